Background: an optimization exercise with open tools, aiming at small area and a short achievable clock period. Do not read the settings as production practice. Where RTL was checked, it was by simulation tests only, not by an equivalence proof against the original. Order is by start time. A run may have started before the one above it ended, and the first run may already hold edits. Not every run is shown, and edits may drop behaviour that the tests do not exercise. The RTL of runs 8 to 10 and 17 was laid out without a check of its function.

`design/flow/run.sh`:
```
#!/bin/bash
# synth_recipe.tcl (not shown) runs the flow's synth.tcl, then flattens the netlist and writes it again
# the make line also repeats each setting of config.mk as NAME=value (left out here)
make -C /OpenROAD-flow-scripts/flow DESIGN_CONFIG=/design/flow/config.mk WORK_HOME=/design/flow/orfs CLKGATE_MAP_FILE= SYNTH_SCRIPT=/design/flow/synth_recipe.tcl finish
```
`design/flow/config.mk`:
```
export PLATFORM = sky130hd
export DESIGN_NAME = fir_filter
export DESIGN_NICKNAME = fir_filter
export VERILOG_FILES = /design/flow/design.v
export SDC_FILE = /design/flow/constraint.sdc
export NUM_CORES = 4
export LEC_CHECK = 0
export CAP_MARGIN = 20
export CORE_MARGIN = 2
export CORE_UTILIZATION = 40
export SLEW_MARGIN = 20
```
`design/flow/constraint.sdc`:
```
create_clock -name core_clock -period 7.0 [get_ports {clk}]
set_input_delay 1.4000 -clock core_clock [delete_from_list [all_inputs] [get_ports {clk}]]
set_output_delay 1.4000 -clock core_clock [all_outputs]
set_load 0.01 [all_outputs]
```
`design/flow/design.v`:
```
module fir_filter
(
    input  logic        clk,      
    input  logic        reset,    
    input  logic [15:0] data_in,  
    output logic [15:0] data_out  
);
localparam FILTER_LENGTH = 10;                
localparam logic [16*FILTER_LENGTH-1:0] COEFFICIENTS = {16'd89, 16'd795, 16'd2665, 16'd5374, 16'd7461, 16'd7461, 16'd5374, 16'd2665, 16'd795, 16'd89};
logic [15:0] x[FILTER_LENGTH-1:0];             
logic [31:0] mult_results[FILTER_LENGTH-1:0];  
logic [31:0] sum_result;                       
logic [31:0] sum_all;                          
always_comb begin
    sum_all = '0;
    for (int i = 0; i < FILTER_LENGTH; i = i + 1)
        sum_all = sum_all + mult_results[i];
end
always_ff @(posedge clk or posedge reset) begin
    if (reset) begin
        for (int i = 0; i < FILTER_LENGTH; i = i + 1)begin
            x[i] <= '0;
            mult_results[i] <= '0;
        end
        sum_result   <= '0;
        data_out     <= '0;
    end else begin
        x[0] <= data_in;
        for(int i = 1; i < FILTER_LENGTH; i = i + 1) begin
            x[i] <= x[i-1];
        end
        for(int i = 0; i < FILTER_LENGTH; i = i + 1) begin
            mult_results[i] <= x[i] * COEFFICIENTS[16*i +: 16];
        end
        sum_result <= sum_all;
        data_out <= sum_result[31:16] + (sum_result[15] ? 1 : 0);  
    end
end
endmodule
```
==> run summary, run 1 <==
status=no timing/DRC/antenna violations; Post-synth ARST share=100%; setup violators final=0; EDFF count, synth=0; synthesized area=just under 50000 um2; Die ar.=roughly 130000 um2; yosys warns=3; RSZ-0062 raised after global routing=no; total number of vias=30500; vias in the first global route=between 30000 and 40000; # DRC=0; WS Path Type=register to register; Setup crit start kind=register; Clk Latency, worst-skew pair=0.64 ns; DP Wirelength=approximately 96000 um; Final Core Density=~44%; Final period util=95.0%; Crit Path Max Fanout=4; Final ANT Viol Nets=0; clk_skew=roughly 0.016 ns; largest net degree at the start of global routing=about 150; # hold bufs at CTS=0; TritonCTS Buffers=54; drt pass-1 iters=7; max-cap violations=0; initial antenna violation count=1; DR vias/cell=between 4 and 5; Fmax achieved=roughly 150 MHz; nets@finish=~6300; clk slew on worst S/H paths=approximately 0.06 ns; Hold Fails Final Rpt=0; GRT Util Overall=between 10% and 20%; data required time of the critical path=around 7.6 ns; Iter 0 DRT Violations=~1300; DRT Wirelength=between 100000 and 150000 um; top cell family by delay on the critical path=adder cells; Max-Slew Margin vs Limit=41.2%; post-layout min period=approximately 6.7 ns; Avg Inst Size Synth=10.9 um2; first-pass GRT wire length=roughly 180000 um; CP bufs+invs=3; Mapped Cells=approximately 4500; synth unique cells=74; crit-path max cell delay=between 0.5 and 0.6 ns; Setup crit end kind=register; Primary FF master, synth=dfrtp_1; Die H=around 360 um; cell area after placement=~52000 um2; clock buffer depth=3; Core Rows=129; PortBufs=33; CTS tree=built; WL/cell=17.7 um; initial cell density of the core=about 40%; Layout area overhead=9.16%; Min-Delay Path Class=register to register; io pins=34; clock root cell=clkbuf_16; Routability Congestion=between 0.8 and 0.9; design area=54100 um2; Yosys reg bits=between 400 and 500; Worst Path Arrival=7.21 ns; CTS HTree Levels=2; final hold slack=roughly 0.47 ns; Core Box Area=about 120000 um2; net count after synthesis=about 6200; Critical Path Slowest Stage Cell=fa_1; Worst-Margin Slew=0.875 ns; Seq/Total Area, Yosys=about 22%; most used cell, CP=fa_1; Die X=approximately 360 um; grt total ovfl=0; clock sink count=444; Pins Over Slew Limit=0; share of cells above drive strength 1=approximately 3.5%
==> layout by cell type (no fill, tap or decap), drive strengths merged, types with 54 or more instances in the layout <==
cell type  netlist  routed
fa             691     691
ha             936     936
xnor2          195     195
nand3           54      54
inv           1171    1178
nor2           134     134
a21o           102     102
dfrtp          444     444
o21ai           87      87
clkbuf           5      65
xor2            65      65
nand2           85      85
a21oi          187     187
==> Yosys cell counts, types with 4 or more instances <==
cell type / number / share of area [%]
a31o_2: 4 / 0.071
nand3_1: 54 / 0.55
a2111oi_0: 4 / 0.071
o21ai_0: 82 / 0.83
o21bai_1: 33 / 0.50
dfrtp_1: 444 / 22
a221oi_1: 5 / 0.088
o21ai_1: 4 / 0.040
a41oi_1: 5 / 0.088
a221oi_2: 4 / 0.12
o21ba_2: 5 / 0.10
nand2b_1: 17 / 0.21
xnor2_1: 195 / 3.4
a211o_1: 5 / 0.088
a21boi_0: 4 / 0.061
a31oi_1: 16 / 0.20
a311oi_1: 4 / 0.071
o2111ai_1: 5 / 0.088
xor2_1: 65 / 1.1
and3_1: 26 / 0.33
nand4b_1: 4 / 0.071
a211oi_1: 20 / 0.30
nor2_1: 134 / 1.0
o31a_1: 4 / 0.071
nor3_1: 31 / 0.31
a21oi_2: 4 / 0.071
clkbuf_1: 5 / 0.038
a21o_1: 102 / 1.5
nand4_1: 15 / 0.19
o31ai_1: 11 / 0.17
or2_2: 9 / 0.11
a221o_1: 6 / 0.12
a21oi_1: 182 / 1.8
ha_1: 936 / 24
or3_1: 17 / 0.21
inv_1: 1171 / 8.9
nand2_1: 85 / 0.64
and4_1: 6 / 0.11
o21a_1: 33 / 0.50
nor2b_1: 28 / 0.35
o211ai_1: 11 / 0.17
fa_1: 691 / 28
and2_1: 9 / 0.11
==> final timing paths <==
kind | from | end | slack [ns] | depth (start not counted)
max reg2reg | mult_results[0][1] | sum_result[30] | 0.35 | 27
max in group asynchronous | reset | x[1][15] | 4.50 | 3
min in group asynchronous | reset | x[7][15] | 1.25 | 2
min | x[0][6] | x[1][6] | 0.47 | 0
min reg2reg | x[0][6] | x[1][6] | 0.47 | 0
max | mult_results[0][1] | sum_result[30] | 0.35 | 27
==> cell families (layout without fill, tap and decap cells) <==
group / after synthesis / count (layout) / synth area share (%)
other cells: 0 / 2 / 0
fa+ha+maj: 1627 / 1627 / 51.6
xor+xnor: 260 / 260 / 4.60
mux: 3 / 3 / 0.0606
simple gates: 443 / 443 / 4.35
compound gates: 589 / 589 / 8.05
flops: 444 / 444 / 22.4
buf+inv: 1176 / 1329 / 8.91
==> area by class of cell <==
class / count / area (um2)
Clock buffer: 65 / 1440
Antenna cell: 2 / 5.00
Inverter: 1171 / 4400
Clock inverter: 35 / 477
Timing Repair Buffer: 58 / 543
Fill cell: 11700 / 69300
Sequential cell: 444 / 11100
Tap cell: 1637 / 2050
Multi-Input combinational cell: 2922 / 34000
==> sequential cells by signal, indices dropped and copies added (netlist names) <==
register	flops
sum_result	17
x	145
data_out	16
mult_results	266
==> metal layers <==
metal	wire length (um)	global-route usage, %	share of wire [%]	vias up
met4	2170	3.92	1.9	0
met5	0	0	0	-
li1	-	-	-	14700
met3	3470	1.90	3.1	113
met1	53900	26.5	48	15300
met2	52800	31.3	47	321
==> metrics by stage <==
stage | worst slack (ns) | TNS (ns) | std cells
6_report | 0.349 | 0 | 6334
5_1_grt | 0.0161 | 0 | 6332
4_1_cts | 0.0146 | 0 | 6327
3_5_place_dp | -0.0203 | -0.0387 | 6227
3_3_place_gp | 0.0382 | 0 | 6227
2_1_floorplan | -0.401 | -178.13 | 4542
==> timing repair <==
item,in CTS,in global routing
pin swaps,0,9
endpoints found under the setup margin,2,8
resized for setup,1,7
buffers inserted,0,5
hold endpoints to repair,0,0
==> worst register-to-register path, stage by stage (launching register included) <==
cell and delay [ns]:
dfrtp_1 0.40, fa_1 0.55, ha_2 0.19, inv_1 0.07
fa_2 0.40, nor2b_1 0.15, o21ai_2 0.07, a21bo_1 0.24
a31oi_4 0.24, nor2_1 0.10, o21bai_1 0.13, a21oi_1 0.09
xnor2_1 0.15, fa_1 0.50, inv_1 0.05, fa_1 0.44
fa_1 0.51, inv_1 0.04, ha_1 0.28, and3_1 0.21
a221oi_2 0.32, o21ai_1 0.09, o211ai_1 0.29, o21ai_2 0.14
a21oi_2 0.22, o211ai_1 0.20, a221oi_2 0.33, xnor2_1 0.15
Power of run 1 is not shown: default switching activity piles up to over one toggle a cycle in this logic, so the estimate is an artifact.
==> run 2: changes to the inputs <==
==> design/flow/design.v (replaced) <==
module fir_filter (
    input  logic        clk,
    input  logic        reset,
    input  logic [15:0] data_in,
    output logic [15:0] data_out
);
logic [15:0] x[8:0];
logic [16:0] p0, p1, p2, p3, p4;
logic [106:0] s0;
logic [47:0] s1;
wire w1 = 1'b1 ^ p0[0] ^ ~p1[0];
wire w2 = (1'b1 & p0[0]) | (1'b1 & ~p1[0]) | (p0[0] & ~p1[0]);
wire w3 = p2[0] ^ p4[0] ^ w1;
wire w4 = (p2[0] & p4[0]) | (p2[0] & w1) | (p4[0] & w1);
wire w5 = 1'b1 ^ p0[1] ^ ~p1[1];
wire w6 = (1'b1 & p0[1]) | (1'b1 & ~p1[1]) | (p0[1] & ~p1[1]);
wire w7 = p2[1] ^ ~p3[0] ^ p4[1];
wire w8 = (p2[1] & ~p3[0]) | (p2[1] & p4[1]) | (~p3[0] & p4[1]);
wire w9 = w2 ^ w5 ^ w7;
wire w10 = (w2 & w5) | (w2 & w7) | (w5 & w7);
wire w11 = w4 ^ w9;
wire w12 = w4 & w9;
wire w13 = 1'b1 ^ p0[2] ^ ~p1[2];
wire w14 = (1'b1 & p0[2]) | (1'b1 & ~p1[2]) | (p0[2] & ~p1[2]);
wire w15 = ~p1[0] ^ p2[2] ^ ~p3[1];
wire w16 = (~p1[0] & p2[2]) | (~p1[0] & ~p3[1]) | (p2[2] & ~p3[1]);
wire w17 = p4[2] ^ p4[0] ^ w6;
wire w18 = (p4[2] & p4[0]) | (p4[2] & w6) | (p4[0] & w6);
wire w19 = w8 ^ w13 ^ w15;
wire w20 = (w8 & w13) | (w8 & w15) | (w13 & w15);
wire w21 = w10 ^ w17 ^ w19;
wire w22 = (w10 & w17) | (w10 & w19) | (w17 & w19);
wire w23 = w12 ^ w21;
wire w24 = w12 & w21;
wire w25 = 1'b1 ^ p0[3] ^ ~p0[0];
wire w26 = (1'b1 & p0[3]) | (1'b1 & ~p0[0]) | (p0[3] & ~p0[0]);
wire w27 = ~p1[3] ^ ~p1[1] ^ p2[3];
wire w28 = (~p1[3] & ~p1[1]) | (~p1[3] & p2[3]) | (~p1[1] & p2[3]);
wire w29 = p2[0] ^ ~p3[2] ^ p4[3];
wire w30 = (p2[0] & ~p3[2]) | (p2[0] & p4[3]) | (~p3[2] & p4[3]);
wire w31 = p4[1] ^ w14 ^ w16;
wire w32 = (p4[1] & w14) | (p4[1] & w16) | (w14 & w16);
wire w33 = w25 ^ w27 ^ w29;
wire w34 = (w25 & w27) | (w25 & w29) | (w27 & w29);
wire w35 = w18 ^ w20 ^ w31;
wire w36 = (w18 & w20) | (w18 & w31) | (w20 & w31);
wire w37 = w33 ^ w22 ^ w35;
wire w38 = (w33 & w22) | (w33 & w35) | (w22 & w35);
wire w39 = p0[4] ^ ~p0[1] ^ ~p1[4];
wire w40 = (p0[4] & ~p0[1]) | (p0[4] & ~p1[4]) | (~p0[1] & ~p1[4]);
wire w41 = ~p1[2] ^ p2[4] ^ p2[1];
wire w42 = (~p1[2] & p2[4]) | (~p1[2] & p2[1]) | (p2[4] & p2[1]);
wire w43 = ~p3[3] ^ p4[4] ^ p4[2];
wire w44 = (~p3[3] & p4[4]) | (~p3[3] & p4[2]) | (p4[4] & p4[2]);
wire w45 = w26 ^ w28 ^ w30;
wire w46 = (w26 & w28) | (w26 & w30) | (w28 & w30);
wire w47 = w39 ^ w41 ^ w43;
wire w48 = (w39 & w41) | (w39 & w43) | (w41 & w43);
wire w49 = w32 ^ w34 ^ w45;
wire w50 = (w32 & w34) | (w32 & w45) | (w34 & w45);
wire w51 = w47 ^ w36 ^ w49;
wire w52 = (w47 & w36) | (w47 & w49) | (w36 & w49);
wire w53 = p0[5] ^ ~p0[2] ^ ~p0[0];
wire w54 = (p0[5] & ~p0[2]) | (p0[5] & ~p0[0]) | (~p0[2] & ~p0[0]);
wire w55 = ~p1[5] ^ ~p1[3] ^ p1[0];
wire w56 = (~p1[5] & ~p1[3]) | (~p1[5] & p1[0]) | (~p1[3] & p1[0]);
wire w57 = p2[5] ^ p2[2] ^ ~p2[0];
wire w58 = (p2[5] & p2[2]) | (p2[5] & ~p2[0]) | (p2[2] & ~p2[0]);
wire w59 = ~p3[4] ^ p4[5] ^ p4[3];
wire w60 = (~p3[4] & p4[5]) | (~p3[4] & p4[3]) | (p4[5] & p4[3]);
wire w61 = p4[0] ^ w40 ^ w42;
wire w62 = (p4[0] & w40) | (p4[0] & w42) | (w40 & w42);
wire w63 = w44 ^ w53 ^ w55;
wire w64 = (w44 & w53) | (w44 & w55) | (w53 & w55);
wire w65 = w57 ^ w59 ^ w46;
wire w66 = (w57 & w59) | (w57 & w46) | (w59 & w46);
wire w67 = w48 ^ w61 ^ w63;
wire w68 = (w48 & w61) | (w48 & w63) | (w61 & w63);
wire w69 = w50 ^ w65 ^ w67;
wire w70 = (w50 & w65) | (w50 & w67) | (w65 & w67);
wire w71 = 1'b1 ^ p0[6] ^ ~p0[3];
wire w72 = (1'b1 & p0[6]) | (1'b1 & ~p0[3]) | (p0[6] & ~p0[3]);
wire w73 = ~p0[1] ^ ~p1[6] ^ ~p1[4];
wire w74 = (~p0[1] & ~p1[6]) | (~p0[1] & ~p1[4]) | (~p1[6] & ~p1[4]);
wire w75 = p1[1] ^ p2[6] ^ p2[3];
wire w76 = (p1[1] & p2[6]) | (p1[1] & p2[3]) | (p2[6] & p2[3]);
wire w77 = ~p2[1] ^ ~p3[5] ^ p4[6];
wire w78 = (~p2[1] & ~p3[5]) | (~p2[1] & p4[6]) | (~p3[5] & p4[6]);
wire w79 = p4[4] ^ p4[1] ^ w54;
wire w80 = (p4[4] & p4[1]) | (p4[4] & w54) | (p4[1] & w54);
wire w81 = w56 ^ w58 ^ w60;
wire w82 = (w56 & w58) | (w56 & w60) | (w58 & w60);
wire w83 = w71 ^ w73 ^ w75;
wire w84 = (w71 & w73) | (w71 & w75) | (w73 & w75);
wire w85 = w77 ^ w62 ^ w64;
wire w86 = (w77 & w62) | (w77 & w64) | (w62 & w64);
wire w87 = w79 ^ w81 ^ w83;
wire w88 = (w79 & w81) | (w79 & w83) | (w81 & w83);
wire w89 = w66 ^ w68 ^ w85;
wire w90 = (w66 & w68) | (w66 & w85) | (w68 & w85);
wire w91 = p0[7] ^ ~p0[4] ^ ~p0[2];
wire w92 = (p0[7] & ~p0[4]) | (p0[7] & ~p0[2]) | (~p0[4] & ~p0[2]);
wire w93 = p0[0] ^ ~p1[7] ^ ~p1[5];
wire w94 = (p0[0] & ~p1[7]) | (p0[0] & ~p1[5]) | (~p1[7] & ~p1[5]);
wire w95 = p1[2] ^ p2[7] ^ p2[4];
wire w96 = (p1[2] & p2[7]) | (p1[2] & p2[4]) | (p2[7] & p2[4]);
wire w97 = ~p2[2] ^ p2[0] ^ ~p3[6];
wire w98 = (~p2[2] & p2[0]) | (~p2[2] & ~p3[6]) | (p2[0] & ~p3[6]);
wire w99 = p4[7] ^ p4[5] ^ p4[2];
wire w100 = (p4[7] & p4[5]) | (p4[7] & p4[2]) | (p4[5] & p4[2]);
wire w101 = w72 ^ w74 ^ w76;
wire w102 = (w72 & w74) | (w72 & w76) | (w74 & w76);
wire w103 = w78 ^ w91 ^ w93;
wire w104 = (w78 & w91) | (w78 & w93) | (w91 & w93);
wire w105 = w95 ^ w97 ^ w99;
wire w106 = (w95 & w97) | (w95 & w99) | (w97 & w99);
wire w107 = w80 ^ w82 ^ w84;
wire w108 = (w80 & w82) | (w80 & w84) | (w82 & w84);
wire w109 = w101 ^ w103 ^ w105;
wire w110 = (w101 & w103) | (w101 & w105) | (w103 & w105);
wire w111 = w86 ^ w88 ^ w107;
wire w112 = (w86 & w88) | (w86 & w107) | (w88 & w107);
wire w113 = 1'b1 ^ p0[8] ^ ~p0[5];
wire w114 = (1'b1 & p0[8]) | (1'b1 & ~p0[5]) | (p0[8] & ~p0[5]);
wire w115 = ~p0[3] ^ p0[1] ^ ~p1[8];
wire w116 = (~p0[3] & p0[1]) | (~p0[3] & ~p1[8]) | (p0[1] & ~p1[8]);
wire w117 = ~p1[6] ^ p1[3] ^ ~p1[0];
wire w118 = (~p1[6] & p1[3]) | (~p1[6] & ~p1[0]) | (p1[3] & ~p1[0]);
wire w119 = p2[8] ^ p2[5] ^ ~p2[3];
wire w120 = (p2[8] & p2[5]) | (p2[8] & ~p2[3]) | (p2[5] & ~p2[3]);
wire w121 = p2[1] ^ ~p3[7] ^ p3[0];
wire w122 = (p2[1] & ~p3[7]) | (p2[1] & p3[0]) | (~p3[7] & p3[0]);
wire w123 = p4[8] ^ p4[6] ^ p4[3];
wire w124 = (p4[8] & p4[6]) | (p4[8] & p4[3]) | (p4[6] & p4[3]);
wire w125 = p4[0] ^ w92 ^ w94;
wire w126 = (p4[0] & w92) | (p4[0] & w94) | (w92 & w94);
wire w127 = w96 ^ w98 ^ w100;
wire w128 = (w96 & w98) | (w96 & w100) | (w98 & w100);
wire w129 = w113 ^ w115 ^ w117;
wire w130 = (w113 & w115) | (w113 & w117) | (w115 & w117);
wire w131 = w119 ^ w121 ^ w123;
wire w132 = (w119 & w121) | (w119 & w123) | (w121 & w123);
wire w133 = w102 ^ w104 ^ w106;
wire w134 = (w102 & w104) | (w102 & w106) | (w104 & w106);
wire w135 = w125 ^ w127 ^ w129;
wire w136 = (w125 & w127) | (w125 & w129) | (w127 & w129);
wire w137 = w131 ^ w108 ^ w110;
wire w138 = (w131 & w108) | (w131 & w110) | (w108 & w110);
wire w139 = p0[9] ^ ~p0[6] ^ ~p0[4];
wire w140 = (p0[9] & ~p0[6]) | (p0[9] & ~p0[4]) | (~p0[6] & ~p0[4]);
wire w141 = p0[2] ^ ~p1[9] ^ ~p1[7];
wire w142 = (p0[2] & ~p1[9]) | (p0[2] & ~p1[7]) | (~p1[9] & ~p1[7]);
wire w143 = p1[4] ^ ~p1[1] ^ p2[9];
wire w144 = (p1[4] & ~p1[1]) | (p1[4] & p2[9]) | (~p1[1] & p2[9]);
wire w145 = p2[6] ^ ~p2[4] ^ p2[2];
wire w146 = (p2[6] & ~p2[4]) | (p2[6] & p2[2]) | (~p2[4] & p2[2]);
wire w147 = p2[0] ^ ~p3[8] ^ p3[1];
wire w148 = (p2[0] & ~p3[8]) | (p2[0] & p3[1]) | (~p3[8] & p3[1]);
wire w149 = p4[9] ^ p4[7] ^ p4[4];
wire w150 = (p4[9] & p4[7]) | (p4[9] & p4[4]) | (p4[7] & p4[4]);
wire w151 = p4[1] ^ w114 ^ w116;
wire w152 = (p4[1] & w114) | (p4[1] & w116) | (w114 & w116);
wire w153 = w118 ^ w120 ^ w122;
wire w154 = (w118 & w120) | (w118 & w122) | (w120 & w122);
wire w155 = w124 ^ w139 ^ w141;
wire w156 = (w124 & w139) | (w124 & w141) | (w139 & w141);
wire w157 = w143 ^ w145 ^ w147;
wire w158 = (w143 & w145) | (w143 & w147) | (w145 & w147);
wire w159 = w149 ^ w126 ^ w128;
wire w160 = (w149 & w126) | (w149 & w128) | (w126 & w128);
wire w161 = w130 ^ w132 ^ w151;
wire w162 = (w130 & w132) | (w130 & w151) | (w132 & w151);
wire w163 = w153 ^ w155 ^ w157;
wire w164 = (w153 & w155) | (w153 & w157) | (w155 & w157);
wire w165 = w134 ^ w136 ^ w159;
wire w166 = (w134 & w136) | (w134 & w159) | (w136 & w159);
wire w167 = 1'b1 ^ p0[10] ^ ~p0[7];
wire w168 = (1'b1 & p0[10]) | (1'b1 & ~p0[7]) | (p0[10] & ~p0[7]);
wire w169 = ~p0[5] ^ p0[3] ^ ~p1[10];
wire w170 = (~p0[5] & p0[3]) | (~p0[5] & ~p1[10]) | (p0[3] & ~p1[10]);
wire w171 = ~p1[8] ^ p1[5] ^ ~p1[2];
wire w172 = (~p1[8] & p1[5]) | (~p1[8] & ~p1[2]) | (p1[5] & ~p1[2]);
wire w173 = p1[0] ^ p2[10] ^ p2[7];
wire w174 = (p1[0] & p2[10]) | (p1[0] & p2[7]) | (p2[10] & p2[7]);
wire w175 = ~p2[5] ^ p2[3] ^ p2[1];
wire w176 = (~p2[5] & p2[3]) | (~p2[5] & p2[1]) | (p2[3] & p2[1]);
wire w177 = ~p3[9] ^ p3[2] ^ p3[0];
wire w178 = (~p3[9] & p3[2]) | (~p3[9] & p3[0]) | (p3[2] & p3[0]);
wire w179 = p4[10] ^ p4[8] ^ p4[5];
wire w180 = (p4[10] & p4[8]) | (p4[10] & p4[5]) | (p4[8] & p4[5]);
wire w181 = p4[2] ^ ~p4[0] ^ w140;
wire w182 = (p4[2] & ~p4[0]) | (p4[2] & w140) | (~p4[0] & w140);
wire w183 = w142 ^ w144 ^ w146;
wire w184 = (w142 & w144) | (w142 & w146) | (w144 & w146);
wire w185 = w148 ^ w150 ^ w167;
wire w186 = (w148 & w150) | (w148 & w167) | (w150 & w167);
wire w187 = w169 ^ w171 ^ w173;
wire w188 = (w169 & w171) | (w169 & w173) | (w171 & w173);
wire w189 = w175 ^ w177 ^ w179;
wire w190 = (w175 & w177) | (w175 & w179) | (w177 & w179);
wire w191 = w152 ^ w154 ^ w156;
wire w192 = (w152 & w154) | (w152 & w156) | (w154 & w156);
wire w193 = w158 ^ w181 ^ w183;
wire w194 = (w158 & w181) | (w158 & w183) | (w181 & w183);
wire w195 = w185 ^ w187 ^ w189;
wire w196 = (w185 & w187) | (w185 & w189) | (w187 & w189);
wire w197 = w160 ^ w162 ^ w164;
wire w198 = (w160 & w162) | (w160 & w164) | (w162 & w164);
wire w199 = w191 ^ w193 ^ w195;
wire w200 = (w191 & w193) | (w191 & w195) | (w193 & w195);
wire w201 = p0[11] ^ ~p0[8] ^ ~p0[6];
wire w202 = (p0[11] & ~p0[8]) | (p0[11] & ~p0[6]) | (~p0[8] & ~p0[6]);
wire w203 = p0[4] ^ ~p1[11] ^ ~p1[9];
wire w204 = (p0[4] & ~p1[11]) | (p0[4] & ~p1[9]) | (~p1[11] & ~p1[9]);
wire w205 = p1[6] ^ ~p1[3] ^ p1[1];
wire w206 = (p1[6] & ~p1[3]) | (p1[6] & p1[1]) | (~p1[3] & p1[1]);
wire w207 = p2[11] ^ p2[8] ^ ~p2[6];
wire w208 = (p2[11] & p2[8]) | (p2[11] & ~p2[6]) | (p2[8] & ~p2[6]);
wire w209 = p2[4] ^ p2[2] ^ p2[0];
wire w210 = (p2[4] & p2[2]) | (p2[4] & p2[0]) | (p2[2] & p2[0]);
wire w211 = ~p3[10] ^ p3[3] ^ p3[1];
wire w212 = (~p3[10] & p3[3]) | (~p3[10] & p3[1]) | (p3[3] & p3[1]);
wire w213 = p4[11] ^ p4[9] ^ p4[6];
wire w214 = (p4[11] & p4[9]) | (p4[11] & p4[6]) | (p4[9] & p4[6]);
wire w215 = p4[3] ^ ~p4[1] ^ w168;
wire w216 = (p4[3] & ~p4[1]) | (p4[3] & w168) | (~p4[1] & w168);
wire w217 = w170 ^ w172 ^ w174;
wire w218 = (w170 & w172) | (w170 & w174) | (w172 & w174);
wire w219 = w176 ^ w178 ^ w180;
wire w220 = (w176 & w178) | (w176 & w180) | (w178 & w180);
wire w221 = w201 ^ w203 ^ w205;
wire w222 = (w201 & w203) | (w201 & w205) | (w203 & w205);
wire w223 = w207 ^ w209 ^ w211;
wire w224 = (w207 & w209) | (w207 & w211) | (w209 & w211);
wire w225 = w213 ^ w182 ^ w184;
wire w226 = (w213 & w182) | (w213 & w184) | (w182 & w184);
wire w227 = w186 ^ w188 ^ w190;
wire w228 = (w186 & w188) | (w186 & w190) | (w188 & w190);
wire w229 = w215 ^ w217 ^ w219;
wire w230 = (w215 & w217) | (w215 & w219) | (w217 & w219);
wire w231 = w221 ^ w223 ^ w192;
wire w232 = (w221 & w223) | (w221 & w192) | (w223 & w192);
wire w233 = w194 ^ w196 ^ w225;
wire w234 = (w194 & w196) | (w194 & w225) | (w196 & w225);
wire w235 = p0[12] ^ ~p0[9] ^ ~p0[7];
wire w236 = (p0[12] & ~p0[9]) | (p0[12] & ~p0[7]) | (~p0[9] & ~p0[7]);
wire w237 = p0[5] ^ ~p1[12] ^ ~p1[10];
wire w238 = (p0[5] & ~p1[12]) | (p0[5] & ~p1[10]) | (~p1[12] & ~p1[10]);
wire w239 = p1[7] ^ ~p1[4] ^ p1[2];
wire w240 = (p1[7] & ~p1[4]) | (p1[7] & p1[2]) | (~p1[4] & p1[2]);
wire w241 = p2[12] ^ p2[9] ^ ~p2[7];
wire w242 = (p2[12] & p2[9]) | (p2[12] & ~p2[7]) | (p2[9] & ~p2[7]);
wire w243 = p2[5] ^ p2[3] ^ p2[1];
wire w244 = (p2[5] & p2[3]) | (p2[5] & p2[1]) | (p2[3] & p2[1]);
wire w245 = ~p3[11] ^ p3[4] ^ p3[2];
wire w246 = (~p3[11] & p3[4]) | (~p3[11] & p3[2]) | (p3[4] & p3[2]);
wire w247 = p3[0] ^ p4[12] ^ p4[10];
wire w248 = (p3[0] & p4[12]) | (p3[0] & p4[10]) | (p4[12] & p4[10]);
wire w249 = p4[7] ^ p4[4] ^ ~p4[2];
wire w250 = (p4[7] & p4[4]) | (p4[7] & ~p4[2]) | (p4[4] & ~p4[2]);
wire w251 = w202 ^ w204 ^ w206;
wire w252 = (w202 & w204) | (w202 & w206) | (w204 & w206);
wire w253 = w208 ^ w210 ^ w212;
wire w254 = (w208 & w210) | (w208 & w212) | (w210 & w212);
wire w255 = w214 ^ w235 ^ w237;
wire w256 = (w214 & w235) | (w214 & w237) | (w235 & w237);
wire w257 = w239 ^ w241 ^ w243;
wire w258 = (w239 & w241) | (w239 & w243) | (w241 & w243);
wire w259 = w245 ^ w247 ^ w249;
wire w260 = (w245 & w247) | (w245 & w249) | (w247 & w249);
wire w261 = w216 ^ w218 ^ w220;
wire w262 = (w216 & w218) | (w216 & w220) | (w218 & w220);
wire w263 = w222 ^ w224 ^ w251;
wire w264 = (w222 & w224) | (w222 & w251) | (w224 & w251);
wire w265 = w253 ^ w255 ^ w257;
wire w266 = (w253 & w255) | (w253 & w257) | (w255 & w257);
wire w267 = w259 ^ w226 ^ w228;
wire w268 = (w259 & w226) | (w259 & w228) | (w226 & w228);
wire w269 = w230 ^ w261 ^ w263;
wire w270 = (w230 & w261) | (w230 & w263) | (w261 & w263);
wire w271 = p0[13] ^ ~p0[10] ^ ~p0[8];
wire w272 = (p0[13] & ~p0[10]) | (p0[13] & ~p0[8]) | (~p0[10] & ~p0[8]);
wire w273 = p0[6] ^ ~p1[13] ^ ~p1[11];
wire w274 = (p0[6] & ~p1[13]) | (p0[6] & ~p1[11]) | (~p1[13] & ~p1[11]);
wire w275 = p1[8] ^ ~p1[5] ^ p1[3];
wire w276 = (p1[8] & ~p1[5]) | (p1[8] & p1[3]) | (~p1[5] & p1[3]);
wire w277 = p2[13] ^ p2[10] ^ ~p2[8];
wire w278 = (p2[13] & p2[10]) | (p2[13] & ~p2[8]) | (p2[10] & ~p2[8]);
wire w279 = p2[6] ^ p2[4] ^ p2[2];
wire w280 = (p2[6] & p2[4]) | (p2[6] & p2[2]) | (p2[4] & p2[2]);
wire w281 = ~p3[12] ^ p3[5] ^ p3[3];
wire w282 = (~p3[12] & p3[5]) | (~p3[12] & p3[3]) | (p3[5] & p3[3]);
wire w283 = p3[1] ^ p4[13] ^ p4[11];
wire w284 = (p3[1] & p4[13]) | (p3[1] & p4[11]) | (p4[13] & p4[11]);
wire w285 = p4[8] ^ p4[5] ^ ~p4[3];
wire w286 = (p4[8] & p4[5]) | (p4[8] & ~p4[3]) | (p4[5] & ~p4[3]);
wire w287 = p4[0] ^ w236 ^ w238;
wire w288 = (p4[0] & w236) | (p4[0] & w238) | (w236 & w238);
wire w289 = w240 ^ w242 ^ w244;
wire w290 = (w240 & w242) | (w240 & w244) | (w242 & w244);
wire w291 = w246 ^ w248 ^ w250;
wire w292 = (w246 & w248) | (w246 & w250) | (w248 & w250);
wire w293 = w271 ^ w273 ^ w275;
wire w294 = (w271 & w273) | (w271 & w275) | (w273 & w275);
wire w295 = w277 ^ w279 ^ w281;
wire w296 = (w277 & w279) | (w277 & w281) | (w279 & w281);
wire w297 = w283 ^ w285 ^ w252;
wire w298 = (w283 & w285) | (w283 & w252) | (w285 & w252);
wire w299 = w254 ^ w256 ^ w258;
wire w300 = (w254 & w256) | (w254 & w258) | (w256 & w258);
wire w301 = w260 ^ w287 ^ w289;
wire w302 = (w260 & w287) | (w260 & w289) | (w287 & w289);
wire w303 = w291 ^ w293 ^ w295;
wire w304 = (w291 & w293) | (w291 & w295) | (w293 & w295);
wire w305 = w262 ^ w264 ^ w266;
wire w306 = (w262 & w264) | (w262 & w266) | (w264 & w266);
wire w307 = w297 ^ w299 ^ w301;
wire w308 = (w297 & w299) | (w297 & w301) | (w299 & w301);
wire w309 = p0[14] ^ ~p0[11] ^ ~p0[9];
wire w310 = (p0[14] & ~p0[11]) | (p0[14] & ~p0[9]) | (~p0[11] & ~p0[9]);
wire w311 = p0[7] ^ ~p1[14] ^ ~p1[12];
wire w312 = (p0[7] & ~p1[14]) | (p0[7] & ~p1[12]) | (~p1[14] & ~p1[12]);
wire w313 = p1[9] ^ ~p1[6] ^ p1[4];
wire w314 = (p1[9] & ~p1[6]) | (p1[9] & p1[4]) | (~p1[6] & p1[4]);
wire w315 = p2[14] ^ p2[11] ^ ~p2[9];
wire w316 = (p2[14] & p2[11]) | (p2[14] & ~p2[9]) | (p2[11] & ~p2[9]);
wire w317 = p2[7] ^ p2[5] ^ p2[3];
wire w318 = (p2[7] & p2[5]) | (p2[7] & p2[3]) | (p2[5] & p2[3]);
wire w319 = ~p3[13] ^ p3[6] ^ p3[4];
wire w320 = (~p3[13] & p3[6]) | (~p3[13] & p3[4]) | (p3[6] & p3[4]);
wire w321 = p3[2] ^ p4[14] ^ p4[12];
wire w322 = (p3[2] & p4[14]) | (p3[2] & p4[12]) | (p4[14] & p4[12]);
wire w323 = p4[9] ^ p4[6] ^ ~p4[4];
wire w324 = (p4[9] & p4[6]) | (p4[9] & ~p4[4]) | (p4[6] & ~p4[4]);
wire w325 = p4[1] ^ w272 ^ w274;
wire w326 = (p4[1] & w272) | (p4[1] & w274) | (w272 & w274);
wire w327 = w276 ^ w278 ^ w280;
wire w328 = (w276 & w278) | (w276 & w280) | (w278 & w280);
wire w329 = w282 ^ w284 ^ w286;
wire w330 = (w282 & w284) | (w282 & w286) | (w284 & w286);
wire w331 = w309 ^ w311 ^ w313;
wire w332 = (w309 & w311) | (w309 & w313) | (w311 & w313);
wire w333 = w315 ^ w317 ^ w319;
wire w334 = (w315 & w317) | (w315 & w319) | (w317 & w319);
wire w335 = w321 ^ w323 ^ w288;
wire w336 = (w321 & w323) | (w321 & w288) | (w323 & w288);
wire w337 = w290 ^ w292 ^ w294;
wire w338 = (w290 & w292) | (w290 & w294) | (w292 & w294);
wire w339 = w296 ^ w325 ^ w327;
wire w340 = (w296 & w325) | (w296 & w327) | (w325 & w327);
wire w341 = w329 ^ w331 ^ w333;
wire w342 = (w329 & w331) | (w329 & w333) | (w331 & w333);
wire w343 = w298 ^ w300 ^ w302;
wire w344 = (w298 & w300) | (w298 & w302) | (w300 & w302);
wire w345 = w304 ^ w335 ^ w337;
wire w346 = (w304 & w335) | (w304 & w337) | (w335 & w337);
wire w347 = 1'b1 ^ p0[15] ^ ~p0[12];
wire w348 = (1'b1 & p0[15]) | (1'b1 & ~p0[12]) | (p0[15] & ~p0[12]);
wire w349 = ~p0[10] ^ p0[8] ^ ~p1[15];
wire w350 = (~p0[10] & p0[8]) | (~p0[10] & ~p1[15]) | (p0[8] & ~p1[15]);
wire w351 = ~p1[13] ^ p1[10] ^ ~p1[7];
wire w352 = (~p1[13] & p1[10]) | (~p1[13] & ~p1[7]) | (p1[10] & ~p1[7]);
wire w353 = p1[5] ^ p2[15] ^ p2[12];
wire w354 = (p1[5] & p2[15]) | (p1[5] & p2[12]) | (p2[15] & p2[12]);
wire w355 = ~p2[10] ^ p2[8] ^ p2[6];
wire w356 = (~p2[10] & p2[8]) | (~p2[10] & p2[6]) | (p2[8] & p2[6]);
wire w357 = p2[4] ^ ~p3[14] ^ p3[7];
wire w358 = (p2[4] & ~p3[14]) | (p2[4] & p3[7]) | (~p3[14] & p3[7]);
wire w359 = p3[5] ^ p3[3] ^ p4[15];
wire w360 = (p3[5] & p3[3]) | (p3[5] & p4[15]) | (p3[3] & p4[15]);
wire w361 = p4[13] ^ p4[10] ^ p4[7];
wire w362 = (p4[13] & p4[10]) | (p4[13] & p4[7]) | (p4[10] & p4[7]);
wire w363 = ~p4[5] ^ p4[2] ^ w310;
wire w364 = (~p4[5] & p4[2]) | (~p4[5] & w310) | (p4[2] & w310);
wire w365 = w312 ^ w314 ^ w316;
wire w366 = (w312 & w314) | (w312 & w316) | (w314 & w316);
wire w367 = w318 ^ w320 ^ w322;
wire w368 = (w318 & w320) | (w318 & w322) | (w320 & w322);
wire w369 = w324 ^ w347 ^ w349;
wire w370 = (w324 & w347) | (w324 & w349) | (w347 & w349);
wire w371 = w351 ^ w353 ^ w355;
wire w372 = (w351 & w353) | (w351 & w355) | (w353 & w355);
wire w373 = w357 ^ w359 ^ w361;
wire w374 = (w357 & w359) | (w357 & w361) | (w359 & w361);
wire w375 = w326 ^ w328 ^ w330;
wire w376 = (w326 & w328) | (w326 & w330) | (w328 & w330);
wire w377 = w332 ^ w334 ^ w363;
wire w378 = (w332 & w334) | (w332 & w363) | (w334 & w363);
wire w379 = w365 ^ w367 ^ w369;
wire w380 = (w365 & w367) | (w365 & w369) | (w367 & w369);
wire w381 = w371 ^ w373 ^ w336;
wire w382 = (w371 & w373) | (w371 & w336) | (w373 & w336);
wire w383 = w338 ^ w340 ^ w342;
wire w384 = (w338 & w340) | (w338 & w342) | (w340 & w342);
wire w385 = w375 ^ w377 ^ w379;
wire w386 = (w375 & w377) | (w375 & w379) | (w377 & w379);
wire w387 = p0[16] ^ ~p0[13] ^ ~p0[11];
wire w388 = (p0[16] & ~p0[13]) | (p0[16] & ~p0[11]) | (~p0[13] & ~p0[11]);
wire w389 = p0[9] ^ ~p1[16] ^ ~p1[14];
wire w390 = (p0[9] & ~p1[16]) | (p0[9] & ~p1[14]) | (~p1[16] & ~p1[14]);
wire w391 = p1[11] ^ ~p1[8] ^ p1[6];
wire w392 = (p1[11] & ~p1[8]) | (p1[11] & p1[6]) | (~p1[8] & p1[6]);
wire w393 = p2[16] ^ p2[13] ^ ~p2[11];
wire w394 = (p2[16] & p2[13]) | (p2[16] & ~p2[11]) | (p2[13] & ~p2[11]);
wire w395 = p2[9] ^ p2[7] ^ p2[5];
wire w396 = (p2[9] & p2[7]) | (p2[9] & p2[5]) | (p2[7] & p2[5]);
wire w397 = ~p3[15] ^ p3[8] ^ p3[6];
wire w398 = (~p3[15] & p3[8]) | (~p3[15] & p3[6]) | (p3[8] & p3[6]);
wire w399 = p3[4] ^ p4[16] ^ p4[14];
wire w400 = (p3[4] & p4[16]) | (p3[4] & p4[14]) | (p4[16] & p4[14]);
wire w401 = p4[11] ^ p4[8] ^ ~p4[6];
wire w402 = (p4[11] & p4[8]) | (p4[11] & ~p4[6]) | (p4[8] & ~p4[6]);
wire w403 = p4[3] ^ w348 ^ w350;
wire w404 = (p4[3] & w348) | (p4[3] & w350) | (w348 & w350);
wire w405 = w352 ^ w354 ^ w356;
wire w406 = (w352 & w354) | (w352 & w356) | (w354 & w356);
wire w407 = w358 ^ w360 ^ w362;
wire w408 = (w358 & w360) | (w358 & w362) | (w360 & w362);
wire w409 = w387 ^ w389 ^ w391;
wire w410 = (w387 & w389) | (w387 & w391) | (w389 & w391);
wire w411 = w393 ^ w395 ^ w397;
wire w412 = (w393 & w395) | (w393 & w397) | (w395 & w397);
wire w413 = w399 ^ w401 ^ w364;
wire w414 = (w399 & w401) | (w399 & w364) | (w401 & w364);
wire w415 = w366 ^ w368 ^ w370;
wire w416 = (w366 & w368) | (w366 & w370) | (w368 & w370);
wire w417 = w372 ^ w374 ^ w403;
wire w418 = (w372 & w374) | (w372 & w403) | (w374 & w403);
wire w419 = w405 ^ w407 ^ w409;
wire w420 = (w405 & w407) | (w405 & w409) | (w407 & w409);
wire w421 = w411 ^ w376 ^ w378;
wire w422 = (w411 & w376) | (w411 & w378) | (w376 & w378);
wire w423 = w380 ^ w413 ^ w415;
wire w424 = (w380 & w413) | (w380 & w415) | (w413 & w415);
wire w425 = 1'b1 ^ ~p0[14] ^ ~p0[12];
wire w426 = (1'b1 & ~p0[14]) | (1'b1 & ~p0[12]) | (~p0[14] & ~p0[12]);
wire w427 = p0[10] ^ ~p1[15] ^ p1[12];
wire w428 = (p0[10] & ~p1[15]) | (p0[10] & p1[12]) | (~p1[15] & p1[12]);
wire w429 = ~p1[9] ^ p1[7] ^ p2[14];
wire w430 = (~p1[9] & p1[7]) | (~p1[9] & p2[14]) | (p1[7] & p2[14]);
wire w431 = ~p2[12] ^ p2[10] ^ p2[8];
wire w432 = (~p2[12] & p2[10]) | (~p2[12] & p2[8]) | (p2[10] & p2[8]);
wire w433 = p2[6] ^ ~p3[16] ^ p3[9];
wire w434 = (p2[6] & ~p3[16]) | (p2[6] & p3[9]) | (~p3[16] & p3[9]);
wire w435 = p3[7] ^ p3[5] ^ p4[15];
wire w436 = (p3[7] & p3[5]) | (p3[7] & p4[15]) | (p3[5] & p4[15]);
wire w437 = p4[12] ^ p4[9] ^ ~p4[7];
wire w438 = (p4[12] & p4[9]) | (p4[12] & ~p4[7]) | (p4[9] & ~p4[7]);
wire w439 = p4[4] ^ w388 ^ w390;
wire w440 = (p4[4] & w388) | (p4[4] & w390) | (w388 & w390);
wire w441 = w392 ^ w394 ^ w396;
wire w442 = (w392 & w394) | (w392 & w396) | (w394 & w396);
wire w443 = w398 ^ w400 ^ w402;
wire w444 = (w398 & w400) | (w398 & w402) | (w400 & w402);
wire w445 = w425 ^ w427 ^ w429;
wire w446 = (w425 & w427) | (w425 & w429) | (w427 & w429);
wire w447 = w431 ^ w433 ^ w435;
wire w448 = (w431 & w433) | (w431 & w435) | (w433 & w435);
wire w449 = w437 ^ w404 ^ w406;
wire w450 = (w437 & w404) | (w437 & w406) | (w404 & w406);
wire w451 = w408 ^ w410 ^ w412;
wire w452 = (w408 & w410) | (w408 & w412) | (w410 & w412);
wire w453 = w439 ^ w441 ^ w443;
wire w454 = (w439 & w441) | (w439 & w443) | (w441 & w443);
wire w455 = w445 ^ w447 ^ w414;
wire w456 = (w445 & w447) | (w445 & w414) | (w447 & w414);
wire w457 = w416 ^ w418 ^ w420;
wire w458 = (w416 & w418) | (w416 & w420) | (w418 & w420);
wire w459 = w449 ^ w451 ^ w453;
wire w460 = (w449 & w451) | (w449 & w453) | (w451 & w453);
wire w461 = ~p0[15] ^ ~p0[13] ^ p0[11];
wire w462 = (~p0[15] & ~p0[13]) | (~p0[15] & p0[11]) | (~p0[13] & p0[11]);
wire w463 = ~p1[16] ^ p1[13] ^ ~p1[10];
wire w464 = (~p1[16] & p1[13]) | (~p1[16] & ~p1[10]) | (p1[13] & ~p1[10]);
wire w465 = p1[8] ^ p2[15] ^ ~p2[13];
wire w466 = (p1[8] & p2[15]) | (p1[8] & ~p2[13]) | (p2[15] & ~p2[13]);
wire w467 = p2[11] ^ p2[9] ^ p2[7];
wire w468 = (p2[11] & p2[9]) | (p2[11] & p2[7]) | (p2[9] & p2[7]);
wire w469 = p3[10] ^ p3[8] ^ p3[6];
wire w470 = (p3[10] & p3[8]) | (p3[10] & p3[6]) | (p3[8] & p3[6]);
wire w471 = p4[16] ^ p4[13] ^ p4[10];
wire w472 = (p4[16] & p4[13]) | (p4[16] & p4[10]) | (p4[13] & p4[10]);
wire w473 = ~p4[8] ^ p4[5] ^ w426;
wire w474 = (~p4[8] & p4[5]) | (~p4[8] & w426) | (p4[5] & w426);
wire w475 = w428 ^ w430 ^ w432;
wire w476 = (w428 & w430) | (w428 & w432) | (w430 & w432);
wire w477 = w434 ^ w436 ^ w438;
wire w478 = (w434 & w436) | (w434 & w438) | (w436 & w438);
wire w479 = w461 ^ w463 ^ w465;
wire w480 = (w461 & w463) | (w461 & w465) | (w463 & w465);
wire w481 = w467 ^ w469 ^ w471;
wire w482 = (w467 & w469) | (w467 & w471) | (w469 & w471);
wire w483 = w440 ^ w442 ^ w444;
wire w484 = (w440 & w442) | (w440 & w444) | (w442 & w444);
wire w485 = w446 ^ w448 ^ w473;
wire w486 = (w446 & w448) | (w446 & w473) | (w448 & w473);
wire w487 = w475 ^ w477 ^ w479;
wire w488 = (w475 & w477) | (w475 & w479) | (w477 & w479);
wire w489 = w481 ^ w450 ^ w452;
wire w490 = (w481 & w450) | (w481 & w452) | (w450 & w452);
wire w491 = w454 ^ w483 ^ w485;
wire w492 = (w454 & w483) | (w454 & w485) | (w483 & w485);
wire w493 = ~p0[16] ^ ~p0[14] ^ p0[12];
wire w494 = (~p0[16] & ~p0[14]) | (~p0[16] & p0[12]) | (~p0[14] & p0[12]);
wire w495 = p1[14] ^ ~p1[11] ^ p1[9];
wire w496 = (p1[14] & ~p1[11]) | (p1[14] & p1[9]) | (~p1[11] & p1[9]);
wire w497 = p2[16] ^ ~p2[14] ^ p2[12];
wire w498 = (p2[16] & ~p2[14]) | (p2[16] & p2[12]) | (~p2[14] & p2[12]);
wire w499 = p2[10] ^ p2[8] ^ p3[11];
wire w500 = (p2[10] & p2[8]) | (p2[10] & p3[11]) | (p2[8] & p3[11]);
wire w501 = p3[9] ^ p3[7] ^ p4[14];
wire w502 = (p3[9] & p3[7]) | (p3[9] & p4[14]) | (p3[7] & p4[14]);
wire w503 = p4[11] ^ ~p4[9] ^ p4[6];
wire w504 = (p4[11] & ~p4[9]) | (p4[11] & p4[6]) | (~p4[9] & p4[6]);
wire w505 = w462 ^ w464 ^ w466;
wire w506 = (w462 & w464) | (w462 & w466) | (w464 & w466);
wire w507 = w468 ^ w470 ^ w472;
wire w508 = (w468 & w470) | (w468 & w472) | (w470 & w472);
wire w509 = w493 ^ w495 ^ w497;
wire w510 = (w493 & w495) | (w493 & w497) | (w495 & w497);
wire w511 = w499 ^ w501 ^ w503;
wire w512 = (w499 & w501) | (w499 & w503) | (w501 & w503);
wire w513 = w474 ^ w476 ^ w478;
wire w514 = (w474 & w476) | (w474 & w478) | (w476 & w478);
wire w515 = w480 ^ w482 ^ w505;
wire w516 = (w480 & w482) | (w480 & w505) | (w482 & w505);
wire w517 = w507 ^ w509 ^ w511;
wire w518 = (w507 & w509) | (w507 & w511) | (w509 & w511);
wire w519 = w484 ^ w486 ^ w488;
wire w520 = (w484 & w486) | (w484 & w488) | (w486 & w488);
wire w521 = w513 ^ w515 ^ w517;
wire w522 = (w513 & w515) | (w513 & w517) | (w515 & w517);
wire w523 = ~p0[15] ^ p0[13] ^ p1[15];
wire w524 = (~p0[15] & p0[13]) | (~p0[15] & p1[15]) | (p0[13] & p1[15]);
wire w525 = ~p1[12] ^ p1[10] ^ ~p2[15];
wire w526 = (~p1[12] & p1[10]) | (~p1[12] & ~p2[15]) | (p1[10] & ~p2[15]);
wire w527 = p2[13] ^ p2[11] ^ p2[9];
wire w528 = (p2[13] & p2[11]) | (p2[13] & p2[9]) | (p2[11] & p2[9]);
wire w529 = p3[12] ^ p3[10] ^ p3[8];
wire w530 = (p3[12] & p3[10]) | (p3[12] & p3[8]) | (p3[10] & p3[8]);
wire w531 = p4[15] ^ p4[12] ^ ~p4[10];
wire w532 = (p4[15] & p4[12]) | (p4[15] & ~p4[10]) | (p4[12] & ~p4[10]);
wire w533 = p4[7] ^ w494 ^ w496;
wire w534 = (p4[7] & w494) | (p4[7] & w496) | (w494 & w496);
wire w535 = w498 ^ w500 ^ w502;
wire w536 = (w498 & w500) | (w498 & w502) | (w500 & w502);
wire w537 = w504 ^ w523 ^ w525;
wire w538 = (w504 & w523) | (w504 & w525) | (w523 & w525);
wire w539 = w527 ^ w529 ^ w531;
wire w540 = (w527 & w529) | (w527 & w531) | (w529 & w531);
wire w541 = w506 ^ w508 ^ w510;
wire w542 = (w506 & w508) | (w506 & w510) | (w508 & w510);
wire w543 = w512 ^ w533 ^ w535;
wire w544 = (w512 & w533) | (w512 & w535) | (w533 & w535);
wire w545 = w537 ^ w539 ^ w514;
wire w546 = (w537 & w539) | (w537 & w514) | (w539 & w514);
wire w547 = w516 ^ w518 ^ w541;
wire w548 = (w516 & w518) | (w516 & w541) | (w518 & w541);
wire w549 = 1'b1 ^ ~p0[16] ^ p0[14];
wire w550 = (1'b1 & ~p0[16]) | (1'b1 & p0[14]) | (~p0[16] & p0[14]);
wire w551 = p1[16] ^ ~p1[13] ^ p1[11];
wire w552 = (p1[16] & ~p1[13]) | (p1[16] & p1[11]) | (~p1[13] & p1[11]);
wire w553 = ~p2[16] ^ p2[14] ^ p2[12];
wire w554 = (~p2[16] & p2[14]) | (~p2[16] & p2[12]) | (p2[14] & p2[12]);
wire w555 = p2[10] ^ p3[13] ^ p3[11];
wire w556 = (p2[10] & p3[13]) | (p2[10] & p3[11]) | (p3[13] & p3[11]);
wire w557 = p3[9] ^ p4[16] ^ p4[13];
wire w558 = (p3[9] & p4[16]) | (p3[9] & p4[13]) | (p4[16] & p4[13]);
wire w559 = ~p4[11] ^ p4[8] ^ w524;
wire w560 = (~p4[11] & p4[8]) | (~p4[11] & w524) | (p4[8] & w524);
wire w561 = w526 ^ w528 ^ w530;
wire w562 = (w526 & w528) | (w526 & w530) | (w528 & w530);
wire w563 = w532 ^ w549 ^ w551;
wire w564 = (w532 & w549) | (w532 & w551) | (w549 & w551);
wire w565 = w553 ^ w555 ^ w557;
wire w566 = (w553 & w555) | (w553 & w557) | (w555 & w557);
wire w567 = w534 ^ w536 ^ w538;
wire w568 = (w534 & w536) | (w534 & w538) | (w536 & w538);
wire w569 = w540 ^ w559 ^ w561;
wire w570 = (w540 & w559) | (w540 & w561) | (w559 & w561);
wire w571 = w563 ^ w565 ^ w542;
wire w572 = (w563 & w565) | (w563 & w542) | (w565 & w542);
wire w573 = w544 ^ w567 ^ w569;
wire w574 = (w544 & w567) | (w544 & w569) | (w567 & w569);
wire w575 = 1'b1 ^ p0[15] ^ ~p1[14];
wire w576 = (1'b1 & p0[15]) | (1'b1 & ~p1[14]) | (p0[15] & ~p1[14]);
wire w577 = p1[12] ^ p2[15] ^ p2[13];
wire w578 = (p1[12] & p2[15]) | (p1[12] & p2[13]) | (p2[15] & p2[13]);
wire w579 = p2[11] ^ p3[14] ^ p3[12];
wire w580 = (p2[11] & p3[14]) | (p2[11] & p3[12]) | (p3[14] & p3[12]);
wire w581 = p3[10] ^ p4[14] ^ ~p4[12];
wire w582 = (p3[10] & p4[14]) | (p3[10] & ~p4[12]) | (p4[14] & ~p4[12]);
wire w583 = p4[9] ^ w550 ^ w552;
wire w584 = (p4[9] & w550) | (p4[9] & w552) | (w550 & w552);
wire w585 = w554 ^ w556 ^ w558;
wire w586 = (w554 & w556) | (w554 & w558) | (w556 & w558);
wire w587 = w575 ^ w577 ^ w579;
wire w588 = (w575 & w577) | (w575 & w579) | (w577 & w579);
wire w589 = w581 ^ w560 ^ w562;
wire w590 = (w581 & w560) | (w581 & w562) | (w560 & w562);
wire w591 = w564 ^ w566 ^ w583;
wire w592 = (w564 & w566) | (w564 & w583) | (w566 & w583);
wire w593 = w585 ^ w587 ^ w568;
wire w594 = (w585 & w587) | (w585 & w568) | (w587 & w568);
wire w595 = w570 ^ w589 ^ w591;
wire w596 = (w570 & w589) | (w570 & w591) | (w589 & w591);
wire w597 = p0[16] ^ ~p1[15] ^ p1[13];
wire w598 = (p0[16] & ~p1[15]) | (p0[16] & p1[13]) | (~p1[15] & p1[13]);
wire w599 = p2[16] ^ p2[14] ^ p2[12];
wire w600 = (p2[16] & p2[14]) | (p2[16] & p2[12]) | (p2[14] & p2[12]);
wire w601 = p3[15] ^ p3[13] ^ p3[11];
wire w602 = (p3[15] & p3[13]) | (p3[15] & p3[11]) | (p3[13] & p3[11]);
wire w603 = p4[15] ^ ~p4[13] ^ p4[10];
wire w604 = (p4[15] & ~p4[13]) | (p4[15] & p4[10]) | (~p4[13] & p4[10]);
wire w605 = w576 ^ w578 ^ w580;
wire w606 = (w576 & w578) | (w576 & w580) | (w578 & w580);
wire w607 = w582 ^ w597 ^ w599;
wire w608 = (w582 & w597) | (w582 & w599) | (w597 & w599);
wire w609 = w601 ^ w603 ^ w584;
wire w610 = (w601 & w603) | (w601 & w584) | (w603 & w584);
wire w611 = w586 ^ w588 ^ w605;
wire w612 = (w586 & w588) | (w586 & w605) | (w588 & w605);
wire w613 = w607 ^ w590 ^ w592;
wire w614 = (w607 & w590) | (w607 & w592) | (w590 & w592);
wire w615 = 1'b1 ^ ~p1[16] ^ p1[14];
wire w616 = (1'b1 & ~p1[16]) | (1'b1 & p1[14]) | (~p1[16] & p1[14]);
wire w617 = p2[15] ^ p2[13] ^ p3[16];
wire w618 = (p2[15] & p2[13]) | (p2[15] & p3[16]) | (p2[13] & p3[16]);
wire w619 = p3[14] ^ p3[12] ^ p4[16];
wire w620 = (p3[14] & p3[12]) | (p3[14] & p4[16]) | (p3[12] & p4[16]);
wire w621 = ~p4[14] ^ p4[11] ^ w598;
wire w622 = (~p4[14] & p4[11]) | (~p4[14] & w598) | (p4[11] & w598);
wire w623 = w600 ^ w602 ^ w604;
wire w624 = (w600 & w602) | (w600 & w604) | (w602 & w604);
wire w625 = w615 ^ w617 ^ w619;
wire w626 = (w615 & w617) | (w615 & w619) | (w617 & w619);
wire w627 = w606 ^ w608 ^ w621;
wire w628 = (w606 & w608) | (w606 & w621) | (w608 & w621);
wire w629 = w623 ^ w625 ^ w610;
wire w630 = (w623 & w625) | (w623 & w610) | (w625 & w610);
wire w631 = p1[15] ^ p2[16] ^ p2[14];
wire w632 = (p1[15] & p2[16]) | (p1[15] & p2[14]) | (p2[16] & p2[14]);
wire w633 = p3[15] ^ p3[13] ^ ~p4[15];
wire w634 = (p3[15] & p3[13]) | (p3[15] & ~p4[15]) | (p3[13] & ~p4[15]);
wire w635 = p4[12] ^ w616 ^ w618;
wire w636 = (p4[12] & w616) | (p4[12] & w618) | (w616 & w618);
wire w637 = w620 ^ w631 ^ w633;
wire w638 = (w620 & w631) | (w620 & w633) | (w631 & w633);
wire w639 = w622 ^ w624 ^ w626;
wire w640 = (w622 & w624) | (w622 & w626) | (w624 & w626);
wire w641 = w635 ^ w637 ^ w628;
wire w642 = (w635 & w637) | (w635 & w628) | (w637 & w628);
wire w643 = 1'b1 ^ p1[16] ^ p2[15];
wire w644 = (1'b1 & p1[16]) | (1'b1 & p2[15]) | (p1[16] & p2[15]);
wire w645 = p3[16] ^ p3[14] ^ ~p4[16];
wire w646 = (p3[16] & p3[14]) | (p3[16] & ~p4[16]) | (p3[14] & ~p4[16]);
wire w647 = p4[13] ^ w632 ^ w634;
wire w648 = (p4[13] & w632) | (p4[13] & w634) | (w632 & w634);
wire w649 = w643 ^ w645 ^ w636;
wire w650 = (w643 & w645) | (w643 & w636) | (w645 & w636);
wire w651 = w638 ^ w647 ^ w640;
wire w652 = (w638 & w647) | (w638 & w640) | (w647 & w640);
wire w653 = p2[16] ^ p3[15] ^ p4[14];
wire w654 = (p2[16] & p3[15]) | (p2[16] & p4[14]) | (p3[15] & p4[14]);
wire w655 = w644 ^ w646 ^ w653;
wire w656 = (w644 & w646) | (w644 & w653) | (w646 & w653);
wire w657 = w648 ^ w655 ^ w650;
wire w658 = (w648 & w655) | (w648 & w650) | (w655 & w650);
wire w659 = 1'b1 ^ p3[16] ^ p4[15];
wire w660 = (1'b1 & p3[16]) | (1'b1 & p4[15]) | (p3[16] & p4[15]);
wire w661 = w654 ^ w659 ^ w656;
wire w662 = (w654 & w659) | (w654 & w656) | (w659 & w656);
wire w663 = 1'b1 ^ p4[16] ^ w660;
wire w664 = (1'b1 & p4[16]) | (1'b1 & w660) | (p4[16] & w660);
wire w665 = s0[0] ^ s0[1];
wire w666 = s0[0] & s0[1];
wire w667 = s0[2] ^ s0[3] ^ w666;
wire w668 = (s0[2] & s0[3]) | (s0[2] & w666) | (s0[3] & w666);
wire w669 = s0[4] ^ s0[5] ^ w668;
wire w670 = (s0[4] & s0[5]) | (s0[4] & w668) | (s0[5] & w668);
wire w671 = s0[6] ^ s0[7] ^ s0[8];
wire w672 = (s0[6] & s0[7]) | (s0[6] & s0[8]) | (s0[7] & s0[8]);
wire w673 = w671 ^ w670;
wire w674 = w671 & w670;
wire w675 = s0[9] ^ s0[10] ^ s0[11];
wire w676 = (s0[9] & s0[10]) | (s0[9] & s0[11]) | (s0[10] & s0[11]);
wire w677 = s0[12] ^ s0[13] ^ s0[14];
wire w678 = (s0[12] & s0[13]) | (s0[12] & s0[14]) | (s0[13] & s0[14]);
wire w679 = s0[15] ^ w676 ^ w677;
wire w680 = (s0[15] & w676) | (s0[15] & w677) | (w676 & w677);
wire w681 = s0[16] ^ s0[17] ^ s0[18];
wire w682 = (s0[16] & s0[17]) | (s0[16] & s0[18]) | (s0[17] & s0[18]);
wire w683 = s0[19] ^ w678 ^ w681;
wire w684 = (s0[19] & w678) | (s0[19] & w681) | (w678 & w681);
wire w685 = w680 ^ w683;
wire w686 = w680 & w683;
wire w687 = s0[20] ^ s0[21] ^ s0[22];
wire w688 = (s0[20] & s0[21]) | (s0[20] & s0[22]) | (s0[21] & s0[22]);
wire w689 = w682 ^ w687 ^ w684;
wire w690 = (w682 & w687) | (w682 & w684) | (w687 & w684);
wire w691 = w686 ^ w689;
wire w692 = w686 & w689;
wire w693 = s0[23] ^ s0[24] ^ s0[25];
wire w694 = (s0[23] & s0[24]) | (s0[23] & s0[25]) | (s0[24] & s0[25]);
wire w695 = s0[26] ^ s0[27] ^ s0[28];
wire w696 = (s0[26] & s0[27]) | (s0[26] & s0[28]) | (s0[27] & s0[28]);
wire w697 = w688 ^ w693 ^ w695;
wire w698 = (w688 & w693) | (w688 & w695) | (w693 & w695);
wire w699 = s0[29] ^ s0[30] ^ s0[31];
wire w700 = (s0[29] & s0[30]) | (s0[29] & s0[31]) | (s0[30] & s0[31]);
wire w701 = s0[32] ^ s0[33] ^ w694;
wire w702 = (s0[32] & s0[33]) | (s0[32] & w694) | (s0[33] & w694);
wire w703 = w696 ^ w699 ^ w698;
wire w704 = (w696 & w699) | (w696 & w698) | (w699 & w698);
wire w705 = w701 ^ w703;
wire w706 = w701 & w703;
wire w707 = s0[34] ^ s0[35] ^ s0[36];
wire w708 = (s0[34] & s0[35]) | (s0[34] & s0[36]) | (s0[35] & s0[36]);
wire w709 = s0[37] ^ s0[38] ^ w700;
wire w710 = (s0[37] & s0[38]) | (s0[37] & w700) | (s0[38] & w700);
wire w711 = w707 ^ w702 ^ w709;
wire w712 = (w707 & w702) | (w707 & w709) | (w702 & w709);
wire w713 = s0[39] ^ s0[40] ^ s0[41];
wire w714 = (s0[39] & s0[40]) | (s0[39] & s0[41]) | (s0[40] & s0[41]);
wire w715 = s0[42] ^ s0[43] ^ s0[44];
wire w716 = (s0[42] & s0[43]) | (s0[42] & s0[44]) | (s0[43] & s0[44]);
wire w717 = w708 ^ w713 ^ w715;
wire w718 = (w708 & w713) | (w708 & w715) | (w713 & w715);
wire w719 = w710 ^ w717 ^ w712;
wire w720 = (w710 & w717) | (w710 & w712) | (w717 & w712);
wire w721 = s0[45] ^ s0[46] ^ s0[47];
wire w722 = (s0[45] & s0[46]) | (s0[45] & s0[47]) | (s0[46] & s0[47]);
wire w723 = s0[48] ^ s0[49] ^ w714;
wire w724 = (s0[48] & s0[49]) | (s0[48] & w714) | (s0[49] & w714);
wire w725 = w716 ^ w721 ^ w718;
wire w726 = (w716 & w721) | (w716 & w718) | (w721 & w718);
wire w727 = s0[50] ^ s0[51] ^ s0[52];
wire w728 = (s0[50] & s0[51]) | (s0[50] & s0[52]) | (s0[51] & s0[52]);
wire w729 = s0[53] ^ s0[54] ^ s0[55];
wire w730 = (s0[53] & s0[54]) | (s0[53] & s0[55]) | (s0[54] & s0[55]);
wire w731 = s0[56] ^ w722 ^ w727;
wire w732 = (s0[56] & w722) | (s0[56] & w727) | (w722 & w727);
wire w733 = w729 ^ w724 ^ w731;
wire w734 = (w729 & w724) | (w729 & w731) | (w724 & w731);
wire w735 = s0[57] ^ s0[58] ^ s0[59];
wire w736 = (s0[57] & s0[58]) | (s0[57] & s0[59]) | (s0[58] & s0[59]);
wire w737 = s0[60] ^ s0[61] ^ w728;
wire w738 = (s0[60] & s0[61]) | (s0[60] & w728) | (s0[61] & w728);
wire w739 = w730 ^ w735 ^ w732;
wire w740 = (w730 & w735) | (w730 & w732) | (w735 & w732);
wire w741 = w737 ^ w734;
wire w742 = w737 & w734;
wire w743 = s0[62] ^ s0[63] ^ s0[64];
wire w744 = (s0[62] & s0[63]) | (s0[62] & s0[64]) | (s0[63] & s0[64]);
wire w745 = s0[65] ^ s0[66] ^ s0[67];
wire w746 = (s0[65] & s0[66]) | (s0[65] & s0[67]) | (s0[66] & s0[67]);
wire w747 = w736 ^ w743 ^ w745;
wire w748 = (w736 & w743) | (w736 & w745) | (w743 & w745);
wire w749 = w738 ^ w747 ^ w740;
wire w750 = (w738 & w747) | (w738 & w740) | (w747 & w740);
wire w751 = s0[68] ^ s0[69] ^ s0[70];
wire w752 = (s0[68] & s0[69]) | (s0[68] & s0[70]) | (s0[69] & s0[70]);
wire w753 = s0[71] ^ w744 ^ w746;
wire w754 = (s0[71] & w744) | (s0[71] & w746) | (w744 & w746);
wire w755 = w751 ^ w748 ^ w753;
wire w756 = (w751 & w748) | (w751 & w753) | (w748 & w753);
wire w757 = s0[72] ^ s0[73] ^ s0[74];
wire w758 = (s0[72] & s0[73]) | (s0[72] & s0[74]) | (s0[73] & s0[74]);
wire w759 = s0[75] ^ s0[76] ^ w752;
wire w760 = (s0[75] & s0[76]) | (s0[75] & w752) | (s0[76] & w752);
wire w761 = w757 ^ w754 ^ w759;
wire w762 = (w757 & w754) | (w757 & w759) | (w754 & w759);
wire w763 = s0[77] ^ s0[78] ^ s0[79];
wire w764 = (s0[77] & s0[78]) | (s0[77] & s0[79]) | (s0[78] & s0[79]);
wire w765 = s0[80] ^ w758 ^ w763;
wire w766 = (s0[80] & w758) | (s0[80] & w763) | (w758 & w763);
wire w767 = w760 ^ w765;
wire w768 = w760 & w765;
wire w769 = s0[81] ^ s0[82] ^ s0[83];
wire w770 = (s0[81] & s0[82]) | (s0[81] & s0[83]) | (s0[82] & s0[83]);
wire w771 = s0[84] ^ w764 ^ w769;
wire w772 = (s0[84] & w764) | (s0[84] & w769) | (w764 & w769);
wire w773 = w766 ^ w771;
wire w774 = w766 & w771;
wire w775 = s0[85] ^ s0[86] ^ s0[87];
wire w776 = (s0[85] & s0[86]) | (s0[85] & s0[87]) | (s0[86] & s0[87]);
wire w777 = s0[88] ^ s0[89] ^ w770;
wire w778 = (s0[88] & s0[89]) | (s0[88] & w770) | (s0[89] & w770);
wire w779 = w775 ^ w772 ^ w777;
wire w780 = (w775 & w772) | (w775 & w777) | (w772 & w777);
wire w781 = s0[90] ^ s0[91] ^ s0[92];
wire w782 = (s0[90] & s0[91]) | (s0[90] & s0[92]) | (s0[91] & s0[92]);
wire w783 = s0[93] ^ w776 ^ w781;
wire w784 = (s0[93] & w776) | (s0[93] & w781) | (w776 & w781);
wire w785 = w778 ^ w783;
wire w786 = w778 & w783;
wire w787 = s0[94] ^ s0[95] ^ s0[96];
wire w788 = (s0[94] & s0[95]) | (s0[94] & s0[96]) | (s0[95] & s0[96]);
wire w789 = w782 ^ w787 ^ w784;
wire w790 = (w782 & w787) | (w782 & w784) | (w787 & w784);
wire w791 = s0[97] ^ s0[98] ^ s0[99];
wire w792 = (s0[97] & s0[98]) | (s0[97] & s0[99]) | (s0[98] & s0[99]);
wire w793 = w788 ^ w791;
wire w794 = w788 & w791;
wire w795 = s0[100] ^ s0[101] ^ w792;
wire w796 = (s0[100] & s0[101]) | (s0[100] & w792) | (s0[101] & w792);
wire w797 = s0[102] ^ s0[103];
wire w798 = s0[102] & s0[103];
wire w799 = s0[104] ^ s0[105];
wire w800 = s0[104] & s0[105];
wire w801 = 1'b1 ^ s0[106];
wire w802 = 1'b1 & s0[106];
wire w803 = s1[0] ^ s1[1] ^ s1[2];
wire w804 = (s1[0] & s1[1]) | (s1[0] & s1[2]) | (s1[1] & s1[2]);
wire w805 = s1[6] ^ s1[7] ^ s1[8];
wire w806 = (s1[6] & s1[7]) | (s1[6] & s1[8]) | (s1[7] & s1[8]);
wire w807 = s1[10] ^ s1[11] ^ s1[12];
wire w808 = (s1[10] & s1[11]) | (s1[10] & s1[12]) | (s1[11] & s1[12]);
wire w809 = s1[14] ^ s1[15] ^ s1[16];
wire w810 = (s1[14] & s1[15]) | (s1[14] & s1[16]) | (s1[15] & s1[16]);
wire w811 = s1[17] ^ s1[18];
wire w812 = s1[17] & s1[18];
wire w813 = s1[19] ^ s1[20];
wire w814 = s1[19] & s1[20];
wire w815 = s1[21] ^ s1[22];
wire w816 = s1[21] & s1[22];
wire w817 = s1[23] ^ s1[24];
wire w818 = s1[23] & s1[24];
wire w819 = s1[25] ^ s1[26];
wire w820 = s1[25] & s1[26];
wire w821 = s1[27] ^ s1[28];
wire w822 = s1[27] & s1[28];
wire w823 = s1[29] ^ s1[30];
wire w824 = s1[29] & s1[30];
wire w825 = s1[31] ^ s1[32];
wire w826 = s1[31] & s1[32];
wire w827 = s1[33] ^ s1[34];
wire w828 = s1[33] & s1[34];
wire w829 = s1[35] ^ s1[36];
wire w830 = s1[35] & s1[36];
wire w831 = s1[37] ^ s1[38];
wire w832 = s1[37] & s1[38];
wire w833 = s1[39] ^ s1[40];
wire w834 = s1[39] & s1[40];
wire w835 = s1[41] ^ s1[42];
wire w836 = s1[41] & s1[42];
wire w837 = s1[43] ^ s1[44];
wire w838 = s1[43] & s1[44];
wire w839 = s1[45] ^ s1[46];
wire w840 = s1[45] & s1[46];
wire w841 = 1'b1 ^ s1[47];
wire w842 = 1'b1 & s1[47];
wire [106:0] s0_d = {w664, w662, w663, w658, w661, w657, w652, w651, w642, w649, w641, w630, w639, w629, w614, w627, w612, w613, w596, w594, w611, w609, w595, w593, w574, w572, w573, w571, w548, w546, w547, w545, w522, w520, w543, w521, w519, w492, w490, w491, w489, w460, w458, w456, w487, w459, w457, w455, w424, w422, w423, w421, w386, w384, w382, w419, w417, w385, w383, w381, w346, w344, w345, w343, w308, w306, w341, w339, w307, w305, w270, w268, w303, w269, w267, w234, w232, w265, w233, w231, w200, w198, w229, w227, w199, w197, w166, w165, w138, w163, w161, w137, w112, w135, w133, w111, w90, w109, w89, w70, w87, w69, w52, w51, w38, w37, w24};
wire [47:0] s1_d = {w802, w801, w800, w799, w798, w796, w797, w795, w794, w790, w793, w789, w786, w780, w785, w779, w774, w773, w768, w762, w767, w761, w756, w750, w755, w749, w742, w741, w739, w733, w726, w720, w725, w723, w719, w706, w711, w704, w705, w692, w690, w697, w691, w685, w679, w674, w675, w672};
wire [23:0] fa_ = {w840, w838, w836, w834, w832, w830, w828, w826, w824, w822, w820, w818, w816, w814, w812, w811, w809, s1[13], w807, s1[9], w805, s1[5], s1[4], s1[3]};
wire [23:0] fb_ = {w841, w839, w837, w835, w833, w831, w829, w827, w825, w823, w821, w819, w817, w815, w813, w810, 1'b0, w808, 1'b0, w806, 1'b0, 1'b0, 1'b0, w804};
wire [23:0] tot = fa_ + fb_;
always_ff @(posedge clk or posedge reset) begin
    if (reset) begin
        for (int i = 0; i < 9; i++) x[i] <= '0;
        p0 <= '0; p1 <= '0; p2 <= '0; p3 <= '0; p4 <= '0;
        s0 <= 107'h1640b72a54cf0528da688e93e6c;
        s1 <= 48'h53334cd6267e;
        data_out <= '0;
    end else begin
        x[0] <= data_in;
        for (int i = 1; i < 9; i++) x[i] <= x[i-1];
        p0 <= data_in + x[8];
        p1 <= x[0] + x[7];
        p2 <= x[1] + x[6];
        p3 <= x[2] + x[5];
        p4 <= x[3] + x[4];
        s0 <= s0_d;
        s1 <= s1_d;
        data_out <= tot[23:8];
    end
end
endmodule
==> run 2 against run 1 <==
  * Hold slack worse by 0.099 ns
  * Via count down 60%
  * Non-clock buffer count is 19 lower
  * First-iteration DRC count shrank 53%
  * Register-to-register slack better by 3.4 ns
  * Synthesized cell count fell by 61%
  * Clock skew rose by 0.0070 ns
  * Critical path type is now input port to register
==> run summary, run 2 <==
total number of vias=12300 (-60%); setup ws final=3.44 ns (+3.09 ns); Avg Inst Size Synth=13.4 um2 (+23%); n_diodes=0 (-2); commonest non-fill, non-tap cell in the layout=inv_1; design area=26700 um2 (-51%); synthesized area=23800 um2 (-52%); Setup crit start kind=input port; Regs by FF count=x (144), s0 (107), s1 (48); Setup crit end kind=register; RSZ-0062 raised after global routing=no; Hold Fails Final Rpt=0 (unchanged); main combinational cell family by area after synthesis=adder cells; Die X=248 um (-30%); Max-Slew Margin vs Limit=37.9% (-3.3 points); min-delay src=x[5][10]; EDFF count, synth=0 (unchanged); Synth area leaders=dfrtp_1 34%, fa_1 32%, dfstp_2 8.2%, ha_1 7.4%, inv_1 7.3%; Post-Synth Adder-Cell Area=39.1% (-12 points); Clk Latency, worst-skew pair=0.58 ns (-0.06 ns); most instantiated library cell after synthesis=inv_1; nets@finish=2386 (-62%); PortBufs=33 (unchanged); Post-Synth Simple-Gate Area=2.39% (-2.0 points); max-cap violations=0 (unchanged); Core Box Area=58900 um2 (-52%); Die ar.=61300 um2 (-52%); Layout area overhead=12.3%; initial cell density of the core=40.3% (+0.17 points); worst reg-to-reg setup slack=3.73 ns (+3.38 ns); clock root cell=clkbuf_16; Pins Over Slew Limit=0 (unchanged); Die H=248 um (-30%); DP Wirelength=44900 um (-53%); vias in the first global route=14200 (-57%); Crit Path Max Fanout=4 (unchanged); Synth top cells by count=459 x inv_1, 376 x fa_1, 326 x dfrtp_1; initial antenna violation count=0 (-1); Post-Synth XOR/XNOR Area=3.02% (-1.6 points); DR vias/cell=4.64 (-3.6%); Worst Path Arrival=4.01 ns (-3.20 ns); post-CTS setup buffer count=0 (unchanged); TritonCTS Buffers=45 (-17%); cell area after placement=25100 um2 (-52%); # hold bufs at CTS=0 (unchanged); Worst R2R Start=p4[9]; clk_skew=0.0231 ns (+0.00697 ns); Core Rows=89 (-31%); Seq/Total Area, Yosys=42.5% (+20 points); share of cells above drive strength 1=9.23% (+5.7 points); max FFs per register=144 (-46%); mux share of post-synthesis cell area=0.0474% (-0.013 points); Worst-Margin Slew=0.925 ns (+0.0501 ns); commonest cells after routing, fill and taps aside=458 x inv_1, 376 x fa_1, 326 x dfrtp_1; Primary FF master, synth=dfrtp_1; Iter 0 DRT Violations=602 (-53%); status=no timing/DRC/antenna violations; CTS tree=built; # DRC=0 (unchanged); yosys warns=2 (-1); Routability Congestion=0.929 (+3.8%); Yosys reg bits=400 (-9.9%); largest net degree at the start of global routing=200 (+38%); Reg with most FFs=x; Fmax achieved=281 MHz (+87%); Min-Delay Path Class=register to register; clock sink count=400 (-9.9%); first-pass GRT wire length=85500 um (-54%); data required time of the critical path=7.45 ns (-0.11 ns); WS Path Type=input port to register; WL/cell=20.4 um (+15%); post-layout min period=3.56 ns (-3.09 ns); synth unique cells=61 (-18%); Mapped Cells=1767 (-61%); DRT Wirelength=54200 um (-52%); net count after synthesis=2301 (-63%); Placement Setup Slack=2.78 ns (+2.80 ns); CTS HTree Levels=2 (unchanged); post-CTS resize count=0 (-1); clock buffer depth=3 (unchanged); setup TNS=0 ns (unchanged); Post-synth ARST share=100% (unchanged); clk slew on worst S/H paths=0.06 ns (about the same); Final ANT Viol Nets=0 (unchanged); CP startpoint=data_in[0]; top cell type by total area after synthesis=dfrtp_1; setup violators final=0 (unchanged); grt total ovfl=0 (unchanged); drt pass-1 iters=4 (-3); io pins=34 (unchanged); GRT Util Overall=19.0% (+0.26 points); Synth top area share=34.3% (+6.4 points); compound-gate portion of the synthesized area=5.63% (-2.4 points); Final period util=50.9% (-44 points)
## run 2: metal layers
metal  wire [um]  global-route usage, %
met1       24500                   25.8
met2       26300                   31.7
met3        1920                   3.10
met4        1510                   5.53
met5           0                      0
## run 2: worst paths after layout
| check | to | cells past startpoint |
|---|---|---|
| setup / recovery | p0[10] | 10 |
| hold / removal | x[6][10] | 0 |
| setup reg to reg | s0[71] | 7 |
| hold reg to reg | x[6][10] | 0 |
| max in group asynchronous | p2[12] | 5 |
| min in group asynchronous | data_out[0] | 2 |
## run 2: cell families (layout without fill, tap and decap cells)
logic type	after synthesis	after routing
xor+xnor	82	82
simple gates	113	113
mux	1	1
buf+inv	460	579
compound gates	194	194
flops	400	400
fa+ha+maj	517	517
## run 2: per-stage QoR
| stage | instances | hold WS [ns] | util (%) |
|---|---|---|---|
| finish | 2659 | 0.373 | 45.3 |
| global route | 2659 | 0.381 | 45.3 |
| CTS | 2657 | 0.374 | 45.2 |
| detailed placement | 2576 | 0.364 | 42.6 |
| global placement | 2576 | 0.362 | 42.6 |
| floorplan | 1767 | 0.354 | - |
## run 2: final cells by class
cell class	instances	area, um2
Clock inverter	21	239
Timing Repair Buffer	39	433
Clock buffer	60	1280
Multi-Input combinational cell	907	11900
Fill cell	5255	32200
Tap cell	773	967
Inverter	459	1730
Sequential cell	400	10100
## run 2: critical path, stage by stage
cell and delay [ns]:
clkdlybuf4s50_1 0.43, ha_1 0.24, fa_1 0.40, a21o_1 0.19, a21oi_1 0.23, nor2b_1 0.10
o22ai_1 0.45, inv_1 0.13, a41o_1 0.27, xor2_1 0.16
Power of run 2 is not shown: the default activity estimate is doubtful for this run.
==> run 3: changes to the inputs <==
--- a/design/flow/config.mk
+++ b/design/flow/config.mk
@@ -7,2 +7,3 @@
 export LEC_CHECK = 0
+export ABC_CLOCK_PERIOD_IN_PS = 2500
 export CAP_MARGIN = 20
@@ -10,2 +11,3 @@
 export CORE_UTILIZATION = 40
+export SETUP_SLACK_MARGIN = 4.3
 export SLEW_MARGIN = 20
==> run 3 against run 2 <==
  * Critical endpoint is now s0[71]
  * Still clean on timing, DRC and antenna
  * Register-to-register slack improved by 0.39 ns
  * Routed wire length is 5.6% higher
  * Maximum frequency rose by 24%
==> run summary, run 3 <==
top cell type by total area after synthesis=dfrtp_1; commonest non-fill, non-tap cell in the layout=inv_1; Die X=248 um (unchanged); grt total ovfl=0 (unchanged); RSZ-0062 raised after global routing=yes; Yosys reg bits=400 (unchanged); Cells after DPL=2576 (unchanged); clock sink count=400 (unchanged); Fmax achieved=348 MHz (+24%); Iter 0 DRT Violations=746 (+24%); WS Path Type=register to register; Core Box Area=58900 um2 (unchanged); TritonCTS Buffers=44 (-2.2%); yosys warns=2 (unchanged); Die ar.=61300 um2 (unchanged); n_diodes=0 (unchanged); first-pass GRT wire length=88700 um (+3.7%); clk slew on worst S/H paths=0.06 ns (about the same); synth unique cells=61 (unchanged); worst path cell trace=clkinvlp_4 -> fa_1 -> inv_2 -> fa_1 -> inv_1 -> fa_1 -> inv_2 -> fa_2; Pins Over Slew Limit=0 (unchanged); commonest cells after routing, fill and taps aside=385 x inv_1, 297 x fa_1, 257 x dfrtp_1; Min-Delay Path Class=register to register; Mapped Cells=1767 (unchanged); setup ws final=4.12 ns (+0.683 ns); CTS tree=built; R2R depth=8 (+1); Hold Fails Final Rpt=0 (unchanged); Finished Layout Cells=2778 (+4.5%); Max-Slew Margin vs Limit=39.8% (+1.9 points); max-cap violations=0 (unchanged); Synth area leaders=dfrtp_1 34%, fa_1 32%, dfstp_2 8.2%, ha_1 7.4%, inv_1 7.3%; Final ANT Viol Nets=0 (unchanged); Synth top cells by count=459 x inv_1, 376 x fa_1, 326 x dfrtp_1; Worst Path Arrival=3.38 ns (-0.63 ns); total number of vias=13000 (+5.4%); DRT Wirelength=57200 um (+5.6%); Reg with most FFs=x; Setup crit end kind=register; worst hold stages=0 (unchanged); io pins=34 (unchanged); WL/cell=20.6 um (+1.1%); data required time of the critical path=7.50 ns (+0.05 ns); PortBufs=33 (unchanged); Core Rows=89 (unchanged); WL met1=25500 um (+4.3%); met2 routed WL=27600 um (+5.1%); status=no timing/DRC/antenna violations; initial antenna violation count=0 (unchanged); clock buffer depth=3 (unchanged); Die H=248 um (unchanged); DR vias/cell=4.67 (+0.84%); Clk Latency, worst-skew pair=0.58 ns (about the same); setup violators final=0 (unchanged); Seq/Total Area, Yosys=42.5% (unchanged); Primary FF master, synth=dfrtp_1; CTS HTree Levels=2 (unchanged); max FFs per register=144 (unchanged); post-layout min period=2.88 ns (-0.683 ns); largest net degree at the start of global routing=173 (-14%); Crit Path Max Fanout=3 (-1); nets@finish=2505 (+5.0%); most used cell, CP=fa_1; Routability Congestion=0.925 (-0.50%); GRT Util Overall=19.7% (+0.65 points); clk_skew=0.0203 ns (-0.00282 ns); most instantiated library cell after synthesis=inv_1; Final period util=41.1% (-9.8 points); Critical Path Slowest Stage Cell=fa_2; Synth top area share=34.3% (unchanged); DP Wirelength=45000 um (about the same); Setup crit start kind=register; synthesized area=23800 um2 (unchanged); Post-synth ARST share=100% (unchanged); DR top layer=met4; Placement Setup Slack=3.19 ns (+0.402 ns); crit-path max cell delay=0.53 ns (+0.08 ns); Avg Inst Size Synth=13.4 um2 (unchanged); Worst-Margin Slew=0.898 ns (-0.0271 ns); initial cell density of the core=40.3% (unchanged); # DRC=0 (unchanged); Regs by FF count=x (144), s0 (107), s1 (48); share of cells above drive strength 1=28.4% (+19 points); vias in the first global route=14700 (+3.7%); setup TNS=0 ns (unchanged); EDFF count, synth=0 (unchanged); Layout area overhead=20.0%; drt pass-1 iters=5 (+1); net count after synthesis=2301 (unchanged); met3 wire len=2120 um (+10%); clock root cell=clkbuf_16
==> run 3: cell counts after synthesis <==
No cell type changed its count.
==> run 3: final cells by class <==
| cell class | count | area, um2 |
|---|---|---|
| clock inverter | 24 | 368 |
| sequential | 400 | 10200 |
| timing repair inverter | 1 | 5.00 |
| multi-input combinational | 907 | 12500 |
| clock buffer | 56 | 1280 |
| fill | 5094 | 30400 |
| timing repair buffer | 158 | 1410 |
| inverter | 459 | 1780 |
| tap | 773 | 967 |
==> run 3: cell families (layout without fill, tap and decap cells) <==
group / after synthesis / in the layout / synth area share, %
fa+ha+maj: 517 / 517 / 39.1
buf+inv: 460 / 698 / 7.27
flops: 400 / 400 / 42.5
compound gates: 194 / 194 / 5.63
simple gates: 113 / 113 / 2.39
xor+xnor: 82 / 82 / 3.02
mux: 1 / 1 / 0.0474
==> run 3: timing repair <==
action | CTS | global route
hold buffers | 0 | 0
buffers inserted | 83 | 37
pin swaps | 75 | 72
resized for setup | 233 | 108
gates cloned | 1 | 1
endpoints found under the setup margin | 281 | 203
==> run 3: path summary, 6_finish.rpt <==
check | start | to | slack (ns)
setup / recovery | p2[8] | s0[71] | 4.12
max in group asynchronous | reset | data_out[15] | 4.62
setup reg to reg | p2[8] | s0[71] | 4.12
min in group asynchronous | reset | s1[8] | 1.39
hold reg to reg | x[5][5] | x[6][5] | 0.38
hold / removal | x[5][5] | x[6][5] | 0.38
==> run 3: stage by stage <==
step / cell area, um2 / util (%) / hold WS (ns)
final: 28500 / 48.4 / 0.380
after global routing: 28500 / 48.4 / 0.393
after CTS: 27900 / 47.4 / 0.382
after detailed placement: 25200 / 42.8 / 0.364
after global placement: 25200 / 42.8 / 0.361
after floorplan: 23900 / - / 0.354
==> run 3: critical path: cells and delay by family, from the launching register on <==
family / cells / cell delay, ns
adder cells (fa/ha/maj): 4 / 2.06
buffers and inverters: 4 / 0.31
flip-flops: 1 / 0.43
==> run 3: metal layers <==
layer  track usage, %  vias to the layer above
met3             2.51                      101
met1             26.9                     6833
met4             7.20                        0
met2             32.3                      264
met5                0                        -
li1                 -                     5789
Power of run 3 is not shown: the default activity estimate is doubtful for this run.
==> run 4: changes to the inputs <==
--- a/design/flow/config.mk
+++ b/design/flow/config.mk
@@ -11,3 +11,2 @@
 export CORE_UTILIZATION = 40
-export SETUP_SLACK_MARGIN = 4.3
 export SLEW_MARGIN = 20
==> run 4 against run 3 <==
  * Flip-flop and latch count stayed put
  * Worst setup slack worse by 0.68 ns
  * Area after synthesis stayed put
  * Non-clock buffer count is 119 lower
  * Cell area is 6.4% lower
  * Critical path depth is 2 higher
  * Register-to-register slack worse by 0.39 ns
  * Routed wire length is 5.3% lower
  * Clock skew is 0.0028 ns higher
  * Maximum frequency is 19% lower
  * Via count is 5.1% lower
  * First-iteration DRC count is 19% lower
  * Critical endpoint is now p0[10]
==> run summary, run 4 <==
status=no timing/DRC/antenna violations; Die ar.=61300 um2 (unchanged); # DRC=0 (unchanged); DR vias/cell=4.64 (-0.83%); grt total ovfl=0 (unchanged); Synth top area share=34.3% (unchanged); Finished Layout Cells=2659 (-4.3%); post-CTS setup buffer count=0 (-100%); # hold bufs at CTS=0 (unchanged); Setup crit end kind=register; Fmax achieved=281 MHz (-19%); design area=26700 um2 (-6.4%); yosys warns=2 (unchanged); drt pass-1 iters=4 (-1); commonest cells after routing, fill and taps aside=458 x inv_1, 376 x fa_1, 326 x dfrtp_1; Regs by FF count=x (144), s0 (107), s1 (48); Reg with most FFs=x; Seq/Total Area, Yosys=42.5% (unchanged); Core Rows=89 (unchanged); worst hold stages=0 (unchanged); top cell type by total area after synthesis=dfrtp_1; largest net degree at the start of global routing=200 (+16%); CTS HTree Levels=2 (unchanged); DRT Wirelength=54200 um (-5.3%); initial cell density of the core=40.3% (unchanged); Min-Delay Path Class=register to register; Primary FF master, synth=dfrtp_1; total number of vias=12300 (-5.1%); PortBufs=33 (unchanged); nets@finish=2386 (-4.8%); vias in the first global route=14200 (-3.6%); Pins Over Slew Limit=0 (unchanged); Avg Inst Size Synth=13.4 um2 (unchanged); Hold Fails Final Rpt=0 (unchanged); DP Wirelength=44900 um (about the same); Core Box Area=58900 um2 (unchanged); Final period util=50.9% (+9.8 points); clock buffer depth=3 (unchanged); EDFF count, synth=0 (unchanged); n_diodes=0 (unchanged); post-CTS resize count=0 (-100%); max FFs per register=144 (unchanged); setup TNS=0 ns (unchanged); Final ANT Viol Nets=0 (unchanged); Layout area overhead=12.3%; most instantiated library cell after synthesis=inv_1; clk slew on worst S/H paths=0.06 ns (about the same); Post-synth ARST share=100% (unchanged); Yosys reg bits=400 (unchanged); net count after synthesis=2301 (unchanged); commonest non-fill, non-tap cell in the layout=inv_1; Final Core Density=45.3% (-3.1 points); initial antenna violation count=0 (unchanged); Cells after DPL=2576 (unchanged); WL/cell=20.4 um (-1.1%); Die X=248 um (unchanged); Setup crit start kind=input port; data required time of the critical path=7.45 ns (-0.05 ns); Clk Latency, worst-skew pair=0.58 ns (about the same); Crit Path Max Fanout=4 (+1); share of cells above drive strength 1=9.23% (-19 points); io pins=34 (unchanged); Max-Slew Margin vs Limit=37.9% (-1.9 points); Iter 0 DRT Violations=602 (-19%); Die H=248 um (unchanged); GRT Util Overall=19.0% (-0.65 points); max-cap violations=0 (unchanged); Worst-Margin Slew=0.925 ns (+0.0271 ns); synth unique cells=61 (unchanged); synthesized area=23800 um2 (unchanged); setup violators final=0 (unchanged); Worst Path Arrival=4.01 ns (+0.63 ns); clock root cell=clkbuf_16; Synth top cells by count=459 x inv_1, 376 x fa_1, 326 x dfrtp_1; WS Path Type=input port to register; TritonCTS Buffers=45 (+2.3%); Mapped Cells=1767 (unchanged); post-layout min period=3.56 ns (+0.683 ns); R2R depth=7 (-1); CTS tree=built; clock sink count=400 (unchanged); cell area after placement=25100 um2 (-0.41%); Routability Congestion=0.929 (+0.50%); clk_skew=0.0231 ns (+0.00282 ns); first-pass GRT wire length=85500 um (-3.5%); Synth area leaders=dfrtp_1 34%, fa_1 32%, dfstp_2 8.2%, ha_1 7.4%, inv_1 7.3%; RSZ-0062 raised after global routing=no
run 4: cell counts after synthesis:
Identical to the previous run, type by type.
run 4: routing by layer:
| metal | part of all wire (%) | vias to the layer above | GRT usage (%) |
|---|---|---|---|
| met1 | 45 | 6497 | 25.8 |
| met3 | 3.5 | 89 | 3.10 |
| met5 | 0 | - | 0 |
| li1 | - | 5539 | - |
| met2 | 48 | 202 | 31.7 |
| met4 | 2.8 | 0 | 5.53 |
run 4: final timing paths:
check	start	to	slack, ns
worst min register to register	x[5][10]	x[6][10]	0.37
max in group asynchronous	reset	p2[12]	4.30
worst min-delay path	x[5][10]	x[6][10]	0.37
worst max-delay path	data_in[0]	p0[10]	3.44
worst max register to register	p4[9]	s0[71]	3.73
min in group asynchronous	reset	data_out[0]	1.15
run 4: per-stage QoR:
stage / worst slack, ns / hold slack (ns)
final: 3.44 / 0.373
after global routing: 3.28 / 0.381
after CTS: 3.39 / 0.374
after detailed placement: 2.78 / 0.364
after global placement: 2.88 / 0.362
after floorplan: 0.275 / 0.354
run 4: kinds of logic (layout without fill, tap and decap cells):
kind of cell | after synthesis | count (layout) | synth area share, %
simple gates | 113 | 113 | 2.39
compound gates | 194 | 194 | 5.63
buf+inv | 460 | 579 | 7.27
flops | 400 | 400 | 42.5
mux | 1 | 1 | 0.0474
xor+xnor | 82 | 82 | 3.02
fa+ha+maj | 517 | 517 | 39.1
run 4: worst max-delay path: stages:
cell,delay (ns)
clkdlybuf4s50_1,0.43
ha_1,0.24
fa_1,0.40
a21o_1,0.19
a21oi_1,0.23
nor2b_1,0.10
o22ai_1,0.45
inv_1,0.13
a41o_1,0.27
xor2_1,0.16
run 4: cell type report:
cell class | count | area, um2
Multi-Input combinational cell | 907 | 11900
Clock inverter | 21 | 239
Inverter | 459 | 1730
Tap cell | 773 | 967
Timing Repair Buffer | 39 | 433
Fill cell | 5255 | 32200
Clock buffer | 60 | 1280
Sequential cell | 400 | 10100
Power of run 4 is not shown: the default activity estimate is doubtful for this run.
==> run 5: changes to the inputs <==
==> design/flow/flow/run.sh (new file) <==
#!/bin/bash
# Own layout flow: the standard ORFS flow (standard.sh), with two changes:
#  - after the standard synthesis (synth_recipe.tcl, unchanged) has written the
#    netlist, flow/fixinv.py removes the inverters Yosys leaves around full adders
#    (a full adder is self-dual, so complementing all its pins keeps its function);
#    registers are not touched;
#  - extra ORFS settings exported from flow/env.sh (port buffer cell etc.).
# Each tool's output goes to a log file in this folder (ORFS keeps its own per-step
# logs under orfs/logs).
set -euo pipefail
HERE=$(pwd)
cp synth_recipe.tcl my_synth.tcl
cat >> my_synth.tcl <<EOS
exec python3 $HERE/flow/fixinv.py \$::env(RESULTS_DIR)/1_2_yosys.v \$::env(RESULTS_DIR)/1_2_yosys.v 2> $HERE/fixinv.log
EOS
sed "s#SYNTH_SCRIPT=[^ ]*#SYNTH_SCRIPT=$HERE/my_synth.tcl#" standard.sh > my_standard.sh
if [[ -f flow/env.sh ]]; then source flow/env.sh; fi
bash my_standard.sh > flow_make.log 2>&1
==> design/flow/flow/env.sh (new file) <==
export BUFFER_PORTS_ARGS="-buffer_cell sky130_fd_sc_hd__buf_2"
==> design/flow/flow/fixinv.py (new file) <==
#!/usr/bin/env python3
"""Remove inverters around full adders in a flat gate-level netlist written by Yosys.
A full adder is self-dual: FA(~a,~b,~c) = (~sum, ~cout). Each full adder may be
'flipped' (its inputs and outputs complemented); flips are chosen greedily to
minimise the number of inverters, which are then rebuilt (one per net that needs
its complement)."""
import re, sys

INV = re.compile(r'sky130_fd_sc_hd__(inv|clkinv)_\d+$')
FA = re.compile(r'sky130_fd_sc_hd__fa_\d+$')
OUTPINS = {'Y', 'X', 'Q', 'Q_N', 'SUM', 'COUT', 'HI', 'LO'}

def esc(n):
    return n + ' ' if n.startswith('\\') else n

def main(src, dst):
    text = open(src).read()
    m = re.search(r'^\s*module\s', text, re.M)
    # split into statements inside the (single) module
    head_end = text.index(';', m.start()) + 1
    body_end = text.rindex('endmodule')
    head, body, tail = text[:head_end], text[head_end:body_end], text[body_end:]
    stmts = []
    i = 0
    # statements end with ';' ; escaped identifiers may contain anything but whitespace
    tok = re.compile(r'\\\S+\s|[^;\\]+|;|\\')
    cur = ''
    for t in tok.findall(body):
        cur += t
        if t == ';':
            stmts.append(cur); cur = ''
    rest = cur
    inst_re = re.compile(r'^\s*(\S+)\s+(\\\S+\s|\S+)\s*\((.*)\)\s*;\s*$', re.S)
    pin_re = re.compile(r'\.(\w+)\s*\(\s*(\\\S+\s|[^()\s]+(?:\s*\[\s*\d+\s*\])?)\s*\)')
    cells = []
    others = []
    for s in stmts:
        st = s.strip()
        mm = inst_re.match(st)
        if mm and not st.startswith(('wire', 'input', 'output', 'assign', 'reg')):
            typ, name, pins = mm.group(1), mm.group(2).strip(), mm.group(3)
            pl = [(p, n.strip()) for p, n in pin_re.findall(pins)]
            cells.append([typ, name, pl])
        else:
            others.append(s)
    norm = lambda n: re.sub(r'\s+', '', n) if not n.startswith('\\') else n
    # drivers
    drv = {}
    for ci, (typ, name, pl) in enumerate(cells):
        for p, n in pl:
            if p in OUTPINS: drv[norm(n)] = (ci, p)
    inv_cells = [ci for ci, c in enumerate(cells) if INV.match(c[0])]
    inv_set = set(inv_cells)
    # base + parity for every net
    memo = {}
    def base(n):
        n = norm(n)
        if n in memo: return memo[n]
        d = drv.get(n)
        if d and d[0] in inv_set:
            a = dict(cells[d[0]][2])['A']
            b, q = base(a)
            r = (b, q ^ 1)
        else:
            r = (n, 0)
        memo[n] = r
        return r
    fa_cells = [ci for ci, c in enumerate(cells) if FA.match(c[0])]
    fa_idx = {ci: k for k, ci in enumerate(fa_cells)}
    flip = [0] * len(fa_cells)
    # consumers of each base: list of (ci, pin, parity)
    cons = {}
    ports_out = set()
    for s in others:
        mo = re.match(r'\s*output\s+(?:\[(\d+):(\d+)\]\s*)?(\S+)\s*;', s)
        if mo:
            nm = mo.group(3)
            if mo.group(1):
                for k in range(int(mo.group(2)), int(mo.group(1)) + 1): ports_out.add(f"{nm}[{k}]")
            else: ports_out.add(nm)
    for ci, (typ, name, pl) in enumerate(cells):
        if ci in inv_set: continue
        for p, n in pl:
            if p in OUTPINS: continue
            b, q = base(n)
            cons.setdefault(b, []).append((ci, p, q))
    assigns = [s for s in others if s.strip().startswith('assign')]
    for s in assigns:
        ma = re.match(r'\s*assign\s+(.*?)\s*=\s*(.*?)\s*;', s, re.S)
        b, q = base(ma.group(2))
        cons.setdefault(b, []).append((-1, ma.group(1), q))
    for po in ports_out:
        n = norm(po)
        if n in drv and drv[n][0] in inv_set:
            sys.exit("output port driven by an inverter; not handled")
    # nets driven by inverters that feed output ports directly are not handled (checked above)
    def src_flip(b):
        d = drv.get(b)
        if d and d[0] in fa_idx: return flip[fa_idx[d[0]]]
        return 0
    def is_const(b):
        return b in ("1'h0", "1'h1", "1'b0", "1'b1")
    def net_cost(b):
        if is_const(b): return 0
        fs = src_flip(b)
        for ci, p, q in cons.get(b, []):
            fc = flip[fa_idx[ci]] if ci in fa_idx else 0
            if q ^ fc ^ fs: return 1
        return 0
    # nets touched by each FA
    fa_nets = {}
    for ci in fa_cells:
        ns = set()
        for p, n in cells[ci][2]:
            ns.add(base(n)[0])
        fa_nets[ci] = ns
    def total():
        return sum(net_cost(b) for b in cons)
    before = sum(1 for b in cons if any(q for _, _, q in cons[b]) and not is_const(b))
    improved = True
    it = 0
    while improved and it < 50:
        improved = False; it += 1
        for ci in fa_cells:
            k = fa_idx[ci]
            c0 = sum(net_cost(b) for b in fa_nets[ci])
            flip[k] ^= 1
            c1 = sum(net_cost(b) for b in fa_nets[ci])
            if c1 < c0: improved = True
            else: flip[k] ^= 1
    after = total()
    # rebuild
    newinv = {}
    ninv = 0
    def inv_of(b):
        nonlocal ninv
        if b not in newinv:
            ninv += 1
            newinv[b] = f"_fixinv_{ninv}_"
        return newinv[b]
    out_cells = []
    for ci, (typ, name, pl) in enumerate(cells):
        if ci in inv_set: continue
        fc = flip[fa_idx[ci]] if ci in fa_idx else 0
        npl = []
        for p, n in pl:
            if p in OUTPINS:
                npl.append((p, n)); continue
            b, q = base(n)
            need = q ^ fc ^ src_flip(b)
            if is_const(b):
                v = b[-1] == '1'
                val = v ^ (q ^ fc)
                npl.append((p, "1'h1" if val else "1'h0"))
            elif need:
                npl.append((p, inv_of(b)))
            else:
                npl.append((p, b))
        out_cells.append((typ, name, npl))
    new_assigns = []
    for s in assigns:
        ma = re.match(r'\s*assign\s+(.*?)\s*=\s*(.*?)\s*;', s, re.S)
        b, q = base(ma.group(2))
        need = q ^ src_flip(b)
        if is_const(b):
            v = (b[-1] == '1') ^ q
            new_assigns.append(f"  assign {ma.group(1)} = {'1' if v else '0'}'h{'1' if v else '0'};\n")
        else:
            new_assigns.append(f"  assign {ma.group(1)} = {inv_of(b) if need else esc(b)};\n")
    lines = [head]
    for s in others:
        if s.strip().startswith('assign'): continue
        lines.append(s)
    for b, w in newinv.items():
        lines.append(f"\n  wire {w};")
    k = 0
    for b, w in newinv.items():
        k += 1
        lines.append(f"\n  sky130_fd_sc_hd__inv_1 _fixinv_cell_{k}_ ( .A({esc(b)}), .Y({w}) );")
    for typ, name, pl in out_cells:
        lines.append(f"\n  {typ} {name} ( " + ", ".join(f".{p}({n if not n.startswith(chr(92)) else n + ' '})" for p, n in pl) + " );")
    lines.append("\n" + "".join(new_assigns))
    lines.append(rest)
    lines.append(tail)
    open(dst, 'w').write("".join(lines))
    sys.stderr.write(f"fixinv: {len(inv_cells)} inverters before, {len(newinv)} after, {sum(flip)} of {len(fa_cells)} full adders flipped\n")

main(sys.argv[1], sys.argv[2])
==> design/flow/standard.sh (new file) <==
#!/bin/bash
# synth_recipe.tcl (not shown) runs the flow's synth.tcl, then flattens the netlist and writes it again
# the make line also repeats each setting of config.mk as NAME=value (left out here)
make -C /OpenROAD-flow-scripts/flow DESIGN_CONFIG=/design/flow/config.mk WORK_HOME=/design/flow/orfs CLKGATE_MAP_FILE= SYNTH_SCRIPT=/design/flow/synth_recipe.tcl "${@:-finish}"
--- a/design/flow/config.mk
+++ b/design/flow/config.mk
@@ -7,3 +7,2 @@
 export LEC_CHECK = 0
-export ABC_CLOCK_PERIOD_IN_PS = 2500
 export CAP_MARGIN = 20
@@ -11,2 +10,3 @@
 export CORE_UTILIZATION = 40
+export SETUP_SLACK_MARGIN = 4.3
 export SLEW_MARGIN = 20
removed: design/flow/run.sh
==> run 5 against run 4 <==
  * Clock skew is 0.0071 ns lower
  * Hold slack better by 0.0076 ns
  * Highest routed layer is now met5
  * First-iteration DRC count is 10% higher
  * Sequential share of layout area is 0.45 points higher
  * Cell area is 0.38% lower
  * Clock-buffer cell count is 6 lower
  * Critical endpoint is now s0[71]
  * Non-clock buffer count is 67 higher
==> run summary, run 5 <==
status=no timing/DRC/antenna violations; clk slew on worst S/H paths=0.06 ns (about the same); Placement Setup Slack=3.58 ns (+0.792 ns); # DRC=0 (unchanged); Avg Inst Size Synth=15.2 um2 (+13%); Core Rows=87 (-2.2%); clk_skew=0.0160 ns (-0.00709 ns); setup violators final=0 (unchanged); Min-Delay Path Class=register to register; max FFs per register=144 (unchanged); DP Wirelength=43600 um (-3.0%); Iter 0 DRT Violations=663 (+10%); grt total ovfl=0 (unchanged); CTS HTree Levels=2 (unchanged); worst hold stages=0 (unchanged); Final period util=39.3% (-12 points); largest net degree at the start of global routing=162 (-19%); WL/cell=22.1 um (+8.7%); n_diodes=0 (unchanged); Pins Over Slew Limit=0 (unchanged); total number of vias=11800 (-4.6%); Crit Path Max Fanout=4 (unchanged); data required time of the critical path=7.43 ns (-0.02 ns); net count after synthesis=2032 (-12%); Clk Latency, worst-skew pair=0.57 ns (about the same); initial antenna violation count=1 (+1); first-pass GRT wire length=84200 um (-1.6%); Die H=242 um (-2.1%); drt pass-1 iters=4 (unchanged); Setup crit end kind=register; setup ws final=4.25 ns (+0.806 ns); share of cells above drive strength 1=29.0% (+20 points); # hold bufs at CTS=0 (unchanged); Final ANT Viol Nets=0 (unchanged); TritonCTS Buffers=43 (-4.4%); Layout area overhead=16.8%; Max-Slew Margin vs Limit=35.6% (-2.2 points); Regs by FF count=x (144), s0 (107), s1 (48); CTS tree=built; initial cell density of the core=40.4% (+0.090 points); PortBufs=33 (unchanged); io pins=34 (unchanged); DRT Wirelength=53900 um (-0.40%); Fmax achieved=363 MHz (+29%); WS Path Type=register to register; DR vias/cell=4.82 (+4.1%); Core Box Area=56300 um2 (-4.5%); synthesized area=22700 um2 (-4.3%); R2R depth=5 (-2); Routability Congestion=0.874 (-5.9%); Worst Path Arrival=3.18 ns (-0.83 ns); min-delay src=x[6][11]; yosys warns=2 (unchanged); commonest non-fill, non-tap cell in the layout=fa_1; multi-input logic area=12400 um2 (+3.8%); register area=10200 um2 (+0.79%); RSZ-0062 raised after global routing=yes; Die X=242 um (-2.1%); final hold slack=0.381 ns (+0.00759 ns); Mapped Cells=1498 (-15%); GRT Util Overall=19.3% (+0.32 points); Worst-Margin Slew=0.965 ns (+0.0400 ns); clock root cell=clkbuf_16; Die ar.=58800 um2 (-4.2%); setup TNS=0 ns (unchanged); hold path endpoint=x[7][11]; post-layout min period=2.75 ns (-0.806 ns); worst reg-to-reg setup slack=4.25 ns (+0.52 ns); clock sink count=400 (unchanged); nets@finish=2182 (-8.5%); vias in the first global route=13500 (-5.0%); commonest cells after routing, fill and taps aside=305 x fa_1, 262 x dfrtp_1, 143 x inv_1; Hold Fails Final Rpt=0 (unchanged); clock buffer depth=3 (unchanged); Worst R2R Start=p0[14]; Reg with most FFs=x; fillcell total=4891 (-6.9%); Setup crit start kind=register; max-cap violations=0 (unchanged); Worst R2R End=s0[71]
## run 5: changes by cell type in the layout (fill, tap and decap cells not counted), sizes merged
cell	previous run	this run
bufinv	4	7
clkinv	11	9
clkinvlp	4	12
clkbuf	60	54
buf	6	106
inv	461	186
clkdlybuf4s50	33	0
## run 5: what timing repair did
item                       4_1_cts  5_1_grt
resized for setup              153       67
buffers inserted                58       12
pin swaps                       40       55
setup endpoints to repair       89       69
## run 5: area by class of cell
class	instances	share of cell area (%)
clock inverters	24	1.21
clock buffers	54	4.43
flip-flops and latches	400	38.3
repair buffers	106	3.04
multi-input cells	907	46.6
inverters	190	2.85
well taps	756	3.56
## run 5: worst max path at each step
stage                from           end  slack (ns)
5_1_grt             s1[6]  data_out[13]        4.21
3_5_place_dp   data_in[0]        p0[10]        3.58
2_1_floorplan       reset   data_out[0]        0.27
3_3_place_gp   data_in[1]        p0[15]        3.62
4_1_cts            p0[11]        s0[49]        4.24
6_report           p0[14]        s0[71]        4.25
## run 5: through the flow
| step | cells | cell area [um2] | util, % |
|---|---|---|---|
| floorplan | 1498 | 22800 | - |
| global placement | 2289 | 24000 | 42.6 |
| detailed placement | 2289 | 24000 | 42.6 |
| CTS | 2425 | 26300 | 46.7 |
| global route | 2437 | 26600 | 47.2 |
| finish | 2437 | 26600 | 47.2 |
## run 5: routing by layer
layer | vias to the layer above | track usage (%) | share of wire (%)
li1 | 5127 | - | -
met1 | 6271 | 27.3 | 45
met2 | 253 | 31.5 | 48
met3 | 105 | 2.90 | 4.1
met4 | 2 | 5.17 | 2.9
met5 | - | 0 | 0.024
## run 5: worst max-delay path: stages, from the launching register on
cell	delay (ns)
dfrtp_1	0.43
inv_1	0.20
fa_1	0.47
fa_1	0.53
fa_2	0.56
fa_1	0.41
Power of run 5 is not shown: the default activity estimate is doubtful for this run.
==> run 6: changes to the inputs <==
--- a/design/flow/config.mk
+++ b/design/flow/config.mk
@@ -10,2 +10,3 @@
 export CORE_UTILIZATION = 40
+export CTS_BUF_LIST = sky130_fd_sc_hd__clkbuf_8
 export SETUP_SLACK_MARGIN = 4.3
==> run 6 against run 5 <==
  * Still clean
  * First-iteration DRC count decreased by 3.8%
  * Clock skew increased by 0.018 ns
  * Global-route usage increased by 0.19 points
  * Synthesized cell count unchanged
  * Cell area increased by 0.42%
  * Flip-flop and latch count unchanged
  * Worst setup slack got worse by 0.0074 ns
  * Critical path depth increased by 1
  * Core utilization increased by 0.20 points
  * Hold slack got worse by 0.0047 ns
  * Maximum frequency decreased by 0.27%
  * Highest routed layer unchanged
==> run summary, run 6 <==
clock sink count=400 (unchanged); Reg with most FFs=x; setup violators final=0 (unchanged); Die X=242 um (unchanged); DP Wirelength=43600 um (unchanged); Fmax achieved=362 MHz (-0.27%); most used cell, CP=fa_2; CTS tree=built; status=no timing/DRC/antenna violations; io pins=34 (unchanged); Worst-Margin Slew=0.971 ns (+0.00582 ns); Setup crit start kind=register; clk slew on worst S/H paths=0.06 ns (about the same); Setup crit end kind=register; WS Path Type=register to register; data required time of the critical path=7.57 ns (+0.14 ns); max FFs per register=144 (unchanged); nets@finish=2216 (+1.6%); RSZ-0062 raised after global routing=yes; commonest non-fill, non-tap cell in the layout=fa_1; Avg Inst Size Synth=15.2 um2 (unchanged); crit-path max cell delay=0.60 ns (+0.04 ns); synthesized area=22700 um2 (unchanged); Die H=242 um (unchanged); vias in the first global route=13900 (+2.7%); Final period util=39.4% (+0.11 points); # hold bufs at CTS=0 (unchanged); Max-Slew Margin vs Limit=35.3% (-0.39 points); Regs by FF count=x (144), s0 (107), s1 (48); Cells after DPL=2289 (unchanged); Hold Fails Final Rpt=0 (unchanged); Crit Path Max Fanout=3 (-1); Iter 0 DRT Violations=638 (-3.8%); Mapped Cells=1498 (unchanged); met3 usage in global routing=3.35% (+0.44 points); Layout area overhead=17.3%; commonest cells after routing, fill and taps aside=291 x fa_1, 259 x dfrtp_1, 156 x inv_1; Pins Over Slew Limit=0 (unchanged); clk_skew=0.0338 ns (+0.0178 ns); M1 GR Usage=26.9% (-0.32 points); CTS HTree Levels=3 (+1); Worst Path Arrival=3.33 ns (+0.15 ns); net count after synthesis=2032 (unchanged); Finished Layout Cells=2495 (+2.4%); PortBufs=33 (unchanged); worst path cell trace=buf_6 -> fa_2 -> fa_1 -> inv_1 -> fa_2 -> fa_2; clock root cell=clkbuf_8; Routability Congestion=0.874 (unchanged); grt total ovfl=0 (unchanged); largest net degree at the start of global routing=162 (unchanged); clock buffer depth=3 (unchanged); DRT Wirelength=54100 um (+0.23%); max-cap violations=0 (unchanged); Final ANT Viol Nets=0 (unchanged); Core Rows=87 (unchanged); post-layout min period=2.76 ns (+0.00740 ns); Clk Latency, worst-skew pair=0.65 ns (+0.08 ns); WL/cell=21.7 um (-2.1%); initial cell density of the core=40.4% (unchanged); first-pass GRT wire length=84800 um (+0.73%); CP bufs+invs=2 (+1); top cell family by delay on the critical path=adder cells; met2 Usage GRT=31.5% (-0.059 points); total number of vias=11900 (+1.5%); gr busiest metal=met2; share of cells above drive strength 1=31.6% (+2.6 points); Core Box Area=56300 um2 (unchanged); DR vias/cell=4.78 (-0.85%); drt pass-1 iters=4 (unchanged); Min-Delay Path Class=register to register; Critical Path Slowest Stage Cell=fa_2; Die ar.=58800 um2 (unchanged); yosys warns=2 (unchanged); initial antenna violation count=2 (+1); setup TNS=0 ns (unchanged); # DRC=0 (unchanged); GRT Util Overall=19.5% (+0.19 points); TritonCTS Buffers=71 (+65%)
[run 6: final timing paths]
check,startpoint,endpoint,slack (ns),cells after the start
worst min-delay path,x[5][11],x[6][11],0.38,0
worst max register to register,p2[3],s0[22],4.24,6
worst max-delay path,p2[3],s0[22],4.24,6
min in group asynchronous,reset,p0[0],0.73,2
max in group asynchronous,reset,p3[7],5.02,3
worst min register to register,x[5][11],x[6][11],0.38,0
[run 6: area by class of cell]
cell class,count,area (um2)
Fill cell,4938,29600
Sequential cell,400,10200
Inverter,190,773
Timing Repair Buffer,112,880
Multi-Input combinational cell,907,12400
Clock buffer,92,1270
Antenna cell,1,2.50
Clock inverter,37,230
Tap cell,756,946
[run 6: layer usage]
metal | share of wire [%] | routed length, um
met5 | 0.024 | 13
met1 | 45 | 24300
met4 | 3.0 | 1600
met3 | 4.0 | 2160
met2 | 48 | 25900
[run 6: repair_timing]
item,4_1_cts,5_1_grt
buffers inserted,64,12
pin swaps,41,63
endpoints found under the setup margin,84,66
resized for setup,163,87
[run 6: per-stage QoR]
stage                     hold WS (ns)  util, %  cell area (um2)  setup WS, ns
after floorplan                  0.354        -            22800         0.275
after global placement           0.364     42.6            24000          3.62
after detailed placement         0.366     42.6            24000          3.58
after CTS                        0.377     46.8            26400          4.21
after global routing             0.379     47.4            26700          4.20
final                            0.376     47.4            26700          4.24
Power of run 6 is not shown: the default activity estimate is doubtful for this run.
==> run 7: changes to the inputs <==
--- a/design/flow/config.mk
+++ b/design/flow/config.mk
@@ -10,3 +10,3 @@
 export CORE_UTILIZATION = 40
-export CTS_BUF_LIST = sky130_fd_sc_hd__clkbuf_8
+export CTS_CLUSTER_SIZE = 30
 export SETUP_SLACK_MARGIN = 4.3
==> run 7 against run 6 <==
  * Cell area fell by 0.42%
  * Non-clock buffer count down 6
  * Still clean
  * Area after synthesis stayed put
  * Register-to-register slack hardly changed
  * Worst setup slack gained 0.0074 ns
  * Critical path type unchanged
  * Routed wire length shrank 0.23%
  * Sequential share of layout area increased by 0.14 points
  * Die area is the same
==> run summary, run 7 <==
status=no timing/DRC/antenna violations; post-layout min period=2.75 ns (-0.00740 ns); CTS tree=built; Setup crit end=s0[71]; Worst R2R End=s0[71]; commonest cells after routing, fill and taps aside=305 x fa_1, 262 x dfrtp_1, 143 x inv_1; TritonCTS Buffers=43 (-39%); Setup crit start kind=register; Layout area overhead=16.8%; Crit Path Max Fanout=4 (+1); worst reg-to-reg setup slack=4.25 ns (about the same); PortBufs=33 (unchanged); Routability Congestion=0.874 (unchanged); drt pass-1 iters=4 (unchanged); largest net degree at the start of global routing=162 (unchanged); GRT Util Overall=19.3% (-0.19 points); setup violators final=0 (unchanged); Iter 0 DRT Violations=663 (+3.9%); CTS HTree Levels=2 (-1); Worst R2R Start=p0[14]; Setup crit end kind=register; n_diodes=0 (-1); Die ar.=58800 um2 (unchanged); Regs by FF count=x (144), s0 (107), s1 (48); R2R depth=5 (-1); setup ws final=4.25 ns (+0.00740 ns); DP Wirelength=43600 um (unchanged); clock buffer depth=3 (unchanged); Reg with most FFs=x; clock root cell=clkbuf_16; Core Rows=87 (unchanged); # DRC=0 (unchanged); Min-Delay Path Class=register to register; vias in the first global route=13500 (-2.6%); Clk Latency, worst-skew pair=0.57 ns (-0.08 ns); Pins Over Slew Limit=0 (unchanged); CP startpoint=p0[14]; max-cap violations=0 (unchanged); Mapped Cells=1498 (unchanged); commonest non-fill, non-tap cell in the layout=fa_1; yosys warns=2 (unchanged); first-pass GRT wire length=84200 um (-0.72%); DR vias/cell=4.82 (+0.85%); io pins=34 (unchanged); net count after synthesis=2032 (unchanged); RSZ-0062 raised after global routing=yes; clock sink count=400 (unchanged); data required time of the critical path=7.43 ns (-0.14 ns); share of cells above drive strength 1=29.0% (-2.6 points); synthesized area=22700 um2 (unchanged); Avg Inst Size Synth=15.2 um2 (unchanged); Placement Setup Slack=3.58 ns (unchanged); Fmax achieved=363 MHz (+0.27%); Hold Fails Final Rpt=0 (unchanged); grt total ovfl=0 (unchanged); DRT Wirelength=53900 um (-0.23%); WL/cell=22.1 um (+2.1%); setup TNS=0 ns (unchanged); Final period util=39.3% (-0.11 points); Worst Path Arrival=3.18 ns (-0.15 ns); Worst-Margin Slew=0.965 ns (-0.00582 ns); WS Path Type=register to register; clk_skew=0.0160 ns (-0.0178 ns); Die H=242 um (unchanged); clk slew on worst S/H paths=0.06 ns (about the same); Core Box Area=56300 um2 (unchanged); total number of vias=11800 (-1.5%); Die X=242 um (unchanged); Final ANT Viol Nets=0 (unchanged); max FFs per register=144 (unchanged); initial cell density of the core=40.4% (unchanged); Max-Slew Margin vs Limit=35.6% (+0.39 points); nets@finish=2182 (-1.5%); initial antenna violation count=1 (-1)
-- run 7: cell count changes in the layout (fill, tap and decap cells not counted), moves of 4 or more --
cell | before | now
clkbuf_16 | 0 | 43
fa_1 | 291 | 305
buf_6 | 9 | 5
bufinv_16 | 1 | 7
clkbuf_1 | 0 | 5
inv_1 | 156 | 143
clkbuf_8 | 92 | 6
inv_4 | 12 | 7
fa_2 | 85 | 71
-- run 7: timing repair --
action,CTS,global route
buffers inserted,58,12
gates resized for setup,153,67
pin swaps,40,55
hold endpoints to repair,0,0
setup endpoints to repair,89,69
hold buffers,0,0
-- run 7: cell type report --
cell class / instances / area [um2]
fillers: 4891 / 29700
multi-input cells: 907 / 12400
flip-flops and latches: 400 / 10200
clock buffers: 54 / 1180
well taps: 756 / 946
repair buffers: 106 / 807
inverters: 190 / 757
clock inverters: 24 / 323
-- run 7: layer usage --
metal | vias to the layer above | wire, um | track usage [%]
met5 | - | 13 | 0
met1 | 6271 | 24400 | 27.3
met4 | 2 | 1570 | 5.17
met2 | 253 | 25700 | 31.5
li1 | 5127 | - | -
met3 | 105 | 2230 | 2.90
-- run 7: critical path: stages, from the launching register on --
cell and delay [ns]:
dfrtp_1 0.43, inv_1 0.20, fa_1 0.47, fa_1 0.53, fa_2 0.56, fa_1 0.41
-- run 7: worst min-delay path by stage --
stage / startpoint / end / slack, ns / depth (start not counted)
6_report: x[6][11] / x[7][11] / 0.38 / 0
5_1_grt: x[2][12] / x[3][12] / 0.39 / 0
4_1_cts: x[0][12] / x[1][12] / 0.38 / 0
3_5_place_dp: x[2][13] / x[3][13] / 0.37 / 0
3_3_place_gp: x[2][13] / x[3][13] / 0.36 / 0
2_1_floorplan: s0[106] / s1[47] / 0.35 / 0
-- run 7: metrics by stage --
stage	util [%]	hold WS [ns]	area, um2	cells
2_1_floorplan	-	0.354	22800	1498
3_3_place_gp	42.6	0.364	24000	2289
3_5_place_dp	42.6	0.366	24000	2289
4_1_cts	46.7	0.381	26300	2425
5_1_grt	47.2	0.386	26600	2437
6_report	47.2	0.381	26600	2437
Power of run 7 is not shown: the default activity estimate is doubtful for this run.
--- run 8: outline of the changes from run 7 ---
design/flow/design.v: 878 -> 1632 lines; modules unchanged: 0
  fir_filter: edited, 878 -> 1632 lines, shown in part
==> module fir_filter, changes in run 8, first 51 of 2474 lines <==
@@ -7,13 +7,518 @@
 logic [15:0] x[8:0];
-logic [16:0] p0, p1, p2, p3, p4;
-logic [106:0] s0;
-logic [47:0] s1;
-wire w1 = 1'b1 ^ p0[0] ^ ~p1[0];
-wire w2 = (1'b1 & p0[0]) | (1'b1 & ~p1[0]) | (p0[0] & ~p1[0]);
-wire w3 = p2[0] ^ p4[0] ^ w1;
-wire w4 = (p2[0] & p4[0]) | (p2[0] & w1) | (p4[0] & w1);
-wire w5 = 1'b1 ^ p0[1] ^ ~p1[1];
-wire w6 = (1'b1 & p0[1]) | (1'b1 & ~p1[1]) | (p0[1] & ~p1[1]);
-wire w7 = p2[1] ^ ~p3[0] ^ p4[1];
-wire w8 = (p2[1] & ~p3[0]) | (p2[1] & p4[1]) | (~p3[0] & p4[1]);
+logic [16:0] p1, p2, p3, p4;
+logic [8:0] p0lo;
+logic [7:0] x9h;
+wire [8:0] p0hi;
+wire [16:0] p0 = {p0hi, p0lo[7:0]};
+logic [112:0] s0;
+logic [56:0] s1;
+wire pa1_g0_0 = x[0][0] & x[7][0];
+wire pa1_p0 = x[0][0] ^ x[7][0];
+wire pa1_g1_0 = x[0][1] & x[7][1];
+wire pa1_p1 = x[0][1] ^ x[7][1];
+wire pa1_g2_0 = x[0][2] & x[7][2];
+wire pa1_p2 = x[0][2] ^ x[7][2];
+wire pa1_g3_0 = x[0][3] & x[7][3];
+wire pa1_p3 = x[0][3] ^ x[7][3];
+wire pa1_g4_0 = x[0][4] & x[7][4];
+wire pa1_p4 = x[0][4] ^ x[7][4];
+wire pa1_g5_0 = x[0][5] & x[7][5];
+wire pa1_p5 = x[0][5] ^ x[7][5];
+wire pa1_g6_0 = x[0][6] & x[7][6];
+wire pa1_p6 = x[0][6] ^ x[7][6];
+wire pa1_g7_0 = x[0][7] & x[7][7];
+wire pa1_p7 = x[0][7] ^ x[7][7];
+wire pa1_g8_0 = x[0][8] & x[7][8];
+wire pa1_p8 = x[0][8] ^ x[7][8];
+wire pa1_g9_0 = x[0][9] & x[7][9];
+wire pa1_p9 = x[0][9] ^ x[7][9];
+wire pa1_g10_0 = x[0][10] & x[7][10];
+wire pa1_p10 = x[0][10] ^ x[7][10];
+wire pa1_g11_0 = x[0][11] & x[7][11];
+wire pa1_p11 = x[0][11] ^ x[7][11];
+wire pa1_g12_0 = x[0][12] & x[7][12];
+wire pa1_p12 = x[0][12] ^ x[7][12];
+wire pa1_g13_0 = x[0][13] & x[7][13];
+wire pa1_p13 = x[0][13] ^ x[7][13];
+wire pa1_g14_0 = x[0][14] & x[7][14];
+wire pa1_p14 = x[0][14] ^ x[7][14];
+wire pa1_g15_0 = x[0][15] & x[7][15];
--- a/design/flow/flow/run.sh
+++ b/design/flow/flow/run.sh
@@ -2,4 +2,4 @@
 # Own layout flow: the standard ORFS flow (standard.sh), with two changes:
-#  - after the standard synthesis (synth_recipe.tcl, unchanged) has written the
-#    netlist, flow/fixinv.py removes the inverters Yosys leaves around full adders
+#  - synthesis skips the fine-grained 'abc -fast' pre-mapping (see below), and after it
+#    has written the netlist, flow/fixinv.py removes the inverters Yosys leaves around full adders
 #    (a full adder is self-dual, so complementing all its pins keeps its function);
@@ -11,3 +11,7 @@
 HERE=$(pwd)
-cp synth_recipe.tcl my_synth.tcl
+# The standard flow's synthesis script, with Yosys's fine-grained 'abc -fast' pre-mapping skipped
+# (-noabc), so the explicit full adders of the RTL reach extract_fa as written; the
+# final ABC mapping of synth.tcl still runs. Registers are mapped exactly as before.
+sed '1s/yosys synth -nofsm -noshare/yosys synth -nofsm -noshare -noabc/' synth_recipe.tcl > my_synth.tcl
+grep -q -- '-noabc' my_synth.tcl
 cat >> my_synth.tcl <<EOS
--- a/design/flow/config.mk
+++ b/design/flow/config.mk
@@ -10,2 +10,3 @@
 export CORE_UTILIZATION = 40
+export CTS_CLUSTER_DIAMETER = 120
 export CTS_CLUSTER_SIZE = 30
==> run 8 against run 7 <==
  * Routed wire length decreased by 13%
  * Non-clock buffer count rose by 10
  * Flip-flop and latch count up 15
  * Die area shrank 1.1%
  * Cell area down 4.4%
  * Sequential share of layout area increased by 3.3 points
  * Via count decreased by 13%
  * Synthesized cell count is 16% lower
  * First-iteration DRC count down 13%
  * Maximum frequency down 11%
  * Cell count down 12%
==> run summary, run 8 <==
worst hold stages=0 (unchanged); Critical Path Slowest Stage Cell=dfrtp_1; DR vias/cell=4.75 (-1.6%); initial antenna violation count=0 (-1); worst reg-to-reg setup slack=3.90 ns (-0.34 ns); net count after synthesis=1834 (-9.7%); data required time of the critical path=7.44 ns (about the same); Pins Over Slew Limit=0 (unchanged); Max-Slew Margin vs Limit=36.9% (+1.3 points); register area=10600 um2 (+3.9%); Worst R2R End=p4[15]; first-pass GRT wire length=75400 um (-10%); synthesized area=22500 um2 (-1.1%); fillcell total=4767 (-2.5%); Core Box Area=55300 um2 (-1.7%); Core Rows=86 (-1.1%); # DRC=0 (unchanged); Clk Latency, worst-skew pair=0.56 ns (about the same); largest net degree at the start of global routing=156 (-3.7%); total number of vias=10200 (-13%); nets@finish=1970 (-9.7%); n_diodes=0 (unchanged); drt pass-1 iters=4 (unchanged); initial cell density of the core=40.7% (+0.26 points); Worst-Margin Slew=0.946 ns (-0.0190 ns); clk slew on worst S/H paths=0.11 ns (+0.05 ns); Die ar.=58200 um2 (-1.1%); clock sink count=415 (+3.8%); setup TNS=0 ns (unchanged); grt total ovfl=0 (unchanged); io pins=34 (unchanged); Layout area overhead=12.9%; RSZ-0062 raised after global routing=yes; setup violators final=0 (unchanged); min-delay src=x[8][15]; Setup crit end kind=register; Setup crit start kind=register; Final period util=44.2% (+4.9 points); Fmax achieved=323 MHz (-11%); Iter 0 DRT Violations=577 (-13%); vias in the first global route=12300 (-8.6%); CTS tree=built; Die X=241 um (-0.54%); Mapped Cells=1259 (-16%); CTS HTree Levels=1 (-1); Worst R2R Start=x[4][0]; clock root cell=clkbuf_16; # hold bufs at CTS=0 (unchanged); worst path cell trace=ha_2 -> fa_2 -> a21o_1 -> a21o_4 -> a2111oi_4 -> o21bai_2 -> a21o_1 -> a2111oi_4 -> buf_4 -> o41ai_4 -> fa_2 -> xor2_1; R2R depth=12 (+7); GRT Util Overall=17.9% (-1.4 points); status=no timing/DRC/antenna violations; clock buffer depth=3 (unchanged); CP bufs+invs=1 (unchanged); multi-input logic area=12100 um2 (-2.3%); Crit Path Max Fanout=3 (-1); clk_skew=0.0343 ns (+0.0183 ns); post-layout min period=3.10 ns (+0.342 ns); commonest non-fill, non-tap cell in the layout=fa_1; Reg with most FFs=x; Min-Delay Path Class=register to register; top cell family by delay on the critical path=compound AO/OA/AOI/OAI gates; WL/cell=21.9 um (-1.2%); share of cells above drive strength 1=28.5% (-0.53 points); Final ANT Viol Nets=0 (unchanged); yosys warns=2 (unchanged); Worst Path Arrival=3.53 ns (+0.35 ns); max FFs per register=144 (unchanged); crit-path max cell delay=0.41 ns (-0.15 ns); max-cap violations=0 (unchanged); WS Path Type=register to register; DRT Wirelength=47100 um (-13%); Routability Congestion=0.874 (about the same); Avg Inst Size Synth=17.9 um2 (+18%); TritonCTS Buffers=18 (-58%); Regs by FF count=x (144), s0 (113), s1 (57); PortBufs=33 (unchanged); Hold Fails Final Rpt=0 (unchanged); hold path endpoint=x9h[7]; DP Wirelength=37000 um (-15%); commonest cells after routing, fill and taps aside=354 x fa_1, 274 x dfrtp_1, 120 x ha_1; Die H=241 um (-0.54%)
[run 8: changes by cell type in the layout (fill, tap and decap cells not counted), moves of 12 or more]
cell       previous run  this run
a21o_1               22        39
a21oi_1              50        12
clkbuf_16            43        18
dfrtp_1             262       274
fa_1                305       354
inv_1               143        91
inv_2                33         2
nor2_1               41        14
xnor2_1              51         8
[run 8: final cells by class]
cell class	count	area share, %
clock inverters	3	0.207
multi-input cells	749	47.6
inverters	95	1.43
well taps	748	3.68
clock buffers	29	1.94
repair buffers	116	3.52
flip-flops and latches	415	41.6
[run 8: how the worst max path moves through the flow]
stage | start | to | slack, ns | cells after the start
floorplan | reset | data_out[0] | 0.06 | 1
global placement | s1[3] | data_out[15] | 3.75 | 11
detailed placement | s1[3] | data_out[15] | 3.66 | 11
CTS | x[1][0] | p2[13] | 3.85 | 12
global route | x[3][0] | p4[15] | 3.70 | 12
finish | x[4][0] | p4[15] | 3.90 | 12
[run 8: metal layers]
layer	wire [um]	vias up	global-route usage [%]	share of wire, %
met1	19700	5687	24.2	42
li1	-	4270	-	-
met5	0	-	0	0
met4	1300	0	4.41	2.7
met2	23400	216	29.9	50
met3	2780	61	3.69	5.9
[run 8: timing repair]
item / in CTS / in global routing
endpoints found under the setup margin: 113 / 108
pin swaps: 24 / 54
setup buffers: 37 / 42
resized for setup: 84 / 100
[run 8: through the flow]
step                      setup WS, ns  utilization, %  instance area, um2  hold WS (ns)  instances
after floorplan                 0.0591               -               22600         0.331       1259
after global placement            3.75            43.0               23800         0.333       2044
after detailed placement          3.66            43.0               23800         0.335       2044
after CTS                         3.85            44.9               24800         0.355       2113
after global routing              3.70            45.9               25400         0.367       2155
final                             3.90            45.9               25400         0.350       2155
[run 8: worst register-to-register path, delay by kind of cell, from the launching register on]
kind	cells	cell delay, ns
xor+xnor	1	0.14
flops	1	0.41
compound gates	7	1.35
buf+inv	1	0.18
fa+ha+maj	3	0.88
Power of run 8 is not shown: the default activity estimate is doubtful for this run.
==> run 9: changes to the inputs <==
--- a/design/flow/design.v
+++ b/design/flow/design.v
@@ -13,3 +13,3 @@
 logic [112:0] s0;
-logic [56:0] s1;
+logic [47:0] s1;
 wire pa1_g0_0 = x[0][0] & x[7][0];
@@ -1231,30 +1231,30 @@
 wire w716 = (1'b1 & p4[16]) | (1'b1 & w712) | (p4[16] & w712);
-wire w717 = s0[0] ^ s0[1];
-wire w718 = s0[0] & s0[1];
-wire w719 = s0[3] ^ s0[4];
-wire w720 = s0[3] & s0[4];
-wire w721 = s0[5] ^ s0[6];
-wire w722 = s0[5] & s0[6];
+wire w717 = s0[0] ^ s0[1] ^ s0[2];
+wire w718 = (s0[0] & s0[1]) | (s0[0] & s0[2]) | (s0[1] & s0[2]);
+wire w719 = s0[3] ^ s0[4] ^ w718;
+wire w720 = (s0[3] & s0[4]) | (s0[3] & w718) | (s0[4] & w718);
+wire w721 = s0[5] ^ s0[6] ^ w720;
+wire w722 = (s0[5] & s0[6]) | (s0[5] & w720) | (s0[6] & w720);
 wire w723 = s0[7] ^ s0[8] ^ s0[9];
 wire w724 = (s0[7] & s0[8]) | (s0[7] & s0[9]) | (s0[8] & s0[9]);
-wire w725 = s0[10] ^ w722;
-wire w726 = s0[10] & w722;
+wire w725 = s0[10] ^ w723 ^ w722;
+wire w726 = (s0[10] & w723) | (s0[10] & w722) | (w723 & w722);
 wire w727 = s0[11] ^ s0[12] ^ s0[13];
 wire w728 = (s0[11] & s0[12]) | (s0[11] & s0[13]) | (s0[12] & s0[13]);
-wire w729 = w724 ^ w727;
-wire w730 = w724 & w727;
-wire w731 = s0[14] ^ s0[15] ^ s0[16];
-wire w732 = (s0[14] & s0[15]) | (s0[14] & s0[16]) | (s0[15] & s0[16]);
-wire w733 = w728 ^ w731;
-wire w734 = w728 & w731;
-wire w735 = s0[17] ^ s0[18] ^ s0[19];
-wire w736 = (s0[17] & s0[18]) | (s0[17] & s0[19]) | (s0[18] & s0[19]);
-wire w737 = s0[20] ^ s0[21] ^ w732;
-wire w738 = (s0[20] & s0[21]) | (s0[20] & w732) | (s0[21] & w732);
-wire w739 = w735 ^ w734;
-wire w740 = w735 & w734;
-wire w741 = s0[22] ^ s0[23] ^ s0[24];
-wire w742 = (s0[22] & s0[23]) | (s0[22] & s0[24]) | (s0[23] & s0[24]);
-wire w743 = w736 ^ w741 ^ w738;
-wire w744 = (w736 & w741) | (w736 & w738) | (w741 & w738);
+wire w729 = s0[14] ^ s0[15] ^ s0[16];
+wire w730 = (s0[14] & s0[15]) | (s0[14] & s0[16]) | (s0[15] & s0[16]);
+wire w731 = w728 ^ w729;
+wire w732 = w728 & w729;
+wire w733 = s0[17] ^ s0[18] ^ s0[19];
+wire w734 = (s0[17] & s0[18]) | (s0[17] & s0[19]) | (s0[18] & s0[19]);
+wire w735 = s0[20] ^ s0[21] ^ w730;
+wire w736 = (s0[20] & s0[21]) | (s0[20] & w730) | (s0[21] & w730);
+wire w737 = w733 ^ w732 ^ w735;
+wire w738 = (w733 & w732) | (w733 & w735) | (w732 & w735);
+wire w739 = s0[22] ^ s0[23] ^ s0[24];
+wire w740 = (s0[22] & s0[23]) | (s0[22] & s0[24]) | (s0[23] & s0[24]);
+wire w741 = w734 ^ w739 ^ w736;
+wire w742 = (w734 & w739) | (w734 & w736) | (w739 & w736);
+wire w743 = w738 ^ w741;
+wire w744 = w738 & w741;
 wire w745 = s0[25] ^ s0[26] ^ s0[27];
@@ -1263,4 +1263,4 @@
 wire w748 = (s0[28] & s0[29]) | (s0[28] & s0[30]) | (s0[29] & s0[30]);
-wire w749 = w742 ^ w745 ^ w747;
-wire w750 = (w742 & w745) | (w742 & w747) | (w745 & w747);
+wire w749 = w740 ^ w745 ^ w747;
+wire w750 = (w740 & w745) | (w740 & w747) | (w745 & w747);
 wire w751 = s0[31] ^ s0[32] ^ s0[33];
@@ -1271,26 +1271,26 @@
 wire w756 = (w748 & w751) | (w748 & w750) | (w751 & w750);
-wire w757 = s0[36] ^ s0[37] ^ s0[38];
-wire w758 = (s0[36] & s0[37]) | (s0[36] & s0[38]) | (s0[37] & s0[38]);
-wire w759 = s0[39] ^ s0[40] ^ w752;
-wire w760 = (s0[39] & s0[40]) | (s0[39] & w752) | (s0[40] & w752);
-wire w761 = w757 ^ w754 ^ w759;
-wire w762 = (w757 & w754) | (w757 & w759) | (w754 & w759);
-wire w763 = s0[41] ^ s0[42] ^ s0[43];
-wire w764 = (s0[41] & s0[42]) | (s0[41] & s0[43]) | (s0[42] & s0[43]);
-wire w765 = s0[44] ^ s0[45] ^ s0[46];
-wire w766 = (s0[44] & s0[45]) | (s0[44] & s0[46]) | (s0[45] & s0[46]);
-wire w767 = w758 ^ w763 ^ w765;
-wire w768 = (w758 & w763) | (w758 & w765) | (w763 & w765);
-wire w769 = w760 ^ w767;
-wire w770 = w760 & w767;
-wire w771 = s0[47] ^ s0[48] ^ s0[49];
-wire w772 = (s0[47] & s0[48]) | (s0[47] & s0[49]) | (s0[48] & s0[49]);
-wire w773 = s0[50] ^ s0[51] ^ s0[52];
-wire w774 = (s0[50] & s0[51]) | (s0[50] & s0[52]) | (s0[51] & s0[52]);
-wire w775 = s0[53] ^ w764 ^ w766;
-wire w776 = (s0[53] & w764) | (s0[53] & w766) | (w764 & w766);
-wire w777 = w771 ^ w773 ^ w768;
-wire w778 = (w771 & w773) | (w771 & w768) | (w773 & w768);
-wire w779 = w775 ^ w770;
-wire w780 = w775 & w770;
+wire w757 = w753 ^ w755;
+wire w758 = w753 & w755;
+wire w759 = s0[36] ^ s0[37] ^ s0[38];
+wire w760 = (s0[36] & s0[37]) | (s0[36] & s0[38]) | (s0[37] & s0[38]);
+wire w761 = s0[39] ^ s0[40] ^ w752;
+wire w762 = (s0[39] & s0[40]) | (s0[39] & w752) | (s0[40] & w752);
+wire w763 = w759 ^ w754 ^ w761;
+wire w764 = (w759 & w754) | (w759 & w761) | (w754 & w761);
+wire w765 = s0[41] ^ s0[42] ^ s0[43];
+wire w766 = (s0[41] & s0[42]) | (s0[41] & s0[43]) | (s0[42] & s0[43]);
+wire w767 = s0[44] ^ s0[45] ^ s0[46];
+wire w768 = (s0[44] & s0[45]) | (s0[44] & s0[46]) | (s0[45] & s0[46]);
+wire w769 = w760 ^ w765 ^ w767;
+wire w770 = (w760 & w765) | (w760 & w767) | (w765 & w767);
+wire w771 = w762 ^ w769 ^ w764;
+wire w772 = (w762 & w769) | (w762 & w764) | (w769 & w764);
+wire w773 = s0[47] ^ s0[48] ^ s0[49];
+wire w774 = (s0[47] & s0[48]) | (s0[47] & s0[49]) | (s0[48] & s0[49]);
+wire w775 = s0[50] ^ s0[51] ^ s0[52];
+wire w776 = (s0[50] & s0[51]) | (s0[50] & s0[52]) | (s0[51] & s0[52]);
+wire w777 = s0[53] ^ w766 ^ w768;
+wire w778 = (s0[53] & w766) | (s0[53] & w768) | (w766 & w768);
+wire w779 = w773 ^ w775 ^ w770;
+wire w780 = (w773 & w775) | (w773 & w770) | (w775 & w770);
 wire w781 = s0[54] ^ s0[55] ^ s0[56];
@@ -1299,92 +1299,130 @@
 wire w784 = (s0[57] & s0[58]) | (s0[57] & s0[59]) | (s0[58] & s0[59]);
-wire w785 = w772 ^ w774 ^ w781;
-wire w786 = (w772 & w774) | (w772 & w781) | (w774 & w781);
-wire w787 = w783 ^ w776 ^ w785;
-wire w788 = (w783 & w776) | (w783 & w785) | (w776 & w785);
-wire w789 = w778 ^ w787;
-wire w790 = w778 & w787;
-wire w791 = s0[60] ^ s0[61] ^ s0[62];
-wire w792 = (s0[60] & s0[61]) | (s0[60] & s0[62]) | (s0[61] & s0[62]);
-wire w793 = s0[63] ^ s0[64] ^ s0[65];
-wire w794 = (s0[63] & s0[64]) | (s0[63] & s0[65]) | (s0[64] & s0[65]);
-wire w795 = s0[66] ^ w782 ^ w784;
-wire w796 = (s0[66] & w782) | (s0[66] & w784) | (w782 & w784);
-wire w797 = w791 ^ w793 ^ w786;
-wire w798 = (w791 & w793) | (w791 & w786) | (w793 & w786);
-wire w799 = w795 ^ w788 ^ w797;
-wire w800 = (w795 & w788) | (w795 & w797) | (w788 & w797);
-wire w801 = s0[67] ^ s0[68] ^ s0[69];
-wire w802 = (s0[67] & s0[68]) | (s0[67] & s0[69]) | (s0[68] & s0[69]);
-wire w803 = s0[70] ^ s0[71] ^ w792;
-wire w804 = (s0[70] & s0[71]) | (s0[70] & w792) | (s0[71] & w792);
-wire w805 = w794 ^ w801 ^ w796;
-wire w806 = (w794 & w801) | (w794 & w796) | (w801 & w796);
-wire w807 = w803 ^ w798 ^ w805;
-wire w808 = (w803 & w798) | (w803 & w805) | (w798 & w805);
-wire w809 = s0[72] ^ s0[73] ^ s0[74];
-wire w810 = (s0[72] & s0[73]) | (s0[72] & s0[74]) | (s0[73] & s0[74]);
-wire w811 = s0[75] ^ s0[76] ^ s0[77];
-wire w812 = (s0[75] & s0[76]) | (s0[75] & s0[77]) | (s0[76] & s0[77]);
-wire w813 = w802 ^ w809 ^ w811;
-wire w814 = (w802 & w809) | (w802 & w811) | (w809 & w811);
-wire w815 = w804 ^ w813 ^ w806;
-wire w816 = (w804 & w813) | (w804 & w806) | (w813 & w806);
-wire w817 = s0[78] ^ s0[79] ^ s0[80];
-wire w818 = (s0[78] & s0[79]) | (s0[78] & s0[80]) | (s0[79] & s0[80]);
-wire w819 = s0[81] ^ s0[82] ^ w810;
-wire w820 = (s0[81] & s0[82]) | (s0[81] & w810) | (s0[82] & w810);
-wire w821 = w812 ^ w817 ^ w814;
-wire w822 = (w812 & w817) | (w812 & w814) | (w817 & w814);
-wire w823 = w819 ^ w821;
-wire w824 = w819 & w821;
-wire w825 = s0[83] ^ s0[84] ^ s0[85];
-wire w826 = (s0[83] & s0[84]) | (s0[83] & s0[85]) | (s0[84] & s0[85]);
-wire w827 = s0[86] ^ s0[87] ^ w818;
-wire w828 = (s0[86] & s0[87]) | (s0[86] & w818) | (s0[87] & w818);
-wire w829 = w825 ^ w820 ^ w827;
-wire w830 = (w825 & w820) | (w825 & w827) | (w820 & w827);
-wire w831 = w822 ^ w829;
-wire w832 = w822 & w829;
-wire w833 = s0[88] ^ s0[89] ^ s0[90];
-wire w834 = (s0[88] & s0[89]) | (s0[88] & s0[90]) | (s0[89] & s0[90]);
-wire w835 = s0[91] ^ s0[92] ^ w826;
-wire w836 = (s0[91] & s0[92]) | (s0[91] & w826) | (s0[92] & w826);
-wire w837 = w833 ^ w828 ^ w835;
-wire w838 = (w833 & w828) | (w833 & w835) | (w828 & w835);
-wire w839 = w830 ^ w837;
-wire w840 = w830 & w837;
-wire w841 = s0[93] ^ s0[94] ^ s0[95];
-wire w842 = (s0[93] & s0[94]) | (s0[93] & s0[95]) | (s0[94] & s0[95]);
-wire w843 = w834 ^ w841 ^ w836;
-wire w844 = (w834 & w841) | (w834 & w836) | (w841 & w836);
-wire w845 = w838 ^ w843;
-wire w846 = w838 & w843;
-wire w847 = s0[96] ^ s0[97] ^ s0[98];
-wire w848 = (s0[96] & s0[97]) | (s0[96] & s0[98]) | (s0[97] & s0[98]);
-wire w849 = s0[99] ^ w842 ^ w847;
-wire w850 = (s0[99] & w842) | (s0[99] & w847) | (w842 & w847);
-wire w851 = w849 ^ w844;
-wire w852 = w849 & w844;
-wire w853 = s0[100] ^ s0[101] ^ s0[102];
-wire w854 = (s0[100] & s0[101]) | (s0[100] & s0[102]) | (s0[101] & s0[102]);
-wire w855 = s0[103] ^ w848 ^ w853;
-wire w856 = (s0[103] & w848) | (s0[103] & w853) | (w848 & w853);
-wire w857 = w850 ^ w855;
-wire w858 = w850 & w855;
-wire w859 = s0[104] ^ s0[105] ^ w854;
-wire w860 = (s0[104] & s0[105]) | (s0[104] & w854) | (s0[105] & w854);
-wire w861 = w856 ^ w859;
-wire w862 = w856 & w859;
-wire w863 = s0[106] ^ s0[107] ^ w860;
-wire w864 = (s0[106] & s0[107]) | (s0[106] & w860) | (s0[107] & w860);
-wire w865 = s0[108] ^ s0[109];
-wire w866 = s0[108] & s0[109];
-wire w867 = s0[110] ^ s0[111];
-wire w868 = s0[110] & s0[111];
-wire w869 = 1'b1 ^ s0[112];
-wire w870 = 1'b1 & s0[112];
+wire w785 = w774 ^ w776 ^ w781;
+wire w786 = (w774 & w776) | (w774 & w781) | (w776 & w781);
+wire w787 = w783 ^ w778 ^ w785;
+wire w788 = (w783 & w778) | (w783 & w785) | (w778 & w785);
+wire w789 = s0[60] ^ s0[61] ^ s0[62];
+wire w790 = (s0[60] & s0[61]) | (s0[60] & s0[62]) | (s0[61] & s0[62]);
+wire w791 = s0[63] ^ s0[64] ^ s0[65];
+wire w792 = (s0[63] & s0[64]) | (s0[63] & s0[65]) | (s0[64] & s0[65]);
+wire w793 = s0[66] ^ w782 ^ w784;
+wire w794 = (s0[66] & w782) | (s0[66] & w784) | (w782 & w784);
+wire w795 = w789 ^ w791 ^ w786;
+wire w796 = (w789 & w791) | (w789 & w786) | (w791 & w786);
+wire w797 = w793 ^ w788;
+wire w798 = w793 & w788;
+wire w799 = s0[67] ^ s0[68] ^ s0[69];
+wire w800 = (s0[67] & s0[68]) | (s0[67] & s0[69]) | (s0[68] & s0[69]);
+wire w801 = s0[70] ^ s0[71] ^ w790;
+wire w802 = (s0[70] & s0[71]) | (s0[70] & w790) | (s0[71] & w790);
+wire w803 = w792 ^ w799 ^ w794;
+wire w804 = (w792 & w799) | (w792 & w794) | (w799 & w794);
+wire w805 = w801 ^ w796 ^ w803;
+wire w806 = (w801 & w796) | (w801 & w803) | (w796 & w803);
+wire w807 = s0[72] ^ s0[73] ^ s0[74];
+wire w808 = (s0[72] & s0[73]) | (s0[72] & s0[74]) | (s0[73] & s0[74]);
+wire w809 = s0[75] ^ s0[76] ^ s0[77];
+wire w810 = (s0[75] & s0[76]) | (s0[75] & s0[77]) | (s0[76] & s0[77]);
+wire w811 = w800 ^ w807 ^ w809;
+wire w812 = (w800 & w807) | (w800 & w809) | (w807 & w809);
+wire w813 = w802 ^ w811 ^ w804;
+wire w814 = (w802 & w811) | (w802 & w804) | (w811 & w804);
+wire w815 = s0[78] ^ s0[79] ^ s0[80];
+wire w816 = (s0[78] & s0[79]) | (s0[78] & s0[80]) | (s0[79] & s0[80]);
+wire w817 = s0[81] ^ s0[82] ^ w808;
+wire w818 = (s0[81] & s0[82]) | (s0[81] & w808) | (s0[82] & w808);
+wire w819 = w810 ^ w815 ^ w812;
+wire w820 = (w810 & w815) | (w810 & w812) | (w815 & w812);
+wire w821 = w817 ^ w819;
+wire w822 = w817 & w819;
+wire w823 = s0[83] ^ s0[84] ^ s0[85];
+wire w824 = (s0[83] & s0[84]) | (s0[83] & s0[85]) | (s0[84] & s0[85]);
+wire w825 = s0[86] ^ s0[87] ^ w816;
+wire w826 = (s0[86] & s0[87]) | (s0[86] & w816) | (s0[87] & w816);
+wire w827 = w823 ^ w818 ^ w825;
+wire w828 = (w823 & w818) | (w823 & w825) | (w818 & w825);
+wire w829 = w820 ^ w827;
+wire w830 = w820 & w827;
+wire w831 = s0[88] ^ s0[89] ^ s0[90];
+wire w832 = (s0[88] & s0[89]) | (s0[88] & s0[90]) | (s0[89] & s0[90]);
+wire w833 = s0[91] ^ s0[92] ^ w824;
+wire w834 = (s0[91] & s0[92]) | (s0[91] & w824) | (s0[92] & w824);
+wire w835 = w831 ^ w826 ^ w833;
+wire w836 = (w831 & w826) | (w831 & w833) | (w826 & w833);
+wire w837 = w828 ^ w835;
+wire w838 = w828 & w835;
+wire w839 = s0[93] ^ s0[94] ^ s0[95];
+wire w840 = (s0[93] & s0[94]) | (s0[93] & s0[95]) | (s0[94] & s0[95]);
+wire w841 = w832 ^ w839 ^ w834;
+wire w842 = (w832 & w839) | (w832 & w834) | (w839 & w834);
+wire w843 = w836 ^ w841;
+wire w844 = w836 & w841;
+wire w845 = s0[96] ^ s0[97] ^ s0[98];
+wire w846 = (s0[96] & s0[97]) | (s0[96] & s0[98]) | (s0[97] & s0[98]);
+wire w847 = s0[99] ^ w840 ^ w845;
+wire w848 = (s0[99] & w840) | (s0[99] & w845) | (w840 & w845);
+wire w849 = w847 ^ w842;
+wire w850 = w847 & w842;
+wire w851 = s0[100] ^ s0[101] ^ s0[102];
+wire w852 = (s0[100] & s0[101]) | (s0[100] & s0[102]) | (s0[101] & s0[102]);
+wire w853 = s0[103] ^ w846 ^ w851;
+wire w854 = (s0[103] & w846) | (s0[103] & w851) | (w846 & w851);
+wire w855 = w848 ^ w853;
+wire w856 = w848 & w853;
+wire w857 = s0[104] ^ s0[105] ^ w852;
+wire w858 = (s0[104] & s0[105]) | (s0[104] & w852) | (s0[105] & w852);
+wire w859 = w854 ^ w857;
+wire w860 = w854 & w857;
+wire w861 = s0[106] ^ s0[107] ^ w858;
+wire w862 = (s0[106] & s0[107]) | (s0[106] & w858) | (s0[107] & w858);
+wire w863 = s0[108] ^ s0[109];
+wire w864 = s0[108] & s0[109];
+wire w865 = s0[110] ^ s0[111];
+wire w866 = s0[110] & s0[111];
+wire w867 = 1'b1 ^ s0[112];
+wire w868 = 1'b1 & s0[112];
+wire w869 = s1[0] ^ s1[1] ^ s1[2];
+wire w870 = (s1[0] & s1[1]) | (s1[0] & s1[2]) | (s1[1] & s1[2]);
+wire w871 = s1[6] ^ s1[7] ^ s1[8];
+wire w872 = (s1[6] & s1[7]) | (s1[6] & s1[8]) | (s1[7] & s1[8]);
+wire w873 = s1[10] ^ s1[11] ^ s1[12];
+wire w874 = (s1[10] & s1[11]) | (s1[10] & s1[12]) | (s1[11] & s1[12]);
+wire w875 = s1[14] ^ s1[15] ^ s1[16];
+wire w876 = (s1[14] & s1[15]) | (s1[14] & s1[16]) | (s1[15] & s1[16]);
+wire w877 = s1[17] ^ s1[18];
+wire w878 = s1[17] & s1[18];
+wire w879 = s1[19] ^ s1[20];
+wire w880 = s1[19] & s1[20];
+wire w881 = s1[21] ^ s1[22];
+wire w882 = s1[21] & s1[22];
+wire w883 = s1[23] ^ s1[24];
+wire w884 = s1[23] & s1[24];
+wire w885 = s1[25] ^ s1[26];
+wire w886 = s1[25] & s1[26];
+wire w887 = s1[27] ^ s1[28];
+wire w888 = s1[27] & s1[28];
+wire w889 = s1[29] ^ s1[30];
+wire w890 = s1[29] & s1[30];
+wire w891 = s1[31] ^ s1[32];
+wire w892 = s1[31] & s1[32];
+wire w893 = s1[33] ^ s1[34];
+wire w894 = s1[33] & s1[34];
+wire w895 = s1[35] ^ s1[36];
+wire w896 = s1[35] & s1[36];
+wire w897 = s1[37] ^ s1[38];
+wire w898 = s1[37] & s1[38];
+wire w899 = s1[39] ^ s1[40];
+wire w900 = s1[39] & s1[40];
+wire w901 = s1[41] ^ s1[42];
+wire w902 = s1[41] & s1[42];
+wire w903 = s1[43] ^ s1[44];
+wire w904 = s1[43] & s1[44];
+wire w905 = s1[45] ^ s1[46];
+wire w906 = s1[45] & s1[46];
+wire w907 = 1'b1 ^ s1[47];
+wire w908 = 1'b1 & s1[47];
 wire [112:0] s0_d = {w716, w714, w715, w710, w713, w709, w704, w703, w694, w693, w682, w691, w680, w681, w666, w664, w679, w665, w648, w663, w647, w628, w626, w645, w643, w627, w625, w602, w600, w623, w601, w599, w574, w572, w570, w542, w573, w571, w569, w540, w538, w541, w539, w537, w504, w502, w464, w503, w501, w462, w460, w499, w458, w463, w461, w459, w420, w418, w416, w374, w419, w417, w415, w372, w370, w368, w373, w328, w371, w369, w326, w324, w327, w325, w323, w284, w282, w283, w281, w242, w240, w279, w204, w241, w239, w202, w200, w237, w203, w201, w168, w138, w167, w136, w165, w163, w137, w135, w110, w109, w88, w107, w68, w87, w66, w85, w67, w50, w49, w36, w24, w35, w22};
-wire [56:0] s1_d = {w870, w869, w868, w867, w866, w864, w865, w863, w862, w861, w858, w852, w857, w851, w846, w845, w840, w839, w832, w831, w824, w816, w823, w815, w808, w807, w800, w799, w790, w789, w780, w779, w777, w762, w769, w761, w756, w755, w753, w744, w749, w743, w740, w739, w737, w733, w730, w729, w726, w725, w723, w721, w720, w719, w718, w717, s0[2]};
-wire [28:0] fa_ = {1'b1, s1[54], s1[52], s1[50], s1[48], s1[46], s1[44], s1[42], s1[40], s1[38], s1[36], s1[34], s1[32], s1[30], s1[28], s1[26], s1[24], s1[22], s1[20], s1[18], s1[16], s1[14], s1[12], s1[10], s1[8], s1[6], s1[4], s1[2], s1[0]};
-wire [28:0] fb_ = {s1[56], s1[55], s1[53], s1[51], s1[49], s1[47], s1[45], s1[43], s1[41], s1[39], s1[37], s1[35], s1[33], s1[31], s1[29], s1[27], s1[25], s1[23], s1[21], s1[19], s1[17], s1[15], s1[13], s1[11], s1[9], s1[7], s1[5], s1[3], s1[1]};
+wire [47:0] s1_d = {w868, w867, w866, w865, w864, w862, w863, w861, w860, w859, w856, w850, w855, w849, w844, w843, w838, w837, w830, w829, w822, w814, w821, w813, w806, w805, w798, w797, w795, w787, w780, w772, w779, w777, w771, w758, w763, w756, w757, w744, w742, w749, w743, w737, w731, w726, w727, w724};
+wire [23:0] fa_ = {w906, w904, w902, w900, w898, w896, w894, w892, w890, w888, w886, w884, w882, w880, w878, w877, w875, s1[13], w873, s1[9], w871, s1[5], s1[4], s1[3]};
+wire [23:0] fb_ = {w907, w905, w903, w901, w899, w897, w895, w893, w891, w889, w887, w885, w883, w881, w879, w876, 1'b0, w874, 1'b0, w872, 1'b0, 1'b0, 1'b0, w870};
 wire fz_g0_0 = fa_[0] & fb_[0];
@@ -1437,12 +1475,2 @@
 wire fz_p23 = fa_[23] ^ fb_[23];
-wire fz_g24_0 = fa_[24] & fb_[24];
-wire fz_p24 = fa_[24] ^ fb_[24];
-wire fz_g25_0 = fa_[25] & fb_[25];
-wire fz_p25 = fa_[25] ^ fb_[25];
-wire fz_g26_0 = fa_[26] & fb_[26];
-wire fz_p26 = fa_[26] ^ fb_[26];
-wire fz_g27_0 = fa_[27] & fb_[27];
-wire fz_p27 = fa_[27] ^ fb_[27];
-wire fz_g28_0 = fa_[28] & fb_[28];
-wire fz_p28 = fa_[28] ^ fb_[28];
 wire fz_G1 = fz_g1_0 | (fz_p1 & fz_g0_0);
@@ -1471,141 +1499,106 @@
 wire fz_P12 = fz_p23 & fz_p22;
-wire fz_G13 = fz_g25_0 | (fz_p25 & fz_g24_0);
-wire fz_P13 = fz_p25 & fz_p24;
-wire fz_G14 = fz_g27_0 | (fz_p27 & fz_g26_0);
-wire fz_P14 = fz_p27 & fz_p26;
-wire fz_G15 = fz_g2_0 | (fz_p2 & fz_G1);
-wire fz_P15 = fz_p2 & fz_P1;
-wire fz_G16 = fz_G2 | (fz_P2 & fz_G1);
-wire fz_P16 = fz_P2 & fz_P1;
-wire fz_G17 = fz_g6_0 | (fz_p6 & fz_G3);
-wire fz_P17 = fz_p6 & fz_P3;
-wire fz_G18 = fz_G4 | (fz_P4 & fz_G3);
-wire fz_P18 = fz_P4 & fz_P3;
-wire fz_G19 = fz_g10_0 | (fz_p10 & fz_G5);
-wire fz_P19 = fz_p10 & fz_P5;
-wire fz_G20 = fz_G6 | (fz_P6 & fz_G5);
-wire fz_P20 = fz_P6 & fz_P5;
-wire fz_G21 = fz_g14_0 | (fz_p14 & fz_G7);
-wire fz_P21 = fz_p14 & fz_P7;
-wire fz_G22 = fz_G8 | (fz_P8 & fz_G7);
-wire fz_P22 = fz_P8 & fz_P7;
-wire fz_G23 = fz_g18_0 | (fz_p18 & fz_G9);
-wire fz_P23 = fz_p18 & fz_P9;
-wire fz_G24 = fz_G10 | (fz_P10 & fz_G9);
-wire fz_P24 = fz_P10 & fz_P9;
-wire fz_G25 = fz_g22_0 | (fz_p22 & fz_G11);
-wire fz_P25 = fz_p22 & fz_P11;
-wire fz_G26 = fz_G12 | (fz_P12 & fz_G11);
-wire fz_P26 = fz_P12 & fz_P11;
-wire fz_G27 = fz_g26_0 | (fz_p26 & fz_G13);
-wire fz_P27 = fz_p26 & fz_P13;
-wire fz_G28 = fz_G14 | (fz_P14 & fz_G13);
-wire fz_P28 = fz_P14 & fz_P13;
-wire fz_G29 = fz_g4_0 | (fz_p4 & fz_G16);
-wire fz_P29 = fz_p4 & fz_P16;
-wire fz_G30 = fz_G3 | (fz_P3 & fz_G16);
-wire fz_P30 = fz_P3 & fz_P16;
-wire fz_G31 = fz_G17 | (fz_P17 & fz_G16);
-wire fz_P31 = fz_P17 & fz_P16;
-wire fz_G32 = fz_G18 | (fz_P18 & fz_G16);
-wire fz_P32 = fz_P18 & fz_P16;
-wire fz_G33 = fz_g12_0 | (fz_p12 & fz_G20);
-wire fz_P33 = fz_p12 & fz_P20;
-wire fz_G34 = fz_G7 | (fz_P7 & fz_G20);
-wire fz_P34 = fz_P7 & fz_P20;
-wire fz_G35 = fz_G21 | (fz_P21 & fz_G20);
-wire fz_P35 = fz_P21 & fz_P20;
-wire fz_G36 = fz_G22 | (fz_P22 & fz_G20);
-wire fz_P36 = fz_P22 & fz_P20;
-wire fz_G37 = fz_g20_0 | (fz_p20 & fz_G24);
-wire fz_P37 = fz_p20 & fz_P24;
-wire fz_G38 = fz_G11 | (fz_P11 & fz_G24);
-wire fz_P38 = fz_P11 & fz_P24;
-wire fz_G39 = fz_G25 | (fz_P25 & fz_G24);
-wire fz_P39 = fz_P25 & fz_P24;
-wire fz_G40 = fz_G26 | (fz_P26 & fz_G24);
-wire fz_P40 = fz_P26 & fz_P24;
-wire fz_G41 = fz_g28_0 | (fz_p28 & fz_G28);
-wire fz_P41 = fz_p28 & fz_P28;
-wire fz_G42 = fz_g8_0 | (fz_p8 & fz_G32);
-wire fz_P42 = fz_p8 & fz_P32;
-wire fz_G43 = fz_G5 | (fz_P5 & fz_G32);
-wire fz_P43 = fz_P5 & fz_P32;
-wire fz_G44 = fz_G19 | (fz_P19 & fz_G32);
-wire fz_P44 = fz_P19 & fz_P32;
-wire fz_G45 = fz_G20 | (fz_P20 & fz_G32);
-wire fz_P45 = fz_P20 & fz_P32;
-wire fz_G46 = fz_G33 | (fz_P33 & fz_G32);
-wire fz_P46 = fz_P33 & fz_P32;
-wire fz_G47 = fz_G34 | (fz_P34 & fz_G32);
-wire fz_P47 = fz_P34 & fz_P32;
-wire fz_G48 = fz_G35 | (fz_P35 & fz_G32);
-wire fz_P48 = fz_P35 & fz_P32;
-wire fz_G49 = fz_G36 | (fz_P36 & fz_G32);
-wire fz_P49 = fz_P36 & fz_P32;
-wire fz_G50 = fz_g24_0 | (fz_p24 & fz_G40);
-wire fz_P50 = fz_p24 & fz_P40;
-wire fz_G51 = fz_G13 | (fz_P13 & fz_G40);
-wire fz_P51 = fz_P13 & fz_P40;
-wire fz_G52 = fz_G27 | (fz_P27 & fz_G40);
-wire fz_P52 = fz_P27 & fz_P40;
-wire fz_G53 = fz_G28 | (fz_P28 & fz_G40);
-wire fz_P53 = fz_P28 & fz_P40;
-wire fz_G54 = fz_G41 | (fz_P41 & fz_G40);
-wire fz_P54 = fz_P41 & fz_P40;
-wire fz_G55 = fz_g16_0 | (fz_p16 & fz_G49);
-wire fz_P55 = fz_p16 & fz_P49;
-wire fz_G56 = fz_G9 | (fz_P9 & fz_G49);
-wire fz_P56 = fz_P9 & fz_P49;
-wire fz_G57 = fz_G23 | (fz_P23 & fz_G49);
-wire fz_P57 = fz_P23 & fz_P49;
-wire fz_G58 = fz_G24 | (fz_P24 & fz_G49);
-wire fz_P58 = fz_P24 & fz_P49;
-wire fz_G59 = fz_G37 | (fz_P37 & fz_G49);
-wire fz_P59 = fz_P37 & fz_P49;
-wire fz_G60 = fz_G38 | (fz_P38 & fz_G49);
-wire fz_P60 = fz_P38 & fz_P49;
-wire fz_G61 = fz_G39 | (fz_P39 & fz_G49);
-wire fz_P61 = fz_P39 & fz_P49;
-wire fz_G62 = fz_G40 | (fz_P40 & fz_G49);
-wire fz_P62 = fz_P40 & fz_P49;
-wire fz_G63 = fz_G50 | (fz_P50 & fz_G49);
-wire fz_P63 = fz_P50 & fz_P49;
-wire fz_G64 = fz_G51 | (fz_P51 & fz_G49);
-wire fz_P64 = fz_P51 & fz_P49;
-wire fz_G65 = fz_G52 | (fz_P52 & fz_G49);
-wire fz_P65 = fz_P52 & fz_P49;
-wire fz_G66 = fz_G53 | (fz_P53 & fz_G49);
-wire fz_P66 = fz_P53 & fz_P49;
-wire fz_G67 = fz_G54 | (fz_P54 & fz_G49);
-wire fz_P67 = fz_P54 & fz_P49;
+wire fz_G13 = fz_g2_0 | (fz_p2 & fz_G1);
+wire fz_P13 = fz_p2 & fz_P1;
+wire fz_G14 = fz_G2 | (fz_P2 & fz_G1);
+wire fz_P14 = fz_P2 & fz_P1;
+wire fz_G15 = fz_g6_0 | (fz_p6 & fz_G3);
+wire fz_P15 = fz_p6 & fz_P3;
+wire fz_G16 = fz_G4 | (fz_P4 & fz_G3);
+wire fz_P16 = fz_P4 & fz_P3;
+wire fz_G17 = fz_g10_0 | (fz_p10 & fz_G5);
+wire fz_P17 = fz_p10 & fz_P5;
+wire fz_G18 = fz_G6 | (fz_P6 & fz_G5);
+wire fz_P18 = fz_P6 & fz_P5;
+wire fz_G19 = fz_g14_0 | (fz_p14 & fz_G7);
+wire fz_P19 = fz_p14 & fz_P7;
+wire fz_G20 = fz_G8 | (fz_P8 & fz_G7);
+wire fz_P20 = fz_P8 & fz_P7;
+wire fz_G21 = fz_g18_0 | (fz_p18 & fz_G9);
+wire fz_P21 = fz_p18 & fz_P9;
+wire fz_G22 = fz_G10 | (fz_P10 & fz_G9);
+wire fz_P22 = fz_P10 & fz_P9;
+wire fz_G23 = fz_g22_0 | (fz_p22 & fz_G11);
+wire fz_P23 = fz_p22 & fz_P11;
+wire fz_G24 = fz_G12 | (fz_P12 & fz_G11);
+wire fz_P24 = fz_P12 & fz_P11;
+wire fz_G25 = fz_g4_0 | (fz_p4 & fz_G14);
+wire fz_P25 = fz_p4 & fz_P14;
+wire fz_G26 = fz_G3 | (fz_P3 & fz_G14);
+wire fz_P26 = fz_P3 & fz_P14;
+wire fz_G27 = fz_G15 | (fz_P15 & fz_G14);
+wire fz_P27 = fz_P15 & fz_P14;
+wire fz_G28 = fz_G16 | (fz_P16 & fz_G14);
+wire fz_P28 = fz_P16 & fz_P14;
+wire fz_G29 = fz_g12_0 | (fz_p12 & fz_G18);
+wire fz_P29 = fz_p12 & fz_P18;
+wire fz_G30 = fz_G7 | (fz_P7 & fz_G18);
+wire fz_P30 = fz_P7 & fz_P18;
+wire fz_G31 = fz_G19 | (fz_P19 & fz_G18);
+wire fz_P31 = fz_P19 & fz_P18;
+wire fz_G32 = fz_G20 | (fz_P20 & fz_G18);
+wire fz_P32 = fz_P20 & fz_P18;
+wire fz_G33 = fz_g20_0 | (fz_p20 & fz_G22);
+wire fz_P33 = fz_p20 & fz_P22;
+wire fz_G34 = fz_G11 | (fz_P11 & fz_G22);
+wire fz_P34 = fz_P11 & fz_P22;
+wire fz_G35 = fz_G23 | (fz_P23 & fz_G22);
+wire fz_P35 = fz_P23 & fz_P22;
+wire fz_G36 = fz_G24 | (fz_P24 & fz_G22);
+wire fz_P36 = fz_P24 & fz_P22;
+wire fz_G37 = fz_g8_0 | (fz_p8 & fz_G28);
+wire fz_P37 = fz_p8 & fz_P28;
+wire fz_G38 = fz_G5 | (fz_P5 & fz_G28);
+wire fz_P38 = fz_P5 & fz_P28;
+wire fz_G39 = fz_G17 | (fz_P17 & fz_G28);
+wire fz_P39 = fz_P17 & fz_P28;
+wire fz_G40 = fz_G18 | (fz_P18 & fz_G28);
+wire fz_P40 = fz_P18 & fz_P28;
+wire fz_G41 = fz_G29 | (fz_P29 & fz_G28);
+wire fz_P41 = fz_P29 & fz_P28;
+wire fz_G42 = fz_G30 | (fz_P30 & fz_G28);
+wire fz_P42 = fz_P30 & fz_P28;
+wire fz_G43 = fz_G31 | (fz_P31 & fz_G28);
+wire fz_P43 = fz_P31 & fz_P28;
+wire fz_G44 = fz_G32 | (fz_P32 & fz_G28);
+wire fz_P44 = fz_P32 & fz_P28;
+wire fz_G45 = fz_g16_0 | (fz_p16 & fz_G44);
+wire fz_P45 = fz_p16 & fz_P44;
+wire fz_G46 = fz_G9 | (fz_P9 & fz_G44);
+wire fz_P46 = fz_P9 & fz_P44;
+wire fz_G47 = fz_G21 | (fz_P21 & fz_G44);
+wire fz_P47 = fz_P21 & fz_P44;
+wire fz_G48 = fz_G22 | (fz_P22 & fz_G44);
+wire fz_P48 = fz_P22 & fz_P44;
+wire fz_G49 = fz_G33 | (fz_P33 & fz_G44);
+wire fz_P49 = fz_P33 & fz_P44;
+wire fz_G50 = fz_G34 | (fz_P34 & fz_G44);
+wire fz_P50 = fz_P34 & fz_P44;
+wire fz_G51 = fz_G35 | (fz_P35 & fz_G44);
+wire fz_P51 = fz_P35 & fz_P44;
+wire fz_G52 = fz_G36 | (fz_P36 & fz_G44);
+wire fz_P52 = fz_P36 & fz_P44;
 wire fz_s1 = fz_p1 ^ fz_g0_0;
 wire fz_s2 = fz_p2 ^ fz_G1;
-wire fz_s3 = fz_p3 ^ fz_G15;
-wire fz_s4 = fz_p4 ^ fz_G16;
-wire fz_s5 = fz_p5 ^ fz_G29;
-wire fz_s6 = fz_p6 ^ fz_G30;
-wire fz_s7 = fz_p7 ^ fz_G31;
-wire fz_s8 = fz_p8 ^ fz_G32;
-wire fz_s9 = fz_p9 ^ fz_G42;
-wire fz_s10 = fz_p10 ^ fz_G43;
-wire fz_s11 = fz_p11 ^ fz_G44;
-wire fz_s12 = fz_p12 ^ fz_G45;
-wire fz_s13 = fz_p13 ^ fz_G46;
-wire fz_s14 = fz_p14 ^ fz_G47;
-wire fz_s15 = fz_p15 ^ fz_G48;
-wire fz_s16 = fz_p16 ^ fz_G49;
-wire fz_s17 = fz_p17 ^ fz_G55;
-wire fz_s18 = fz_p18 ^ fz_G56;
-wire fz_s19 = fz_p19 ^ fz_G57;
-wire fz_s20 = fz_p20 ^ fz_G58;
-wire fz_s21 = fz_p21 ^ fz_G59;
-wire fz_s22 = fz_p22 ^ fz_G60;
-wire fz_s23 = fz_p23 ^ fz_G61;
-wire fz_s24 = fz_p24 ^ fz_G62;
-wire fz_s25 = fz_p25 ^ fz_G63;
-wire fz_s26 = fz_p26 ^ fz_G64;
-wire fz_s27 = fz_p27 ^ fz_G65;
-wire fz_s28 = fz_p28 ^ fz_G66;
-wire [28:0] tot = {fz_s28, fz_s27, fz_s26, fz_s25, fz_s24, fz_s23, fz_s22, fz_s21, fz_s20, fz_s19, fz_s18, fz_s17, fz_s16, fz_s15, fz_s14, fz_s13, fz_s12, fz_s11, fz_s10, fz_s9, fz_s8, fz_s7, fz_s6, fz_s5, fz_s4, fz_s3, fz_s2, fz_s1, fz_p0};
+wire fz_s3 = fz_p3 ^ fz_G13;
+wire fz_s4 = fz_p4 ^ fz_G14;
+wire fz_s5 = fz_p5 ^ fz_G25;
+wire fz_s6 = fz_p6 ^ fz_G26;
+wire fz_s7 = fz_p7 ^ fz_G27;
+wire fz_s8 = fz_p8 ^ fz_G28;
+wire fz_s9 = fz_p9 ^ fz_G37;
+wire fz_s10 = fz_p10 ^ fz_G38;
+wire fz_s11 = fz_p11 ^ fz_G39;
+wire fz_s12 = fz_p12 ^ fz_G40;
+wire fz_s13 = fz_p13 ^ fz_G41;
+wire fz_s14 = fz_p14 ^ fz_G42;
+wire fz_s15 = fz_p15 ^ fz_G43;
+wire fz_s16 = fz_p16 ^ fz_G44;
+wire fz_s17 = fz_p17 ^ fz_G45;
+wire fz_s18 = fz_p18 ^ fz_G46;
+wire fz_s19 = fz_p19 ^ fz_G47;
+wire fz_s20 = fz_p20 ^ fz_G48;
+wire fz_s21 = fz_p21 ^ fz_G49;
+wire fz_s22 = fz_p22 ^ fz_G50;
+wire fz_s23 = fz_p23 ^ fz_G51;
+wire [23:0] tot = {fz_s23, fz_s22, fz_s21, fz_s20, fz_s19, fz_s18, fz_s17, fz_s16, fz_s15, fz_s14, fz_s13, fz_s12, fz_s11, fz_s10, fz_s9, fz_s8, fz_s7, fz_s6, fz_s5, fz_s4, fz_s3, fz_s2, fz_s1, fz_p0};
 always_ff @(posedge clk or posedge reset) begin
@@ -1615,3 +1608,3 @@
         s0 <= 113'h5510b26900d0065030e14081cc36;
-        s1 <= 57'ha69aa6ab699aab;
+        s1 <= 48'h534d5354ea7e;
         data_out <= '0;
@@ -1628,3 +1621,3 @@
         s1 <= s1_d;
-        data_out <= tot[28:13];
+        data_out <= tot[23:8];
     end
==> run 9 against run 8 <==
  * Still clean on timing, DRC and antenna
  * Non-clock buffer count grew 14
  * Clock-buffer cell count shrank 3
  * Routed wire length grew 2.3%
  * Cell count grew 1.3%
  * Core utilization is essentially flat
  * Worst setup slack gained 0.26 ns
  * Critical path depth shrank 1
  * Sequential share of layout area shrank 0.85 points
  * Critical endpoint unchanged
  * Highest routed layer unchanged
==> run summary, run 9 <==
multi-input logic area=12200 um2 (+0.83%); max FFs per register=144 (unchanged); Core Box Area=55200 um2 (-0.19%); total number of vias=10300 (+0.35%); Critical Path Slowest Stage Cell=dfrtp_1; final hold slack=0.360 ns (+0.00966 ns); worst path cell trace=ha_2 -> fa_2 -> a21o_1 -> a21o_4 -> a21oi_4 -> o31ai_4 -> o31a_1 -> nor4_4 -> nor2_2 -> fa_2 -> xor2_1; worst hold stages=0 (unchanged); Clk Latency, worst-skew pair=0.56 ns (about the same); DRT Wirelength=48200 um (+2.3%); Worst-Margin Slew=0.885 ns (-0.0611 ns); clock root cell=clkbuf_16; net count after synthesis=1855 (+1.1%); crit-path max cell delay=0.41 ns (about the same); Die H=240 um (-0.35%); Worst R2R Start=x[3][0]; vias in the first global route=12300 (-0.70%); TritonCTS Buffers=17 (-1); Final period util=40.5% (-3.7 points); status=no timing/DRC/antenna violations; Die ar.=57800 um2 (-0.69%); commonest non-fill, non-tap cell in the layout=fa_1; Mapped Cells=1276 (+1.4%); Setup crit start kind=register; drt pass-1 iters=4 (unchanged); grt total ovfl=0 (unchanged); Core Rows=86 (unchanged); hold path endpoint=x9h[0]; clock buffer depth=3 (unchanged); commonest cells after routing, fill and taps aside=378 x fa_1, 275 x dfrtp_1, 115 x ha_1; first-pass GRT wire length=75300 um (-0.17%); largest net degree at the start of global routing=144 (-7.7%); most used cell, CP=fa_2; DP Wirelength=37200 um (+0.79%); Worst Path Arrival=3.29 ns (-0.24 ns); share of cells above drive strength 1=27.9% (-0.63 points); Hold Fails Final Rpt=0 (unchanged); max-cap violations=0 (unchanged); # hold bufs at CTS=0 (unchanged); Iter 0 DRT Violations=677 (+17%); # DRC=0 (unchanged); WL/cell=22.1 um (+0.96%); top cell family by delay on the critical path=compound AO/OA/AOI/OAI gates; Crit path depth=11 (-1); RSZ-0062 raised after global routing=yes; clk_skew=0.0213 ns (-0.0131 ns); Avg Inst Size Synth=17.5 um2 (-2.0%); clk slew on worst S/H paths=0.12 ns (about the same); Reg with most FFs=x; setup TNS=0 ns (unchanged); data required time of the critical path=7.45 ns (about the same); Die X=240 um (-0.35%); io pins=34 (unchanged); yosys warns=2 (unchanged); Regs by FF count=x (144), s0 (113), s1 (48); Worst R2R End=p4[15]; Routability Congestion=0.896 (+2.6%); R2R depth=11 (-1); Crit Path Max Fanout=3 (unchanged); register area=10400 um2 (-2.2%); setup violators final=0 (unchanged); Min-Delay Path Class=register to register; initial cell density of the core=40.5% (-0.21 points); min-delay src=x[8][8]; GRT Util Overall=18.0% (+0.15 points); post-layout min period=2.84 ns (-0.259 ns); clock sink count=406 (-2.2%); WS Path Type=register to register; fillcell total=4723 (-0.92%); initial antenna violation count=0 (unchanged); DR vias/cell=4.70 (-0.94%); PortBufs=33 (unchanged); Max-Slew Margin vs Limit=41.0% (+4.1 points); Final ANT Viol Nets=0 (unchanged); CP bufs+invs=0 (-1); Pins Over Slew Limit=0 (unchanged); Layout area overhead=13.6%; Fmax achieved=353 MHz (+9.1%); CTS HTree Levels=1 (unchanged); Setup crit end kind=register; n_diodes=0 (unchanged); worst reg-to-reg setup slack=4.16 ns (+0.26 ns); nets@finish=2004 (+1.7%); CTS tree=built; synthesized area=22300 um2 (-0.71%)
-- run 9: how the worst max path moves through the flow --
stage | start | end | slack, ns
2_1_floorplan | reset | data_out[0] | 0.18
3_3_place_gp | data_in[0] | p0lo[7] | 3.81
3_5_place_dp | data_in[0] | p0lo[8] | 3.80
4_1_cts | x[3][0] | p4[15] | 4.14
5_1_grt | x[3][0] | p4[15] | 4.04
6_report | x[3][0] | p4[15] | 4.16
-- run 9: metrics by stage --
stage	instances	util (%)	area (um2)	setup WS, ns
finish	2183	46.0	25400	4.16
global route	2183	46.0	25400	4.04
detailed placement	2061	42.7	23600	3.80
CTS	2141	44.9	24800	4.14
floorplan	1276	-	22400	0.182
global placement	2061	42.7	23600	3.81
-- run 9: final cells by class --
type | instances | share of cell area (%)
Multi-Input combinational cell | 768 | 48.0
Sequential cell | 406 | 40.8
Timing Repair Buffer | 130 | 4.03
Tap cell | 748 | 3.69
Clock buffer | 26 | 1.81
Inverter | 102 | 1.54
Clock inverter | 3 | 0.108
-- run 9: layer usage --
metal	part of all wire, %	up-vias	global-route usage [%]
met5	0	-	0
met4	2.3	0	4.63
met2	48	187	28.8
met1	45	5701	25.7
li1	-	4331	-
met3	4.7	51	3.34
-- run 9: what timing repair did --
| action | CTS | global route |
|---|---|---|
| pin swaps | 58 | 65 |
| gates resized for setup | 121 | 74 |
| setup endpoints to repair | 104 | 65 |
| endpoints found under the hold margin | 0 | 0 |
| setup buffers | 51 | 42 |
Power of run 9 is not shown: the default activity estimate is doubtful for this run.
==> run 10: changes to the inputs <==
--- a/design/flow/design.v
+++ b/design/flow/design.v
@@ -46,70 +46,101 @@
 wire pa1_p15 = x[0][15] ^ x[7][15];
-wire pa1_G1 = pa1_g1_0 | (pa1_p1 & pa1_g0_0);
-wire pa1_P1 = pa1_p1 & pa1_p0;
-wire pa1_G2 = pa1_g3_0 | (pa1_p3 & pa1_g2_0);
-wire pa1_P2 = pa1_p3 & pa1_p2;
-wire pa1_G3 = pa1_g5_0 | (pa1_p5 & pa1_g4_0);
-wire pa1_P3 = pa1_p5 & pa1_p4;
-wire pa1_G4 = pa1_g7_0 | (pa1_p7 & pa1_g6_0);
-wire pa1_P4 = pa1_p7 & pa1_p6;
-wire pa1_G5 = pa1_g9_0 | (pa1_p9 & pa1_g8_0);
-wire pa1_P5 = pa1_p9 & pa1_p8;
-wire pa1_G6 = pa1_g11_0 | (pa1_p11 & pa1_g10_0);
-wire pa1_P6 = pa1_p11 & pa1_p10;
-wire pa1_G7 = pa1_g13_0 | (pa1_p13 & pa1_g12_0);
-wire pa1_P7 = pa1_p13 & pa1_p12;
-wire pa1_G8 = pa1_g15_0 | (pa1_p15 & pa1_g14_0);
-wire pa1_P8 = pa1_p15 & pa1_p14;
-wire pa1_G9 = pa1_G2 | (pa1_P2 & pa1_G1);
-wire pa1_P9 = pa1_P2 & pa1_P1;
-wire pa1_G10 = pa1_G4 | (pa1_P4 & pa1_G3);
-wire pa1_P10 = pa1_P4 & pa1_P3;
-wire pa1_G11 = pa1_G6 | (pa1_P6 & pa1_G5);
-wire pa1_P11 = pa1_P6 & pa1_P5;
-wire pa1_G12 = pa1_G8 | (pa1_P8 & pa1_G7);
-wire pa1_P12 = pa1_P8 & pa1_P7;
-wire pa1_G13 = pa1_G10 | (pa1_P10 & pa1_G9);
-wire pa1_P13 = pa1_P10 & pa1_P9;
-wire pa1_G14 = pa1_G12 | (pa1_P12 & pa1_G11);
-wire pa1_P14 = pa1_P12 & pa1_P11;
-wire pa1_G15 = pa1_G14 | (pa1_P14 & pa1_G13);
-wire pa1_P15 = pa1_P14 & pa1_P13;
-wire pa1_G16 = pa1_G11 | (pa1_P11 & pa1_G13);
-wire pa1_P16 = pa1_P11 & pa1_P13;
-wire pa1_G17 = pa1_G3 | (pa1_P3 & pa1_G9);
-wire pa1_P17 = pa1_P3 & pa1_P9;
-wire pa1_G18 = pa1_G5 | (pa1_P5 & pa1_G13);
-wire pa1_P18 = pa1_P5 & pa1_P13;
-wire pa1_G19 = pa1_G7 | (pa1_P7 & pa1_G16);
-wire pa1_P19 = pa1_P7 & pa1_P16;
-wire pa1_G20 = pa1_g2_0 | (pa1_p2 & pa1_G1);
-wire pa1_P20 = pa1_p2 & pa1_P1;
-wire pa1_G21 = pa1_g4_0 | (pa1_p4 & pa1_G9);
-wire pa1_P21 = pa1_p4 & pa1_P9;
-wire pa1_G22 = pa1_g6_0 | (pa1_p6 & pa1_G17);
-wire pa1_P22 = pa1_p6 & pa1_P17;
-wire pa1_G23 = pa1_g8_0 | (pa1_p8 & pa1_G13);
-wire pa1_P23 = pa1_p8 & pa1_P13;
-wire pa1_G24 = pa1_g10_0 | (pa1_p10 & pa1_G18);
-wire pa1_P24 = pa1_p10 & pa1_P18;
-wire pa1_G25 = pa1_g12_0 | (pa1_p12 & pa1_G16);
-wire pa1_P25 = pa1_p12 & pa1_P16;
-wire pa1_G26 = pa1_g14_0 | (pa1_p14 & pa1_G19);
-wire pa1_P26 = pa1_p14 & pa1_P19;
+wire pa1_G1 = pa1_g15_0 | (pa1_p15 & pa1_g14_0);
+wire pa1_P1 = pa1_p15 & pa1_p14;
+wire pa1_G2 = pa1_g14_0 | (pa1_p14 & pa1_g13_0);
+wire pa1_P2 = pa1_p14 & pa1_p13;
+wire pa1_G3 = pa1_g13_0 | (pa1_p13 & pa1_g12_0);
+wire pa1_P3 = pa1_p13 & pa1_p12;
+wire pa1_G4 = pa1_g12_0 | (pa1_p12 & pa1_g11_0);
+wire pa1_P4 = pa1_p12 & pa1_p11;
+wire pa1_G5 = pa1_g11_0 | (pa1_p11 & pa1_g10_0);
+wire pa1_P5 = pa1_p11 & pa1_p10;
+wire pa1_G6 = pa1_g10_0 | (pa1_p10 & pa1_g9_0);
+wire pa1_P6 = pa1_p10 & pa1_p9;
+wire pa1_G7 = pa1_g9_0 | (pa1_p9 & pa1_g8_0);
+wire pa1_P7 = pa1_p9 & pa1_p8;
+wire pa1_G8 = pa1_g8_0 | (pa1_p8 & pa1_g7_0);
+wire pa1_P8 = pa1_p8 & pa1_p7;
+wire pa1_G9 = pa1_g7_0 | (pa1_p7 & pa1_g6_0);
+wire pa1_P9 = pa1_p7 & pa1_p6;
+wire pa1_G10 = pa1_g6_0 | (pa1_p6 & pa1_g5_0);
+wire pa1_P10 = pa1_p6 & pa1_p5;
+wire pa1_G11 = pa1_g5_0 | (pa1_p5 & pa1_g4_0);
+wire pa1_P11 = pa1_p5 & pa1_p4;
+wire pa1_G12 = pa1_g4_0 | (pa1_p4 & pa1_g3_0);
+wire pa1_P12 = pa1_p4 & pa1_p3;
+wire pa1_G13 = pa1_g3_0 | (pa1_p3 & pa1_g2_0);
+wire pa1_P13 = pa1_p3 & pa1_p2;
+wire pa1_G14 = pa1_g2_0 | (pa1_p2 & pa1_g1_0);
+wire pa1_P14 = pa1_p2 & pa1_p1;
+wire pa1_G15 = pa1_g1_0 | (pa1_p1 & pa1_g0_0);
+wire pa1_G16 = pa1_G1 | (pa1_P1 & pa1_G3);
+wire pa1_P16 = pa1_P1 & pa1_P3;
+wire pa1_G17 = pa1_G2 | (pa1_P2 & pa1_G4);
+wire pa1_P17 = pa1_P2 & pa1_P4;
+wire pa1_G18 = pa1_G3 | (pa1_P3 & pa1_G5);
+wire pa1_P18 = pa1_P3 & pa1_P5;
+wire pa1_G19 = pa1_G4 | (pa1_P4 & pa1_G6);
+wire pa1_P19 = pa1_P4 & pa1_P6;
+wire pa1_G20 = pa1_G5 | (pa1_P5 & pa1_G7);
+wire pa1_P20 = pa1_P5 & pa1_P7;
+wire pa1_G21 = pa1_G6 | (pa1_P6 & pa1_G8);
+wire pa1_P21 = pa1_P6 & pa1_P8;
+wire pa1_G22 = pa1_G7 | (pa1_P7 & pa1_G9);
+wire pa1_P22 = pa1_P7 & pa1_P9;
+wire pa1_G23 = pa1_G8 | (pa1_P8 & pa1_G10);
+wire pa1_P23 = pa1_P8 & pa1_P10;
+wire pa1_G24 = pa1_G9 | (pa1_P9 & pa1_G11);
+wire pa1_P24 = pa1_P9 & pa1_P11;
+wire pa1_G25 = pa1_G10 | (pa1_P10 & pa1_G12);
+wire pa1_P25 = pa1_P10 & pa1_P12;
+wire pa1_G26 = pa1_G11 | (pa1_P11 & pa1_G13);
+wire pa1_P26 = pa1_P11 & pa1_P13;
+wire pa1_G27 = pa1_G12 | (pa1_P12 & pa1_G14);
+wire pa1_P27 = pa1_P12 & pa1_P14;
+wire pa1_G28 = pa1_G13 | (pa1_P13 & pa1_G15);
+wire pa1_G29 = pa1_G14 | (pa1_P14 & pa1_g0_0);
+wire pa1_G30 = pa1_G16 | (pa1_P16 & pa1_G20);
+wire pa1_P30 = pa1_P16 & pa1_P20;
+wire pa1_G31 = pa1_G17 | (pa1_P17 & pa1_G21);
+wire pa1_P31 = pa1_P17 & pa1_P21;
+wire pa1_G32 = pa1_G18 | (pa1_P18 & pa1_G22);
+wire pa1_P32 = pa1_P18 & pa1_P22;
+wire pa1_G33 = pa1_G19 | (pa1_P19 & pa1_G23);
+wire pa1_P33 = pa1_P19 & pa1_P23;
+wire pa1_G34 = pa1_G20 | (pa1_P20 & pa1_G24);
+wire pa1_P34 = pa1_P20 & pa1_P24;
+wire pa1_G35 = pa1_G21 | (pa1_P21 & pa1_G25);
+wire pa1_P35 = pa1_P21 & pa1_P25;
+wire pa1_G36 = pa1_G22 | (pa1_P22 & pa1_G26);
+wire pa1_P36 = pa1_P22 & pa1_P26;
+wire pa1_G37 = pa1_G23 | (pa1_P23 & pa1_G27);
+wire pa1_P37 = pa1_P23 & pa1_P27;
+wire pa1_G38 = pa1_G24 | (pa1_P24 & pa1_G28);
+wire pa1_G39 = pa1_G25 | (pa1_P25 & pa1_G29);
+wire pa1_G40 = pa1_G26 | (pa1_P26 & pa1_G15);
+wire pa1_G41 = pa1_G27 | (pa1_P27 & pa1_g0_0);
+wire pa1_G42 = pa1_G30 | (pa1_P30 & pa1_G38);
+wire pa1_G43 = pa1_G31 | (pa1_P31 & pa1_G39);
+wire pa1_G44 = pa1_G32 | (pa1_P32 & pa1_G40);
+wire pa1_G45 = pa1_G33 | (pa1_P33 & pa1_G41);
+wire pa1_G46 = pa1_G34 | (pa1_P34 & pa1_G28);
+wire pa1_G47 = pa1_G35 | (pa1_P35 & pa1_G29);
+wire pa1_G48 = pa1_G36 | (pa1_P36 & pa1_G15);
+wire pa1_G49 = pa1_G37 | (pa1_P37 & pa1_g0_0);
 wire pa1_s1 = pa1_p1 ^ pa1_g0_0;
-wire pa1_s2 = pa1_p2 ^ pa1_G1;
-wire pa1_s3 = pa1_p3 ^ pa1_G20;
-wire pa1_s4 = pa1_p4 ^ pa1_G9;
-wire pa1_s5 = pa1_p5 ^ pa1_G21;
-wire pa1_s6 = pa1_p6 ^ pa1_G17;
-wire pa1_s7 = pa1_p7 ^ pa1_G22;
-wire pa1_s8 = pa1_p8 ^ pa1_G13;
-wire pa1_s9 = pa1_p9 ^ pa1_G23;
-wire pa1_s10 = pa1_p10 ^ pa1_G18;
-wire pa1_s11 = pa1_p11 ^ pa1_G24;
-wire pa1_s12 = pa1_p12 ^ pa1_G16;
-wire pa1_s13 = pa1_p13 ^ pa1_G25;
-wire pa1_s14 = pa1_p14 ^ pa1_G19;
-wire pa1_s15 = pa1_p15 ^ pa1_G26;
-wire [16:0] p1_d = {pa1_G15, pa1_s15, pa1_s14, pa1_s13, pa1_s12, pa1_s11, pa1_s10, pa1_s9, pa1_s8, pa1_s7, pa1_s6, pa1_s5, pa1_s4, pa1_s3, pa1_s2, pa1_s1, pa1_p0};
+wire pa1_s2 = pa1_p2 ^ pa1_G15;
+wire pa1_s3 = pa1_p3 ^ pa1_G29;
+wire pa1_s4 = pa1_p4 ^ pa1_G28;
+wire pa1_s5 = pa1_p5 ^ pa1_G41;
+wire pa1_s6 = pa1_p6 ^ pa1_G40;
+wire pa1_s7 = pa1_p7 ^ pa1_G39;
+wire pa1_s8 = pa1_p8 ^ pa1_G38;
+wire pa1_s9 = pa1_p9 ^ pa1_G49;
+wire pa1_s10 = pa1_p10 ^ pa1_G48;
+wire pa1_s11 = pa1_p11 ^ pa1_G47;
+wire pa1_s12 = pa1_p12 ^ pa1_G46;
+wire pa1_s13 = pa1_p13 ^ pa1_G45;
+wire pa1_s14 = pa1_p14 ^ pa1_G44;
+wire pa1_s15 = pa1_p15 ^ pa1_G43;
+wire [16:0] p1_d = {pa1_G42, pa1_s15, pa1_s14, pa1_s13, pa1_s12, pa1_s11, pa1_s10, pa1_s9, pa1_s8, pa1_s7, pa1_s6, pa1_s5, pa1_s4, pa1_s3, pa1_s2, pa1_s1, pa1_p0};
 wire pa2_g0_0 = x[1][0] & x[6][0];
@@ -146,70 +177,101 @@
 wire pa2_p15 = x[1][15] ^ x[6][15];
-wire pa2_G1 = pa2_g1_0 | (pa2_p1 & pa2_g0_0);
-wire pa2_P1 = pa2_p1 & pa2_p0;
-wire pa2_G2 = pa2_g3_0 | (pa2_p3 & pa2_g2_0);
-wire pa2_P2 = pa2_p3 & pa2_p2;
-wire pa2_G3 = pa2_g5_0 | (pa2_p5 & pa2_g4_0);
-wire pa2_P3 = pa2_p5 & pa2_p4;
-wire pa2_G4 = pa2_g7_0 | (pa2_p7 & pa2_g6_0);
-wire pa2_P4 = pa2_p7 & pa2_p6;
-wire pa2_G5 = pa2_g9_0 | (pa2_p9 & pa2_g8_0);
-wire pa2_P5 = pa2_p9 & pa2_p8;
-wire pa2_G6 = pa2_g11_0 | (pa2_p11 & pa2_g10_0);
-wire pa2_P6 = pa2_p11 & pa2_p10;
-wire pa2_G7 = pa2_g13_0 | (pa2_p13 & pa2_g12_0);
-wire pa2_P7 = pa2_p13 & pa2_p12;
-wire pa2_G8 = pa2_g15_0 | (pa2_p15 & pa2_g14_0);
-wire pa2_P8 = pa2_p15 & pa2_p14;
-wire pa2_G9 = pa2_G2 | (pa2_P2 & pa2_G1);
-wire pa2_P9 = pa2_P2 & pa2_P1;
-wire pa2_G10 = pa2_G4 | (pa2_P4 & pa2_G3);
-wire pa2_P10 = pa2_P4 & pa2_P3;
-wire pa2_G11 = pa2_G6 | (pa2_P6 & pa2_G5);
-wire pa2_P11 = pa2_P6 & pa2_P5;
-wire pa2_G12 = pa2_G8 | (pa2_P8 & pa2_G7);
-wire pa2_P12 = pa2_P8 & pa2_P7;
-wire pa2_G13 = pa2_G10 | (pa2_P10 & pa2_G9);
-wire pa2_P13 = pa2_P10 & pa2_P9;
-wire pa2_G14 = pa2_G12 | (pa2_P12 & pa2_G11);
-wire pa2_P14 = pa2_P12 & pa2_P11;
-wire pa2_G15 = pa2_G14 | (pa2_P14 & pa2_G13);
-wire pa2_P15 = pa2_P14 & pa2_P13;
-wire pa2_G16 = pa2_G11 | (pa2_P11 & pa2_G13);
-wire pa2_P16 = pa2_P11 & pa2_P13;
-wire pa2_G17 = pa2_G3 | (pa2_P3 & pa2_G9);
-wire pa2_P17 = pa2_P3 & pa2_P9;
-wire pa2_G18 = pa2_G5 | (pa2_P5 & pa2_G13);
-wire pa2_P18 = pa2_P5 & pa2_P13;
-wire pa2_G19 = pa2_G7 | (pa2_P7 & pa2_G16);
-wire pa2_P19 = pa2_P7 & pa2_P16;
-wire pa2_G20 = pa2_g2_0 | (pa2_p2 & pa2_G1);
-wire pa2_P20 = pa2_p2 & pa2_P1;
-wire pa2_G21 = pa2_g4_0 | (pa2_p4 & pa2_G9);
-wire pa2_P21 = pa2_p4 & pa2_P9;
-wire pa2_G22 = pa2_g6_0 | (pa2_p6 & pa2_G17);
-wire pa2_P22 = pa2_p6 & pa2_P17;
-wire pa2_G23 = pa2_g8_0 | (pa2_p8 & pa2_G13);
-wire pa2_P23 = pa2_p8 & pa2_P13;
-wire pa2_G24 = pa2_g10_0 | (pa2_p10 & pa2_G18);
-wire pa2_P24 = pa2_p10 & pa2_P18;
-wire pa2_G25 = pa2_g12_0 | (pa2_p12 & pa2_G16);
-wire pa2_P25 = pa2_p12 & pa2_P16;
-wire pa2_G26 = pa2_g14_0 | (pa2_p14 & pa2_G19);
-wire pa2_P26 = pa2_p14 & pa2_P19;
+wire pa2_G1 = pa2_g15_0 | (pa2_p15 & pa2_g14_0);
+wire pa2_P1 = pa2_p15 & pa2_p14;
+wire pa2_G2 = pa2_g14_0 | (pa2_p14 & pa2_g13_0);
+wire pa2_P2 = pa2_p14 & pa2_p13;
+wire pa2_G3 = pa2_g13_0 | (pa2_p13 & pa2_g12_0);
+wire pa2_P3 = pa2_p13 & pa2_p12;
+wire pa2_G4 = pa2_g12_0 | (pa2_p12 & pa2_g11_0);
+wire pa2_P4 = pa2_p12 & pa2_p11;
+wire pa2_G5 = pa2_g11_0 | (pa2_p11 & pa2_g10_0);
+wire pa2_P5 = pa2_p11 & pa2_p10;
+wire pa2_G6 = pa2_g10_0 | (pa2_p10 & pa2_g9_0);
+wire pa2_P6 = pa2_p10 & pa2_p9;
+wire pa2_G7 = pa2_g9_0 | (pa2_p9 & pa2_g8_0);
+wire pa2_P7 = pa2_p9 & pa2_p8;
+wire pa2_G8 = pa2_g8_0 | (pa2_p8 & pa2_g7_0);
+wire pa2_P8 = pa2_p8 & pa2_p7;
+wire pa2_G9 = pa2_g7_0 | (pa2_p7 & pa2_g6_0);
+wire pa2_P9 = pa2_p7 & pa2_p6;
+wire pa2_G10 = pa2_g6_0 | (pa2_p6 & pa2_g5_0);
+wire pa2_P10 = pa2_p6 & pa2_p5;
+wire pa2_G11 = pa2_g5_0 | (pa2_p5 & pa2_g4_0);
+wire pa2_P11 = pa2_p5 & pa2_p4;
+wire pa2_G12 = pa2_g4_0 | (pa2_p4 & pa2_g3_0);
+wire pa2_P12 = pa2_p4 & pa2_p3;
+wire pa2_G13 = pa2_g3_0 | (pa2_p3 & pa2_g2_0);
+wire pa2_P13 = pa2_p3 & pa2_p2;
+wire pa2_G14 = pa2_g2_0 | (pa2_p2 & pa2_g1_0);
+wire pa2_P14 = pa2_p2 & pa2_p1;
+wire pa2_G15 = pa2_g1_0 | (pa2_p1 & pa2_g0_0);
+wire pa2_G16 = pa2_G1 | (pa2_P1 & pa2_G3);
+wire pa2_P16 = pa2_P1 & pa2_P3;
+wire pa2_G17 = pa2_G2 | (pa2_P2 & pa2_G4);
+wire pa2_P17 = pa2_P2 & pa2_P4;
+wire pa2_G18 = pa2_G3 | (pa2_P3 & pa2_G5);
+wire pa2_P18 = pa2_P3 & pa2_P5;
+wire pa2_G19 = pa2_G4 | (pa2_P4 & pa2_G6);
+wire pa2_P19 = pa2_P4 & pa2_P6;
+wire pa2_G20 = pa2_G5 | (pa2_P5 & pa2_G7);
+wire pa2_P20 = pa2_P5 & pa2_P7;
+wire pa2_G21 = pa2_G6 | (pa2_P6 & pa2_G8);
+wire pa2_P21 = pa2_P6 & pa2_P8;
+wire pa2_G22 = pa2_G7 | (pa2_P7 & pa2_G9);
+wire pa2_P22 = pa2_P7 & pa2_P9;
+wire pa2_G23 = pa2_G8 | (pa2_P8 & pa2_G10);
+wire pa2_P23 = pa2_P8 & pa2_P10;
+wire pa2_G24 = pa2_G9 | (pa2_P9 & pa2_G11);
+wire pa2_P24 = pa2_P9 & pa2_P11;
+wire pa2_G25 = pa2_G10 | (pa2_P10 & pa2_G12);
+wire pa2_P25 = pa2_P10 & pa2_P12;
+wire pa2_G26 = pa2_G11 | (pa2_P11 & pa2_G13);
+wire pa2_P26 = pa2_P11 & pa2_P13;
+wire pa2_G27 = pa2_G12 | (pa2_P12 & pa2_G14);
+wire pa2_P27 = pa2_P12 & pa2_P14;
+wire pa2_G28 = pa2_G13 | (pa2_P13 & pa2_G15);
+wire pa2_G29 = pa2_G14 | (pa2_P14 & pa2_g0_0);
+wire pa2_G30 = pa2_G16 | (pa2_P16 & pa2_G20);
+wire pa2_P30 = pa2_P16 & pa2_P20;
+wire pa2_G31 = pa2_G17 | (pa2_P17 & pa2_G21);
+wire pa2_P31 = pa2_P17 & pa2_P21;
+wire pa2_G32 = pa2_G18 | (pa2_P18 & pa2_G22);
+wire pa2_P32 = pa2_P18 & pa2_P22;
+wire pa2_G33 = pa2_G19 | (pa2_P19 & pa2_G23);
+wire pa2_P33 = pa2_P19 & pa2_P23;
+wire pa2_G34 = pa2_G20 | (pa2_P20 & pa2_G24);
+wire pa2_P34 = pa2_P20 & pa2_P24;
+wire pa2_G35 = pa2_G21 | (pa2_P21 & pa2_G25);
+wire pa2_P35 = pa2_P21 & pa2_P25;
+wire pa2_G36 = pa2_G22 | (pa2_P22 & pa2_G26);
+wire pa2_P36 = pa2_P22 & pa2_P26;
+wire pa2_G37 = pa2_G23 | (pa2_P23 & pa2_G27);
+wire pa2_P37 = pa2_P23 & pa2_P27;
+wire pa2_G38 = pa2_G24 | (pa2_P24 & pa2_G28);
+wire pa2_G39 = pa2_G25 | (pa2_P25 & pa2_G29);
+wire pa2_G40 = pa2_G26 | (pa2_P26 & pa2_G15);
+wire pa2_G41 = pa2_G27 | (pa2_P27 & pa2_g0_0);
+wire pa2_G42 = pa2_G30 | (pa2_P30 & pa2_G38);
+wire pa2_G43 = pa2_G31 | (pa2_P31 & pa2_G39);
+wire pa2_G44 = pa2_G32 | (pa2_P32 & pa2_G40);
+wire pa2_G45 = pa2_G33 | (pa2_P33 & pa2_G41);
+wire pa2_G46 = pa2_G34 | (pa2_P34 & pa2_G28);
+wire pa2_G47 = pa2_G35 | (pa2_P35 & pa2_G29);
+wire pa2_G48 = pa2_G36 | (pa2_P36 & pa2_G15);
+wire pa2_G49 = pa2_G37 | (pa2_P37 & pa2_g0_0);
 wire pa2_s1 = pa2_p1 ^ pa2_g0_0;
-wire pa2_s2 = pa2_p2 ^ pa2_G1;
-wire pa2_s3 = pa2_p3 ^ pa2_G20;
-wire pa2_s4 = pa2_p4 ^ pa2_G9;
-wire pa2_s5 = pa2_p5 ^ pa2_G21;
-wire pa2_s6 = pa2_p6 ^ pa2_G17;
-wire pa2_s7 = pa2_p7 ^ pa2_G22;
-wire pa2_s8 = pa2_p8 ^ pa2_G13;
-wire pa2_s9 = pa2_p9 ^ pa2_G23;
-wire pa2_s10 = pa2_p10 ^ pa2_G18;
-wire pa2_s11 = pa2_p11 ^ pa2_G24;
-wire pa2_s12 = pa2_p12 ^ pa2_G16;
-wire pa2_s13 = pa2_p13 ^ pa2_G25;
-wire pa2_s14 = pa2_p14 ^ pa2_G19;
-wire pa2_s15 = pa2_p15 ^ pa2_G26;
-wire [16:0] p2_d = {pa2_G15, pa2_s15, pa2_s14, pa2_s13, pa2_s12, pa2_s11, pa2_s10, pa2_s9, pa2_s8, pa2_s7, pa2_s6, pa2_s5, pa2_s4, pa2_s3, pa2_s2, pa2_s1, pa2_p0};
+wire pa2_s2 = pa2_p2 ^ pa2_G15;
+wire pa2_s3 = pa2_p3 ^ pa2_G29;
+wire pa2_s4 = pa2_p4 ^ pa2_G28;
+wire pa2_s5 = pa2_p5 ^ pa2_G41;
+wire pa2_s6 = pa2_p6 ^ pa2_G40;
+wire pa2_s7 = pa2_p7 ^ pa2_G39;
+wire pa2_s8 = pa2_p8 ^ pa2_G38;
+wire pa2_s9 = pa2_p9 ^ pa2_G49;
+wire pa2_s10 = pa2_p10 ^ pa2_G48;
+wire pa2_s11 = pa2_p11 ^ pa2_G47;
+wire pa2_s12 = pa2_p12 ^ pa2_G46;
+wire pa2_s13 = pa2_p13 ^ pa2_G45;
+wire pa2_s14 = pa2_p14 ^ pa2_G44;
+wire pa2_s15 = pa2_p15 ^ pa2_G43;
+wire [16:0] p2_d = {pa2_G42, pa2_s15, pa2_s14, pa2_s13, pa2_s12, pa2_s11, pa2_s10, pa2_s9, pa2_s8, pa2_s7, pa2_s6, pa2_s5, pa2_s4, pa2_s3, pa2_s2, pa2_s1, pa2_p0};
 wire pa3_g0_0 = x[2][0] & x[5][0];
@@ -246,70 +308,101 @@
 wire pa3_p15 = x[2][15] ^ x[5][15];
-wire pa3_G1 = pa3_g1_0 | (pa3_p1 & pa3_g0_0);
-wire pa3_P1 = pa3_p1 & pa3_p0;
-wire pa3_G2 = pa3_g3_0 | (pa3_p3 & pa3_g2_0);
-wire pa3_P2 = pa3_p3 & pa3_p2;
-wire pa3_G3 = pa3_g5_0 | (pa3_p5 & pa3_g4_0);
-wire pa3_P3 = pa3_p5 & pa3_p4;
-wire pa3_G4 = pa3_g7_0 | (pa3_p7 & pa3_g6_0);
-wire pa3_P4 = pa3_p7 & pa3_p6;
-wire pa3_G5 = pa3_g9_0 | (pa3_p9 & pa3_g8_0);
-wire pa3_P5 = pa3_p9 & pa3_p8;
-wire pa3_G6 = pa3_g11_0 | (pa3_p11 & pa3_g10_0);
-wire pa3_P6 = pa3_p11 & pa3_p10;
-wire pa3_G7 = pa3_g13_0 | (pa3_p13 & pa3_g12_0);
-wire pa3_P7 = pa3_p13 & pa3_p12;
-wire pa3_G8 = pa3_g15_0 | (pa3_p15 & pa3_g14_0);
-wire pa3_P8 = pa3_p15 & pa3_p14;
-wire pa3_G9 = pa3_G2 | (pa3_P2 & pa3_G1);
-wire pa3_P9 = pa3_P2 & pa3_P1;
-wire pa3_G10 = pa3_G4 | (pa3_P4 & pa3_G3);
-wire pa3_P10 = pa3_P4 & pa3_P3;
-wire pa3_G11 = pa3_G6 | (pa3_P6 & pa3_G5);
-wire pa3_P11 = pa3_P6 & pa3_P5;
-wire pa3_G12 = pa3_G8 | (pa3_P8 & pa3_G7);
-wire pa3_P12 = pa3_P8 & pa3_P7;
-wire pa3_G13 = pa3_G10 | (pa3_P10 & pa3_G9);
-wire pa3_P13 = pa3_P10 & pa3_P9;
-wire pa3_G14 = pa3_G12 | (pa3_P12 & pa3_G11);
-wire pa3_P14 = pa3_P12 & pa3_P11;
-wire pa3_G15 = pa3_G14 | (pa3_P14 & pa3_G13);
-wire pa3_P15 = pa3_P14 & pa3_P13;
-wire pa3_G16 = pa3_G11 | (pa3_P11 & pa3_G13);
-wire pa3_P16 = pa3_P11 & pa3_P13;
-wire pa3_G17 = pa3_G3 | (pa3_P3 & pa3_G9);
-wire pa3_P17 = pa3_P3 & pa3_P9;
-wire pa3_G18 = pa3_G5 | (pa3_P5 & pa3_G13);
-wire pa3_P18 = pa3_P5 & pa3_P13;
-wire pa3_G19 = pa3_G7 | (pa3_P7 & pa3_G16);
-wire pa3_P19 = pa3_P7 & pa3_P16;
-wire pa3_G20 = pa3_g2_0 | (pa3_p2 & pa3_G1);
-wire pa3_P20 = pa3_p2 & pa3_P1;
-wire pa3_G21 = pa3_g4_0 | (pa3_p4 & pa3_G9);
-wire pa3_P21 = pa3_p4 & pa3_P9;
-wire pa3_G22 = pa3_g6_0 | (pa3_p6 & pa3_G17);
-wire pa3_P22 = pa3_p6 & pa3_P17;
-wire pa3_G23 = pa3_g8_0 | (pa3_p8 & pa3_G13);
-wire pa3_P23 = pa3_p8 & pa3_P13;
-wire pa3_G24 = pa3_g10_0 | (pa3_p10 & pa3_G18);
-wire pa3_P24 = pa3_p10 & pa3_P18;
-wire pa3_G25 = pa3_g12_0 | (pa3_p12 & pa3_G16);
-wire pa3_P25 = pa3_p12 & pa3_P16;
-wire pa3_G26 = pa3_g14_0 | (pa3_p14 & pa3_G19);
-wire pa3_P26 = pa3_p14 & pa3_P19;
+wire pa3_G1 = pa3_g15_0 | (pa3_p15 & pa3_g14_0);
+wire pa3_P1 = pa3_p15 & pa3_p14;
+wire pa3_G2 = pa3_g14_0 | (pa3_p14 & pa3_g13_0);
+wire pa3_P2 = pa3_p14 & pa3_p13;
+wire pa3_G3 = pa3_g13_0 | (pa3_p13 & pa3_g12_0);
+wire pa3_P3 = pa3_p13 & pa3_p12;
+wire pa3_G4 = pa3_g12_0 | (pa3_p12 & pa3_g11_0);
+wire pa3_P4 = pa3_p12 & pa3_p11;
+wire pa3_G5 = pa3_g11_0 | (pa3_p11 & pa3_g10_0);
+wire pa3_P5 = pa3_p11 & pa3_p10;
+wire pa3_G6 = pa3_g10_0 | (pa3_p10 & pa3_g9_0);
+wire pa3_P6 = pa3_p10 & pa3_p9;
+wire pa3_G7 = pa3_g9_0 | (pa3_p9 & pa3_g8_0);
+wire pa3_P7 = pa3_p9 & pa3_p8;
+wire pa3_G8 = pa3_g8_0 | (pa3_p8 & pa3_g7_0);
+wire pa3_P8 = pa3_p8 & pa3_p7;
+wire pa3_G9 = pa3_g7_0 | (pa3_p7 & pa3_g6_0);
+wire pa3_P9 = pa3_p7 & pa3_p6;
+wire pa3_G10 = pa3_g6_0 | (pa3_p6 & pa3_g5_0);
+wire pa3_P10 = pa3_p6 & pa3_p5;
+wire pa3_G11 = pa3_g5_0 | (pa3_p5 & pa3_g4_0);
+wire pa3_P11 = pa3_p5 & pa3_p4;
+wire pa3_G12 = pa3_g4_0 | (pa3_p4 & pa3_g3_0);
+wire pa3_P12 = pa3_p4 & pa3_p3;
+wire pa3_G13 = pa3_g3_0 | (pa3_p3 & pa3_g2_0);
+wire pa3_P13 = pa3_p3 & pa3_p2;
+wire pa3_G14 = pa3_g2_0 | (pa3_p2 & pa3_g1_0);
+wire pa3_P14 = pa3_p2 & pa3_p1;
+wire pa3_G15 = pa3_g1_0 | (pa3_p1 & pa3_g0_0);
+wire pa3_G16 = pa3_G1 | (pa3_P1 & pa3_G3);
+wire pa3_P16 = pa3_P1 & pa3_P3;
+wire pa3_G17 = pa3_G2 | (pa3_P2 & pa3_G4);
+wire pa3_P17 = pa3_P2 & pa3_P4;
+wire pa3_G18 = pa3_G3 | (pa3_P3 & pa3_G5);
+wire pa3_P18 = pa3_P3 & pa3_P5;
+wire pa3_G19 = pa3_G4 | (pa3_P4 & pa3_G6);
+wire pa3_P19 = pa3_P4 & pa3_P6;
+wire pa3_G20 = pa3_G5 | (pa3_P5 & pa3_G7);
+wire pa3_P20 = pa3_P5 & pa3_P7;
+wire pa3_G21 = pa3_G6 | (pa3_P6 & pa3_G8);
+wire pa3_P21 = pa3_P6 & pa3_P8;
+wire pa3_G22 = pa3_G7 | (pa3_P7 & pa3_G9);
+wire pa3_P22 = pa3_P7 & pa3_P9;
+wire pa3_G23 = pa3_G8 | (pa3_P8 & pa3_G10);
+wire pa3_P23 = pa3_P8 & pa3_P10;
+wire pa3_G24 = pa3_G9 | (pa3_P9 & pa3_G11);
+wire pa3_P24 = pa3_P9 & pa3_P11;
+wire pa3_G25 = pa3_G10 | (pa3_P10 & pa3_G12);
+wire pa3_P25 = pa3_P10 & pa3_P12;
+wire pa3_G26 = pa3_G11 | (pa3_P11 & pa3_G13);
+wire pa3_P26 = pa3_P11 & pa3_P13;
+wire pa3_G27 = pa3_G12 | (pa3_P12 & pa3_G14);
+wire pa3_P27 = pa3_P12 & pa3_P14;
+wire pa3_G28 = pa3_G13 | (pa3_P13 & pa3_G15);
+wire pa3_G29 = pa3_G14 | (pa3_P14 & pa3_g0_0);
+wire pa3_G30 = pa3_G16 | (pa3_P16 & pa3_G20);
+wire pa3_P30 = pa3_P16 & pa3_P20;
+wire pa3_G31 = pa3_G17 | (pa3_P17 & pa3_G21);
+wire pa3_P31 = pa3_P17 & pa3_P21;
+wire pa3_G32 = pa3_G18 | (pa3_P18 & pa3_G22);
+wire pa3_P32 = pa3_P18 & pa3_P22;
+wire pa3_G33 = pa3_G19 | (pa3_P19 & pa3_G23);
+wire pa3_P33 = pa3_P19 & pa3_P23;
+wire pa3_G34 = pa3_G20 | (pa3_P20 & pa3_G24);
+wire pa3_P34 = pa3_P20 & pa3_P24;
+wire pa3_G35 = pa3_G21 | (pa3_P21 & pa3_G25);
+wire pa3_P35 = pa3_P21 & pa3_P25;
+wire pa3_G36 = pa3_G22 | (pa3_P22 & pa3_G26);
+wire pa3_P36 = pa3_P22 & pa3_P26;
+wire pa3_G37 = pa3_G23 | (pa3_P23 & pa3_G27);
+wire pa3_P37 = pa3_P23 & pa3_P27;
+wire pa3_G38 = pa3_G24 | (pa3_P24 & pa3_G28);
+wire pa3_G39 = pa3_G25 | (pa3_P25 & pa3_G29);
+wire pa3_G40 = pa3_G26 | (pa3_P26 & pa3_G15);
+wire pa3_G41 = pa3_G27 | (pa3_P27 & pa3_g0_0);
+wire pa3_G42 = pa3_G30 | (pa3_P30 & pa3_G38);
+wire pa3_G43 = pa3_G31 | (pa3_P31 & pa3_G39);
+wire pa3_G44 = pa3_G32 | (pa3_P32 & pa3_G40);
+wire pa3_G45 = pa3_G33 | (pa3_P33 & pa3_G41);
+wire pa3_G46 = pa3_G34 | (pa3_P34 & pa3_G28);
+wire pa3_G47 = pa3_G35 | (pa3_P35 & pa3_G29);
+wire pa3_G48 = pa3_G36 | (pa3_P36 & pa3_G15);
+wire pa3_G49 = pa3_G37 | (pa3_P37 & pa3_g0_0);
 wire pa3_s1 = pa3_p1 ^ pa3_g0_0;
-wire pa3_s2 = pa3_p2 ^ pa3_G1;
-wire pa3_s3 = pa3_p3 ^ pa3_G20;
-wire pa3_s4 = pa3_p4 ^ pa3_G9;
-wire pa3_s5 = pa3_p5 ^ pa3_G21;
-wire pa3_s6 = pa3_p6 ^ pa3_G17;
-wire pa3_s7 = pa3_p7 ^ pa3_G22;
-wire pa3_s8 = pa3_p8 ^ pa3_G13;
-wire pa3_s9 = pa3_p9 ^ pa3_G23;
-wire pa3_s10 = pa3_p10 ^ pa3_G18;
-wire pa3_s11 = pa3_p11 ^ pa3_G24;
-wire pa3_s12 = pa3_p12 ^ pa3_G16;
-wire pa3_s13 = pa3_p13 ^ pa3_G25;
-wire pa3_s14 = pa3_p14 ^ pa3_G19;
-wire pa3_s15 = pa3_p15 ^ pa3_G26;
-wire [16:0] p3_d = {pa3_G15, pa3_s15, pa3_s14, pa3_s13, pa3_s12, pa3_s11, pa3_s10, pa3_s9, pa3_s8, pa3_s7, pa3_s6, pa3_s5, pa3_s4, pa3_s3, pa3_s2, pa3_s1, pa3_p0};
+wire pa3_s2 = pa3_p2 ^ pa3_G15;
+wire pa3_s3 = pa3_p3 ^ pa3_G29;
+wire pa3_s4 = pa3_p4 ^ pa3_G28;
+wire pa3_s5 = pa3_p5 ^ pa3_G41;
+wire pa3_s6 = pa3_p6 ^ pa3_G40;
+wire pa3_s7 = pa3_p7 ^ pa3_G39;
+wire pa3_s8 = pa3_p8 ^ pa3_G38;
+wire pa3_s9 = pa3_p9 ^ pa3_G49;
+wire pa3_s10 = pa3_p10 ^ pa3_G48;
+wire pa3_s11 = pa3_p11 ^ pa3_G47;
+wire pa3_s12 = pa3_p12 ^ pa3_G46;
+wire pa3_s13 = pa3_p13 ^ pa3_G45;
+wire pa3_s14 = pa3_p14 ^ pa3_G44;
+wire pa3_s15 = pa3_p15 ^ pa3_G43;
+wire [16:0] p3_d = {pa3_G42, pa3_s15, pa3_s14, pa3_s13, pa3_s12, pa3_s11, pa3_s10, pa3_s9, pa3_s8, pa3_s7, pa3_s6, pa3_s5, pa3_s4, pa3_s3, pa3_s2, pa3_s1, pa3_p0};
 wire pa4_g0_0 = x[3][0] & x[4][0];
@@ -346,70 +439,101 @@
 wire pa4_p15 = x[3][15] ^ x[4][15];
-wire pa4_G1 = pa4_g1_0 | (pa4_p1 & pa4_g0_0);
-wire pa4_P1 = pa4_p1 & pa4_p0;
-wire pa4_G2 = pa4_g3_0 | (pa4_p3 & pa4_g2_0);
-wire pa4_P2 = pa4_p3 & pa4_p2;
-wire pa4_G3 = pa4_g5_0 | (pa4_p5 & pa4_g4_0);
-wire pa4_P3 = pa4_p5 & pa4_p4;
-wire pa4_G4 = pa4_g7_0 | (pa4_p7 & pa4_g6_0);
-wire pa4_P4 = pa4_p7 & pa4_p6;
-wire pa4_G5 = pa4_g9_0 | (pa4_p9 & pa4_g8_0);
-wire pa4_P5 = pa4_p9 & pa4_p8;
-wire pa4_G6 = pa4_g11_0 | (pa4_p11 & pa4_g10_0);
-wire pa4_P6 = pa4_p11 & pa4_p10;
-wire pa4_G7 = pa4_g13_0 | (pa4_p13 & pa4_g12_0);
-wire pa4_P7 = pa4_p13 & pa4_p12;
-wire pa4_G8 = pa4_g15_0 | (pa4_p15 & pa4_g14_0);
-wire pa4_P8 = pa4_p15 & pa4_p14;
-wire pa4_G9 = pa4_G2 | (pa4_P2 & pa4_G1);
-wire pa4_P9 = pa4_P2 & pa4_P1;
-wire pa4_G10 = pa4_G4 | (pa4_P4 & pa4_G3);
-wire pa4_P10 = pa4_P4 & pa4_P3;
-wire pa4_G11 = pa4_G6 | (pa4_P6 & pa4_G5);
-wire pa4_P11 = pa4_P6 & pa4_P5;
-wire pa4_G12 = pa4_G8 | (pa4_P8 & pa4_G7);
-wire pa4_P12 = pa4_P8 & pa4_P7;
-wire pa4_G13 = pa4_G10 | (pa4_P10 & pa4_G9);
-wire pa4_P13 = pa4_P10 & pa4_P9;
-wire pa4_G14 = pa4_G12 | (pa4_P12 & pa4_G11);
-wire pa4_P14 = pa4_P12 & pa4_P11;
-wire pa4_G15 = pa4_G14 | (pa4_P14 & pa4_G13);
-wire pa4_P15 = pa4_P14 & pa4_P13;
-wire pa4_G16 = pa4_G11 | (pa4_P11 & pa4_G13);
-wire pa4_P16 = pa4_P11 & pa4_P13;
-wire pa4_G17 = pa4_G3 | (pa4_P3 & pa4_G9);
-wire pa4_P17 = pa4_P3 & pa4_P9;
-wire pa4_G18 = pa4_G5 | (pa4_P5 & pa4_G13);
-wire pa4_P18 = pa4_P5 & pa4_P13;
-wire pa4_G19 = pa4_G7 | (pa4_P7 & pa4_G16);
-wire pa4_P19 = pa4_P7 & pa4_P16;
-wire pa4_G20 = pa4_g2_0 | (pa4_p2 & pa4_G1);
-wire pa4_P20 = pa4_p2 & pa4_P1;
-wire pa4_G21 = pa4_g4_0 | (pa4_p4 & pa4_G9);
-wire pa4_P21 = pa4_p4 & pa4_P9;
-wire pa4_G22 = pa4_g6_0 | (pa4_p6 & pa4_G17);
-wire pa4_P22 = pa4_p6 & pa4_P17;
-wire pa4_G23 = pa4_g8_0 | (pa4_p8 & pa4_G13);
-wire pa4_P23 = pa4_p8 & pa4_P13;
-wire pa4_G24 = pa4_g10_0 | (pa4_p10 & pa4_G18);
-wire pa4_P24 = pa4_p10 & pa4_P18;
-wire pa4_G25 = pa4_g12_0 | (pa4_p12 & pa4_G16);
-wire pa4_P25 = pa4_p12 & pa4_P16;
-wire pa4_G26 = pa4_g14_0 | (pa4_p14 & pa4_G19);
-wire pa4_P26 = pa4_p14 & pa4_P19;
+wire pa4_G1 = pa4_g15_0 | (pa4_p15 & pa4_g14_0);
+wire pa4_P1 = pa4_p15 & pa4_p14;
+wire pa4_G2 = pa4_g14_0 | (pa4_p14 & pa4_g13_0);
+wire pa4_P2 = pa4_p14 & pa4_p13;
+wire pa4_G3 = pa4_g13_0 | (pa4_p13 & pa4_g12_0);
+wire pa4_P3 = pa4_p13 & pa4_p12;
+wire pa4_G4 = pa4_g12_0 | (pa4_p12 & pa4_g11_0);
+wire pa4_P4 = pa4_p12 & pa4_p11;
+wire pa4_G5 = pa4_g11_0 | (pa4_p11 & pa4_g10_0);
+wire pa4_P5 = pa4_p11 & pa4_p10;
+wire pa4_G6 = pa4_g10_0 | (pa4_p10 & pa4_g9_0);
+wire pa4_P6 = pa4_p10 & pa4_p9;
+wire pa4_G7 = pa4_g9_0 | (pa4_p9 & pa4_g8_0);
+wire pa4_P7 = pa4_p9 & pa4_p8;
+wire pa4_G8 = pa4_g8_0 | (pa4_p8 & pa4_g7_0);
+wire pa4_P8 = pa4_p8 & pa4_p7;
+wire pa4_G9 = pa4_g7_0 | (pa4_p7 & pa4_g6_0);
+wire pa4_P9 = pa4_p7 & pa4_p6;
+wire pa4_G10 = pa4_g6_0 | (pa4_p6 & pa4_g5_0);
+wire pa4_P10 = pa4_p6 & pa4_p5;
+wire pa4_G11 = pa4_g5_0 | (pa4_p5 & pa4_g4_0);
+wire pa4_P11 = pa4_p5 & pa4_p4;
+wire pa4_G12 = pa4_g4_0 | (pa4_p4 & pa4_g3_0);
+wire pa4_P12 = pa4_p4 & pa4_p3;
+wire pa4_G13 = pa4_g3_0 | (pa4_p3 & pa4_g2_0);
+wire pa4_P13 = pa4_p3 & pa4_p2;
+wire pa4_G14 = pa4_g2_0 | (pa4_p2 & pa4_g1_0);
+wire pa4_P14 = pa4_p2 & pa4_p1;
+wire pa4_G15 = pa4_g1_0 | (pa4_p1 & pa4_g0_0);
+wire pa4_G16 = pa4_G1 | (pa4_P1 & pa4_G3);
+wire pa4_P16 = pa4_P1 & pa4_P3;
+wire pa4_G17 = pa4_G2 | (pa4_P2 & pa4_G4);
+wire pa4_P17 = pa4_P2 & pa4_P4;
+wire pa4_G18 = pa4_G3 | (pa4_P3 & pa4_G5);
+wire pa4_P18 = pa4_P3 & pa4_P5;
+wire pa4_G19 = pa4_G4 | (pa4_P4 & pa4_G6);
+wire pa4_P19 = pa4_P4 & pa4_P6;
+wire pa4_G20 = pa4_G5 | (pa4_P5 & pa4_G7);
+wire pa4_P20 = pa4_P5 & pa4_P7;
+wire pa4_G21 = pa4_G6 | (pa4_P6 & pa4_G8);
+wire pa4_P21 = pa4_P6 & pa4_P8;
+wire pa4_G22 = pa4_G7 | (pa4_P7 & pa4_G9);
+wire pa4_P22 = pa4_P7 & pa4_P9;
+wire pa4_G23 = pa4_G8 | (pa4_P8 & pa4_G10);
+wire pa4_P23 = pa4_P8 & pa4_P10;
+wire pa4_G24 = pa4_G9 | (pa4_P9 & pa4_G11);
+wire pa4_P24 = pa4_P9 & pa4_P11;
+wire pa4_G25 = pa4_G10 | (pa4_P10 & pa4_G12);
+wire pa4_P25 = pa4_P10 & pa4_P12;
+wire pa4_G26 = pa4_G11 | (pa4_P11 & pa4_G13);
+wire pa4_P26 = pa4_P11 & pa4_P13;
+wire pa4_G27 = pa4_G12 | (pa4_P12 & pa4_G14);
+wire pa4_P27 = pa4_P12 & pa4_P14;
+wire pa4_G28 = pa4_G13 | (pa4_P13 & pa4_G15);
+wire pa4_G29 = pa4_G14 | (pa4_P14 & pa4_g0_0);
+wire pa4_G30 = pa4_G16 | (pa4_P16 & pa4_G20);
+wire pa4_P30 = pa4_P16 & pa4_P20;
+wire pa4_G31 = pa4_G17 | (pa4_P17 & pa4_G21);
+wire pa4_P31 = pa4_P17 & pa4_P21;
+wire pa4_G32 = pa4_G18 | (pa4_P18 & pa4_G22);
+wire pa4_P32 = pa4_P18 & pa4_P22;
+wire pa4_G33 = pa4_G19 | (pa4_P19 & pa4_G23);
+wire pa4_P33 = pa4_P19 & pa4_P23;
+wire pa4_G34 = pa4_G20 | (pa4_P20 & pa4_G24);
+wire pa4_P34 = pa4_P20 & pa4_P24;
+wire pa4_G35 = pa4_G21 | (pa4_P21 & pa4_G25);
+wire pa4_P35 = pa4_P21 & pa4_P25;
+wire pa4_G36 = pa4_G22 | (pa4_P22 & pa4_G26);
+wire pa4_P36 = pa4_P22 & pa4_P26;
+wire pa4_G37 = pa4_G23 | (pa4_P23 & pa4_G27);
+wire pa4_P37 = pa4_P23 & pa4_P27;
+wire pa4_G38 = pa4_G24 | (pa4_P24 & pa4_G28);
+wire pa4_G39 = pa4_G25 | (pa4_P25 & pa4_G29);
+wire pa4_G40 = pa4_G26 | (pa4_P26 & pa4_G15);
+wire pa4_G41 = pa4_G27 | (pa4_P27 & pa4_g0_0);
+wire pa4_G42 = pa4_G30 | (pa4_P30 & pa4_G38);
+wire pa4_G43 = pa4_G31 | (pa4_P31 & pa4_G39);
+wire pa4_G44 = pa4_G32 | (pa4_P32 & pa4_G40);
+wire pa4_G45 = pa4_G33 | (pa4_P33 & pa4_G41);
+wire pa4_G46 = pa4_G34 | (pa4_P34 & pa4_G28);
+wire pa4_G47 = pa4_G35 | (pa4_P35 & pa4_G29);
+wire pa4_G48 = pa4_G36 | (pa4_P36 & pa4_G15);
+wire pa4_G49 = pa4_G37 | (pa4_P37 & pa4_g0_0);
 wire pa4_s1 = pa4_p1 ^ pa4_g0_0;
-wire pa4_s2 = pa4_p2 ^ pa4_G1;
-wire pa4_s3 = pa4_p3 ^ pa4_G20;
-wire pa4_s4 = pa4_p4 ^ pa4_G9;
-wire pa4_s5 = pa4_p5 ^ pa4_G21;
-wire pa4_s6 = pa4_p6 ^ pa4_G17;
-wire pa4_s7 = pa4_p7 ^ pa4_G22;
-wire pa4_s8 = pa4_p8 ^ pa4_G13;
-wire pa4_s9 = pa4_p9 ^ pa4_G23;
-wire pa4_s10 = pa4_p10 ^ pa4_G18;
-wire pa4_s11 = pa4_p11 ^ pa4_G24;
-wire pa4_s12 = pa4_p12 ^ pa4_G16;
-wire pa4_s13 = pa4_p13 ^ pa4_G25;
-wire pa4_s14 = pa4_p14 ^ pa4_G19;
-wire pa4_s15 = pa4_p15 ^ pa4_G26;
-wire [16:0] p4_d = {pa4_G15, pa4_s15, pa4_s14, pa4_s13, pa4_s12, pa4_s11, pa4_s10, pa4_s9, pa4_s8, pa4_s7, pa4_s6, pa4_s5, pa4_s4, pa4_s3, pa4_s2, pa4_s1, pa4_p0};
+wire pa4_s2 = pa4_p2 ^ pa4_G15;
+wire pa4_s3 = pa4_p3 ^ pa4_G29;
+wire pa4_s4 = pa4_p4 ^ pa4_G28;
+wire pa4_s5 = pa4_p5 ^ pa4_G41;
+wire pa4_s6 = pa4_p6 ^ pa4_G40;
+wire pa4_s7 = pa4_p7 ^ pa4_G39;
+wire pa4_s8 = pa4_p8 ^ pa4_G38;
+wire pa4_s9 = pa4_p9 ^ pa4_G49;
+wire pa4_s10 = pa4_p10 ^ pa4_G48;
+wire pa4_s11 = pa4_p11 ^ pa4_G47;
+wire pa4_s12 = pa4_p12 ^ pa4_G46;
+wire pa4_s13 = pa4_p13 ^ pa4_G45;
+wire pa4_s14 = pa4_p14 ^ pa4_G44;
+wire pa4_s15 = pa4_p15 ^ pa4_G43;
+wire [16:0] p4_d = {pa4_G42, pa4_s15, pa4_s14, pa4_s13, pa4_s12, pa4_s11, pa4_s10, pa4_s9, pa4_s8, pa4_s7, pa4_s6, pa4_s5, pa4_s4, pa4_s3, pa4_s2, pa4_s1, pa4_p0};
 wire pa0_g0_0 = data_in[0] & x[8][0];
==> run 10 against run 9 <==
  * Register-to-register slack improved by 0.14 ns
  * Clock skew increased by 0.0047 ns
  * Global-route usage decreased by 0.43 points
  * Clock-buffer cell count increased by 1
  * Non-clock buffer count decreased by 53
  * Worst setup slack improved by 0.14 ns
  * Cell count increased by 3.9%
  * Flip-flop and latch count unchanged
  * Routed wire length increased by 1.8%
==> run summary, run 10 <==
status=no timing/DRC/antenna violations; Critical Path Slowest Stage Cell=fa_1; nets@finish=2057 (+2.6%); vias in the first global route=13000 (+6.0%); drt pass-1 iters=5 (+1); Min-Delay Path Class=register to register; Layout area overhead=10.6%; max FFs per register=144 (unchanged); DR vias/cell=4.92 (+4.5%); crit-path max cell delay=0.55 ns (+0.14 ns); Reg with most FFs=x; clk_skew=0.0260 ns (+0.00473 ns); initial cell density of the core=40.5% (+0.059 points); CTS HTree Levels=1 (unchanged); data required time of the critical path=7.43 ns (-0.02 ns); commonest cells after routing, fill and taps aside=367 x fa_1, 272 x dfrtp_1, 123 x ha_1; Mapped Cells=1406 (+10%); Setup crit start kind=register; Worst-Margin Slew=0.878 ns (-0.00698 ns); RSZ-0062 raised after global routing=yes; cell area after placement=24000 um2 (+2.1%); Die H=243 um (+1.1%); worst path cell trace=buf_12 -> fa_1 -> fa_1 -> fa_1 -> fa_1; Final period util=38.5% (-2.0 points); synthesized area=22900 um2 (+2.3%); # DRC=0 (unchanged); Setup crit end kind=register; gr busiest metal=met2; setup ws final=4.30 ns (+0.140 ns); Die X=243 um (+1.1%); Max-Slew Margin vs Limit=41.5% (+0.47 points); Regs by FF count=x (144), s0 (113), s1 (48); Core Box Area=56400 um2 (+2.1%); Core Rows=87 (+1.2%); most used cell, CP=fa_1; Routability Congestion=0.900 (+0.40%); n_diodes=0 (unchanged); clock root cell=clkbuf_16; Fmax achieved=371 MHz (+5.2%); yosys warns=2 (unchanged); setup TNS=0 ns (unchanged); multi-input logic area=12500 um2 (+2.6%); io pins=34 (unchanged); Placement Setup Slack=3.79 ns (-0.0129 ns); largest net degree at the start of global routing=159 (+10%); met2 Usage GRT=28.7% (-0.089 points); clk slew on worst S/H paths=0.12 ns (about the same); Pins Over Slew Limit=0 (unchanged); design area=25300 um2 (-0.41%); GRT Util Overall=17.6% (-0.43 points); final hold slack=0.355 ns (-0.00454 ns); Worst Path Arrival=3.13 ns (-0.16 ns); setup violators final=0 (unchanged); Hold Fails Final Rpt=0 (unchanged); Final ANT Viol Nets=0 (unchanged); WS Path Type=register to register; post-layout min period=2.70 ns (-0.140 ns); DRT Wirelength=49100 um (+1.8%); total number of vias=11200 (+8.7%); max-cap violations=0 (unchanged); CP bufs+invs=1 (+1); register area=10300 um2 (-0.11%); grt total ovfl=0 (unchanged); met3 usage in global routing=1.86% (-1.5 points); commonest non-fill, non-tap cell in the layout=fa_1; M1 GR Usage=25.2% (-0.54 points); clock buffer depth=3 (unchanged); first-pass GRT wire length=78000 um (+3.6%); PortBufs=33 (unchanged); Iter 0 DRT Violations=799 (+18%); CTS tree=built; WL/cell=21.6 um (-2.1%); DP Wirelength=39000 um (+4.7%); Avg Inst Size Synth=16.3 um2 (-7.2%); initial antenna violation count=0 (unchanged); Crit Path Max Fanout=3 (unchanged); net count after synthesis=1961 (+5.7%); top cell family by delay on the critical path=adder cells; TritonCTS Buffers=17 (unchanged); Die ar.=59100 um2 (+2.3%); Clk Latency, worst-skew pair=0.56 ns (about the same); share of cells above drive strength 1=21.1% (-6.8 points); clock sink count=406 (unchanged); worst reg-to-reg setup slack=4.30 ns (+0.14 ns); fillcell total=4979 (+5.4%)
[run 10: worst register-to-register path: cells and delay by family, from the launching register on]
| kind | cells | cell delay (ns) |
|---|---|---|
| adders and majority gates | 4 | 1.93 |
| DFF | 1 | 0.49 |
| buffers and inverters | 1 | 0.16 |
[run 10: area by class of cell]
cell class / instances / area share [%]
Inverter: 105 / 1.57
Clock buffer: 27 / 1.92
Tap cell: 756 / 3.74
Timing Repair Buffer: 77 / 2.29
Sequential cell: 406 / 40.9
Clock inverter: 3 / 0.0891
Multi-Input combinational cell: 895 / 49.5
[run 10: what timing repair did]
action	4_1_cts	5_1_grt
pin swaps	21	60
setup endpoints to repair	83	49
hold buffers	0	0
resized for setup	85	65
buffers inserted	12	28
[run 10: path summary, 6_finish.rpt]
kind | startpoint | to | cells after the start
max | p1[8] | s0[65] | 5
min | x[8][15] | x9h[7] | 0
max reg2reg | p1[8] | s0[65] | 5
min reg2reg | x[8][15] | x9h[7] | 0
max in group asynchronous | reset | p4[4] | 4
min in group asynchronous | reset | s0[12] | 3
[run 10: per-stage QoR]
step,instances,utilization (%)
2_1_floorplan,1406,-
3_3_place_gp,2199,42.6
3_5_place_dp,2199,42.6
4_1_cts,2241,44.0
5_1_grt,2269,44.8
6_report,2269,44.8
[run 10: metal layers]
layer  up-vias  wire, um  part of all wire [%]
met5         -         0                     0
met4         0      1500                   3.0
met3        74      2050                   4.2
met2       239     23300                    48
met1      6080     22200                    45
li1       4767         -                     -
Power of run 10 is not shown: the default activity estimate is doubtful for this run.
==> run 11: changes to the inputs <==
--- a/design/flow/design.v
+++ b/design/flow/design.v
@@ -46,101 +46,82 @@
 wire pa1_p15 = x[0][15] ^ x[7][15];
-wire pa1_G1 = pa1_g15_0 | (pa1_p15 & pa1_g14_0);
-wire pa1_P1 = pa1_p15 & pa1_p14;
-wire pa1_G2 = pa1_g14_0 | (pa1_p14 & pa1_g13_0);
-wire pa1_P2 = pa1_p14 & pa1_p13;
-wire pa1_G3 = pa1_g13_0 | (pa1_p13 & pa1_g12_0);
-wire pa1_P3 = pa1_p13 & pa1_p12;
-wire pa1_G4 = pa1_g12_0 | (pa1_p12 & pa1_g11_0);
-wire pa1_P4 = pa1_p12 & pa1_p11;
-wire pa1_G5 = pa1_g11_0 | (pa1_p11 & pa1_g10_0);
-wire pa1_P5 = pa1_p11 & pa1_p10;
-wire pa1_G6 = pa1_g10_0 | (pa1_p10 & pa1_g9_0);
-wire pa1_P6 = pa1_p10 & pa1_p9;
-wire pa1_G7 = pa1_g9_0 | (pa1_p9 & pa1_g8_0);
-wire pa1_P7 = pa1_p9 & pa1_p8;
-wire pa1_G8 = pa1_g8_0 | (pa1_p8 & pa1_g7_0);
-wire pa1_P8 = pa1_p8 & pa1_p7;
-wire pa1_G9 = pa1_g7_0 | (pa1_p7 & pa1_g6_0);
-wire pa1_P9 = pa1_p7 & pa1_p6;
-wire pa1_G10 = pa1_g6_0 | (pa1_p6 & pa1_g5_0);
-wire pa1_P10 = pa1_p6 & pa1_p5;
-wire pa1_G11 = pa1_g5_0 | (pa1_p5 & pa1_g4_0);
-wire pa1_P11 = pa1_p5 & pa1_p4;
-wire pa1_G12 = pa1_g4_0 | (pa1_p4 & pa1_g3_0);
-wire pa1_P12 = pa1_p4 & pa1_p3;
-wire pa1_G13 = pa1_g3_0 | (pa1_p3 & pa1_g2_0);
-wire pa1_P13 = pa1_p3 & pa1_p2;
-wire pa1_G14 = pa1_g2_0 | (pa1_p2 & pa1_g1_0);
-wire pa1_P14 = pa1_p2 & pa1_p1;
-wire pa1_G15 = pa1_g1_0 | (pa1_p1 & pa1_g0_0);
-wire pa1_G16 = pa1_G1 | (pa1_P1 & pa1_G3);
-wire pa1_P16 = pa1_P1 & pa1_P3;
-wire pa1_G17 = pa1_G2 | (pa1_P2 & pa1_G4);
-wire pa1_P17 = pa1_P2 & pa1_P4;
-wire pa1_G18 = pa1_G3 | (pa1_P3 & pa1_G5);
-wire pa1_P18 = pa1_P3 & pa1_P5;
-wire pa1_G19 = pa1_G4 | (pa1_P4 & pa1_G6);
-wire pa1_P19 = pa1_P4 & pa1_P6;
-wire pa1_G20 = pa1_G5 | (pa1_P5 & pa1_G7);
-wire pa1_P20 = pa1_P5 & pa1_P7;
-wire pa1_G21 = pa1_G6 | (pa1_P6 & pa1_G8);
-wire pa1_P21 = pa1_P6 & pa1_P8;
-wire pa1_G22 = pa1_G7 | (pa1_P7 & pa1_G9);
-wire pa1_P22 = pa1_P7 & pa1_P9;
-wire pa1_G23 = pa1_G8 | (pa1_P8 & pa1_G10);
-wire pa1_P23 = pa1_P8 & pa1_P10;
-wire pa1_G24 = pa1_G9 | (pa1_P9 & pa1_G11);
-wire pa1_P24 = pa1_P9 & pa1_P11;
-wire pa1_G25 = pa1_G10 | (pa1_P10 & pa1_G12);
-wire pa1_P25 = pa1_P10 & pa1_P12;
-wire pa1_G26 = pa1_G11 | (pa1_P11 & pa1_G13);
-wire pa1_P26 = pa1_P11 & pa1_P13;
-wire pa1_G27 = pa1_G12 | (pa1_P12 & pa1_G14);
-wire pa1_P27 = pa1_P12 & pa1_P14;
-wire pa1_G28 = pa1_G13 | (pa1_P13 & pa1_G15);
-wire pa1_G29 = pa1_G14 | (pa1_P14 & pa1_g0_0);
-wire pa1_G30 = pa1_G16 | (pa1_P16 & pa1_G20);
-wire pa1_P30 = pa1_P16 & pa1_P20;
-wire pa1_G31 = pa1_G17 | (pa1_P17 & pa1_G21);
-wire pa1_P31 = pa1_P17 & pa1_P21;
-wire pa1_G32 = pa1_G18 | (pa1_P18 & pa1_G22);
-wire pa1_P32 = pa1_P18 & pa1_P22;
-wire pa1_G33 = pa1_G19 | (pa1_P19 & pa1_G23);
-wire pa1_P33 = pa1_P19 & pa1_P23;
-wire pa1_G34 = pa1_G20 | (pa1_P20 & pa1_G24);
-wire pa1_P34 = pa1_P20 & pa1_P24;
-wire pa1_G35 = pa1_G21 | (pa1_P21 & pa1_G25);
-wire pa1_P35 = pa1_P21 & pa1_P25;
-wire pa1_G36 = pa1_G22 | (pa1_P22 & pa1_G26);
-wire pa1_P36 = pa1_P22 & pa1_P26;
-wire pa1_G37 = pa1_G23 | (pa1_P23 & pa1_G27);
-wire pa1_P37 = pa1_P23 & pa1_P27;
-wire pa1_G38 = pa1_G24 | (pa1_P24 & pa1_G28);
-wire pa1_G39 = pa1_G25 | (pa1_P25 & pa1_G29);
-wire pa1_G40 = pa1_G26 | (pa1_P26 & pa1_G15);
-wire pa1_G41 = pa1_G27 | (pa1_P27 & pa1_g0_0);
-wire pa1_G42 = pa1_G30 | (pa1_P30 & pa1_G38);
-wire pa1_G43 = pa1_G31 | (pa1_P31 & pa1_G39);
-wire pa1_G44 = pa1_G32 | (pa1_P32 & pa1_G40);
-wire pa1_G45 = pa1_G33 | (pa1_P33 & pa1_G41);
-wire pa1_G46 = pa1_G34 | (pa1_P34 & pa1_G28);
-wire pa1_G47 = pa1_G35 | (pa1_P35 & pa1_G29);
-wire pa1_G48 = pa1_G36 | (pa1_P36 & pa1_G15);
-wire pa1_G49 = pa1_G37 | (pa1_P37 & pa1_g0_0);
+wire pa1_G1 = pa1_g1_0 | (pa1_p1 & pa1_g0_0);
+wire pa1_P1 = pa1_p1 & pa1_p0;
+wire pa1_G2 = pa1_g3_0 | (pa1_p3 & pa1_g2_0);
+wire pa1_P2 = pa1_p3 & pa1_p2;
+wire pa1_G3 = pa1_g5_0 | (pa1_p5 & pa1_g4_0);
+wire pa1_P3 = pa1_p5 & pa1_p4;
+wire pa1_G4 = pa1_g7_0 | (pa1_p7 & pa1_g6_0);
+wire pa1_P4 = pa1_p7 & pa1_p6;
+wire pa1_G5 = pa1_g9_0 | (pa1_p9 & pa1_g8_0);
+wire pa1_P5 = pa1_p9 & pa1_p8;
+wire pa1_G6 = pa1_g11_0 | (pa1_p11 & pa1_g10_0);
+wire pa1_P6 = pa1_p11 & pa1_p10;
+wire pa1_G7 = pa1_g13_0 | (pa1_p13 & pa1_g12_0);
+wire pa1_P7 = pa1_p13 & pa1_p12;
+wire pa1_G8 = pa1_g15_0 | (pa1_p15 & pa1_g14_0);
+wire pa1_P8 = pa1_p15 & pa1_p14;
+wire pa1_G9 = pa1_g2_0 | (pa1_p2 & pa1_G1);
+wire pa1_P9 = pa1_p2 & pa1_P1;
+wire pa1_G10 = pa1_G2 | (pa1_P2 & pa1_G1);
+wire pa1_P10 = pa1_P2 & pa1_P1;
+wire pa1_G11 = pa1_g6_0 | (pa1_p6 & pa1_G3);
+wire pa1_P11 = pa1_p6 & pa1_P3;
+wire pa1_G12 = pa1_G4 | (pa1_P4 & pa1_G3);
+wire pa1_P12 = pa1_P4 & pa1_P3;
+wire pa1_G13 = pa1_g10_0 | (pa1_p10 & pa1_G5);
+wire pa1_P13 = pa1_p10 & pa1_P5;
+wire pa1_G14 = pa1_G6 | (pa1_P6 & pa1_G5);
+wire pa1_P14 = pa1_P6 & pa1_P5;
+wire pa1_G15 = pa1_g14_0 | (pa1_p14 & pa1_G7);
+wire pa1_P15 = pa1_p14 & pa1_P7;
+wire pa1_G16 = pa1_G8 | (pa1_P8 & pa1_G7);
+wire pa1_P16 = pa1_P8 & pa1_P7;
+wire pa1_G17 = pa1_g4_0 | (pa1_p4 & pa1_G10);
+wire pa1_P17 = pa1_p4 & pa1_P10;
+wire pa1_G18 = pa1_G3 | (pa1_P3 & pa1_G10);
+wire pa1_P18 = pa1_P3 & pa1_P10;
+wire pa1_G19 = pa1_G11 | (pa1_P11 & pa1_G10);
+wire pa1_P19 = pa1_P11 & pa1_P10;
+wire pa1_G20 = pa1_G12 | (pa1_P12 & pa1_G10);
+wire pa1_P20 = pa1_P12 & pa1_P10;
+wire pa1_G21 = pa1_g12_0 | (pa1_p12 & pa1_G14);
+wire pa1_P21 = pa1_p12 & pa1_P14;
+wire pa1_G22 = pa1_G7 | (pa1_P7 & pa1_G14);
+wire pa1_P22 = pa1_P7 & pa1_P14;
+wire pa1_G23 = pa1_G15 | (pa1_P15 & pa1_G14);
+wire pa1_P23 = pa1_P15 & pa1_P14;
+wire pa1_G24 = pa1_G16 | (pa1_P16 & pa1_G14);
+wire pa1_P24 = pa1_P16 & pa1_P14;
+wire pa1_G25 = pa1_g8_0 | (pa1_p8 & pa1_G20);
+wire pa1_P25 = pa1_p8 & pa1_P20;
+wire pa1_G26 = pa1_G5 | (pa1_P5 & pa1_G20);
+wire pa1_P26 = pa1_P5 & pa1_P20;
+wire pa1_G27 = pa1_G13 | (pa1_P13 & pa1_G20);
+wire pa1_P27 = pa1_P13 & pa1_P20;
+wire pa1_G28 = pa1_G14 | (pa1_P14 & pa1_G20);
+wire pa1_P28 = pa1_P14 & pa1_P20;
+wire pa1_G29 = pa1_G21 | (pa1_P21 & pa1_G20);
+wire pa1_P29 = pa1_P21 & pa1_P20;
+wire pa1_G30 = pa1_G22 | (pa1_P22 & pa1_G20);
+wire pa1_P30 = pa1_P22 & pa1_P20;
+wire pa1_G31 = pa1_G23 | (pa1_P23 & pa1_G20);
+wire pa1_P31 = pa1_P23 & pa1_P20;
+wire pa1_G32 = pa1_G24 | (pa1_P24 & pa1_G20);
+wire pa1_P32 = pa1_P24 & pa1_P20;
 wire pa1_s1 = pa1_p1 ^ pa1_g0_0;
-wire pa1_s2 = pa1_p2 ^ pa1_G15;
-wire pa1_s3 = pa1_p3 ^ pa1_G29;
-wire pa1_s4 = pa1_p4 ^ pa1_G28;
-wire pa1_s5 = pa1_p5 ^ pa1_G41;
-wire pa1_s6 = pa1_p6 ^ pa1_G40;
-wire pa1_s7 = pa1_p7 ^ pa1_G39;
-wire pa1_s8 = pa1_p8 ^ pa1_G38;
-wire pa1_s9 = pa1_p9 ^ pa1_G49;
-wire pa1_s10 = pa1_p10 ^ pa1_G48;
-wire pa1_s11 = pa1_p11 ^ pa1_G47;
-wire pa1_s12 = pa1_p12 ^ pa1_G46;
-wire pa1_s13 = pa1_p13 ^ pa1_G45;
-wire pa1_s14 = pa1_p14 ^ pa1_G44;
-wire pa1_s15 = pa1_p15 ^ pa1_G43;
-wire [16:0] p1_d = {pa1_G42, pa1_s15, pa1_s14, pa1_s13, pa1_s12, pa1_s11, pa1_s10, pa1_s9, pa1_s8, pa1_s7, pa1_s6, pa1_s5, pa1_s4, pa1_s3, pa1_s2, pa1_s1, pa1_p0};
+wire pa1_s2 = pa1_p2 ^ pa1_G1;
+wire pa1_s3 = pa1_p3 ^ pa1_G9;
+wire pa1_s4 = pa1_p4 ^ pa1_G10;
+wire pa1_s5 = pa1_p5 ^ pa1_G17;
+wire pa1_s6 = pa1_p6 ^ pa1_G18;
+wire pa1_s7 = pa1_p7 ^ pa1_G19;
+wire pa1_s8 = pa1_p8 ^ pa1_G20;
+wire pa1_s9 = pa1_p9 ^ pa1_G25;
+wire pa1_s10 = pa1_p10 ^ pa1_G26;
+wire pa1_s11 = pa1_p11 ^ pa1_G27;
+wire pa1_s12 = pa1_p12 ^ pa1_G28;
+wire pa1_s13 = pa1_p13 ^ pa1_G29;
+wire pa1_s14 = pa1_p14 ^ pa1_G30;
+wire pa1_s15 = pa1_p15 ^ pa1_G31;
+wire [16:0] p1_d = {pa1_G32, pa1_s15, pa1_s14, pa1_s13, pa1_s12, pa1_s11, pa1_s10, pa1_s9, pa1_s8, pa1_s7, pa1_s6, pa1_s5, pa1_s4, pa1_s3, pa1_s2, pa1_s1, pa1_p0};
 wire pa2_g0_0 = x[1][0] & x[6][0];
@@ -177,101 +158,82 @@
 wire pa2_p15 = x[1][15] ^ x[6][15];
-wire pa2_G1 = pa2_g15_0 | (pa2_p15 & pa2_g14_0);
-wire pa2_P1 = pa2_p15 & pa2_p14;
-wire pa2_G2 = pa2_g14_0 | (pa2_p14 & pa2_g13_0);
-wire pa2_P2 = pa2_p14 & pa2_p13;
-wire pa2_G3 = pa2_g13_0 | (pa2_p13 & pa2_g12_0);
-wire pa2_P3 = pa2_p13 & pa2_p12;
-wire pa2_G4 = pa2_g12_0 | (pa2_p12 & pa2_g11_0);
-wire pa2_P4 = pa2_p12 & pa2_p11;
-wire pa2_G5 = pa2_g11_0 | (pa2_p11 & pa2_g10_0);
-wire pa2_P5 = pa2_p11 & pa2_p10;
-wire pa2_G6 = pa2_g10_0 | (pa2_p10 & pa2_g9_0);
-wire pa2_P6 = pa2_p10 & pa2_p9;
-wire pa2_G7 = pa2_g9_0 | (pa2_p9 & pa2_g8_0);
-wire pa2_P7 = pa2_p9 & pa2_p8;
-wire pa2_G8 = pa2_g8_0 | (pa2_p8 & pa2_g7_0);
-wire pa2_P8 = pa2_p8 & pa2_p7;
-wire pa2_G9 = pa2_g7_0 | (pa2_p7 & pa2_g6_0);
-wire pa2_P9 = pa2_p7 & pa2_p6;
-wire pa2_G10 = pa2_g6_0 | (pa2_p6 & pa2_g5_0);
-wire pa2_P10 = pa2_p6 & pa2_p5;
-wire pa2_G11 = pa2_g5_0 | (pa2_p5 & pa2_g4_0);
-wire pa2_P11 = pa2_p5 & pa2_p4;
-wire pa2_G12 = pa2_g4_0 | (pa2_p4 & pa2_g3_0);
-wire pa2_P12 = pa2_p4 & pa2_p3;
-wire pa2_G13 = pa2_g3_0 | (pa2_p3 & pa2_g2_0);
-wire pa2_P13 = pa2_p3 & pa2_p2;
-wire pa2_G14 = pa2_g2_0 | (pa2_p2 & pa2_g1_0);
-wire pa2_P14 = pa2_p2 & pa2_p1;
-wire pa2_G15 = pa2_g1_0 | (pa2_p1 & pa2_g0_0);
-wire pa2_G16 = pa2_G1 | (pa2_P1 & pa2_G3);
-wire pa2_P16 = pa2_P1 & pa2_P3;
-wire pa2_G17 = pa2_G2 | (pa2_P2 & pa2_G4);
-wire pa2_P17 = pa2_P2 & pa2_P4;
-wire pa2_G18 = pa2_G3 | (pa2_P3 & pa2_G5);
-wire pa2_P18 = pa2_P3 & pa2_P5;
-wire pa2_G19 = pa2_G4 | (pa2_P4 & pa2_G6);
-wire pa2_P19 = pa2_P4 & pa2_P6;
-wire pa2_G20 = pa2_G5 | (pa2_P5 & pa2_G7);
-wire pa2_P20 = pa2_P5 & pa2_P7;
-wire pa2_G21 = pa2_G6 | (pa2_P6 & pa2_G8);
-wire pa2_P21 = pa2_P6 & pa2_P8;
-wire pa2_G22 = pa2_G7 | (pa2_P7 & pa2_G9);
-wire pa2_P22 = pa2_P7 & pa2_P9;
-wire pa2_G23 = pa2_G8 | (pa2_P8 & pa2_G10);
-wire pa2_P23 = pa2_P8 & pa2_P10;
-wire pa2_G24 = pa2_G9 | (pa2_P9 & pa2_G11);
-wire pa2_P24 = pa2_P9 & pa2_P11;
-wire pa2_G25 = pa2_G10 | (pa2_P10 & pa2_G12);
-wire pa2_P25 = pa2_P10 & pa2_P12;
-wire pa2_G26 = pa2_G11 | (pa2_P11 & pa2_G13);
-wire pa2_P26 = pa2_P11 & pa2_P13;
-wire pa2_G27 = pa2_G12 | (pa2_P12 & pa2_G14);
-wire pa2_P27 = pa2_P12 & pa2_P14;
-wire pa2_G28 = pa2_G13 | (pa2_P13 & pa2_G15);
-wire pa2_G29 = pa2_G14 | (pa2_P14 & pa2_g0_0);
-wire pa2_G30 = pa2_G16 | (pa2_P16 & pa2_G20);
-wire pa2_P30 = pa2_P16 & pa2_P20;
-wire pa2_G31 = pa2_G17 | (pa2_P17 & pa2_G21);
-wire pa2_P31 = pa2_P17 & pa2_P21;
-wire pa2_G32 = pa2_G18 | (pa2_P18 & pa2_G22);
-wire pa2_P32 = pa2_P18 & pa2_P22;
-wire pa2_G33 = pa2_G19 | (pa2_P19 & pa2_G23);
-wire pa2_P33 = pa2_P19 & pa2_P23;
-wire pa2_G34 = pa2_G20 | (pa2_P20 & pa2_G24);
-wire pa2_P34 = pa2_P20 & pa2_P24;
-wire pa2_G35 = pa2_G21 | (pa2_P21 & pa2_G25);
-wire pa2_P35 = pa2_P21 & pa2_P25;
-wire pa2_G36 = pa2_G22 | (pa2_P22 & pa2_G26);
-wire pa2_P36 = pa2_P22 & pa2_P26;
-wire pa2_G37 = pa2_G23 | (pa2_P23 & pa2_G27);
-wire pa2_P37 = pa2_P23 & pa2_P27;
-wire pa2_G38 = pa2_G24 | (pa2_P24 & pa2_G28);
-wire pa2_G39 = pa2_G25 | (pa2_P25 & pa2_G29);
-wire pa2_G40 = pa2_G26 | (pa2_P26 & pa2_G15);
-wire pa2_G41 = pa2_G27 | (pa2_P27 & pa2_g0_0);
-wire pa2_G42 = pa2_G30 | (pa2_P30 & pa2_G38);
-wire pa2_G43 = pa2_G31 | (pa2_P31 & pa2_G39);
-wire pa2_G44 = pa2_G32 | (pa2_P32 & pa2_G40);
-wire pa2_G45 = pa2_G33 | (pa2_P33 & pa2_G41);
-wire pa2_G46 = pa2_G34 | (pa2_P34 & pa2_G28);
-wire pa2_G47 = pa2_G35 | (pa2_P35 & pa2_G29);
-wire pa2_G48 = pa2_G36 | (pa2_P36 & pa2_G15);
-wire pa2_G49 = pa2_G37 | (pa2_P37 & pa2_g0_0);
+wire pa2_G1 = pa2_g1_0 | (pa2_p1 & pa2_g0_0);
+wire pa2_P1 = pa2_p1 & pa2_p0;
+wire pa2_G2 = pa2_g3_0 | (pa2_p3 & pa2_g2_0);
+wire pa2_P2 = pa2_p3 & pa2_p2;
+wire pa2_G3 = pa2_g5_0 | (pa2_p5 & pa2_g4_0);
+wire pa2_P3 = pa2_p5 & pa2_p4;
+wire pa2_G4 = pa2_g7_0 | (pa2_p7 & pa2_g6_0);
+wire pa2_P4 = pa2_p7 & pa2_p6;
+wire pa2_G5 = pa2_g9_0 | (pa2_p9 & pa2_g8_0);
+wire pa2_P5 = pa2_p9 & pa2_p8;
+wire pa2_G6 = pa2_g11_0 | (pa2_p11 & pa2_g10_0);
+wire pa2_P6 = pa2_p11 & pa2_p10;
+wire pa2_G7 = pa2_g13_0 | (pa2_p13 & pa2_g12_0);
+wire pa2_P7 = pa2_p13 & pa2_p12;
+wire pa2_G8 = pa2_g15_0 | (pa2_p15 & pa2_g14_0);
+wire pa2_P8 = pa2_p15 & pa2_p14;
+wire pa2_G9 = pa2_g2_0 | (pa2_p2 & pa2_G1);
+wire pa2_P9 = pa2_p2 & pa2_P1;
+wire pa2_G10 = pa2_G2 | (pa2_P2 & pa2_G1);
+wire pa2_P10 = pa2_P2 & pa2_P1;
+wire pa2_G11 = pa2_g6_0 | (pa2_p6 & pa2_G3);
+wire pa2_P11 = pa2_p6 & pa2_P3;
+wire pa2_G12 = pa2_G4 | (pa2_P4 & pa2_G3);
+wire pa2_P12 = pa2_P4 & pa2_P3;
+wire pa2_G13 = pa2_g10_0 | (pa2_p10 & pa2_G5);
+wire pa2_P13 = pa2_p10 & pa2_P5;
+wire pa2_G14 = pa2_G6 | (pa2_P6 & pa2_G5);
+wire pa2_P14 = pa2_P6 & pa2_P5;
+wire pa2_G15 = pa2_g14_0 | (pa2_p14 & pa2_G7);
+wire pa2_P15 = pa2_p14 & pa2_P7;
+wire pa2_G16 = pa2_G8 | (pa2_P8 & pa2_G7);
+wire pa2_P16 = pa2_P8 & pa2_P7;
+wire pa2_G17 = pa2_g4_0 | (pa2_p4 & pa2_G10);
+wire pa2_P17 = pa2_p4 & pa2_P10;
+wire pa2_G18 = pa2_G3 | (pa2_P3 & pa2_G10);
+wire pa2_P18 = pa2_P3 & pa2_P10;
+wire pa2_G19 = pa2_G11 | (pa2_P11 & pa2_G10);
+wire pa2_P19 = pa2_P11 & pa2_P10;
+wire pa2_G20 = pa2_G12 | (pa2_P12 & pa2_G10);
+wire pa2_P20 = pa2_P12 & pa2_P10;
+wire pa2_G21 = pa2_g12_0 | (pa2_p12 & pa2_G14);
+wire pa2_P21 = pa2_p12 & pa2_P14;
+wire pa2_G22 = pa2_G7 | (pa2_P7 & pa2_G14);
+wire pa2_P22 = pa2_P7 & pa2_P14;
+wire pa2_G23 = pa2_G15 | (pa2_P15 & pa2_G14);
+wire pa2_P23 = pa2_P15 & pa2_P14;
+wire pa2_G24 = pa2_G16 | (pa2_P16 & pa2_G14);
+wire pa2_P24 = pa2_P16 & pa2_P14;
+wire pa2_G25 = pa2_g8_0 | (pa2_p8 & pa2_G20);
+wire pa2_P25 = pa2_p8 & pa2_P20;
+wire pa2_G26 = pa2_G5 | (pa2_P5 & pa2_G20);
+wire pa2_P26 = pa2_P5 & pa2_P20;
+wire pa2_G27 = pa2_G13 | (pa2_P13 & pa2_G20);
+wire pa2_P27 = pa2_P13 & pa2_P20;
+wire pa2_G28 = pa2_G14 | (pa2_P14 & pa2_G20);
+wire pa2_P28 = pa2_P14 & pa2_P20;
+wire pa2_G29 = pa2_G21 | (pa2_P21 & pa2_G20);
+wire pa2_P29 = pa2_P21 & pa2_P20;
+wire pa2_G30 = pa2_G22 | (pa2_P22 & pa2_G20);
+wire pa2_P30 = pa2_P22 & pa2_P20;
+wire pa2_G31 = pa2_G23 | (pa2_P23 & pa2_G20);
+wire pa2_P31 = pa2_P23 & pa2_P20;
+wire pa2_G32 = pa2_G24 | (pa2_P24 & pa2_G20);
+wire pa2_P32 = pa2_P24 & pa2_P20;
 wire pa2_s1 = pa2_p1 ^ pa2_g0_0;
-wire pa2_s2 = pa2_p2 ^ pa2_G15;
-wire pa2_s3 = pa2_p3 ^ pa2_G29;
-wire pa2_s4 = pa2_p4 ^ pa2_G28;
-wire pa2_s5 = pa2_p5 ^ pa2_G41;
-wire pa2_s6 = pa2_p6 ^ pa2_G40;
-wire pa2_s7 = pa2_p7 ^ pa2_G39;
-wire pa2_s8 = pa2_p8 ^ pa2_G38;
-wire pa2_s9 = pa2_p9 ^ pa2_G49;
-wire pa2_s10 = pa2_p10 ^ pa2_G48;
-wire pa2_s11 = pa2_p11 ^ pa2_G47;
-wire pa2_s12 = pa2_p12 ^ pa2_G46;
-wire pa2_s13 = pa2_p13 ^ pa2_G45;
-wire pa2_s14 = pa2_p14 ^ pa2_G44;
-wire pa2_s15 = pa2_p15 ^ pa2_G43;
-wire [16:0] p2_d = {pa2_G42, pa2_s15, pa2_s14, pa2_s13, pa2_s12, pa2_s11, pa2_s10, pa2_s9, pa2_s8, pa2_s7, pa2_s6, pa2_s5, pa2_s4, pa2_s3, pa2_s2, pa2_s1, pa2_p0};
+wire pa2_s2 = pa2_p2 ^ pa2_G1;
+wire pa2_s3 = pa2_p3 ^ pa2_G9;
+wire pa2_s4 = pa2_p4 ^ pa2_G10;
+wire pa2_s5 = pa2_p5 ^ pa2_G17;
+wire pa2_s6 = pa2_p6 ^ pa2_G18;
+wire pa2_s7 = pa2_p7 ^ pa2_G19;
+wire pa2_s8 = pa2_p8 ^ pa2_G20;
+wire pa2_s9 = pa2_p9 ^ pa2_G25;
+wire pa2_s10 = pa2_p10 ^ pa2_G26;
+wire pa2_s11 = pa2_p11 ^ pa2_G27;
+wire pa2_s12 = pa2_p12 ^ pa2_G28;
+wire pa2_s13 = pa2_p13 ^ pa2_G29;
+wire pa2_s14 = pa2_p14 ^ pa2_G30;
+wire pa2_s15 = pa2_p15 ^ pa2_G31;
+wire [16:0] p2_d = {pa2_G32, pa2_s15, pa2_s14, pa2_s13, pa2_s12, pa2_s11, pa2_s10, pa2_s9, pa2_s8, pa2_s7, pa2_s6, pa2_s5, pa2_s4, pa2_s3, pa2_s2, pa2_s1, pa2_p0};
 wire pa3_g0_0 = x[2][0] & x[5][0];
@@ -308,101 +270,82 @@
 wire pa3_p15 = x[2][15] ^ x[5][15];
-wire pa3_G1 = pa3_g15_0 | (pa3_p15 & pa3_g14_0);
-wire pa3_P1 = pa3_p15 & pa3_p14;
-wire pa3_G2 = pa3_g14_0 | (pa3_p14 & pa3_g13_0);
-wire pa3_P2 = pa3_p14 & pa3_p13;
-wire pa3_G3 = pa3_g13_0 | (pa3_p13 & pa3_g12_0);
-wire pa3_P3 = pa3_p13 & pa3_p12;
-wire pa3_G4 = pa3_g12_0 | (pa3_p12 & pa3_g11_0);
-wire pa3_P4 = pa3_p12 & pa3_p11;
-wire pa3_G5 = pa3_g11_0 | (pa3_p11 & pa3_g10_0);
-wire pa3_P5 = pa3_p11 & pa3_p10;
-wire pa3_G6 = pa3_g10_0 | (pa3_p10 & pa3_g9_0);
-wire pa3_P6 = pa3_p10 & pa3_p9;
-wire pa3_G7 = pa3_g9_0 | (pa3_p9 & pa3_g8_0);
-wire pa3_P7 = pa3_p9 & pa3_p8;
-wire pa3_G8 = pa3_g8_0 | (pa3_p8 & pa3_g7_0);
-wire pa3_P8 = pa3_p8 & pa3_p7;
-wire pa3_G9 = pa3_g7_0 | (pa3_p7 & pa3_g6_0);
-wire pa3_P9 = pa3_p7 & pa3_p6;
-wire pa3_G10 = pa3_g6_0 | (pa3_p6 & pa3_g5_0);
-wire pa3_P10 = pa3_p6 & pa3_p5;
-wire pa3_G11 = pa3_g5_0 | (pa3_p5 & pa3_g4_0);
-wire pa3_P11 = pa3_p5 & pa3_p4;
-wire pa3_G12 = pa3_g4_0 | (pa3_p4 & pa3_g3_0);
-wire pa3_P12 = pa3_p4 & pa3_p3;
-wire pa3_G13 = pa3_g3_0 | (pa3_p3 & pa3_g2_0);
-wire pa3_P13 = pa3_p3 & pa3_p2;
-wire pa3_G14 = pa3_g2_0 | (pa3_p2 & pa3_g1_0);
-wire pa3_P14 = pa3_p2 & pa3_p1;
-wire pa3_G15 = pa3_g1_0 | (pa3_p1 & pa3_g0_0);
-wire pa3_G16 = pa3_G1 | (pa3_P1 & pa3_G3);
-wire pa3_P16 = pa3_P1 & pa3_P3;
-wire pa3_G17 = pa3_G2 | (pa3_P2 & pa3_G4);
-wire pa3_P17 = pa3_P2 & pa3_P4;
-wire pa3_G18 = pa3_G3 | (pa3_P3 & pa3_G5);
-wire pa3_P18 = pa3_P3 & pa3_P5;
-wire pa3_G19 = pa3_G4 | (pa3_P4 & pa3_G6);
-wire pa3_P19 = pa3_P4 & pa3_P6;
-wire pa3_G20 = pa3_G5 | (pa3_P5 & pa3_G7);
-wire pa3_P20 = pa3_P5 & pa3_P7;
-wire pa3_G21 = pa3_G6 | (pa3_P6 & pa3_G8);
-wire pa3_P21 = pa3_P6 & pa3_P8;
-wire pa3_G22 = pa3_G7 | (pa3_P7 & pa3_G9);
-wire pa3_P22 = pa3_P7 & pa3_P9;
-wire pa3_G23 = pa3_G8 | (pa3_P8 & pa3_G10);
-wire pa3_P23 = pa3_P8 & pa3_P10;
-wire pa3_G24 = pa3_G9 | (pa3_P9 & pa3_G11);
-wire pa3_P24 = pa3_P9 & pa3_P11;
-wire pa3_G25 = pa3_G10 | (pa3_P10 & pa3_G12);
-wire pa3_P25 = pa3_P10 & pa3_P12;
-wire pa3_G26 = pa3_G11 | (pa3_P11 & pa3_G13);
-wire pa3_P26 = pa3_P11 & pa3_P13;
-wire pa3_G27 = pa3_G12 | (pa3_P12 & pa3_G14);
-wire pa3_P27 = pa3_P12 & pa3_P14;
-wire pa3_G28 = pa3_G13 | (pa3_P13 & pa3_G15);
-wire pa3_G29 = pa3_G14 | (pa3_P14 & pa3_g0_0);
-wire pa3_G30 = pa3_G16 | (pa3_P16 & pa3_G20);
-wire pa3_P30 = pa3_P16 & pa3_P20;
-wire pa3_G31 = pa3_G17 | (pa3_P17 & pa3_G21);
-wire pa3_P31 = pa3_P17 & pa3_P21;
-wire pa3_G32 = pa3_G18 | (pa3_P18 & pa3_G22);
-wire pa3_P32 = pa3_P18 & pa3_P22;
-wire pa3_G33 = pa3_G19 | (pa3_P19 & pa3_G23);
-wire pa3_P33 = pa3_P19 & pa3_P23;
-wire pa3_G34 = pa3_G20 | (pa3_P20 & pa3_G24);
-wire pa3_P34 = pa3_P20 & pa3_P24;
-wire pa3_G35 = pa3_G21 | (pa3_P21 & pa3_G25);
-wire pa3_P35 = pa3_P21 & pa3_P25;
-wire pa3_G36 = pa3_G22 | (pa3_P22 & pa3_G26);
-wire pa3_P36 = pa3_P22 & pa3_P26;
-wire pa3_G37 = pa3_G23 | (pa3_P23 & pa3_G27);
-wire pa3_P37 = pa3_P23 & pa3_P27;
-wire pa3_G38 = pa3_G24 | (pa3_P24 & pa3_G28);
-wire pa3_G39 = pa3_G25 | (pa3_P25 & pa3_G29);
-wire pa3_G40 = pa3_G26 | (pa3_P26 & pa3_G15);
-wire pa3_G41 = pa3_G27 | (pa3_P27 & pa3_g0_0);
-wire pa3_G42 = pa3_G30 | (pa3_P30 & pa3_G38);
-wire pa3_G43 = pa3_G31 | (pa3_P31 & pa3_G39);
-wire pa3_G44 = pa3_G32 | (pa3_P32 & pa3_G40);
-wire pa3_G45 = pa3_G33 | (pa3_P33 & pa3_G41);
-wire pa3_G46 = pa3_G34 | (pa3_P34 & pa3_G28);
-wire pa3_G47 = pa3_G35 | (pa3_P35 & pa3_G29);
-wire pa3_G48 = pa3_G36 | (pa3_P36 & pa3_G15);
-wire pa3_G49 = pa3_G37 | (pa3_P37 & pa3_g0_0);
+wire pa3_G1 = pa3_g1_0 | (pa3_p1 & pa3_g0_0);
+wire pa3_P1 = pa3_p1 & pa3_p0;
+wire pa3_G2 = pa3_g3_0 | (pa3_p3 & pa3_g2_0);
+wire pa3_P2 = pa3_p3 & pa3_p2;
+wire pa3_G3 = pa3_g5_0 | (pa3_p5 & pa3_g4_0);
+wire pa3_P3 = pa3_p5 & pa3_p4;
+wire pa3_G4 = pa3_g7_0 | (pa3_p7 & pa3_g6_0);
+wire pa3_P4 = pa3_p7 & pa3_p6;
+wire pa3_G5 = pa3_g9_0 | (pa3_p9 & pa3_g8_0);
+wire pa3_P5 = pa3_p9 & pa3_p8;
+wire pa3_G6 = pa3_g11_0 | (pa3_p11 & pa3_g10_0);
+wire pa3_P6 = pa3_p11 & pa3_p10;
+wire pa3_G7 = pa3_g13_0 | (pa3_p13 & pa3_g12_0);
+wire pa3_P7 = pa3_p13 & pa3_p12;
+wire pa3_G8 = pa3_g15_0 | (pa3_p15 & pa3_g14_0);
+wire pa3_P8 = pa3_p15 & pa3_p14;
+wire pa3_G9 = pa3_g2_0 | (pa3_p2 & pa3_G1);
+wire pa3_P9 = pa3_p2 & pa3_P1;
+wire pa3_G10 = pa3_G2 | (pa3_P2 & pa3_G1);
+wire pa3_P10 = pa3_P2 & pa3_P1;
+wire pa3_G11 = pa3_g6_0 | (pa3_p6 & pa3_G3);
+wire pa3_P11 = pa3_p6 & pa3_P3;
+wire pa3_G12 = pa3_G4 | (pa3_P4 & pa3_G3);
+wire pa3_P12 = pa3_P4 & pa3_P3;
+wire pa3_G13 = pa3_g10_0 | (pa3_p10 & pa3_G5);
+wire pa3_P13 = pa3_p10 & pa3_P5;
+wire pa3_G14 = pa3_G6 | (pa3_P6 & pa3_G5);
+wire pa3_P14 = pa3_P6 & pa3_P5;
+wire pa3_G15 = pa3_g14_0 | (pa3_p14 & pa3_G7);
+wire pa3_P15 = pa3_p14 & pa3_P7;
+wire pa3_G16 = pa3_G8 | (pa3_P8 & pa3_G7);
+wire pa3_P16 = pa3_P8 & pa3_P7;
+wire pa3_G17 = pa3_g4_0 | (pa3_p4 & pa3_G10);
+wire pa3_P17 = pa3_p4 & pa3_P10;
+wire pa3_G18 = pa3_G3 | (pa3_P3 & pa3_G10);
+wire pa3_P18 = pa3_P3 & pa3_P10;
+wire pa3_G19 = pa3_G11 | (pa3_P11 & pa3_G10);
+wire pa3_P19 = pa3_P11 & pa3_P10;
+wire pa3_G20 = pa3_G12 | (pa3_P12 & pa3_G10);
+wire pa3_P20 = pa3_P12 & pa3_P10;
+wire pa3_G21 = pa3_g12_0 | (pa3_p12 & pa3_G14);
+wire pa3_P21 = pa3_p12 & pa3_P14;
+wire pa3_G22 = pa3_G7 | (pa3_P7 & pa3_G14);
+wire pa3_P22 = pa3_P7 & pa3_P14;
+wire pa3_G23 = pa3_G15 | (pa3_P15 & pa3_G14);
+wire pa3_P23 = pa3_P15 & pa3_P14;
+wire pa3_G24 = pa3_G16 | (pa3_P16 & pa3_G14);
+wire pa3_P24 = pa3_P16 & pa3_P14;
+wire pa3_G25 = pa3_g8_0 | (pa3_p8 & pa3_G20);
+wire pa3_P25 = pa3_p8 & pa3_P20;
+wire pa3_G26 = pa3_G5 | (pa3_P5 & pa3_G20);
+wire pa3_P26 = pa3_P5 & pa3_P20;
+wire pa3_G27 = pa3_G13 | (pa3_P13 & pa3_G20);
+wire pa3_P27 = pa3_P13 & pa3_P20;
+wire pa3_G28 = pa3_G14 | (pa3_P14 & pa3_G20);
+wire pa3_P28 = pa3_P14 & pa3_P20;
+wire pa3_G29 = pa3_G21 | (pa3_P21 & pa3_G20);
+wire pa3_P29 = pa3_P21 & pa3_P20;
+wire pa3_G30 = pa3_G22 | (pa3_P22 & pa3_G20);
+wire pa3_P30 = pa3_P22 & pa3_P20;
+wire pa3_G31 = pa3_G23 | (pa3_P23 & pa3_G20);
+wire pa3_P31 = pa3_P23 & pa3_P20;
+wire pa3_G32 = pa3_G24 | (pa3_P24 & pa3_G20);
+wire pa3_P32 = pa3_P24 & pa3_P20;
 wire pa3_s1 = pa3_p1 ^ pa3_g0_0;
-wire pa3_s2 = pa3_p2 ^ pa3_G15;
-wire pa3_s3 = pa3_p3 ^ pa3_G29;
-wire pa3_s4 = pa3_p4 ^ pa3_G28;
-wire pa3_s5 = pa3_p5 ^ pa3_G41;
-wire pa3_s6 = pa3_p6 ^ pa3_G40;
-wire pa3_s7 = pa3_p7 ^ pa3_G39;
-wire pa3_s8 = pa3_p8 ^ pa3_G38;
-wire pa3_s9 = pa3_p9 ^ pa3_G49;
-wire pa3_s10 = pa3_p10 ^ pa3_G48;
-wire pa3_s11 = pa3_p11 ^ pa3_G47;
-wire pa3_s12 = pa3_p12 ^ pa3_G46;
-wire pa3_s13 = pa3_p13 ^ pa3_G45;
-wire pa3_s14 = pa3_p14 ^ pa3_G44;
-wire pa3_s15 = pa3_p15 ^ pa3_G43;
-wire [16:0] p3_d = {pa3_G42, pa3_s15, pa3_s14, pa3_s13, pa3_s12, pa3_s11, pa3_s10, pa3_s9, pa3_s8, pa3_s7, pa3_s6, pa3_s5, pa3_s4, pa3_s3, pa3_s2, pa3_s1, pa3_p0};
+wire pa3_s2 = pa3_p2 ^ pa3_G1;
+wire pa3_s3 = pa3_p3 ^ pa3_G9;
+wire pa3_s4 = pa3_p4 ^ pa3_G10;
+wire pa3_s5 = pa3_p5 ^ pa3_G17;
+wire pa3_s6 = pa3_p6 ^ pa3_G18;
+wire pa3_s7 = pa3_p7 ^ pa3_G19;
+wire pa3_s8 = pa3_p8 ^ pa3_G20;
+wire pa3_s9 = pa3_p9 ^ pa3_G25;
+wire pa3_s10 = pa3_p10 ^ pa3_G26;
+wire pa3_s11 = pa3_p11 ^ pa3_G27;
+wire pa3_s12 = pa3_p12 ^ pa3_G28;
+wire pa3_s13 = pa3_p13 ^ pa3_G29;
+wire pa3_s14 = pa3_p14 ^ pa3_G30;
+wire pa3_s15 = pa3_p15 ^ pa3_G31;
+wire [16:0] p3_d = {pa3_G32, pa3_s15, pa3_s14, pa3_s13, pa3_s12, pa3_s11, pa3_s10, pa3_s9, pa3_s8, pa3_s7, pa3_s6, pa3_s5, pa3_s4, pa3_s3, pa3_s2, pa3_s1, pa3_p0};
 wire pa4_g0_0 = x[3][0] & x[4][0];
@@ -439,101 +382,82 @@
 wire pa4_p15 = x[3][15] ^ x[4][15];
-wire pa4_G1 = pa4_g15_0 | (pa4_p15 & pa4_g14_0);
-wire pa4_P1 = pa4_p15 & pa4_p14;
-wire pa4_G2 = pa4_g14_0 | (pa4_p14 & pa4_g13_0);
-wire pa4_P2 = pa4_p14 & pa4_p13;
-wire pa4_G3 = pa4_g13_0 | (pa4_p13 & pa4_g12_0);
-wire pa4_P3 = pa4_p13 & pa4_p12;
-wire pa4_G4 = pa4_g12_0 | (pa4_p12 & pa4_g11_0);
-wire pa4_P4 = pa4_p12 & pa4_p11;
-wire pa4_G5 = pa4_g11_0 | (pa4_p11 & pa4_g10_0);
-wire pa4_P5 = pa4_p11 & pa4_p10;
-wire pa4_G6 = pa4_g10_0 | (pa4_p10 & pa4_g9_0);
-wire pa4_P6 = pa4_p10 & pa4_p9;
-wire pa4_G7 = pa4_g9_0 | (pa4_p9 & pa4_g8_0);
-wire pa4_P7 = pa4_p9 & pa4_p8;
-wire pa4_G8 = pa4_g8_0 | (pa4_p8 & pa4_g7_0);
-wire pa4_P8 = pa4_p8 & pa4_p7;
-wire pa4_G9 = pa4_g7_0 | (pa4_p7 & pa4_g6_0);
-wire pa4_P9 = pa4_p7 & pa4_p6;
-wire pa4_G10 = pa4_g6_0 | (pa4_p6 & pa4_g5_0);
-wire pa4_P10 = pa4_p6 & pa4_p5;
-wire pa4_G11 = pa4_g5_0 | (pa4_p5 & pa4_g4_0);
-wire pa4_P11 = pa4_p5 & pa4_p4;
-wire pa4_G12 = pa4_g4_0 | (pa4_p4 & pa4_g3_0);
-wire pa4_P12 = pa4_p4 & pa4_p3;
-wire pa4_G13 = pa4_g3_0 | (pa4_p3 & pa4_g2_0);
-wire pa4_P13 = pa4_p3 & pa4_p2;
-wire pa4_G14 = pa4_g2_0 | (pa4_p2 & pa4_g1_0);
-wire pa4_P14 = pa4_p2 & pa4_p1;
-wire pa4_G15 = pa4_g1_0 | (pa4_p1 & pa4_g0_0);
-wire pa4_G16 = pa4_G1 | (pa4_P1 & pa4_G3);
-wire pa4_P16 = pa4_P1 & pa4_P3;
-wire pa4_G17 = pa4_G2 | (pa4_P2 & pa4_G4);
-wire pa4_P17 = pa4_P2 & pa4_P4;
-wire pa4_G18 = pa4_G3 | (pa4_P3 & pa4_G5);
-wire pa4_P18 = pa4_P3 & pa4_P5;
-wire pa4_G19 = pa4_G4 | (pa4_P4 & pa4_G6);
-wire pa4_P19 = pa4_P4 & pa4_P6;
-wire pa4_G20 = pa4_G5 | (pa4_P5 & pa4_G7);
-wire pa4_P20 = pa4_P5 & pa4_P7;
-wire pa4_G21 = pa4_G6 | (pa4_P6 & pa4_G8);
-wire pa4_P21 = pa4_P6 & pa4_P8;
-wire pa4_G22 = pa4_G7 | (pa4_P7 & pa4_G9);
-wire pa4_P22 = pa4_P7 & pa4_P9;
-wire pa4_G23 = pa4_G8 | (pa4_P8 & pa4_G10);
-wire pa4_P23 = pa4_P8 & pa4_P10;
-wire pa4_G24 = pa4_G9 | (pa4_P9 & pa4_G11);
-wire pa4_P24 = pa4_P9 & pa4_P11;
-wire pa4_G25 = pa4_G10 | (pa4_P10 & pa4_G12);
-wire pa4_P25 = pa4_P10 & pa4_P12;
-wire pa4_G26 = pa4_G11 | (pa4_P11 & pa4_G13);
-wire pa4_P26 = pa4_P11 & pa4_P13;
-wire pa4_G27 = pa4_G12 | (pa4_P12 & pa4_G14);
-wire pa4_P27 = pa4_P12 & pa4_P14;
-wire pa4_G28 = pa4_G13 | (pa4_P13 & pa4_G15);
-wire pa4_G29 = pa4_G14 | (pa4_P14 & pa4_g0_0);
-wire pa4_G30 = pa4_G16 | (pa4_P16 & pa4_G20);
-wire pa4_P30 = pa4_P16 & pa4_P20;
-wire pa4_G31 = pa4_G17 | (pa4_P17 & pa4_G21);
-wire pa4_P31 = pa4_P17 & pa4_P21;
-wire pa4_G32 = pa4_G18 | (pa4_P18 & pa4_G22);
-wire pa4_P32 = pa4_P18 & pa4_P22;
-wire pa4_G33 = pa4_G19 | (pa4_P19 & pa4_G23);
-wire pa4_P33 = pa4_P19 & pa4_P23;
-wire pa4_G34 = pa4_G20 | (pa4_P20 & pa4_G24);
-wire pa4_P34 = pa4_P20 & pa4_P24;
-wire pa4_G35 = pa4_G21 | (pa4_P21 & pa4_G25);
-wire pa4_P35 = pa4_P21 & pa4_P25;
-wire pa4_G36 = pa4_G22 | (pa4_P22 & pa4_G26);
-wire pa4_P36 = pa4_P22 & pa4_P26;
-wire pa4_G37 = pa4_G23 | (pa4_P23 & pa4_G27);
-wire pa4_P37 = pa4_P23 & pa4_P27;
-wire pa4_G38 = pa4_G24 | (pa4_P24 & pa4_G28);
-wire pa4_G39 = pa4_G25 | (pa4_P25 & pa4_G29);
-wire pa4_G40 = pa4_G26 | (pa4_P26 & pa4_G15);
-wire pa4_G41 = pa4_G27 | (pa4_P27 & pa4_g0_0);
-wire pa4_G42 = pa4_G30 | (pa4_P30 & pa4_G38);
-wire pa4_G43 = pa4_G31 | (pa4_P31 & pa4_G39);
-wire pa4_G44 = pa4_G32 | (pa4_P32 & pa4_G40);
-wire pa4_G45 = pa4_G33 | (pa4_P33 & pa4_G41);
-wire pa4_G46 = pa4_G34 | (pa4_P34 & pa4_G28);
-wire pa4_G47 = pa4_G35 | (pa4_P35 & pa4_G29);
-wire pa4_G48 = pa4_G36 | (pa4_P36 & pa4_G15);
-wire pa4_G49 = pa4_G37 | (pa4_P37 & pa4_g0_0);
+wire pa4_G1 = pa4_g1_0 | (pa4_p1 & pa4_g0_0);
+wire pa4_P1 = pa4_p1 & pa4_p0;
+wire pa4_G2 = pa4_g3_0 | (pa4_p3 & pa4_g2_0);
+wire pa4_P2 = pa4_p3 & pa4_p2;
+wire pa4_G3 = pa4_g5_0 | (pa4_p5 & pa4_g4_0);
+wire pa4_P3 = pa4_p5 & pa4_p4;
+wire pa4_G4 = pa4_g7_0 | (pa4_p7 & pa4_g6_0);
+wire pa4_P4 = pa4_p7 & pa4_p6;
+wire pa4_G5 = pa4_g9_0 | (pa4_p9 & pa4_g8_0);
+wire pa4_P5 = pa4_p9 & pa4_p8;
+wire pa4_G6 = pa4_g11_0 | (pa4_p11 & pa4_g10_0);
+wire pa4_P6 = pa4_p11 & pa4_p10;
+wire pa4_G7 = pa4_g13_0 | (pa4_p13 & pa4_g12_0);
+wire pa4_P7 = pa4_p13 & pa4_p12;
+wire pa4_G8 = pa4_g15_0 | (pa4_p15 & pa4_g14_0);
+wire pa4_P8 = pa4_p15 & pa4_p14;
+wire pa4_G9 = pa4_g2_0 | (pa4_p2 & pa4_G1);
+wire pa4_P9 = pa4_p2 & pa4_P1;
+wire pa4_G10 = pa4_G2 | (pa4_P2 & pa4_G1);
+wire pa4_P10 = pa4_P2 & pa4_P1;
+wire pa4_G11 = pa4_g6_0 | (pa4_p6 & pa4_G3);
+wire pa4_P11 = pa4_p6 & pa4_P3;
+wire pa4_G12 = pa4_G4 | (pa4_P4 & pa4_G3);
+wire pa4_P12 = pa4_P4 & pa4_P3;
+wire pa4_G13 = pa4_g10_0 | (pa4_p10 & pa4_G5);
+wire pa4_P13 = pa4_p10 & pa4_P5;
+wire pa4_G14 = pa4_G6 | (pa4_P6 & pa4_G5);
+wire pa4_P14 = pa4_P6 & pa4_P5;
+wire pa4_G15 = pa4_g14_0 | (pa4_p14 & pa4_G7);
+wire pa4_P15 = pa4_p14 & pa4_P7;
+wire pa4_G16 = pa4_G8 | (pa4_P8 & pa4_G7);
+wire pa4_P16 = pa4_P8 & pa4_P7;
+wire pa4_G17 = pa4_g4_0 | (pa4_p4 & pa4_G10);
+wire pa4_P17 = pa4_p4 & pa4_P10;
+wire pa4_G18 = pa4_G3 | (pa4_P3 & pa4_G10);
+wire pa4_P18 = pa4_P3 & pa4_P10;
+wire pa4_G19 = pa4_G11 | (pa4_P11 & pa4_G10);
+wire pa4_P19 = pa4_P11 & pa4_P10;
+wire pa4_G20 = pa4_G12 | (pa4_P12 & pa4_G10);
+wire pa4_P20 = pa4_P12 & pa4_P10;
+wire pa4_G21 = pa4_g12_0 | (pa4_p12 & pa4_G14);
+wire pa4_P21 = pa4_p12 & pa4_P14;
+wire pa4_G22 = pa4_G7 | (pa4_P7 & pa4_G14);
+wire pa4_P22 = pa4_P7 & pa4_P14;
+wire pa4_G23 = pa4_G15 | (pa4_P15 & pa4_G14);
+wire pa4_P23 = pa4_P15 & pa4_P14;
+wire pa4_G24 = pa4_G16 | (pa4_P16 & pa4_G14);
+wire pa4_P24 = pa4_P16 & pa4_P14;
+wire pa4_G25 = pa4_g8_0 | (pa4_p8 & pa4_G20);
+wire pa4_P25 = pa4_p8 & pa4_P20;
+wire pa4_G26 = pa4_G5 | (pa4_P5 & pa4_G20);
+wire pa4_P26 = pa4_P5 & pa4_P20;
+wire pa4_G27 = pa4_G13 | (pa4_P13 & pa4_G20);
+wire pa4_P27 = pa4_P13 & pa4_P20;
+wire pa4_G28 = pa4_G14 | (pa4_P14 & pa4_G20);
+wire pa4_P28 = pa4_P14 & pa4_P20;
+wire pa4_G29 = pa4_G21 | (pa4_P21 & pa4_G20);
+wire pa4_P29 = pa4_P21 & pa4_P20;
+wire pa4_G30 = pa4_G22 | (pa4_P22 & pa4_G20);
+wire pa4_P30 = pa4_P22 & pa4_P20;
+wire pa4_G31 = pa4_G23 | (pa4_P23 & pa4_G20);
+wire pa4_P31 = pa4_P23 & pa4_P20;
+wire pa4_G32 = pa4_G24 | (pa4_P24 & pa4_G20);
+wire pa4_P32 = pa4_P24 & pa4_P20;
 wire pa4_s1 = pa4_p1 ^ pa4_g0_0;
-wire pa4_s2 = pa4_p2 ^ pa4_G15;
-wire pa4_s3 = pa4_p3 ^ pa4_G29;
-wire pa4_s4 = pa4_p4 ^ pa4_G28;
-wire pa4_s5 = pa4_p5 ^ pa4_G41;
-wire pa4_s6 = pa4_p6 ^ pa4_G40;
-wire pa4_s7 = pa4_p7 ^ pa4_G39;
-wire pa4_s8 = pa4_p8 ^ pa4_G38;
-wire pa4_s9 = pa4_p9 ^ pa4_G49;
-wire pa4_s10 = pa4_p10 ^ pa4_G48;
-wire pa4_s11 = pa4_p11 ^ pa4_G47;
-wire pa4_s12 = pa4_p12 ^ pa4_G46;
-wire pa4_s13 = pa4_p13 ^ pa4_G45;
-wire pa4_s14 = pa4_p14 ^ pa4_G44;
-wire pa4_s15 = pa4_p15 ^ pa4_G43;
-wire [16:0] p4_d = {pa4_G42, pa4_s15, pa4_s14, pa4_s13, pa4_s12, pa4_s11, pa4_s10, pa4_s9, pa4_s8, pa4_s7, pa4_s6, pa4_s5, pa4_s4, pa4_s3, pa4_s2, pa4_s1, pa4_p0};
+wire pa4_s2 = pa4_p2 ^ pa4_G1;
+wire pa4_s3 = pa4_p3 ^ pa4_G9;
+wire pa4_s4 = pa4_p4 ^ pa4_G10;
+wire pa4_s5 = pa4_p5 ^ pa4_G17;
+wire pa4_s6 = pa4_p6 ^ pa4_G18;
+wire pa4_s7 = pa4_p7 ^ pa4_G19;
+wire pa4_s8 = pa4_p8 ^ pa4_G20;
+wire pa4_s9 = pa4_p9 ^ pa4_G25;
+wire pa4_s10 = pa4_p10 ^ pa4_G26;
+wire pa4_s11 = pa4_p11 ^ pa4_G27;
+wire pa4_s12 = pa4_p12 ^ pa4_G28;
+wire pa4_s13 = pa4_p13 ^ pa4_G29;
+wire pa4_s14 = pa4_p14 ^ pa4_G30;
+wire pa4_s15 = pa4_p15 ^ pa4_G31;
+wire [16:0] p4_d = {pa4_G32, pa4_s15, pa4_s14, pa4_s13, pa4_s12, pa4_s11, pa4_s10, pa4_s9, pa4_s8, pa4_s7, pa4_s6, pa4_s5, pa4_s4, pa4_s3, pa4_s2, pa4_s1, pa4_p0};
 wire pa0_g0_0 = data_in[0] & x[8][0];
==> run 11 against run 10 <==
  * Still clean on timing, DRC and antenna
  * Clock skew decreased by 0.0094 ns
  * Cell count shrank 5.2%
  * Via count shrank 8.2%
  * Maximum frequency decreased by 2.6%
  * First-iteration DRC count decreased by 9.3%
  * Die area shrank 2.7%
  * Sequential share of layout area is 0.97 points higher
  * Hold slack better by 0.0010 ns
  * Critical endpoint is now s0[71]
  * Largest cell class unchanged
==> run summary, run 11 <==
DR top layer=met4; Regs by FF count=x (144), s0 (113), s1 (48); Final period util=39.5% (+1.0 points); Routability Congestion=0.883 (-1.9%); Placement Setup Slack=3.72 ns (-0.0714 ns); Clk Latency, worst-skew pair=0.54 ns (-0.02 ns); Mapped Cells=1292 (-8.1%); worst hold stages=0 (unchanged); Avg Inst Size Synth=17.2 um2 (+5.9%); grt total ovfl=0 (unchanged); setup TNS=0 ns (unchanged); clk slew on worst S/H paths=0.11 ns (about the same); clk_skew=0.0166 ns (-0.00944 ns); Reg with most FFs=x; Hold Fails Final Rpt=0 (unchanged); drt pass-1 iters=4 (-1); Die ar.=57500 um2 (-2.7%); vias in the first global route=12000 (-7.8%); total number of vias=10200 (-8.2%); fillcell total=4764 (-4.3%); initial cell density of the core=40.4% (-0.094 points); first-pass GRT wire length=72700 um (-6.8%); multi-input logic area=11900 um2 (-4.7%); Pins Over Slew Limit=0 (unchanged); clock sink count=406 (unchanged); Core Box Area=55000 um2 (-2.5%); worst reg-to-reg setup slack=4.23 ns (-0.07 ns); # DRC=0 (unchanged); DP Wirelength=36600 um (-6.2%); nets@finish=1957 (-4.9%); data required time of the critical path=7.48 ns (+0.05 ns); largest net degree at the start of global routing=194 (+22%); R2R depth=5 (unchanged); Iter 0 DRT Violations=725 (-9.3%); CTS tree=built; post-layout min period=2.77 ns (+0.0714 ns); PortBufs=33 (unchanged); RSZ-0062 raised after global routing=yes; met2 routed WL=22100 um (-5.4%); Crit Path Max Fanout=4 (+1); initial antenna violation count=0 (unchanged); WL/cell=21.7 um (+0.24%); synthesized area=22200 um2 (-2.7%); commonest cells after routing, fill and taps aside=369 x fa_1, 269 x dfrtp_1, 120 x ha_1; Final Core Density=44.9% (+0.093 points); register area=10300 um2 (about the same); Setup crit end kind=register; Worst R2R End=s0[71]; Min-Delay Path Class=register to register; met3 wire len=2270 um (+11%); status=no timing/DRC/antenna violations; io pins=34 (unchanged); Max-Slew Margin vs Limit=38.1% (-3.3 points); Setup crit start kind=register; Die X=240 um (-1.3%); Die H=240 um (-1.3%); clock root cell=clkbuf_16; share of cells above drive strength 1=23.6% (+2.6 points); commonest non-fill, non-tap cell in the layout=fa_1; WL met1=21500 um (-3.2%); hold path endpoint=x9h[7]; CTS HTree Levels=1 (unchanged); Worst-Margin Slew=0.923 ns (+0.0450 ns); yosys warns=2 (unchanged); max FFs per register=144 (unchanged); DRT Wirelength=46700 um (-4.9%); Fmax achieved=361 MHz (-2.6%); TritonCTS Buffers=17 (unchanged); Core Rows=86 (-1.1%); setup ws final=4.23 ns (-0.0714 ns); Worst Path Arrival=3.25 ns (+0.12 ns); WS Path Type=register to register; max-cap violations=0 (unchanged); setup violators final=0 (unchanged); min-delay src=x[8][15]; Final ANT Viol Nets=0 (unchanged); # hold bufs at CTS=0 (unchanged); Layout area overhead=11.1%; net count after synthesis=1855 (-5.4%); Worst R2R Start=p2[12]; DR vias/cell=4.76 (-3.2%); n_diodes=0 (unchanged); clock buffer depth=3 (unchanged); GRT Util Overall=17.3% (-0.34 points)
[run 11: what timing repair did]
item                                    4_1_cts  5_1_grt
setup buffers                                18       27
pin swaps                                    27       39
gates cloned                                  0        1
resized for setup                            98       66
endpoints found under the setup margin       94      189
[run 11: area by class of cell]
| class | instances | area share, % |
|---|---|---|
| Sequential cell | 406 | 41.9 |
| Clock inverter | 2 | 0.0608 |
| Multi-Input combinational cell | 789 | 48.3 |
| Clock buffer | 27 | 1.87 |
| Timing Repair inverter | 1 | 0.0203 |
| Timing Repair Buffer | 82 | 2.60 |
| Tap cell | 748 | 3.79 |
| Inverter | 97 | 1.49 |
[run 11: metrics by stage]
stage	cell area, um2	hold slack (ns)	instances
6_report	24700	0.356	2152
5_1_grt	24700	0.363	2152
4_1_cts	24200	0.358	2123
3_5_place_dp	23400	0.335	2076
3_3_place_gp	23400	0.332	2076
2_1_floorplan	22300	0.331	1292
[run 11: worst max path at each step]
stage / to / cells after the start / slack [ns] / startpoint
floorplan: data_out[0] / 1 / 0.18 / reset
global placement: p0lo[8] / 10 / 3.74 / data_in[0]
detailed placement: p0lo[7] / 10 / 3.72 / data_in[0]
CTS: data_out[8] / 10 / 4.25 / s1[10]
global route: data_out[8] / 10 / 4.16 / s1[7]
finish: s0[71] / 5 / 4.23 / p2[12]
[run 11: layer usage]
metal / vias up / GRT usage [%]
met1: 5695 / 25.2
met5: - / 0
met2: 207 / 28.0
met3: 47 / 2.22
met4: 0 / 3.58
li1: 4292 / -
[run 11: critical path, stage by stage (launching register included)]
cell and delay (ns):
dfrtp_2 0.46, buf_4 0.17, fa_1 0.47, fa_2 0.63, fa_1 0.45, fa_2 0.54
Power of run 11 is not shown: the default activity estimate is doubtful for this run.
==> run 12: changes to the inputs <==
--- a/design/flow/config.mk
+++ b/design/flow/config.mk
@@ -9,5 +9,6 @@
 export CORE_MARGIN = 2
-export CORE_UTILIZATION = 40
+export CORE_UTILIZATION = 60
 export CTS_CLUSTER_DIAMETER = 120
 export CTS_CLUSTER_SIZE = 30
+export PLACE_DENSITY = 0.7
 export SETUP_SLACK_MARGIN = 4.3
==> run 12 against run 11 <==
  * Flip-flop and latch count unchanged
  * Sequential share of layout area up 0.63 points
  * Register-to-register slack better by 0.03 ns
==> run summary, run 12 <==
status=no timing/DRC/antenna violations; clk_skew=0.0199 ns (+0.00337 ns); Core Box Area=36500 um2 (-34%); share of cells above drive strength 1=23.7% (+0.081 points); nets@finish=1949 (-0.41%); Routability Congestion=0.939 (+6.4%); WL/cell=24.1 um (+11%); Mapped Cells=1292 (unchanged); Regs by FF count=x (144), s0 (113), s1 (48); Min-Delay Path Class=register to register; clock root cell=clkbuf_16; top cell family by delay on the critical path=adder cells; CTS tree=built; data required time of the critical path=7.47 ns (about the same); vias in the first global route=12000 (+0.18%); CP startpoint=p2[9]; Final ANT Viol Nets=0 (unchanged); net count after synthesis=1855 (unchanged); Fmax achieved=365 MHz (+0.96%); TritonCTS Buffers=17 (unchanged); Clk Latency, worst-skew pair=0.53 ns (about the same); most used cell, CP=fa_2; worst path cell trace=fa_1 -> fa_2 -> fa_2 -> fa_2; Hold Fails Final Rpt=0 (unchanged); max FFs per register=144 (unchanged); commonest cells after routing, fill and taps aside=364 x fa_1, 268 x dfrtp_1, 116 x ha_1; Worst R2R Start=p2[9]; Die ar.=38600 um2 (-33%); clock sink count=406 (unchanged); Final period util=39.2% (-0.38 points); DRT Wirelength=44900 um (-3.9%); Worst R2R End=s0[46]; Worst-Margin Slew=0.932 ns (+0.00850 ns); Core Rows=70 (-19%); max-cap violations=0 (unchanged); yosys warns=2 (unchanged); clk slew on worst S/H paths=0.11 ns (about the same); Setup crit end=s0[46]; Layout area overhead=9.45%; Pins Over Slew Limit=0 (unchanged); initial antenna violation count=0 (unchanged); Die X=196 um (-18%); WS Path Type=register to register; # hold bufs at CTS=0 (unchanged); DR vias/cell=5.50 (+16%); Iter 0 DRT Violations=865 (+19%); largest net degree at the start of global routing=177 (-8.8%); Crit Path Max Fanout=6 (+2); drt pass-1 iters=5 (+1); synthesized area=22200 um2 (unchanged); commonest non-fill, non-tap cell in the layout=fa_1; first-pass GRT wire length=70600 um (-2.8%); CP bufs+invs=0 (-1); total number of vias=10200 (+0.049%); initial cell density of the core=60.9% (+20 points); crit-path max cell delay=0.59 ns (-0.04 ns); Crit path depth=4 (-1); grt total ovfl=0 (unchanged); setup TNS=0 ns (unchanged); setup violators final=0 (unchanged); Worst Path Arrival=3.22 ns (-0.03 ns); DP Wirelength=35300 um (-3.4%); io pins=34 (unchanged); Setup crit start kind=register; worst reg-to-reg setup slack=4.26 ns (+0.03 ns); n_diodes=0 (unchanged); CTS HTree Levels=1 (unchanged); clock buffer depth=3 (unchanged); post-layout min period=2.74 ns (-0.0264 ns); Reg with most FFs=x; R2R depth=4 (-1); Avg Inst Size Synth=17.2 um2 (unchanged); Critical Path Slowest Stage Cell=dfrtp_2; PortBufs=33 (unchanged); # DRC=0 (unchanged); Setup crit end kind=register; GRT Util Overall=25.4% (+8.1 points); RSZ-0062 raised after global routing=yes; Die H=196 um (-18%); Max-Slew Margin vs Limit=37.9% (-0.23 points)
-- run 12: cell types whose count changed in the layout (fill, tap and decap cells not counted), moves of 2 or more --
cell / delta
ha_1: -4
ha_4: +2
fa_2: +5
a21oi_1: +2
buf_12: +2
ha_2: +2
buf_6: -3
fa_1: -5
a21oi_2: -2
buf_4: -5
-- run 12: cell type report --
type	count	area, um2
fillers	2486	12200
multi-input cells	789	12000
flip-flops and latches	406	10300
repair buffers	75	594
well taps	468	586
clock buffers	26	459
inverters	97	372
clock inverters	2	21.3
-- run 12: through the flow --
| step | util (%) | worst slack (ns) | hold slack, ns | instance area [um2] | instances |
|---|---|---|---|---|---|
| after floorplan | - | 0.182 | 0.331 | 22300 | 1292 |
| final | 66.6 | 4.26 | 0.358 | 24300 | 1863 |
| after global routing | 66.6 | 4.13 | 0.367 | 24300 | 1863 |
| after CTS | 65.4 | 4.25 | 0.359 | 23900 | 1842 |
| after detailed placement | 63.1 | 3.75 | 0.336 | 23100 | 1796 |
| after global placement | 63.1 | 3.77 | 0.333 | 23100 | 1796 |
-- run 12: metal layers --
metal  vias up  track usage (%)  share of wire [%]  wire, um
met5         -                0                  0         0
li1       4279                -                  -         -
met2       331             38.4                 46     20600
met1      5580             38.0                 44     19600
met4         0             5.92                2.1       958
met3        56             6.66                8.3      3720
-- run 12: worst min-delay path by stage --
| stage | startpoint | endpoint | depth (start not counted) |
|---|---|---|---|
| 2_1_floorplan | x[8][8] | x9h[0] | 0 |
| 3_3_place_gp | x[8][12] | x9h[4] | 0 |
| 3_5_place_dp | x[8][10] | x9h[2] | 0 |
| 4_1_cts | x[8][15] | x9h[7] | 0 |
| 5_1_grt | x[8][13] | x9h[5] | 0 |
| 6_report | x[8][15] | x9h[7] | 0 |
-- run 12: worst reg2reg max path, stage by stage (launching register included) --
cell and delay [ns]:
dfrtp_2 0.59, fa_1 0.52, fa_2 0.59, fa_2 0.46, fa_2 0.53
-- run 12: timing repair --
action / 4_1_cts / 5_1_grt
endpoints found under the setup margin: 89 / 59
pin swaps: 24 / 54
setup buffers: 18 / 21
resized for setup: 94 / 77
Power of run 12 is not shown: the default activity estimate is doubtful for this run.
==> run 13: changes to the inputs <==
--- a/design/flow/config.mk
+++ b/design/flow/config.mk
@@ -13,3 +13,3 @@
 export PLACE_DENSITY = 0.7
-export SETUP_SLACK_MARGIN = 4.3
+export SETUP_SLACK_MARGIN = 4.6
 export SLEW_MARGIN = 20
==> run 13 against run 12 <==
  * Still clean
  * Area after synthesis is the same
  * Register-to-register slack worse by 0.02 ns
  * Sequential share of layout area shrank 2.2 points
  * Via count rose by 3.6%
  * Critical path depth unchanged
  * Clock skew fell by 0.0035 ns
  * First-iteration DRC count decreased by 29%
  * Global-route usage up 0.94 points
  * Core utilization up 3.7 points
  * Non-clock buffer count rose by 70
  * Cell area increased by 5.5%
  * Worst setup slack got worse by 0.021 ns
  * Critical endpoint is now s0[71]
  * Largest cell class unchanged
==> run summary, run 13 <==
Max-Slew Margin vs Limit=40.0% (+2.2 points); Avg Inst Size Synth=17.2 um2 (unchanged); Die H=196 um (unchanged); Die X=196 um (unchanged); Min-Delay Path Class=register to register; status=no timing/DRC/antenna violations; Final period util=39.5% (+0.31 points); initial antenna violation count=1 (+1); commonest non-fill, non-tap cell in the layout=dfrtp_1; clock root cell=clkbuf_16; DR vias/cell=5.49 (-0.19%); Layout area overhead=15.5%; fillcell total=2294 (-7.7%); WS Path Type=register to register; Pins Over Slew Limit=0 (unchanged); WL/cell=24.2 um (+0.70%); data required time of the critical path=7.47 ns (about the same); vias in the first global route=12600 (+4.9%); clock buffer depth=3 (unchanged); GRT Util Overall=26.3% (+0.94 points); largest net degree at the start of global routing=159 (-10%); share of cells above drive strength 1=41.1% (+17 points); Mapped Cells=1292 (unchanged); worst reg-to-reg setup slack=4.24 ns (-0.02 ns); DP Wirelength=35900 um (+1.6%); commonest cells after routing, fill and taps aside=261 x dfrtp_1, 213 x fa_2, 207 x fa_1; net count after synthesis=1855 (unchanged); n_diodes=0 (unchanged); CTS HTree Levels=1 (unchanged); Die ar.=38600 um2 (unchanged); CTS tree=built; clk_skew=0.0164 ns (-0.00349 ns); io pins=34 (unchanged); post-layout min period=2.76 ns (+0.0214 ns); Routability Congestion=0.932 (-0.78%); max FFs per register=144 (unchanged); nets@finish=2019 (+3.6%); Regs by FF count=x (144), s0 (113), s1 (48); Core Box Area=36500 um2 (unchanged); drt pass-1 iters=5 (unchanged); R2R depth=4 (unchanged); PortBufs=33 (unchanged); initial cell density of the core=60.9% (unchanged); Hold Fails Final Rpt=0 (unchanged); synthesized area=22200 um2 (unchanged); setup violators final=0 (unchanged); Fmax achieved=362 MHz (-0.77%); yosys warns=2 (unchanged); Clk Latency, worst-skew pair=0.53 ns (about the same); clock sink count=406 (unchanged); multi-input logic area=12600 um2 (+5.6%); RSZ-0062 raised after global routing=yes; Worst Path Arrival=3.24 ns (+0.02 ns); Worst-Margin Slew=0.899 ns (-0.0323 ns); total number of vias=10600 (+3.6%); first-pass GRT wire length=73500 um (+4.0%); Reg with most FFs=x; # hold bufs at CTS=0 (unchanged); # DRC=0 (unchanged); Setup crit start kind=register; DRT Wirelength=46900 um (+4.5%); Iter 0 DRT Violations=616 (-29%); TritonCTS Buffers=17 (unchanged); Final ANT Viol Nets=0 (unchanged); worst hold stages=0 (unchanged); Core Rows=70 (unchanged); max-cap violations=0 (unchanged); grt total ovfl=0 (unchanged); setup TNS=0 ns (unchanged); clk slew on worst S/H paths=0.11 ns (about the same); Crit Path Max Fanout=6 (unchanged); Setup crit end kind=register; register area=10400 um2 (about the same)
run 13: per-layer routing:
metal	wire [um]	vias to the layer above	track usage [%]
li1	-	4411	-
met1	20300	5763	38.7
met2	21800	363	41.0
met3	3570	77	6.43
met4	1210	2	6.26
met5	15	-	0
run 13: critical path, stage by stage, from the launching register on:
cell	delay, ns
dfrtp_2	0.59
fa_2	0.52
fa_1	0.57
fa_2	0.47
fa_2	0.54
run 13: through the flow:
stage | cells | utilization [%] | hold slack [ns] | setup WS (ns) | area, um2
finish | 1934 | 70.3 | 0.356 | 4.24 | 25700
detailed placement | 1797 | 63.5 | 0.336 | 3.69 | 23200
global placement | 1797 | 63.5 | 0.332 | 3.78 | 23200
floorplan | 1292 | - | 0.331 | 0.182 | 22400
global route | 1934 | 70.3 | 0.371 | 4.20 | 25700
CTS | 1896 | 68.4 | 0.361 | 4.27 | 25000
run 13: area by class of cell:
type / instances / share of cell area [%]
clock inverters: 2 / 0.151
well taps: 468 / 2.28
multi-input cells: 789 / 49.2
clock buffers: 27 / 1.84
flip-flops and latches: 406 / 40.3
inverters: 97 / 1.45
repair buffers: 145 / 4.79
run 13: final timing paths:
| check | startpoint | to |
|---|---|---|
| worst max-delay path | p2[9] | s0[71] |
| worst min-delay path | x[8][10] | x9h[2] |
| worst max register to register | p2[9] | s0[71] |
| worst min register to register | x[8][10] | x9h[2] |
| max in group asynchronous | reset | p0lo[2] |
| min in group asynchronous | reset | s0[8] |
run 13: repair_timing:
item / 4_1_cts / 5_1_grt
pin swaps: 120 / 95
gates resized for setup: 297 / 97
endpoints found under the setup margin: 154 / 192
buffers inserted: 70 / 38
cloned: 0 / 0
Power of run 13 is not shown: the default activity estimate is doubtful for this run.
==> run 14: changes to the inputs <==
--- a/design/flow/config.mk
+++ b/design/flow/config.mk
@@ -13,3 +13,3 @@
 export PLACE_DENSITY = 0.7
-export SETUP_SLACK_MARGIN = 4.6
+export SETUP_SLACK_MARGIN = 4.0
 export SLEW_MARGIN = 20
==> run 14 against run 13 <==
  * Hold slack better by 0.00073 ns
  * Global-route usage is 1.1 points lower
  * Flip-flop and latch count stayed put
  * Register-to-register slack worse by 0.16 ns
  * Worst setup slack worse by 0.16 ns
  * Non-clock buffer count is 107 lower
  * Cell count is 5.5% lower
  * Clock-buffer cell count stayed put
  * Area after synthesis stayed put
  * Sequential share of layout area is 3.1 points higher
==> run summary, run 14 <==
Setup crit start kind=register; WS Path Type=register to register; min-delay src=x[8][12]; DR vias/cell=5.53 (+0.83%); share of cells above drive strength 1=10.6% (-31 points); Critical Path Slowest Stage Cell=dfrtp_1; Final period util=41.8% (+2.3 points); max FFs per register=144 (unchanged); post-layout min period=2.92 ns (+0.162 ns); Core Box Area=36500 um2 (unchanged); Crit Path Max Fanout=6 (unchanged); clk_skew=0.0163 ns (-0.000132 ns); yosys warns=2 (unchanged); synthesized area=22200 um2 (unchanged); worst path cell trace=fa_1 -> fa_1 -> fa_1 -> fa_1; Die X=196 um (unchanged); Hold Fails Final Rpt=0 (unchanged); grt total ovfl=0 (unchanged); Iter 0 DRT Violations=744 (+21%); net count after synthesis=1855 (unchanged); clock root cell=clkbuf_16; PortBufs=33 (unchanged); hold path endpoint=x9h[4]; clk slew on worst S/H paths=0.11 ns (about the same); Avg Inst Size Synth=17.2 um2 (unchanged); Worst-Margin Slew=1.00 ns (+0.105 ns); Min-Delay Path Class=register to register; Worst R2R End=s0[6]; Die H=196 um (unchanged); CTS HTree Levels=1 (unchanged); Setup crit end kind=register; largest net degree at the start of global routing=191 (+20%); Pins Over Slew Limit=0 (unchanged); Fmax achieved=342 MHz (-5.5%); Core Rows=70 (unchanged); io pins=34 (unchanged); initial antenna violation count=0 (-1); TritonCTS Buffers=17 (unchanged); # DRC=0 (unchanged); clock buffer depth=3 (unchanged); worst reg-to-reg setup slack=4.08 ns (-0.16 ns); data required time of the critical path=7.42 ns (-0.05 ns); Layout area overhead=6.07%; GRT Util Overall=25.2% (-1.1 points); Routability Congestion=0.902 (-3.3%); status=no timing/DRC/antenna violations; max-cap violations=0 (unchanged); worst hold stages=0 (unchanged); Worst Path Arrival=3.34 ns (+0.10 ns); setup violators final=0 (unchanged); commonest non-fill, non-tap cell in the layout=fa_1; Final ANT Viol Nets=0 (unchanged); crit-path max cell delay=0.82 ns (+0.23 ns); WL/cell=24.1 um (-0.43%); DP Wirelength=35400 um (-1.3%); # hold bufs at CTS=0 (unchanged); fillcell total=2612 (+14%); Mapped Cells=1292 (unchanged); nets@finish=1912 (-5.3%); most used cell, CP=fa_1; Worst R2R Start=p4[5]; drt pass-1 iters=5 (unchanged); R2R depth=4 (unchanged); DRT Wirelength=44100 um (-5.9%); Clk Latency, worst-skew pair=0.54 ns (about the same); clock sink count=406 (unchanged); Reg with most FFs=x; Regs by FF count=x (144), s0 (113), s1 (48); commonest cells after routing, fill and taps aside=419 x fa_1, 342 x dfrtp_1, 124 x ha_1; initial cell density of the core=60.9% (unchanged); n_diodes=0 (unchanged); vias in the first global route=11800 (-6.4%); total number of vias=10100 (-4.7%); first-pass GRT wire length=70300 um (-4.3%); RSZ-0062 raised after global routing=yes; Max-Slew Margin vs Limit=33.1% (-7.0 points); Die ar.=38600 um2 (unchanged); CTS tree=built; setup TNS=0 ns (unchanged)
[run 14: routing by layer]
layer  GRT usage, %  up-vias  wire length (um)  part of all wire [%]
met5              0        -                 0                     0
met4           5.75        0              1030                   2.3
met3           4.48       56              2820                   6.4
met2           38.3      285             20200                    46
met1           39.3     5564             20100                    45
li1               -     4212                 -                     -
[run 14: what timing repair did]
action / in CTS / in global routing
pin swaps: 0 / 3
buffers inserted: 0 / 2
endpoints found under the setup margin: 1 / 14
resized for setup: 1 / 6
[run 14: metrics by stage]
step,area (um2),util (%),setup WS (ns),cells,hold slack [ns]
after floorplan,22200,-,0.182,1292,0.331
after global placement,23000,63.1,3.75,1796,0.332
after detailed placement,23000,63.1,3.74,1796,0.337
after CTS,23500,64.4,4.02,1826,0.351
after global routing,23600,64.6,3.88,1828,0.368
final,23600,64.6,4.08,1828,0.357
[run 14: how the worst max path moves through the flow]
| stage | from | to | slack [ns] | cells past startpoint |
|---|---|---|---|---|
| global route | s1[6] | data_out[8] | 3.88 | 10 |
| CTS | s1[10] | data_out[8] | 4.02 | 10 |
| floorplan | reset | data_out[0] | 0.18 | 1 |
| global placement | data_in[0] | p0lo[7] | 3.75 | 10 |
| finish | p4[5] | s0[6] | 4.08 | 4 |
| detailed placement | data_in[0] | p0lo[7] | 3.74 | 10 |
[run 14: final cells by class]
type / count / area, um2 / area share [%]
Inverter: 97 / 368 / 1.56
Sequential cell: 406 / 10200 / 43.4
Timing Repair Buffer: 38 / 228 / 0.966
Tap cell: 468 / 586 / 2.48
Multi-Input combinational cell: 789 / 11700 / 49.5
Clock buffer: 27 / 463 / 1.96
Clock inverter: 3 / 23.8 / 0.101
[run 14: critical path: cells and delay by family, from the launching register on]
kind	cells	cell delay [ns]
flops	1	0.82
fa+ha+maj	4	1.99
Power of run 14 is not shown: the default activity estimate is doubtful for this run.
==> run 15: changes to the inputs <==
--- a/design/flow/design.v
+++ b/design/flow/design.v
@@ -13,3 +13,3 @@
 logic [112:0] s0;
-logic [47:0] s1;
+logic [44:0] s1;
 wire pa1_g0_0 = x[0][0] & x[7][0];
@@ -1359,4 +1359,4 @@
 wire w796 = (w789 & w791) | (w789 & w786) | (w791 & w786);
-wire w797 = w793 ^ w788;
-wire w798 = w793 & w788;
+wire w797 = w793 ^ w788 ^ w795;
+wire w798 = (w793 & w788) | (w793 & w795) | (w788 & w795);
 wire w799 = s0[67] ^ s0[68] ^ s0[69];
@@ -1383,94 +1383,64 @@
 wire w820 = (w810 & w815) | (w810 & w812) | (w815 & w812);
-wire w821 = w817 ^ w819;
-wire w822 = w817 & w819;
-wire w823 = s0[83] ^ s0[84] ^ s0[85];
-wire w824 = (s0[83] & s0[84]) | (s0[83] & s0[85]) | (s0[84] & s0[85]);
-wire w825 = s0[86] ^ s0[87] ^ w816;
-wire w826 = (s0[86] & s0[87]) | (s0[86] & w816) | (s0[87] & w816);
-wire w827 = w823 ^ w818 ^ w825;
-wire w828 = (w823 & w818) | (w823 & w825) | (w818 & w825);
-wire w829 = w820 ^ w827;
-wire w830 = w820 & w827;
-wire w831 = s0[88] ^ s0[89] ^ s0[90];
-wire w832 = (s0[88] & s0[89]) | (s0[88] & s0[90]) | (s0[89] & s0[90]);
-wire w833 = s0[91] ^ s0[92] ^ w824;
-wire w834 = (s0[91] & s0[92]) | (s0[91] & w824) | (s0[92] & w824);
-wire w835 = w831 ^ w826 ^ w833;
-wire w836 = (w831 & w826) | (w831 & w833) | (w826 & w833);
-wire w837 = w828 ^ w835;
-wire w838 = w828 & w835;
-wire w839 = s0[93] ^ s0[94] ^ s0[95];
-wire w840 = (s0[93] & s0[94]) | (s0[93] & s0[95]) | (s0[94] & s0[95]);
-wire w841 = w832 ^ w839 ^ w834;
-wire w842 = (w832 & w839) | (w832 & w834) | (w839 & w834);
-wire w843 = w836 ^ w841;
-wire w844 = w836 & w841;
-wire w845 = s0[96] ^ s0[97] ^ s0[98];
-wire w846 = (s0[96] & s0[97]) | (s0[96] & s0[98]) | (s0[97] & s0[98]);
-wire w847 = s0[99] ^ w840 ^ w845;
-wire w848 = (s0[99] & w840) | (s0[99] & w845) | (w840 & w845);
-wire w849 = w847 ^ w842;
-wire w850 = w847 & w842;
-wire w851 = s0[100] ^ s0[101] ^ s0[102];
-wire w852 = (s0[100] & s0[101]) | (s0[100] & s0[102]) | (s0[101] & s0[102]);
-wire w853 = s0[103] ^ w846 ^ w851;
-wire w854 = (s0[103] & w846) | (s0[103] & w851) | (w846 & w851);
-wire w855 = w848 ^ w853;
-wire w856 = w848 & w853;
-wire w857 = s0[104] ^ s0[105] ^ w852;
-wire w858 = (s0[104] & s0[105]) | (s0[104] & w852) | (s0[105] & w852);
-wire w859 = w854 ^ w857;
-wire w860 = w854 & w857;
-wire w861 = s0[106] ^ s0[107] ^ w858;
-wire w862 = (s0[106] & s0[107]) | (s0[106] & w858) | (s0[107] & w858);
-wire w863 = s0[108] ^ s0[109];
-wire w864 = s0[108] & s0[109];
-wire w865 = s0[110] ^ s0[111];
-wire w866 = s0[110] & s0[111];
-wire w867 = 1'b1 ^ s0[112];
-wire w868 = 1'b1 & s0[112];
-wire w869 = s1[0] ^ s1[1] ^ s1[2];
-wire w870 = (s1[0] & s1[1]) | (s1[0] & s1[2]) | (s1[1] & s1[2]);
-wire w871 = s1[6] ^ s1[7] ^ s1[8];
-wire w872 = (s1[6] & s1[7]) | (s1[6] & s1[8]) | (s1[7] & s1[8]);
-wire w873 = s1[10] ^ s1[11] ^ s1[12];
-wire w874 = (s1[10] & s1[11]) | (s1[10] & s1[12]) | (s1[11] & s1[12]);
-wire w875 = s1[14] ^ s1[15] ^ s1[16];
-wire w876 = (s1[14] & s1[15]) | (s1[14] & s1[16]) | (s1[15] & s1[16]);
-wire w877 = s1[17] ^ s1[18];
-wire w878 = s1[17] & s1[18];
-wire w879 = s1[19] ^ s1[20];
-wire w880 = s1[19] & s1[20];
-wire w881 = s1[21] ^ s1[22];
-wire w882 = s1[21] & s1[22];
-wire w883 = s1[23] ^ s1[24];
-wire w884 = s1[23] & s1[24];
-wire w885 = s1[25] ^ s1[26];
-wire w886 = s1[25] & s1[26];
-wire w887 = s1[27] ^ s1[28];
-wire w888 = s1[27] & s1[28];
-wire w889 = s1[29] ^ s1[30];
-wire w890 = s1[29] & s1[30];
-wire w891 = s1[31] ^ s1[32];
-wire w892 = s1[31] & s1[32];
-wire w893 = s1[33] ^ s1[34];
-wire w894 = s1[33] & s1[34];
-wire w895 = s1[35] ^ s1[36];
-wire w896 = s1[35] & s1[36];
-wire w897 = s1[37] ^ s1[38];
-wire w898 = s1[37] & s1[38];
-wire w899 = s1[39] ^ s1[40];
-wire w900 = s1[39] & s1[40];
-wire w901 = s1[41] ^ s1[42];
-wire w902 = s1[41] & s1[42];
-wire w903 = s1[43] ^ s1[44];
-wire w904 = s1[43] & s1[44];
-wire w905 = s1[45] ^ s1[46];
-wire w906 = s1[45] & s1[46];
-wire w907 = 1'b1 ^ s1[47];
-wire w908 = 1'b1 & s1[47];
+wire w821 = s0[83] ^ s0[84] ^ s0[85];
+wire w822 = (s0[83] & s0[84]) | (s0[83] & s0[85]) | (s0[84] & s0[85]);
+wire w823 = s0[86] ^ s0[87] ^ w816;
+wire w824 = (s0[86] & s0[87]) | (s0[86] & w816) | (s0[87] & w816);
+wire w825 = w821 ^ w818 ^ w823;
+wire w826 = (w821 & w818) | (w821 & w823) | (w818 & w823);
+wire w827 = s0[88] ^ s0[89] ^ s0[90];
+wire w828 = (s0[88] & s0[89]) | (s0[88] & s0[90]) | (s0[89] & s0[90]);
+wire w829 = s0[91] ^ s0[92] ^ w822;
+wire w830 = (s0[91] & s0[92]) | (s0[91] & w822) | (s0[92] & w822);
+wire w831 = w827 ^ w824 ^ w829;
+wire w832 = (w827 & w824) | (w827 & w829) | (w824 & w829);
+wire w833 = s0[93] ^ s0[94] ^ s0[95];
+wire w834 = (s0[93] & s0[94]) | (s0[93] & s0[95]) | (s0[94] & s0[95]);
+wire w835 = w828 ^ w833 ^ w830;
+wire w836 = (w828 & w833) | (w828 & w830) | (w833 & w830);
+wire w837 = s0[96] ^ s0[97] ^ s0[98];
+wire w838 = (s0[96] & s0[97]) | (s0[96] & s0[98]) | (s0[97] & s0[98]);
+wire w839 = s0[99] ^ w834 ^ w837;
+wire w840 = (s0[99] & w834) | (s0[99] & w837) | (w834 & w837);
+wire w841 = s0[100] ^ s0[101] ^ s0[102];
+wire w842 = (s0[100] & s0[101]) | (s0[100] & s0[102]) | (s0[101] & s0[102]);
+wire w843 = s0[103] ^ w838 ^ w841;
+wire w844 = (s0[103] & w838) | (s0[103] & w841) | (w838 & w841);
+wire w845 = s0[104] ^ s0[105] ^ w842;
+wire w846 = (s0[104] & s0[105]) | (s0[104] & w842) | (s0[105] & w842);
+wire w847 = s0[106] ^ s0[107] ^ w846;
+wire w848 = (s0[106] & s0[107]) | (s0[106] & w846) | (s0[107] & w846);
+wire w849 = s0[108] ^ s0[109] ^ w848;
+wire w850 = (s0[108] & s0[109]) | (s0[108] & w848) | (s0[109] & w848);
+wire w851 = s1[0] ^ s1[1];
+wire w852 = s1[0] & s1[1];
+wire w853 = s1[6] ^ s1[7];
+wire w854 = s1[6] & s1[7];
+wire w855 = s1[10] ^ s1[11];
+wire w856 = s1[10] & s1[11];
+wire w857 = s1[14] ^ s1[15];
+wire w858 = s1[14] & s1[15];
+wire w859 = s1[17] ^ s1[18];
+wire w860 = s1[17] & s1[18];
+wire w861 = s1[24] ^ s1[25];
+wire w862 = s1[24] & s1[25];
+wire w863 = s1[27] ^ s1[28];
+wire w864 = s1[27] & s1[28];
+wire w865 = s1[29] ^ s1[30];
+wire w866 = s1[29] & s1[30];
+wire w867 = s1[31] ^ s1[32];
+wire w868 = s1[31] & s1[32];
+wire w869 = s1[33] ^ s1[34];
+wire w870 = s1[33] & s1[34];
+wire w871 = s1[35] ^ s1[36];
+wire w872 = s1[35] & s1[36];
+wire w873 = s1[37] ^ s1[38];
+wire w874 = s1[37] & s1[38];
+wire w875 = s1[41] ^ s1[42];
+wire w876 = s1[41] & s1[42];
+wire w877 = 1'b1 ^ s1[44];
+wire w878 = 1'b1 & s1[44];
 wire [112:0] s0_d = {w716, w714, w715, w710, w713, w709, w704, w703, w694, w693, w682, w691, w680, w681, w666, w664, w679, w665, w648, w663, w647, w628, w626, w645, w643, w627, w625, w602, w600, w623, w601, w599, w574, w572, w570, w542, w573, w571, w569, w540, w538, w541, w539, w537, w504, w502, w464, w503, w501, w462, w460, w499, w458, w463, w461, w459, w420, w418, w416, w374, w419, w417, w415, w372, w370, w368, w373, w328, w371, w369, w326, w324, w327, w325, w323, w284, w282, w283, w281, w242, w240, w279, w204, w241, w239, w202, w200, w237, w203, w201, w168, w138, w167, w136, w165, w163, w137, w135, w110, w109, w88, w107, w68, w87, w66, w85, w67, w50, w49, w36, w24, w35, w22};
-wire [47:0] s1_d = {w868, w867, w866, w865, w864, w862, w863, w861, w860, w859, w856, w850, w855, w849, w844, w843, w838, w837, w830, w829, w822, w814, w821, w813, w806, w805, w798, w797, w795, w787, w780, w772, w779, w777, w771, w758, w763, w756, w757, w744, w742, w749, w743, w737, w731, w726, w727, w724};
-wire [23:0] fa_ = {w906, w904, w902, w900, w898, w896, w894, w892, w890, w888, w886, w884, w882, w880, w878, w877, w875, s1[13], w873, s1[9], w871, s1[5], s1[4], s1[3]};
-wire [23:0] fb_ = {w907, w905, w903, w901, w899, w897, w895, w893, w891, w889, w887, w885, w883, w881, w879, w876, 1'b0, w874, 1'b0, w872, 1'b0, 1'b0, 1'b0, w870};
+wire [44:0] s1_d = {s0[112], w850, s0[111], s0[110], w849, w847, w845, w844, w843, w840, w836, w839, w835, w832, w831, w826, w825, w820, w814, w819, w817, w813, w806, w805, w798, w797, w787, w780, w772, w779, w777, w771, w758, w763, w756, w757, w744, w742, w749, w743, w737, w731, w726, w727, w724};
+wire [24:0] fa_ = {1'b1, w876, s1[43], s1[40], s1[39], w872, w870, w868, w866, w864, w862, s1[26], s1[22], s1[20], s1[19], w858, s1[16], s1[13], s1[12], s1[9], s1[8], s1[5], s1[4], s1[3], s1[2]};
+wire [24:0] fb_ = {w878, w877, w875, 1'b0, w874, w873, w871, w869, w867, w865, w863, w861, s1[23], s1[21], w860, w859, w857, w856, w855, w854, w853, 1'b0, 1'b0, w852, w851};
 wire fz_g0_0 = fa_[0] & fb_[0];
@@ -1523,2 +1493,4 @@
 wire fz_p23 = fa_[23] ^ fb_[23];
+wire fz_g24_0 = fa_[24] & fb_[24];
+wire fz_p24 = fa_[24] ^ fb_[24];
 wire fz_G1 = fz_g1_0 | (fz_p1 & fz_g0_0);
@@ -1611,18 +1583,22 @@
 wire fz_P44 = fz_P32 & fz_P28;
-wire fz_G45 = fz_g16_0 | (fz_p16 & fz_G44);
-wire fz_P45 = fz_p16 & fz_P44;
-wire fz_G46 = fz_G9 | (fz_P9 & fz_G44);
-wire fz_P46 = fz_P9 & fz_P44;
-wire fz_G47 = fz_G21 | (fz_P21 & fz_G44);
-wire fz_P47 = fz_P21 & fz_P44;
-wire fz_G48 = fz_G22 | (fz_P22 & fz_G44);
-wire fz_P48 = fz_P22 & fz_P44;
-wire fz_G49 = fz_G33 | (fz_P33 & fz_G44);
-wire fz_P49 = fz_P33 & fz_P44;
-wire fz_G50 = fz_G34 | (fz_P34 & fz_G44);
-wire fz_P50 = fz_P34 & fz_P44;
-wire fz_G51 = fz_G35 | (fz_P35 & fz_G44);
-wire fz_P51 = fz_P35 & fz_P44;
-wire fz_G52 = fz_G36 | (fz_P36 & fz_G44);
-wire fz_P52 = fz_P36 & fz_P44;
+wire fz_G45 = fz_g24_0 | (fz_p24 & fz_G36);
+wire fz_P45 = fz_p24 & fz_P36;
+wire fz_G46 = fz_g16_0 | (fz_p16 & fz_G44);
+wire fz_P46 = fz_p16 & fz_P44;
+wire fz_G47 = fz_G9 | (fz_P9 & fz_G44);
+wire fz_P47 = fz_P9 & fz_P44;
+wire fz_G48 = fz_G21 | (fz_P21 & fz_G44);
+wire fz_P48 = fz_P21 & fz_P44;
+wire fz_G49 = fz_G22 | (fz_P22 & fz_G44);
+wire fz_P49 = fz_P22 & fz_P44;
+wire fz_G50 = fz_G33 | (fz_P33 & fz_G44);
+wire fz_P50 = fz_P33 & fz_P44;
+wire fz_G51 = fz_G34 | (fz_P34 & fz_G44);
+wire fz_P51 = fz_P34 & fz_P44;
+wire fz_G52 = fz_G35 | (fz_P35 & fz_G44);
+wire fz_P52 = fz_P35 & fz_P44;
+wire fz_G53 = fz_G36 | (fz_P36 & fz_G44);
+wire fz_P53 = fz_P36 & fz_P44;
+wire fz_G54 = fz_G45 | (fz_P45 & fz_G44);
+wire fz_P54 = fz_P45 & fz_P44;
 wire fz_s1 = fz_p1 ^ fz_g0_0;
@@ -1643,10 +1619,12 @@
 wire fz_s16 = fz_p16 ^ fz_G44;
-wire fz_s17 = fz_p17 ^ fz_G45;
-wire fz_s18 = fz_p18 ^ fz_G46;
-wire fz_s19 = fz_p19 ^ fz_G47;
-wire fz_s20 = fz_p20 ^ fz_G48;
-wire fz_s21 = fz_p21 ^ fz_G49;
-wire fz_s22 = fz_p22 ^ fz_G50;
-wire fz_s23 = fz_p23 ^ fz_G51;
-wire [23:0] tot = {fz_s23, fz_s22, fz_s21, fz_s20, fz_s19, fz_s18, fz_s17, fz_s16, fz_s15, fz_s14, fz_s13, fz_s12, fz_s11, fz_s10, fz_s9, fz_s8, fz_s7, fz_s6, fz_s5, fz_s4, fz_s3, fz_s2, fz_s1, fz_p0};
+wire fz_s17 = fz_p17 ^ fz_G46;
+wire fz_s18 = fz_p18 ^ fz_G47;
+wire fz_s19 = fz_p19 ^ fz_G48;
+wire fz_s20 = fz_p20 ^ fz_G49;
+wire fz_s21 = fz_p21 ^ fz_G50;
+wire fz_s22 = fz_p22 ^ fz_G51;
+wire fz_s23 = fz_p23 ^ fz_G52;
+wire fz_s24 = fz_p24 ^ fz_G53;
+wire [24:0] tot = {fz_s24, fz_s23, fz_s22, fz_s21, fz_s20, fz_s19, fz_s18, fz_s17, fz_s16, fz_s15, fz_s14, fz_s13, fz_s12, fz_s11, fz_s10, fz_s9, fz_s8, fz_s7, fz_s6, fz_s5, fz_s4, fz_s3, fz_s2, fz_s1, fz_p0};
+logic [2:0] vld;
 always_ff @(posedge clk or posedge reset) begin
@@ -1654,5 +1632,3 @@
         for (int i = 0; i < 9; i++) x[i] <= '0;
-        p0lo <= '0; x9h <= '0; p1 <= '0; p2 <= '0; p3 <= '0; p4 <= '0;
-        s0 <= 113'h5510b26900d0065030e14081cc36;
-        s1 <= 48'h534d5354ea7e;
+        vld <= '0;
         data_out <= '0;
@@ -1661,2 +1637,7 @@
         for (int i = 1; i < 9; i++) x[i] <= x[i-1];
+        vld <= {vld[1:0], 1'b1};
+        data_out <= vld[2] ? tot[24:9] : 16'd0;
+    end
+end
+always_ff @(posedge clk) begin
         p0lo <= p0lo_d;
@@ -1669,4 +1650,2 @@
         s1 <= s1_d;
-        data_out <= tot[23:8];
-    end
 end
--- a/design/flow/config.mk
+++ b/design/flow/config.mk
@@ -13,3 +13,3 @@
 export PLACE_DENSITY = 0.7
-export SETUP_SLACK_MARGIN = 4.0
+export SETUP_SLACK_MARGIN = 4.3
 export SLEW_MARGIN = 20
==> run 15 against run 14 <==
  * Cell count is 1.6% higher
  * Register-to-register slack improved by 0.19 ns
  * Cell area down 4.1%
  * Via count is 1.5% lower
  * Clock-buffer cell count is 1 higher
  * Largest cell class unchanged
  * Routed wire length is 4.2% lower
  * Synthesized cell count is 1.5% higher
==> run summary, run 15 <==
min-delay src=s0[110]; initial cell density of the core=60.7% (-0.19 points); RSZ-0062 raised after global routing=yes; net count after synthesis=1864 (+0.49%); Crit Path Max Fanout=3 (-3); max FFs per register=144 (unchanged); worst path cell trace=ha_2 -> fa_2 -> a21o_1 -> a21o_1 -> a21o_1 -> o31a_1 -> a21o_1 -> o211a_1 -> o31a_1 -> or2_1; Worst R2R Start=x[2][0]; Clk Latency, worst-skew pair=0.53 ns (about the same); multi-input logic area=11700 um2 (+0.16%); first-pass GRT wire length=66200 um (-5.8%); Fmax achieved=365 MHz (+6.8%); n_diodes=0 (unchanged); status=no timing/DRC/antenna violations; Worst Path Arrival=3.16 ns (-0.18 ns); worst hold stages=0 (unchanged); Core Box Area=34500 um2 (-5.7%); DRT Wirelength=42300 um (-4.2%); CTS tree=built; hold path endpoint=s1[41]; Worst R2R End=p3[16]; register area=9060 um2 (-11%); Pins Over Slew Limit=0 (unchanged); Layout area overhead=8.19%; Worst-Margin Slew=0.748 ns (-0.256 ns); clock buffer depth=3 (unchanged); Routability Congestion=0.972 (+7.8%); Die ar.=36400 um2 (-5.8%); WL/cell=22.8 um (-5.8%); fillcell total=2454 (-6.0%); commonest cells after routing, fill and taps aside=402 x fa_1, 179 x dfxtp_1, 156 x dfrtp_1; GRT Util Overall=25.3% (+0.046 points); PortBufs=33 (unchanged); yosys warns=2 (unchanged); largest net degree at the start of global routing=64 (-66%); # DRC=0 (unchanged); Regs by FF count=x (144), s0 (113), s1 (45); crit-path max cell delay=0.40 ns (-0.42 ns); Hold Fails Final Rpt=0 (unchanged); # hold bufs at CTS=0 (unchanged); Critical Path Slowest Stage Cell=dfrtp_1; DR vias/cell=5.36 (-3.1%); max-cap violations=0 (unchanged); Die H=191 um (-3.0%); commonest non-fill, non-tap cell in the layout=fa_1; Setup crit end kind=register; clk_skew=0.0150 ns (-0.00127 ns); clock root cell=clkbuf_16; clock sink count=406 (unchanged); setup TNS=0 ns (unchanged); DP Wirelength=34000 um (-4.1%); Min-Delay Path Class=register to register; total number of vias=9963 (-1.5%); R2R depth=10 (+6); worst reg-to-reg setup slack=4.26 ns (+0.19 ns); Core Rows=68 (-2.9%); nets@finish=1945 (+1.7%); Reg with most FFs=x; TritonCTS Buffers=17 (unchanged); Iter 0 DRT Violations=569 (-24%); Die X=191 um (-3.0%); Setup crit start kind=register; Mapped Cells=1312 (+1.5%); CTS HTree Levels=1 (unchanged); Final ANT Viol Nets=0 (unchanged); drt pass-1 iters=5 (unchanged); data required time of the critical path=7.43 ns (about the same); Avg Inst Size Synth=15.9 um2 (-7.4%); most used cell, CP=a21o_1; grt total ovfl=0 (unchanged); Max-Slew Margin vs Limit=50.1% (+17 points); initial antenna violation count=0 (unchanged); post-layout min period=2.74 ns (-0.187 ns); vias in the first global route=11300 (-3.7%); setup violators final=0 (unchanged); clk slew on worst S/H paths=0.11 ns (about the same); share of cells above drive strength 1=13.8% (+3.2 points); synthesized area=20900 um2 (-5.9%); WS Path Type=register to register; Final period util=39.1% (-2.7 points); io pins=34 (unchanged)
## run 15: critical path: cells and delay by family, from the launching register on
family          cells  cell delay, ns
simple gates        1            0.20
compound gates      7            1.49
fa+ha+maj           2            0.54
flops               1            0.40
## run 15: how the worst max path moves through the flow
| stage | start | to | slack, ns | cells past startpoint |
|---|---|---|---|---|
| 6_report | x[2][0] | p3[16] | 4.26 | 10 |
| 5_1_grt | x[2][0] | p3[16] | 4.11 | 10 |
| 3_3_place_gp | data_in[0] | p0lo[8] | 3.83 | 10 |
| 4_1_cts | x[3][0] | p4[16] | 4.18 | 10 |
| 3_5_place_dp | data_in[0] | p0lo[8] | 3.79 | 10 |
| 2_1_floorplan | reset | data_out[0] | 3.53 | 1 |
## run 15: cell type report
cell class | instances | share of cell area (%)
timing repair buffer | 64 | 1.81
sequential | 406 | 40.1
clock buffer | 28 | 2.06
tap | 455 | 2.52
clock inverter | 1 | 0.0719
multi-input combinational | 797 | 51.7
inverter | 107 | 1.79
## run 15: routing by layer
layer  wire length [um]  global-route usage [%]
met5                  0                       0
met4                907                    5.99
met3               3650                    7.34
met2              18800                    37.7
met1              18900                    37.3
## run 15: timing repair
| item | in CTS | in global routing |
|---|---|---|
| pin swaps | 14 | 17 |
| gates resized for setup | 66 | 41 |
| setup endpoints to repair | 82 | 51 |
| setup buffers | 13 | 15 |
## run 15: per-stage QoR
step	worst slack (ns)	hold WS, ns	area (um2)	utilization [%]	instances
2_1_floorplan	3.53	0.310	21000	-	1312
3_3_place_gp	3.83	0.312	21700	63.0	1800
3_5_place_dp	3.79	0.314	21700	63.0	1800
4_1_cts	4.18	0.341	22400	65.0	1842
5_1_grt	4.11	0.344	22600	65.6	1858
6_report	4.26	0.339	22600	65.6	1858
Power of run 15 is not shown: the default activity estimate is doubtful for this run.
==> run 16: changes to the inputs <==
--- a/design/flow/config.mk
+++ b/design/flow/config.mk
@@ -13,3 +13,3 @@
 export PLACE_DENSITY = 0.7
-export SETUP_SLACK_MARGIN = 4.3
+export SETUP_SLACK_MARGIN = 4.45
 export SLEW_MARGIN = 20
==> run 16 against run 15 <==
  * Synthesized cell count did not move
  * Clock skew rose by 0.0036 ns
  * Via count rose by 3.6%
  * Area after synthesis did not move
  * Worst setup slack got worse by 0.078 ns
  * Critical path depth did not move
  * Flip-flop and latch count did not move
  * Routed wire length rose by 8.1%
  * Global-route usage rose by 1.7 points
  * Highest routed layer unchanged
==> run summary, run 16 <==
Avg Inst Size Synth=15.9 um2 (unchanged); RSZ-0062 raised after global routing=yes; Worst Path Arrival=3.24 ns (+0.08 ns); GRT Util Overall=27.0% (+1.7 points); Max-Slew Margin vs Limit=40.3% (-9.8 points); Setup crit end=p3[16]; Pins Over Slew Limit=0 (unchanged); nets@finish=1998 (+2.7%); Die ar.=36400 um2 (unchanged); setup violators final=0 (unchanged); max-cap violations=0 (unchanged); DRT Wirelength=45700 um (+8.1%); Hold Fails Final Rpt=0 (unchanged); Setup crit end kind=register; Final period util=40.2% (+1.1 points); clk_skew=0.0187 ns (+0.00364 ns); net count after synthesis=1864 (unchanged); post-layout min period=2.82 ns (+0.0780 ns); DR vias/cell=5.40 (+0.77%); max FFs per register=144 (unchanged); clock buffer depth=3 (unchanged); TritonCTS Buffers=17 (unchanged); register area=9190 um2 (+1.4%); WL/cell=23.9 um (+5.2%); io pins=34 (unchanged); Routability Congestion=0.963 (-0.93%); CTS HTree Levels=1 (unchanged); CP startpoint=x[2][0]; clock root cell=clkbuf_16; Iter 0 DRT Violations=545 (-4.2%); total number of vias=10300 (+3.6%); yosys warns=2 (unchanged); status=no timing/DRC/antenna violations; Reg with most FFs=x; Die X=191 um (unchanged); Fmax achieved=355 MHz (-2.8%); fillcell total=2292 (-6.6%); commonest non-fill, non-tap cell in the layout=fa_1; worst reg-to-reg setup slack=4.18 ns (-0.08 ns); Worst R2R End=p3[16]; commonest cells after routing, fill and taps aside=321 x fa_1, 158 x dfxtp_1, 155 x dfrtp_1; Crit Path Max Fanout=2 (-1); Core Box Area=34500 um2 (unchanged); Worst R2R Start=x[2][0]; Regs by FF count=x (144), s0 (113), s1 (45); share of cells above drive strength 1=27.0% (+13 points); vias in the first global route=11900 (+4.6%); Clk Latency, worst-skew pair=0.53 ns (about the same); Min-Delay Path Class=register to register; Core Rows=68 (unchanged); clk slew on worst S/H paths=0.11 ns (about the same); # DRC=0 (unchanged); largest net degree at the start of global routing=164 (+160%); WS Path Type=register to register; min-delay src=s0[112]; first-pass GRT wire length=70300 um (+6.1%); Worst-Margin Slew=0.896 ns (+0.147 ns); setup TNS=0 ns (unchanged); initial antenna violation count=0 (unchanged); DP Wirelength=35000 um (+3.0%); data required time of the critical path=7.42 ns (about the same); multi-input logic area=12200 um2 (+4.1%); Setup crit start kind=register; drt pass-1 iters=5 (unchanged); PortBufs=33 (unchanged); synthesized area=20900 um2 (unchanged); CTS tree=built; R2R depth=10 (unchanged); Final ANT Viol Nets=0 (unchanged); Mapped Cells=1312 (unchanged); grt total ovfl=0 (unchanged); Die H=191 um (unchanged); Layout area overhead=13.5%; n_diodes=0 (unchanged); clock sink count=406 (unchanged); initial cell density of the core=60.7% (unchanged)
## run 16: through the flow
stage / utilization, % / instance area (um2) / std cells / hold WS, ns / setup slack, ns
2_1_floorplan: - / 21000 / 1312 / 0.310 / 3.53
3_3_place_gp: 63.0 / 21700 / 1799 / 0.317 / 3.85
3_5_place_dp: 63.0 / 21700 / 1799 / 0.315 / 3.83
4_1_cts: 66.6 / 22900 / 1870 / 0.334 / 4.18
5_1_grt: 68.9 / 23700 / 1910 / 0.349 / 4.09
6_report: 68.9 / 23700 / 1910 / 0.337 / 4.18
## run 16: cell type report
| type | count | share of cell area, % |
|---|---|---|
| Tap cell | 455 | 2.40 |
| Inverter | 107 | 1.74 |
| Multi-Input combinational cell | 797 | 51.3 |
| Clock buffer | 27 | 1.95 |
| Timing Repair Buffer | 117 | 3.84 |
| Clock inverter | 1 | 0.0685 |
| Sequential cell | 406 | 38.7 |
## run 16: worst min path at each step
stage / slack [ns] / cells after the start / to
5_1_grt: 0.35 / 0 / s1[44]
2_1_floorplan: 0.31 / 0 / s1[41]
3_5_place_dp: 0.31 / 0 / s1[42]
4_1_cts: 0.33 / 0 / s1[44]
6_report: 0.34 / 0 / s1[44]
3_3_place_gp: 0.32 / 0 / s1[44]
## run 16: critical path, cell delays in order (launching register included)
cell and delay, ns:
dfrtp_1 0.42, ha_2 0.20, fa_2 0.37, a21o_1 0.17, a21o_1 0.19, a21o_1 0.17
o31a_1 0.29, a21o_1 0.21, o211a_1 0.23, o31a_1 0.25, or2_1 0.20
## run 16: per-layer routing
metal	up-vias	GRT usage [%]	wire, um
met1	5474	39.0	19600
met2	363	40.9	20700
met3	75	8.19	4060
met5	-	0	0
met4	0	6.44	1270
li1	4409	-	-
## run 16: repair_timing
| item | 4_1_cts | 5_1_grt |
|---|---|---|
| pin swaps | 73 | 93 |
| endpoints found under the setup margin | 118 | 103 |
| gates resized for setup | 173 | 141 |
| hold buffers | 0 | 0 |
| setup buffers | 43 | 40 |
Power of run 16 is not shown: the default activity estimate is doubtful for this run.
--- run 17: outline of the changes from run 16 ---
design/flow/design.v: 1652 -> 1616 lines; modules unchanged: 0
  fir_filter: edited, 1652 -> 1616 lines, shown in part
==> module fir_filter, changes in run 17, first 53 of 1686 lines <==
@@ -8,8 +8,8 @@
 logic [16:0] p1, p2, p3, p4;
-logic [8:0] p0lo;
-logic [7:0] x9h;
-wire [8:0] p0hi;
-wire [16:0] p0 = {p0hi, p0lo[7:0]};
-logic [112:0] s0;
-logic [44:0] s1;
+logic [12:0] p0lo;
+logic [3:0] x9h;
+wire [4:0] p0hi;
+wire [16:0] p0 = {p0hi, p0lo[11:0]};
+logic [110:0] s0;
+logic [43:0] s1;
 wire pa1_g0_0 = x[0][0] & x[7][0];
@@ -478,2 +478,10 @@
 wire pa0_p7 = data_in[7] ^ x[8][7];
+wire pa0_g8_0 = data_in[8] & x[8][8];
+wire pa0_p8 = data_in[8] ^ x[8][8];
+wire pa0_g9_0 = data_in[9] & x[8][9];
+wire pa0_p9 = data_in[9] ^ x[8][9];
+wire pa0_g10_0 = data_in[10] & x[8][10];
+wire pa0_p10 = data_in[10] ^ x[8][10];
+wire pa0_g11_0 = data_in[11] & x[8][11];
+wire pa0_p11 = data_in[11] ^ x[8][11];
 wire pa0_G1 = pa0_g1_0 | (pa0_p1 & pa0_g0_0);
@@ -486,79 +494,67 @@
 wire pa0_P4 = pa0_p7 & pa0_p6;
-wire pa0_G5 = pa0_g2_0 | (pa0_p2 & pa0_G1);
-wire pa0_P5 = pa0_p2 & pa0_P1;
-wire pa0_G6 = pa0_G2 | (pa0_P2 & pa0_G1);
-wire pa0_P6 = pa0_P2 & pa0_P1;
-wire pa0_G7 = pa0_g6_0 | (pa0_p6 & pa0_G3);
-wire pa0_P7 = pa0_p6 & pa0_P3;
-wire pa0_G8 = pa0_G4 | (pa0_P4 & pa0_G3);
-wire pa0_P8 = pa0_P4 & pa0_P3;
-wire pa0_G9 = pa0_g4_0 | (pa0_p4 & pa0_G6);
-wire pa0_P9 = pa0_p4 & pa0_P6;
-wire pa0_G10 = pa0_G3 | (pa0_P3 & pa0_G6);
-wire pa0_P10 = pa0_P3 & pa0_P6;
-wire pa0_G11 = pa0_G7 | (pa0_P7 & pa0_G6);
-wire pa0_P11 = pa0_P7 & pa0_P6;
-wire pa0_G12 = pa0_G8 | (pa0_P8 & pa0_G6);
-wire pa0_P12 = pa0_P8 & pa0_P6;
+wire pa0_G5 = pa0_g9_0 | (pa0_p9 & pa0_g8_0);
+wire pa0_P5 = pa0_p9 & pa0_p8;
+wire pa0_G6 = pa0_g11_0 | (pa0_p11 & pa0_g10_0);
+wire pa0_P6 = pa0_p11 & pa0_p10;
+wire pa0_G7 = pa0_g2_0 | (pa0_p2 & pa0_G1);
+wire pa0_P7 = pa0_p2 & pa0_P1;
+wire pa0_G8 = pa0_G2 | (pa0_P2 & pa0_G1);
+wire pa0_P8 = pa0_P2 & pa0_P1;
+wire pa0_G9 = pa0_g6_0 | (pa0_p6 & pa0_G3);
--- a/design/flow/config.mk
+++ b/design/flow/config.mk
@@ -13,3 +13,3 @@
 export PLACE_DENSITY = 0.7
-export SETUP_SLACK_MARGIN = 4.45
+export SETUP_SLACK_MARGIN = 4.3
 export SLEW_MARGIN = 20
==> run 17 against run 16 <==
  * Still clean on timing, DRC and antenna
  * Register-to-register slack better by 0.13 ns
  * Cell count fell by 2.5%
  * Clock skew up 0.0020 ns
==> run summary, run 17 <==
DP Wirelength=34100 um (-2.5%); DRT Wirelength=42500 um (-7.1%); WL/cell=22.8 um (-4.7%); multi-input logic area=11700 um2 (-4.0%); Die X=190 um (-0.22%); Max-Slew Margin vs Limit=37.7% (-2.5 points); largest net degree at the start of global routing=76 (-54%); cell area after placement=21600 um2 (-0.61%); design area=22400 um2 (-5.7%); Clk Latency, worst-skew pair=0.54 ns (about the same); vias in the first global route=11900 (-0.042%); # DRC=0 (unchanged); DR vias/cell=5.49 (+1.6%); min-delay src=s0[108]; Critical Path Slowest Stage Cell=a2111oi_4; Worst Path Arrival=3.48 ns (+0.24 ns); most used cell, CP=a21o_1; post-layout min period=3.00 ns (+0.181 ns); net count after synthesis=1874 (+0.54%); Worst R2R Start=x[0][12]; Worst-Margin Slew=0.934 ns (+0.0380 ns); Avg Inst Size Synth=15.6 um2 (-2.2%); PortBufs=33 (unchanged); Iter 0 DRT Violations=629 (+15%); CTS HTree Levels=1 (unchanged); commonest cells after routing, fill and taps aside=397 x fa_1, 179 x dfxtp_1, 160 x dfrtp_1; setup TNS=0 ns (unchanged); Core Box Area=34400 um2 (-0.25%); clk_skew=0.0207 ns (+0.00199 ns); Layout area overhead=7.59%; Placement Setup Slack=3.33 ns (-0.491 ns); GRT Util Overall=25.7% (-1.3 points); crit-path max cell delay=0.36 ns (-0.06 ns); share of cells above drive strength 1=11.8% (-15 points); setup ws final=4.00 ns (-0.181 ns); Mapped Cells=1335 (+1.8%); Min-Delay Path Class=register to register; yosys warns=2 (unchanged); drt pass-1 iters=5 (unchanged); Setup crit end kind=register; Pins Over Slew Limit=0 (unchanged); Hold Fails Final Rpt=0 (unchanged); register area=8980 um2 (-2.2%); clock buffer depth=3 (unchanged); grt total ovfl=0 (unchanged); Core Rows=68 (unchanged); CP startpoint=data_in[0]; max FFs per register=144 (unchanged); Final ANT Viol Nets=0 (unchanged); Crit Path Max Fanout=3 (+1); first-pass GRT wire length=67400 um (-4.0%); initial cell density of the core=60.6% (-0.12 points); Final period util=42.8% (+2.6 points); status=no timing/DRC/antenna violations; total number of vias=10200 (-0.98%); RSZ-0062 raised after global routing=yes; # hold bufs at CTS=0 (unchanged); synthesized area=20800 um2 (-0.45%); Routability Congestion=0.918 (-4.6%); io pins=34 (unchanged); nets@finish=1934 (-3.2%); max-cap violations=0 (unchanged); CP bufs+invs=3 (+3); Die H=190 um (-0.22%); Reg with most FFs=x; Die ar.=36200 um2 (-0.44%); TritonCTS Buffers=17 (unchanged); CTS tree=built; Fmax achieved=334 MHz (-6.1%); clk slew on worst S/H paths=0.11 ns (about the same); fillcell total=2510 (+9.5%); worst path cell trace=buf_8 -> ha_4 -> fa_2 -> a21o_1 -> a21o_1 -> buf_6 -> a2111oi_4 -> nor3_4 -> buf_4 -> o31ai_4 -> o41a_1; Setup crit start kind=input port; commonest non-fill, non-tap cell in the layout=fa_1; initial antenna violation count=1 (+1); clock sink count=403 (-0.74%); Regs by FF count=x (144), s0 (111), s1 (44); setup violators final=0 (unchanged); clock root cell=clkbuf_16; top cell family by delay on the critical path=compound AO/OA/AOI/OAI gates; WS Path Type=input port to register; data required time of the critical path=7.48 ns (+0.06 ns)
run 17: cell count changes in the layout (fill, tap and decap cells not counted), moves of 10 or more:
cell,delta
fa_2,-91
fa_1,+76
buf_4,-56
dfxtp_4,-44
dfxtp_1,+21
ha_1,+21
dfxtp_2,+20
buf_6,-16
ha_4,-14
nor2_1,+12
nand2_1,+10
run 17: per-stage QoR:
stage               hold WS [ns]  cells  utilization (%)
floorplan                  0.310   1335                -
global placement           0.311   1824             62.8
detailed placement         0.315   1824             62.8
CTS                        0.343   1856             64.7
global route               0.353   1862             65.2
finish                     0.340   1862             65.2
run 17: final cells by class:
cell class                      instances  share of cell area, %
Multi-Input combinational cell        825                   52.2
Sequential cell                       403                   40.1
Tap cell                              455                   2.54
Clock buffer                           28                   2.08
Inverter                              106                   1.81
Timing Repair Buffer                   42                   1.10
Clock inverter                          2                  0.128
Antenna cell                            1                 0.0112
run 17: routing by layer:
metal | routed length, um | global-route usage (%) | vias to the layer above
li1 | - | - | 4405
met2 | 19500 | 40.7 | 334
met3 | 3150 | 5.59 | 75
met5 | 0 | 0 | -
met4 | 1310 | 6.74 | 0
met1 | 18500 | 36.7 | 5406
run 17: path summary, 6_finish.rpt:
path                            end  slack (ns)  cells past startpoint
setup reg to reg             s0[35]        4.31                      4
max in group asynchronous   x[2][0]        4.70                      3
min in group asynchronous   x[4][5]        0.95                      2
setup / recovery           p0lo[10]        4.00                     11
hold / removal               s1[40]        0.34                      0
hold reg to reg              s1[40]        0.34                      0
run 17: repair_timing:
item | CTS | global route
pin swaps | 7 | 3
buffers inserted | 2 | 5
endpoints found under the setup margin | 77 | 47
resized for setup | 70 | 41
Power of run 17 is not shown: the default activity estimate is doubtful for this run.
--- run 18: outline of the changes from run 17 ---
design/flow/design.v: 1616 -> 1598 lines; modules unchanged: 0
  fir_filter: edited, 1616 -> 1598 lines, shown in part
==> module fir_filter, changes in run 18, first 52 of 1633 lines <==
@@ -8,8 +8,7 @@
 logic [16:0] p1, p2, p3, p4;
-logic [12:0] p0lo;
-logic [3:0] x9h;
-wire [4:0] p0hi;
-wire [16:0] p0 = {p0hi, p0lo[11:0]};
-logic [110:0] s0;
-logic [43:0] s1;
+logic [8:0] p0lo;
+logic [7:0] x9h;
+wire [7:0] p0 = p0lo[7:0];
+logic [112:0] s0;
+logic [44:0] s1;
 wire pa1_g0_0 = x[0][0] & x[7][0];
@@ -478,10 +477,2 @@
 wire pa0_p7 = data_in[7] ^ x[8][7];
-wire pa0_g8_0 = data_in[8] & x[8][8];
-wire pa0_p8 = data_in[8] ^ x[8][8];
-wire pa0_g9_0 = data_in[9] & x[8][9];
-wire pa0_p9 = data_in[9] ^ x[8][9];
-wire pa0_g10_0 = data_in[10] & x[8][10];
-wire pa0_p10 = data_in[10] ^ x[8][10];
-wire pa0_g11_0 = data_in[11] & x[8][11];
-wire pa0_p11 = data_in[11] ^ x[8][11];
 wire pa0_G1 = pa0_g1_0 | (pa0_p1 & pa0_g0_0);
@@ -494,67 +485,26 @@
 wire pa0_P4 = pa0_p7 & pa0_p6;
-wire pa0_G5 = pa0_g9_0 | (pa0_p9 & pa0_g8_0);
-wire pa0_P5 = pa0_p9 & pa0_p8;
-wire pa0_G6 = pa0_g11_0 | (pa0_p11 & pa0_g10_0);
-wire pa0_P6 = pa0_p11 & pa0_p10;
-wire pa0_G7 = pa0_g2_0 | (pa0_p2 & pa0_G1);
-wire pa0_P7 = pa0_p2 & pa0_P1;
-wire pa0_G8 = pa0_G2 | (pa0_P2 & pa0_G1);
-wire pa0_P8 = pa0_P2 & pa0_P1;
-wire pa0_G9 = pa0_g6_0 | (pa0_p6 & pa0_G3);
-wire pa0_P9 = pa0_p6 & pa0_P3;
-wire pa0_G10 = pa0_G4 | (pa0_P4 & pa0_G3);
-wire pa0_P10 = pa0_P4 & pa0_P3;
-wire pa0_G11 = pa0_g10_0 | (pa0_p10 & pa0_G5);
-wire pa0_P11 = pa0_p10 & pa0_P5;
-wire pa0_G12 = pa0_G6 | (pa0_P6 & pa0_G5);
-wire pa0_P12 = pa0_P6 & pa0_P5;
-wire pa0_G13 = pa0_g4_0 | (pa0_p4 & pa0_G8);
-wire pa0_P13 = pa0_p4 & pa0_P8;
-wire pa0_G14 = pa0_G3 | (pa0_P3 & pa0_G8);
-wire pa0_P14 = pa0_P3 & pa0_P8;
-wire pa0_G15 = pa0_G9 | (pa0_P9 & pa0_G8);
-wire pa0_P15 = pa0_P9 & pa0_P8;
-wire pa0_G16 = pa0_G10 | (pa0_P10 & pa0_G8);
-wire pa0_P16 = pa0_P10 & pa0_P8;
-wire pa0_G17 = pa0_g8_0 | (pa0_p8 & pa0_G16);
==> run 18 against run 17 <==
  * Global-route usage increased by 0.73 points
  * Maximum frequency is 11% higher
  * Critical endpoint is now s0[46]
  * Routed wire length up 3.7%
  * Largest cell class unchanged
  * Critical path type is now register to register
==> run summary, run 18 <==
Routability Congestion=0.931 (+1.4%); nets@finish=1926 (-0.41%); initial cell density of the core=61.0% (+0.44 points); design area=22600 um2 (+0.99%); clk_skew=0.0280 ns (+0.00730 ns); DRT Wirelength=44000 um (+3.7%); Core Rows=68 (unchanged); Avg Inst Size Synth=16.0 um2 (+2.5%); setup violators final=0 (unchanged); Crit Path Max Fanout=6 (+3); Pins Over Slew Limit=0 (unchanged); Max-Slew Margin vs Limit=40.8% (+3.1 points); GRT Util Overall=26.4% (+0.73 points); setup TNS=0 ns (unchanged); Die H=191 um (+0.60%); Cells after DPL=1806 (-0.99%); Setup crit end kind=register; Setup crit start kind=register; clk slew on worst S/H paths=0.12 ns (about the same); io pins=34 (unchanged); yosys warns=2 (unchanged); Clk Latency, worst-skew pair=0.54 ns (about the same); n_diodes=0 (-1); grt total ovfl=0 (unchanged); TritonCTS Buffers=17 (unchanged); Iter 0 DRT Violations=640 (+1.7%); Worst-Margin Slew=0.888 ns (-0.0463 ns); Fmax achieved=369 MHz (+11%); Worst Path Arrival=3.11 ns (-0.37 ns); Die ar.=36600 um2 (+1.2%); Min-Delay Path Class=register to register; initial antenna violation count=0 (-1); Final period util=38.7% (-4.1 points); Mapped Cells=1319 (-1.2%); DP Wirelength=35000 um (+2.7%); max FFs per register=144 (unchanged); # DRC=0 (unchanged); PortBufs=33 (unchanged); clock sink count=406 (+0.74%); Hold Fails Final Rpt=0 (unchanged); net count after synthesis=1871 (-0.16%); DR vias/cell=5.53 (+0.80%); # hold bufs at CTS=0 (unchanged); Layout area overhead=7.34%; RSZ-0062 raised after global routing=yes; CTS tree=built; Final ANT Viol Nets=0 (unchanged); WS Path Type=register to register; first-pass GRT wire length=69500 um (+3.1%); Reg with most FFs=x; clock buffer depth=3 (unchanged); WL/cell=23.9 um (+5.0%); commonest cells after routing, fill and taps aside=409 x fa_1, 173 x dfxtp_1, 155 x dfrtp_1; status=no timing/DRC/antenna violations; vias in the first global route=11600 (-1.9%); clock root cell=clkbuf_16; CTS HTree Levels=1 (unchanged); largest net degree at the start of global routing=164 (+120%); Core Box Area=34500 um2 (+0.49%); share of cells above drive strength 1=12.8% (+0.98 points); Finished Layout Cells=1839 (-1.2%); max-cap violations=0 (unchanged); cell area after placement=21800 um2 (+1.2%); commonest non-fill, non-tap cell in the layout=fa_1; data required time of the critical path=7.40 ns (-0.08 ns); total number of vias=10200 (-0.44%); Regs by FF count=x (144), s0 (113), s1 (45); post-layout min period=2.71 ns (-0.288 ns); drt pass-1 iters=4 (-1); synthesized area=21100 um2 (+1.2%); Die X=191 um (+0.60%)
run 18: path summary, 6_finish.rpt:
check,start,slack (ns),cells after the start,endpoint
max reg2reg,x[0][10],4.29,4,s0[46]
min reg2reg,x[8][8],0.34,0,x9h[0]
max,x[0][10],4.29,4,s0[46]
min in group asynchronous,reset,1.10,3,x[0][3]
min,x[8][8],0.34,0,x9h[0]
max in group asynchronous,reset,5.19,3,x[0][15]
run 18: area by class of cell:
class,instances,area (um2)
multi-input combinational,807,11900
clock inverter,3,25.0
fill,2516,11900
sequential,406,9080
timing repair buffer,38,215
inverter,104,394
tap,455,569
clock buffer,26,469
run 18: critical path, stage by stage (launching register included):
cell     delay [ns]
dfrtp_2        0.54
fa_1           0.48
fa_1           0.54
fa_1           0.58
fa_1           0.44
run 18: metal layers:
metal | up-vias | wire length (um) | global-route usage (%)
met1 | 5413 | 19600 | 39.5
met3 | 67 | 3750 | 6.39
met5 | - | 0 | 0
met4 | 0 | 1170 | 6.54
li1 | 4341 | - | -
met2 | 354 | 19500 | 39.6
run 18: stage by stage:
stage                     util [%]  setup WS, ns  hold WS [ns]
final                         65.5          4.29         0.345
after global routing          65.5          4.26         0.359
after CTS                     65.2          4.30         0.344
after detailed placement      63.2          3.80         0.327
after global placement        63.2          3.84         0.315
after floorplan                  -          3.53         0.310
run 18: repair_timing:
| item | in CTS | in global routing |
|---|---|---|
| pin swaps | 1 | 9 |
| buffers inserted | 2 | 2 |
| resized for setup | 80 | 36 |
| endpoints found under the setup margin | 80 | 42 |
Power of run 18 is not shown: the default activity estimate is doubtful for this run.

==> afterwards: timing with drivers on the ports <==
The flow's constraints put no driver on any port. The routed layouts listed below were extracted and timed again, unchanged, in two steps. Step 1 (the two cells are an assumption about what drives the block):
set clk [get_ports {clk}]
set_driving_cell -lib_cell sky130_fd_sc_hd__clkbuf_16 $clk
set_driving_cell -lib_cell sky130_fd_sc_hd__buf_2 [delete_from_list [all_inputs] $clk]
Step 2 also shifts input and output timing later by t, the mid clock arrival at the registers, as if the neighbouring blocks saw the same clock. a / b / c = ideal ports / drivers / drivers and shift; a / b = the first two.
run	t, ns	setup WS [ns]	worst setup path at the end	clock arrival spread, ns	cell pins on the clock port's net
run 1	0.706	0.349 / 0.349 / 0.349	register to register	0.022 / 0.022	1
run 2	0.627	3.440 / 3.480 / 2.853	input to register	0.025 / 0.025	1
run 3	0.633	4.123 / 4.123 / 3.749	input to register	0.021 / 0.021	1
run 4	0.627	3.440 / 3.480 / 2.853	input to register	0.025 / 0.025	1
run 5	0.623	4.246 / 4.246 / 3.710	input to register	0.018 / 0.017	1
run 6	0.690	4.239 / 4.239 / 3.644	input to register	0.035 / 0.035	1
run 7	0.623	4.246 / 4.246 / 3.710	input to register	0.018 / 0.017	1
run 8	0.602	3.905 / 3.905 / 3.847	input to register	0.038 / 0.038	1
run 9	0.611	4.163 / 4.163 / 3.792	input to register	0.022 / 0.022	1
run 10	0.597	4.304 / 4.304 / 3.820	input to register	0.026 / 0.027	1
run 11	0.583	4.232 / 4.232 / 3.846	input to register	0.017 / 0.017	1
run 12	0.575	4.259 / 4.259 / 3.800	input to register	0.020 / 0.020	1
run 13	0.581	4.237 / 4.237 / 3.824	input to register	0.017 / 0.017	1
run 14	0.583	4.076 / 4.076 / 3.776	input to register	0.016 / 0.017	1
run 15	0.572	4.263 / 4.263 / 3.829	input to register	0.018 / 0.018	1
run 16	0.577	4.185 / 4.185 / 3.938	input to register	0.018 / 0.019	1
run 17	0.579	4.003 / 4.003 / 3.424	input to register	0.021 / 0.021	1
run 18	0.580	4.291 / 4.291 / 3.813	input to register	0.033 / 0.032	1
After both steps setup and hold are still met in every run listed. For run 6, which loses most, drivers alone change the setup slack by 0.000 ns; drivers and shift together by -0.595 ns.
